This design comes from an exercise in tuning for small area on the open sky130 flow, not from production work. At most, simulation tests tie the RTL to the original design; equivalence was not proved. Order is by start time. A run may have started before the one above it ended, and the first run may already hold edits. The series may have gaps, and a smaller design here may also do less where the tests do not look. The RTL of runs 4 to 10 was laid out without a check of its function. Power and IR drop assume default switching activity.

$ cat design/flow/config.mk
export PLATFORM = sky130hd
export DESIGN_NAME = sound_unit
export DESIGN_NICKNAME = sound_unit
export VERILOG_FILES = /design/flow/design.v
export SDC_FILE = /design/flow/constraint.sdc
export NUM_CORES = 4
export LEC_CHECK = 0
export CAP_MARGIN = 20
export CORE_MARGIN = 2
export CORE_UTILIZATION = 40
export SLEW_MARGIN = 20
$ cat design/flow/design.v
module OneStage(
		input 	     srst,
		input 	     clk, 
		input 	     wr_en,
		input 	     wr_clk,
		input [3:0]  din,
		output reg [3:0] outp,
		output reg	     empty,
		input 	     rd_en,
		input 	     rd_clk
		);
   reg 			rd_dly, wr_dly;
   always@(posedge clk) begin
      if (srst) begin
	 rd_dly <= 0;
	 wr_dly <= 0;
      end else begin
	 rd_dly <= rd_en;
	 wr_dly <= wr_en;
      end
   end
   always@(posedge clk) begin
      if (srst) begin
	 outp <= 4'ha;
	 empty <= 1;
      end else if(wr_dly & wr_clk) begin
	 outp <= din;
	 empty <= 0;
      end else if (rd_dly & rd_clk) begin
	 empty <= 1;
      end
   end
endmodule  
module mkSoundFSM0(CLK,
		   RST_N,
		   sound_code,
		   rom_indata,
		   sync_lrclk,
		   empty_flag,
		   readstate,
		   rom_address,
		   sdout,
		   soundon,
		   fNO9,
		   fifo_ren);
  input  CLK;
  input  RST_N;
  input  [3 : 0] sound_code;
  input  [7 : 0] rom_indata;
  input  sync_lrclk;
  input  empty_flag;
  output [4 : 0] readstate;
  output [14 : 0] rom_address;
  output [7 : 0] sdout;
  output soundon;
  output fifo_ren;
   output fNO9;
  wire [14 : 0] rom_address;
  wire [7 : 0] sdout;
  wire [4 : 0] readstate;
  wire fifo_ren, soundon;
  reg [14 : 0] addr;
  wire [14 : 0] addr_D_IN;
  wire addr_EN;
  reg [3 : 0] current;
  wire [3 : 0] current_D_IN;
  wire current_EN;
  reg [7 : 0] data;
  wire [7 : 0] data_D_IN;
  wire data_EN;
  reg [14 : 0] dcount;
  wire [14 : 0] dcount_D_IN;
  wire dcount_EN;
  reg [7 : 0] dout;
  reg [7 : 0] dout_D_IN;
  wire dout_EN;
  reg emptyf;
  wire emptyf_D_IN, emptyf_EN;
  reg fNO9;
  wire fNO9_D_IN, fNO9_EN;
  reg fUFO;
  wire fUFO_D_IN, fUFO_EN;
  reg [7 : 0] i;
  wire [7 : 0] i_D_IN;
  wire i_EN;
  reg ren;
  wire ren_D_IN, ren_EN;
  reg [14 : 0] romaddr;
  reg [14 : 0] romaddr_D_IN;
  wire romaddr_EN;
  reg [7 : 0] romdata;
  wire [7 : 0] romdata_D_IN;
  wire romdata_EN;
  reg [4 : 0] rs_0;
  reg [4 : 0] rs_0_D_IN;
  wire rs_0_EN;
  reg [4 : 0] rs_1;
  reg [4 : 0] rs_1_D_IN;
  wire rs_1_EN;
  reg [4 : 0] rs_2;
  reg [4 : 0] rs_2_D_IN;
  wire rs_2_EN;
  reg son;
  wire son_D_IN, son_EN;
  reg sonEarly;
  wire sonEarly_D_IN, sonEarly_EN;
  reg [1 : 0] sp;
  reg [1 : 0] sp_D_IN;
  wire sp_EN;
  reg [4 : 0] state;
  reg [4 : 0] state_D_IN;
  wire state_EN;
  reg [14 : 0] worka;
  wire [14 : 0] worka_D_IN;
  wire worka_EN;
  reg [31 : 0] workd;
  wire [31 : 0] workd_D_IN;
  wire workd_EN;
  wire WILL_FIRE_RL_rule_DATALEN_rule_S0,
       WILL_FIRE_RL_rule_DATALEN_rule_S1,
       WILL_FIRE_RL_rule_FORMAT_rule_S0,
       WILL_FIRE_RL_rule_FORMAT_rule_S1,
       WILL_FIRE_RL_rule_GETPACKET_rule_S0,
       WILL_FIRE_RL_rule_GETPACKET_rule_S1,
       WILL_FIRE_RL_rule_PLAY_rule_S0,
       WILL_FIRE_RL_rule_PLAY_rule_S1,
       WILL_FIRE_RL_rule_PLAY_rule_S2,
       WILL_FIRE_RL_rule_PLAY_rule_S3,
       WILL_FIRE_RL_rule_READCOUNT_rule_S0,
       WILL_FIRE_RL_rule_READCOUNT_rule_S1,
       WILL_FIRE_RL_rule_READCOUNT_rule_S2,
       WILL_FIRE_RL_rule_READMEM_rule_S0,
       WILL_FIRE_RL_rule_READMEM_rule_S1,
       WILL_FIRE_RL_rule_READMEM_rule_S2,
       WILL_FIRE_RL_rule_SYNCLRCLK_rule_S0,
       WILL_FIRE_RL_rule_SYNCLRCLK_rule_S1,
       WILL_FIRE_RL_rule_WAIT_rule_S0,
       WILL_FIRE_RL_rule_WAIT_rule_S1;
  reg [14 : 0] MUX_romaddr_write_1__VAL_3;
  wire [31 : 0] MUX_workd_write_1__VAL_1;
  wire [14 : 0] MUX_dcount_write_1__VAL_1,
		MUX_dcount_write_1__VAL_2,
		MUX_romaddr_write_1__VAL_1,
		MUX_romaddr_write_1__VAL_2,
		MUX_romaddr_write_1__VAL_5,
		MUX_romaddr_write_1__VAL_6,
		MUX_worka_write_1__VAL_2;
  wire [7 : 0] MUX_dout_write_1__VAL_1,
	       MUX_dout_write_1__VAL_2,
	       MUX_dout_write_1__VAL_3,
	       MUX_i_write_1__VAL_1;
  wire [4 : 0] MUX_state_write_1__VAL_3,
	       MUX_state_write_1__VAL_7,
	       MUX_state_write_1__VAL_8;
  wire [1 : 0] MUX_sp_write_1__VAL_1;
  wire MUX_dcount_write_1__SEL_1,
       MUX_dcount_write_1__SEL_2,
       MUX_dout_write_1__SEL_1,
       MUX_i_write_1__SEL_1,
       MUX_ren_write_1__SEL_1,
       MUX_romaddr_write_1__SEL_3,
       MUX_rs_0_write_1__PSEL_1,
       MUX_rs_0_write_1__SEL_1,
       MUX_rs_0_write_1__SEL_2,
       MUX_rs_0_write_1__SEL_3,
       MUX_rs_0_write_1__SEL_4,
       MUX_rs_1_write_1__SEL_1,
       MUX_rs_1_write_1__SEL_2,
       MUX_rs_1_write_1__SEL_3,
       MUX_rs_1_write_1__SEL_4,
       MUX_rs_2_write_1__SEL_1,
       MUX_rs_2_write_1__SEL_2,
       MUX_rs_2_write_1__SEL_3,
       MUX_rs_2_write_1__SEL_4,
       MUX_son_write_1__SEL_1,
       MUX_sonEarly_write_1__SEL_1,
       MUX_sp_write_1__SEL_3,
       MUX_sp_write_1__SEL_4,
       MUX_state_write_1__SEL_1,
       MUX_state_write_1__SEL_10,
       MUX_state_write_1__SEL_3,
       MUX_state_write_1__SEL_4,
       MUX_state_write_1__SEL_5,
       MUX_state_write_1__SEL_9;
  reg [2 : 0] CASE_state_BITS_4_TO_2_0_1_1_2_2_3_4__q4,
	      CASE_x393_0_rs_0_BITS_4_TO_2_1_rs_1_BITS_4_TO__ETC__q2;
  reg [1 : 0] CASE_state_BITS_1_TO_0_0_1_1_2_3__q1,
	      CASE_x393_0_rs_0_BITS_1_TO_0_1_rs_1_BITS_1_TO__ETC__q3;
  wire [4 : 0] SEL_ARR_rs_0_09_BITS_4_TO_2_10_rs_1_11_BITS_4__ETC___d123,
	       state_BITS_4_TO_2_CONCAT_IF_state_BITS_1_TO_0__ETC___d21;
  wire [1 : 0] x__h3393;
  wire NOT_code_wget__2_EQ_1_3_7_AND_NOT_code_wget__2_ETC___d93,
       code_wget__2_EQ_1_3_OR_code_wget__2_EQ_2_4_5_O_ETC___d82;
  assign readstate = state ;
  assign rom_address = addr ;
  assign sdout = dout ;
  assign soundon = son ;
  assign fifo_ren = ren ;
  assign WILL_FIRE_RL_rule_GETPACKET_rule_S0 =
	     state[4:2] == 3'd0 && state[1:0] == 2'd0 && !emptyf ;
  assign WILL_FIRE_RL_rule_GETPACKET_rule_S1 =
	     state[4:2] == 3'd0 && state[1:0] == 2'd1 ;
  assign WILL_FIRE_RL_rule_SYNCLRCLK_rule_S0 =
	     state[4:2] == 3'd1 && state[1:0] == 2'd0 ;
  assign WILL_FIRE_RL_rule_SYNCLRCLK_rule_S1 =
	     state[4:2] == 3'd1 && state[1:0] == 2'd1 ;
  assign WILL_FIRE_RL_rule_FORMAT_rule_S0 =
	     state[4:2] == 3'd2 && state[1:0] == 2'd0 ;
  assign WILL_FIRE_RL_rule_FORMAT_rule_S1 =
	     state[4:2] == 3'd2 && state[1:0] == 2'd1 ;
  assign WILL_FIRE_RL_rule_DATALEN_rule_S0 =
	     state[4:2] == 3'd3 && state[1:0] == 2'd0 ;
  assign WILL_FIRE_RL_rule_DATALEN_rule_S1 =
	     state[4:2] == 3'd3 && state[1:0] == 2'd1 ;
  assign WILL_FIRE_RL_rule_PLAY_rule_S0 =
	     state[4:2] == 3'd4 && state[1:0] == 2'd0 ;
  assign WILL_FIRE_RL_rule_PLAY_rule_S1 =
	     state[4:2] == 3'd4 && state[1:0] == 2'd1 ;
  assign WILL_FIRE_RL_rule_PLAY_rule_S2 =
	     state[4:2] == 3'd4 && state[1:0] == 2'd2 ;
  assign WILL_FIRE_RL_rule_PLAY_rule_S3 =
	     state[4:2] == 3'd4 && state[1:0] == 2'd3 ;
  assign WILL_FIRE_RL_rule_READCOUNT_rule_S0 =
	     state[4:2] == 3'd5 && state[1:0] == 2'd0 ;
  assign WILL_FIRE_RL_rule_READCOUNT_rule_S1 =
	     state[4:2] == 3'd5 && state[1:0] == 2'd1 ;
  assign WILL_FIRE_RL_rule_READCOUNT_rule_S2 =
	     state[4:2] == 3'd5 && state[1:0] == 2'd2 ;
  assign WILL_FIRE_RL_rule_READMEM_rule_S0 =
	     state[4:2] == 3'd6 && state[1:0] == 2'd0 ;
  assign WILL_FIRE_RL_rule_READMEM_rule_S1 =
	     state[4:2] == 3'd6 && state[1:0] == 2'd1 ;
  assign WILL_FIRE_RL_rule_READMEM_rule_S2 =
	     state[4:2] == 3'd6 && state[1:0] == 2'd2 ;
  assign WILL_FIRE_RL_rule_WAIT_rule_S0 =
	     state[4:2] == 3'd7 && state[1:0] == 2'd0 ;
  assign WILL_FIRE_RL_rule_WAIT_rule_S1 =
	     state[4:2] == 3'd7 && state[1:0] == 2'd1 ;
  assign MUX_dcount_write_1__SEL_1 =
	     WILL_FIRE_RL_rule_PLAY_rule_S3 &&
	     NOT_code_wget__2_EQ_1_3_7_AND_NOT_code_wget__2_ETC___d93 &&
	     dcount != 15'd0 ;
  assign MUX_dcount_write_1__SEL_2 =
	     WILL_FIRE_RL_rule_READCOUNT_rule_S2 && i == 8'd0 ;
  assign MUX_dout_write_1__SEL_1 =
	     WILL_FIRE_RL_rule_PLAY_rule_S2 ||
	     WILL_FIRE_RL_rule_PLAY_rule_S1 ;
  assign MUX_i_write_1__SEL_1 =
	     WILL_FIRE_RL_rule_READCOUNT_rule_S2 && i != 8'd0 ;
  assign MUX_ren_write_1__SEL_1 =
	     WILL_FIRE_RL_rule_GETPACKET_rule_S0 &&
	     (sound_code == 4'd1 || sound_code == 4'd2 ||
	      sound_code == 4'd9) ;
  assign MUX_romaddr_write_1__SEL_3 =
	     WILL_FIRE_RL_rule_FORMAT_rule_S0 &&
	     (current == 4'd1 || current == 4'd2 || current == 4'd9) ;
  assign MUX_rs_0_write_1__PSEL_1 =
	     WILL_FIRE_RL_rule_READCOUNT_rule_S1 ||
	     WILL_FIRE_RL_rule_PLAY_rule_S2 ||
	     WILL_FIRE_RL_rule_PLAY_rule_S1 ||
	     WILL_FIRE_RL_rule_DATALEN_rule_S0 ||
	     WILL_FIRE_RL_rule_FORMAT_rule_S0 ;
  assign MUX_rs_0_write_1__SEL_1 = MUX_rs_0_write_1__PSEL_1 && sp == 2'd0 ;
  assign MUX_rs_0_write_1__SEL_2 =
	     WILL_FIRE_RL_rule_DATALEN_rule_S1 && sp == 2'd0 ;
  assign MUX_rs_0_write_1__SEL_3 =
	     WILL_FIRE_RL_rule_PLAY_rule_S3 && sp == 2'd0 &&
	     NOT_code_wget__2_EQ_1_3_7_AND_NOT_code_wget__2_ETC___d93 &&
	     dcount != 15'd0 ;
  assign MUX_rs_0_write_1__SEL_4 =
	     WILL_FIRE_RL_rule_PLAY_rule_S0 && sp == 2'd0 ;
  assign MUX_rs_1_write_1__SEL_1 = MUX_rs_0_write_1__PSEL_1 && sp == 2'd1 ;
  assign MUX_rs_1_write_1__SEL_2 =
	     WILL_FIRE_RL_rule_DATALEN_rule_S1 && sp == 2'd1 ;
  assign MUX_rs_1_write_1__SEL_3 =
	     WILL_FIRE_RL_rule_PLAY_rule_S3 && sp == 2'd1 &&
	     NOT_code_wget__2_EQ_1_3_7_AND_NOT_code_wget__2_ETC___d93 &&
	     dcount != 15'd0 ;
  assign MUX_rs_1_write_1__SEL_4 =
	     WILL_FIRE_RL_rule_PLAY_rule_S0 && sp == 2'd1 ;
  assign MUX_rs_2_write_1__SEL_1 = MUX_rs_0_write_1__PSEL_1 && sp == 2'd2 ;
  assign MUX_rs_2_write_1__SEL_2 =
	     WILL_FIRE_RL_rule_DATALEN_rule_S1 && sp == 2'd2 ;
  assign MUX_rs_2_write_1__SEL_3 =
	     WILL_FIRE_RL_rule_PLAY_rule_S3 && sp == 2'd2 &&
	     NOT_code_wget__2_EQ_1_3_7_AND_NOT_code_wget__2_ETC___d93 &&
	     dcount != 15'd0 ;
  assign MUX_rs_2_write_1__SEL_4 =
	     WILL_FIRE_RL_rule_PLAY_rule_S0 && sp == 2'd2 ;
  assign MUX_son_write_1__SEL_1 =
	     WILL_FIRE_RL_rule_PLAY_rule_S3 &&
	     (code_wget__2_EQ_1_3_OR_code_wget__2_EQ_2_4_5_O_ETC___d82 ||
	      dcount == 15'd0) ;
  assign MUX_sonEarly_write_1__SEL_1 =
	     WILL_FIRE_RL_rule_PLAY_rule_S0 && !sonEarly ;
  assign MUX_sp_write_1__SEL_3 =
	     WILL_FIRE_RL_rule_WAIT_rule_S1 ||
	     WILL_FIRE_RL_rule_READMEM_rule_S2 ;
  assign MUX_sp_write_1__SEL_4 =
	     WILL_FIRE_RL_rule_READCOUNT_rule_S1 ||
	     WILL_FIRE_RL_rule_PLAY_rule_S2 ||
	     WILL_FIRE_RL_rule_PLAY_rule_S1 ||
	     WILL_FIRE_RL_rule_PLAY_rule_S0 ||
	     WILL_FIRE_RL_rule_DATALEN_rule_S1 ||
	     WILL_FIRE_RL_rule_DATALEN_rule_S0 ||
	     WILL_FIRE_RL_rule_FORMAT_rule_S0 ;
  assign MUX_state_write_1__SEL_1 =
	     WILL_FIRE_RL_rule_SYNCLRCLK_rule_S0 && sync_lrclk ;
  assign MUX_state_write_1__SEL_3 =
	     WILL_FIRE_RL_rule_SYNCLRCLK_rule_S1 && !sync_lrclk ;
  assign MUX_state_write_1__SEL_4 =
	     WILL_FIRE_RL_rule_WAIT_rule_S0 ||
	     WILL_FIRE_RL_rule_READMEM_rule_S1 ||
	     WILL_FIRE_RL_rule_READMEM_rule_S0 ||
	     WILL_FIRE_RL_rule_READCOUNT_rule_S0 ;
  assign MUX_state_write_1__SEL_5 =
	     WILL_FIRE_RL_rule_FORMAT_rule_S1 ||
	     WILL_FIRE_RL_rule_GETPACKET_rule_S1 ;
  assign MUX_state_write_1__SEL_9 =
	     WILL_FIRE_RL_rule_DATALEN_rule_S0 ||
	     WILL_FIRE_RL_rule_FORMAT_rule_S0 ;
  assign MUX_state_write_1__SEL_10 =
	     WILL_FIRE_RL_rule_READCOUNT_rule_S1 ||
	     WILL_FIRE_RL_rule_PLAY_rule_S2 ||
	     WILL_FIRE_RL_rule_PLAY_rule_S1 ||
	     WILL_FIRE_RL_rule_PLAY_rule_S0 ;
  assign MUX_dcount_write_1__VAL_1 = dcount - 15'd1 ;
  assign MUX_dcount_write_1__VAL_2 = { workd[6:0], romdata } ;
  assign MUX_dout_write_1__VAL_1 = son ? romdata : 8'h80 ;
  assign MUX_dout_write_1__VAL_2 = sonEarly ? romdata : 8'h80 ;
  assign MUX_dout_write_1__VAL_3 =
	     (code_wget__2_EQ_1_3_OR_code_wget__2_EQ_2_4_5_O_ETC___d82 ||
	      dcount == 15'd0) ?
	       8'h80 :
	       (son ? romdata : 8'h80) ;
  assign MUX_i_write_1__VAL_1 = i - 8'd1 ;
  assign MUX_romaddr_write_1__VAL_1 = romaddr + 15'd1 ;
  assign MUX_romaddr_write_1__VAL_2 = romaddr + 15'd4 ;
  always@(current)
  begin
    case (current)
      4'd1: MUX_romaddr_write_1__VAL_3 = 15'd16;
      4'd2: MUX_romaddr_write_1__VAL_3 = 15'd4334;
      default: MUX_romaddr_write_1__VAL_3 = 15'd13110;
    endcase
  end
  assign MUX_romaddr_write_1__VAL_5 = romaddr + dcount ;
  assign MUX_romaddr_write_1__VAL_6 = romaddr - 15'd1 ;
  assign MUX_sp_write_1__VAL_1 = sp + 2'd1 ;
  assign MUX_state_write_1__VAL_3 =
	     { CASE_state_BITS_4_TO_2_0_1_1_2_2_3_4__q4, 2'd0 } ;
  assign MUX_state_write_1__VAL_7 =
	     (code_wget__2_EQ_1_3_OR_code_wget__2_EQ_2_4_5_O_ETC___d82 ||
	      dcount == 15'd0) ?
	       5'd0 :
	       5'd24 ;
  assign MUX_state_write_1__VAL_8 =
	     (i == 8'd0) ?
	       SEL_ARR_rs_0_09_BITS_4_TO_2_10_rs_1_11_BITS_4__ETC___d123 :
	       { state[4:2], 2'd1 } ;
  assign MUX_worka_write_1__VAL_2 = romaddr + { 7'd0, i } ;
  assign MUX_workd_write_1__VAL_1 = { workd[23:0], romdata } ;
  assign addr_D_IN = worka ;
  assign addr_EN = WILL_FIRE_RL_rule_READMEM_rule_S0 ;
  assign current_D_IN = sound_code ;
  assign current_EN = MUX_ren_write_1__SEL_1 ;
  assign data_D_IN = romdata ;
  assign data_EN = WILL_FIRE_RL_rule_READMEM_rule_S2 ;
  assign dcount_D_IN =
	     MUX_dcount_write_1__SEL_1 ?
	       MUX_dcount_write_1__VAL_1 :
	       MUX_dcount_write_1__VAL_2 ;
  assign dcount_EN =
	     WILL_FIRE_RL_rule_PLAY_rule_S3 &&
	     NOT_code_wget__2_EQ_1_3_7_AND_NOT_code_wget__2_ETC___d93 &&
	     dcount != 15'd0 ||
	     WILL_FIRE_RL_rule_READCOUNT_rule_S2 && i == 8'd0 ;
  always@(MUX_dout_write_1__SEL_1 or
	  MUX_dout_write_1__VAL_1 or
	  WILL_FIRE_RL_rule_PLAY_rule_S0 or
	  MUX_dout_write_1__VAL_2 or
	  WILL_FIRE_RL_rule_PLAY_rule_S3 or
	  MUX_dout_write_1__VAL_3 or WILL_FIRE_RL_rule_GETPACKET_rule_S0)
  begin
    case (1'b1)  
      MUX_dout_write_1__SEL_1: dout_D_IN = MUX_dout_write_1__VAL_1;
      WILL_FIRE_RL_rule_PLAY_rule_S0: dout_D_IN = MUX_dout_write_1__VAL_2;
      WILL_FIRE_RL_rule_PLAY_rule_S3: dout_D_IN = MUX_dout_write_1__VAL_3;
      WILL_FIRE_RL_rule_GETPACKET_rule_S0: dout_D_IN = 8'h80;
      default: dout_D_IN = 8'b10101010   ;
    endcase
  end
  assign dout_EN =
	     WILL_FIRE_RL_rule_PLAY_rule_S2 ||
	     WILL_FIRE_RL_rule_PLAY_rule_S1 ||
	     WILL_FIRE_RL_rule_PLAY_rule_S0 ||
	     WILL_FIRE_RL_rule_PLAY_rule_S3 ||
	     WILL_FIRE_RL_rule_GETPACKET_rule_S0 ;
  assign emptyf_D_IN = empty_flag ;
  assign emptyf_EN = 1'd1 ;
  assign fNO9_D_IN = sound_code == 4'd9 ;
  assign fNO9_EN = MUX_ren_write_1__SEL_1 ;
  assign fUFO_D_IN = 1'b0 ;
  assign fUFO_EN = 1'b0 ;
  assign i_D_IN = MUX_i_write_1__SEL_1 ? MUX_i_write_1__VAL_1 : 8'd3 ;
  assign i_EN =
	     WILL_FIRE_RL_rule_READCOUNT_rule_S2 && i != 8'd0 ||
	     WILL_FIRE_RL_rule_READCOUNT_rule_S0 ;
  assign ren_D_IN = MUX_ren_write_1__SEL_1 ;
  assign ren_EN =
	     WILL_FIRE_RL_rule_GETPACKET_rule_S0 &&
	     (sound_code == 4'd1 || sound_code == 4'd2 ||
	      sound_code == 4'd9) ||
	     WILL_FIRE_RL_rule_GETPACKET_rule_S1 ;
  always@(MUX_dcount_write_1__SEL_1 or
	  MUX_romaddr_write_1__VAL_1 or
	  MUX_dcount_write_1__SEL_2 or
	  MUX_romaddr_write_1__VAL_2 or
	  MUX_romaddr_write_1__SEL_3 or
	  MUX_romaddr_write_1__VAL_3 or
	  WILL_FIRE_RL_rule_DATALEN_rule_S0 or
	  WILL_FIRE_RL_rule_FORMAT_rule_S1 or
	  MUX_romaddr_write_1__VAL_5 or
	  WILL_FIRE_RL_rule_DATALEN_rule_S1 or MUX_romaddr_write_1__VAL_6)
  begin
    case (1'b1)  
      MUX_dcount_write_1__SEL_1: romaddr_D_IN = MUX_romaddr_write_1__VAL_1;
      MUX_dcount_write_1__SEL_2: romaddr_D_IN = MUX_romaddr_write_1__VAL_2;
      MUX_romaddr_write_1__SEL_3: romaddr_D_IN = MUX_romaddr_write_1__VAL_3;
      WILL_FIRE_RL_rule_DATALEN_rule_S0:
	  romaddr_D_IN = MUX_romaddr_write_1__VAL_2;
      WILL_FIRE_RL_rule_FORMAT_rule_S1:
	  romaddr_D_IN = MUX_romaddr_write_1__VAL_5;
      WILL_FIRE_RL_rule_DATALEN_rule_S1:
	  romaddr_D_IN = MUX_romaddr_write_1__VAL_6;
      default: romaddr_D_IN = 15'b010101010101010   ;
    endcase
  end
  assign romaddr_EN =
	     WILL_FIRE_RL_rule_PLAY_rule_S3 &&
	     NOT_code_wget__2_EQ_1_3_7_AND_NOT_code_wget__2_ETC___d93 &&
	     dcount != 15'd0 ||
	     WILL_FIRE_RL_rule_READCOUNT_rule_S2 && i == 8'd0 ||
	     WILL_FIRE_RL_rule_FORMAT_rule_S0 &&
	     (current == 4'd1 || current == 4'd2 || current == 4'd9) ||
	     WILL_FIRE_RL_rule_DATALEN_rule_S0 ||
	     WILL_FIRE_RL_rule_FORMAT_rule_S1 ||
	     WILL_FIRE_RL_rule_DATALEN_rule_S1 ;
  assign romdata_D_IN = rom_indata ;
  assign romdata_EN = 1'd1 ;
  always@(MUX_rs_0_write_1__SEL_4 or
	  state_BITS_4_TO_2_CONCAT_IF_state_BITS_1_TO_0__ETC___d21 or
	  MUX_rs_0_write_1__SEL_1 or
	  MUX_rs_0_write_1__SEL_2 or MUX_rs_0_write_1__SEL_3)
  begin
    case (1'b1)  
      MUX_rs_0_write_1__SEL_4:
	  rs_0_D_IN =
	      state_BITS_4_TO_2_CONCAT_IF_state_BITS_1_TO_0__ETC___d21;
      MUX_rs_0_write_1__SEL_1:
	  rs_0_D_IN =
	      state_BITS_4_TO_2_CONCAT_IF_state_BITS_1_TO_0__ETC___d21;
      MUX_rs_0_write_1__SEL_2 || MUX_rs_0_write_1__SEL_3: rs_0_D_IN = 5'd16;
      default: rs_0_D_IN = 5'b01010   ;
    endcase
  end
  assign rs_0_EN =
	     MUX_rs_0_write_1__PSEL_1 && sp == 2'd0 ||
	     WILL_FIRE_RL_rule_DATALEN_rule_S1 && sp == 2'd0 ||
	     WILL_FIRE_RL_rule_PLAY_rule_S3 && sp == 2'd0 &&
	     NOT_code_wget__2_EQ_1_3_7_AND_NOT_code_wget__2_ETC___d93 &&
	     dcount != 15'd0 ||
	     WILL_FIRE_RL_rule_PLAY_rule_S0 && sp == 2'd0 ;
  always@(MUX_rs_1_write_1__SEL_4 or
	  state_BITS_4_TO_2_CONCAT_IF_state_BITS_1_TO_0__ETC___d21 or
	  MUX_rs_1_write_1__SEL_1 or
	  MUX_rs_1_write_1__SEL_2 or MUX_rs_1_write_1__SEL_3)
  begin
    case (1'b1)  
      MUX_rs_1_write_1__SEL_4:
	  rs_1_D_IN =
	      state_BITS_4_TO_2_CONCAT_IF_state_BITS_1_TO_0__ETC___d21;
      MUX_rs_1_write_1__SEL_1:
	  rs_1_D_IN =
	      state_BITS_4_TO_2_CONCAT_IF_state_BITS_1_TO_0__ETC___d21;
      MUX_rs_1_write_1__SEL_2 || MUX_rs_1_write_1__SEL_3: rs_1_D_IN = 5'd16;
      default: rs_1_D_IN = 5'b01010   ;
    endcase
  end
  assign rs_1_EN =
	     MUX_rs_0_write_1__PSEL_1 && sp == 2'd1 ||
	     WILL_FIRE_RL_rule_DATALEN_rule_S1 && sp == 2'd1 ||
	     WILL_FIRE_RL_rule_PLAY_rule_S3 && sp == 2'd1 &&
	     NOT_code_wget__2_EQ_1_3_7_AND_NOT_code_wget__2_ETC___d93 &&
	     dcount != 15'd0 ||
	     WILL_FIRE_RL_rule_PLAY_rule_S0 && sp == 2'd1 ;
  always@(MUX_rs_2_write_1__SEL_4 or
	  state_BITS_4_TO_2_CONCAT_IF_state_BITS_1_TO_0__ETC___d21 or
	  MUX_rs_2_write_1__SEL_1 or
	  MUX_rs_2_write_1__SEL_2 or MUX_rs_2_write_1__SEL_3)
  begin
    case (1'b1)  
      MUX_rs_2_write_1__SEL_4:
	  rs_2_D_IN =
	      state_BITS_4_TO_2_CONCAT_IF_state_BITS_1_TO_0__ETC___d21;
      MUX_rs_2_write_1__SEL_1:
	  rs_2_D_IN =
	      state_BITS_4_TO_2_CONCAT_IF_state_BITS_1_TO_0__ETC___d21;
      MUX_rs_2_write_1__SEL_2 || MUX_rs_2_write_1__SEL_3: rs_2_D_IN = 5'd16;
      default: rs_2_D_IN = 5'b01010   ;
    endcase
  end
  assign rs_2_EN =
	     MUX_rs_0_write_1__PSEL_1 && sp == 2'd2 ||
	     WILL_FIRE_RL_rule_DATALEN_rule_S1 && sp == 2'd2 ||
	     WILL_FIRE_RL_rule_PLAY_rule_S3 && sp == 2'd2 &&
	     NOT_code_wget__2_EQ_1_3_7_AND_NOT_code_wget__2_ETC___d93 &&
	     dcount != 15'd0 ||
	     WILL_FIRE_RL_rule_PLAY_rule_S0 && sp == 2'd2 ;
  assign son_D_IN = !MUX_son_write_1__SEL_1 && sonEarly ;
  assign son_EN =
	     WILL_FIRE_RL_rule_PLAY_rule_S3 &&
	     (code_wget__2_EQ_1_3_OR_code_wget__2_EQ_2_4_5_O_ETC___d82 ||
	      dcount == 15'd0) ||
	     WILL_FIRE_RL_rule_PLAY_rule_S0 ;
  assign sonEarly_D_IN = MUX_sonEarly_write_1__SEL_1 ;
  assign sonEarly_EN =
	     WILL_FIRE_RL_rule_PLAY_rule_S0 && !sonEarly ||
	     WILL_FIRE_RL_rule_PLAY_rule_S3 &&
	     (code_wget__2_EQ_1_3_OR_code_wget__2_EQ_2_4_5_O_ETC___d82 ||
	      dcount == 15'd0) ;
  always@(MUX_dcount_write_1__SEL_1 or
	  MUX_sp_write_1__VAL_1 or
	  MUX_dcount_write_1__SEL_2 or
	  x__h3393 or MUX_sp_write_1__SEL_3 or MUX_sp_write_1__SEL_4)
  begin
    case (1'b1)  
      MUX_dcount_write_1__SEL_1: sp_D_IN = MUX_sp_write_1__VAL_1;
      MUX_dcount_write_1__SEL_2: sp_D_IN = x__h3393;
      MUX_sp_write_1__SEL_3: sp_D_IN = x__h3393;
      MUX_sp_write_1__SEL_4: sp_D_IN = MUX_sp_write_1__VAL_1;
      default: sp_D_IN = 2'b10   ;
    endcase
  end
  assign sp_EN =
	     WILL_FIRE_RL_rule_PLAY_rule_S3 &&
	     NOT_code_wget__2_EQ_1_3_7_AND_NOT_code_wget__2_ETC___d93 &&
	     dcount != 15'd0 ||
	     WILL_FIRE_RL_rule_READCOUNT_rule_S2 && i == 8'd0 ||
	     WILL_FIRE_RL_rule_WAIT_rule_S1 ||
	     WILL_FIRE_RL_rule_READMEM_rule_S2 ||
	     WILL_FIRE_RL_rule_READCOUNT_rule_S1 ||
	     WILL_FIRE_RL_rule_PLAY_rule_S2 ||
	     WILL_FIRE_RL_rule_PLAY_rule_S1 ||
	     WILL_FIRE_RL_rule_PLAY_rule_S0 ||
	     WILL_FIRE_RL_rule_DATALEN_rule_S1 ||
	     WILL_FIRE_RL_rule_DATALEN_rule_S0 ||
	     WILL_FIRE_RL_rule_FORMAT_rule_S0 ;
  always@(MUX_state_write_1__SEL_1 or
	  state_BITS_4_TO_2_CONCAT_IF_state_BITS_1_TO_0__ETC___d21 or
	  MUX_ren_write_1__SEL_1 or
	  MUX_state_write_1__SEL_3 or
	  MUX_state_write_1__VAL_3 or
	  MUX_state_write_1__SEL_4 or
	  MUX_state_write_1__SEL_5 or
	  MUX_sp_write_1__SEL_3 or
	  SEL_ARR_rs_0_09_BITS_4_TO_2_10_rs_1_11_BITS_4__ETC___d123 or
	  WILL_FIRE_RL_rule_PLAY_rule_S3 or
	  MUX_state_write_1__VAL_7 or
	  WILL_FIRE_RL_rule_READCOUNT_rule_S2 or
	  MUX_state_write_1__VAL_8 or
	  MUX_state_write_1__SEL_9 or
	  MUX_state_write_1__SEL_10 or WILL_FIRE_RL_rule_DATALEN_rule_S1)
  begin
    case (1'b1)  
      MUX_state_write_1__SEL_1:
	  state_D_IN =
	      state_BITS_4_TO_2_CONCAT_IF_state_BITS_1_TO_0__ETC___d21;
      MUX_ren_write_1__SEL_1:
	  state_D_IN =
	      state_BITS_4_TO_2_CONCAT_IF_state_BITS_1_TO_0__ETC___d21;
      MUX_state_write_1__SEL_3: state_D_IN = MUX_state_write_1__VAL_3;
      MUX_state_write_1__SEL_4:
	  state_D_IN =
	      state_BITS_4_TO_2_CONCAT_IF_state_BITS_1_TO_0__ETC___d21;
      MUX_state_write_1__SEL_5: state_D_IN = MUX_state_write_1__VAL_3;
      MUX_sp_write_1__SEL_3:
	  state_D_IN =
	      SEL_ARR_rs_0_09_BITS_4_TO_2_10_rs_1_11_BITS_4__ETC___d123;
      WILL_FIRE_RL_rule_PLAY_rule_S3: state_D_IN = MUX_state_write_1__VAL_7;
      WILL_FIRE_RL_rule_READCOUNT_rule_S2:
	  state_D_IN = MUX_state_write_1__VAL_8;
      MUX_state_write_1__SEL_9: state_D_IN = 5'd20;
      MUX_state_write_1__SEL_10: state_D_IN = 5'd24;
      WILL_FIRE_RL_rule_DATALEN_rule_S1: state_D_IN = 5'd28;
      default: state_D_IN = 5'b01010   ;
    endcase
  end
  assign state_EN =
	     WILL_FIRE_RL_rule_SYNCLRCLK_rule_S0 && sync_lrclk ||
	     WILL_FIRE_RL_rule_GETPACKET_rule_S0 &&
	     (sound_code == 4'd1 || sound_code == 4'd2 ||
	      sound_code == 4'd9) ||
	     WILL_FIRE_RL_rule_SYNCLRCLK_rule_S1 && !sync_lrclk ||
	     WILL_FIRE_RL_rule_WAIT_rule_S0 ||
	     WILL_FIRE_RL_rule_READMEM_rule_S1 ||
	     WILL_FIRE_RL_rule_READMEM_rule_S0 ||
	     WILL_FIRE_RL_rule_READCOUNT_rule_S0 ||
	     WILL_FIRE_RL_rule_FORMAT_rule_S1 ||
	     WILL_FIRE_RL_rule_GETPACKET_rule_S1 ||
	     WILL_FIRE_RL_rule_WAIT_rule_S1 ||
	     WILL_FIRE_RL_rule_READMEM_rule_S2 ||
	     WILL_FIRE_RL_rule_PLAY_rule_S3 ||
	     WILL_FIRE_RL_rule_READCOUNT_rule_S2 ||
	     WILL_FIRE_RL_rule_DATALEN_rule_S0 ||
	     WILL_FIRE_RL_rule_FORMAT_rule_S0 ||
	     WILL_FIRE_RL_rule_READCOUNT_rule_S1 ||
	     WILL_FIRE_RL_rule_PLAY_rule_S2 ||
	     WILL_FIRE_RL_rule_PLAY_rule_S1 ||
	     WILL_FIRE_RL_rule_PLAY_rule_S0 ||
	     WILL_FIRE_RL_rule_DATALEN_rule_S1 ;
  assign worka_D_IN =
	     MUX_dcount_write_1__SEL_1 ?
	       MUX_romaddr_write_1__VAL_1 :
	       MUX_worka_write_1__VAL_2 ;
  assign worka_EN =
	     WILL_FIRE_RL_rule_PLAY_rule_S3 &&
	     NOT_code_wget__2_EQ_1_3_7_AND_NOT_code_wget__2_ETC___d93 &&
	     dcount != 15'd0 ||
	     WILL_FIRE_RL_rule_READCOUNT_rule_S1 ;
  assign workd_D_IN =
	     MUX_i_write_1__SEL_1 ? MUX_workd_write_1__VAL_1 : 32'd0 ;
  assign workd_EN =
	     WILL_FIRE_RL_rule_READCOUNT_rule_S2 && i != 8'd0 ||
	     WILL_FIRE_RL_rule_READCOUNT_rule_S0 ;
  assign NOT_code_wget__2_EQ_1_3_7_AND_NOT_code_wget__2_ETC___d93 =
	     sound_code != 4'd1 && sound_code != 4'd2 && sound_code != 4'd9 ||
	     fNO9 ||
	     emptyf ;
  assign SEL_ARR_rs_0_09_BITS_4_TO_2_10_rs_1_11_BITS_4__ETC___d123 =
	     { CASE_x393_0_rs_0_BITS_4_TO_2_1_rs_1_BITS_4_TO__ETC__q2,
	       CASE_x393_0_rs_0_BITS_1_TO_0_1_rs_1_BITS_1_TO__ETC__q3 } ;
  assign code_wget__2_EQ_1_3_OR_code_wget__2_EQ_2_4_5_O_ETC___d82 =
	     (sound_code == 4'd1 || sound_code == 4'd2 ||
	      sound_code == 4'd9) &&
	     !fNO9 &&
	     !emptyf ;
  assign state_BITS_4_TO_2_CONCAT_IF_state_BITS_1_TO_0__ETC___d21 =
	     { state[4:2], CASE_state_BITS_1_TO_0_0_1_1_2_3__q1 } ;
  assign x__h3393 = sp - 2'd1 ;
  always@(state)
  begin
    case (state[1:0])
      2'd0: CASE_state_BITS_1_TO_0_0_1_1_2_3__q1 = 2'd1;
      2'd1: CASE_state_BITS_1_TO_0_0_1_1_2_3__q1 = 2'd2;
      default: CASE_state_BITS_1_TO_0_0_1_1_2_3__q1 = 2'd3;
    endcase
  end
  always@(x__h3393 or rs_0 or rs_1 or rs_2)
  begin
    case (x__h3393)
      2'd0:
	  CASE_x393_0_rs_0_BITS_4_TO_2_1_rs_1_BITS_4_TO__ETC__q2 = rs_0[4:2];
      2'd1:
	  CASE_x393_0_rs_0_BITS_4_TO_2_1_rs_1_BITS_4_TO__ETC__q2 = rs_1[4:2];
      2'd2:
	  CASE_x393_0_rs_0_BITS_4_TO_2_1_rs_1_BITS_4_TO__ETC__q2 = rs_2[4:2];
      2'd3:
	  CASE_x393_0_rs_0_BITS_4_TO_2_1_rs_1_BITS_4_TO__ETC__q2 =
	      3'b010   ;
    endcase
  end
  always@(x__h3393 or rs_0 or rs_1 or rs_2)
  begin
    case (x__h3393)
      2'd0:
	  CASE_x393_0_rs_0_BITS_1_TO_0_1_rs_1_BITS_1_TO__ETC__q3 = rs_0[1:0];
      2'd1:
	  CASE_x393_0_rs_0_BITS_1_TO_0_1_rs_1_BITS_1_TO__ETC__q3 = rs_1[1:0];
      2'd2:
	  CASE_x393_0_rs_0_BITS_1_TO_0_1_rs_1_BITS_1_TO__ETC__q3 = rs_2[1:0];
      2'd3:
	  CASE_x393_0_rs_0_BITS_1_TO_0_1_rs_1_BITS_1_TO__ETC__q3 =
	      2'b10   ;
    endcase
  end
  always@(state)
  begin
    case (state[4:2])
      3'd0: CASE_state_BITS_4_TO_2_0_1_1_2_2_3_4__q4 = 3'd1;
      3'd1: CASE_state_BITS_4_TO_2_0_1_1_2_2_3_4__q4 = 3'd2;
      3'd2: CASE_state_BITS_4_TO_2_0_1_1_2_2_3_4__q4 = 3'd3;
      default: CASE_state_BITS_4_TO_2_0_1_1_2_2_3_4__q4 = 3'd4;
    endcase
  end
  always@(posedge CLK)
  begin
    if (RST_N == 1'b0)
      begin
        addr <=  15'd0;
        dout <=  8'h80;
	emptyf <=  1'd1;
	fNO9 <=  1'd0;
	fUFO <=  1'd0;
	i <=  8'd0;
	ren <=  1'd0;
	son <=  1'd0;
	sonEarly <=  1'd0;
	sp <=  2'd0;
	state <=  5'd0;
      end
    else
      begin
        if (addr_EN) addr <=  addr_D_IN;
        if (dout_EN) dout <=  dout_D_IN;
	if (emptyf_EN) emptyf <=  emptyf_D_IN;
	if (fNO9_EN) fNO9 <=  fNO9_D_IN;
	if (fUFO_EN) fUFO <=  fUFO_D_IN;
	if (i_EN) i <=  i_D_IN;
	if (ren_EN) ren <=  ren_D_IN;
	if (son_EN) son <=  son_D_IN;
	if (sonEarly_EN) sonEarly <=  sonEarly_D_IN;
	if (sp_EN) sp <=  sp_D_IN;
	if (state_EN) state <=  state_D_IN;
      end
    if (RST_N == 1'b0)
      begin
        current <=  0;
        data <=  0;
        dcount <=  0;
        romaddr <=  0;
        romdata <=  0;
        rs_0 <=  0;
        rs_1 <=  0;
        rs_2 <=  0;
        worka <=  0;
        workd <=  0;
      end
    else
      begin
        if (current_EN) current <=  current_D_IN;
        if (data_EN) data <=  data_D_IN;
        if (dcount_EN) dcount <=  dcount_D_IN;
        if (romaddr_EN) romaddr <=  romaddr_D_IN;
        if (romdata_EN) romdata <=  romdata_D_IN;
        if (rs_0_EN) rs_0 <=  rs_0_D_IN;
        if (rs_1_EN) rs_1 <=  rs_1_D_IN;
        if (rs_2_EN) rs_2 <=  rs_2_D_IN;
        if (worka_EN) worka <=  worka_D_IN;
        if (workd_EN) workd <=  workd_D_IN;
      end
  end
endmodule   
module mkSoundFSM1(CLK,
		   RST_N,
		   sound_code,
		   rom_indata,
		   sync_lrclk,
		   empty_flag,
		   readstate,
		   rom_address,
		   sdout,
		   soundon,
		   fifo_ren);
  input  CLK;
  input  RST_N;
  input  [3 : 0] sound_code;
  input  [7 : 0] rom_indata;
  input  sync_lrclk;
  input  empty_flag;
  output [4 : 0] readstate;
  output [14 : 0] rom_address;
  output [7 : 0] sdout;
  output soundon;
  output fifo_ren;
  wire [14 : 0] rom_address;
  wire [7 : 0] sdout;
  wire [4 : 0] readstate;
  wire fifo_ren, soundon;
  reg [14 : 0] addr;
  wire [14 : 0] addr_D_IN;
  wire addr_EN;
  reg [3 : 0] current;
  wire [3 : 0] current_D_IN;
  wire current_EN;
  reg [7 : 0] data;
  wire [7 : 0] data_D_IN;
  wire data_EN;
  reg [14 : 0] dcount;
  wire [14 : 0] dcount_D_IN;
  wire dcount_EN;
  reg [7 : 0] dout;
  reg [7 : 0] dout_D_IN;
  wire dout_EN;
  reg emptyf;
  wire emptyf_D_IN, emptyf_EN;
  reg fNO9;
  wire fNO9_D_IN, fNO9_EN;
  reg fUFO;
  wire fUFO_D_IN, fUFO_EN;
  reg [7 : 0] i;
  wire [7 : 0] i_D_IN;
  wire i_EN;
  reg ren;
  wire ren_D_IN, ren_EN;
  reg [14 : 0] romaddr;
  reg [14 : 0] romaddr_D_IN;
  wire romaddr_EN;
  reg [7 : 0] romdata;
  wire [7 : 0] romdata_D_IN;
  wire romdata_EN;
  reg [4 : 0] rs_0;
  reg [4 : 0] rs_0_D_IN;
  wire rs_0_EN;
  reg [4 : 0] rs_1;
  reg [4 : 0] rs_1_D_IN;
  wire rs_1_EN;
  reg [4 : 0] rs_2;
  reg [4 : 0] rs_2_D_IN;
  wire rs_2_EN;
  reg son;
  wire son_D_IN, son_EN;
  reg sonEarly;
  wire sonEarly_D_IN, sonEarly_EN;
  reg [1 : 0] sp;
  reg [1 : 0] sp_D_IN;
  wire sp_EN;
  reg [4 : 0] state;
  reg [4 : 0] state_D_IN;
  wire state_EN;
  reg [14 : 0] worka;
  wire [14 : 0] worka_D_IN;
  wire worka_EN;
  reg [31 : 0] workd;
  wire [31 : 0] workd_D_IN;
  wire workd_EN;
  wire WILL_FIRE_RL_rule_DATALEN_rule_S0,
       WILL_FIRE_RL_rule_DATALEN_rule_S1,
       WILL_FIRE_RL_rule_FORMAT_rule_S0,
       WILL_FIRE_RL_rule_FORMAT_rule_S1,
       WILL_FIRE_RL_rule_GETPACKET_rule_S0,
       WILL_FIRE_RL_rule_GETPACKET_rule_S1,
       WILL_FIRE_RL_rule_PLAY_rule_S0,
       WILL_FIRE_RL_rule_PLAY_rule_S1,
       WILL_FIRE_RL_rule_PLAY_rule_S2,
       WILL_FIRE_RL_rule_PLAY_rule_S3,
       WILL_FIRE_RL_rule_READCOUNT_rule_S0,
       WILL_FIRE_RL_rule_READCOUNT_rule_S1,
       WILL_FIRE_RL_rule_READCOUNT_rule_S2,
       WILL_FIRE_RL_rule_READMEM_rule_S0,
       WILL_FIRE_RL_rule_READMEM_rule_S1,
       WILL_FIRE_RL_rule_READMEM_rule_S2,
       WILL_FIRE_RL_rule_SYNCLRCLK_rule_S0,
       WILL_FIRE_RL_rule_SYNCLRCLK_rule_S1,
       WILL_FIRE_RL_rule_WAIT_rule_S0,
       WILL_FIRE_RL_rule_WAIT_rule_S1;
  wire [31 : 0] MUX_workd_write_1__VAL_1;
  wire [14 : 0] MUX_dcount_write_1__VAL_1,
		MUX_dcount_write_1__VAL_2,
		MUX_romaddr_write_1__VAL_1,
		MUX_romaddr_write_1__VAL_2,
		MUX_romaddr_write_1__VAL_5,
		MUX_romaddr_write_1__VAL_6,
		MUX_worka_write_1__VAL_2;
  wire [7 : 0] MUX_dout_write_1__VAL_1,
	       MUX_dout_write_1__VAL_2,
	       MUX_dout_write_1__VAL_3,
	       MUX_i_write_1__VAL_1;
  wire [4 : 0] MUX_state_write_1__VAL_3,
	       MUX_state_write_1__VAL_7,
	       MUX_state_write_1__VAL_8;
  wire [1 : 0] MUX_sp_write_1__VAL_1;
  wire MUX_dcount_write_1__SEL_1,
       MUX_dcount_write_1__SEL_2,
       MUX_dout_write_1__SEL_1,
       MUX_i_write_1__SEL_1,
       MUX_ren_write_1__SEL_1,
       MUX_romaddr_write_1__SEL_3,
       MUX_rs_0_write_1__PSEL_1,
       MUX_rs_0_write_1__SEL_1,
       MUX_rs_0_write_1__SEL_2,
       MUX_rs_0_write_1__SEL_3,
       MUX_rs_0_write_1__SEL_4,
       MUX_rs_1_write_1__SEL_1,
       MUX_rs_1_write_1__SEL_2,
       MUX_rs_1_write_1__SEL_3,
       MUX_rs_1_write_1__SEL_4,
       MUX_rs_2_write_1__SEL_1,
       MUX_rs_2_write_1__SEL_2,
       MUX_rs_2_write_1__SEL_3,
       MUX_rs_2_write_1__SEL_4,
       MUX_son_write_1__SEL_1,
       MUX_sonEarly_write_1__SEL_1,
       MUX_sp_write_1__SEL_3,
       MUX_sp_write_1__SEL_4,
       MUX_state_write_1__SEL_1,
       MUX_state_write_1__SEL_10,
       MUX_state_write_1__SEL_3,
       MUX_state_write_1__SEL_4,
       MUX_state_write_1__SEL_5,
       MUX_state_write_1__SEL_9;
  reg [2 : 0] CASE_state_BITS_4_TO_2_0_1_1_2_2_3_4__q4,
	      CASE_x286_0_rs_0_BITS_4_TO_2_1_rs_1_BITS_4_TO__ETC__q2;
  reg [1 : 0] CASE_state_BITS_1_TO_0_0_1_1_2_3__q1,
	      CASE_x286_0_rs_0_BITS_1_TO_0_1_rs_1_BITS_1_TO__ETC__q3;
  wire [4 : 0] SEL_ARR_rs_0_1_BITS_4_TO_2_2_rs_1_3_BITS_4_TO__ETC___d105,
	       state_BITS_4_TO_2_CONCAT_IF_state_BITS_1_TO_0__ETC___d17;
  wire [1 : 0] x__h3286;
  wire sp_5_EQ_0_6_AND_NOT_code_wget__2_EQ_3_3_4_OR_e_ETC___d80,
       sp_5_EQ_1_7_AND_NOT_code_wget__2_EQ_3_3_4_OR_e_ETC___d81,
       sp_5_EQ_2_8_AND_NOT_code_wget__2_EQ_3_3_4_OR_e_ETC___d82;
  assign readstate = state ;
  assign rom_address = addr ;
  assign sdout = dout ;
  assign soundon = son ;
  assign fifo_ren = ren ;
  assign WILL_FIRE_RL_rule_GETPACKET_rule_S0 =
	     state[4:2] == 3'd0 && state[1:0] == 2'd0 && !emptyf ;
  assign WILL_FIRE_RL_rule_GETPACKET_rule_S1 =
	     state[4:2] == 3'd0 && state[1:0] == 2'd1 ;
  assign WILL_FIRE_RL_rule_SYNCLRCLK_rule_S0 =
	     state[4:2] == 3'd1 && state[1:0] == 2'd0 ;
  assign WILL_FIRE_RL_rule_SYNCLRCLK_rule_S1 =
	     state[4:2] == 3'd1 && state[1:0] == 2'd1 ;
  assign WILL_FIRE_RL_rule_FORMAT_rule_S0 =
	     state[4:2] == 3'd2 && state[1:0] == 2'd0 ;
  assign WILL_FIRE_RL_rule_FORMAT_rule_S1 =
	     state[4:2] == 3'd2 && state[1:0] == 2'd1 ;
  assign WILL_FIRE_RL_rule_DATALEN_rule_S0 =
	     state[4:2] == 3'd3 && state[1:0] == 2'd0 ;
  assign WILL_FIRE_RL_rule_DATALEN_rule_S1 =
	     state[4:2] == 3'd3 && state[1:0] == 2'd1 ;
  assign WILL_FIRE_RL_rule_PLAY_rule_S0 =
	     state[4:2] == 3'd4 && state[1:0] == 2'd0 ;
  assign WILL_FIRE_RL_rule_PLAY_rule_S1 =
	     state[4:2] == 3'd4 && state[1:0] == 2'd1 ;
  assign WILL_FIRE_RL_rule_PLAY_rule_S2 =
	     state[4:2] == 3'd4 && state[1:0] == 2'd2 ;
  assign WILL_FIRE_RL_rule_PLAY_rule_S3 =
	     state[4:2] == 3'd4 && state[1:0] == 2'd3 ;
  assign WILL_FIRE_RL_rule_READCOUNT_rule_S0 =
	     state[4:2] == 3'd5 && state[1:0] == 2'd0 ;
  assign WILL_FIRE_RL_rule_READCOUNT_rule_S1 =
	     state[4:2] == 3'd5 && state[1:0] == 2'd1 ;
  assign WILL_FIRE_RL_rule_READCOUNT_rule_S2 =
	     state[4:2] == 3'd5 && state[1:0] == 2'd2 ;
  assign WILL_FIRE_RL_rule_READMEM_rule_S0 =
	     state[4:2] == 3'd6 && state[1:0] == 2'd0 ;
  assign WILL_FIRE_RL_rule_READMEM_rule_S1 =
	     state[4:2] == 3'd6 && state[1:0] == 2'd1 ;
  assign WILL_FIRE_RL_rule_READMEM_rule_S2 =
	     state[4:2] == 3'd6 && state[1:0] == 2'd2 ;
  assign WILL_FIRE_RL_rule_WAIT_rule_S0 =
	     state[4:2] == 3'd7 && state[1:0] == 2'd0 ;
  assign WILL_FIRE_RL_rule_WAIT_rule_S1 =
	     state[4:2] == 3'd7 && state[1:0] == 2'd1 ;
  assign MUX_dcount_write_1__SEL_1 =
	     WILL_FIRE_RL_rule_PLAY_rule_S3 &&
	     (sound_code != 4'd3 || emptyf) &&
	     dcount != 15'd0 ;
  assign MUX_dcount_write_1__SEL_2 =
	     WILL_FIRE_RL_rule_READCOUNT_rule_S2 && i == 8'd0 ;
  assign MUX_dout_write_1__SEL_1 =
	     WILL_FIRE_RL_rule_PLAY_rule_S2 ||
	     WILL_FIRE_RL_rule_PLAY_rule_S1 ;
  assign MUX_i_write_1__SEL_1 =
	     WILL_FIRE_RL_rule_READCOUNT_rule_S2 && i != 8'd0 ;
  assign MUX_ren_write_1__SEL_1 =
	     WILL_FIRE_RL_rule_GETPACKET_rule_S0 && sound_code == 4'd3 ;
  assign MUX_romaddr_write_1__SEL_3 =
	     WILL_FIRE_RL_rule_FORMAT_rule_S0 && current == 4'd3 ;
  assign MUX_rs_0_write_1__PSEL_1 =
	     WILL_FIRE_RL_rule_READCOUNT_rule_S1 ||
	     WILL_FIRE_RL_rule_PLAY_rule_S2 ||
	     WILL_FIRE_RL_rule_PLAY_rule_S1 ||
	     WILL_FIRE_RL_rule_DATALEN_rule_S0 ||
	     WILL_FIRE_RL_rule_FORMAT_rule_S0 ;
  assign MUX_rs_0_write_1__SEL_1 = MUX_rs_0_write_1__PSEL_1 && sp == 2'd0 ;
  assign MUX_rs_0_write_1__SEL_2 =
	     WILL_FIRE_RL_rule_DATALEN_rule_S1 && sp == 2'd0 ;
  assign MUX_rs_0_write_1__SEL_3 =
	     WILL_FIRE_RL_rule_PLAY_rule_S3 &&
	     sp_5_EQ_0_6_AND_NOT_code_wget__2_EQ_3_3_4_OR_e_ETC___d80 ;
  assign MUX_rs_0_write_1__SEL_4 =
	     WILL_FIRE_RL_rule_PLAY_rule_S0 && sp == 2'd0 ;
  assign MUX_rs_1_write_1__SEL_1 = MUX_rs_0_write_1__PSEL_1 && sp == 2'd1 ;
  assign MUX_rs_1_write_1__SEL_2 =
	     WILL_FIRE_RL_rule_DATALEN_rule_S1 && sp == 2'd1 ;
  assign MUX_rs_1_write_1__SEL_3 =
	     WILL_FIRE_RL_rule_PLAY_rule_S3 &&
	     sp_5_EQ_1_7_AND_NOT_code_wget__2_EQ_3_3_4_OR_e_ETC___d81 ;
  assign MUX_rs_1_write_1__SEL_4 =
	     WILL_FIRE_RL_rule_PLAY_rule_S0 && sp == 2'd1 ;
  assign MUX_rs_2_write_1__SEL_1 = MUX_rs_0_write_1__PSEL_1 && sp == 2'd2 ;
  assign MUX_rs_2_write_1__SEL_2 =
	     WILL_FIRE_RL_rule_DATALEN_rule_S1 && sp == 2'd2 ;
  assign MUX_rs_2_write_1__SEL_3 =
	     WILL_FIRE_RL_rule_PLAY_rule_S3 &&
	     sp_5_EQ_2_8_AND_NOT_code_wget__2_EQ_3_3_4_OR_e_ETC___d82 ;
  assign MUX_rs_2_write_1__SEL_4 =
	     WILL_FIRE_RL_rule_PLAY_rule_S0 && sp == 2'd2 ;
  assign MUX_son_write_1__SEL_1 =
	     WILL_FIRE_RL_rule_PLAY_rule_S3 &&
	     (sound_code == 4'd3 && !emptyf || dcount == 15'd0) ;
  assign MUX_sonEarly_write_1__SEL_1 =
	     WILL_FIRE_RL_rule_PLAY_rule_S0 && !sonEarly ;
  assign MUX_sp_write_1__SEL_3 =
	     WILL_FIRE_RL_rule_WAIT_rule_S1 ||
	     WILL_FIRE_RL_rule_READMEM_rule_S2 ;
  assign MUX_sp_write_1__SEL_4 =
	     WILL_FIRE_RL_rule_READCOUNT_rule_S1 ||
	     WILL_FIRE_RL_rule_PLAY_rule_S2 ||
	     WILL_FIRE_RL_rule_PLAY_rule_S1 ||
	     WILL_FIRE_RL_rule_PLAY_rule_S0 ||
	     WILL_FIRE_RL_rule_DATALEN_rule_S1 ||
	     WILL_FIRE_RL_rule_DATALEN_rule_S0 ||
	     WILL_FIRE_RL_rule_FORMAT_rule_S0 ;
  assign MUX_state_write_1__SEL_1 =
	     WILL_FIRE_RL_rule_SYNCLRCLK_rule_S0 && sync_lrclk ;
  assign MUX_state_write_1__SEL_3 =
	     WILL_FIRE_RL_rule_SYNCLRCLK_rule_S1 && !sync_lrclk ;
  assign MUX_state_write_1__SEL_4 =
	     WILL_FIRE_RL_rule_WAIT_rule_S0 ||
	     WILL_FIRE_RL_rule_READMEM_rule_S1 ||
	     WILL_FIRE_RL_rule_READMEM_rule_S0 ||
	     WILL_FIRE_RL_rule_READCOUNT_rule_S0 ;
  assign MUX_state_write_1__SEL_5 =
	     WILL_FIRE_RL_rule_FORMAT_rule_S1 ||
	     WILL_FIRE_RL_rule_GETPACKET_rule_S1 ;
  assign MUX_state_write_1__SEL_9 =
	     WILL_FIRE_RL_rule_DATALEN_rule_S0 ||
	     WILL_FIRE_RL_rule_FORMAT_rule_S0 ;
  assign MUX_state_write_1__SEL_10 =
	     WILL_FIRE_RL_rule_READCOUNT_rule_S1 ||
	     WILL_FIRE_RL_rule_PLAY_rule_S2 ||
	     WILL_FIRE_RL_rule_PLAY_rule_S1 ||
	     WILL_FIRE_RL_rule_PLAY_rule_S0 ;
  assign MUX_dcount_write_1__VAL_1 = dcount - 15'd1 ;
  assign MUX_dcount_write_1__VAL_2 = { workd[6:0], romdata } ;
  assign MUX_dout_write_1__VAL_1 = son ? romdata : 8'h80 ;
  assign MUX_dout_write_1__VAL_2 = sonEarly ? romdata : 8'h80 ;
  assign MUX_dout_write_1__VAL_3 =
	     (sound_code == 4'd3 && !emptyf || dcount == 15'd0) ?
	       8'h80 :
	       (son ? romdata : 8'h80) ;
  assign MUX_i_write_1__VAL_1 = i - 8'd1 ;
  assign MUX_romaddr_write_1__VAL_1 = romaddr + 15'd1 ;
  assign MUX_romaddr_write_1__VAL_2 = romaddr + 15'd4 ;
  assign MUX_romaddr_write_1__VAL_5 = romaddr + dcount ;
  assign MUX_romaddr_write_1__VAL_6 = romaddr - 15'd1 ;
  assign MUX_sp_write_1__VAL_1 = sp + 2'd1 ;
  assign MUX_state_write_1__VAL_3 =
	     { CASE_state_BITS_4_TO_2_0_1_1_2_2_3_4__q4, 2'd0 } ;
  assign MUX_state_write_1__VAL_7 =
	     (sound_code == 4'd3 && !emptyf || dcount == 15'd0) ?
	       5'd0 :
	       5'd24 ;
  assign MUX_state_write_1__VAL_8 =
	     (i == 8'd0) ?
	       SEL_ARR_rs_0_1_BITS_4_TO_2_2_rs_1_3_BITS_4_TO__ETC___d105 :
	       { state[4:2], 2'd1 } ;
  assign MUX_worka_write_1__VAL_2 = romaddr + { 7'd0, i } ;
  assign MUX_workd_write_1__VAL_1 = { workd[23:0], romdata } ;
  assign addr_D_IN = worka ;
  assign addr_EN = WILL_FIRE_RL_rule_READMEM_rule_S0 ;
  assign current_D_IN = sound_code ;
  assign current_EN = MUX_ren_write_1__SEL_1 ;
  assign data_D_IN = romdata ;
  assign data_EN = WILL_FIRE_RL_rule_READMEM_rule_S2 ;
  assign dcount_D_IN =
	     MUX_dcount_write_1__SEL_1 ?
	       MUX_dcount_write_1__VAL_1 :
	       MUX_dcount_write_1__VAL_2 ;
  assign dcount_EN =
	     WILL_FIRE_RL_rule_PLAY_rule_S3 &&
	     (sound_code != 4'd3 || emptyf) &&
	     dcount != 15'd0 ||
	     WILL_FIRE_RL_rule_READCOUNT_rule_S2 && i == 8'd0 ;
  always@(MUX_dout_write_1__SEL_1 or
	  MUX_dout_write_1__VAL_1 or
	  WILL_FIRE_RL_rule_PLAY_rule_S0 or
	  MUX_dout_write_1__VAL_2 or
	  WILL_FIRE_RL_rule_PLAY_rule_S3 or
	  MUX_dout_write_1__VAL_3 or WILL_FIRE_RL_rule_GETPACKET_rule_S0)
  begin
    case (1'b1)  
      MUX_dout_write_1__SEL_1: dout_D_IN = MUX_dout_write_1__VAL_1;
      WILL_FIRE_RL_rule_PLAY_rule_S0: dout_D_IN = MUX_dout_write_1__VAL_2;
      WILL_FIRE_RL_rule_PLAY_rule_S3: dout_D_IN = MUX_dout_write_1__VAL_3;
      WILL_FIRE_RL_rule_GETPACKET_rule_S0: dout_D_IN = 8'h80;
      default: dout_D_IN = 8'b10101010   ;
    endcase
  end
  assign dout_EN =
	     WILL_FIRE_RL_rule_PLAY_rule_S2 ||
	     WILL_FIRE_RL_rule_PLAY_rule_S1 ||
	     WILL_FIRE_RL_rule_PLAY_rule_S0 ||
	     WILL_FIRE_RL_rule_PLAY_rule_S3 ||
	     WILL_FIRE_RL_rule_GETPACKET_rule_S0 ;
  assign emptyf_D_IN = empty_flag ;
  assign emptyf_EN = 1'd1 ;
  assign fNO9_D_IN = 1'b0 ;
  assign fNO9_EN = 1'b0 ;
  assign fUFO_D_IN = 1'b0 ;
  assign fUFO_EN = 1'b0 ;
  assign i_D_IN = MUX_i_write_1__SEL_1 ? MUX_i_write_1__VAL_1 : 8'd3 ;
  assign i_EN =
	     WILL_FIRE_RL_rule_READCOUNT_rule_S2 && i != 8'd0 ||
	     WILL_FIRE_RL_rule_READCOUNT_rule_S0 ;
  assign ren_D_IN = MUX_ren_write_1__SEL_1 ;
  assign ren_EN =
	     WILL_FIRE_RL_rule_GETPACKET_rule_S0 && sound_code == 4'd3 ||
	     WILL_FIRE_RL_rule_GETPACKET_rule_S1 ;
  always@(MUX_dcount_write_1__SEL_1 or
	  MUX_romaddr_write_1__VAL_1 or
	  MUX_dcount_write_1__SEL_2 or
	  MUX_romaddr_write_1__VAL_2 or
	  MUX_romaddr_write_1__SEL_3 or
	  WILL_FIRE_RL_rule_DATALEN_rule_S0 or
	  WILL_FIRE_RL_rule_FORMAT_rule_S1 or
	  MUX_romaddr_write_1__VAL_5 or
	  WILL_FIRE_RL_rule_DATALEN_rule_S1 or MUX_romaddr_write_1__VAL_6)
  begin
    case (1'b1)  
      MUX_dcount_write_1__SEL_1: romaddr_D_IN = MUX_romaddr_write_1__VAL_1;
      MUX_dcount_write_1__SEL_2: romaddr_D_IN = MUX_romaddr_write_1__VAL_2;
      MUX_romaddr_write_1__SEL_3: romaddr_D_IN = 15'd16;
      WILL_FIRE_RL_rule_DATALEN_rule_S0:
	  romaddr_D_IN = MUX_romaddr_write_1__VAL_2;
      WILL_FIRE_RL_rule_FORMAT_rule_S1:
	  romaddr_D_IN = MUX_romaddr_write_1__VAL_5;
      WILL_FIRE_RL_rule_DATALEN_rule_S1:
	  romaddr_D_IN = MUX_romaddr_write_1__VAL_6;
      default: romaddr_D_IN = 15'b010101010101010   ;
    endcase
  end
  assign romaddr_EN =
	     WILL_FIRE_RL_rule_PLAY_rule_S3 &&
	     (sound_code != 4'd3 || emptyf) &&
	     dcount != 15'd0 ||
	     WILL_FIRE_RL_rule_READCOUNT_rule_S2 && i == 8'd0 ||
	     WILL_FIRE_RL_rule_FORMAT_rule_S0 && current == 4'd3 ||
	     WILL_FIRE_RL_rule_DATALEN_rule_S0 ||
	     WILL_FIRE_RL_rule_FORMAT_rule_S1 ||
	     WILL_FIRE_RL_rule_DATALEN_rule_S1 ;
  assign romdata_D_IN = rom_indata ;
  assign romdata_EN = 1'd1 ;
  always@(MUX_rs_0_write_1__SEL_4 or
	  state_BITS_4_TO_2_CONCAT_IF_state_BITS_1_TO_0__ETC___d17 or
	  MUX_rs_0_write_1__SEL_1 or
	  MUX_rs_0_write_1__SEL_2 or MUX_rs_0_write_1__SEL_3)
  begin
    case (1'b1)  
      MUX_rs_0_write_1__SEL_4:
	  rs_0_D_IN =
	      state_BITS_4_TO_2_CONCAT_IF_state_BITS_1_TO_0__ETC___d17;
      MUX_rs_0_write_1__SEL_1:
	  rs_0_D_IN =
	      state_BITS_4_TO_2_CONCAT_IF_state_BITS_1_TO_0__ETC___d17;
      MUX_rs_0_write_1__SEL_2 || MUX_rs_0_write_1__SEL_3: rs_0_D_IN = 5'd16;
      default: rs_0_D_IN = 5'b01010   ;
    endcase
  end
  assign rs_0_EN =
	     MUX_rs_0_write_1__PSEL_1 && sp == 2'd0 ||
	     WILL_FIRE_RL_rule_DATALEN_rule_S1 && sp == 2'd0 ||
	     WILL_FIRE_RL_rule_PLAY_rule_S3 &&
	     sp_5_EQ_0_6_AND_NOT_code_wget__2_EQ_3_3_4_OR_e_ETC___d80 ||
	     WILL_FIRE_RL_rule_PLAY_rule_S0 && sp == 2'd0 ;
  always@(MUX_rs_1_write_1__SEL_4 or
	  state_BITS_4_TO_2_CONCAT_IF_state_BITS_1_TO_0__ETC___d17 or
	  MUX_rs_1_write_1__SEL_1 or
	  MUX_rs_1_write_1__SEL_2 or MUX_rs_1_write_1__SEL_3)
  begin
    case (1'b1)  
      MUX_rs_1_write_1__SEL_4:
	  rs_1_D_IN =
	      state_BITS_4_TO_2_CONCAT_IF_state_BITS_1_TO_0__ETC___d17;
      MUX_rs_1_write_1__SEL_1:
	  rs_1_D_IN =
	      state_BITS_4_TO_2_CONCAT_IF_state_BITS_1_TO_0__ETC___d17;
      MUX_rs_1_write_1__SEL_2 || MUX_rs_1_write_1__SEL_3: rs_1_D_IN = 5'd16;
      default: rs_1_D_IN = 5'b01010   ;
    endcase
  end
  assign rs_1_EN =
	     MUX_rs_0_write_1__PSEL_1 && sp == 2'd1 ||
	     WILL_FIRE_RL_rule_DATALEN_rule_S1 && sp == 2'd1 ||
	     WILL_FIRE_RL_rule_PLAY_rule_S3 &&
	     sp_5_EQ_1_7_AND_NOT_code_wget__2_EQ_3_3_4_OR_e_ETC___d81 ||
	     WILL_FIRE_RL_rule_PLAY_rule_S0 && sp == 2'd1 ;
  always@(MUX_rs_2_write_1__SEL_4 or
	  state_BITS_4_TO_2_CONCAT_IF_state_BITS_1_TO_0__ETC___d17 or
	  MUX_rs_2_write_1__SEL_1 or
	  MUX_rs_2_write_1__SEL_2 or MUX_rs_2_write_1__SEL_3)
  begin
    case (1'b1)  
      MUX_rs_2_write_1__SEL_4:
	  rs_2_D_IN =
	      state_BITS_4_TO_2_CONCAT_IF_state_BITS_1_TO_0__ETC___d17;
      MUX_rs_2_write_1__SEL_1:
	  rs_2_D_IN =
	      state_BITS_4_TO_2_CONCAT_IF_state_BITS_1_TO_0__ETC___d17;
      MUX_rs_2_write_1__SEL_2 || MUX_rs_2_write_1__SEL_3: rs_2_D_IN = 5'd16;
      default: rs_2_D_IN = 5'b01010   ;
    endcase
  end
  assign rs_2_EN =
	     MUX_rs_0_write_1__PSEL_1 && sp == 2'd2 ||
	     WILL_FIRE_RL_rule_DATALEN_rule_S1 && sp == 2'd2 ||
	     WILL_FIRE_RL_rule_PLAY_rule_S3 &&
	     sp_5_EQ_2_8_AND_NOT_code_wget__2_EQ_3_3_4_OR_e_ETC___d82 ||
	     WILL_FIRE_RL_rule_PLAY_rule_S0 && sp == 2'd2 ;
  assign son_D_IN = !MUX_son_write_1__SEL_1 && sonEarly ;
  assign son_EN = MUX_son_write_1__SEL_1 || WILL_FIRE_RL_rule_PLAY_rule_S0 ;
  assign sonEarly_D_IN = MUX_sonEarly_write_1__SEL_1 ;
  assign sonEarly_EN =
	     WILL_FIRE_RL_rule_PLAY_rule_S0 && !sonEarly ||
	     MUX_son_write_1__SEL_1 ;
  always@(MUX_dcount_write_1__SEL_1 or
	  MUX_sp_write_1__VAL_1 or
	  MUX_dcount_write_1__SEL_2 or
	  x__h3286 or MUX_sp_write_1__SEL_3 or MUX_sp_write_1__SEL_4)
  begin
    case (1'b1)  
      MUX_dcount_write_1__SEL_1: sp_D_IN = MUX_sp_write_1__VAL_1;
      MUX_dcount_write_1__SEL_2: sp_D_IN = x__h3286;
      MUX_sp_write_1__SEL_3: sp_D_IN = x__h3286;
      MUX_sp_write_1__SEL_4: sp_D_IN = MUX_sp_write_1__VAL_1;
      default: sp_D_IN = 2'b10   ;
    endcase
  end
  assign sp_EN =
	     WILL_FIRE_RL_rule_PLAY_rule_S3 &&
	     (sound_code != 4'd3 || emptyf) &&
	     dcount != 15'd0 ||
	     WILL_FIRE_RL_rule_READCOUNT_rule_S2 && i == 8'd0 ||
	     WILL_FIRE_RL_rule_WAIT_rule_S1 ||
	     WILL_FIRE_RL_rule_READMEM_rule_S2 ||
	     WILL_FIRE_RL_rule_READCOUNT_rule_S1 ||
	     WILL_FIRE_RL_rule_PLAY_rule_S2 ||
	     WILL_FIRE_RL_rule_PLAY_rule_S1 ||
	     WILL_FIRE_RL_rule_PLAY_rule_S0 ||
	     WILL_FIRE_RL_rule_DATALEN_rule_S1 ||
	     WILL_FIRE_RL_rule_DATALEN_rule_S0 ||
	     WILL_FIRE_RL_rule_FORMAT_rule_S0 ;
  always@(MUX_state_write_1__SEL_1 or
	  state_BITS_4_TO_2_CONCAT_IF_state_BITS_1_TO_0__ETC___d17 or
	  MUX_ren_write_1__SEL_1 or
	  MUX_state_write_1__SEL_3 or
	  MUX_state_write_1__VAL_3 or
	  MUX_state_write_1__SEL_4 or
	  MUX_state_write_1__SEL_5 or
	  MUX_sp_write_1__SEL_3 or
	  SEL_ARR_rs_0_1_BITS_4_TO_2_2_rs_1_3_BITS_4_TO__ETC___d105 or
	  WILL_FIRE_RL_rule_PLAY_rule_S3 or
	  MUX_state_write_1__VAL_7 or
	  WILL_FIRE_RL_rule_READCOUNT_rule_S2 or
	  MUX_state_write_1__VAL_8 or
	  MUX_state_write_1__SEL_9 or
	  MUX_state_write_1__SEL_10 or WILL_FIRE_RL_rule_DATALEN_rule_S1)
  begin
    case (1'b1)  
      MUX_state_write_1__SEL_1:
	  state_D_IN =
	      state_BITS_4_TO_2_CONCAT_IF_state_BITS_1_TO_0__ETC___d17;
      MUX_ren_write_1__SEL_1:
	  state_D_IN =
	      state_BITS_4_TO_2_CONCAT_IF_state_BITS_1_TO_0__ETC___d17;
      MUX_state_write_1__SEL_3: state_D_IN = MUX_state_write_1__VAL_3;
      MUX_state_write_1__SEL_4:
	  state_D_IN =
	      state_BITS_4_TO_2_CONCAT_IF_state_BITS_1_TO_0__ETC___d17;
      MUX_state_write_1__SEL_5: state_D_IN = MUX_state_write_1__VAL_3;
      MUX_sp_write_1__SEL_3:
	  state_D_IN =
	      SEL_ARR_rs_0_1_BITS_4_TO_2_2_rs_1_3_BITS_4_TO__ETC___d105;
      WILL_FIRE_RL_rule_PLAY_rule_S3: state_D_IN = MUX_state_write_1__VAL_7;
      WILL_FIRE_RL_rule_READCOUNT_rule_S2:
	  state_D_IN = MUX_state_write_1__VAL_8;
      MUX_state_write_1__SEL_9: state_D_IN = 5'd20;
      MUX_state_write_1__SEL_10: state_D_IN = 5'd24;
      WILL_FIRE_RL_rule_DATALEN_rule_S1: state_D_IN = 5'd28;
      default: state_D_IN = 5'b01010   ;
    endcase
  end
  assign state_EN =
	     WILL_FIRE_RL_rule_SYNCLRCLK_rule_S0 && sync_lrclk ||
	     WILL_FIRE_RL_rule_GETPACKET_rule_S0 && sound_code == 4'd3 ||
	     WILL_FIRE_RL_rule_SYNCLRCLK_rule_S1 && !sync_lrclk ||
	     WILL_FIRE_RL_rule_WAIT_rule_S0 ||
	     WILL_FIRE_RL_rule_READMEM_rule_S1 ||
	     WILL_FIRE_RL_rule_READMEM_rule_S0 ||
	     WILL_FIRE_RL_rule_READCOUNT_rule_S0 ||
	     WILL_FIRE_RL_rule_FORMAT_rule_S1 ||
	     WILL_FIRE_RL_rule_GETPACKET_rule_S1 ||
	     WILL_FIRE_RL_rule_WAIT_rule_S1 ||
	     WILL_FIRE_RL_rule_READMEM_rule_S2 ||
	     WILL_FIRE_RL_rule_PLAY_rule_S3 ||
	     WILL_FIRE_RL_rule_READCOUNT_rule_S2 ||
	     WILL_FIRE_RL_rule_DATALEN_rule_S0 ||
	     WILL_FIRE_RL_rule_FORMAT_rule_S0 ||
	     WILL_FIRE_RL_rule_READCOUNT_rule_S1 ||
	     WILL_FIRE_RL_rule_PLAY_rule_S2 ||
	     WILL_FIRE_RL_rule_PLAY_rule_S1 ||
	     WILL_FIRE_RL_rule_PLAY_rule_S0 ||
	     WILL_FIRE_RL_rule_DATALEN_rule_S1 ;
  assign worka_D_IN =
	     MUX_dcount_write_1__SEL_1 ?
	       MUX_romaddr_write_1__VAL_1 :
	       MUX_worka_write_1__VAL_2 ;
  assign worka_EN =
	     WILL_FIRE_RL_rule_PLAY_rule_S3 &&
	     (sound_code != 4'd3 || emptyf) &&
	     dcount != 15'd0 ||
	     WILL_FIRE_RL_rule_READCOUNT_rule_S1 ;
  assign workd_D_IN =
	     MUX_i_write_1__SEL_1 ? MUX_workd_write_1__VAL_1 : 32'd0 ;
  assign workd_EN =
	     WILL_FIRE_RL_rule_READCOUNT_rule_S2 && i != 8'd0 ||
	     WILL_FIRE_RL_rule_READCOUNT_rule_S0 ;
  assign SEL_ARR_rs_0_1_BITS_4_TO_2_2_rs_1_3_BITS_4_TO__ETC___d105 =
	     { CASE_x286_0_rs_0_BITS_4_TO_2_1_rs_1_BITS_4_TO__ETC__q2,
	       CASE_x286_0_rs_0_BITS_1_TO_0_1_rs_1_BITS_1_TO__ETC__q3 } ;
  assign sp_5_EQ_0_6_AND_NOT_code_wget__2_EQ_3_3_4_OR_e_ETC___d80 =
	     sp == 2'd0 && (sound_code != 4'd3 || emptyf) && dcount != 15'd0 ;
  assign sp_5_EQ_1_7_AND_NOT_code_wget__2_EQ_3_3_4_OR_e_ETC___d81 =
	     sp == 2'd1 && (sound_code != 4'd3 || emptyf) && dcount != 15'd0 ;
  assign sp_5_EQ_2_8_AND_NOT_code_wget__2_EQ_3_3_4_OR_e_ETC___d82 =
	     sp == 2'd2 && (sound_code != 4'd3 || emptyf) && dcount != 15'd0 ;
  assign state_BITS_4_TO_2_CONCAT_IF_state_BITS_1_TO_0__ETC___d17 =
	     { state[4:2], CASE_state_BITS_1_TO_0_0_1_1_2_3__q1 } ;
  assign x__h3286 = sp - 2'd1 ;
  always@(state)
  begin
    case (state[1:0])
      2'd0: CASE_state_BITS_1_TO_0_0_1_1_2_3__q1 = 2'd1;
      2'd1: CASE_state_BITS_1_TO_0_0_1_1_2_3__q1 = 2'd2;
      default: CASE_state_BITS_1_TO_0_0_1_1_2_3__q1 = 2'd3;
    endcase
  end
  always@(x__h3286 or rs_0 or rs_1 or rs_2)
  begin
    case (x__h3286)
      2'd0:
	  CASE_x286_0_rs_0_BITS_4_TO_2_1_rs_1_BITS_4_TO__ETC__q2 = rs_0[4:2];
      2'd1:
	  CASE_x286_0_rs_0_BITS_4_TO_2_1_rs_1_BITS_4_TO__ETC__q2 = rs_1[4:2];
      2'd2:
	  CASE_x286_0_rs_0_BITS_4_TO_2_1_rs_1_BITS_4_TO__ETC__q2 = rs_2[4:2];
      2'd3:
	  CASE_x286_0_rs_0_BITS_4_TO_2_1_rs_1_BITS_4_TO__ETC__q2 =
	      3'b010   ;
    endcase
  end
  always@(x__h3286 or rs_0 or rs_1 or rs_2)
  begin
    case (x__h3286)
      2'd0:
	  CASE_x286_0_rs_0_BITS_1_TO_0_1_rs_1_BITS_1_TO__ETC__q3 = rs_0[1:0];
      2'd1:
	  CASE_x286_0_rs_0_BITS_1_TO_0_1_rs_1_BITS_1_TO__ETC__q3 = rs_1[1:0];
      2'd2:
	  CASE_x286_0_rs_0_BITS_1_TO_0_1_rs_1_BITS_1_TO__ETC__q3 = rs_2[1:0];
      2'd3:
	  CASE_x286_0_rs_0_BITS_1_TO_0_1_rs_1_BITS_1_TO__ETC__q3 =
	      2'b10   ;
    endcase
  end
  always@(state)
  begin
    case (state[4:2])
      3'd0: CASE_state_BITS_4_TO_2_0_1_1_2_2_3_4__q4 = 3'd1;
      3'd1: CASE_state_BITS_4_TO_2_0_1_1_2_2_3_4__q4 = 3'd2;
      3'd2: CASE_state_BITS_4_TO_2_0_1_1_2_2_3_4__q4 = 3'd3;
      default: CASE_state_BITS_4_TO_2_0_1_1_2_2_3_4__q4 = 3'd4;
    endcase
  end
  always@(posedge CLK)
  begin
    if (RST_N == 1'b0)
      begin
        addr <=  15'd0;
        dout <=  8'h80;
	emptyf <=  1'd1;
	fNO9 <=  1'd0;
	fUFO <=  1'd0;
	i <=  8'd0;
	ren <=  1'd0;
	son <=  1'd0;
	sonEarly <=  1'd0;
	sp <=  2'd0;
	state <=  5'd0;
      end
    else
      begin
        if (addr_EN) addr <=  addr_D_IN;
        if (dout_EN) dout <=  dout_D_IN;
	if (emptyf_EN) emptyf <=  emptyf_D_IN;
	if (fNO9_EN) fNO9 <=  fNO9_D_IN;
	if (fUFO_EN) fUFO <=  fUFO_D_IN;
	if (i_EN) i <=  i_D_IN;
	if (ren_EN) ren <=  ren_D_IN;
	if (son_EN) son <=  son_D_IN;
	if (sonEarly_EN) sonEarly <=  sonEarly_D_IN;
	if (sp_EN) sp <=  sp_D_IN;
	if (state_EN) state <=  state_D_IN;
      end
    if (RST_N == 1'b0)
      begin
        current <=  0;
        data <=  0;
        dcount <=  0;
        romaddr <=  0;
        romdata <=  0;
        rs_0 <=  0;
        rs_1 <=  0;
        rs_2 <=  0;
        worka <=  0;
        workd <=  0;
      end
    else
      begin
        if (current_EN) current <=  current_D_IN;
        if (data_EN) data <=  data_D_IN;
        if (dcount_EN) dcount <=  dcount_D_IN;
        if (romaddr_EN) romaddr <=  romaddr_D_IN;
        if (romdata_EN) romdata <=  romdata_D_IN;
        if (rs_0_EN) rs_0 <=  rs_0_D_IN;
        if (rs_1_EN) rs_1 <=  rs_1_D_IN;
        if (rs_2_EN) rs_2 <=  rs_2_D_IN;
        if (worka_EN) worka <=  worka_D_IN;
        if (workd_EN) workd <=  workd_D_IN;
      end
  end
endmodule   
module mkSoundFSM2(CLK,
		   RST_N,
		   sound_code,
		   rom_indata,
		   sync_lrclk,
		   empty_flag,
		   readstate,
		   rom_address,
		   sdout,
		   soundon,
		   fifo_ren);
  input  CLK;
  input  RST_N;
  input  [3 : 0] sound_code;
  input  [7 : 0] rom_indata;
  input  sync_lrclk;
  input  empty_flag;
  output [4 : 0] readstate;
  output [14 : 0] rom_address;
  output [7 : 0] sdout;
  output soundon;
  output fifo_ren;
  wire [14 : 0] rom_address;
  wire [7 : 0] sdout;
  wire [4 : 0] readstate;
  wire fifo_ren, soundon;
  reg [14 : 0] addr;
  wire [14 : 0] addr_D_IN;
  wire addr_EN;
  reg [3 : 0] current;
  wire [3 : 0] current_D_IN;
  wire current_EN;
  reg [7 : 0] data;
  wire [7 : 0] data_D_IN;
  wire data_EN;
  reg [14 : 0] dcount;
  wire [14 : 0] dcount_D_IN;
  wire dcount_EN;
  reg [7 : 0] dout;
  reg [7 : 0] dout_D_IN;
  wire dout_EN;
  reg emptyf;
  wire emptyf_D_IN, emptyf_EN;
  reg fNO9;
  wire fNO9_D_IN, fNO9_EN;
  reg fUFO;
  wire fUFO_D_IN, fUFO_EN;
  reg [7 : 0] i;
  wire [7 : 0] i_D_IN;
  wire i_EN;
  reg ren;
  wire ren_D_IN, ren_EN;
  reg [14 : 0] romaddr;
  reg [14 : 0] romaddr_D_IN;
  wire romaddr_EN;
  reg [7 : 0] romdata;
  wire [7 : 0] romdata_D_IN;
  wire romdata_EN;
  reg [4 : 0] rs_0;
  reg [4 : 0] rs_0_D_IN;
  wire rs_0_EN;
  reg [4 : 0] rs_1;
  reg [4 : 0] rs_1_D_IN;
  wire rs_1_EN;
  reg [4 : 0] rs_2;
  reg [4 : 0] rs_2_D_IN;
  wire rs_2_EN;
  reg son;
  wire son_D_IN, son_EN;
  reg sonEarly;
  wire sonEarly_D_IN, sonEarly_EN;
  reg [1 : 0] sp;
  reg [1 : 0] sp_D_IN;
  wire sp_EN;
  reg [4 : 0] state;
  reg [4 : 0] state_D_IN;
  wire state_EN;
  reg [14 : 0] worka;
  wire [14 : 0] worka_D_IN;
  wire worka_EN;
  reg [31 : 0] workd;
  wire [31 : 0] workd_D_IN;
  wire workd_EN;
  wire WILL_FIRE_RL_rule_DATALEN_rule_S0,
       WILL_FIRE_RL_rule_DATALEN_rule_S1,
       WILL_FIRE_RL_rule_FORMAT_rule_S0,
       WILL_FIRE_RL_rule_FORMAT_rule_S1,
       WILL_FIRE_RL_rule_GETPACKET_rule_S0,
       WILL_FIRE_RL_rule_GETPACKET_rule_S1,
       WILL_FIRE_RL_rule_PLAY_rule_S0,
       WILL_FIRE_RL_rule_PLAY_rule_S1,
       WILL_FIRE_RL_rule_PLAY_rule_S2,
       WILL_FIRE_RL_rule_PLAY_rule_S3,
       WILL_FIRE_RL_rule_READCOUNT_rule_S0,
       WILL_FIRE_RL_rule_READCOUNT_rule_S1,
       WILL_FIRE_RL_rule_READCOUNT_rule_S2,
       WILL_FIRE_RL_rule_READMEM_rule_S0,
       WILL_FIRE_RL_rule_READMEM_rule_S1,
       WILL_FIRE_RL_rule_READMEM_rule_S2,
       WILL_FIRE_RL_rule_SYNCLRCLK_rule_S0,
       WILL_FIRE_RL_rule_SYNCLRCLK_rule_S1,
       WILL_FIRE_RL_rule_WAIT_rule_S0,
       WILL_FIRE_RL_rule_WAIT_rule_S1;
  reg [14 : 0] MUX_romaddr_write_1__VAL_3;
  wire [31 : 0] MUX_workd_write_1__VAL_1;
  wire [14 : 0] MUX_dcount_write_1__VAL_1,
		MUX_dcount_write_1__VAL_2,
		MUX_romaddr_write_1__VAL_1,
		MUX_romaddr_write_1__VAL_2,
		MUX_romaddr_write_1__VAL_5,
		MUX_romaddr_write_1__VAL_6,
		MUX_worka_write_1__VAL_2;
  wire [7 : 0] MUX_dout_write_1__VAL_1,
	       MUX_dout_write_1__VAL_2,
	       MUX_dout_write_1__VAL_3,
	       MUX_i_write_1__VAL_1;
  wire [4 : 0] MUX_state_write_1__VAL_3,
	       MUX_state_write_1__VAL_7,
	       MUX_state_write_1__VAL_8;
  wire [1 : 0] MUX_sp_write_1__VAL_1;
  wire MUX_dcount_write_1__SEL_1,
       MUX_dcount_write_1__SEL_2,
       MUX_dout_write_1__SEL_1,
       MUX_i_write_1__SEL_1,
       MUX_ren_write_1__SEL_1,
       MUX_romaddr_write_1__SEL_3,
       MUX_rs_0_write_1__PSEL_1,
       MUX_rs_0_write_1__SEL_1,
       MUX_rs_0_write_1__SEL_2,
       MUX_rs_0_write_1__SEL_3,
       MUX_rs_0_write_1__SEL_4,
       MUX_rs_1_write_1__SEL_1,
       MUX_rs_1_write_1__SEL_2,
       MUX_rs_1_write_1__SEL_3,
       MUX_rs_1_write_1__SEL_4,
       MUX_rs_2_write_1__SEL_1,
       MUX_rs_2_write_1__SEL_2,
       MUX_rs_2_write_1__SEL_3,
       MUX_rs_2_write_1__SEL_4,
       MUX_son_write_1__SEL_1,
       MUX_sonEarly_write_1__SEL_1,
       MUX_sp_write_1__SEL_3,
       MUX_sp_write_1__SEL_4,
       MUX_state_write_1__SEL_1,
       MUX_state_write_1__SEL_10,
       MUX_state_write_1__SEL_3,
       MUX_state_write_1__SEL_4,
       MUX_state_write_1__SEL_5,
       MUX_state_write_1__SEL_9;
  reg [2 : 0] CASE_state_BITS_4_TO_2_0_1_1_2_2_3_4__q4,
	      CASE_x451_0_rs_0_BITS_4_TO_2_1_rs_1_BITS_4_TO__ETC__q2;
  reg [1 : 0] CASE_state_BITS_1_TO_0_0_1_1_2_3__q1,
	      CASE_x451_0_rs_0_BITS_1_TO_0_1_rs_1_BITS_1_TO__ETC__q3;
  wire [4 : 0] SEL_ARR_rs_0_12_BITS_4_TO_2_13_rs_1_14_BITS_4__ETC___d126,
	       state_BITS_4_TO_2_CONCAT_IF_state_BITS_1_TO_0__ETC___d23;
  wire [1 : 0] x__h3451;
  wire NOT_code_wget__2_EQ_4_3_9_AND_NOT_code_wget__2_ETC___d98,
       code_wget__2_EQ_4_3_OR_code_wget__2_EQ_5_4_5_O_ETC___d86;
  assign readstate = state ;
  assign rom_address = addr ;
  assign sdout = dout ;
  assign soundon = son ;
  assign fifo_ren = ren ;
  assign WILL_FIRE_RL_rule_GETPACKET_rule_S0 =
	     state[4:2] == 3'd0 && state[1:0] == 2'd0 && !emptyf ;
  assign WILL_FIRE_RL_rule_GETPACKET_rule_S1 =
	     state[4:2] == 3'd0 && state[1:0] == 2'd1 ;
  assign WILL_FIRE_RL_rule_SYNCLRCLK_rule_S0 =
	     state[4:2] == 3'd1 && state[1:0] == 2'd0 ;
  assign WILL_FIRE_RL_rule_SYNCLRCLK_rule_S1 =
	     state[4:2] == 3'd1 && state[1:0] == 2'd1 ;
  assign WILL_FIRE_RL_rule_FORMAT_rule_S0 =
	     state[4:2] == 3'd2 && state[1:0] == 2'd0 ;
  assign WILL_FIRE_RL_rule_FORMAT_rule_S1 =
	     state[4:2] == 3'd2 && state[1:0] == 2'd1 ;
  assign WILL_FIRE_RL_rule_DATALEN_rule_S0 =
	     state[4:2] == 3'd3 && state[1:0] == 2'd0 ;
  assign WILL_FIRE_RL_rule_DATALEN_rule_S1 =
	     state[4:2] == 3'd3 && state[1:0] == 2'd1 ;
  assign WILL_FIRE_RL_rule_PLAY_rule_S0 =
	     state[4:2] == 3'd4 && state[1:0] == 2'd0 ;
  assign WILL_FIRE_RL_rule_PLAY_rule_S1 =
	     state[4:2] == 3'd4 && state[1:0] == 2'd1 ;
  assign WILL_FIRE_RL_rule_PLAY_rule_S2 =
	     state[4:2] == 3'd4 && state[1:0] == 2'd2 ;
  assign WILL_FIRE_RL_rule_PLAY_rule_S3 =
	     state[4:2] == 3'd4 && state[1:0] == 2'd3 ;
  assign WILL_FIRE_RL_rule_READCOUNT_rule_S0 =
	     state[4:2] == 3'd5 && state[1:0] == 2'd0 ;
  assign WILL_FIRE_RL_rule_READCOUNT_rule_S1 =
	     state[4:2] == 3'd5 && state[1:0] == 2'd1 ;
  assign WILL_FIRE_RL_rule_READCOUNT_rule_S2 =
	     state[4:2] == 3'd5 && state[1:0] == 2'd2 ;
  assign WILL_FIRE_RL_rule_READMEM_rule_S0 =
	     state[4:2] == 3'd6 && state[1:0] == 2'd0 ;
  assign WILL_FIRE_RL_rule_READMEM_rule_S1 =
	     state[4:2] == 3'd6 && state[1:0] == 2'd1 ;
  assign WILL_FIRE_RL_rule_READMEM_rule_S2 =
	     state[4:2] == 3'd6 && state[1:0] == 2'd2 ;
  assign WILL_FIRE_RL_rule_WAIT_rule_S0 =
	     state[4:2] == 3'd7 && state[1:0] == 2'd0 ;
  assign WILL_FIRE_RL_rule_WAIT_rule_S1 =
	     state[4:2] == 3'd7 && state[1:0] == 2'd1 ;
  assign MUX_dcount_write_1__SEL_1 =
	     WILL_FIRE_RL_rule_PLAY_rule_S3 &&
	     NOT_code_wget__2_EQ_4_3_9_AND_NOT_code_wget__2_ETC___d98 ;
  assign MUX_dcount_write_1__SEL_2 =
	     WILL_FIRE_RL_rule_READCOUNT_rule_S2 && i == 8'd0 ;
  assign MUX_dout_write_1__SEL_1 =
	     WILL_FIRE_RL_rule_PLAY_rule_S2 ||
	     WILL_FIRE_RL_rule_PLAY_rule_S1 ;
  assign MUX_i_write_1__SEL_1 =
	     WILL_FIRE_RL_rule_READCOUNT_rule_S2 && i != 8'd0 ;
  assign MUX_ren_write_1__SEL_1 =
	     WILL_FIRE_RL_rule_GETPACKET_rule_S0 &&
	     (sound_code == 4'd4 || sound_code == 4'd5 ||
	      sound_code == 4'd6 ||
	      sound_code == 4'd7) ;
  assign MUX_romaddr_write_1__SEL_3 =
	     WILL_FIRE_RL_rule_FORMAT_rule_S0 &&
	     (current == 4'd4 || current == 4'd5 || current == 4'd6 ||
	      current == 4'd7) ;
  assign MUX_rs_0_write_1__PSEL_1 =
	     WILL_FIRE_RL_rule_READCOUNT_rule_S1 ||
	     WILL_FIRE_RL_rule_PLAY_rule_S2 ||
	     WILL_FIRE_RL_rule_PLAY_rule_S1 ||
	     WILL_FIRE_RL_rule_DATALEN_rule_S0 ||
	     WILL_FIRE_RL_rule_FORMAT_rule_S0 ;
  assign MUX_rs_0_write_1__SEL_1 = MUX_rs_0_write_1__PSEL_1 && sp == 2'd0 ;
  assign MUX_rs_0_write_1__SEL_2 =
	     WILL_FIRE_RL_rule_DATALEN_rule_S1 && sp == 2'd0 ;
  assign MUX_rs_0_write_1__SEL_3 =
	     WILL_FIRE_RL_rule_PLAY_rule_S3 && sp == 2'd0 &&
	     NOT_code_wget__2_EQ_4_3_9_AND_NOT_code_wget__2_ETC___d98 ;
  assign MUX_rs_0_write_1__SEL_4 =
	     WILL_FIRE_RL_rule_PLAY_rule_S0 && sp == 2'd0 ;
  assign MUX_rs_1_write_1__SEL_1 = MUX_rs_0_write_1__PSEL_1 && sp == 2'd1 ;
  assign MUX_rs_1_write_1__SEL_2 =
	     WILL_FIRE_RL_rule_DATALEN_rule_S1 && sp == 2'd1 ;
  assign MUX_rs_1_write_1__SEL_3 =
	     WILL_FIRE_RL_rule_PLAY_rule_S3 && sp == 2'd1 &&
	     NOT_code_wget__2_EQ_4_3_9_AND_NOT_code_wget__2_ETC___d98 ;
  assign MUX_rs_1_write_1__SEL_4 =
	     WILL_FIRE_RL_rule_PLAY_rule_S0 && sp == 2'd1 ;
  assign MUX_rs_2_write_1__SEL_1 = MUX_rs_0_write_1__PSEL_1 && sp == 2'd2 ;
  assign MUX_rs_2_write_1__SEL_2 =
	     WILL_FIRE_RL_rule_DATALEN_rule_S1 && sp == 2'd2 ;
  assign MUX_rs_2_write_1__SEL_3 =
	     WILL_FIRE_RL_rule_PLAY_rule_S3 && sp == 2'd2 &&
	     NOT_code_wget__2_EQ_4_3_9_AND_NOT_code_wget__2_ETC___d98 ;
  assign MUX_rs_2_write_1__SEL_4 =
	     WILL_FIRE_RL_rule_PLAY_rule_S0 && sp == 2'd2 ;
  assign MUX_son_write_1__SEL_1 =
	     WILL_FIRE_RL_rule_PLAY_rule_S3 &&
	     code_wget__2_EQ_4_3_OR_code_wget__2_EQ_5_4_5_O_ETC___d86 ;
  assign MUX_sonEarly_write_1__SEL_1 =
	     WILL_FIRE_RL_rule_PLAY_rule_S0 && !sonEarly ;
  assign MUX_sp_write_1__SEL_3 =
	     WILL_FIRE_RL_rule_WAIT_rule_S1 ||
	     WILL_FIRE_RL_rule_READMEM_rule_S2 ;
  assign MUX_sp_write_1__SEL_4 =
	     WILL_FIRE_RL_rule_READCOUNT_rule_S1 ||
	     WILL_FIRE_RL_rule_PLAY_rule_S2 ||
	     WILL_FIRE_RL_rule_PLAY_rule_S1 ||
	     WILL_FIRE_RL_rule_PLAY_rule_S0 ||
	     WILL_FIRE_RL_rule_DATALEN_rule_S1 ||
	     WILL_FIRE_RL_rule_DATALEN_rule_S0 ||
	     WILL_FIRE_RL_rule_FORMAT_rule_S0 ;
  assign MUX_state_write_1__SEL_1 =
	     WILL_FIRE_RL_rule_SYNCLRCLK_rule_S0 && sync_lrclk ;
  assign MUX_state_write_1__SEL_3 =
	     WILL_FIRE_RL_rule_SYNCLRCLK_rule_S1 && !sync_lrclk ;
  assign MUX_state_write_1__SEL_4 =
	     WILL_FIRE_RL_rule_WAIT_rule_S0 ||
	     WILL_FIRE_RL_rule_READMEM_rule_S1 ||
	     WILL_FIRE_RL_rule_READMEM_rule_S0 ||
	     WILL_FIRE_RL_rule_READCOUNT_rule_S0 ;
  assign MUX_state_write_1__SEL_5 =
	     WILL_FIRE_RL_rule_FORMAT_rule_S1 ||
	     WILL_FIRE_RL_rule_GETPACKET_rule_S1 ;
  assign MUX_state_write_1__SEL_9 =
	     WILL_FIRE_RL_rule_DATALEN_rule_S0 ||
	     WILL_FIRE_RL_rule_FORMAT_rule_S0 ;
  assign MUX_state_write_1__SEL_10 =
	     WILL_FIRE_RL_rule_READCOUNT_rule_S1 ||
	     WILL_FIRE_RL_rule_PLAY_rule_S2 ||
	     WILL_FIRE_RL_rule_PLAY_rule_S1 ||
	     WILL_FIRE_RL_rule_PLAY_rule_S0 ;
  assign MUX_dcount_write_1__VAL_1 = dcount - 15'd1 ;
  assign MUX_dcount_write_1__VAL_2 = { workd[6:0], romdata } ;
  assign MUX_dout_write_1__VAL_1 = son ? romdata : 8'h80 ;
  assign MUX_dout_write_1__VAL_2 = sonEarly ? romdata : 8'h80 ;
  assign MUX_dout_write_1__VAL_3 =
	     code_wget__2_EQ_4_3_OR_code_wget__2_EQ_5_4_5_O_ETC___d86 ?
	       8'h80 :
	       (son ? romdata : 8'h80) ;
  assign MUX_i_write_1__VAL_1 = i - 8'd1 ;
  assign MUX_romaddr_write_1__VAL_1 = romaddr + 15'd1 ;
  assign MUX_romaddr_write_1__VAL_2 = romaddr + 15'd4 ;
  always@(current)
  begin
    case (current)
      4'd4: MUX_romaddr_write_1__VAL_3 = 15'd16;
      4'd5: MUX_romaddr_write_1__VAL_3 = 15'd1282;
      4'd6: MUX_romaddr_write_1__VAL_3 = 15'd2852;
      default: MUX_romaddr_write_1__VAL_3 = 15'd4422;
    endcase
  end
  assign MUX_romaddr_write_1__VAL_5 = romaddr + dcount ;
  assign MUX_romaddr_write_1__VAL_6 = romaddr - 15'd1 ;
  assign MUX_sp_write_1__VAL_1 = sp + 2'd1 ;
  assign MUX_state_write_1__VAL_3 =
	     { CASE_state_BITS_4_TO_2_0_1_1_2_2_3_4__q4, 2'd0 } ;
  assign MUX_state_write_1__VAL_7 =
	     code_wget__2_EQ_4_3_OR_code_wget__2_EQ_5_4_5_O_ETC___d86 ?
	       5'd0 :
	       5'd24 ;
  assign MUX_state_write_1__VAL_8 =
	     (i == 8'd0) ?
	       SEL_ARR_rs_0_12_BITS_4_TO_2_13_rs_1_14_BITS_4__ETC___d126 :
	       { state[4:2], 2'd1 } ;
  assign MUX_worka_write_1__VAL_2 = romaddr + { 7'd0, i } ;
  assign MUX_workd_write_1__VAL_1 = { workd[23:0], romdata } ;
  assign addr_D_IN = worka ;
  assign addr_EN = WILL_FIRE_RL_rule_READMEM_rule_S0 ;
  assign current_D_IN = sound_code ;
  assign current_EN = MUX_ren_write_1__SEL_1 ;
  assign data_D_IN = romdata ;
  assign data_EN = WILL_FIRE_RL_rule_READMEM_rule_S2 ;
  assign dcount_D_IN =
	     MUX_dcount_write_1__SEL_1 ?
	       MUX_dcount_write_1__VAL_1 :
	       MUX_dcount_write_1__VAL_2 ;
  assign dcount_EN =
	     WILL_FIRE_RL_rule_PLAY_rule_S3 &&
	     NOT_code_wget__2_EQ_4_3_9_AND_NOT_code_wget__2_ETC___d98 ||
	     WILL_FIRE_RL_rule_READCOUNT_rule_S2 && i == 8'd0 ;
  always@(MUX_dout_write_1__SEL_1 or
	  MUX_dout_write_1__VAL_1 or
	  WILL_FIRE_RL_rule_PLAY_rule_S0 or
	  MUX_dout_write_1__VAL_2 or
	  WILL_FIRE_RL_rule_PLAY_rule_S3 or
	  MUX_dout_write_1__VAL_3 or WILL_FIRE_RL_rule_GETPACKET_rule_S0)
  begin
    case (1'b1)  
      MUX_dout_write_1__SEL_1: dout_D_IN = MUX_dout_write_1__VAL_1;
      WILL_FIRE_RL_rule_PLAY_rule_S0: dout_D_IN = MUX_dout_write_1__VAL_2;
      WILL_FIRE_RL_rule_PLAY_rule_S3: dout_D_IN = MUX_dout_write_1__VAL_3;
      WILL_FIRE_RL_rule_GETPACKET_rule_S0: dout_D_IN = 8'h80;
      default: dout_D_IN = 8'b10101010   ;
    endcase
  end
  assign dout_EN =
	     WILL_FIRE_RL_rule_PLAY_rule_S2 ||
	     WILL_FIRE_RL_rule_PLAY_rule_S1 ||
	     WILL_FIRE_RL_rule_PLAY_rule_S0 ||
	     WILL_FIRE_RL_rule_PLAY_rule_S3 ||
	     WILL_FIRE_RL_rule_GETPACKET_rule_S0 ;
  assign emptyf_D_IN = empty_flag ;
  assign emptyf_EN = 1'd1 ;
  assign fNO9_D_IN = 1'b0 ;
  assign fNO9_EN = 1'b0 ;
  assign fUFO_D_IN = 1'b0 ;
  assign fUFO_EN = 1'b0 ;
  assign i_D_IN = MUX_i_write_1__SEL_1 ? MUX_i_write_1__VAL_1 : 8'd3 ;
  assign i_EN =
	     WILL_FIRE_RL_rule_READCOUNT_rule_S2 && i != 8'd0 ||
	     WILL_FIRE_RL_rule_READCOUNT_rule_S0 ;
  assign ren_D_IN = MUX_ren_write_1__SEL_1 ;
  assign ren_EN =
	     WILL_FIRE_RL_rule_GETPACKET_rule_S0 &&
	     (sound_code == 4'd4 || sound_code == 4'd5 ||
	      sound_code == 4'd6 ||
	      sound_code == 4'd7) ||
	     WILL_FIRE_RL_rule_GETPACKET_rule_S1 ;
  always@(MUX_dcount_write_1__SEL_1 or
	  MUX_romaddr_write_1__VAL_1 or
	  MUX_dcount_write_1__SEL_2 or
	  MUX_romaddr_write_1__VAL_2 or
	  MUX_romaddr_write_1__SEL_3 or
	  MUX_romaddr_write_1__VAL_3 or
	  WILL_FIRE_RL_rule_DATALEN_rule_S0 or
	  WILL_FIRE_RL_rule_FORMAT_rule_S1 or
	  MUX_romaddr_write_1__VAL_5 or
	  WILL_FIRE_RL_rule_DATALEN_rule_S1 or MUX_romaddr_write_1__VAL_6)
  begin
    case (1'b1)  
      MUX_dcount_write_1__SEL_1: romaddr_D_IN = MUX_romaddr_write_1__VAL_1;
      MUX_dcount_write_1__SEL_2: romaddr_D_IN = MUX_romaddr_write_1__VAL_2;
      MUX_romaddr_write_1__SEL_3: romaddr_D_IN = MUX_romaddr_write_1__VAL_3;
      WILL_FIRE_RL_rule_DATALEN_rule_S0:
	  romaddr_D_IN = MUX_romaddr_write_1__VAL_2;
      WILL_FIRE_RL_rule_FORMAT_rule_S1:
	  romaddr_D_IN = MUX_romaddr_write_1__VAL_5;
      WILL_FIRE_RL_rule_DATALEN_rule_S1:
	  romaddr_D_IN = MUX_romaddr_write_1__VAL_6;
      default: romaddr_D_IN = 15'b010101010101010   ;
    endcase
  end
  assign romaddr_EN =
	     WILL_FIRE_RL_rule_PLAY_rule_S3 &&
	     NOT_code_wget__2_EQ_4_3_9_AND_NOT_code_wget__2_ETC___d98 ||
	     WILL_FIRE_RL_rule_READCOUNT_rule_S2 && i == 8'd0 ||
	     WILL_FIRE_RL_rule_FORMAT_rule_S0 &&
	     (current == 4'd4 || current == 4'd5 || current == 4'd6 ||
	      current == 4'd7) ||
	     WILL_FIRE_RL_rule_DATALEN_rule_S0 ||
	     WILL_FIRE_RL_rule_FORMAT_rule_S1 ||
	     WILL_FIRE_RL_rule_DATALEN_rule_S1 ;
  assign romdata_D_IN = rom_indata ;
  assign romdata_EN = 1'd1 ;
  always@(MUX_rs_0_write_1__SEL_4 or
	  state_BITS_4_TO_2_CONCAT_IF_state_BITS_1_TO_0__ETC___d23 or
	  MUX_rs_0_write_1__SEL_1 or
	  MUX_rs_0_write_1__SEL_2 or MUX_rs_0_write_1__SEL_3)
  begin
    case (1'b1)  
      MUX_rs_0_write_1__SEL_4:
	  rs_0_D_IN =
	      state_BITS_4_TO_2_CONCAT_IF_state_BITS_1_TO_0__ETC___d23;
      MUX_rs_0_write_1__SEL_1:
	  rs_0_D_IN =
	      state_BITS_4_TO_2_CONCAT_IF_state_BITS_1_TO_0__ETC___d23;
      MUX_rs_0_write_1__SEL_2 || MUX_rs_0_write_1__SEL_3: rs_0_D_IN = 5'd16;
      default: rs_0_D_IN = 5'b01010   ;
    endcase
  end
  assign rs_0_EN =
	     MUX_rs_0_write_1__PSEL_1 && sp == 2'd0 ||
	     WILL_FIRE_RL_rule_DATALEN_rule_S1 && sp == 2'd0 ||
	     WILL_FIRE_RL_rule_PLAY_rule_S3 && sp == 2'd0 &&
	     NOT_code_wget__2_EQ_4_3_9_AND_NOT_code_wget__2_ETC___d98 ||
	     WILL_FIRE_RL_rule_PLAY_rule_S0 && sp == 2'd0 ;
  always@(MUX_rs_1_write_1__SEL_4 or
	  state_BITS_4_TO_2_CONCAT_IF_state_BITS_1_TO_0__ETC___d23 or
	  MUX_rs_1_write_1__SEL_1 or
	  MUX_rs_1_write_1__SEL_2 or MUX_rs_1_write_1__SEL_3)
  begin
    case (1'b1)  
      MUX_rs_1_write_1__SEL_4:
	  rs_1_D_IN =
	      state_BITS_4_TO_2_CONCAT_IF_state_BITS_1_TO_0__ETC___d23;
      MUX_rs_1_write_1__SEL_1:
	  rs_1_D_IN =
	      state_BITS_4_TO_2_CONCAT_IF_state_BITS_1_TO_0__ETC___d23;
      MUX_rs_1_write_1__SEL_2 || MUX_rs_1_write_1__SEL_3: rs_1_D_IN = 5'd16;
      default: rs_1_D_IN = 5'b01010   ;
    endcase
  end
  assign rs_1_EN =
	     MUX_rs_0_write_1__PSEL_1 && sp == 2'd1 ||
	     WILL_FIRE_RL_rule_DATALEN_rule_S1 && sp == 2'd1 ||
	     WILL_FIRE_RL_rule_PLAY_rule_S3 && sp == 2'd1 &&
	     NOT_code_wget__2_EQ_4_3_9_AND_NOT_code_wget__2_ETC___d98 ||
	     WILL_FIRE_RL_rule_PLAY_rule_S0 && sp == 2'd1 ;
  always@(MUX_rs_2_write_1__SEL_4 or
	  state_BITS_4_TO_2_CONCAT_IF_state_BITS_1_TO_0__ETC___d23 or
	  MUX_rs_2_write_1__SEL_1 or
	  MUX_rs_2_write_1__SEL_2 or MUX_rs_2_write_1__SEL_3)
  begin
    case (1'b1)  
      MUX_rs_2_write_1__SEL_4:
	  rs_2_D_IN =
	      state_BITS_4_TO_2_CONCAT_IF_state_BITS_1_TO_0__ETC___d23;
      MUX_rs_2_write_1__SEL_1:
	  rs_2_D_IN =
	      state_BITS_4_TO_2_CONCAT_IF_state_BITS_1_TO_0__ETC___d23;
      MUX_rs_2_write_1__SEL_2 || MUX_rs_2_write_1__SEL_3: rs_2_D_IN = 5'd16;
      default: rs_2_D_IN = 5'b01010   ;
    endcase
  end
  assign rs_2_EN =
	     MUX_rs_0_write_1__PSEL_1 && sp == 2'd2 ||
	     WILL_FIRE_RL_rule_DATALEN_rule_S1 && sp == 2'd2 ||
	     WILL_FIRE_RL_rule_PLAY_rule_S3 && sp == 2'd2 &&
	     NOT_code_wget__2_EQ_4_3_9_AND_NOT_code_wget__2_ETC___d98 ||
	     WILL_FIRE_RL_rule_PLAY_rule_S0 && sp == 2'd2 ;
  assign son_D_IN = !MUX_son_write_1__SEL_1 && sonEarly ;
  assign son_EN =
	     WILL_FIRE_RL_rule_PLAY_rule_S3 &&
	     code_wget__2_EQ_4_3_OR_code_wget__2_EQ_5_4_5_O_ETC___d86 ||
	     WILL_FIRE_RL_rule_PLAY_rule_S0 ;
  assign sonEarly_D_IN = MUX_sonEarly_write_1__SEL_1 ;
  assign sonEarly_EN =
	     WILL_FIRE_RL_rule_PLAY_rule_S0 && !sonEarly ||
	     WILL_FIRE_RL_rule_PLAY_rule_S3 &&
	     code_wget__2_EQ_4_3_OR_code_wget__2_EQ_5_4_5_O_ETC___d86 ;
  always@(MUX_dcount_write_1__SEL_1 or
	  MUX_sp_write_1__VAL_1 or
	  MUX_dcount_write_1__SEL_2 or
	  x__h3451 or MUX_sp_write_1__SEL_3 or MUX_sp_write_1__SEL_4)
  begin
    case (1'b1)  
      MUX_dcount_write_1__SEL_1: sp_D_IN = MUX_sp_write_1__VAL_1;
      MUX_dcount_write_1__SEL_2: sp_D_IN = x__h3451;
      MUX_sp_write_1__SEL_3: sp_D_IN = x__h3451;
      MUX_sp_write_1__SEL_4: sp_D_IN = MUX_sp_write_1__VAL_1;
      default: sp_D_IN = 2'b10   ;
    endcase
  end
  assign sp_EN =
	     WILL_FIRE_RL_rule_PLAY_rule_S3 &&
	     NOT_code_wget__2_EQ_4_3_9_AND_NOT_code_wget__2_ETC___d98 ||
	     WILL_FIRE_RL_rule_READCOUNT_rule_S2 && i == 8'd0 ||
	     WILL_FIRE_RL_rule_WAIT_rule_S1 ||
	     WILL_FIRE_RL_rule_READMEM_rule_S2 ||
	     WILL_FIRE_RL_rule_READCOUNT_rule_S1 ||
	     WILL_FIRE_RL_rule_PLAY_rule_S2 ||
	     WILL_FIRE_RL_rule_PLAY_rule_S1 ||
	     WILL_FIRE_RL_rule_PLAY_rule_S0 ||
	     WILL_FIRE_RL_rule_DATALEN_rule_S1 ||
	     WILL_FIRE_RL_rule_DATALEN_rule_S0 ||
	     WILL_FIRE_RL_rule_FORMAT_rule_S0 ;
  always@(MUX_state_write_1__SEL_1 or
	  state_BITS_4_TO_2_CONCAT_IF_state_BITS_1_TO_0__ETC___d23 or
	  MUX_ren_write_1__SEL_1 or
	  MUX_state_write_1__SEL_3 or
	  MUX_state_write_1__VAL_3 or
	  MUX_state_write_1__SEL_4 or
	  MUX_state_write_1__SEL_5 or
	  MUX_sp_write_1__SEL_3 or
	  SEL_ARR_rs_0_12_BITS_4_TO_2_13_rs_1_14_BITS_4__ETC___d126 or
	  WILL_FIRE_RL_rule_PLAY_rule_S3 or
	  MUX_state_write_1__VAL_7 or
	  WILL_FIRE_RL_rule_READCOUNT_rule_S2 or
	  MUX_state_write_1__VAL_8 or
	  MUX_state_write_1__SEL_9 or
	  MUX_state_write_1__SEL_10 or WILL_FIRE_RL_rule_DATALEN_rule_S1)
  begin
    case (1'b1)  
      MUX_state_write_1__SEL_1:
	  state_D_IN =
	      state_BITS_4_TO_2_CONCAT_IF_state_BITS_1_TO_0__ETC___d23;
      MUX_ren_write_1__SEL_1:
	  state_D_IN =
	      state_BITS_4_TO_2_CONCAT_IF_state_BITS_1_TO_0__ETC___d23;
      MUX_state_write_1__SEL_3: state_D_IN = MUX_state_write_1__VAL_3;
      MUX_state_write_1__SEL_4:
	  state_D_IN =
	      state_BITS_4_TO_2_CONCAT_IF_state_BITS_1_TO_0__ETC___d23;
      MUX_state_write_1__SEL_5: state_D_IN = MUX_state_write_1__VAL_3;
      MUX_sp_write_1__SEL_3:
	  state_D_IN =
	      SEL_ARR_rs_0_12_BITS_4_TO_2_13_rs_1_14_BITS_4__ETC___d126;
      WILL_FIRE_RL_rule_PLAY_rule_S3: state_D_IN = MUX_state_write_1__VAL_7;
      WILL_FIRE_RL_rule_READCOUNT_rule_S2:
	  state_D_IN = MUX_state_write_1__VAL_8;
      MUX_state_write_1__SEL_9: state_D_IN = 5'd20;
      MUX_state_write_1__SEL_10: state_D_IN = 5'd24;
      WILL_FIRE_RL_rule_DATALEN_rule_S1: state_D_IN = 5'd28;
      default: state_D_IN = 5'b01010   ;
    endcase
  end
  assign state_EN =
	     WILL_FIRE_RL_rule_SYNCLRCLK_rule_S0 && sync_lrclk ||
	     WILL_FIRE_RL_rule_GETPACKET_rule_S0 &&
	     (sound_code == 4'd4 || sound_code == 4'd5 ||
	      sound_code == 4'd6 ||
	      sound_code == 4'd7) ||
	     WILL_FIRE_RL_rule_SYNCLRCLK_rule_S1 && !sync_lrclk ||
	     WILL_FIRE_RL_rule_WAIT_rule_S0 ||
	     WILL_FIRE_RL_rule_READMEM_rule_S1 ||
	     WILL_FIRE_RL_rule_READMEM_rule_S0 ||
	     WILL_FIRE_RL_rule_READCOUNT_rule_S0 ||
	     WILL_FIRE_RL_rule_FORMAT_rule_S1 ||
	     WILL_FIRE_RL_rule_GETPACKET_rule_S1 ||
	     WILL_FIRE_RL_rule_WAIT_rule_S1 ||
	     WILL_FIRE_RL_rule_READMEM_rule_S2 ||
	     WILL_FIRE_RL_rule_PLAY_rule_S3 ||
	     WILL_FIRE_RL_rule_READCOUNT_rule_S2 ||
	     WILL_FIRE_RL_rule_DATALEN_rule_S0 ||
	     WILL_FIRE_RL_rule_FORMAT_rule_S0 ||
	     WILL_FIRE_RL_rule_READCOUNT_rule_S1 ||
	     WILL_FIRE_RL_rule_PLAY_rule_S2 ||
	     WILL_FIRE_RL_rule_PLAY_rule_S1 ||
	     WILL_FIRE_RL_rule_PLAY_rule_S0 ||
	     WILL_FIRE_RL_rule_DATALEN_rule_S1 ;
  assign worka_D_IN =
	     MUX_dcount_write_1__SEL_1 ?
	       MUX_romaddr_write_1__VAL_1 :
	       MUX_worka_write_1__VAL_2 ;
  assign worka_EN =
	     WILL_FIRE_RL_rule_PLAY_rule_S3 &&
	     NOT_code_wget__2_EQ_4_3_9_AND_NOT_code_wget__2_ETC___d98 ||
	     WILL_FIRE_RL_rule_READCOUNT_rule_S1 ;
  assign workd_D_IN =
	     MUX_i_write_1__SEL_1 ? MUX_workd_write_1__VAL_1 : 32'd0 ;
  assign workd_EN =
	     WILL_FIRE_RL_rule_READCOUNT_rule_S2 && i != 8'd0 ||
	     WILL_FIRE_RL_rule_READCOUNT_rule_S0 ;
  assign NOT_code_wget__2_EQ_4_3_9_AND_NOT_code_wget__2_ETC___d98 =
	     (sound_code != 4'd4 && sound_code != 4'd5 &&
	      sound_code != 4'd6 &&
	      sound_code != 4'd7 ||
	      emptyf) &&
	     dcount != 15'd0 ;
  assign SEL_ARR_rs_0_12_BITS_4_TO_2_13_rs_1_14_BITS_4__ETC___d126 =
	     { CASE_x451_0_rs_0_BITS_4_TO_2_1_rs_1_BITS_4_TO__ETC__q2,
	       CASE_x451_0_rs_0_BITS_1_TO_0_1_rs_1_BITS_1_TO__ETC__q3 } ;
  assign code_wget__2_EQ_4_3_OR_code_wget__2_EQ_5_4_5_O_ETC___d86 =
	     (sound_code == 4'd4 || sound_code == 4'd5 ||
	      sound_code == 4'd6 ||
	      sound_code == 4'd7) &&
	     !emptyf ||
	     dcount == 15'd0 ;
  assign state_BITS_4_TO_2_CONCAT_IF_state_BITS_1_TO_0__ETC___d23 =
	     { state[4:2], CASE_state_BITS_1_TO_0_0_1_1_2_3__q1 } ;
  assign x__h3451 = sp - 2'd1 ;
  always@(state)
  begin
    case (state[1:0])
      2'd0: CASE_state_BITS_1_TO_0_0_1_1_2_3__q1 = 2'd1;
      2'd1: CASE_state_BITS_1_TO_0_0_1_1_2_3__q1 = 2'd2;
      default: CASE_state_BITS_1_TO_0_0_1_1_2_3__q1 = 2'd3;
    endcase
  end
  always@(x__h3451 or rs_0 or rs_1 or rs_2)
  begin
    case (x__h3451)
      2'd0:
	  CASE_x451_0_rs_0_BITS_4_TO_2_1_rs_1_BITS_4_TO__ETC__q2 = rs_0[4:2];
      2'd1:
	  CASE_x451_0_rs_0_BITS_4_TO_2_1_rs_1_BITS_4_TO__ETC__q2 = rs_1[4:2];
      2'd2:
	  CASE_x451_0_rs_0_BITS_4_TO_2_1_rs_1_BITS_4_TO__ETC__q2 = rs_2[4:2];
      2'd3:
	  CASE_x451_0_rs_0_BITS_4_TO_2_1_rs_1_BITS_4_TO__ETC__q2 =
	      3'b010   ;
    endcase
  end
  always@(x__h3451 or rs_0 or rs_1 or rs_2)
  begin
    case (x__h3451)
      2'd0:
	  CASE_x451_0_rs_0_BITS_1_TO_0_1_rs_1_BITS_1_TO__ETC__q3 = rs_0[1:0];
      2'd1:
	  CASE_x451_0_rs_0_BITS_1_TO_0_1_rs_1_BITS_1_TO__ETC__q3 = rs_1[1:0];
      2'd2:
	  CASE_x451_0_rs_0_BITS_1_TO_0_1_rs_1_BITS_1_TO__ETC__q3 = rs_2[1:0];
      2'd3:
	  CASE_x451_0_rs_0_BITS_1_TO_0_1_rs_1_BITS_1_TO__ETC__q3 =
	      2'b10   ;
    endcase
  end
  always@(state)
  begin
    case (state[4:2])
      3'd0: CASE_state_BITS_4_TO_2_0_1_1_2_2_3_4__q4 = 3'd1;
      3'd1: CASE_state_BITS_4_TO_2_0_1_1_2_2_3_4__q4 = 3'd2;
      3'd2: CASE_state_BITS_4_TO_2_0_1_1_2_2_3_4__q4 = 3'd3;
      default: CASE_state_BITS_4_TO_2_0_1_1_2_2_3_4__q4 = 3'd4;
    endcase
  end
  always@(posedge CLK)
  begin
    if (RST_N == 1'b0)
      begin
        addr <=  15'd0;
        dout <=  8'h80;
	emptyf <=  1'd1;
	fNO9 <=  1'd0;
	fUFO <=  1'd0;
	i <=  8'd0;
	ren <=  1'd0;
	son <=  1'd0;
	sonEarly <=  1'd0;
	sp <=  2'd0;
	state <=  5'd0;
      end
    else
      begin
        if (addr_EN) addr <=  addr_D_IN;
        if (dout_EN) dout <=  dout_D_IN;
	if (emptyf_EN) emptyf <=  emptyf_D_IN;
	if (fNO9_EN) fNO9 <=  fNO9_D_IN;
	if (fUFO_EN) fUFO <=  fUFO_D_IN;
	if (i_EN) i <=  i_D_IN;
	if (ren_EN) ren <=  ren_D_IN;
	if (son_EN) son <=  son_D_IN;
	if (sonEarly_EN) sonEarly <=  sonEarly_D_IN;
	if (sp_EN) sp <=  sp_D_IN;
	if (state_EN) state <=  state_D_IN;
      end
    if (RST_N == 1'b0)
      begin
        current <=  0;
        data <=  0;
        dcount <=  0;
        romaddr <=  0;
        romdata <=  0;
        rs_0 <=  0;
        rs_1 <=  0;
        rs_2 <=  0;
        worka <=  0;
        workd <=  0;
      end
    else
      begin
        if (current_EN) current <=  current_D_IN;
        if (data_EN) data <=  data_D_IN;
        if (dcount_EN) dcount <=  dcount_D_IN;
        if (romaddr_EN) romaddr <=  romaddr_D_IN;
        if (romdata_EN) romdata <=  romdata_D_IN;
        if (rs_0_EN) rs_0 <=  rs_0_D_IN;
        if (rs_1_EN) rs_1 <=  rs_1_D_IN;
        if (rs_2_EN) rs_2 <=  rs_2_D_IN;
        if (worka_EN) worka <=  worka_D_IN;
        if (workd_EN) workd <=  workd_D_IN;
      end
  end
endmodule   
module mkSoundFSM3(CLK,
		   RST_N,
		   sound_code,
		   rom_indata,
		   sync_lrclk,
		   empty_flag,
		   readstate,
		   rom_address,
		   sdout,
		   soundon,
		   fifo_ren);
  input  CLK;
  input  RST_N;
  input  [3 : 0] sound_code;
  input  [7 : 0] rom_indata;
  input  sync_lrclk;
  input  empty_flag;
  output [4 : 0] readstate;
  output [14 : 0] rom_address;
  output [7 : 0] sdout;
  output soundon;
  output fifo_ren;
  wire [14 : 0] rom_address;
  wire [7 : 0] sdout;
  wire [4 : 0] readstate;
  wire fifo_ren, soundon;
  reg [14 : 0] addr;
  wire [14 : 0] addr_D_IN;
  wire addr_EN;
  reg [3 : 0] current;
  wire [3 : 0] current_D_IN;
  wire current_EN;
  reg [7 : 0] data;
  wire [7 : 0] data_D_IN;
  wire data_EN;
  reg [14 : 0] dcount;
  wire [14 : 0] dcount_D_IN;
  wire dcount_EN;
  reg [7 : 0] dout;
  reg [7 : 0] dout_D_IN;
  wire dout_EN;
  reg emptyf;
  wire emptyf_D_IN, emptyf_EN;
  reg fNO9;
  wire fNO9_D_IN, fNO9_EN;
  reg fUFO;
  wire fUFO_D_IN, fUFO_EN;
  reg [7 : 0] i;
  wire [7 : 0] i_D_IN;
  wire i_EN;
  reg ren;
  wire ren_D_IN, ren_EN;
  reg [14 : 0] romaddr;
  reg [14 : 0] romaddr_D_IN;
  wire romaddr_EN;
  reg [7 : 0] romdata;
  wire [7 : 0] romdata_D_IN;
  wire romdata_EN;
  reg [4 : 0] rs_0;
  reg [4 : 0] rs_0_D_IN;
  wire rs_0_EN;
  reg [4 : 0] rs_1;
  reg [4 : 0] rs_1_D_IN;
  wire rs_1_EN;
  reg [4 : 0] rs_2;
  reg [4 : 0] rs_2_D_IN;
  wire rs_2_EN;
  reg son;
  wire son_D_IN, son_EN;
  reg sonEarly;
  wire sonEarly_D_IN, sonEarly_EN;
  reg [1 : 0] sp;
  reg [1 : 0] sp_D_IN;
  wire sp_EN;
  reg [4 : 0] state;
  reg [4 : 0] state_D_IN;
  wire state_EN;
  reg [14 : 0] worka;
  wire [14 : 0] worka_D_IN;
  wire worka_EN;
  reg [31 : 0] workd;
  wire [31 : 0] workd_D_IN;
  wire workd_EN;
  wire WILL_FIRE_RL_rule_DATALEN_rule_S0,
       WILL_FIRE_RL_rule_DATALEN_rule_S1,
       WILL_FIRE_RL_rule_FORMAT_rule_S0,
       WILL_FIRE_RL_rule_FORMAT_rule_S1,
       WILL_FIRE_RL_rule_GETPACKET_rule_S0,
       WILL_FIRE_RL_rule_GETPACKET_rule_S1,
       WILL_FIRE_RL_rule_PLAY_rule_S0,
       WILL_FIRE_RL_rule_PLAY_rule_S1,
       WILL_FIRE_RL_rule_PLAY_rule_S2,
       WILL_FIRE_RL_rule_PLAY_rule_S3,
       WILL_FIRE_RL_rule_READCOUNT_rule_S0,
       WILL_FIRE_RL_rule_READCOUNT_rule_S1,
       WILL_FIRE_RL_rule_READCOUNT_rule_S2,
       WILL_FIRE_RL_rule_READMEM_rule_S0,
       WILL_FIRE_RL_rule_READMEM_rule_S1,
       WILL_FIRE_RL_rule_READMEM_rule_S2,
       WILL_FIRE_RL_rule_SYNCLRCLK_rule_S0,
       WILL_FIRE_RL_rule_SYNCLRCLK_rule_S1,
       WILL_FIRE_RL_rule_WAIT_rule_S0,
       WILL_FIRE_RL_rule_WAIT_rule_S1;
  wire [31 : 0] MUX_workd_write_1__VAL_1;
  wire [14 : 0] MUX_dcount_write_1__VAL_1,
		MUX_dcount_write_1__VAL_2,
		MUX_romaddr_write_1__VAL_1,
		MUX_romaddr_write_1__VAL_2,
		MUX_romaddr_write_1__VAL_3,
		MUX_romaddr_write_1__VAL_5,
		MUX_romaddr_write_1__VAL_6,
		MUX_worka_write_1__VAL_2;
  wire [7 : 0] MUX_dout_write_1__VAL_1,
	       MUX_dout_write_1__VAL_2,
	       MUX_dout_write_1__VAL_3,
	       MUX_i_write_1__VAL_1;
  wire [4 : 0] MUX_state_write_1__VAL_3,
	       MUX_state_write_1__VAL_7,
	       MUX_state_write_1__VAL_8,
	       MUX_state_write_1__VAL_9;
  wire [1 : 0] MUX_sp_write_1__VAL_1;
  wire MUX_dcount_write_1__SEL_1,
       MUX_dcount_write_1__SEL_2,
       MUX_dout_write_1__SEL_1,
       MUX_i_write_1__SEL_1,
       MUX_ren_write_1__SEL_1,
       MUX_romaddr_write_1__SEL_3,
       MUX_rs_0_write_1__PSEL_1,
       MUX_rs_0_write_1__SEL_1,
       MUX_rs_0_write_1__SEL_2,
       MUX_rs_0_write_1__SEL_3,
       MUX_rs_0_write_1__SEL_4,
       MUX_rs_1_write_1__SEL_1,
       MUX_rs_1_write_1__SEL_2,
       MUX_rs_1_write_1__SEL_3,
       MUX_rs_1_write_1__SEL_4,
       MUX_rs_2_write_1__SEL_1,
       MUX_rs_2_write_1__SEL_2,
       MUX_rs_2_write_1__SEL_3,
       MUX_rs_2_write_1__SEL_4,
       MUX_son_write_1__SEL_1,
       MUX_sonEarly_write_1__SEL_1,
       MUX_sp_write_1__SEL_3,
       MUX_sp_write_1__SEL_4,
       MUX_state_write_1__SEL_1,
       MUX_state_write_1__SEL_10,
       MUX_state_write_1__SEL_11,
       MUX_state_write_1__SEL_3,
       MUX_state_write_1__SEL_4;
  reg [2 : 0] CASE_state_BITS_4_TO_2_0_1_1_2_2_3_4__q4,
	      CASE_x544_0_rs_0_BITS_4_TO_2_1_rs_1_BITS_4_TO__ETC__q2;
  reg [1 : 0] CASE_state_BITS_1_TO_0_0_1_1_2_3__q1,
	      CASE_x544_0_rs_0_BITS_1_TO_0_1_rs_1_BITS_1_TO__ETC__q3;
  wire [4 : 0] IF_dcount_1_EQ_0_0_THEN_IF_fUFO_9_AND_emptyf_3_ETC___d85,
	       SEL_ARR_rs_0_06_BITS_4_TO_2_07_rs_1_08_BITS_4__ETC___d120,
	       state_BITS_4_TO_2_CONCAT_IF_state_BITS_1_TO_0__ETC___d21;
  wire [1 : 0] x__h3544;
  wire sp_4_EQ_0_5_AND_NOT_code_wget__2_EQ_8_3_7_AND__ETC___d95,
       sp_4_EQ_1_6_AND_NOT_code_wget__2_EQ_8_3_7_AND__ETC___d96,
       sp_4_EQ_2_7_AND_NOT_code_wget__2_EQ_8_3_7_AND__ETC___d97;
  assign readstate = state ;
  assign rom_address = addr ;
  assign sdout = dout ;
  assign soundon = son ;
  assign fifo_ren = ren ;
  assign WILL_FIRE_RL_rule_GETPACKET_rule_S0 =
	     state[4:2] == 3'd0 && state[1:0] == 2'd0 && !emptyf ;
  assign WILL_FIRE_RL_rule_GETPACKET_rule_S1 =
	     state[4:2] == 3'd0 && state[1:0] == 2'd1 ;
  assign WILL_FIRE_RL_rule_SYNCLRCLK_rule_S0 =
	     state[4:2] == 3'd1 && state[1:0] == 2'd0 ;
  assign WILL_FIRE_RL_rule_SYNCLRCLK_rule_S1 =
	     state[4:2] == 3'd1 && state[1:0] == 2'd1 ;
  assign WILL_FIRE_RL_rule_FORMAT_rule_S0 =
	     state[4:2] == 3'd2 && state[1:0] == 2'd0 ;
  assign WILL_FIRE_RL_rule_FORMAT_rule_S1 =
	     state[4:2] == 3'd2 && state[1:0] == 2'd1 ;
  assign WILL_FIRE_RL_rule_DATALEN_rule_S0 =
	     state[4:2] == 3'd3 && state[1:0] == 2'd0 ;
  assign WILL_FIRE_RL_rule_DATALEN_rule_S1 =
	     state[4:2] == 3'd3 && state[1:0] == 2'd1 ;
  assign WILL_FIRE_RL_rule_PLAY_rule_S0 =
	     state[4:2] == 3'd4 && state[1:0] == 2'd0 ;
  assign WILL_FIRE_RL_rule_PLAY_rule_S1 =
	     state[4:2] == 3'd4 && state[1:0] == 2'd1 ;
  assign WILL_FIRE_RL_rule_PLAY_rule_S2 =
	     state[4:2] == 3'd4 && state[1:0] == 2'd2 ;
  assign WILL_FIRE_RL_rule_PLAY_rule_S3 =
	     state[4:2] == 3'd4 && state[1:0] == 2'd3 ;
  assign WILL_FIRE_RL_rule_READCOUNT_rule_S0 =
	     state[4:2] == 3'd5 && state[1:0] == 2'd0 ;
  assign WILL_FIRE_RL_rule_READCOUNT_rule_S1 =
	     state[4:2] == 3'd5 && state[1:0] == 2'd1 ;
  assign WILL_FIRE_RL_rule_READCOUNT_rule_S2 =
	     state[4:2] == 3'd5 && state[1:0] == 2'd2 ;
  assign WILL_FIRE_RL_rule_READMEM_rule_S0 =
	     state[4:2] == 3'd6 && state[1:0] == 2'd0 ;
  assign WILL_FIRE_RL_rule_READMEM_rule_S1 =
	     state[4:2] == 3'd6 && state[1:0] == 2'd1 ;
  assign WILL_FIRE_RL_rule_READMEM_rule_S2 =
	     state[4:2] == 3'd6 && state[1:0] == 2'd2 ;
  assign WILL_FIRE_RL_rule_WAIT_rule_S0 =
	     state[4:2] == 3'd7 && state[1:0] == 2'd0 ;
  assign WILL_FIRE_RL_rule_WAIT_rule_S1 =
	     state[4:2] == 3'd7 && state[1:0] == 2'd1 ;
  assign MUX_dcount_write_1__SEL_1 =
	     WILL_FIRE_RL_rule_PLAY_rule_S3 &&
	     (sound_code != 4'd8 && sound_code != 4'd11 || emptyf) &&
	     dcount != 15'd0 ;
  assign MUX_dcount_write_1__SEL_2 =
	     WILL_FIRE_RL_rule_READCOUNT_rule_S2 && i == 8'd0 ;
  assign MUX_dout_write_1__SEL_1 =
	     WILL_FIRE_RL_rule_PLAY_rule_S2 ||
	     WILL_FIRE_RL_rule_PLAY_rule_S1 ;
  assign MUX_i_write_1__SEL_1 =
	     WILL_FIRE_RL_rule_READCOUNT_rule_S2 && i != 8'd0 ;
  assign MUX_ren_write_1__SEL_1 =
	     WILL_FIRE_RL_rule_GETPACKET_rule_S0 &&
	     (sound_code == 4'd8 || sound_code == 4'd10 ||
	      sound_code == 4'd11) ;
  assign MUX_romaddr_write_1__SEL_3 =
	     WILL_FIRE_RL_rule_FORMAT_rule_S0 && (fUFO || current == 4'd8) ;
  assign MUX_rs_0_write_1__PSEL_1 =
	     WILL_FIRE_RL_rule_READCOUNT_rule_S1 ||
	     WILL_FIRE_RL_rule_PLAY_rule_S2 ||
	     WILL_FIRE_RL_rule_PLAY_rule_S1 ||
	     WILL_FIRE_RL_rule_DATALEN_rule_S0 ||
	     WILL_FIRE_RL_rule_FORMAT_rule_S0 ;
  assign MUX_rs_0_write_1__SEL_1 = MUX_rs_0_write_1__PSEL_1 && sp == 2'd0 ;
  assign MUX_rs_0_write_1__SEL_2 =
	     WILL_FIRE_RL_rule_DATALEN_rule_S1 && sp == 2'd0 ;
  assign MUX_rs_0_write_1__SEL_3 =
	     WILL_FIRE_RL_rule_PLAY_rule_S3 &&
	     sp_4_EQ_0_5_AND_NOT_code_wget__2_EQ_8_3_7_AND__ETC___d95 ;
  assign MUX_rs_0_write_1__SEL_4 =
	     WILL_FIRE_RL_rule_PLAY_rule_S0 && sp == 2'd0 ;
  assign MUX_rs_1_write_1__SEL_1 = MUX_rs_0_write_1__PSEL_1 && sp == 2'd1 ;
  assign MUX_rs_1_write_1__SEL_2 =
	     WILL_FIRE_RL_rule_DATALEN_rule_S1 && sp == 2'd1 ;
  assign MUX_rs_1_write_1__SEL_3 =
	     WILL_FIRE_RL_rule_PLAY_rule_S3 &&
	     sp_4_EQ_1_6_AND_NOT_code_wget__2_EQ_8_3_7_AND__ETC___d96 ;
  assign MUX_rs_1_write_1__SEL_4 =
	     WILL_FIRE_RL_rule_PLAY_rule_S0 && sp == 2'd1 ;
  assign MUX_rs_2_write_1__SEL_1 = MUX_rs_0_write_1__PSEL_1 && sp == 2'd2 ;
  assign MUX_rs_2_write_1__SEL_2 =
	     WILL_FIRE_RL_rule_DATALEN_rule_S1 && sp == 2'd2 ;
  assign MUX_rs_2_write_1__SEL_3 =
	     WILL_FIRE_RL_rule_PLAY_rule_S3 &&
	     sp_4_EQ_2_7_AND_NOT_code_wget__2_EQ_8_3_7_AND__ETC___d97 ;
  assign MUX_rs_2_write_1__SEL_4 =
	     WILL_FIRE_RL_rule_PLAY_rule_S0 && sp == 2'd2 ;
  assign MUX_son_write_1__SEL_1 =
	     WILL_FIRE_RL_rule_PLAY_rule_S3 &&
	     ((sound_code == 4'd8 || sound_code == 4'd11) && !emptyf ||
	      dcount == 15'd0) ;
  assign MUX_sonEarly_write_1__SEL_1 =
	     WILL_FIRE_RL_rule_PLAY_rule_S0 && !sonEarly ;
  assign MUX_sp_write_1__SEL_3 =
	     WILL_FIRE_RL_rule_WAIT_rule_S1 ||
	     WILL_FIRE_RL_rule_READMEM_rule_S2 ;
  assign MUX_sp_write_1__SEL_4 =
	     WILL_FIRE_RL_rule_READCOUNT_rule_S1 ||
	     WILL_FIRE_RL_rule_PLAY_rule_S2 ||
	     WILL_FIRE_RL_rule_PLAY_rule_S1 ||
	     WILL_FIRE_RL_rule_PLAY_rule_S0 ||
	     WILL_FIRE_RL_rule_DATALEN_rule_S1 ||
	     WILL_FIRE_RL_rule_DATALEN_rule_S0 ||
	     WILL_FIRE_RL_rule_FORMAT_rule_S0 ;
  assign MUX_state_write_1__SEL_1 =
	     WILL_FIRE_RL_rule_SYNCLRCLK_rule_S0 && sync_lrclk ;
  assign MUX_state_write_1__SEL_3 =
	     WILL_FIRE_RL_rule_SYNCLRCLK_rule_S1 && !sync_lrclk ;
  assign MUX_state_write_1__SEL_4 =
	     WILL_FIRE_RL_rule_WAIT_rule_S0 ||
	     WILL_FIRE_RL_rule_READMEM_rule_S1 ||
	     WILL_FIRE_RL_rule_READMEM_rule_S0 ||
	     WILL_FIRE_RL_rule_READCOUNT_rule_S0 ;
  assign MUX_state_write_1__SEL_10 =
	     WILL_FIRE_RL_rule_DATALEN_rule_S0 ||
	     WILL_FIRE_RL_rule_FORMAT_rule_S0 ;
  assign MUX_state_write_1__SEL_11 =
	     WILL_FIRE_RL_rule_READCOUNT_rule_S1 ||
	     WILL_FIRE_RL_rule_PLAY_rule_S2 ||
	     WILL_FIRE_RL_rule_PLAY_rule_S1 ||
	     WILL_FIRE_RL_rule_PLAY_rule_S0 ;
  assign MUX_dcount_write_1__VAL_1 = dcount - 15'd1 ;
  assign MUX_dcount_write_1__VAL_2 = { workd[6:0], romdata } ;
  assign MUX_dout_write_1__VAL_1 = son ? romdata : 8'h80 ;
  assign MUX_dout_write_1__VAL_2 = sonEarly ? romdata : 8'h80 ;
  assign MUX_dout_write_1__VAL_3 =
	     ((sound_code == 4'd8 || sound_code == 4'd11) && !emptyf ||
	      dcount == 15'd0) ?
	       8'h80 :
	       (son ? romdata : 8'h80) ;
  assign MUX_i_write_1__VAL_1 = i - 8'd1 ;
  assign MUX_romaddr_write_1__VAL_1 = romaddr + 15'd1 ;
  assign MUX_romaddr_write_1__VAL_2 = romaddr + 15'd4 ;
  assign MUX_romaddr_write_1__VAL_3 = fUFO ? 15'd25984 : 15'd16 ;
  assign MUX_romaddr_write_1__VAL_5 = romaddr + dcount ;
  assign MUX_romaddr_write_1__VAL_6 = romaddr - 15'd1 ;
  assign MUX_sp_write_1__VAL_1 = sp + 2'd1 ;
  assign MUX_state_write_1__VAL_3 =
	     { CASE_state_BITS_4_TO_2_0_1_1_2_2_3_4__q4, 2'd0 } ;
  assign MUX_state_write_1__VAL_7 =
	     (sound_code == 4'd11) ?
	       5'd0 :
	       { CASE_state_BITS_4_TO_2_0_1_1_2_2_3_4__q4, 2'd0 } ;
  assign MUX_state_write_1__VAL_8 =
	     ((sound_code == 4'd8 || sound_code == 4'd11) && !emptyf) ?
	       5'd0 :
	       IF_dcount_1_EQ_0_0_THEN_IF_fUFO_9_AND_emptyf_3_ETC___d85 ;
  assign MUX_state_write_1__VAL_9 =
	     (i == 8'd0) ?
	       SEL_ARR_rs_0_06_BITS_4_TO_2_07_rs_1_08_BITS_4__ETC___d120 :
	       { state[4:2], 2'd1 } ;
  assign MUX_worka_write_1__VAL_2 = romaddr + { 7'd0, i } ;
  assign MUX_workd_write_1__VAL_1 = { workd[23:0], romdata } ;
  assign addr_D_IN = worka ;
  assign addr_EN = WILL_FIRE_RL_rule_READMEM_rule_S0 ;
  assign current_D_IN = sound_code ;
  assign current_EN = MUX_ren_write_1__SEL_1 ;
  assign data_D_IN = romdata ;
  assign data_EN = WILL_FIRE_RL_rule_READMEM_rule_S2 ;
  assign dcount_D_IN =
	     MUX_dcount_write_1__SEL_1 ?
	       MUX_dcount_write_1__VAL_1 :
	       MUX_dcount_write_1__VAL_2 ;
  assign dcount_EN =
	     MUX_dcount_write_1__SEL_1 ||
	     WILL_FIRE_RL_rule_READCOUNT_rule_S2 && i == 8'd0 ;
  always@(MUX_dout_write_1__SEL_1 or
	  MUX_dout_write_1__VAL_1 or
	  WILL_FIRE_RL_rule_PLAY_rule_S0 or
	  MUX_dout_write_1__VAL_2 or
	  WILL_FIRE_RL_rule_PLAY_rule_S3 or
	  MUX_dout_write_1__VAL_3 or WILL_FIRE_RL_rule_GETPACKET_rule_S0)
  begin
    case (1'b1)  
      MUX_dout_write_1__SEL_1: dout_D_IN = MUX_dout_write_1__VAL_1;
      WILL_FIRE_RL_rule_PLAY_rule_S0: dout_D_IN = MUX_dout_write_1__VAL_2;
      WILL_FIRE_RL_rule_PLAY_rule_S3: dout_D_IN = MUX_dout_write_1__VAL_3;
      WILL_FIRE_RL_rule_GETPACKET_rule_S0: dout_D_IN = 8'h80;
      default: dout_D_IN = 8'b10101010   ;
    endcase
  end
  assign dout_EN =
	     WILL_FIRE_RL_rule_PLAY_rule_S2 ||
	     WILL_FIRE_RL_rule_PLAY_rule_S1 ||
	     WILL_FIRE_RL_rule_PLAY_rule_S0 ||
	     WILL_FIRE_RL_rule_PLAY_rule_S3 ||
	     WILL_FIRE_RL_rule_GETPACKET_rule_S0 ;
  assign emptyf_D_IN = empty_flag ;
  assign emptyf_EN = 1'd1 ;
  assign fNO9_D_IN = 1'b0 ;
  assign fNO9_EN = 1'b0 ;
  assign fUFO_D_IN = sound_code == 4'd10 ;
  assign fUFO_EN = MUX_ren_write_1__SEL_1 ;
  assign i_D_IN = MUX_i_write_1__SEL_1 ? MUX_i_write_1__VAL_1 : 8'd3 ;
  assign i_EN =
	     WILL_FIRE_RL_rule_READCOUNT_rule_S2 && i != 8'd0 ||
	     WILL_FIRE_RL_rule_READCOUNT_rule_S0 ;
  assign ren_D_IN = MUX_ren_write_1__SEL_1 ;
  assign ren_EN =
	     WILL_FIRE_RL_rule_GETPACKET_rule_S0 &&
	     (sound_code == 4'd8 || sound_code == 4'd10 ||
	      sound_code == 4'd11) ||
	     WILL_FIRE_RL_rule_GETPACKET_rule_S1 ;
  always@(MUX_dcount_write_1__SEL_1 or
	  MUX_romaddr_write_1__VAL_1 or
	  MUX_dcount_write_1__SEL_2 or
	  MUX_romaddr_write_1__VAL_2 or
	  MUX_romaddr_write_1__SEL_3 or
	  MUX_romaddr_write_1__VAL_3 or
	  WILL_FIRE_RL_rule_DATALEN_rule_S0 or
	  WILL_FIRE_RL_rule_FORMAT_rule_S1 or
	  MUX_romaddr_write_1__VAL_5 or
	  WILL_FIRE_RL_rule_DATALEN_rule_S1 or MUX_romaddr_write_1__VAL_6)
  begin
    case (1'b1)  
      MUX_dcount_write_1__SEL_1: romaddr_D_IN = MUX_romaddr_write_1__VAL_1;
      MUX_dcount_write_1__SEL_2: romaddr_D_IN = MUX_romaddr_write_1__VAL_2;
      MUX_romaddr_write_1__SEL_3: romaddr_D_IN = MUX_romaddr_write_1__VAL_3;
      WILL_FIRE_RL_rule_DATALEN_rule_S0:
	  romaddr_D_IN = MUX_romaddr_write_1__VAL_2;
      WILL_FIRE_RL_rule_FORMAT_rule_S1:
	  romaddr_D_IN = MUX_romaddr_write_1__VAL_5;
      WILL_FIRE_RL_rule_DATALEN_rule_S1:
	  romaddr_D_IN = MUX_romaddr_write_1__VAL_6;
      default: romaddr_D_IN = 15'b010101010101010   ;
    endcase
  end
  assign romaddr_EN =
	     MUX_dcount_write_1__SEL_1 ||
	     WILL_FIRE_RL_rule_READCOUNT_rule_S2 && i == 8'd0 ||
	     WILL_FIRE_RL_rule_FORMAT_rule_S0 && (fUFO || current == 4'd8) ||
	     WILL_FIRE_RL_rule_DATALEN_rule_S0 ||
	     WILL_FIRE_RL_rule_FORMAT_rule_S1 ||
	     WILL_FIRE_RL_rule_DATALEN_rule_S1 ;
  assign romdata_D_IN = rom_indata ;
  assign romdata_EN = 1'd1 ;
  always@(MUX_rs_0_write_1__SEL_4 or
	  state_BITS_4_TO_2_CONCAT_IF_state_BITS_1_TO_0__ETC___d21 or
	  MUX_rs_0_write_1__SEL_1 or
	  MUX_rs_0_write_1__SEL_2 or MUX_rs_0_write_1__SEL_3)
  begin
    case (1'b1)  
      MUX_rs_0_write_1__SEL_4:
	  rs_0_D_IN =
	      state_BITS_4_TO_2_CONCAT_IF_state_BITS_1_TO_0__ETC___d21;
      MUX_rs_0_write_1__SEL_1:
	  rs_0_D_IN =
	      state_BITS_4_TO_2_CONCAT_IF_state_BITS_1_TO_0__ETC___d21;
      MUX_rs_0_write_1__SEL_2 || MUX_rs_0_write_1__SEL_3: rs_0_D_IN = 5'd16;
      default: rs_0_D_IN = 5'b01010   ;
    endcase
  end
  assign rs_0_EN =
	     MUX_rs_0_write_1__PSEL_1 && sp == 2'd0 ||
	     WILL_FIRE_RL_rule_DATALEN_rule_S1 && sp == 2'd0 ||
	     WILL_FIRE_RL_rule_PLAY_rule_S3 &&
	     sp_4_EQ_0_5_AND_NOT_code_wget__2_EQ_8_3_7_AND__ETC___d95 ||
	     WILL_FIRE_RL_rule_PLAY_rule_S0 && sp == 2'd0 ;
  always@(MUX_rs_1_write_1__SEL_4 or
	  state_BITS_4_TO_2_CONCAT_IF_state_BITS_1_TO_0__ETC___d21 or
	  MUX_rs_1_write_1__SEL_1 or
	  MUX_rs_1_write_1__SEL_2 or MUX_rs_1_write_1__SEL_3)
  begin
    case (1'b1)  
      MUX_rs_1_write_1__SEL_4:
	  rs_1_D_IN =
	      state_BITS_4_TO_2_CONCAT_IF_state_BITS_1_TO_0__ETC___d21;
      MUX_rs_1_write_1__SEL_1:
	  rs_1_D_IN =
	      state_BITS_4_TO_2_CONCAT_IF_state_BITS_1_TO_0__ETC___d21;
      MUX_rs_1_write_1__SEL_2 || MUX_rs_1_write_1__SEL_3: rs_1_D_IN = 5'd16;
      default: rs_1_D_IN = 5'b01010   ;
    endcase
  end
  assign rs_1_EN =
	     MUX_rs_0_write_1__PSEL_1 && sp == 2'd1 ||
	     WILL_FIRE_RL_rule_DATALEN_rule_S1 && sp == 2'd1 ||
	     WILL_FIRE_RL_rule_PLAY_rule_S3 &&
	     sp_4_EQ_1_6_AND_NOT_code_wget__2_EQ_8_3_7_AND__ETC___d96 ||
	     WILL_FIRE_RL_rule_PLAY_rule_S0 && sp == 2'd1 ;
  always@(MUX_rs_2_write_1__SEL_4 or
	  state_BITS_4_TO_2_CONCAT_IF_state_BITS_1_TO_0__ETC___d21 or
	  MUX_rs_2_write_1__SEL_1 or
	  MUX_rs_2_write_1__SEL_2 or MUX_rs_2_write_1__SEL_3)
  begin
    case (1'b1)  
      MUX_rs_2_write_1__SEL_4:
	  rs_2_D_IN =
	      state_BITS_4_TO_2_CONCAT_IF_state_BITS_1_TO_0__ETC___d21;
      MUX_rs_2_write_1__SEL_1:
	  rs_2_D_IN =
	      state_BITS_4_TO_2_CONCAT_IF_state_BITS_1_TO_0__ETC___d21;
      MUX_rs_2_write_1__SEL_2 || MUX_rs_2_write_1__SEL_3: rs_2_D_IN = 5'd16;
      default: rs_2_D_IN = 5'b01010   ;
    endcase
  end
  assign rs_2_EN =
	     MUX_rs_0_write_1__PSEL_1 && sp == 2'd2 ||
	     WILL_FIRE_RL_rule_DATALEN_rule_S1 && sp == 2'd2 ||
	     WILL_FIRE_RL_rule_PLAY_rule_S3 &&
	     sp_4_EQ_2_7_AND_NOT_code_wget__2_EQ_8_3_7_AND__ETC___d97 ||
	     WILL_FIRE_RL_rule_PLAY_rule_S0 && sp == 2'd2 ;
  assign son_D_IN = !MUX_son_write_1__SEL_1 && sonEarly ;
  assign son_EN = MUX_son_write_1__SEL_1 || WILL_FIRE_RL_rule_PLAY_rule_S0 ;
  assign sonEarly_D_IN = MUX_sonEarly_write_1__SEL_1 ;
  assign sonEarly_EN =
	     WILL_FIRE_RL_rule_PLAY_rule_S0 && !sonEarly ||
	     MUX_son_write_1__SEL_1 ;
  always@(MUX_dcount_write_1__SEL_1 or
	  MUX_sp_write_1__VAL_1 or
	  MUX_dcount_write_1__SEL_2 or
	  x__h3544 or MUX_sp_write_1__SEL_3 or MUX_sp_write_1__SEL_4)
  begin
    case (1'b1)  
      MUX_dcount_write_1__SEL_1: sp_D_IN = MUX_sp_write_1__VAL_1;
      MUX_dcount_write_1__SEL_2: sp_D_IN = x__h3544;
      MUX_sp_write_1__SEL_3: sp_D_IN = x__h3544;
      MUX_sp_write_1__SEL_4: sp_D_IN = MUX_sp_write_1__VAL_1;
      default: sp_D_IN = 2'b10   ;
    endcase
  end
  assign sp_EN =
	     MUX_dcount_write_1__SEL_1 ||
	     WILL_FIRE_RL_rule_READCOUNT_rule_S2 && i == 8'd0 ||
	     WILL_FIRE_RL_rule_WAIT_rule_S1 ||
	     WILL_FIRE_RL_rule_READMEM_rule_S2 ||
	     WILL_FIRE_RL_rule_READCOUNT_rule_S1 ||
	     WILL_FIRE_RL_rule_PLAY_rule_S2 ||
	     WILL_FIRE_RL_rule_PLAY_rule_S1 ||
	     WILL_FIRE_RL_rule_PLAY_rule_S0 ||
	     WILL_FIRE_RL_rule_DATALEN_rule_S1 ||
	     WILL_FIRE_RL_rule_DATALEN_rule_S0 ||
	     WILL_FIRE_RL_rule_FORMAT_rule_S0 ;
  always@(MUX_state_write_1__SEL_1 or
	  state_BITS_4_TO_2_CONCAT_IF_state_BITS_1_TO_0__ETC___d21 or
	  MUX_ren_write_1__SEL_1 or
	  MUX_state_write_1__SEL_3 or
	  MUX_state_write_1__VAL_3 or
	  MUX_state_write_1__SEL_4 or
	  WILL_FIRE_RL_rule_FORMAT_rule_S1 or
	  MUX_sp_write_1__SEL_3 or
	  SEL_ARR_rs_0_06_BITS_4_TO_2_07_rs_1_08_BITS_4__ETC___d120 or
	  WILL_FIRE_RL_rule_GETPACKET_rule_S1 or
	  MUX_state_write_1__VAL_7 or
	  WILL_FIRE_RL_rule_PLAY_rule_S3 or
	  MUX_state_write_1__VAL_8 or
	  WILL_FIRE_RL_rule_READCOUNT_rule_S2 or
	  MUX_state_write_1__VAL_9 or
	  MUX_state_write_1__SEL_10 or
	  MUX_state_write_1__SEL_11 or WILL_FIRE_RL_rule_DATALEN_rule_S1)
  begin
    case (1'b1)  
      MUX_state_write_1__SEL_1:
	  state_D_IN =
	      state_BITS_4_TO_2_CONCAT_IF_state_BITS_1_TO_0__ETC___d21;
      MUX_ren_write_1__SEL_1:
	  state_D_IN =
	      state_BITS_4_TO_2_CONCAT_IF_state_BITS_1_TO_0__ETC___d21;
      MUX_state_write_1__SEL_3: state_D_IN = MUX_state_write_1__VAL_3;
      MUX_state_write_1__SEL_4:
	  state_D_IN =
	      state_BITS_4_TO_2_CONCAT_IF_state_BITS_1_TO_0__ETC___d21;
      WILL_FIRE_RL_rule_FORMAT_rule_S1: state_D_IN = MUX_state_write_1__VAL_3;
      MUX_sp_write_1__SEL_3:
	  state_D_IN =
	      SEL_ARR_rs_0_06_BITS_4_TO_2_07_rs_1_08_BITS_4__ETC___d120;
      WILL_FIRE_RL_rule_GETPACKET_rule_S1:
	  state_D_IN = MUX_state_write_1__VAL_7;
      WILL_FIRE_RL_rule_PLAY_rule_S3: state_D_IN = MUX_state_write_1__VAL_8;
      WILL_FIRE_RL_rule_READCOUNT_rule_S2:
	  state_D_IN = MUX_state_write_1__VAL_9;
      MUX_state_write_1__SEL_10: state_D_IN = 5'd20;
      MUX_state_write_1__SEL_11: state_D_IN = 5'd24;
      WILL_FIRE_RL_rule_DATALEN_rule_S1: state_D_IN = 5'd28;
      default: state_D_IN = 5'b01010   ;
    endcase
  end
  assign state_EN =
	     WILL_FIRE_RL_rule_SYNCLRCLK_rule_S0 && sync_lrclk ||
	     WILL_FIRE_RL_rule_GETPACKET_rule_S0 &&
	     (sound_code == 4'd8 || sound_code == 4'd10 ||
	      sound_code == 4'd11) ||
	     WILL_FIRE_RL_rule_SYNCLRCLK_rule_S1 && !sync_lrclk ||
	     WILL_FIRE_RL_rule_WAIT_rule_S0 ||
	     WILL_FIRE_RL_rule_READMEM_rule_S1 ||
	     WILL_FIRE_RL_rule_READMEM_rule_S0 ||
	     WILL_FIRE_RL_rule_READCOUNT_rule_S0 ||
	     WILL_FIRE_RL_rule_FORMAT_rule_S1 ||
	     WILL_FIRE_RL_rule_WAIT_rule_S1 ||
	     WILL_FIRE_RL_rule_READMEM_rule_S2 ||
	     WILL_FIRE_RL_rule_GETPACKET_rule_S1 ||
	     WILL_FIRE_RL_rule_PLAY_rule_S3 ||
	     WILL_FIRE_RL_rule_READCOUNT_rule_S2 ||
	     WILL_FIRE_RL_rule_DATALEN_rule_S0 ||
	     WILL_FIRE_RL_rule_FORMAT_rule_S0 ||
	     WILL_FIRE_RL_rule_READCOUNT_rule_S1 ||
	     WILL_FIRE_RL_rule_PLAY_rule_S2 ||
	     WILL_FIRE_RL_rule_PLAY_rule_S1 ||
	     WILL_FIRE_RL_rule_PLAY_rule_S0 ||
	     WILL_FIRE_RL_rule_DATALEN_rule_S1 ;
  assign worka_D_IN =
	     MUX_dcount_write_1__SEL_1 ?
	       MUX_romaddr_write_1__VAL_1 :
	       MUX_worka_write_1__VAL_2 ;
  assign worka_EN =
	     MUX_dcount_write_1__SEL_1 ||
	     WILL_FIRE_RL_rule_READCOUNT_rule_S1 ;
  assign workd_D_IN =
	     MUX_i_write_1__SEL_1 ? MUX_workd_write_1__VAL_1 : 32'd0 ;
  assign workd_EN =
	     WILL_FIRE_RL_rule_READCOUNT_rule_S2 && i != 8'd0 ||
	     WILL_FIRE_RL_rule_READCOUNT_rule_S0 ;
  assign IF_dcount_1_EQ_0_0_THEN_IF_fUFO_9_AND_emptyf_3_ETC___d85 =
	     (dcount == 15'd0) ? ((fUFO && emptyf) ? 5'd4 : 5'd0) : 5'd24 ;
  assign SEL_ARR_rs_0_06_BITS_4_TO_2_07_rs_1_08_BITS_4__ETC___d120 =
	     { CASE_x544_0_rs_0_BITS_4_TO_2_1_rs_1_BITS_4_TO__ETC__q2,
	       CASE_x544_0_rs_0_BITS_1_TO_0_1_rs_1_BITS_1_TO__ETC__q3 } ;
  assign sp_4_EQ_0_5_AND_NOT_code_wget__2_EQ_8_3_7_AND__ETC___d95 =
	     sp == 2'd0 &&
	     (sound_code != 4'd8 && sound_code != 4'd11 || emptyf) &&
	     dcount != 15'd0 ;
  assign sp_4_EQ_1_6_AND_NOT_code_wget__2_EQ_8_3_7_AND__ETC___d96 =
	     sp == 2'd1 &&
	     (sound_code != 4'd8 && sound_code != 4'd11 || emptyf) &&
	     dcount != 15'd0 ;
  assign sp_4_EQ_2_7_AND_NOT_code_wget__2_EQ_8_3_7_AND__ETC___d97 =
	     sp == 2'd2 &&
	     (sound_code != 4'd8 && sound_code != 4'd11 || emptyf) &&
	     dcount != 15'd0 ;
  assign state_BITS_4_TO_2_CONCAT_IF_state_BITS_1_TO_0__ETC___d21 =
	     { state[4:2], CASE_state_BITS_1_TO_0_0_1_1_2_3__q1 } ;
  assign x__h3544 = sp - 2'd1 ;
  always@(state)
  begin
    case (state[1:0])
      2'd0: CASE_state_BITS_1_TO_0_0_1_1_2_3__q1 = 2'd1;
      2'd1: CASE_state_BITS_1_TO_0_0_1_1_2_3__q1 = 2'd2;
      default: CASE_state_BITS_1_TO_0_0_1_1_2_3__q1 = 2'd3;
    endcase
  end
  always@(x__h3544 or rs_0 or rs_1 or rs_2)
  begin
    case (x__h3544)
      2'd0:
	  CASE_x544_0_rs_0_BITS_4_TO_2_1_rs_1_BITS_4_TO__ETC__q2 = rs_0[4:2];
      2'd1:
	  CASE_x544_0_rs_0_BITS_4_TO_2_1_rs_1_BITS_4_TO__ETC__q2 = rs_1[4:2];
      2'd2:
	  CASE_x544_0_rs_0_BITS_4_TO_2_1_rs_1_BITS_4_TO__ETC__q2 = rs_2[4:2];
      2'd3:
	  CASE_x544_0_rs_0_BITS_4_TO_2_1_rs_1_BITS_4_TO__ETC__q2 =
	      3'b010   ;
    endcase
  end
  always@(x__h3544 or rs_0 or rs_1 or rs_2)
  begin
    case (x__h3544)
      2'd0:
	  CASE_x544_0_rs_0_BITS_1_TO_0_1_rs_1_BITS_1_TO__ETC__q3 = rs_0[1:0];
      2'd1:
	  CASE_x544_0_rs_0_BITS_1_TO_0_1_rs_1_BITS_1_TO__ETC__q3 = rs_1[1:0];
      2'd2:
	  CASE_x544_0_rs_0_BITS_1_TO_0_1_rs_1_BITS_1_TO__ETC__q3 = rs_2[1:0];
      2'd3:
	  CASE_x544_0_rs_0_BITS_1_TO_0_1_rs_1_BITS_1_TO__ETC__q3 =
	      2'b10   ;
    endcase
  end
  always@(state)
  begin
    case (state[4:2])
      3'd0: CASE_state_BITS_4_TO_2_0_1_1_2_2_3_4__q4 = 3'd1;
      3'd1: CASE_state_BITS_4_TO_2_0_1_1_2_2_3_4__q4 = 3'd2;
      3'd2: CASE_state_BITS_4_TO_2_0_1_1_2_2_3_4__q4 = 3'd3;
      default: CASE_state_BITS_4_TO_2_0_1_1_2_2_3_4__q4 = 3'd4;
    endcase
  end
  always@(posedge CLK)
  begin
    if (RST_N == 1'b0)
      begin
        addr <=  15'd0;
        dout <=  8'h80;
	emptyf <=  1'd1;
	fNO9 <=  1'd0;
	fUFO <=  1'd0;
	i <=  8'd0;
	ren <=  1'd0;
	son <=  1'd0;
	sonEarly <=  1'd0;
	sp <=  2'd0;
	state <=  5'd0;
      end
    else
      begin
        if (addr_EN) addr <=  addr_D_IN;
        if (dout_EN) dout <=  dout_D_IN;
	if (emptyf_EN) emptyf <=  emptyf_D_IN;
	if (fNO9_EN) fNO9 <=  fNO9_D_IN;
	if (fUFO_EN) fUFO <=  fUFO_D_IN;
	if (i_EN) i <=  i_D_IN;
	if (ren_EN) ren <=  ren_D_IN;
	if (son_EN) son <=  son_D_IN;
	if (sonEarly_EN) sonEarly <=  sonEarly_D_IN;
	if (sp_EN) sp <=  sp_D_IN;
	if (state_EN) state <=  state_D_IN;
      end
    if (RST_N == 1'b0)
      begin
        current <=  0;
        data <=  0;
        dcount <=  0;
        romaddr <=  0;
        romdata <=  0;
        rs_0 <=  0;
        rs_1 <=  0;
        rs_2 <=  0;
        worka <=  0;
        workd <=  0;
      end
    else
      begin
        if (current_EN) current <=  current_D_IN;
        if (data_EN) data <=  data_D_IN;
        if (dcount_EN) dcount <=  dcount_D_IN;
        if (romaddr_EN) romaddr <=  romaddr_D_IN;
        if (romdata_EN) romdata <=  romdata_D_IN;
        if (rs_0_EN) rs_0 <=  rs_0_D_IN;
        if (rs_1_EN) rs_1 <=  rs_1_D_IN;
        if (rs_2_EN) rs_2 <=  rs_2_D_IN;
        if (worka_EN) worka <=  worka_D_IN;
        if (workd_EN) workd <=  workd_D_IN;
      end
  end
endmodule   
module mixer(
	     input signed [7:0]   ch0, ch1, ch2, ch3,
	     input 		  son0, son1, son2, son3,
	     output signed [15:0] mout,
	     output  	  soundon
	     );
   wire signed [15:0] 		  tmp1;
   reg signed [15:0] 		  tmp2;
   function [15:0] signext (
			    input [7:0] in
			    );
      begin
         signext = {{9{in[7]^1'b1}},in[6:0]};
      end
   endfunction
   assign soundon = son0 | son1 | son2 | son3;
   assign tmp1 = signext(ch0) + signext(ch1) + signext(ch2) + signext(ch3);
   always @* begin
      if (tmp1 >= 256) tmp2 = 255;
      else if (tmp1 <= -257) tmp2 = -256;
      else tmp2 = tmp1;
   end
   assign mout = tmp2 << 6;
endmodule
module sound_unit (
    input         CLK,
    input         RST_N,
    input         cmd_wr,
    input  [3:0]  cmd_code,
    input         sync_lrclk,
    input  [7:0]  rom0_data,
    input  [7:0]  rom1_data,
    input  [7:0]  rom2_data,
    input  [7:0]  rom3_data,
    output [14:0] rom0_addr,
    output [14:0] rom1_addr,
    output [14:0] rom2_addr,
    output [14:0] rom3_addr,
    output        cmd_empty,
    output [15:0] mout,
    output        soundon,
    output        fNO9
);
  wire [3:0] code;
  wire       empty;
  wire [3:0] ren;
  wire [7:0] sd0, sd1, sd2, sd3;
  wire       son0, son1, son2, son3;
  wire [4:0] rs0, rs1, rs2, rs3;
  OneStage handshake (
      .srst (~RST_N),
      .clk  (CLK),
      .wr_en(cmd_wr),
      .wr_clk(1'b1),
      .din  (cmd_code),
      .outp (code),
      .empty(empty),
      .rd_en(|ren),
      .rd_clk(1'b1));
  mkSoundFSM0 ch0 (.CLK(CLK), .RST_N(RST_N), .sound_code(code),
      .rom_indata(rom0_data), .sync_lrclk(sync_lrclk), .empty_flag(empty),
      .readstate(rs0), .rom_address(rom0_addr), .sdout(sd0),
      .soundon(son0), .fNO9(fNO9), .fifo_ren(ren[0]));
  mkSoundFSM1 ch1 (.CLK(CLK), .RST_N(RST_N), .sound_code(code),
      .rom_indata(rom1_data), .sync_lrclk(sync_lrclk), .empty_flag(empty),
      .readstate(rs1), .rom_address(rom1_addr), .sdout(sd1),
      .soundon(son1), .fifo_ren(ren[1]));
  mkSoundFSM2 ch2 (.CLK(CLK), .RST_N(RST_N), .sound_code(code),
      .rom_indata(rom2_data), .sync_lrclk(sync_lrclk), .empty_flag(empty),
      .readstate(rs2), .rom_address(rom2_addr), .sdout(sd2),
      .soundon(son2), .fifo_ren(ren[2]));
  mkSoundFSM3 ch3 (.CLK(CLK), .RST_N(RST_N), .sound_code(code),
      .rom_indata(rom3_data), .sync_lrclk(sync_lrclk), .empty_flag(empty),
      .readstate(rs3), .rom_address(rom3_addr), .sdout(sd3),
      .soundon(son3), .fifo_ren(ren[3]));
  assign cmd_empty = empty;
  mixer mixer_0 (.ch0(sd0), .ch1(sd1), .ch2(sd2), .ch3(sd3),
      .son0(son0), .son1(son1), .son2(son2), .son3(son3),
      .mout(mout), .soundon(soundon));
endmodule
$ cat design/flow/constraint.sdc
create_clock -name core_clock -period 10.0 [get_ports {CLK}]
set_input_delay 2.0000 -clock core_clock [delete_from_list [all_inputs] [get_ports {CLK}]]
set_output_delay 2.0000 -clock core_clock [all_outputs]
set_load 0.01 [all_outputs]
$ cat design/flow/run.sh
#!/bin/bash
# synth_recipe.tcl (not shown) runs the flow's synth.tcl, then flattens the netlist and writes it again
# the make line also repeats each setting of config.mk as NAME=value (left out here)
make -C /OpenROAD-flow-scripts/flow DESIGN_CONFIG=/design/flow/config.mk WORK_HOME=/design/flow/orfs CLKGATE_MAP_FILE= SYNTH_SCRIPT=/design/flow/synth_recipe.tcl finish
==> reports/metrics.cfg, run 1 <==
[global_routing]
use_met3_pct=3.11
grt.met2_usage_pct=38.1
grt_pass1_vias=29400
met1_usage_pct=34.4
grt.total_usage_pct=24.1
grt_overflow=0
grt_pass1_wl_um=164000
top_usage_layer=met2
grt_max_degree=126
antenna_found_initial=0

[synth]
synth_top_area_cell=dfxtp_1
synth.distinct_cells=95
yosys-top-cells-count=504 x nand2_1, 490 x dfxtp_1, 430 x a21oi_1
syn_inst=4225
synth_xor_area_share_pct=4.43
yosysMostFrequentCell=nand2_1
synth_mux_area_share_pct=1.13
yosys.area_share.adder_pct=7.37
synth_area_leaders=dfxtp_1 31%, a21oi_1 6.7%, ha_1 6.1%, nand2_1 5.9%, nor2_1 4.1%
synth_compound_area_share_pct=26.7
synth_top_flop_cell=dfxtp_1
syn_area_um2=32000
ys_ff_latch=490
synth_edf_count=0
yosysWarnings=6
synth-simple-area-share_pct=24.8
synth_top_family_by_area=compound AO/OA/AOI/OAI gates
synth.top_cell.area_share_pct=30.6
seq_area_frac_synth_pct=30.6
synth-async-reset-ratio_pct=0
avgSynthCellArea_um2=7.59

[worst_setup_path]
critPathCaptureType=primary output
path_max_fanout=5
cp.arrival_ns=5.75
timing.rr.start=ch2.state[3]
critPathLaunchType=register
r2r_setup_slack_ns=6.23
worst-setup-path-type=reg -> out
cp.required_ns=8.00
reg2regPathDepth=7
timing.rr.end=ch2.dcount[12]

[detailed_routing]
drc=0
wl_um=102000
num_vias=31600
vias_per_cell=6.01
drt-initial-drc-count=2826
antenna_left=0
drt_pass1_iterations=6
post_drt_wl_per_cell_um=19.5

[floorplanning]
start_util_pct=40.5
die-area_um2=82400
die_w_um=287
ioPinCount=119
die_h_um=287
rows=103
coreArea_um2=79100

[clock_network]
cts_tree=built
cts.reportedPaths.clkPinSlew_ns=0.06
cts_root_buf=clkbuf_16
cts_buffers=57
cts-hold-fix-buffers=0
htreeDepth=2
clock_latency_ns=0.63
cts_setup_buffers=0
cts.sinks=490
cts-resized-gates=0
cts_buffer_depth=3

[finish]
seq_area_um2=9810
fin_nets=4383
area_growth_pct=11.3
multiInputGateArea_um2=20700
nFillCells=8081
antenna_cells=0
final_layout_size_suffix_gt1_share_pct=4.59
fin_area_um2=35700

[timing]
fin_skew_ns=0.0149
tns_ns=0
relSlewSlack_pct=26.5
setup-violations-final=0
tightestPinTransition_ns=1.10
period_share_pct=77.5
slew_viol_final=0
period_needed_ns=7.75
fmax_mhz=129
finalHoldViolCount=0
grt_setup_unrepaired=false

[hold_path]
hold_end=ch1.addr[9]
min_from=ch1.worka[9]
hold_depth=2
hold_path.class=reg -> reg

[power]
power_leakage_nw=13.3
powerDensity_nw_per_um2=193
ir_worst_vdd_mv=0.145

[placement]
hpwl_um=72800
placed_area_um2=33800
routabilityCongestion=0.923
io_buffers=112

[outcome]
status=finished clean

[flow_run]
drv_cap=0

final cells by class:
cell class / count / area share (%)
clock inverter: 21 / 0.744
multi-input combinational: 3339 / 58.1
clock buffer: 75 / 4.50
timing repair buffer: 158 / 4.12
sequential: 490 / 27.5
tap: 1050 / 3.68
inverter: 122 / 1.31
through the flow:
step | utilization (%) | std cells | power [W] | setup WS [ns] | hold slack, ns
after floorplan | - | 4230 | 0.00411 | 4.11 | 0.421
after global placement | 42.7 | 5158 | 0.00471 | 2.98 | 0.432
after detailed placement | 42.7 | 5158 | 0.00472 | 2.97 | 0.441
after CTS | 45.1 | 5254 | 0.00689 | 2.23 | 0.439
after global routing | 45.1 | 5255 | 0.00730 | 1.94 | 0.464
final | 45.1 | 5255 | 0.00690 | 2.25 | 0.442
where the power goes:
group	internal (W)	switching, W
sequential	0.00211	0.000363
clock	0.00127	0.000878
combinational	0.000897	0.00138
layer usage:
layer | vias up | wire [um] | share of wire, %
li1 | 15400 | - | -
met5 | - | 0 | 0
met1 | 15000 | 48600 | 47
met3 | 146 | 5810 | 5.7
met4 | 0 | 2350 | 2.3
met2 | 1003 | 45600 | 45
worst max-delay path by stage:
stage / end / startpoint / slack (ns)
final: mout[14] / ch0.dout[0] / 2.25
after global placement: mout[15] / ch0.dout[0] / 2.98
after floorplan: mout[10] / ch0.dout[0] / 4.11
after CTS: mout[15] / ch0.dout[0] / 2.23
after detailed placement: mout[15] / ch0.dout[0] / 2.97
after global routing: mout[14] / ch0.dout[0] / 1.94
cell families (layout without fill, tap and decap cells):
| group | count (synthesis) | in the layout |
|---|---|---|
| compound gates | 1327 | 1327 |
| xor+xnor | 162 | 162 |
| fa+ha+maj | 178 | 178 |
| buf+inv | 401 | 376 |
| flops | 490 | 490 |
| mux | 34 | 34 |
| other cells | 1 | 6 |
| simple gates | 1632 | 1632 |
critical path: stages (launching register included):
cell and delay, ns:
dfxtp_1 0.31, ha_1 0.22, fa_1 0.41, a21o_1 0.17, a21oi_1 0.22, o21bai_1 0.09, a21oi_1 0.22, xnor2_1 0.19
fa_1 0.44, ha_1 0.39, nand3_1 0.11, o211ai_1 0.11, o41ai_1 0.62, inv_1 0.11, o21ai_0 0.81, clkdlybuf4s50_1 0.70
cell usage in the layout, fill, tap and decap left out, types with 37 or more instances in the layout:
cell,Yosys,layout
and3_1,46,46
nor3_1,126,124
nand3_1,162,162
and2_1,75,75
clkbuf_16,0,57
clkdlybuf4s50_1,0,111
inv_1,121,120
xor2_1,63,63
or3_1,77,77
o22ai_1,37,37
a221oi_1,38,38
nand2b_1,37,37
nor4_1,45,44
a21oi_1,430,430
nor2b_1,41,41
a211oi_1,53,53
xnor2_1,99,99
nand2_1,504,504
a22oi_1,68,68
o21ai_0,243,243
a31oi_1,62,62
o211ai_1,62,62
a21o_1,39,39
buf_4,6,46
ha_1,156,156
dfxtp_1,490,490
nor2_1,352,351
==> run 2: changes to the inputs <==
==> design/flow/design.v (replaced) <==
module OneStage(
    input            srst,
    input            clk,
    input            wr_en,
    input      [3:0] din,
    output reg [3:0] outp,
    output reg       empty,
    input            rd_en
);
  reg rd_dly, wr_dly;
  always @(posedge clk) begin
    if (srst) begin
      rd_dly <= 1'b0;
      wr_dly <= 1'b0;
      empty  <= 1'b1;
    end else begin
      rd_dly <= rd_en;
      wr_dly <= wr_en;
      if (wr_dly) empty <= 1'b0;
      else if (rd_dly) empty <= 1'b1;
    end
    if (wr_dly) outp <= din;
  end
endmodule
module sound_ch #(parameter CH = 0) (
    input             CLK,
    input             RST_N,
    input      [3:0]  sound_code,
    input      [7:0]  rom_indata,
    input             sync_lrclk,
    input             emptyf,
    output reg [14:0] rom_address,
    output reg [7:0]  sdout,
    output reg        soundon,
    output reg        fNO9,
    output            fifo_ren
);
  localparam [5:0]
    G0   = 6'd0,  G1   = 6'd1,  L0   = 6'd2,  L1   = 6'd3,
    F0   = 6'd4,  F1   = 6'd5,  D0   = 6'd6,  D1   = 6'd7,
    W0   = 6'd8,  W1   = 6'd9,
    FRC1 = 6'd16, FRM0 = 6'd17, FRM1 = 6'd18, FRM2 = 6'd19, FRC2 = 6'd20, FRC0 = 6'd21,
    DRC1 = 6'd24, DRM0 = 6'd25, DRM1 = 6'd26, DRM2 = 6'd27, DRC2 = 6'd28, DRC0 = 6'd29,
    P0   = 6'd48, P1   = 6'd52, P2   = 6'd56, P3   = 6'd60, P3M0 = 6'd61;
  reg  [5:0]  state;
  reg  [14:0] romaddr;
  reg  [14:0] dcount;
  reg  [1:0]  i;
  reg  [7:0]  romdata;
  reg         sonEarly;
  reg  [1:0]  cur;    
  wire own = (CH == 0) ? (sound_code == 4'd1 || sound_code == 4'd2 || sound_code == 4'd9) :
             (CH == 1) ? (sound_code == 4'd3) :
             (CH == 2) ? (sound_code[3:2] == 2'b01) :
                         (sound_code == 4'd8 || sound_code == 4'd10 || sound_code == 4'd11);
  wire intr_code = (CH == 0) ? (own && !fNO9) :
                   (CH == 3) ? (sound_code == 4'd8 || sound_code == 4'd11) : own;
  wire intr = intr_code && !emptyf;
  wire dzero = (dcount == 15'd0);
  wire stop = intr || dzero;
  wire ufo = (CH == 3) && cur == 2'b10;
  wire in_rc   = state[5:4] == 2'b01;
  wire rc_rm0  = in_rc && state[2:0] == 3'd1;
  wire rc_2    = in_rc && state[2:0] == 3'd4;
  wire play    = state[5:4] == 2'b11;
  wire p_main  = play && state[1:0] == 2'd0;    
  wire is_p3   = state == P3;
  reg [14:0] start;
  reg        load_start;
  always @* begin
    load_start = 1'b1;
    case (CH)
      0: start = cur[0] ? 15'd16 : fNO9 ? 15'd13110 : 15'd4334;
      1: start = 15'd16;
      2: case (cur)
           2'd0: start = 15'd16;
           2'd1: start = 15'd1282;
           2'd2: start = 15'd2852;
           default: start = 15'd4422;
         endcase
      default: begin
        start = cur[1] ? 15'd25984 : 15'd16;
        load_start = (cur != 2'b11);
      end
    endcase
  end
  reg [14:0] addb;
  always @* begin
    addb = 15'd0;
    if (state == F1) addb = dcount;
    else if (state == D1) addb = 15'h7fff;
    else if (state == D0 || rc_2) addb = 15'd4;
    else if (is_p3) addb = 15'd1;
    else if (rc_rm0) addb = {13'd0, i};
  end
  wire [14:0] sum = romaddr + addb;
  assign fifo_ren = (state == G1);
  reg [5:0] nstate;
  always @* begin
    nstate = state;
    case (state)
      G0: if (!emptyf && own) nstate = G1;
      G1: nstate = (CH == 3 && sound_code == 4'd11) ? G0 : L0;
      L0: if (sync_lrclk) nstate = L1;
      L1: if (!sync_lrclk) nstate = F0;
      F0: nstate = FRC0;
      F1: nstate = D0;
      D0: nstate = DRC0;
      D1: nstate = W0;
      W0: nstate = W1;
      W1: nstate = P0;
      FRC0, DRC0: nstate = {state[5:3], 3'd0};
      FRC2, DRC2: nstate = (i != 2'd0) ? {state[5:3], 3'd0} : (state[3] ? D1 : F1);
      P3: nstate = stop ? ((ufo && emptyf && !intr) ? L0 : G0) : P3M0;
      default: nstate = play ? {2'b11, state[3:0] + 4'd1} : state + 6'd1;
    endcase
  end
  always @(posedge CLK) begin
    romdata <= rom_indata;
    if (state == G0 && !emptyf && own) begin
      if (CH == 0) cur <= {1'b0, sound_code == 4'd1};
      else cur <= sound_code[1:0];
    end
    if (state == FRC0 || state == DRC0) i <= 2'd3;
    else if (rc_2 && i != 2'd0) i <= i - 2'd1;
    if (rc_2 && i == 2'd1) dcount[14:8] <= romdata[6:0];
    if (rc_2 && i == 2'd0) dcount[7:0] <= romdata;
    else if (is_p3 && !stop) dcount <= dcount - 15'd1;
    if (CH == 3 && !RST_N) romaddr <= 15'd0;
    else if (state == F0) begin
      if (load_start) romaddr <= start;
    end else if ((rc_2 && i == 2'd0) || state == F1 || state == D0 || state == D1 ||
                 (is_p3 && !stop))
      romaddr <= sum;
    if (!RST_N) begin
      state <= G0;
      rom_address <= 15'd0;
      sdout <= 8'h80;
      soundon <= 1'b0;
      sonEarly <= 1'b0;
      fNO9 <= 1'b0;
    end else begin
      state <= nstate;
      if (rc_rm0 || state == P3M0) rom_address <= sum;
      if (CH == 0 && state == G0 && !emptyf && own) fNO9 <= (sound_code == 4'd9);
      if (p_main) begin
        if (state == P0) begin
          sdout <= sonEarly ? romdata : 8'h80;
          soundon <= sonEarly;
          sonEarly <= 1'b1;
        end else if (is_p3 && stop) begin
          sdout <= 8'h80;
          soundon <= 1'b0;
          sonEarly <= 1'b0;
        end else
          sdout <= soundon ? romdata : 8'h80;
      end
    end
  end
endmodule
module mixer(
    input  [7:0]  ch0, ch1, ch2, ch3,
    input         son0, son1, son2, son3,
    output [15:0] mout,
    output        soundon
);
  wire [9:0] u = ch0 + ch1 + ch2 + ch3;
  wire [7:0] lo = (u[9] ^ u[8]) ? u[7:0] : {8{u[9]}};
  assign soundon = son0 | son1 | son2 | son3;
  assign mout = {~u[9], ~u[9], lo, 6'd0};
endmodule
module sound_unit (
    input         CLK,
    input         RST_N,
    input         cmd_wr,
    input  [3:0]  cmd_code,
    input         sync_lrclk,
    input  [7:0]  rom0_data,
    input  [7:0]  rom1_data,
    input  [7:0]  rom2_data,
    input  [7:0]  rom3_data,
    output [14:0] rom0_addr,
    output [14:0] rom1_addr,
    output [14:0] rom2_addr,
    output [14:0] rom3_addr,
    output        cmd_empty,
    output [15:0] mout,
    output        soundon,
    output        fNO9
);
  wire [3:0] code;
  wire       empty;
  wire [3:0] ren;
  wire [7:0] sd0, sd1, sd2, sd3;
  wire       son0, son1, son2, son3;
  wire [2:0] nc;
  reg        emptyf;    
  always @(posedge CLK)
    if (!RST_N) emptyf <= 1'b1;
    else emptyf <= empty;
  OneStage handshake (
      .srst (~RST_N),
      .clk  (CLK),
      .wr_en(cmd_wr),
      .din  (cmd_code),
      .outp (code),
      .empty(empty),
      .rd_en(|ren));
  sound_ch #(.CH(0)) ch0 (.CLK(CLK), .RST_N(RST_N), .sound_code(code),
      .rom_indata(rom0_data), .sync_lrclk(sync_lrclk), .emptyf(emptyf),
      .rom_address(rom0_addr), .sdout(sd0), .soundon(son0), .fNO9(fNO9),
      .fifo_ren(ren[0]));
  sound_ch #(.CH(1)) ch1 (.CLK(CLK), .RST_N(RST_N), .sound_code(code),
      .rom_indata(rom1_data), .sync_lrclk(sync_lrclk), .emptyf(emptyf),
      .rom_address(rom1_addr), .sdout(sd1), .soundon(son1), .fNO9(nc[0]),
      .fifo_ren(ren[1]));
  sound_ch #(.CH(2)) ch2 (.CLK(CLK), .RST_N(RST_N), .sound_code(code),
      .rom_indata(rom2_data), .sync_lrclk(sync_lrclk), .emptyf(emptyf),
      .rom_address(rom2_addr), .sdout(sd2), .soundon(son2), .fNO9(nc[1]),
      .fifo_ren(ren[2]));
  sound_ch #(.CH(3)) ch3 (.CLK(CLK), .RST_N(RST_N), .sound_code(code),
      .rom_indata(rom3_data), .sync_lrclk(sync_lrclk), .emptyf(emptyf),
      .rom_address(rom3_addr), .sdout(sd3), .soundon(son3), .fNO9(nc[2]),
      .fifo_ren(ren[3]));
  assign cmd_empty = empty;
  mixer mixer_0 (.ch0(sd0), .ch1(sd1), .ch2(sd2), .ch3(sd3),
      .son0(son0), .son1(son1), .son2(son2), .son3(son3),
      .mout(mout), .soundon(soundon));
endmodule
==> run 2 against run 1 <==
Effect of this change: non-clock buffer count down 39; sequential share of layout area is 4.9 points higher; area after synthesis down 44%; clock power decreased by 37%; combinational power shrank 56%; first-iteration DRC count down 61%; hold slack better by 0.015 ns; die area decreased by 44%; largest power group unchanged.
==> reports/metrics.cfg, run 2 <==
[clock_network]
cts-hold-fix-buffers=0  ; unchanged
cts-resized-gates=0  ; unchanged
cts.sinks=298  ; -39%
cts_buffers=36  ; -37%
cts_tree=built
cts_setup_buffers=0  ; unchanged
htreeDepth=2  ; unchanged
cts_root_buf=clkbuf_16
clock_latency_ns=0.55  ; -0.08 ns
cts.reportedPaths.clkPinSlew_ns=0.07  ; about the same
cts_buffer_depth=3  ; unchanged

[detailed_routing]
drt_pass1_iterations=5  ; -1
wl_um=51300  ; -50%
drt-initial-drc-count=1109  ; -61%
vias_per_cell=5.63  ; -6.2%
antenna_left=0  ; unchanged
num_vias=15900  ; -50%
drc=0  ; unchanged
post_drt_wl_per_cell_um=18.2  ; -6.6%

[global_routing]
antenna_found_initial=3  ; +3
grt_pass1_vias=15100  ; -49%
grt.met2_usage_pct=34.5  ; -3.6 points
grt.total_usage_pct=21.6  ; -2.5 points
grt_max_degree=70  ; -44%
use_met3_pct=4.24  ; +1.1 points
grt_pass1_wl_um=81800  ; -50%
met1_usage_pct=29.1  ; -5.3 points
top_usage_layer=met2
grt_overflow=0  ; unchanged

[floorplanning]
rows=77  ; -25%
start_util_pct=40.4  ; -0.052 points
coreArea_um2=44200  ; -44%
die_w_um=215  ; -25%
ioPinCount=119  ; unchanged
die_h_um=215  ; -25%
die-area_um2=46400  ; -44%

[synth]
synth_top_flop_cell=dfxtp_1
synth-async-reset-ratio_pct=0  ; unchanged
yosys-top-cells-count=294 x nor2_1, 227 x dfxtp_1, 199 x nand2_1
syn_inst=2143  ; -49%
synth.distinct_cells=96  ; +1.1%
synth_edf_count=71  ; +71
avgSynthCellArea_um2=8.35  ; +10%
yosysMostFrequentCell=nor2_1
yosysWarnings=6  ; unchanged
ys_ff_latch=298  ; -39%
synth_area_leaders=dfxtp_1 25%, edfxtp_1 12%, ha_1 7.0%, nor2_1 6.2%, a21oi_1 5.3%
seq_area_frac_synth_pct=37.3  ; +6.7 points
syn_area_um2=17900  ; -44%
synth_top_area_cell=dfxtp_1
synth.top_cell.area_share_pct=25.4  ; -5.2 points

[worst_setup_path]
worst-setup-path-type=reg -> out
timing.rr.start=ch3.state[0]
cp.required_ns=8.00  ; about the same
critPathCaptureType=primary output
critPathLaunchType=register
timing.rr.end=ch3.rom_address[10]
path_max_fanout=8  ; +3
reg2regPathDepth=14  ; +7
r2r_setup_slack_ns=5.48  ; -0.75 ns
worstSetupStartpoint=ch0.sdout[0]
cp.arrival_ns=5.20  ; -0.55 ns
crit_path_end=mout[8]

[hold_path]
hold_path.class=reg -> reg
min_from=ch0.rom_address[1]

[finish]
final_cell_mix=292 x nor2_1, 227 x dfxtp_1, 199 x nand2_1, 187 x a21oi_1, 116 x o21ai_0
antenna_cells=0  ; unchanged
final_layout_size_suffix_gt1_share_pct=5.34  ; +0.75 points
fin_nets=2354  ; -46%
area_growth_pct=15.0
layout_commonest_cell=nor2_1
fin_cells=2820  ; -46%
nFillCells=4271  ; -47%

[timing]
whs_ns=0.456  ; +0.0145 ns
fmax_mhz=139  ; +7.7%
setup-violations-final=0  ; unchanged
finalHoldViolCount=0  ; unchanged
fin_skew_ns=0.0143  ; -0.000621 ns
tns_ns=0  ; unchanged
grt_setup_unrepaired=false
period_share_pct=72.0  ; -5.6 points
relSlewSlack_pct=37.5  ; +11 points
tightestPinTransition_ns=0.935  ; -0.167 ns
period_needed_ns=7.20  ; -0.557 ns
slew_viol_final=0  ; unchanged
fin_ws_ns=2.80  ; +0.557 ns

[power]
power_leakage_nw=7.91  ; -41%
powerDensity_nw_per_um2=188  ; -2.6%
power_w=0.00388  ; -44%
ir_worst_vdd_mv=0.134  ; -7.2%

[outcome]
status=finished clean

[placement]
place_inst=2754  ; -47%
routabilityCongestion=0.865  ; -6.3%
hpwl_um=37300  ; -49%
post-place-ws_ns=3.49  ; +0.516 ns
io_buffers=112  ; unchanged

[flow_run]
drv_cap=0  ; unchanged

## run 2: per-stage QoR
stage	area (um2)	util, %
2_1_floorplan	17900	-
3_3_place_gp	19300	43.7
3_5_place_dp	19300	43.8
4_1_cts	20600	46.5
5_1_grt	20600	46.5
6_report	20600	46.5
## run 2: power breakdown
group / switching (W) / internal, W / total, W / leakage (nW)
clock: 0.000566 / 0.000789 / 0.00135 / 0.598
sequential: 0.000161 / 0.00137 / 0.00153 / 2.50
combinational: 0.000606 / 0.000389 / 0.000996 / 4.82
total: 0.00133 / 0.00254 / 0.00388 / 7.91
## run 2: area by class of cell
type / instances / area [um2] / area share, %
repair buffers: 119 / 1170 / 5.68
multi-input cells: 1643 / 10400 / 50.5
well taps: 592 / 741 / 3.60
clock inverters: 15 / 106 / 0.517
flip-flops and latches: 298 / 6680 / 32.4
clock buffers: 51 / 1110 / 5.42
inverters: 102 / 383 / 1.86
## run 2: logic make-up (layout without fill, tap and decap cells)
logic type	Yosys count	count (layout)	share of synthesized area [%]
fa+ha+maj	114	114	8.56
flops	298	298	37.3
mux	20	20	1.17
simple gates	820	820	22.2
buf+inv	207	287	4.78
xor+xnor	84	84	4.11
compound gates	599	599	21.8
other cells	1	6	0.0210
## run 2: metal layers
metal	up-vias	part of all wire (%)
met2	433	45
met1	7523	46
met3	77	6.1
met4	2	2.9
li1	7849	-
met5	-	0.031
## run 2: worst min path at each step
stage	end	slack, ns	cells after the start
finish	ch0.rom_address[1]	0.46	2
detailed placement	ch1.romaddr[0]	0.45	2
floorplan	ch0.sdout[7]	0.42	2
global placement	ch3.i[1]	0.44	2
global route	ch2.rom_address[10]	0.48	2
CTS	ch1.romaddr[0]	0.46	2
## run 2: critical path: stages, from the launching register on
cell and delay, ns:
dfxtp_1 0.35, ha_1 0.18, inv_1 0.06, fa_1 0.45
nor2b_1 0.12, o21ai_0 0.10, a21oi_1 0.20, o21a_1 0.13
nor2_1 0.05, xor2_1 0.16, fa_1 0.53, inv_1 0.05
ha_1 0.23, nor4_1 0.36, o21ai_0 0.23, o211ai_1 0.22
xnor2_1 0.13, a32oi_1 0.42, o21ai_0 0.17, clkdlybuf4s50_1 0.51
==> run 3: changes to the inputs <==
--- a/design/flow/design.v
+++ b/design/flow/design.v
@@ -45,3 +45,2 @@
   reg  [5:0]  state;
-  reg  [14:0] romaddr;
   reg  [14:0] dcount;
@@ -50,3 +49,4 @@
   reg         sonEarly;
-  reg  [1:0]  cur;    
+  reg  [1:0]  cur;     
+  reg         late3;   
   wire own = (CH == 0) ? (sound_code == 4'd1 || sound_code == 4'd2 || sound_code == 4'd9) :
@@ -67,3 +67,4 @@
   wire is_p3   = state == P3;
-  reg [14:0] start;
+  wire first   = (i == 2'd3);
+  reg [14:0] start3;
   reg        load_start;
@@ -72,12 +73,12 @@
     case (CH)
-      0: start = cur[0] ? 15'd16 : fNO9 ? 15'd13110 : 15'd4334;
-      1: start = 15'd16;
+      0: start3 = cur[0] ? 15'd19 : fNO9 ? 15'd13113 : 15'd4337;
+      1: start3 = 15'd19;
       2: case (cur)
-           2'd0: start = 15'd16;
-           2'd1: start = 15'd1282;
-           2'd2: start = 15'd2852;
-           default: start = 15'd4422;
+           2'd0: start3 = 15'd19;
+           2'd1: start3 = 15'd1285;
+           2'd2: start3 = 15'd2855;
+           default: start3 = 15'd4425;
          endcase
       default: begin
-        start = cur[1] ? 15'd25984 : 15'd16;
+        start3 = cur[1] ? 15'd25987 : 15'd19;
         load_start = (cur != 2'b11);
@@ -86,12 +87,27 @@
   end
-  reg [14:0] addb;
+  wire use_dc = (state == F1) || is_p3;
+  wire ld_const = (state == FRM0) && first && load_start;
+  reg [14:0] addy;
   always @* begin
-    addb = 15'd0;
-    if (state == F1) addb = dcount;
-    else if (state == D1) addb = 15'h7fff;
-    else if (state == D0 || rc_2) addb = 15'd4;
-    else if (is_p3) addb = 15'd1;
-    else if (rc_rm0) addb = {13'd0, i};
-  end
-  wire [14:0] sum = romaddr + addb;
+    if (state == F1) addy = 15'd11;
+    else if (is_p3) addy = 15'h7fff;
+    else if (state == DRM0 && first) addy = dcount;
+    else if (ld_const) addy = start3;
+    else if (state == FRM0 && first) addy = late3 ? 15'd6 : 15'd3;
+    else if (rc_rm0) addy = 15'h7fff;
+    else addy = soundon ? 15'd1 : 15'd4;       
+  end
+  wire [14:0] addx = use_dc ? dcount : ld_const ? 15'd0 : rom_address;
+  function [14:0] radd15(input [14:0] a, input [14:0] b);
+    integer k;
+    reg c;
+    begin
+      c = 1'b0;
+      for (k = 0; k < 15; k = k + 1) begin
+        radd15[k] = a[k] ^ b[k] ^ c;
+        c = (a[k] & b[k]) | (c & (a[k] ^ b[k]));
+      end
+    end
+  endfunction
+  wire [14:0] sum = radd15(addx, addy);
   assign fifo_ren = (state == G1);
@@ -127,9 +143,7 @@
     if (rc_2 && i == 2'd0) dcount[7:0] <= romdata;
-    else if (is_p3 && !stop) dcount <= dcount - 15'd1;
-    if (CH == 3 && !RST_N) romaddr <= 15'd0;
-    else if (state == F0) begin
-      if (load_start) romaddr <= start;
-    end else if ((rc_2 && i == 2'd0) || state == F1 || state == D0 || state == D1 ||
-                 (is_p3 && !stop))
-      romaddr <= sum;
+    else if ((is_p3 && !stop) || state == F1) dcount <= sum;
+    if (CH == 3) begin
+      if (!RST_N) late3 <= 1'b0;
+      else if (is_p3 && stop) late3 <= !soundon;
+    end
     if (!RST_N) begin
@@ -166,3 +180,17 @@
 );
-  wire [9:0] u = ch0 + ch1 + ch2 + ch3;
+  function [9:0] radd(input [8:0] a, input [8:0] b);
+    integer k;
+    reg c;
+    begin
+      c = 1'b0;
+      for (k = 0; k < 9; k = k + 1) begin
+        radd[k] = a[k] ^ b[k] ^ c;
+        c = (a[k] & b[k]) | (c & (a[k] ^ b[k]));
+      end
+      radd[9] = c;
+    end
+  endfunction
+  wire [8:0] s01 = radd({1'b0, ch0}, {1'b0, ch1});
+  wire [8:0] s23 = radd({1'b0, ch2}, {1'b0, ch3});
+  wire [9:0] u = radd(s01, s23);
   wire [7:0] lo = (u[9] ^ u[8]) ? u[7:0] : {8{u[9]}};
==> run 3 against run 2 <==
Effect of this change: still clean on timing, DRC and antenna; flip-flop and latch count fell by 59; via count is 26% lower; cell area fell by 19%; utilization increased by 0.70 points; sequential power decreased by 16%; maximum frequency down 16%; clock-buffer cell count down 11; setup slack lost 1.3 ns; combinational power about the same; largest power group unchanged; highest routed layer is now met4.
==> reports/metrics.cfg, run 3 <==
[outcome]
status=finished clean

[floorplanning]
die-area_um2=37100  ; -20%
start_util_pct=40.4  ; -0.096 points
coreArea_um2=35300  ; -20%
rows=69  ; -10%
ioPinCount=119  ; unchanged
die_w_um=193  ; -11%
die_h_um=193  ; -11%

[finish]
fin_area_um2=16700  ; -19%
fin_nets=1789  ; -24%
area_growth_pct=17.1
layout_commonest_cell=dfxtp_1
nFillCells=3318  ; -22%
antenna_cells=0  ; unchanged
final_cell_mix=198 x dfxtp_1, 173 x nand2_1, 143 x nor2_1, 112 x clkdlybuf4s50_1, 101 x inv_1
final_layout_size_suffix_gt1_share_pct=7.00  ; +1.7 points

[detailed_routing]
wl_um=39400  ; -23%
antenna_left=0  ; unchanged
num_vias=11700  ; -26%
vias_per_cell=5.53  ; -1.8%
post_drt_wl_per_cell_um=18.6  ; +2.4%
drt-initial-drc-count=674  ; -39%
drt_pass1_iterations=5  ; unchanged
drc=0  ; unchanged

[synth]
synth.top_cell.area_share_pct=27.8  ; +2.4 points
yosysMostFrequentCell=dfxtp_1
ys_ff_latch=239  ; -20%
synth_top_flop_cell=dfxtp_1
synth_area_leaders=dfxtp_1 28%, fa_1 10%, edfxtp_1 8.6%, mux2i_1 5.5%, nand2_1 4.6%
yosysWarnings=10  ; +4
synth_top_area_cell=dfxtp_1
syn_inst=1574  ; -27%
synth-async-reset-ratio_pct=0  ; unchanged
avgSynthCellArea_um2=9.05  ; +8.5%
synth_edf_count=41  ; -42%
seq_area_frac_synth_pct=36.5  ; -0.87 points
yosys-top-cells-count=198 x dfxtp_1, 173 x nand2_1, 143 x nor2_1
syn_area_um2=14200  ; -20%
synth.distinct_cells=87  ; -9.4%

[worst_setup_path]
cp.required_ns=8.00  ; about the same
critPathCaptureType=primary output
worst-setup-path-type=reg -> out
cp_cell_sequence=ha_1, inv_1, fa_1, fa_1, fa_1, fa_1, fa_1, fa_1, inv_1, fa_1, fa_1, fa_1, nor2_1, o21ai_0, clkdlybuf4s50_1
path_max_fanout=9  ; +1
critPathSlowestCell=fa_1
path_common_cell=fa_1
critPathLaunchType=register
reg2regPathDepth=24  ; +10
cp_slowest_stage_delay_ns=0.88  ; +0.35 ns
cp.arrival_ns=6.52  ; +1.32 ns

[timing]
tns_ns=0  ; unchanged
setup-violations-final=0  ; unchanged
period_needed_ns=8.52  ; +1.33 ns
finalHoldViolCount=0  ; unchanged
fin_skew_ns=0.0151  ; +0.000851 ns
slew_viol_final=0  ; unchanged
period_share_pct=85.2  ; +13 points
relSlewSlack_pct=29.3  ; -8.2 points
tightestPinTransition_ns=1.06  ; +0.125 ns
grt_setup_unrepaired=false
fmax_mhz=117  ; -16%

[global_routing]
antenna_found_initial=0  ; -3
grt_pass1_vias=11800  ; -22%
grt_overflow=0  ; unchanged
grt_pass1_wl_um=63600  ; -22%
grt_max_degree=43  ; -39%
grt.total_usage_pct=21.6  ; -0.057 points

[clock_network]
cts-resized-gates=0  ; unchanged
cts.reportedPaths.clkPinSlew_ns=0.06  ; about the same
cts_tree=built
cts_buffer_depth=3  ; unchanged
cts_buffers=29  ; -19%
cts_root_buf=clkbuf_16
clock_latency_ns=0.56  ; about the same
cts_setup_buffers=0  ; unchanged
htreeDepth=1  ; -1
cts-hold-fix-buffers=0  ; unchanged
cts.sinks=239  ; -20%

[power]
ir_worst_vdd_mv=0.138  ; +2.8%
powerDensity_nw_per_um2=204  ; +8.4%
power_leakage_nw=6.91  ; -13%

[flow_run]
drv_cap=0  ; unchanged

[placement]
io_buffers=112  ; unchanged
placed_area_um2=15600  ; -19%
hpwl_um=28400  ; -24%
routabilityCongestion=0.896  ; +3.5%

[hold_path]
hold_path.class=reg -> reg
hold_depth=1  ; -1

run 3: cell count changes after synthesis, sizes merged, moves of 19 or more:
cell,previous run,this run
a21oi,188,83
and2,24,5
dfxtp,227,198
edfxtp,71,41
fa,14,74
ha,100,41
mux2,7,28
mux2i,13,79
nand2,201,173
nor2,295,143
nor3,53,30
o21ai,123,75
xnor2,56,7
xor2,28,4
run 3: cells by family after synthesis:
kind of cell / Yosys count / share of synthesized area (%)
buffers and inverters: 201 / 5.60
AOI/OAI and AO/OA: 342 / 16.4
adders and majority gates: 122 / 14.5
other: 1 / 0.0263
xor gates and xnor gates: 12 / 0.834
DFF: 239 / 36.5
muxes: 107 / 7.76
and+or+nand+nor: 550 / 18.4
run 3: layout make-up:
cell class | count | area, um2 | share of cell area, %
Multi-Input combinational cell | 1139 | 8290 | 49.7
Sequential cell | 239 | 5190 | 31.1
Timing Repair Buffer | 123 | 1200 | 7.22
Clock buffer | 40 | 903 | 5.42
Tap cell | 461 | 577 | 3.46
Inverter | 102 | 383 | 2.30
Clock inverter | 13 | 129 | 0.773
run 3: critical path: cells and delay by family (launching register included):
family,cells,cell delay [ns]
fa+ha+maj,10,4.69
buf+inv,3,0.66
flops,1,0.34
compound gates,1,0.18
simple gates,1,0.11
run 3: worst paths after layout:
| path | start | to | slack, ns |
|---|---|---|---|
| hold reg to reg | ch3.sdout[5] | ch3.sdout[5] | 0.47 |
| setup reg to reg | ch1.state[1] | ch1.rom_address[13] | 2.16 |
| hold / removal | ch3.sdout[5] | ch3.sdout[5] | 0.47 |
| setup / recovery | ch2.sdout[0] | mout[7] | 1.48 |
run 3: metal layers:
layer / vias up / part of all wire [%] / global-route usage (%)
li1: 5664 / - / -
met1: 5615 / 46 / 29.6
met2: 357 / 45 / 34.8
met3: 71 / 5.9 / 3.62
met4: 0 / 3.0 / 6.43
met5: - / 0 / 0
run 3: through the flow:
step	total power, W	hold slack [ns]	util [%]	cells	worst slack (ns)
after detailed placement	0.00230	0.461	44.3	2064	2.05
after floorplan	0.00201	0.427	-	1579	2.80
after global placement	0.00228	0.459	44.3	2064	2.20
after global routing	0.00361	0.486	47.2	2117	1.17
final	0.00341	0.474	47.2	2117	1.48
after CTS	0.00342	0.475	47.2	2117	1.46
run 3: report_power, final:
part	leakage, nW	internal, W	switching [W]
sequential	1.99	0.00110	0.000177
clock	0.511	0.000684	0.000430
combinational	4.41	0.000420	0.000592
==> run 4: changes to the inputs <==
--- a/design/flow/design.v
+++ b/design/flow/design.v
@@ -38,7 +38,7 @@
   localparam [5:0]
-    G0   = 6'd0,  G1   = 6'd1,  L0   = 6'd2,  L1   = 6'd3,
-    F0   = 6'd4,  F1   = 6'd5,  D0   = 6'd6,  D1   = 6'd7,
-    W0   = 6'd8,  W1   = 6'd9,
-    FRC1 = 6'd16, FRM0 = 6'd17, FRM1 = 6'd18, FRM2 = 6'd19, FRC2 = 6'd20, FRC0 = 6'd21,
-    DRC1 = 6'd24, DRM0 = 6'd25, DRM1 = 6'd26, DRM2 = 6'd27, DRC2 = 6'd28, DRC0 = 6'd29,
+    G0   = 6'd0,  G1   = 6'd1,  L0   = 6'd2,  L1   = 6'd3,  F0   = 6'd4,
+    FRC0 = 6'd5,  FRC1 = 6'd6,  FRM0 = 6'd7,  FRM1 = 6'd8,  FRM2 = 6'd9,  FRC2 = 6'd10,
+    F1   = 6'd11, D0   = 6'd12,
+    DRC0 = 6'd13, DRC1 = 6'd14, DRM0 = 6'd15, DRM1 = 6'd16, DRM2 = 6'd17, DRC2 = 6'd18,
+    D1   = 6'd19, W0   = 6'd20, W1   = 6'd21,
     P0   = 6'd48, P1   = 6'd52, P2   = 6'd56, P3   = 6'd60, P3M0 = 6'd61;
@@ -61,5 +61,4 @@
   wire ufo = (CH == 3) && cur == 2'b10;
-  wire in_rc   = state[5:4] == 2'b01;
-  wire rc_rm0  = in_rc && state[2:0] == 3'd1;
-  wire rc_2    = in_rc && state[2:0] == 3'd4;
+  wire rc_rm0  = (state == FRM0) || (state == DRM0);
+  wire rc_2    = (state == FRC2) || (state == DRC2);
   wire play    = state[5:4] == 2'b11;
@@ -91,3 +90,4 @@
   always @* begin
-    if (state == F1) addy = 15'd11;
+    if (!RST_N) addy = 15'd0;
+    else if (state == F1) addy = 15'd11;
     else if (is_p3) addy = 15'h7fff;
@@ -99,3 +99,3 @@
   end
-  wire [14:0] addx = use_dc ? dcount : ld_const ? 15'd0 : rom_address;
+  wire [14:0] addx = (use_dc && RST_N) ? dcount : (ld_const || !RST_N) ? 15'd0 : rom_address;
   function [14:0] radd15(input [14:0] a, input [14:0] b);
@@ -121,10 +121,5 @@
       L1: if (!sync_lrclk) nstate = F0;
-      F0: nstate = FRC0;
-      F1: nstate = D0;
-      D0: nstate = DRC0;
-      D1: nstate = W0;
-      W0: nstate = W1;
+      FRC2: nstate = (i != 2'd0) ? FRC1 : F1;
+      DRC2: nstate = (i != 2'd0) ? DRC1 : D1;
       W1: nstate = P0;
-      FRC0, DRC0: nstate = {state[5:3], 3'd0};
-      FRC2, DRC2: nstate = (i != 2'd0) ? {state[5:3], 3'd0} : (state[3] ? D1 : F1);
       P3: nstate = stop ? ((ufo && emptyf && !intr) ? L0 : G0) : P3M0;
@@ -148,5 +143,5 @@
     end
+    if (!RST_N || rc_rm0 || state == P3M0) rom_address <= sum;
     if (!RST_N) begin
       state <= G0;
-      rom_address <= 15'd0;
       sdout <= 8'h80;
@@ -157,3 +152,2 @@
       state <= nstate;
-      if (rc_rm0 || state == P3M0) rom_address <= sum;
       if (CH == 0 && state == G0 && !emptyf && own) fNO9 <= (sound_code == 4'd9);
--- a/design/flow/config.mk
+++ b/design/flow/config.mk
@@ -10,2 +10,5 @@
 export CORE_UTILIZATION = 40
+export CTS_BUF_LIST = sky130_fd_sc_hd__clkbuf_8
+export CTS_CLUSTER_DIAMETER = 50
+export CTS_CLUSTER_SIZE = 20
 export SLEW_MARGIN = 20
==> run 4 against run 3 <==
Effect of this change: still clean on timing, DRC and antenna; wire length is 8.5% lower; total power is 18% lower; utilization grew 0.22 points; first-iteration DRC count is 32% higher; clock-buffer cell count down 9; clock power shrank 21%; register-to-register slack got worse by 0.03 ns.
==> reports/metrics.cfg, run 4 <==
[detailed_routing]
drt-initial-drc-count=889  ; +32%
vias_per_cell=5.55  ; +0.36%
antenna_left=0  ; unchanged
drt_pass1_iterations=6  ; +1
num_vias=10600  ; -9.5%
post_drt_wl_per_cell_um=18.9  ; +1.4%
wl_um=36100  ; -8.5%
drc=0  ; unchanged

[placement]
routabilityCongestion=0.899  ; +0.40%
hpwl_um=26900  ; -5.5%
io_buffers=112  ; unchanged
post-place-ws_ns=0.743  ; -1.31 ns

[clock_network]
cts-hold-fix-buffers=0  ; unchanged
cts_buffers=30  ; +3.4%
cts.sinks=239  ; unchanged
cts-resized-gates=0  ; unchanged
clock_latency_ns=0.62  ; +0.06 ns
htreeDepth=1  ; unchanged
cts_tree=built
cts_root_buf=clkbuf_8
cts_buffer_depth=3  ; unchanged
cts_setup_buffers=0  ; unchanged
cts.reportedPaths.clkPinSlew_ns=0.10  ; +0.04 ns

[global_routing]
grt.total_usage_pct=20.3  ; -1.3 points
grt_pass1_vias=10400  ; -11%
grt_overflow=0  ; unchanged
grt_max_degree=19  ; -56%
grt_pass1_wl_um=58200  ; -8.5%
antenna_found_initial=0  ; unchanged

[floorplanning]
rows=67  ; -2.9%
die-area_um2=35700  ; -4.0%
die_h_um=189  ; -2.0%
die_w_um=189  ; -2.0%
start_util_pct=40.7  ; +0.30 points
ioPinCount=119  ; unchanged
coreArea_um2=33600  ; -4.8%

[synth]
yosys-top-cells-count=138 x dfxtp_1, 114 x nand2_1, 101 x edfxtp_1
avgSynthCellArea_um2=10.2  ; +12%
yosysWarnings=10  ; unchanged
synth_compound_area_share_pct=17.3  ; +0.88 points
seq_area_frac_synth_pct=42.4  ; +6.0 points
synth-simple-area-share_pct=13.7  ; -4.6 points
synth.top_cell.area_share_pct=22.2  ; -5.6 points
syn_area_um2=13700  ; -4.1%
synth_edf_count=101  ; +150%
synth-async-reset-ratio_pct=0  ; unchanged
ys_ff_latch=239  ; unchanged
yosysMostFrequentCell=dfxtp_1
synth_top_family_by_area=compound AO/OA/AOI/OAI gates
synth_top_flop_cell=dfxtp_1
synth.distinct_cells=82  ; -5.7%
synth_area_leaders=edfxtp_1 22%, dfxtp_1 20%, fa_1 11%, a22o_1 5.0%, ha_1 3.8%
syn_inst=1342  ; -15%
yosys.area_share.adder_pct=15.1  ; +0.62 points
synth_top_area_cell=edfxtp_1
synth_mux_area_share_pct=4.95  ; -2.8 points
synth_xor_area_share_pct=1.32  ; +0.48 points

[timing]
fin_ws_ns=1.36  ; -0.118 ns
whs_ns=0.463  ; -0.0107 ns
tightestPinTransition_ns=1.07  ; +0.00583 ns
period_share_pct=86.4  ; +1.2 points
finalHoldViolCount=0  ; unchanged
period_needed_ns=8.64  ; +0.118 ns
relSlewSlack_pct=28.3  ; -1.0 points
fmax_mhz=116  ; -1.4%
fin_skew_ns=0.0285  ; +0.0134 ns
tns_ns=0  ; unchanged
grt_setup_unrepaired=false
setup-violations-final=0  ; unchanged
slew_viol_final=0  ; unchanged

[worst_setup_path]
critPathLaunchType=primary input
critPathCaptureType=register
timing.rr.end=ch0.dcount[14]
worst-setup-path-type=in -> reg
reg2regPathDepth=25  ; +4.2%
r2r_setup_slack_ns=2.13  ; -0.03 ns
timing.rr.start=ch0.state[0]
cp.arrival_ns=9.16  ; +2.64 ns
worstSetupStartpoint=RST_N
cp.required_ns=10.52  ; +2.52 ns
path_max_fanout=15  ; +6

[finish]
final_layout_size_suffix_gt1_share_pct=8.07  ; +1.1 points
layout_commonest_cell=dfxtp_1
fin_nets=1593  ; -11%
area_growth_pct=16.7
antenna_cells=0  ; unchanged
final_cell_mix=138 x dfxtp_1, 114 x nand2_1, 112 x clkdlybuf4s50_1, 101 x edfxtp_1, 97 x inv_1

[flow_run]
drv_cap=0  ; unchanged

[hold_path]
min_from=ch2.sonEarly
hold_depth=2  ; +1
hold_path.class=reg -> reg
hold_end=ch2.sonEarly

[power]
powerDensity_nw_per_um2=176  ; -14%
power_leakage_nw=6.27  ; -9.3%
ir_worst_vdd_mv=0.102  ; -26%

[outcome]
status=finished clean

[run 4: stage by stage]
step | instances | power [W] | util (%) | area (um2)
after floorplan | 1347 | 0.00173 | - | 13700
after global placement | 1854 | 0.00193 | 45.2 | 15200
after detailed placement | 1854 | 0.00194 | 45.2 | 15200
after CTS | 1910 | 0.00282 | 47.5 | 16000
after global routing | 1910 | 0.00296 | 47.5 | 16000
final | 1910 | 0.00281 | 47.5 | 16000
[run 4: cell type report]
cell class              instances  area (um2)
fillers                      3126       17700
multi-input cells             937        7190
flip-flops and latches        239        5800
repair buffers                133        1280
well taps                     448         561
clock buffers                  31         427
inverters                      97         364
clock inverters                25         335
[run 4: routing by layer]
| layer | global-route usage, % | part of all wire (%) | up-vias |
|---|---|---|---|
| li1 | - | - | 5035 |
| met5 | 0 | 0 | - |
| met3 | 2.72 | 5.2 | 50 |
| met2 | 33.4 | 47 | 317 |
| met1 | 28.4 | 45 | 5198 |
| met4 | 4.78 | 2.0 | 0 |
[run 4: how the worst max path moves through the flow]
| stage | endpoint | depth (start not counted) |
|---|---|---|
| floorplan | ch1.dcount[14] | 23 |
| detailed placement | ch2.dcount[14] | 25 |
| finish | ch2.dcount[13] | 25 |
| CTS | mout[7] | 15 |
| global route | ch2.dcount[13] | 25 |
| global placement | ch2.dcount[13] | 25 |
[run 4: cell families after synthesis]
group           Yosys count
compound gates          352
xor+xnor                 19
fa+ha+maj               122
buf+inv                 171
flops                   239
mux                      64
other cells               1
simple gates            374
[run 4: power breakdown]
part           total, W  internal (W)  leakage (nW)  switching, W
Combinational  0.000663      0.000293          3.77      0.000370
Sequential      0.00127       0.00113          2.12      0.000138
Clock          0.000875      0.000411         0.382      0.000464
Total           0.00281       0.00184          6.27      0.000973
[run 4: worst max-delay path, cell delays in order]
cell	delay [ns]
clkdlybuf4s50_1	0.44
buf_4	0.24
clkinv_1	0.30
a21o_1	0.14
nor3_1	0.05
buf_4	0.22
a22o_1	0.19
ha_1	0.20
fa_1	0.39
fa_1	0.39
fa_1	0.39
fa_1	0.39
fa_1	0.38
fa_1	0.39
fa_1	0.39
fa_1	0.39
fa_1	0.39
fa_1	0.39
fa_1	0.38
fa_1	0.39
inv_1	0.08
fa_1	0.40
inv_1	0.07
nand2_1	0.05
o21ai_0	0.10
==> run 5: changes to the inputs <==
--- a/design/flow/config.mk
+++ b/design/flow/config.mk
@@ -10,5 +10,5 @@
 export CORE_UTILIZATION = 40
-export CTS_BUF_LIST = sky130_fd_sc_hd__clkbuf_8
-export CTS_CLUSTER_DIAMETER = 50
-export CTS_CLUSTER_SIZE = 20
+export CTS_BUF_LIST = sky130_fd_sc_hd__clkbuf_4
+export CTS_CLUSTER_DIAMETER = 30
+export CTS_CLUSTER_SIZE = 10
 export SLEW_MARGIN = 20
==> run 5 against run 4 <==
Effect of this change: clock power rose by 2%; sequential share of layout area fell by 0.13 points; global-route usage rose by 0.33 points; wire length rose by 0.95%; via count rose by 1.6%; sequential power barely moved; setup slack got worse by 0.098 ns; clock skew rose by 0.036 ns; non-clock buffer count did not move; first-iteration DRC count fell by 3.3%; total power rose by 0.53%; cell count rose by 2.5%; critical path type is now reg -> out; largest power group unchanged; highest routed layer unchanged.
==> reports/metrics.cfg, run 5 <==
[worst_setup_path]
path_common_cell=fa_1
critPathLaunchType=register
r2r_setup_slack_ns=2.15  ; +0.02 ns
cp.arrival_ns=6.74  ; -2.42 ns
reg2regPathDepth=25  ; unchanged
worstSetupStartpoint=ch3.sdout[0]
critPathCaptureType=primary output
crit_cells=15  ; -40%
worst-setup-path-type=reg -> out
worst-path-buf-inv=3  ; -3
cp.required_ns=8.00  ; -2.52 ns
cp_slowest_stage_delay_ns=0.70  ; +0.26 ns
critPathTopFamily=adder cells
cp_cell_sequence=ha_1, inv_1, fa_1, fa_1, fa_1, fa_1, fa_1, fa_1, inv_1, fa_1, fa_1, fa_1, nor2_1, o21ai_0, clkdlybuf4s50_1
critPathSlowestCell=fa_1
path_max_fanout=9  ; -6
timing.rr.start=ch0.state[0]

[global_routing]
grt_max_degree=19  ; unchanged
antenna_found_initial=2  ; +2
grt_pass1_wl_um=58500  ; +0.56%
grt.total_usage_pct=20.6  ; +0.33 points
grt_overflow=0  ; unchanged
grt_pass1_vias=10600  ; +1.9%

[floorplanning]
die-area_um2=35700  ; unchanged
die_w_um=189  ; unchanged
rows=67  ; unchanged
die_h_um=189  ; unchanged
coreArea_um2=33600  ; unchanged
ioPinCount=119  ; unchanged
start_util_pct=40.7  ; unchanged

[detailed_routing]
num_vias=10800  ; +1.6%
antenna_left=0  ; unchanged
drt_pass1_iterations=5  ; -1
post_drt_wl_per_cell_um=18.6  ; -1.5%
wl_um=36400  ; +0.95%
drt-initial-drc-count=860  ; -3.3%
vias_per_cell=5.50  ; -0.86%
drc=0  ; unchanged

[power]
p_int_w=0.00184  ; about the same
ir_worst_vdd_mv=0.0740  ; -27%
powerDensity_nw_per_um2=176  ; +0.16%
p_sw_share_pct=34.9  ; +0.30 points
clkPwrFrac_pct=31.5  ; +0.3 points
power_leakage_nw=6.34  ; +1.1%
p_seq_share_pct=45.0  ; -0.2 points
comb_power_share_pct=23.5  ; about the same
switchingPower_w=0.000986  ; +1.4%

[clock_network]
cts-resized-gates=0  ; unchanged
cts_setup_buffers=0  ; unchanged
clock_latency_ns=0.75  ; +0.13 ns
cts_buffer_depth=3  ; unchanged
cts_tree=built
cts_buffers=54  ; +80%
htreeDepth=2  ; +1
cts.reportedPaths.clkPinSlew_ns=0.11  ; about the same
cts.sinks=239  ; unchanged
cts-hold-fix-buffers=0  ; unchanged
cts_root_buf=clkbuf_4

[timing]
tightestPinTransition_ns=1.02  ; -0.0457 ns
tns_ns=0  ; unchanged
fin_skew_ns=0.0642  ; +0.0356 ns
period_share_pct=87.4  ; +0.98 points
grt_setup_unrepaired=false
whs_ns=0.447  ; -0.0169 ns
setup-violations-final=0  ; unchanged
relSlewSlack_pct=31.3  ; +3.1 points
slew_viol_final=0  ; unchanged
period_needed_ns=8.74  ; +0.0978 ns
fmax_mhz=114  ; -1.1%
finalHoldViolCount=0  ; unchanged

[placement]
io_buffers=112  ; unchanged
routabilityCongestion=0.899  ; unchanged
hpwl_um=26900  ; unchanged

[synth]
synth.top_cell.area_share_pct=22.2  ; unchanged
seq_area_frac_synth_pct=42.4  ; unchanged
synth-async-reset-ratio_pct=0  ; unchanged
syn_area_um2=13700  ; unchanged
syn_inst=1342  ; unchanged
yosys-top-cells-count=138 x dfxtp_1, 114 x nand2_1, 101 x edfxtp_1
synth_edf_count=101  ; unchanged
synth_area_leaders=edfxtp_1 22%, dfxtp_1 20%, fa_1 11%, a22o_1 5.0%, ha_1 3.8%
avgSynthCellArea_um2=10.2  ; unchanged
synth.distinct_cells=82  ; unchanged
synth_top_area_cell=edfxtp_1
yosysWarnings=10  ; unchanged
ys_ff_latch=239  ; unchanged
yosysMostFrequentCell=dfxtp_1
synth_top_flop_cell=dfxtp_1

[finish]
area_growth_pct=17.2
final_cell_mix=138 x dfxtp_1, 114 x nand2_1, 112 x clkdlybuf4s50_1, 101 x edfxtp_1, 96 x inv_1
fin_nets=1617  ; +1.5%
layout_commonest_cell=dfxtp_1
nFillCells=3154  ; +0.90%
final_layout_size_suffix_gt1_share_pct=10.7  ; +2.7 points

[flow_run]
drv_cap=0  ; unchanged

[hold_path]
hold_path.class=reg -> reg
hold_depth=2  ; unchanged
min_from=handshake.rd_dly

[outcome]
status=finished clean

## run 5: power by group through the flow
stage	Sequential [W]	Clock (W)	Combinational [W]
2_1_floorplan	0.00124	0	0.000493
3_3_place_gp	0.00129	0	0.000643
3_5_place_dp	0.00129	0	0.000653
4_1_cts	0.00127	0.000916	0.000657
5_1_grt	0.00129	0.000958	0.000743
6_report	0.00127	0.000889	0.000662
## run 5: cell families (layout without fill, tap and decap cells)
logic type	Yosys count	count (layout)	share of synthesized area [%]
compound gates	352	352	17.3
xor+xnor	19	19	1.32
fa+ha+maj	122	122	15.1
buf+inv	171	332	5.13
flops	239	239	42.4
mux	64	64	4.95
other cells	1	8	0.0274
simple gates	374	374	13.7
## run 5: final timing paths
| kind | to |
|---|---|
| worst max register to register | ch0.dcount[14] |
| worst max-delay path | mout[7] |
| worst min register to register | handshake.empty |
| worst min-delay path | handshake.empty |
## run 5: stage by stage
stage | instances | setup WS [ns] | power (W) | instance area, um2 | utilization (%)
final | 1958 | 1.26 | 0.00282 | 16000 | 47.6
after global routing | 1958 | 1.03 | 0.00299 | 16000 | 47.6
after CTS | 1956 | 1.11 | 0.00284 | 16000 | 47.6
after detailed placement | 1854 | 0.743 | 0.00194 | 15200 | 45.2
after global placement | 1854 | 0.843 | 0.00193 | 15200 | 45.2
after floorplan | 1347 | 1.14 | 0.00173 | 13700 | -
## run 5: worst reg2reg max path, stage by stage, from the launching register on
cell	delay (ns)
dfxtp_1	0.44
ha_1	0.37
or4b_1	0.51
o21ai_1	0.14
buf_4	0.21
nor3_1	0.07
buf_4	0.19
a22o_1	0.25
ha_1	0.21
fa_1	0.40
fa_1	0.40
fa_1	0.39
fa_1	0.39
fa_1	0.38
fa_1	0.39
fa_1	0.39
fa_1	0.38
fa_1	0.39
fa_1	0.39
fa_1	0.39
fa_1	0.36
inv_1	0.07
fa_1	0.18
xor2_1	0.16
xnor2_1	0.10
a21o_1	0.19
## run 5: cell type report
type	count	area, um2	share of cell area (%)
clock buffers	62	465	2.91
well taps	448	561	3.50
clock inverters	40	350	2.19
multi-input cells	937	7190	44.9
diodes	2	5.00	0.0313
repair buffers	133	1280	7.99
inverters	97	364	2.27
flip-flops and latches	239	5800	36.2
## run 5: routing by layer
layer / vias to the layer above / global-route usage [%] / part of all wire, %
li1: 5117 / - / -
met1: 5265 / 28.0 / 45
met2: 320 / 33.3 / 47
met3: 71 / 3.84 / 5.3
met4: 0 / 6.67 / 2.5
met5: - / 0 / 0
==> run 6: changes to the inputs <==
==> design/flow/flow/run.sh (new file) <==
#!/bin/bash
# Standard ORFS layout (standard.sh, standard synthesis unchanged) with two
# layout choices: the smallest buffer for the port buffers, and a clock tree of
# clkbuf_4 cells in small clusters without dummy loads.
set -euo pipefail
bash standard.sh \
  BUFFER_PORTS_ARGS="-buffer_cell sky130_fd_sc_hd__buf_1" \
  CTS_ARGS="-sink_clustering_enable -repair_clock_nets -buf_list sky130_fd_sc_hd__clkbuf_4 -sink_clustering_size 10 -sink_clustering_max_diameter 30 -dont_use_dummy_load" \
  finish > standard_make.log 2>&1
==> design/flow/standard.sh (new file) <==
#!/bin/bash
# synth_recipe.tcl (not shown) runs the flow's synth.tcl, then flattens the netlist and writes it again
# the make line also repeats each setting of config.mk as NAME=value (left out here)
make -C /OpenROAD-flow-scripts/flow DESIGN_CONFIG=/design/flow/config.mk WORK_HOME=/design/flow/orfs CLKGATE_MAP_FILE= SYNTH_SCRIPT=/design/flow/synth_recipe.tcl "${@:-finish}"
--- a/design/flow/config.mk
+++ b/design/flow/config.mk
@@ -10,5 +10,2 @@
 export CORE_UTILIZATION = 40
-export CTS_BUF_LIST = sky130_fd_sc_hd__clkbuf_4
-export CTS_CLUSTER_DIAMETER = 30
-export CTS_CLUSTER_SIZE = 10
 export SLEW_MARGIN = 20
removed: design/flow/run.sh
==> run 6 against run 5 <==
Effect of this change: utilization is 3.3 points lower; combinational power is 4.8% lower; first-iteration DRC count is 7.8% higher; flip-flop and latch count stayed put; critical path depth is 8 higher; critical endpoint is now ch1.dcount[14]; maximum frequency is 3.8% higher; die area stayed put; area after synthesis stayed put; sequential share of layout area is 2.7 points higher; critical path type is now in -> reg.
==> reports/metrics.cfg, run 6 <==
[global_routing]
grt_overflow=0  ; unchanged
antenna_found_initial=1  ; -1
grt.total_usage_pct=19.8  ; -0.85 points
grt_pass1_vias=10200  ; -3.8%
grt_max_degree=22  ; +3
grt_pass1_wl_um=56200  ; -3.9%

[placement]
io_buffers=112  ; unchanged
hpwl_um=26500  ; -1.4%
place_inst=1854  ; unchanged
routabilityCongestion=0.898  ; -0.21%

[clock_network]
cts_buffer_depth=3  ; unchanged
clock_latency_ns=0.73  ; -0.02 ns
cts_tree=built
cts-resized-gates=0  ; unchanged
cts_buffers=55  ; +1.9%
cts.reportedPaths.clkPinSlew_ns=0.11  ; about the same
cts-hold-fix-buffers=0  ; unchanged
htreeDepth=2  ; unchanged
cts.sinks=239  ; unchanged
cts_root_buf=clkbuf_4
cts_setup_buffers=0  ; unchanged

[synth]
synth_top_flop_cell=dfxtp_1
ys_ff_latch=239  ; unchanged
synth_edf_count=101  ; unchanged
synth.distinct_cells=82  ; unchanged
synth_area_leaders=edfxtp_1 22%, dfxtp_1 20%, fa_1 11%, a22o_1 5.0%, ha_1 3.8%
avgSynthCellArea_um2=10.2  ; unchanged
seq_area_frac_synth_pct=42.4  ; unchanged
yosys-top-cells-count=138 x dfxtp_1, 114 x nand2_1, 101 x edfxtp_1
yosysMostFrequentCell=dfxtp_1
synth-async-reset-ratio_pct=0  ; unchanged
yosysWarnings=10  ; unchanged
synth.top_cell.area_share_pct=22.2  ; unchanged
syn_inst=1342  ; unchanged
synth_top_area_cell=edfxtp_1
syn_area_um2=13700  ; unchanged

[worst_setup_path]
path_max_fanout=15  ; +6
worst-setup-path-type=in -> reg
reg2regPathDepth=25  ; unchanged
timing.rr.start=ch2.state[0]
cp.arrival_ns=9.03  ; +2.29 ns
critPathLaunchType=primary input
cp.required_ns=10.61  ; +2.61 ns
r2r_setup_slack_ns=2.15  ; about the same
timing.rr.end=ch2.dcount[14]
critPathCaptureType=register

[detailed_routing]
wl_um=35700  ; -2.1%
antenna_left=0  ; unchanged
wl_met3_um=2080  ; +7.9%
drt_pass1_iterations=5  ; unchanged
vias_per_cell=5.59  ; +1.7%
met2WireLength_um=16800  ; -2.7%
dr.max_layer_used=met4
drc=0  ; unchanged
drt-initial-drc-count=927  ; +7.8%
num_vias=10700  ; -0.81%
post_drt_wl_per_cell_um=18.7  ; +0.31%
routedLengthMet1_um=16000  ; -2.2%

[finish]
nFillCells=3237  ; +2.6%
area_growth_pct=9.05
fin_cells=1910  ; -2.5%
fin_nets=1618  ; +0.062%
multiInputGateArea_um2=7190  ; about the same
final_layout_size_suffix_gt1_share_pct=8.01  ; -2.7 points
final_cell_mix=138 x dfxtp_1, 114 x nand2_1, 112 x buf_1, 101 x edfxtp_1, 96 x inv_1
layout_commonest_cell=dfxtp_1
seq_area_um2=5800  ; unchanged

[timing]
relSlewSlack_pct=33.8  ; +2.4 points
fmax_mhz=119  ; +3.8%
grt_setup_unrepaired=false
period_needed_ns=8.42  ; -0.319 ns
fin_skew_ns=0.0772  ; +0.0131 ns
finalHoldViolCount=0  ; unchanged
setup-violations-final=0  ; unchanged
slew_viol_final=0  ; unchanged
tightestPinTransition_ns=0.991  ; -0.0293 ns
period_share_pct=84.2  ; -3.2 points
tns_ns=0  ; unchanged

[hold_path]
hold_end=emptyf
min_from=handshake.empty
hold_depth=1  ; -1
hold_path.class=reg -> reg

[floorplanning]
die_h_um=189  ; unchanged
rows=67  ; unchanged
ioPinCount=119  ; unchanged
die-area_um2=35700  ; unchanged
start_util_pct=40.7  ; unchanged
coreArea_um2=33600  ; unchanged
die_w_um=189  ; unchanged

[outcome]
status=finished clean

[power]
powerDensity_nw_per_um2=168  ; -5.0%
power_leakage_nw=5.85  ; -7.8%
ir_worst_vdd_mv=0.0829  ; +12%

[flow_run]
drv_cap=0  ; unchanged

==> run 6: cell counts after synthesis <==
Identical to the previous run, type by type.
==> run 6: cell families (layout without fill, tap and decap cells) <==
kind of cell	after synthesis	after routing	synth area share [%]
adder cells (fa/ha/maj)	122	122	15.1
XOR/XNOR	19	19	1.32
other	1	7	0.0274
flip-flops	239	239	42.4
buffers and inverters	171	285	5.13
AND/OR/NAND/NOR	374	374	13.7
multiplexers	64	64	4.95
AO/OA/AOI/OAI	352	352	17.3
==> run 6: worst max-delay path, stage by stage <==
cell,delay [ns]
buf_1,0.30
o31ai_1,0.17
buf_4,0.23
nor3_1,0.08
buf_4,0.21
a22o_1,0.24
ha_1,0.21
fa_1,0.39
fa_1,0.40
fa_1,0.40
fa_1,0.39
fa_1,0.40
fa_1,0.40
fa_1,0.41
fa_1,0.41
fa_1,0.39
fa_1,0.40
fa_1,0.40
fa_1,0.36
inv_1,0.09
fa_1,0.17
xnor3_1,0.40
a21o_1,0.18
==> run 6: how the worst max path moves through the flow <==
stage,cells past startpoint,endpoint,start
after floorplan,23,ch1.dcount[14],RST_N
after global routing,23,ch1.dcount[14],RST_N
final,23,ch1.dcount[14],RST_N
after global placement,23,ch1.dcount[14],RST_N
after CTS,15,mout[7],ch2.sdout[0]
after detailed placement,23,ch1.dcount[14],RST_N
==> run 6: cell type report <==
type	instances	share of cell area (%)
flip-flops and latches	239	38.9
clock buffers	55	2.77
well taps	448	3.76
multi-input cells	937	48.2
diodes	1	0.0168
inverters	97	2.44
repair buffers	133	3.88
==> run 6: report_power, final <==
part	switching, W	internal [W]
Clock	0.000349	0.000247
Sequential	0.000138	0.00113
Combinational	0.000367	0.000263
==> run 6: layer usage <==
| metal | global-route usage (%) | vias to the layer above |
|---|---|---|
| met4 | 6.04 | 0 |
| met1 | 27.1 | 5208 |
| met5 | 0 | - |
| met3 | 3.56 | 64 |
| met2 | 31.9 | 352 |
| li1 | - | 5062 |
==> run 6: through the flow <==
stage / setup WS, ns / total power, W / utilization, % / hold slack (ns) / area [um2]
after floorplan: 1.14 / 0.00173 / - / 0.427 / 13700
after global placement: 1.02 / 0.00190 / 43.1 / 0.443 / 14500
after detailed placement: 0.924 / 0.00191 / 43.1 / 0.454 / 14500
after CTS: 1.62 / 0.00251 / 44.3 / 0.407 / 14900
after global routing: 1.35 / 0.00266 / 44.3 / 0.419 / 14900
final: 1.58 / 0.00250 / 44.3 / 0.418 / 14900
==> run 7: changes to the inputs <==
--- a/design/flow/flow/run.sh
+++ b/design/flow/flow/run.sh
@@ -7,3 +7,3 @@
   BUFFER_PORTS_ARGS="-buffer_cell sky130_fd_sc_hd__buf_1" \
-  CTS_ARGS="-sink_clustering_enable -repair_clock_nets -buf_list sky130_fd_sc_hd__clkbuf_4 -sink_clustering_size 10 -sink_clustering_max_diameter 30 -dont_use_dummy_load" \
+  CTS_ARGS="-sink_clustering_enable -repair_clock_nets -buf_list {sky130_fd_sc_hd__clkbuf_2 sky130_fd_sc_hd__clkbuf_4 sky130_fd_sc_hd__clkbuf_8} -sink_clustering_size 12 -sink_clustering_max_diameter 40 -dont_use_dummy_load" \
   finish > standard_make.log 2>&1
==> run 7 against run 6 <==
Effect of this change: largest cell class unchanged; clock skew down 0.027 ns; register-to-register slack got worse by 0.02 ns; total power rose by 4.6%; via count fell by 1.6%; still clean; cell area up 0.81%; flip-flop and latch count stayed put; non-clock buffer count is the same; hold slack gained 0.030 ns.
==> reports/metrics.cfg, run 7 <==
[power]
p_int_w=0.00174  ; +5.9%
powerDensity_nw_per_um2=174  ; +3.7%
ir_worst_vdd_mv=0.0759  ; -8.5%
p_sw_share_pct=33.4  ; -0.83 points
power_w=0.00261  ; +4.6%
comb_power_share_pct=24.1  ; -1.1 points
p_seq_share_pct=48.7  ; -2.2 points
clkPwrFrac_pct=27.1  ; +3.2 points
switchingPower_w=0.000871  ; +2.0%
power_leakage_nw=5.87  ; +0.47%

[synth]
yosysWarnings=10  ; unchanged
synth-async-reset-ratio_pct=0  ; unchanged
yosys.area_share.adder_pct=15.1  ; unchanged
syn_area_um2=13700  ; unchanged
ys_ff_latch=239  ; unchanged
avgSynthCellArea_um2=10.2  ; unchanged
yosys-top-cells-count=138 x dfxtp_1, 114 x nand2_1, 101 x edfxtp_1
synth_top_family_by_area=compound AO/OA/AOI/OAI gates
synth_xor_area_share_pct=1.32  ; unchanged
syn_inst=1342  ; unchanged
synth_mux_area_share_pct=4.95  ; unchanged
yosysMostFrequentCell=dfxtp_1
synth.top_cell.area_share_pct=22.2  ; unchanged
synth-simple-area-share_pct=13.7  ; unchanged
seq_area_frac_synth_pct=42.4  ; unchanged
synth_compound_area_share_pct=17.3  ; unchanged
synth_edf_count=101  ; unchanged
synth.distinct_cells=82  ; unchanged
synth_area_leaders=edfxtp_1 22%, dfxtp_1 20%, fa_1 11%, a22o_1 5.0%, ha_1 3.8%
synth_top_flop_cell=dfxtp_1
synth_top_area_cell=edfxtp_1

[floorplanning]
start_util_pct=40.7  ; unchanged
rows=67  ; unchanged
die_h_um=189  ; unchanged
ioPinCount=119  ; unchanged
coreArea_um2=33600  ; unchanged
die_w_um=189  ; unchanged
die-area_um2=35700  ; unchanged

[worst_setup_path]
cp_slowest_stage_delay_ns=0.41  ; about the same
cp_cell_sequence=buf_1, o31ai_1, buf_4, nor3_1, buf_4, a22o_1, ha_1, fa_1, fa_1, fa_1, fa_1, fa_1, fa_1, fa_1, fa_1, fa_1, fa_1, fa_1, fa_1, inv_1, fa_1, xnor3_1, a21o_1
timing.rr.end=ch2.dcount[14]
cp.arrival_ns=9.04  ; about the same
worst-setup-path-type=in -> reg
critPathSlowestCell=fa_1
worstSetupStartpoint=RST_N
critPathLaunchType=primary input
critPathCaptureType=register
path_common_cell=fa_1
path_max_fanout=15  ; unchanged
cp.required_ns=10.45  ; -0.16 ns
reg2regPathDepth=25  ; unchanged
r2r_setup_slack_ns=2.13  ; -0.02 ns
timing.rr.start=ch2.state[0]

[placement]
io_buffers=112  ; unchanged
routabilityCongestion=0.898  ; unchanged
hpwl_um=26500  ; unchanged
placed_area_um2=14500  ; unchanged
place_inst=1854  ; unchanged

[detailed_routing]
drt-initial-drc-count=870  ; -6.1%
met2WireLength_um=16900  ; +0.57%
wl_um=35700  ; +0.22%
vias_per_cell=5.55  ; -0.74%
wl_met3_um=1810  ; -13%
dr.max_layer_used=met4
num_vias=10500  ; -1.6%
antenna_left=0  ; unchanged
routedLengthMet1_um=16300  ; +1.8%
drt_pass1_iterations=5  ; unchanged
drc=0  ; unchanged
post_drt_wl_per_cell_um=18.9  ; +1.1%

[global_routing]
grt_max_degree=22  ; unchanged
grt.total_usage_pct=19.9  ; +0.11 points
grt_pass1_wl_um=56300  ; +0.17%
grt_pass1_vias=10100  ; -1.4%
grt_overflow=0  ; unchanged
antenna_found_initial=0  ; -1

[timing]
relSlewSlack_pct=32.9  ; -0.88 points
period_needed_ns=8.59  ; +0.173 ns
slew_viol_final=0  ; unchanged
period_share_pct=85.9  ; +1.7 points
tns_ns=0  ; unchanged
tightestPinTransition_ns=1.00  ; +0.0132 ns
grt_setup_unrepaired=false
finalHoldViolCount=0  ; unchanged
setup-violations-final=0  ; unchanged
fin_skew_ns=0.0503  ; -0.0269 ns
fmax_mhz=116  ; -2.0%

[clock_network]
cts_root_buf=clkbuf_8
cts_setup_buffers=0  ; unchanged
cts-resized-gates=0  ; unchanged
htreeDepth=2  ; unchanged
clock_latency_ns=0.57  ; -0.16 ns
cts.reportedPaths.clkPinSlew_ns=0.06  ; -0.05 ns
cts-hold-fix-buffers=0  ; unchanged
cts.sinks=239  ; unchanged
cts_buffer_depth=3  ; unchanged
cts_buffers=39  ; -29%
cts_tree=built

[finish]
final_layout_size_suffix_gt1_share_pct=6.99  ; -1.0 points
fin_area_um2=15000  ; +0.81%
layout_commonest_cell=dfxtp_1
fin_cells=1893  ; -0.89%
antenna_cells=0  ; -1
final_cell_mix=138 x dfxtp_1, 114 x nand2_1, 112 x buf_1, 101 x edfxtp_1, 96 x inv_1
area_growth_pct=9.93
fin_nets=1602  ; -0.99%

[hold_path]
min_from=handshake.rd_dly
hold_path.class=reg -> reg
hold_depth=2  ; +1
hold_end=handshake.empty

[flow_run]
drv_cap=0  ; unchanged

[outcome]
status=finished clean

==> run 7: logic make-up after synthesis <==
group | count (synthesis)
buf+inv | 171
other cells | 1
fa+ha+maj | 122
mux | 64
compound gates | 352
flops | 239
simple gates | 374
xor+xnor | 19
==> run 7: worst max-delay path, delay by kind of cell <==
kind                       cells  cell delay, ns
buffers and inverters          4            0.83
AOI/OAI and AO/OA              3            0.60
xor gates and xnor gates       1            0.40
and+or+nand+nor                1            0.08
adders and majority gates     14            5.13
==> run 7: through the flow <==
step	hold slack (ns)	utilization, %	setup slack [ns]
floorplan	0.427	-	1.14
global placement	0.443	43.1	1.02
detailed placement	0.454	43.1	0.924
CTS	0.441	44.7	1.48
global route	0.491	44.7	1.15
finish	0.448	44.7	1.41
==> run 7: layer usage <==
metal,GRT usage (%),vias up
met4,5.68,0
li1,-,5013
met2,32.1,316
met5,0,-
met1,27.5,5132
met3,3.35,51
==> run 7: area by class of cell <==
cell class	instances	area, um2
inverters	97	364
repair buffers	133	578
well taps	448	561
multi-input cells	937	7190
flip-flops and latches	239	5800
clock buffers	39	537
fillers	3207	18600
==> run 7: how the worst max path moves through the flow <==
stage | end
final | ch1.dcount[14]
after global routing | ch1.dcount[14]
after CTS | ch1.dcount[14]
after detailed placement | ch1.dcount[14]
after global placement | ch1.dcount[14]
after floorplan | ch1.dcount[14]
==> run 7: power groups by stage <==
stage | Combinational [W] | Clock (W) | Sequential (W)
final | 0.000630 | 0.000708 | 0.00127
after global routing | 0.000712 | 0.000769 | 0.00129
after CTS | 0.000626 | 0.000730 | 0.00127
after detailed placement | 0.000623 | 0 | 0.00129
after global placement | 0.000613 | 0 | 0.00129
after floorplan | 0.000493 | 0 | 0.00124
==> run 8: changes to the inputs <==
==> design/flow/flow/run.sh (replaced) <==
#!/bin/bash
# Standard ORFS layout (standard.sh, standard synthesis unchanged) with two
# layout choices: the smallest buffer for the port buffers, and a clock tree of
# clkbuf_4 cells in small clusters without dummy loads.
set -euo pipefail
bash standard.sh \
  BUFFER_PORTS_ARGS="-buffer_cell sky130_fd_sc_hd__buf_1" \
  CTS_ARGS="-sink_clustering_enable -repair_clock_nets -buf_list sky130_fd_sc_hd__clkbuf_4 -sink_clustering_size 10 -sink_clustering_max_diameter 30 -dont_use_dummy_load" \
  GPL_TIMING_DRIVEN=0 \
  finish > standard_make.log 2>&1
==> run 8 against run 7 <==
Effect of this change: clock-buffer cell count rose by 18; wire length rose by 5.3%; cell area rose by 0.79%; cell count rose by 3.9%; total power fell by 3.2%; setup slack got worse by 0.83 ns; synthesized cell count did not move; global-route usage rose by 1.5 points; first-iteration DRC count fell by 3.3%; combinational power rose by 5.7%; via count rose by 3.9%; area after synthesis did not move; largest power group unchanged.
==> reports/metrics.cfg, run 8 <==
[outcome]
status=finished clean

[global_routing]
grt_pass1_vias=11000  ; +9.0%
grt_overflow=0  ; unchanged
grt.total_usage_pct=21.4  ; +1.5 points
grt_max_degree=16  ; -27%
grt_pass1_wl_um=60500  ; +7.5%
antenna_found_initial=1  ; +1

[finish]
nFillCells=3215  ; +0.25%
layout_commonest_cell=dfxtp_1
fin_nets=1675  ; +4.6%
area_growth_pct=10.8
final_layout_size_suffix_gt1_share_pct=8.56  ; +1.6 points
utilization_pct=45.0  ; +0.35 points
fin_cells=1967  ; +3.9%
final_cell_mix=138 x dfxtp_1, 114 x nand2_1, 110 x buf_1, 101 x edfxtp_1, 97 x inv_1

[timing]
grt_setup_unrepaired=false
fin_skew_ns=0.0493  ; -0.00106 ns
period_share_pct=94.3  ; +8.3 points
fmax_mhz=106  ; -8.8%
period_needed_ns=9.43  ; +0.834 ns
tightestPinTransition_ns=0.996  ; -0.00805 ns
finalHoldViolCount=0  ; unchanged
slew_viol_final=0  ; unchanged
relSlewSlack_pct=33.1  ; +0.17 points
fin_ws_ns=0.573  ; -0.834 ns
setup-violations-final=0  ; unchanged

[clock_network]
cts.sinks=239  ; unchanged
cts_root_buf=clkbuf_4
cts.reportedPaths.clkPinSlew_ns=0.06  ; about the same
cts_buffer_depth=3  ; unchanged
cts_setup_buffers=0  ; unchanged
cts_buffers=57  ; +46%
cts_tree=built
clock_latency_ns=0.71  ; +0.14 ns
htreeDepth=2  ; unchanged

[detailed_routing]
post_drt_wl_per_cell_um=19.1  ; +1.4%
num_vias=10900  ; +3.9%
drt-initial-drc-count=841  ; -3.3%
drt_pass1_iterations=7  ; +2
vias_per_cell=5.55  ; about the same
wl_um=37600  ; +5.3%
antenna_left=0  ; unchanged
drc=0  ; unchanged

[floorplanning]
coreArea_um2=33600  ; unchanged
die_w_um=189  ; unchanged
start_util_pct=40.7  ; unchanged
rows=67  ; unchanged
die-area_um2=35700  ; unchanged
die_h_um=189  ; unchanged
ioPinCount=119  ; unchanged

[worst_setup_path]
critPathLaunchType=primary input
timing.rr.start=ch1.state[1]
critPathCaptureType=register
worst-setup-path-type=in -> reg
cp.arrival_ns=10.00  ; +0.96 ns
r2r_setup_slack_ns=1.76  ; -0.37 ns
reg2regPathDepth=23  ; -8.0%
path_max_fanout=13  ; -2
timing.rr.end=ch1.dcount[14]
cp.required_ns=10.58  ; +0.13 ns

[synth]
synth.top_cell.area_share_pct=22.2  ; unchanged
yosysWarnings=10  ; unchanged
synth.distinct_cells=82  ; unchanged
yosysMostFrequentCell=dfxtp_1
synth_top_area_cell=edfxtp_1
ys_ff_latch=239  ; unchanged
synth-async-reset-ratio_pct=0  ; unchanged
synth_top_flop_cell=dfxtp_1
seq_area_frac_synth_pct=42.4  ; unchanged
yosys-top-cells-count=138 x dfxtp_1, 114 x nand2_1, 101 x edfxtp_1
synth_area_leaders=edfxtp_1 22%, dfxtp_1 20%, fa_1 11%, a22o_1 5.0%, ha_1 3.8%
syn_inst=1342  ; unchanged
synth_edf_count=101  ; unchanged
syn_area_um2=13700  ; unchanged
avgSynthCellArea_um2=10.2  ; unchanged

[placement]
post-place-ws_ns=-0.779  ; -1.70 ns
io_buffers=110  ; -1.8%
hpwl_um=28100  ; +5.9%
routabilityCongestion=0.900  ; +0.31%
place_inst=1910  ; +3.0%

[hold_path]
hold_end=ch2.sonEarly
hold_path.class=reg -> reg
min_from=ch2.sonEarly
hold_depth=2  ; unchanged

[power]
power_leakage_nw=5.97  ; +1.7%
ir_worst_vdd_mv=0.0692  ; -8.8%
powerDensity_nw_per_um2=167  ; -4.0%

[flow_run]
drv_cap=0  ; unchanged

run 8: changes by cell type in the layout (fill, tap and decap cells not counted), moves of 2 or more:
cell,delta
clkbuf_8,-39
clkbuf_4,+57
buf_2,+15
buf_1,-2
buf_4,-10
buf_6,+2
clkbuf_1,+48
run 8: worst max path at each step:
| stage | end | cells past startpoint | start | slack (ns) |
|---|---|---|---|---|
| detailed placement | ch1.dcount[14] | 23 | RST_N | -0.78 |
| CTS | ch0.dcount[14] | 24 | RST_N | 0.12 |
| global placement | ch1.dcount[14] | 23 | RST_N | -0.73 |
| global route | ch1.dcount[14] | 22 | RST_N | 0.21 |
| finish | ch1.dcount[14] | 22 | RST_N | 0.57 |
| floorplan | ch1.dcount[14] | 23 | RST_N | 1.14 |
run 8: layout make-up:
type	instances	area (um2)	share of cell area (%)
inverter	97	364	2.40
antenna	1	2.50	0.0165
timing repair buffer	115	458	3.02
clock buffer	57	428	2.83
sequential	239	5800	38.3
multi-input combinational	937	7200	47.5
buffer	73	335	2.21
tap	448	561	3.70
run 8: power breakdown:
group	internal [W]	total (W)	switching [W]
logic	0.000269	0.000666	0.000397
registers	0.00113	0.00125	0.000115
clock network	0.000257	0.000613	0.000356
total	0.00166	0.00253	0.000868
run 8: logic make-up (layout without fill, tap and decap cells):
family	after synthesis	count (layout)	synth area share [%]
DFF	239	239	42.4
other	1	7	0.0274
adders and majority gates	122	122	15.1
xor gates and xnor gates	19	19	1.32
muxes	64	64	4.95
buffers and inverters	171	342	5.13
and+or+nand+nor	374	374	13.7
AOI/OAI and AO/OA	352	352	17.3
run 8: critical path, stage by stage:
cell and delay (ns):
clkbuf_1 0.37, inv_1 0.65, clkbuf_1 0.56, buf_2 0.45
a31oi_1 0.09, ha_1 0.21, fa_1 0.39, fa_1 0.40
fa_1 0.39, fa_1 0.40, fa_1 0.42, fa_1 0.40
fa_1 0.42, fa_1 0.42, fa_1 0.40, fa_1 0.40
fa_1 0.40, fa_1 0.37, inv_1 0.08, fa_1 0.18
xnor3_1 0.41, a21o_1 0.18
run 8: repair_timing:
item | CTS | global route
hold buffers | 0 | 0
setup endpoints to repair | 2 | 9
gates resized for setup | 1 | 2
run 8: through the flow:
step	area, um2	hold WS (ns)	TNS [ns]	total power (W)
floorplan	13700	0.427	0	0.00173
global placement	14700	0.446	-8.03	0.00191
detailed placement	14700	0.451	-8.88	0.00192
CTS	15100	0.458	0	0.00254
global route	15100	0.485	0	0.00270
finish	15100	0.456	0	0.00253
run 8: routing by layer:
| layer | vias up | track usage [%] | wire length [um] |
|---|---|---|---|
| li1 | 5189 | - | - |
| met1 | 5336 | 28.6 | 16700 |
| met2 | 328 | 35.1 | 17900 |
| met3 | 65 | 3.71 | 2050 |
| met4 | 0 | 7.18 | 926 |
| met5 | - | 0 | 0 |
==> run 9: changes to the inputs <==
==> design/flow/flow/run.sh (replaced) <==
#!/bin/bash
# Standard ORFS layout (standard.sh, standard synthesis unchanged) with two
# layout choices: the smallest buffer for the port buffers, and a clock tree of
# clkbuf_4 cells in small clusters without dummy loads.
set -euo pipefail
bash standard.sh \
  BUFFER_PORTS_ARGS="-buffer_cell sky130_fd_sc_hd__buf_1" \
  CTS_ARGS="-sink_clustering_enable -repair_clock_nets -buf_list sky130_fd_sc_hd__clkbuf_4 -sink_clustering_size 10 -sink_clustering_max_diameter 60 -dont_use_dummy_load" \
  finish > standard_make.log 2>&1
==> run 9 against run 8 <==
Effect of this change: highest routed layer is now met5; combinational power down 5.4%; register-to-register slack gained 0.36 ns; flip-flop and latch count did not move; maximum frequency grew 12%; critical path depth up 1; global-route usage fell by 1.9 points.
==> reports/metrics.cfg, run 9 <==
[worst_setup_path]
path_common_cell=fa_1
critPathLaunchType=primary input
critPathTopFamily=adder cells
cp_slowest_stage_delay_ns=0.41  ; -0.24 ns
path_max_fanout=15  ; +2
cp.arrival_ns=9.04  ; -0.96 ns
worstSetupStartpoint=RST_N
timing.rr.start=ch2.state[0]
cp.required_ns=10.64  ; +0.06 ns
critPathSlowestCell=fa_1
worst-setup-path-type=in -> reg
worst-path-buf-inv=4  ; -1
cp_cell_sequence=buf_1, o31ai_1, buf_4, nor3_1, buf_4, a22o_1, ha_1, fa_1, fa_1, fa_1, fa_1, fa_1, fa_1, fa_1, fa_1, fa_1, fa_1, fa_1, fa_1, inv_1, fa_1, xnor3_1, a21o_1
critPathCaptureType=register

[hold_path]
hold_path.class=reg -> reg
min_from=ch2.sonEarly

[placement]
routabilityCongestion=0.898  ; -0.31%
hpwl_um=26500  ; -5.6%
io_buffers=112  ; +1.8%

[detailed_routing]
num_vias=10500  ; -4.0%
vias_per_cell=5.56  ; +0.19%
drt_pass1_iterations=5  ; -2
antenna_left=0  ; unchanged
drt-initial-drc-count=839  ; -0.24%
post_drt_wl_per_cell_um=18.8  ; -2.0%
wl_um=35400  ; -6.0%
drc=0  ; unchanged

[global_routing]
grt_pass1_vias=10000  ; -8.8%
grt.total_usage_pct=19.5  ; -1.9 points
antenna_found_initial=2  ; +1
grt_overflow=0  ; unchanged
grt_max_degree=22  ; +6
grt_pass1_wl_um=56000  ; -7.5%

[power]
power_w=0.00235  ; -7.0%
powerDensity_nw_per_um2=160  ; -4.3%
power_leakage_nw=5.73  ; -4.0%
ir_worst_vdd_mv=0.0705  ; +1.9%

[synth]
syn_area_um2=13700  ; unchanged
yosys-top-cells-count=138 x dfxtp_1, 114 x nand2_1, 101 x edfxtp_1
synth.distinct_cells=82  ; unchanged
synth_edf_count=101  ; unchanged
avgSynthCellArea_um2=10.2  ; unchanged
synth-async-reset-ratio_pct=0  ; unchanged
seq_area_frac_synth_pct=42.4  ; unchanged
synth_top_flop_cell=dfxtp_1
yosysWarnings=10  ; unchanged
synth_area_leaders=edfxtp_1 22%, dfxtp_1 20%, fa_1 11%, a22o_1 5.0%, ha_1 3.8%
synth.top_cell.area_share_pct=22.2  ; unchanged
ys_ff_latch=239  ; unchanged
synth_top_area_cell=edfxtp_1
yosysMostFrequentCell=dfxtp_1
syn_inst=1342  ; unchanged

[clock_network]
clock_latency_ns=0.73  ; +0.02 ns
cts.sinks=239  ; unchanged
htreeDepth=1  ; -1
cts-resized-gates=0  ; -1
cts_buffers=30  ; -47%
cts_buffer_depth=3  ; unchanged
cts_tree=built
cts_setup_buffers=0  ; unchanged
cts_root_buf=clkbuf_4
cts-hold-fix-buffers=0  ; unchanged
cts.reportedPaths.clkPinSlew_ns=0.11  ; +0.05 ns

[finish]
fin_nets=1593  ; -4.9%
final_layout_size_suffix_gt1_share_pct=6.41  ; -2.2 points
area_growth_pct=7.67
final_cell_mix=138 x dfxtp_1, 114 x nand2_1, 112 x buf_1, 101 x edfxtp_1, 96 x inv_1
utilization_pct=43.8  ; -1.3 points
layout_commonest_cell=dfxtp_1

[floorplanning]
rows=67  ; unchanged
die_h_um=189  ; unchanged
start_util_pct=40.7  ; unchanged
ioPinCount=119  ; unchanged
die-area_um2=35700  ; unchanged
coreArea_um2=33600  ; unchanged
die_w_um=189  ; unchanged

[timing]
tightestPinTransition_ns=0.980  ; -0.0158 ns
grt_setup_unrepaired=false
period_needed_ns=8.40  ; -1.02 ns
tns_ns=0  ; unchanged
finalHoldViolCount=0  ; unchanged
period_share_pct=84.0  ; -10 points
fmax_mhz=119  ; +12%
fin_skew_ns=0.0558  ; +0.00653 ns
slew_viol_final=0  ; unchanged
setup-violations-final=0  ; unchanged
relSlewSlack_pct=34.5  ; +1.4 points

[flow_run]
drv_cap=0  ; unchanged

[outcome]
status=finished clean

run 9: changes by cell type in the layout (fill, tap and decap cells not counted), sizes merged:
cell / delta
inv: -1
buf: -6
clkinv: +1
clkbuf: -76
run 9: through the flow:
stage / instances / setup WS [ns] / hold slack [ns] / cell area (um2)
global placement: 1854 / 1.02 / 0.443 / 14500
global route: 1885 / 1.35 / 0.496 / 14700
finish: 1885 / 1.60 / 0.468 / 14700
CTS: 1884 / 1.61 / 0.469 / 14700
floorplan: 1347 / 1.14 / 0.427 / 13700
detailed placement: 1854 / 0.924 / 0.454 / 14500
run 9: worst reg2reg max path, delay by kind of cell, from the launching register on:
family                   cells  cell delay, ns
flip-flops                   1            0.46
buffers and inverters        4            0.54
AND/OR/NAND/NOR              3            0.61
adder cells (fa/ha/maj)     15            5.70
AO/OA/AOI/OAI                3            0.49
run 9: layout make-up:
| type | instances | area [um2] |
|---|---|---|
| clock buffers | 30 | 225 |
| multi-input cells | 937 | 7190 |
| inverters | 97 | 364 |
| fillers | 3228 | 18900 |
| diodes | 1 | 2.50 |
| repair buffers | 133 | 578 |
| well taps | 448 | 561 |
| flip-flops and latches | 239 | 5800 |
run 9: report_power, final:
group | total, W | internal (W) | switching (W)
sequential | 0.00127 | 0.00113 | 0.000139
clock | 0.000450 | 0.000137 | 0.000313
combinational | 0.000630 | 0.000263 | 0.000367
total | 0.00235 | 0.00153 | 0.000819
run 9: routing by layer:
layer	vias to the layer above	share of wire [%]	track usage, %
li1	5003	-	-
met1	5104	45	27.4
met2	327	47	32.1
met3	47	5.3	2.29
met4	2	2.0	4.81
met5	-	0.051	0
run 9: logic make-up (layout without fill, tap and decap cells):
family,after synthesis,after routing,synth area share [%]
and+or+nand+nor,374,374,13.7
DFF,239,239,42.4
xor gates and xnor gates,19,19,1.32
adders and majority gates,122,122,15.1
buffers and inverters,171,260,5.13
muxes,64,64,4.95
AOI/OAI and AO/OA,352,352,17.3
other,1,7,0.0274
run 9: final timing paths:
kind	cells past startpoint	slack, ns	to
hold / removal	2	0.47	ch2.sonEarly
setup reg to reg	25	2.12	ch2.dcount[13]
setup / recovery	23	1.60	ch1.dcount[14]
hold reg to reg	2	0.47	ch2.sonEarly
==> run 10: changes to the inputs <==
--- a/design/flow/flow/run.sh
+++ b/design/flow/flow/run.sh
@@ -7,3 +7,4 @@
   BUFFER_PORTS_ARGS="-buffer_cell sky130_fd_sc_hd__buf_1" \
-  CTS_ARGS="-sink_clustering_enable -repair_clock_nets -buf_list sky130_fd_sc_hd__clkbuf_4 -sink_clustering_size 10 -sink_clustering_max_diameter 60 -dont_use_dummy_load" \
+  CTS_ARGS="-sink_clustering_enable -repair_clock_nets -buf_list sky130_fd_sc_hd__clkbuf_4 -sink_clustering_size 10 -sink_clustering_max_diameter 30 -dont_use_dummy_load" \
+  SLEW_MARGIN=0 CAP_MARGIN=0 \
   finish > standard_make.log 2>&1
==> run 10 against run 9 <==
Effect of this change: combinational power hardly changed; area after synthesis stayed put; wire length is 0.81% higher; via count is 1.9% higher; hold slack worse by 0.050 ns; synthesized cell count stayed put; clock-buffer cell count is 25 higher; total power is 6.2% higher; sequential power hardly changed; critical endpoint unchanged; largest cell class unchanged.
==> reports/metrics.cfg, run 10 <==
[detailed_routing]
drc=0  ; unchanged
wl_um=35700  ; +0.81%
drt-initial-drc-count=927  ; +10%
num_vias=10700  ; +1.9%
drt_pass1_iterations=5  ; unchanged
post_drt_wl_per_cell_um=18.7  ; -0.51%
vias_per_cell=5.59  ; +0.60%
antenna_left=0  ; unchanged

[timing]
fin_skew_ns=0.0772  ; +0.0214 ns
tns_ns=0  ; unchanged
relSlewSlack_pct=33.8  ; -0.71 points
fmax_mhz=119  ; -0.19%
grt_setup_unrepaired=false
tightestPinTransition_ns=0.991  ; +0.0106 ns
slew_viol_final=0  ; unchanged
setup-violations-final=0  ; unchanged
finalHoldViolCount=0  ; unchanged
period_share_pct=84.2  ; +0.16 points
period_needed_ns=8.42  ; +0.0163 ns

[floorplanning]
rows=67  ; unchanged
die_w_um=189  ; unchanged
start_util_pct=40.7  ; unchanged
die-area_um2=35700  ; unchanged
die_h_um=189  ; unchanged
coreArea_um2=33600  ; unchanged
ioPinCount=119  ; unchanged

[clock_network]
cts.reportedPaths.clkPinSlew_ns=0.11  ; about the same
cts-hold-fix-buffers=0  ; unchanged
cts-resized-gates=0  ; unchanged
cts_buffers=55  ; +83%
htreeDepth=2  ; +1
cts_root_buf=clkbuf_4
cts_setup_buffers=0  ; unchanged
cts.sinks=239  ; unchanged
cts_tree=built
clock_latency_ns=0.73  ; about the same
cts_buffer_depth=3  ; unchanged

[global_routing]
antenna_found_initial=1  ; -1
grt_overflow=0  ; unchanged
grt_max_degree=22  ; unchanged
grt_pass1_wl_um=56200  ; +0.47%
grt_pass1_vias=10200  ; +2.0%
grt.total_usage_pct=19.8  ; +0.26 points

[synth]
synth_top_flop_cell=dfxtp_1
syn_inst=1342  ; unchanged
synth-async-reset-ratio_pct=0  ; unchanged
synth_top_area_cell=edfxtp_1
yosys-top-cells-count=138 x dfxtp_1, 114 x nand2_1, 101 x edfxtp_1
syn_area_um2=13700  ; unchanged
synth_edf_count=101  ; unchanged
ys_ff_latch=239  ; unchanged
synth_area_leaders=edfxtp_1 22%, dfxtp_1 20%, fa_1 11%, a22o_1 5.0%, ha_1 3.8%
yosysMostFrequentCell=dfxtp_1
synth.top_cell.area_share_pct=22.2  ; unchanged
seq_area_frac_synth_pct=42.4  ; unchanged
synth.distinct_cells=82  ; unchanged
avgSynthCellArea_um2=10.2  ; unchanged
yosysWarnings=10  ; unchanged

[worst_setup_path]
cp_cell_sequence=buf_1, o31ai_1, buf_4, nor3_1, buf_4, a22o_1, ha_1, fa_1, fa_1, fa_1, fa_1, fa_1, fa_1, fa_1, fa_1, fa_1, fa_1, fa_1, fa_1, inv_1, fa_1, xnor3_1, a21o_1
critPathCaptureType=register
timing.rr.start=ch2.state[0]
path_common_cell=fa_1
cp_slowest_stage_delay_ns=0.41  ; about the same
worst-setup-path-type=in -> reg
path_max_fanout=15  ; unchanged
critPathSlowestCell=fa_1
critPathLaunchType=primary input
cp.required_ns=10.61  ; -0.03 ns
worstSetupStartpoint=RST_N
cp.arrival_ns=9.03  ; about the same

[placement]
io_buffers=112  ; unchanged
routabilityCongestion=0.898  ; unchanged
hpwl_um=26500  ; unchanged

[flow_run]
drv_cap=0  ; unchanged

[power]
power_w=0.00250  ; +6.2%
powerDensity_nw_per_um2=168  ; +4.9%
power_leakage_nw=5.85  ; +2.0%
ir_worst_vdd_mv=0.0829  ; +18%

[hold_path]
hold_path.class=reg -> reg
min_from=handshake.empty

[outcome]
status=finished clean

[finish]
layout_commonest_cell=dfxtp_1
fin_nets=1618  ; +1.6%
area_growth_pct=9.05
final_cell_mix=138 x dfxtp_1, 114 x nand2_1, 112 x buf_1, 101 x edfxtp_1, 96 x inv_1
final_layout_size_suffix_gt1_share_pct=8.01  ; +1.6 points

run 10: cell counts after synthesis:
No cell type changed its count.
run 10: cell families (layout without fill, tap and decap cells):
logic type	Yosys count	count (layout)	synth area share, %
DFF	239	239	42.4
and+or+nand+nor	374	374	13.7
AOI/OAI and AO/OA	352	352	17.3
buffers and inverters	171	285	5.13
xor gates and xnor gates	19	19	1.32
muxes	64	64	4.95
adders and majority gates	122	122	15.1
other	1	7	0.0274
run 10: final timing paths:
kind	slack [ns]	cells past startpoint	to
hold reg to reg	0.42	1	emptyf
hold / removal	0.42	1	emptyf
setup / recovery	1.58	23	ch1.dcount[14]
setup reg to reg	2.15	25	ch2.dcount[14]
run 10: cell type report:
type	instances	area [um2]
diodes	1	2.50
clock buffers	55	413
fillers	3237	18700
inverters	97	364
multi-input cells	937	7190
flip-flops and latches	239	5800
well taps	448	561
repair buffers	133	578
run 10: worst max-delay path: cells and delay by family:
kind	cells	cell delay, ns
adder cells (fa/ha/maj)	14	5.13
buffers and inverters	4	0.83
AO/OA/AOI/OAI	3	0.59
XOR/XNOR	1	0.40
AND/OR/NAND/NOR	1	0.08
run 10: routing by layer:
metal | share of wire (%) | vias up | global-route usage, %
met5 | 0 | - | 0
met4 | 2.3 | 0 | 6.04
met3 | 5.8 | 64 | 3.56
met2 | 47 | 352 | 31.9
met1 | 45 | 5208 | 27.1
li1 | - | 5062 | -
run 10: through the flow:
stage                     hold slack, ns  area (um2)  utilization, %  setup slack [ns]  instances
after floorplan                    0.427       13700               -              1.14       1347
after global placement             0.443       14500            43.1              1.02       1854
after detailed placement           0.454       14500            43.1             0.924       1854
after CTS                          0.407       14900            44.3              1.62       1909
after global routing               0.419       14900            44.3              1.35       1910
final                              0.418       14900            44.3              1.58       1910
run 10: report_power, final:
part	switching, W	internal (W)
registers	0.000138	0.00113
logic	0.000367	0.000263
clock network	0.000349	0.000247
==> run 11: changes to the inputs <==
--- a/design/flow/design.v
+++ b/design/flow/design.v
@@ -6,2 +6,3 @@
     output reg [3:0] outp,
+    output     [3:0] outp_next,
     output reg       empty,
@@ -10,2 +11,3 @@
   reg rd_dly, wr_dly;
+  assign outp_next = wr_dly ? din : outp;
   always @(posedge clk) begin
@@ -21,3 +23,3 @@
     end
-    if (wr_dly) outp <= din;
+    outp <= outp_next;
   end
@@ -31,5 +33,7 @@
     input             emptyf,
+    input      [3:0]  code_next,    
+    input             emptyf_next,
     output reg [14:0] rom_address,
-    output reg [7:0]  sdout,
-    output reg        soundon,
+    output reg [7:0]  sdout,        
+    output            soundon,
     output reg        fNO9,
@@ -43,3 +47,4 @@
     D1   = 6'd19, W0   = 6'd20, W1   = 6'd21,
-    P0   = 6'd48, P1   = 6'd52, P2   = 6'd56, P3   = 6'd60, P3M0 = 6'd61;
+    Q0   = 6'd32, Q3M2 = 6'd47,
+    P0S  = 6'd31, P0M0 = 6'd49, P2M2 = 6'd59;
   reg  [5:0]  state;
@@ -47,4 +52,2 @@
   reg  [1:0]  i;
-  reg  [7:0]  romdata;
-  reg         sonEarly;
   reg  [1:0]  cur;     
@@ -58,2 +61,8 @@
   wire intr = intr_code && !emptyf;
+  wire own_n = (CH == 0) ? (code_next == 4'd1 || code_next == 4'd2 || code_next == 4'd9) :
+               (CH == 1) ? (code_next == 4'd3) :
+               (CH == 2) ? (code_next[3:2] == 2'b01) :
+                           (code_next == 4'd8 || code_next == 4'd10 || code_next == 4'd11);
+  wire intr_n = ((CH == 0) ? (own_n && !fNO9) :
+                 (CH == 3) ? (code_next == 4'd8 || code_next == 4'd11) : own_n) && !emptyf_next;
   wire dzero = (dcount == 15'd0);
@@ -63,5 +72,8 @@
   wire rc_2    = (state == FRC2) || (state == DRC2);
-  wire play    = state[5:4] == 2'b11;
-  wire p_main  = play && state[1:0] == 2'd0;    
-  wire is_p3   = state == P3;
+  wire play    = state[5];                      
+  wire loop    = state[5:4] == 2'b11;            
+  wire is_p3   = play && state[3:0] == 4'b1100;  
+  wire p3m0    = play && state[3:0] == 4'b1101;  
+  wire rm2_rc  = (state == FRM2) || (state == DRM2);
+  wire rm2_p   = (loop && state[1:0] == 2'd3) || state == Q3M2;   
   wire first   = (i == 2'd3);
@@ -97,3 +109,3 @@
     else if (rc_rm0) addy = 15'h7fff;
-    else addy = soundon ? 15'd1 : 15'd4;       
+    else addy = state[4] ? 15'd1 : 15'd4;      
   end
@@ -123,5 +135,8 @@
       DRC2: nstate = (i != 2'd0) ? DRC1 : D1;
-      W1: nstate = P0;
-      P3: nstate = stop ? ((ufo && emptyf && !intr) ? L0 : G0) : P3M0;
-      default: nstate = play ? {2'b11, state[3:0] + 4'd1} : state + 6'd1;
+      W1: nstate = Q0;
+      Q3M2: nstate = P0S;
+      P0S: nstate = P0M0;
+      default:
+        if (is_p3 && stop) nstate = (ufo && emptyf && !intr) ? L0 : G0;
+        else nstate = play ? {state[5:4], state[3:0] + 4'd1} : state + 6'd1;
     endcase
@@ -129,3 +144,2 @@
   always @(posedge CLK) begin
-    romdata <= rom_indata;
     if (state == G0 && !emptyf && own) begin
@@ -136,4 +150,4 @@
     else if (rc_2 && i != 2'd0) i <= i - 2'd1;
-    if (rc_2 && i == 2'd1) dcount[14:8] <= romdata[6:0];
-    if (rc_2 && i == 2'd0) dcount[7:0] <= romdata;
+    if (rm2_rc && i == 2'd1) dcount[14:8] <= rom_indata[6:0];
+    if (rm2_rc && i == 2'd0) dcount[7:0] <= rom_indata;
     else if ((is_p3 && !stop) || state == F1) dcount <= sum;
@@ -141,5 +155,5 @@
       if (!RST_N) late3 <= 1'b0;
-      else if (is_p3 && stop) late3 <= !soundon;
-    end
-    if (!RST_N || rc_rm0 || state == P3M0) rom_address <= sum;
+      else if (is_p3 && stop) late3 <= !state[4];
+    end
+    if (!RST_N || rc_rm0 || p3m0) rom_address <= sum;
     if (!RST_N) begin
@@ -147,4 +161,2 @@
       sdout <= 8'h80;
-      soundon <= 1'b0;
-      sonEarly <= 1'b0;
       fNO9 <= 1'b0;
@@ -153,18 +165,11 @@
       if (CH == 0 && state == G0 && !emptyf && own) fNO9 <= (sound_code == 4'd9);
-      if (p_main) begin
-        if (state == P0) begin
-          sdout <= sonEarly ? romdata : 8'h80;
-          soundon <= sonEarly;
-          sonEarly <= 1'b1;
-        end else if (is_p3 && stop) begin
-          sdout <= 8'h80;
-          soundon <= 1'b0;
-          sonEarly <= 1'b0;
-        end else
-          sdout <= soundon ? romdata : 8'h80;
-      end
-    end
-  end
+      if (rm2_p)
+        sdout <= (state == P2M2 && (intr_n || dzero)) ? 8'h80 : rom_indata;
+    end
+  end
+  assign soundon = loop;
 endmodule
 module mixer(
+    input         CLK,
+    input         RST_N,
     input  [7:0]  ch0, ch1, ch2, ch3,
@@ -191,3 +196,7 @@
   assign soundon = son0 | son1 | son2 | son3;
-  assign mout = {~u[9], ~u[9], lo, 6'd0};
+  reg [8:0] m;
+  always @(posedge CLK)
+    if (!RST_N) m <= 9'd0;
+    else m <= {~u[9], lo};
+  assign mout = {m[8], m, 6'd0};
 endmodule
@@ -212,3 +221,3 @@
 );
-  wire [3:0] code;
+  wire [3:0] code, code_next;
   wire       empty;
@@ -228,2 +237,3 @@
       .outp (code),
+      .outp_next(code_next),
       .empty(empty),
@@ -232,2 +242,3 @@
       .rom_indata(rom0_data), .sync_lrclk(sync_lrclk), .emptyf(emptyf),
+      .code_next(code_next), .emptyf_next(empty),
       .rom_address(rom0_addr), .sdout(sd0), .soundon(son0), .fNO9(fNO9),
@@ -236,2 +247,3 @@
       .rom_indata(rom1_data), .sync_lrclk(sync_lrclk), .emptyf(emptyf),
+      .code_next(code_next), .emptyf_next(empty),
       .rom_address(rom1_addr), .sdout(sd1), .soundon(son1), .fNO9(nc[0]),
@@ -240,2 +252,3 @@
       .rom_indata(rom2_data), .sync_lrclk(sync_lrclk), .emptyf(emptyf),
+      .code_next(code_next), .emptyf_next(empty),
       .rom_address(rom2_addr), .sdout(sd2), .soundon(son2), .fNO9(nc[1]),
@@ -244,2 +257,3 @@
       .rom_indata(rom3_data), .sync_lrclk(sync_lrclk), .emptyf(emptyf),
+      .code_next(code_next), .emptyf_next(empty),
       .rom_address(rom3_addr), .sdout(sd3), .soundon(son3), .fNO9(nc[2]),
@@ -247,3 +261,3 @@
   assign cmd_empty = empty;
-  mixer mixer_0 (.ch0(sd0), .ch1(sd1), .ch2(sd2), .ch3(sd3),
+  mixer mixer_0 (.CLK(CLK), .RST_N(RST_N), .ch0(sd0), .ch1(sd1), .ch2(sd2), .ch3(sd3),
       .son0(son0), .son1(son1), .son2(son2), .son3(son3),
==> design/flow/flow/run.sh (replaced) <==
#!/bin/bash
# Standard ORFS layout (standard.sh, standard synthesis unchanged) with two
# layout choices: the smallest buffer for the port buffers, and a clock tree of
# clkbuf_4 cells in small clusters without dummy loads.
set -euo pipefail
bash standard.sh \
  BUFFER_PORTS_ARGS="-buffer_cell sky130_fd_sc_hd__buf_1" \
  CTS_ARGS="-sink_clustering_enable -repair_clock_nets -buf_list sky130_fd_sc_hd__clkbuf_4 -sink_clustering_size 10 -sink_clustering_max_diameter 45 -dont_use_dummy_load" \
  finish > standard_make.log 2>&1
==> run 11 against run 10 <==
Effect of this change: hold slack better by 0.062 ns; critical path depth unchanged; die area shrank 1.6%; maximum frequency up 0.45%; clock power is 28% lower; non-clock buffer count fell by 10; wire length decreased by 1.9%; sequential share of layout area shrank 3.2 points; clock-buffer cell count down 24; critical path type is now reg -> reg.
==> reports/metrics.cfg, run 11 <==
[floorplanning]
rows=67  ; unchanged
die_w_um=187  ; -0.81%
ioPinCount=119  ; unchanged
coreArea_um2=33300  ; -1.0%
die-area_um2=35100  ; -1.6%
start_util_pct=40.4  ; -0.27 points
die_h_um=187  ; -0.81%

[global_routing]
grt_max_degree=31  ; +41%
antenna_found_initial=1  ; unchanged
grt_pass1_vias=10300  ; +0.39%
grt_pass1_wl_um=56600  ; +0.70%
grt_overflow=0  ; unchanged
grt.total_usage_pct=19.8  ; about the same

[synth]
yosys.area_share.adder_pct=14.8  ; -0.27 points
yosysWarnings=10  ; unchanged
avgSynthCellArea_um2=9.93  ; -2.5%
synth_xor_area_share_pct=1.73  ; +0.41 points
ys_ff_latch=208  ; -13%
yosys-top-cells-count=119 x nand2_1, 111 x dfxtp_1, 103 x a21oi_1
synth.top_cell.area_share_pct=21.7  ; -0.52 points
synth.distinct_cells=84  ; +2.4%
syn_inst=1354  ; +0.89%
synth_top_flop_cell=dfxtp_1
synth_mux_area_share_pct=8.27  ; +3.3 points
synth_edf_count=97  ; -4.0%
synth_top_area_cell=edfxtp_1
synth-simple-area-share_pct=14.4  ; +0.67 points
synth_area_leaders=edfxtp_1 22%, dfxtp_1 17%, fa_1 11%, a21oi_1 3.8%, ha_1 3.8%
yosysMostFrequentCell=nand2_1
synth_top_family_by_area=compound AO/OA/AOI/OAI gates
seq_area_frac_synth_pct=38.2  ; -4.2 points
synth-async-reset-ratio_pct=0  ; unchanged
syn_area_um2=13400  ; -1.6%
synth_compound_area_share_pct=17.1  ; -0.21 points

[clock_network]
cts-hold-fix-buffers=0  ; unchanged
cts_setup_buffers=0  ; unchanged
cts.reportedPaths.clkPinSlew_ns=0.12  ; about the same
cts-resized-gates=0  ; unchanged
cts_tree=built
cts.sinks=208  ; -13%
cts_buffers=31  ; -44%
clock_latency_ns=0.76  ; +0.03 ns
cts_buffer_depth=3  ; unchanged
htreeDepth=1  ; -1
cts_root_buf=clkbuf_4

[worst_setup_path]
timing.rr.start=ch0.state[0]
r2r_setup_slack_ns=1.62  ; -0.53 ns
cp.arrival_ns=8.99  ; -0.04 ns
worst-setup-path-type=reg -> reg
reg2regPathDepth=23  ; -8.0%
cp_slowest_stage_delay_ns=0.79  ; +0.38 ns
cp_cell_sequence=ha_1, nand2_1, o21ai_1, nor3_2, buf_4, a22o_1, ha_1, fa_1, fa_1, fa_1, fa_1, fa_1, fa_1, fa_1, fa_1, fa_1, fa_1, fa_1, fa_1, inv_1, fa_1, xnor3_1, mux2_4
cp.required_ns=10.61  ; about the same
critPathLaunchType=register
path_common_cell=fa_1
timing.rr.end=ch0.dcount[14]
critPathSlowestCell=o21ai_1
path_max_fanout=15  ; unchanged
critPathCaptureType=register

[finish]
final_layout_size_suffix_gt1_share_pct=7.99  ; -0.019 points
fin_area_um2=14400  ; -3.5%
final_cell_mix=119 x nand2_1, 111 x dfxtp_1, 111 x buf_1, 103 x a21oi_1, 99 x nor2_1
fin_nets=1584  ; -2.1%
area_growth_pct=6.96
layout_commonest_cell=nand2_1
utilization_pct=43.2  ; -1.1 points

[timing]
grt_setup_unrepaired=false
relSlewSlack_pct=29.6  ; -4.2 points
slew_viol_final=0  ; unchanged
fin_skew_ns=0.0951  ; +0.0179 ns
setup-violations-final=0  ; unchanged
period_share_pct=83.8  ; -0.37 points
tightestPinTransition_ns=1.04  ; +0.0519 ns
fmax_mhz=119  ; +0.45%
period_needed_ns=8.38  ; -0.0374 ns
finalHoldViolCount=0  ; unchanged
whs_ns=0.480  ; +0.0623 ns
tns_ns=0  ; unchanged

[detailed_routing]
post_drt_wl_per_cell_um=18.6  ; -0.14%
dr.max_layer_used=met4
wl_met3_um=2520  ; +21%
drc=0  ; unchanged
drt_pass1_iterations=5  ; unchanged
routedLengthMet1_um=16900  ; +5.6%
vias_per_cell=5.63  ; +0.59%
wl_um=35000  ; -1.9%
met2WireLength_um=14900  ; -11%
drt-initial-drc-count=850  ; -8.3%
num_vias=10600  ; -1.2%
antenna_left=0  ; unchanged

[placement]
io_buffers=112  ; unchanged
hpwl_um=26100  ; -1.5%
placed_area_um2=14100  ; -2.4%
routabilityCongestion=0.872  ; -2.9%

[flow_run]
drv_cap=0  ; unchanged

[hold_path]
hold_end=ch1.sdout[7]
hold_path.class=reg -> reg
hold_depth=1  ; unchanged
min_from=ch1.sdout[7]

[power]
power_leakage_nw=5.58  ; -4.5%
powerDensity_nw_per_um2=139  ; -17%
ir_worst_vdd_mv=0.0759  ; -8.4%

[outcome]
status=finished clean

==> run 11: cell count changes in the layout (fill, tap and decap cells not counted), sizes merged, moves of 8 or more <==
cell / delta
dfxtp: -27
a22o: -25
clkbuf: -23
mux2: +22
nor2: +20
o21ai: -18
nand3: -17
mux2i: +16
a21oi: +12
buf: -11
a31oi: -10
nand4: +10
nor2b: +8
o31ai: -8
==> run 11: area by class of cell <==
type                    count  area, um2
inverters                  92        345
repair buffers            123        504
multi-input cells         973       7600
fillers                  3306      18900
clock buffers              31        233
flip-flops and latches    208       5130
diodes                      1       2.50
well taps                 448        561
==> run 11: stage by stage <==
stage / worst slack, ns / total power [W] / std cells
2_1_floorplan: 1.37 / 0.00143 / 1359
3_3_place_gp: 1.11 / 0.00158 / 1844
3_5_place_dp: 1.01 / 0.00158 / 1844
4_1_cts: 1.68 / 0.00202 / 1875
5_1_grt: 1.27 / 0.00213 / 1876
6_report: 1.62 / 0.00200 / 1876
==> run 11: metal layers <==
layer / track usage [%] / vias to the layer above
met2: 29.5 / 403
li1: - / 4995
met4: 4.33 / 0
met5: 0 / -
met1: 29.7 / 5118
met3: 3.56 / 42
==> run 11: worst max-delay path by stage <==
stage,startpoint,end,slack [ns],cells after the start
floorplan,RST_N,ch2.dcount[14],1.37,24
global placement,RST_N,ch0.dcount[14],1.11,24
detailed placement,RST_N,ch0.dcount[14],1.01,22
CTS,ch0.state[0],ch0.dcount[14],1.68,23
global route,ch0.state[0],ch0.dcount[14],1.27,23
finish,ch0.state[0],ch0.dcount[14],1.62,23
==> run 11: critical path, delay by kind of cell, from the launching register on <==
kind / cells / cell delay, ns
buffers and inverters: 2 / 0.30
and+or+nand+nor: 2 / 0.33
DFF: 1 / 0.46
muxes: 1 / 0.26
xor gates and xnor gates: 1 / 0.40
AOI/OAI and AO/OA: 2 / 0.98
adders and majority gates: 15 / 5.49
==> run 11: cell families after synthesis <==
logic type	Yosys count
buffers and inverters	178
XOR/XNOR	25
other	1
AND/OR/NAND/NOR	391
AO/OA/AOI/OAI	334
adder cells (fa/ha/maj)	115
multiplexers	102
flip-flops	208
==> run 11: where the power goes <==
group | internal, W | switching (W)
logic | 0.000218 | 0.000325
registers | 0.000956 | 0.0000704
clock network | 0.000141 | 0.000288
==> run 12: changes to the inputs <==
--- a/design/flow/flow/run.sh
+++ b/design/flow/flow/run.sh
@@ -8,2 +8,3 @@
   CTS_ARGS="-sink_clustering_enable -repair_clock_nets -buf_list sky130_fd_sc_hd__clkbuf_4 -sink_clustering_size 10 -sink_clustering_max_diameter 45 -dont_use_dummy_load" \
+  RECOVER_POWER=100 \
   finish > standard_make.log 2>&1
==> run 12 against run 11 <==
Effect of this change: now fails the layout checks on capacitance limit, slew limit; die area is the same; flip-flop and latch count did not move; global-route usage unchanged; first-iteration DRC count up 0.35%; sequential share of layout area up 0.21 points; sequential power about the same; register-to-register slack gained 0.04 ns; largest cell class unchanged; hold slack is essentially flat; total power shrank 0.25%; area after synthesis unchanged; via count rose by 0.54%; wire length decreased by 0.11%.
==> reports/metrics.cfg, run 12 <==
[outcome]
status=finished with violations
violations=capacitance limit, slew limit

[timing]
setup-violations-final=0  ; unchanged
fin_ws_ns=1.12  ; -0.498 ns
fmax_mhz=113  ; -5.6%
relSlewSlack_pct=-0.292  ; -30 points
fin_skew_ns=0.0967  ; +0.00158 ns
tns_ns=0  ; unchanged
tightestPinTransition_ns=1.48  ; +0.442 ns
period_share_pct=88.8  ; +5.0 points
period_needed_ns=8.88  ; +0.498 ns
slew_viol_final=1  ; +1
grt_setup_unrepaired=false
finalHoldViolCount=0  ; unchanged

[synth]
synth_area_leaders=edfxtp_1 22%, dfxtp_1 17%, fa_1 11%, a21oi_1 3.8%, ha_1 3.8%
synth_top_family_by_area=compound AO/OA/AOI/OAI gates
syn_area_um2=13400  ; unchanged
synth.distinct_cells=84  ; unchanged
ys_ff_latch=208  ; unchanged
seq_area_frac_synth_pct=38.2  ; unchanged
synth_edf_count=97  ; unchanged
synth_compound_area_share_pct=17.1  ; unchanged
synth_mux_area_share_pct=8.27  ; unchanged
yosys-top-cells-count=119 x nand2_1, 111 x dfxtp_1, 103 x a21oi_1
yosysWarnings=10  ; unchanged
synth-simple-area-share_pct=14.4  ; unchanged
synth_xor_area_share_pct=1.73  ; unchanged
synth_top_flop_cell=dfxtp_1
syn_inst=1354  ; unchanged
avgSynthCellArea_um2=9.93  ; unchanged
synth-async-reset-ratio_pct=0  ; unchanged
yosysMostFrequentCell=nand2_1
synth_top_area_cell=edfxtp_1
yosys.area_share.adder_pct=14.8  ; unchanged
synth.top_cell.area_share_pct=21.7  ; unchanged

[clock_network]
cts.reportedPaths.clkPinSlew_ns=0.11  ; about the same
cts.sinks=208  ; unchanged
cts-hold-fix-buffers=0  ; unchanged
cts_buffers=31  ; unchanged
cts_buffer_depth=3  ; unchanged
htreeDepth=1  ; unchanged
clock_latency_ns=0.76  ; about the same
cts_setup_buffers=0  ; unchanged
cts_root_buf=clkbuf_4
cts_tree=built
cts-resized-gates=0  ; unchanged

[placement]
io_buffers=112  ; unchanged
routabilityCongestion=0.872  ; unchanged
post-place-ws_ns=1.01  ; unchanged
hpwl_um=26100  ; unchanged
placed_area_um2=14100  ; unchanged

[hold_path]
min_from=ch1.sdout[7]
hold_end=ch1.sdout[7]
hold_depth=1  ; unchanged
hold_path.class=reg -> reg

[finish]
seq_area_um2=5130  ; unchanged
fin_nets=1584  ; unchanged
final_cell_mix=120 x nand2_1, 111 x dfxtp_1, 110 x buf_1, 103 x a21oi_1, 99 x nor2_1
fin_area_um2=14300  ; -0.58%
multiInputGateArea_um2=7540  ; -0.79%
layout_commonest_cell=nand2_1
final_layout_size_suffix_gt1_share_pct=6.59  ; -1.4 points
nFillCells=3329  ; +0.70%
area_growth_pct=6.34
utilization_pct=42.9  ; -0.25 points

[worst_setup_path]
cp.arrival_ns=9.49  ; +0.50 ns
worst-setup-path-type=in -> reg
critPathLaunchType=primary input
timing.rr.end=ch0.dcount[14]
cp.required_ns=10.61  ; about the same
critPathCaptureType=register
timing.rr.start=ch0.state[0]
r2r_setup_slack_ns=1.66  ; +0.04 ns
path_max_fanout=17  ; +2
reg2regPathDepth=23  ; unchanged

[global_routing]
grt_max_degree=31  ; unchanged
grt.total_usage_pct=19.8  ; unchanged
grt_pass1_vias=10300  ; unchanged
grt_pass1_wl_um=56600  ; unchanged
antenna_found_initial=1  ; unchanged
grt_overflow=0  ; unchanged

[detailed_routing]
drc=0  ; unchanged
antenna_left=0  ; unchanged
vias_per_cell=5.66  ; +0.54%
num_vias=10600  ; +0.54%
drt-initial-drc-count=853  ; +0.35%
wl_um=34900  ; -0.11%
post_drt_wl_per_cell_um=18.6  ; -0.11%
drt_pass1_iterations=5  ; unchanged

[floorplanning]
die-area_um2=35100  ; unchanged
die_h_um=187  ; unchanged
ioPinCount=119  ; unchanged
rows=67  ; unchanged
die_w_um=187  ; unchanged
coreArea_um2=33300  ; unchanged
start_util_pct=40.4  ; unchanged

[power]
powerDensity_nw_per_um2=139  ; +0.33%
power_leakage_nw=5.51  ; -1.3%
ir_worst_vdd_mv=0.0760  ; +0.15%

[flow_run]
drv_cap=1  ; +1

==> run 12: worst max-delay path, cell delays in order <==
cell      delay (ns)
clkbuf_1        0.10
clkbuf_1        0.35
inv_1           0.13
clkbuf_1        0.53
nor2_1          0.13
buf_4           0.22
a22o_1          0.24
ha_1            0.20
fa_1            0.38
fa_1            0.39
fa_1            0.39
fa_1            0.39
fa_1            0.39
fa_1            0.39
fa_1            0.39
fa_1            0.40
fa_1            0.40
fa_1            0.39
fa_1            0.39
fa_1            0.36
inv_1           0.08
fa_1            0.16
xnor3_1         0.39
mux2_1          0.30
==> run 12: per-stage QoR <==
| step | hold slack (ns) | instances | total power (W) |
|---|---|---|---|
| 5_1_grt | 0.509 | 1876 | 0.00212 |
| 4_1_cts | 0.484 | 1875 | 0.00202 |
| 6_report | 0.480 | 1876 | 0.00199 |
| 3_5_place_dp | 0.459 | 1844 | 0.00158 |
| 3_3_place_gp | 0.451 | 1844 | 0.00158 |
| 2_1_floorplan | 0.435 | 1359 | 0.00143 |
==> run 12: power breakdown <==
group          internal [W]  switching (W)
clock              0.000141       0.000288
sequential         0.000956      0.0000698
combinational      0.000214       0.000324
total               0.00131       0.000682
==> run 12: per-layer routing <==
metal  global-route usage, %  vias up  part of all wire, %
met5                       0        -                    0
met3                    3.56       46                  7.5
met2                    29.5      420                   42
li1                        -     5006                    -
met4                    4.33        0                  2.1
met1                    29.7     5143                   48
==> run 12: worst max-delay path by stage <==
stage	end	from	depth (start not counted)	slack, ns
CTS	ch0.dcount[14]	ch0.state[0]	23	1.68
floorplan	ch2.dcount[14]	RST_N	24	1.37
global route	ch0.dcount[14]	RST_N	24	0.75
finish	ch0.dcount[14]	RST_N	24	1.12
global placement	ch0.dcount[14]	RST_N	24	1.11
detailed placement	ch0.dcount[14]	RST_N	22	1.01
==> run 12: cell type report <==
cell class	instances	area share, %
sequential	208	35.9
multi-input combinational	973	52.7
timing repair buffer	123	3.36
inverter	92	2.42
clock buffer	31	1.63
tap	448	3.92
antenna	1	0.0175
==> run 12: cells by family after synthesis <==
kind of cell             count (synthesis)
AND/OR/NAND/NOR                        391
AO/OA/AOI/OAI                          334
flip-flops                             208
buffers and inverters                  178
adder cells (fa/ha/maj)                115
multiplexers                           102
XOR/XNOR                                25
other                                    1
==> run 13: changes to the inputs <==
--- a/design/flow/design.v
+++ b/design/flow/design.v
@@ -42,9 +42,10 @@
   localparam [5:0]
-    G0   = 6'd0,  G1   = 6'd1,  L0   = 6'd2,  L1   = 6'd3,  F0   = 6'd4,
-    FRC0 = 6'd5,  FRC1 = 6'd6,  FRM0 = 6'd7,  FRM1 = 6'd8,  FRM2 = 6'd9,  FRC2 = 6'd10,
-    F1   = 6'd11, D0   = 6'd12,
-    DRC0 = 6'd13, DRC1 = 6'd14, DRM0 = 6'd15, DRM1 = 6'd16, DRM2 = 6'd17, DRC2 = 6'd18,
-    D1   = 6'd19, W0   = 6'd20, W1   = 6'd21,
-    Q0   = 6'd32, Q3M2 = 6'd47,
-    P0S  = 6'd31, P0M0 = 6'd49, P2M2 = 6'd59;
+    G0   = 6'd1,  G1   = 6'd2,  L0   = 6'd4,  L1   = 6'd9,  F0   = 6'd18,
+    FRC0 = 6'd5,  FRC1 = 6'd11, FRM0 = 6'd22, FRM1 = 6'd12, FRM2 = 6'd25, FRC2 = 6'd19,
+    F1   = 6'd7,  D0   = 6'd15,
+    DRC0 = 6'd31, DRC1 = 6'd30, DRM0 = 6'd28, DRM1 = 6'd24, DRM2 = 6'd17, DRC2 = 6'd3,
+    D1   = 6'd6,  W0   = 6'd13, W1   = 6'd27,
+    P0S  = 6'd0,
+    Q0   = 6'b100000, Q3M2 = 6'b101010,
+    P0M0 = 6'b110001, P2M2 = 6'b111110;
   reg  [5:0]  state;
@@ -74,6 +75,6 @@
   wire loop    = state[5:4] == 2'b11;            
-  wire is_p3   = play && state[3:0] == 4'b1100;  
-  wire p3m0    = play && state[3:0] == 4'b1101;  
+  wire is_p3   = play && state[3:0] == 4'b1000;  
+  wire p3m0    = play && state[3:0] == 4'b1001;  
   wire rm2_rc  = (state == FRM2) || (state == DRM2);
-  wire rm2_p   = (loop && state[1:0] == 2'd3) || state == Q3M2;   
+  wire rm2_p   = (loop && state[1:0] == 2'b10) || state == Q3M2;   
   wire first   = (i == 2'd3);
@@ -140,3 +141,7 @@
         if (is_p3 && stop) nstate = (ufo && emptyf && !intr) ? L0 : G0;
-        else nstate = play ? {state[5:4], state[3:0] + 4'd1} : state + 6'd1;
+        else if (play)
+          nstate = {state[5:4], (state[1:0] == 2'b10) ? {state[2], ~state[3]} : state[3:2],
+                    state[0], ~state[1]};
+        else
+          nstate = {1'b0, state[3:0], state[4] ^ state[2]};
     endcase
--- a/design/flow/flow/run.sh
+++ b/design/flow/flow/run.sh
@@ -8,3 +8,2 @@
   CTS_ARGS="-sink_clustering_enable -repair_clock_nets -buf_list sky130_fd_sc_hd__clkbuf_4 -sink_clustering_size 10 -sink_clustering_max_diameter 45 -dont_use_dummy_load" \
-  RECOVER_POWER=100 \
   finish > standard_make.log 2>&1
==> run 13 against run 12 <==
Effect of this change: the run now finishes clean; area after synthesis shrank 2.0%; hold slack lost 0.025 ns; clock power grew 6.1%; cell count grew 0.85%; maximum frequency grew 3.3%; setup slack gained 0.29 ns; sequential share of layout area grew 0.31 points; total power grew 42%; utilization grew 0.72 points; combinational power grew 83%; die area shrank 2.0%; critical endpoint unchanged; highest routed layer unchanged.
==> reports/metrics.cfg, run 13 <==
[outcome]
status=finished clean

[floorplanning]
start_util_pct=40.6  ; +0.20 points
rows=66  ; -1.5%
die_h_um=185  ; -0.99%
coreArea_um2=32500  ; -2.5%
die_w_um=185  ; -0.99%
die-area_um2=34400  ; -2.0%
ioPinCount=119  ; unchanged

[power]
powerDensity_nw_per_um2=200  ; +44%
power_leakage_nw=5.39  ; -2.1%
ir_worst_vdd_mv=0.0808  ; +6.3%
switchingPower_w=0.00115  ; +69%
p_sw_share_pct=40.5  ; +6.3 points
clkPwrFrac_pct=16.0  ; -5.5 points
power_w=0.00284  ; +42%
p_seq_share_pct=49.3  ; -2.2 points
comb_power_share_pct=34.7  ; +7.7 points
p_int_w=0.00169  ; +29%

[synth]
synth_area_leaders=edfxtp_1 22%, dfxtp_1 17%, fa_1 11%, a21oi_1 4.7%, a22o_1 4.4%
yosys-top-cells-count=143 x nand2_1, 123 x a21oi_1, 111 x dfxtp_1
ys_ff_latch=208  ; unchanged
synth-simple-area-share_pct=16.3  ; +1.9 points
synth_top_area_cell=edfxtp_1
yosys.area_share.adder_pct=13.6  ; -1.2 points
synth_xor_area_share_pct=1.13  ; -0.60 points
synth.distinct_cells=85  ; +1.2%
syn_area_um2=13200  ; -2.0%
seq_area_frac_synth_pct=39.0  ; +0.78 points
synth_edf_count=97  ; unchanged
synth_compound_area_share_pct=18.8  ; +1.7 points
synth-async-reset-ratio_pct=0  ; unchanged
synth.top_cell.area_share_pct=22.1  ; +0.44 points
synth_mux_area_share_pct=5.84  ; -2.4 points
yosysMostFrequentCell=nand2_1
synth_top_flop_cell=dfxtp_1
yosysWarnings=10  ; unchanged
syn_inst=1371  ; +1.3%
avgSynthCellArea_um2=9.61  ; -3.2%
synth_top_family_by_area=compound AO/OA/AOI/OAI gates

[worst_setup_path]
cp_cell_sequence=clkbuf_2, inv_2, a41o_1, nor2_1, buf_4, a22o_1, ha_1, fa_1, fa_1, fa_1, fa_1, fa_1, fa_1, fa_1, fa_1, fa_1, fa_1, fa_1, fa_1, inv_1, fa_1, xor2_1, xnor2_1, mux2_2
critPathSlowestCell=a41o_1
worst-setup-path-type=in -> reg
critPathLaunchType=primary input
path_max_fanout=15  ; -2
cp.required_ns=10.53  ; -0.08 ns
path_common_cell=fa_1
critPathTopFamily=adder cells
worst-path-buf-inv=4  ; -2
cp.arrival_ns=9.12  ; -0.37 ns
critPathCaptureType=register
cp_slowest_stage_delay_ns=0.42  ; -0.11 ns

[timing]
fin_skew_ns=0.0572  ; -0.0395 ns
whs_ns=0.455  ; -0.0249 ns
finalHoldViolCount=0  ; unchanged
relSlewSlack_pct=27.6  ; +28 points
fmax_mhz=116  ; +3.3%
fin_ws_ns=1.41  ; +0.286 ns
slew_viol_final=0  ; -1
setup-violations-final=0  ; unchanged
period_share_pct=85.9  ; -2.9 points
tns_ns=0  ; unchanged
grt_setup_unrepaired=false
period_needed_ns=8.59  ; -0.286 ns
tightestPinTransition_ns=1.08  ; -0.403 ns

[global_routing]
grt_pass1_vias=10300  ; +0.23%
grt_pass1_wl_um=57600  ; +1.8%
grt_overflow=0  ; unchanged
grt.total_usage_pct=21.2  ; +1.4 points
grt_max_degree=32  ; +3.2%
antenna_found_initial=2  ; +1

[finish]
nFillCells=3199  ; -3.9%
final_layout_size_suffix_gt1_share_pct=7.73  ; +1.1 points
fin_nets=1589  ; +0.32%
seq_area_um2=5130  ; unchanged
final_cell_mix=143 x nand2_1, 123 x a21oi_1, 111 x dfxtp_1, 111 x buf_1, 97 x edfxtp_1
layout_commonest_cell=nand2_1
utilization_pct=43.7  ; +0.72 points
area_growth_pct=7.59
multiInputGateArea_um2=7350  ; -2.5%

[clock_network]
cts.sinks=208  ; unchanged
clock_latency_ns=0.64  ; -0.12 ns
cts-hold-fix-buffers=0  ; unchanged
cts_root_buf=clkbuf_4
cts.reportedPaths.clkPinSlew_ns=0.09  ; -0.02 ns
cts_buffer_depth=3  ; unchanged
htreeDepth=2  ; +1
cts_setup_buffers=0  ; unchanged
cts_buffers=35  ; +13%
cts-resized-gates=0  ; unchanged
cts_tree=built

[detailed_routing]
wl_um=36600  ; +4.8%
num_vias=10900  ; +2.4%
drt-initial-drc-count=836  ; -2.0%
drt_pass1_iterations=5  ; unchanged
antenna_left=0  ; unchanged
vias_per_cell=5.75  ; +1.6%
drc=0  ; unchanged
post_drt_wl_per_cell_um=19.4  ; +3.9%

[placement]
io_buffers=112  ; unchanged
routabilityCongestion=0.879  ; +0.81%
post-place-ws_ns=0.704  ; -0.306 ns
hpwl_um=26800  ; +2.8%

[hold_path]
hold_path.class=reg -> reg

[flow_run]
drv_cap=0  ; -1

run 13: cell families after synthesis:
kind of cell	count (synthesis)
XOR/XNOR	17
other	1
AND/OR/NAND/NOR	432
AO/OA/AOI/OAI	367
buffers and inverters	175
adder cells (fa/ha/maj)	99
multiplexers	72
flip-flops	208
run 13: power groups by stage:
stage               registers (W)  logic [W]  clock network (W)
floorplan                 0.00124   0.000849                  0
global placement          0.00141   0.000957                  0
detailed placement        0.00141   0.000969                  0
CTS                       0.00139   0.000977           0.000470
global route              0.00143    0.00111           0.000499
finish                    0.00140   0.000984           0.000455
run 13: area by class of cell:
type	count	share of cell area [%]
diodes	2	0.0353
clock buffers	35	1.85
inverters	82	2.17
multi-input cells	993	51.9
flip-flops and latches	208	36.2
well taps	442	3.90
repair buffers	130	3.93
run 13: path summary, 6_finish.rpt:
| path | startpoint | slack (ns) | to | cells after the start |
|---|---|---|---|---|
| worst min register to register | ch1.sdout[4] | 0.46 | ch1.sdout[4] | 2 |
| worst max-delay path | RST_N | 1.41 | ch0.dcount[14] | 24 |
| worst min-delay path | ch1.sdout[4] | 0.46 | ch1.sdout[4] | 2 |
| worst max register to register | ch1.state[2] | 1.95 | ch1.rom_address[14] | 24 |
run 13: through the flow:
step           instances  area, um2
3_3_place_gp        1855      13900
2_1_floorplan       1376      13200
5_1_grt             1891      14200
3_5_place_dp        1855      13900
4_1_cts             1890      14200
6_report            1892      14200
run 13: layer usage:
layer | vias to the layer above | global-route usage, % | part of all wire [%]
met1 | 5284 | 30.0 | 46
li1 | 5127 | - | -
met4 | 0 | 5.43 | 2.0
met5 | - | 0 | 0
met2 | 407 | 33.5 | 46
met3 | 56 | 3.80 | 6.5
run 13: worst reg2reg max path: stages (launching register included):
cell and delay [ns]:
dfxtp_1 0.63, nor2b_1 0.31, nand4_1 0.22, nand2_1 0.41, nor3_1 0.12, buf_4 0.21, a22o_1 0.25, ha_1 0.20
fa_1 0.37, fa_1 0.39, fa_1 0.40, fa_1 0.40, fa_1 0.41, fa_1 0.39, fa_1 0.40, fa_1 0.39
fa_1 0.38, fa_1 0.39, fa_1 0.42, fa_1 0.38, inv_1 0.08, fa_1 0.15, inv_1 0.05, and4_1 0.15
or2_2 0.27
==> run 14: changes to the inputs <==
--- a/design/flow/flow/run.sh
+++ b/design/flow/flow/run.sh
@@ -8,2 +8,3 @@
   CTS_ARGS="-sink_clustering_enable -repair_clock_nets -buf_list sky130_fd_sc_hd__clkbuf_4 -sink_clustering_size 10 -sink_clustering_max_diameter 45 -dont_use_dummy_load" \
+  GPL_KEEP_OVERFLOW=0 \
   finish > standard_make.log 2>&1
==> run 14 against run 13 <==
Effect of this change: critical path type unchanged; critical endpoint unchanged; largest power group unchanged; highest routed layer unchanged; cell area barely moved; flip-flop and latch count stayed put; cell count fell by 0.53%; wire length decreased by 0.83%; setup slack worse by 0.26 ns; area after synthesis unchanged.
==> reports/metrics.cfg, run 14 <==
[finish]
final_cell_mix=143 x nand2_1, 122 x a21oi_1, 111 x dfxtp_1, 111 x buf_1, 97 x edfxtp_1
final_layout_size_suffix_gt1_share_pct=7.59  ; -0.15 points
fin_area_um2=14200  ; about the same
fin_nets=1578  ; -0.69%
utilization_pct=43.6  ; about the same
layout_commonest_cell=nand2_1
area_growth_pct=7.54  ; about the same

[worst_setup_path]
critPathSlowestCell=a41o_1
cp.required_ns=10.51  ; -0.02 ns
critPathTopFamily=adder cells
cp_slowest_stage_delay_ns=0.44  ; +0.02 ns
path_common_cell=fa_1
cp.arrival_ns=9.37  ; +0.25 ns
critPathCaptureType=register
critPathLaunchType=primary input
cp_cell_sequence=buf_2, buf_12, clkinv_2, a41o_1, nor2_1, a22o_1, ha_1, fa_1, fa_1, fa_1, fa_1, fa_1, fa_1, fa_1, fa_1, fa_1, fa_1, fa_1, fa_1, inv_1, fa_1, xor2_1, xnor2_1, mux2_2
path_max_fanout=32  ; +17
worst-setup-path-type=in -> reg
worst-path-buf-inv=4  ; unchanged

[timing]
finalHoldViolCount=0  ; unchanged
whs_ns=0.449  ; -0.00616 ns
period_needed_ns=8.85  ; +0.258 ns
slew_viol_final=0  ; unchanged
grt_setup_unrepaired=false
relSlewSlack_pct=32.3  ; +4.7 points
period_share_pct=88.5  ; +2.6 points
fmax_mhz=113  ; -2.9%
setup-violations-final=0  ; unchanged
tns_ns=0  ; unchanged
tightestPinTransition_ns=1.01  ; -0.0710 ns
fin_skew_ns=0.0716  ; +0.0144 ns

[clock_network]
cts_tree=built
cts.sinks=208  ; unchanged
cts_buffers=35  ; unchanged
htreeDepth=2  ; unchanged
clock_latency_ns=0.66  ; +0.02 ns
cts_buffer_depth=3  ; unchanged
cts.reportedPaths.clkPinSlew_ns=0.11  ; +0.02 ns
cts_setup_buffers=0  ; unchanged
cts-resized-gates=0  ; unchanged
cts_root_buf=clkbuf_4
cts-hold-fix-buffers=0  ; unchanged

[placement]
routabilityCongestion=0.903  ; +2.8%
hpwl_um=26800  ; -0.21%
io_buffers=112  ; unchanged
placed_area_um2=13900  ; -0.13%

[detailed_routing]
num_vias=10800  ; -0.23%
antenna_left=0  ; unchanged
vias_per_cell=5.76  ; +0.30%
drt_pass1_iterations=5  ; unchanged
post_drt_wl_per_cell_um=19.3  ; -0.30%
drc=0  ; unchanged
drt-initial-drc-count=888  ; +6.2%
wl_um=36300  ; -0.83%

[synth]
syn_inst=1371  ; unchanged
synth_area_leaders=edfxtp_1 22%, dfxtp_1 17%, fa_1 11%, a21oi_1 4.7%, a22o_1 4.4%
synth_top_flop_cell=dfxtp_1
synth_edf_count=97  ; unchanged
yosysWarnings=10  ; unchanged
ys_ff_latch=208  ; unchanged
synth_top_area_cell=edfxtp_1
avgSynthCellArea_um2=9.61  ; unchanged
synth.distinct_cells=85  ; unchanged
synth.top_cell.area_share_pct=22.1  ; unchanged
syn_area_um2=13200  ; unchanged
yosys-top-cells-count=143 x nand2_1, 123 x a21oi_1, 111 x dfxtp_1
synth-async-reset-ratio_pct=0  ; unchanged
seq_area_frac_synth_pct=39.0  ; unchanged
yosysMostFrequentCell=nand2_1

[floorplanning]
die_h_um=185  ; unchanged
coreArea_um2=32500  ; unchanged
rows=66  ; unchanged
start_util_pct=40.6  ; unchanged
die-area_um2=34400  ; unchanged
die_w_um=185  ; unchanged
ioPinCount=119  ; unchanged

[hold_path]
hold_path.class=reg -> reg

[outcome]
status=finished clean

[global_routing]
antenna_found_initial=2  ; unchanged
grt_max_degree=37  ; +16%
grt_pass1_vias=10400  ; +1.3%
grt_pass1_wl_um=57900  ; +0.42%
grt.total_usage_pct=21.2  ; +0.038 points
grt_overflow=0  ; unchanged

[power]
power_leakage_nw=5.35  ; -0.82%
ir_worst_vdd_mv=0.0818  ; +1.2%
powerDensity_nw_per_um2=200  ; about the same

[flow_run]
drv_cap=0  ; unchanged

## run 14: cell counts after synthesis
No cell type changed its count.
## run 14: cell families after synthesis
logic type	share of synthesized area, %
multiplexers	5.84
other	0.0285
buffers and inverters	5.35
adder cells (fa/ha/maj)	13.6
flip-flops	39.0
AND/OR/NAND/NOR	16.3
XOR/XNOR	1.13
AO/OA/AOI/OAI	18.8
## run 14: worst register-to-register path, stage by stage (launching register included)
cell and delay (ns):
dfxtp_1 0.78, nand2_1 0.19, nor4_2 0.62, nor2_1 0.27
and3_1 0.42, a22o_1 0.26, ha_1 0.21, fa_1 0.39
fa_1 0.40, fa_1 0.39, fa_1 0.39, fa_1 0.39
fa_1 0.39, fa_1 0.40, fa_1 0.39, fa_1 0.39
fa_1 0.39, fa_1 0.39, fa_1 0.38, inv_1 0.07
fa_1 0.18, xnor2_1 0.13, xnor2_1 0.10, o21a_1 0.17
## run 14: worst paths after layout
check	to	depth (start not counted)	startpoint	slack, ns
min reg2reg	handshake.empty	2	handshake.rd_dly	0.45
max reg2reg	ch2.dcount[14]	23	ch2.state[5]	1.80
min	handshake.empty	2	handshake.rd_dly	0.45
max	ch0.dcount[14]	24	RST_N	1.15
## run 14: per-layer routing
layer  routed length [um]  track usage (%)  part of all wire (%)  vias up
met3                 2090             3.42                   5.7       61
met5                    0                0                     0        -
met4                  762             5.24                   2.1        0
li1                     -                -                     -     5111
met2                16600             33.6                    46      389
met1                16900             30.3                    46     5288
## run 14: report_power, final
group	switching (W)	internal [W]
Clock	0.000295	0.000161
Sequential	0.000302	0.00110
Combinational	0.000553	0.000425
Total	0.00115	0.00169
## run 14: metrics by stage
stage	setup WS, ns	total power [W]	instances
6_report	1.15	0.00284	1882
5_1_grt	0.832	0.00304	1880
4_1_cts	1.21	0.00285	1879
3_5_place_dp	0.507	0.00238	1844
3_3_place_gp	-0.880	0.00236	1837
2_1_floorplan	1.63	0.00209	1376
## run 14: final cells by class
class | count | area, um2
diodes | 3 | 7.51
clock buffers | 35 | 263
fillers | 3194 | 18300
inverters | 82 | 309
multi-input cells | 993 | 7390
flip-flops and latches | 208 | 5130
well taps | 442 | 553
repair buffers | 119 | 503
==> run 15: changes to the inputs <==
--- a/design/flow/flow/run.sh
+++ b/design/flow/flow/run.sh
@@ -8,3 +8,3 @@
   CTS_ARGS="-sink_clustering_enable -repair_clock_nets -buf_list sky130_fd_sc_hd__clkbuf_4 -sink_clustering_size 10 -sink_clustering_max_diameter 45 -dont_use_dummy_load" \
-  GPL_KEEP_OVERFLOW=0 \
+  CORE_UTILIZATION=60 \
   finish > standard_make.log 2>&1
==> run 15 against run 14 <==
Effect of this change: flip-flop and latch count unchanged; hold slack improved by 0.0047 ns; combinational power increased by 0.7%; clock skew decreased by 0.0055 ns; sequential share of layout area increased by 0.52 points; sequential power about the same; register-to-register slack improved by 0.17 ns; via count increased by 0.85%; setup slack improved by 0.38 ns; synthesized cell count unchanged; clock-buffer cell count decreased by 4; critical endpoint is now ch1.rom_address[14]; critical path depth decreased by 1.
==> reports/metrics.cfg, run 15 <==
[power]
switchingPower_w=0.00114  ; -1.2%
comb_power_share_pct=35.2  ; +0.7 points
power_leakage_nw=5.39  ; +0.71%
p_int_w=0.00167  ; -1.1%
p_seq_share_pct=49.6  ; about the same
clkPwrFrac_pct=15.2  ; -0.8 points
powerDensity_nw_per_um2=201  ; +0.29%
ir_worst_vdd_mv=0.151  ; +85%
p_sw_share_pct=40.5  ; about the same

[floorplanning]
die-area_um2=23200  ; -33%
die_w_um=152  ; -18%
coreArea_um2=21700  ; -33%
die_h_um=152  ; -18%
ioPinCount=119  ; unchanged
start_util_pct=60.7  ; +20 points
rows=54  ; -18%

[global_routing]
grt.total_usage_pct=29.6  ; +8.4 points
grt_pass1_wl_um=56300  ; -2.8%
grt_pass1_vias=10500  ; +0.20%
antenna_found_initial=1  ; -1
grt_overflow=0  ; unchanged
grt_max_degree=63  ; +70%

[worst_setup_path]
path_max_fanout=15  ; -53%
critPathLaunchType=primary input
worst-setup-path-type=in -> reg
critPathCaptureType=register
cp.required_ns=10.46  ; -0.05 ns
cp.arrival_ns=8.93  ; -0.44 ns

[clock_network]
cts-hold-fix-buffers=0  ; unchanged
cts_buffers=31  ; -11%
cts_tree=built
clock_latency_ns=0.73  ; +0.07 ns
cts.reportedPaths.clkPinSlew_ns=0.11  ; about the same
htreeDepth=1  ; -1
cts_root_buf=clkbuf_4
cts_buffer_depth=3  ; unchanged
cts.sinks=208  ; unchanged
cts-resized-gates=0  ; unchanged
cts_setup_buffers=0  ; unchanged

[timing]
tightestPinTransition_ns=0.975  ; -0.0362 ns
grt_setup_unrepaired=false
tns_ns=0  ; unchanged
fmax_mhz=118  ; +4.5%
finalHoldViolCount=0  ; unchanged
period_needed_ns=8.47  ; -0.381 ns
fin_skew_ns=0.0661  ; -0.00553 ns
fin_ws_ns=1.53  ; +0.381 ns
slew_viol_final=0  ; unchanged
relSlewSlack_pct=34.8  ; +2.4 points
period_share_pct=84.7  ; -3.8 points
setup-violations-final=0  ; unchanged

[finish]
final_layout_size_suffix_gt1_share_pct=7.61  ; +0.022 points
layout_commonest_cell=nand2_1
nFillCells=1854  ; -42%
final_cell_mix=143 x nand2_1, 123 x a21oi_1, 111 x dfxtp_1, 111 x buf_1, 97 x edfxtp_1
fin_nets=1587  ; +0.57%
area_growth_pct=6.01

[synth]
yosysWarnings=10  ; unchanged
avgSynthCellArea_um2=9.61  ; unchanged
synth_edf_count=97  ; unchanged
synth.top_cell.area_share_pct=22.1  ; unchanged
ys_ff_latch=208  ; unchanged
yosysMostFrequentCell=nand2_1
syn_area_um2=13200  ; unchanged
yosys-top-cells-count=143 x nand2_1, 123 x a21oi_1, 111 x dfxtp_1
synth_top_area_cell=edfxtp_1
seq_area_frac_synth_pct=39.0  ; unchanged
syn_inst=1371  ; unchanged
synth-async-reset-ratio_pct=0  ; unchanged
synth.distinct_cells=85  ; unchanged
synth_top_flop_cell=dfxtp_1
synth_area_leaders=edfxtp_1 22%, dfxtp_1 17%, fa_1 11%, a21oi_1 4.7%, a22o_1 4.4%

[detailed_routing]
drc=0  ; unchanged
num_vias=10900  ; +0.85%
drt-initial-drc-count=801  ; -9.8%
post_drt_wl_per_cell_um=20.1  ; +4.1%
vias_per_cell=6.34  ; +9.9%
drt_pass1_iterations=5  ; unchanged
wl_um=34700  ; -4.5%
antenna_left=0  ; unchanged

[hold_path]
hold_path.class=reg -> reg

[placement]
io_buffers=112  ; unchanged
hpwl_um=25600  ; -4.5%
post-place-ws_ns=0.774  ; +0.268 ns
routabilityCongestion=0.924  ; +2.3%

[flow_run]
drv_cap=0  ; unchanged

[outcome]
status=finished clean

==> run 15: changes by cell type in the layout (fill, tap and decap cells not counted), sizes merged <==
| cell | before | now |
|---|---|---|
| clkinv | 1 | 0 |
| inv | 81 | 82 |
| clkbuf | 35 | 32 |
| diode | 3 | 1 |
| buf | 119 | 131 |
==> run 15: power groups by stage <==
stage          clock [W]  sequential (W)  combinational, W
2_1_floorplan          0         0.00124          0.000849
3_3_place_gp           0         0.00140          0.000962
3_5_place_dp           0         0.00140          0.000973
4_1_cts         0.000437         0.00138          0.000981
5_1_grt         0.000472         0.00143           0.00110
6_report        0.000428         0.00139          0.000986
==> run 15: critical path, stage by stage <==
cell      delay (ns)
clkbuf_2        0.29
nand2_1         0.41
nor3_1          0.11
buf_4           0.21
a22o_1          0.24
ha_1            0.20
fa_1            0.40
fa_1            0.40
fa_1            0.39
fa_1            0.39
fa_1            0.39
fa_1            0.41
fa_1            0.40
fa_1            0.39
fa_1            0.39
fa_1            0.39
fa_1            0.39
fa_1            0.41
inv_1           0.08
fa_1            0.16
inv_1           0.05
and4_1          0.15
or2_2           0.27
==> run 15: cells by family (layout without fill, tap and decap cells) <==
family | Yosys count | count (layout) | share of synthesized area [%]
buffers and inverters | 175 | 245 | 5.35
XOR/XNOR | 17 | 17 | 1.13
flip-flops | 208 | 208 | 39.0
AND/OR/NAND/NOR | 432 | 432 | 16.3
adder cells (fa/ha/maj) | 99 | 99 | 13.6
multiplexers | 72 | 72 | 5.84
other | 1 | 7 | 0.0285
AO/OA/AOI/OAI | 367 | 367 | 18.8
==> run 15: final cells by class <==
class                   count  area, um2  area share (%)
clock buffers              31        233            1.67
well taps                 280        350            2.51
repair buffers            132        584            4.18
diodes                      1       2.50          0.0179
multi-input cells         993       7350            52.6
inverters                  82        308            2.20
flip-flops and latches    208       5130            36.8
==> run 15: per-layer routing <==
metal	vias up	track usage (%)	wire [um]
met1	5277	42.1	15000
met2	472	48.4	16200
met5	-	0	0
li1	5127	-	-
met3	65	4.07	2640
met4	0	7.17	859
==> run 15: through the flow <==
| step | power [W] | hold WS, ns | util, % | std cells | instance area, um2 |
|---|---|---|---|---|---|
| after CTS | 0.00280 | 0.456 | 64.4 | 1726 | 14000 |
| after global placement | 0.00236 | 0.442 | 63.3 | 1695 | 13700 |
| final | 0.00280 | 0.454 | 64.4 | 1727 | 14000 |
| after detailed placement | 0.00237 | 0.446 | 63.3 | 1695 | 13700 |
| after floorplan | 0.00209 | 0.432 | - | 1376 | 13200 |
| after global routing | 0.00300 | 0.476 | 64.4 | 1727 | 14000 |
==> run 15: worst paths after layout <==
kind	start	cells after the start	slack, ns	endpoint
worst max register to register	ch1.state[2]	24	1.97	ch1.rom_address[14]
worst max-delay path	RST_N	23	1.53	ch1.rom_address[14]
worst min register to register	ch2.sdout[6]	2	0.45	ch2.sdout[6]
worst min-delay path	ch2.sdout[6]	2	0.45	ch2.sdout[6]
==> run 16: changes to the inputs <==
==> design/flow/flow/run.sh (replaced) <==
#!/bin/bash
# Standard ORFS layout (standard.sh, standard synthesis unchanged) with two
# layout choices: the smallest buffer for the port buffers, and a clock tree of
# clkbuf_4 cells in small clusters without dummy loads.
set -euo pipefail
bash standard.sh \
  BUFFER_PORTS_ARGS="-buffer_cell sky130_fd_sc_hd__buf_1" \
  CTS_ARGS="-sink_clustering_enable -repair_clock_nets -buf_list sky130_fd_sc_hd__clkbuf_4 -sink_clustering_size 10 -sink_clustering_max_diameter 30 -dont_use_dummy_load" \
  finish > standard_make.log 2>&1
==> run 16 against run 15 <==
Effect of this change: utilization shrank 20 points; synthesized cell count is the same; die area grew 49%; critical path type unchanged; largest power group unchanged.
==> reports/metrics.cfg, run 16 <==
[outcome]
status=finished clean

[synth]
synth.top_cell.area_share_pct=22.1  ; unchanged
seq_area_frac_synth_pct=39.0  ; unchanged
yosys-top-cells-count=143 x nand2_1, 123 x a21oi_1, 111 x dfxtp_1
synth.distinct_cells=85  ; unchanged
syn_area_um2=13200  ; unchanged
synth_area_leaders=edfxtp_1 22%, dfxtp_1 17%, fa_1 11%, a21oi_1 4.7%, a22o_1 4.4%
synth_edf_count=97  ; unchanged
synth_top_area_cell=edfxtp_1
synth_top_flop_cell=dfxtp_1
avgSynthCellArea_um2=9.61  ; unchanged
syn_inst=1371  ; unchanged
yosysWarnings=10  ; unchanged
ys_ff_latch=208  ; unchanged
synth-async-reset-ratio_pct=0  ; unchanged
yosysMostFrequentCell=nand2_1

[floorplanning]
die_h_um=185  ; +22%
die-area_um2=34400  ; +49%
die_w_um=185  ; +22%
ioPinCount=119  ; unchanged
rows=66  ; +22%
coreArea_um2=32500  ; +50%
start_util_pct=40.6  ; -20 points

[flow_run]
drv_cap=0  ; unchanged

[worst_setup_path]
path_max_fanout=31  ; +16
worst-setup-path-type=in -> reg
worstSetupStartpoint=RST_N
crit_path_end=ch2.dcount[14]
cp.required_ns=10.59  ; +0.13 ns
cp.arrival_ns=9.14  ; +0.21 ns
r2r_setup_slack_ns=1.98  ; about the same
timing.rr.end=ch1.rom_address[14]
critPathLaunchType=primary input
reg2regPathDepth=24  ; unchanged
timing.rr.start=ch1.state[2]
critPathCaptureType=register

[clock_network]
cts.reportedPaths.clkPinSlew_ns=0.07  ; -0.04 ns
clock_latency_ns=0.70  ; -0.03 ns
cts_buffers=55  ; +77%
cts-hold-fix-buffers=0  ; unchanged
cts_root_buf=clkbuf_4
cts_buffer_depth=3  ; unchanged
cts_tree=built
cts_setup_buffers=0  ; unchanged
cts.sinks=208  ; unchanged
htreeDepth=2  ; +1
cts-resized-gates=0  ; unchanged

[detailed_routing]
wl_um=36700  ; +5.9%
antenna_left=0  ; unchanged
drc=0  ; unchanged
drt_pass1_iterations=5  ; unchanged
drt-initial-drc-count=780  ; -2.6%
vias_per_cell=5.74  ; -9.4%
num_vias=11000  ; +0.36%
post_drt_wl_per_cell_um=19.2  ; -4.4%

[timing]
relSlewSlack_pct=27.6  ; -7.2 points
tightestPinTransition_ns=1.08  ; +0.107 ns
slew_viol_final=0  ; unchanged
fmax_mhz=117  ; -0.90%
whs_ns=0.451  ; -0.00253 ns
period_share_pct=85.5  ; +0.77 points
finalHoldViolCount=0  ; unchanged
setup-violations-final=0  ; unchanged
period_needed_ns=8.55  ; +0.0771 ns
tns_ns=0  ; unchanged
fin_ws_ns=1.45  ; -0.0771 ns
fin_skew_ns=0.0502  ; -0.0159 ns
grt_setup_unrepaired=false

[finish]
multiInputGateArea_um2=7350  ; unchanged
seq_area_um2=5130  ; unchanged
layout_commonest_cell=nand2_1
area_growth_pct=8.75
final_layout_size_suffix_gt1_share_pct=8.99  ; +1.4 points
nFillCells=3193  ; +72%
final_cell_mix=143 x nand2_1, 123 x a21oi_1, 111 x dfxtp_1, 111 x buf_1, 97 x edfxtp_1
fin_nets=1609  ; +1.4%

[placement]
routabilityCongestion=0.879  ; -4.9%
hpwl_um=26800  ; +4.9%
io_buffers=112  ; unchanged
post-place-ws_ns=0.704  ; -0.0705 ns

[power]
clkPwrFrac_pct=19.1  ; +3.9 points
p_sw_share_pct=39.7  ; -0.81 points
switchingPower_w=0.00117  ; +2.8%
power_leakage_nw=5.49  ; +1.8%
powerDensity_nw_per_um2=205  ; +2.3%
p_seq_share_pct=47.5  ; -2.1 points
comb_power_share_pct=33.4  ; -1.8 points
p_int_w=0.00177  ; +6.3%
ir_worst_vdd_mv=0.0885  ; -42%

[global_routing]
grt_pass1_wl_um=58000  ; +3.1%
grt_max_degree=32  ; -49%
grt_pass1_vias=10500  ; +0.31%
antenna_found_initial=2  ; +1
grt_overflow=0  ; unchanged
grt.total_usage_pct=21.3  ; -8.3 points

[hold_path]
hold_path.class=reg -> reg

==> run 16: worst min path at each step <==
stage / start / end / cells after the start
floorplan: ch1.sdout[1] / ch1.sdout[1] / 2
global placement: ch2.sdout[4] / ch2.sdout[4] / 2
detailed placement: ch2.sdout[4] / ch2.sdout[4] / 2
CTS: ch1.sdout[1] / ch1.sdout[1] / 2
global route: ch1.sdout[5] / ch1.sdout[5] / 2
finish: ch1.sdout[1] / ch1.sdout[1] / 2
==> run 16: per-stage QoR <==
stage / cells / power, W / instance area (um2) / util (%)
after floorplan: 1376 / 0.00209 / 13200 / -
after global placement: 1855 / 0.00237 / 13900 / 42.8
after detailed placement: 1855 / 0.00238 / 13900 / 42.8
after CTS: 1910 / 0.00295 / 14300 / 44.1
after global routing: 1912 / 0.00315 / 14300 / 44.1
final: 1913 / 0.00294 / 14300 / 44.1
==> run 16: cell families after synthesis <==
logic type	Yosys count	synth area share, %
mux	72	5.84
compound gates	367	18.8
other cells	1	0.0285
fa+ha+maj	99	13.6
xor+xnor	17	1.13
buf+inv	175	5.35
flops	208	39.0
simple gates	432	16.3
==> run 16: layout make-up <==
class / count / share of cell area, %
well taps: 442 / 3.86
inverters: 82 / 2.15
flip-flops and latches: 208 / 35.8
repair buffers: 130 / 3.89
diodes: 3 / 0.0524
clock buffers: 55 / 2.88
multi-input cells: 993 / 51.3
==> run 16: routing by layer <==
layer	part of all wire, %	GRT usage, %	vias up
li1	-	-	5164
met1	45	29.7	5331
met2	45	33.6	428
met3	7.4	4.62	57
met4	1.9	5.52	0
met5	0	0	-
==> run 16: power by group through the flow <==
stage,Clock (W),Combinational [W],Sequential (W)
floorplan,0,0.000849,0.00124
global placement,0,0.000957,0.00141
detailed placement,0,0.000969,0.00141
CTS,0.000582,0.000977,0.00139
global route,0.000617,0.00111,0.00143
finish,0.000561,0.000983,0.00140
==> run 16: worst max-delay path: stages <==
cell,delay [ns]
clkbuf_2,0.21
inv_2,0.28
buf_4,0.42
nor2_1,0.32
a22o_1,0.31
ha_1,0.21
fa_1,0.38
fa_1,0.40
fa_1,0.40
fa_1,0.40
fa_1,0.39
fa_1,0.39
fa_1,0.39
fa_1,0.39
fa_1,0.40
fa_1,0.40
fa_1,0.40
fa_1,0.37
inv_1,0.08
fa_1,0.18
xnor2_1,0.14
xnor2_1,0.11
o21a_1,0.17

[static timing again, ports no longer ideal]
Ports are ideal in the flow. The routed layouts listed here were re-timed in OpenROAD.
Step 1, drivers: a clkbuf_16 drives CLK and a buf_2 each remaining input, both assumed.
Step 2 times the ports against the registers' clock, not the clock port: input delays grow and output delays shrink by t, the midpoint of the rising clock arrivals with the driver on.
Three values: ideal, step 1, step 2; two values: the first two.
run | t (ns) | slack for setup (ns) | worst setup path after step 2 | worst slew at a driven data input, ns
run 1 | 0.681 | 2.247 / 2.185 / 2.866 | register to output | 0.06
run 2 | 0.601 | 2.804 / 2.748 / 3.349 | register to output | 0.08
run 3 | 0.601 | 1.477 / 1.429 / 2.030 | register to output | 0.04
run 4 | 0.647 | 1.359 / 1.357 / 0.727 | input to register | 0.04
run 5 | 0.770 | 1.261 / 1.212 / 0.725 | input to register | 0.04
run 6 | 0.738 | 1.580 / 1.595 / 0.856 | input to register | 0.04
run 7 | 0.588 | 1.407 / 1.422 / 0.835 | input to register | 0.04
run 8 | 0.735 | 0.573 / 0.592 / -0.143 | input to register | 0.04
run 9 | 0.751 | 1.596 / 1.610 / 0.859 | input to register | 0.04
run 10 | 0.738 | 1.580 / 1.595 / 0.856 | input to register | 0.04
run 11 | 0.754 | 1.617 / 1.617 / 0.948 | input to register | 0.06
run 12 | 0.754 | 1.119 / 1.108 / 0.354 | input to register | 0.06
run 13 | 0.658 | 1.405 / 1.382 / 0.723 | input to register | 0.09
run 14 | 0.677 | 1.147 / 1.163 / 0.486 | input to register | 0.07
run 15 | 0.736 | 1.528 / 1.545 / 0.810 | input to register | 0.04
run 16 | 0.722 | 1.451 / 1.422 / 0.701 | input to register | 0.10
Met with ideal ports but missed after step 2: setup timing in run 8. For run 12, which loses most, drivers alone change the setup slack by -0.011 ns; drivers and shift together by -0.765 ns.
